Background: an optimization exercise with open tools, aiming at small area, a short achievable clock period and few clock cycles. Do not read the settings as production practice. At most, simulation tests tie the RTL to the original design; equivalence was not proved. Order is by start time. A run may have started before the one above it ended, and the first run may already hold edits. The series may have gaps, and a smaller design here may also do less where the tests do not look. Only the layout flow was run in runs 4, 10 to 12, 17, 21, 23, 24 and 28; the RTL was not checked for function there.

[flow/run.sh]
#!/bin/bash
# synth_recipe.tcl (not shown) runs the flow's synth.tcl, then flattens the netlist and writes it again
# the make line also repeats each setting of config.mk as NAME=value (left out here)
make -C /OpenROAD-flow-scripts/flow DESIGN_CONFIG=/design/flow/config.mk WORK_HOME=/design/flow/orfs CLKGATE_MAP_FILE= SYNTH_SCRIPT=/design/flow/synth_recipe.tcl finish
[flow/config.mk]
export PLATFORM = sky130hd
export DESIGN_NAME = path_math
export DESIGN_NICKNAME = path_math
export VERILOG_FILES = /design/flow/design.v
export SDC_FILE = /design/flow/constraint.sdc
export NUM_CORES = 4
export LEC_CHECK = 0
export CAP_MARGIN = 20
export CORE_MARGIN = 2
export CORE_UTILIZATION = 40
export SLEW_MARGIN = 20
[flow/constraint.sdc]
create_clock -name core_clock -period 12.0 [get_ports {clock}]
set_input_delay 2.4000 -clock core_clock [delete_from_list [all_inputs] [get_ports {clock}]]
set_output_delay 2.4000 -clock core_clock [all_outputs]
set_load 0.01 [all_outputs]
[flow/design.v]
`timescale 1ns / 1ps
module abs_diff_7(
    input [7:0] x,
    input [7:0] y,
    output [7:0] absdiff
    );
	 assign absdiff = (x>y) ? x-y : y-x;
endmodule
`timescale 1ns / 1ps
module abs_diff_9(
    input [9:0] x,
    input [9:0] y,
    output [9:0] absdiff
    );
	 assign absdiff = (x>y) ? x-y : y-x;
endmodule
`timescale 1ns / 1ps
module abs_val_8
    (input signed [8:0] v,
     output wire [7:0] absv);
     assign absv = (v[8] == 1) ? ((~v)+1) : v;
endmodule
`timescale 1ns / 1ps
module quadrant(
    input signed [8:0] x,
    input signed [8:0] y,
    output [1:0] q
    );
	 wire [1:0] x_p;
	 wire [1:0] x_n;
	 assign x_p = (y >= 0) ? 0 : 3;
	 assign x_n = (y >= 0) ? 1 : 2;
	 assign q = (x >= 0) ? x_p : x_n;
endmodule
`timescale 1ns / 1ps
module polar_to_cartesian
    (input [11:0] r_theta,  
     output reg signed [8:0] x_value,  
     output reg signed [8:0] y_value);
	parameter POS = 9'sb0_0000_0001;
	parameter NEG = 9'sb1_1111_1111;
   parameter ZERO = 9'sb0_0000_0000;
   wire [31:0] rsin_15deg;  
   wire [31:0] rsin_30deg;  
   wire [31:0] rsin_45deg;  
   wire [31:0] rsin_60deg;  
   wire [31:0] rsin_75deg;  
   assign rsin_15deg = (r_theta[7:0]*66) >> 8;  
   assign rsin_30deg = r_theta[7:0] >> 2;  
   assign rsin_45deg = (r_theta[7:0]*181) >> 8;             
   assign rsin_60deg = (r_theta[7:0]*222) >> 8;  
   assign rsin_75deg = (r_theta[7:0]*247) >> 8;
   always @(*) begin
      case (r_theta[11:8])
         4'h1: begin  
            x_value = POS*rsin_75deg[7:0]; 
            y_value = POS*rsin_15deg[7:0];
         end
         4'h2: begin  
            x_value = POS*rsin_60deg[7:0]; 
            y_value = POS*rsin_30deg[7:0];
         end
         4'h3: begin  
            x_value = POS*rsin_45deg[7:0]; 
            y_value = POS*rsin_45deg[7:0];
         end
         4'h4: begin  
            x_value = POS*rsin_30deg[7:0]; 
            y_value = POS*rsin_60deg[7:0];
         end
         4'h5: begin  
            x_value = POS*rsin_15deg[7:0]; 
            y_value = POS*rsin_75deg[7:0];
         end
         4'h6: begin  
            x_value = POS*ZERO; 
            y_value = POS*r_theta[7:0];
         end
         4'h7: begin  
            x_value = NEG*rsin_15deg[7:0]; 
            y_value = POS*rsin_75deg[7:0];
         end
         4'h8: begin  
            x_value = NEG*rsin_30deg[7:0]; 
            y_value = POS*rsin_60deg[7:0];
         end
         4'h9: begin  
            x_value = NEG*rsin_45deg[7:0]; 
            y_value = POS*rsin_45deg[7:0];
         end
         4'hA: begin  
            x_value = NEG*rsin_60deg[7:0]; 
            y_value = POS*rsin_30deg[7:0];
         end
         4'hB: begin  
            x_value = NEG*rsin_75deg[7:0]; 
            y_value = POS*rsin_15deg[7:0];
         end
         4'hC: begin  
            x_value = NEG*r_theta[7:0]; 
            y_value = ZERO;
         end
         default: begin  
            x_value = POS*r_theta[7:0]; 
            y_value = ZERO;
         end
      endcase
   end
endmodule
`timescale 1ns / 1ps
module calc_abs7rtan_00_75_15
    (input [7:0] r,
     output wire [7:0] abs7rtan_15,
     output wire [7:0] abs7rtan_30,
     output wire [7:0] abs7rtan_45,
     output wire [9:0] abs7rtan_60,
     output wire [9:0] abs7rtan_75);
		wire signed [31:0] rtan_15deg;  
		wire signed [31:0] rtan_30deg;  
		wire signed [31:0] rtan_60deg;  
		wire signed [31:0] rtan_75deg;  
		assign rtan_15deg = (r*16'sh0225) >>> 11;
		assign rtan_30deg = (r*16'sh024f) >>> 10;
		assign rtan_60deg = (r*16'sh0DDB) >>> 11;
		assign rtan_75deg = (r*16'sh1DDB) >>> 11;
		assign abs7rtan_15 = rtan_15deg[7:0];
		assign abs7rtan_30 = rtan_30deg[7:0];
		assign abs7rtan_45 = r;
		assign abs7rtan_60 = rtan_60deg[9:0];
		assign abs7rtan_75 = rtan_75deg[9:0];
endmodule
`timescale 1ns / 1ps
module find_min_5_vals_cascading(
    input [7:0] input1,
    input [7:0] input2,
    input [7:0] input3,
    input [7:0] input4,
    input [7:0] input5,
    output [2:0] output_index
    );
	wire comp1_2;
	wire comp2_3;
	wire comp3_4;
	wire comp4_5;
	assign comp1_2 = input1 >= input2;
	assign comp2_3 = input2 >= input3;
	assign comp3_4 = input3 >= input4;
	assign comp4_5 = input4 >= input5;
	wire is1;
	wire is5;
	wire is2;
	wire is4;
	assign is1 = ((!comp1_2) & (!comp2_3) & (!comp3_4) & (!comp4_5));
	assign is5 = (comp1_2 & comp2_3 & comp3_4 & comp4_5);
	assign is2 = ((!is1) & (!is5) & (!comp2_3) & (!comp3_4));
	assign is4 = ((!is1) & (!is5) & (comp2_3) & (comp3_4));
	assign output_index = is1 ? 3'h1 : (is5 ? 3'h5 : (is2 ? 3'h2 : (is4 ? 3'h4 : 3'h3)));
endmodule
`timescale 1ns / 1ps
module calc_r_y_theta(
   input [7:0] y,
   input [7:0] x,  
   input [3:0] theta,
   output reg [7:0] r);
   wire [31:0] r_15deg;  
   wire [31:0] r_30deg;  
   wire [31:0] r_45deg;  
   wire [31:0] r_60deg;  
   wire [31:0] r_75deg;  
   assign r_15deg = (y*989) >> 10;
   assign r_30deg = y >> 9;
   assign r_45deg = (y*362) >> 10;
   assign r_60deg = (y*296) >> 10;
   assign r_75deg = (y*265) >> 10;
   always @(*) begin
      case(theta)
         1: r = r_15deg[7:0];
         2: r = r_30deg[7:0];
         3: r = r_45deg[7:0];
         4: r = r_60deg[7:0];
         5: r = r_75deg[7:0];
         6: r = y;  
         default: r = x;  
      endcase
   end
endmodule
`timescale 1ns / 1ps
module orientation_math
    (input [11:0] r_theta_original,  
     input [11:0] r_theta_final,  
     input clock,
     input enable,
     input reset,
     output reg done,
     output reg [4:0] orientation);
	parameter DEG360 = 5'h18;
	parameter DEG180 = 5'h0C;
	parameter ERROR_FACTOR = 4;
	reg [3:0] state;
	parameter IDLE 			 	= 4'h0;
	parameter SHORTCUT_TEST		= 4'h1;
	parameter SHORTCUT_TEST_2	= 4'h2;
	parameter PTC					= 4'h3;
	parameter DELTAS				= 4'h4;
	parameter ABS_DELTA_QUAD 	= 4'h5;
	parameter DX_TAN				= 4'h6;
	parameter ABS_DIFF			= 4'h7;
	parameter BASE_ANGLE_CALC	= 4'h8;
	parameter CALC_ORIENTATION	= 4'h9;
	parameter REPORT			 	= 4'hF;
	reg [4:0] original_base_angle;
	reg [4:0] shortcut_quadrant_adjust;
	reg signed [8:0] x_original;
	reg signed [8:0] y_original;
	reg signed [8:0] x_final;
	reg signed [8:0] y_final;
	wire signed [8:0] x_original_t;
	wire signed [8:0] y_original_t;
	wire signed [8:0] x_final_t;
	wire signed [8:0] y_final_t;
	polar_to_cartesian ptc_original (.r_theta(r_theta_original),.x_value(x_original_t),.y_value(y_original_t));
	polar_to_cartesian ptc_final (.r_theta(r_theta_final),.x_value(x_final_t),.y_value(y_final_t));
	reg signed [8:0] delta_y;
	reg signed [8:0] delta_x;
	wire [7:0] abs_delta_x_t;
	wire [7:0] abs_delta_y_t;
	reg [7:0] abs_delta_x;
	reg [7:0] abs_delta_y;
	reg [1:0] quadrant;
	wire [1:0] quadrant_t;
	abs_val_8 absx (.v(delta_x),.absv(abs_delta_x_t));
	abs_val_8 absy (.v(delta_y),.absv(abs_delta_y_t));
	quadrant q1 (.x(delta_x),.y(delta_y),.q(quadrant_t));
	reg [7:0] abs_dx_tan15;
	reg [7:0] abs_dx_tan30;
	reg [7:0] abs_dx_tan45;
	reg [9:0] abs_dx_tan60;
	reg [9:0] abs_dx_tan75;
	wire [7:0] abs_dx_tan15_t;
	wire [7:0] abs_dx_tan30_t;
	wire [7:0] abs_dx_tan45_t;
	wire [9:0] abs_dx_tan60_t;
	wire [9:0] abs_dx_tan75_t;
	calc_abs7rtan_00_75_15 abstan(.r(abs_delta_x),.abs7rtan_15(abs_dx_tan15_t),
											 .abs7rtan_30(abs_dx_tan30_t),.abs7rtan_45(abs_dx_tan45_t),
											 .abs7rtan_60(abs_dx_tan60_t),.abs7rtan_75(abs_dx_tan75_t));
	reg [7:0] diff_15;
	reg [7:0] diff_30;
	reg [7:0] diff_45;
	reg [7:0] diff_60;
	reg [7:0] diff_75;
	wire [7:0] diff_15_t;
	wire [7:0] diff_30_t;
	wire [7:0] diff_45_t;
	wire [9:0] diff_60_t;
	wire [9:0] diff_75_t;
	abs_diff_7 abdiff15 (.y(abs_delta_y),.x(abs_dx_tan15),.absdiff(diff_15_t));
	abs_diff_7 abdiff30 (.y(abs_delta_y),.x(abs_dx_tan30),.absdiff(diff_30_t));
	abs_diff_7 abdiff45 (.y(abs_delta_y),.x(abs_dx_tan45),.absdiff(diff_45_t));
	abs_diff_9 abdiff60 (.y({2'b00,abs_delta_y}),.x(abs_dx_tan60),.absdiff(diff_60_t));
	abs_diff_9 abdiff75 (.y({2'b00,abs_delta_y}),.x(abs_dx_tan75),.absdiff(diff_75_t));
	reg [2:0] base_angle;
	wire [2:0] base_angle_t;
	find_min_5_vals_cascading min5( 	.input1(diff_15),.input2(diff_30),
												.input3(diff_45),.input4(diff_60),
												.input5(diff_75),.output_index(base_angle_t));
   always @(posedge clock) begin
      if (reset) begin
         state <= IDLE;
         done <= 0;
			orientation <= 5'h00;
      end
      else begin
         case(state)
				SHORTCUT_TEST: begin
					if (r_theta_original[11:8] == r_theta_final[11:8]) begin
						original_base_angle <= {1'b0,r_theta_original[11:8]};
						shortcut_quadrant_adjust <= (r_theta_final[7:0] >= r_theta_original[7:0]) ? 0 : 12;
						state <= SHORTCUT_TEST_2;
					end
					else begin
						state <= PTC;
					end
				end
				SHORTCUT_TEST_2: begin
					orientation <= original_base_angle + shortcut_quadrant_adjust;
					state <= REPORT;
				end
				PTC: begin
					x_original <= x_original_t;
					y_original <= y_original_t;
					x_final <= x_final_t;
					y_final <= y_final_t;
					state <= DELTAS;
				end
				DELTAS: begin
					delta_x <= x_final - x_original;
					delta_y <= y_final - y_original;
					state <= ABS_DELTA_QUAD;
				end
				ABS_DELTA_QUAD: begin
					abs_delta_x <= abs_delta_x_t;
					abs_delta_y <= abs_delta_y_t;
					quadrant <= quadrant_t;
					state <= DX_TAN;
				end
				DX_TAN: begin
					if (abs_delta_y <= ERROR_FACTOR) begin
						orientation <= 0 + (delta_x < 0 ? 12 : 0);
						state <= REPORT;
					end
					else if (abs_delta_x <= ERROR_FACTOR) begin
						orientation <= 6 + (delta_y < 0 ? 12 : 0);
						state <= REPORT;
					end
					else begin
						abs_dx_tan15 <= abs_dx_tan15_t;
						abs_dx_tan30 <= abs_dx_tan30_t;
						abs_dx_tan45 <= abs_dx_tan45_t;
						abs_dx_tan60 <= abs_dx_tan60_t;
						abs_dx_tan75 <= abs_dx_tan75_t;
						state <= ABS_DIFF;
					end
				end
				ABS_DIFF: begin
					diff_15 <= diff_15_t;
					diff_30 <= diff_30_t;
					diff_45 <= diff_45_t;
					diff_60 <= diff_60_t > 8'hFF ? 8'hFE : diff_60_t[7:0];  
					diff_75 <= diff_75_t > 8'hFF ? 8'hFF : diff_75_t[7:0];
					state <= BASE_ANGLE_CALC;
   			end
				BASE_ANGLE_CALC: begin
					base_angle <= base_angle_t;
					state <= CALC_ORIENTATION;
				end
				CALC_ORIENTATION: begin
					case(quadrant)
						1: orientation <= (DEG180 - base_angle);  
						2: orientation <= (DEG180 + base_angle);  
						3: orientation <= (DEG360 - base_angle);  
						default: orientation <= base_angle;  
					endcase
					state <= REPORT;
				end
				REPORT: begin
					done <= 1;
					state <= IDLE;
					if (orientation >= DEG360) begin
						orientation <= orientation - DEG360;
					end
				end
				default: begin
					if (enable) begin
						state <= SHORTCUT_TEST;
						done <= 0;
					end
				end
			endcase
		end
	end
endmodule
`timescale 1ns / 1ps
module path_math
    (input [11:0] location,  
     input [11:0] target,  
     input [4:0] current_orientation,  
     input clock,
     input enable,
     input reset,
     output reg done,
	  output reg [4:0] needed_orientation,  
     output reg [11:0] move_command);  
	parameter DEG360 = 5'h18;
	parameter DEG180 = 5'h0C;
	reg [3:0] state;
	parameter IDLE 			 			= 4'h0;
	parameter NEEDED_ORIENTATION_1	= 4'h1;
	parameter ONE_CYCLE_DELAY_1		= 4'h2;
	parameter NEEDED_ORIENTATION_2	= 4'h3;
	parameter ONE_CYCLE_DELAY_2		= 4'h4;
	parameter PTC_AND_ANGLE 			= 4'h5;
	parameter DELTAS						= 4'h6;
	parameter ABS_DELTA_QUAD 			= 4'h7;
   parameter ORIENT_BASE_ANGLE		= 4'h8;
	parameter ABS_DY_DIV_SIN			= 4'h9;
	parameter REPORT			 			= 4'hF;
	reg orientation_helper_enable;
   wire [4:0] orientation_t;
	wire orientation_done;
   orientation_math om (.r_theta_original(location),.r_theta_final(target),.orientation(orientation_t),
                        .enable(orientation_helper_enable),.done(orientation_done),.reset(reset),.clock(clock));
   reg [4:0] angle;
	reg signed [8:0] x_location;
	reg signed [8:0] y_location;
	reg signed [8:0] x_target;
	reg signed [8:0] y_target;
	wire signed [8:0] x_location_t;
	wire signed [8:0] y_location_t;
	wire signed [8:0] x_target_t;
	wire signed [8:0] y_target_t;
	polar_to_cartesian ptc_original (.r_theta(location),.x_value(x_location_t),.y_value(y_location_t));
	polar_to_cartesian ptc_final (.r_theta(target),.x_value(x_target_t),.y_value(y_target_t));
	reg signed [8:0] delta_y;
	reg signed [8:0] delta_x;
	wire [7:0] abs_delta_x_t;
	wire [7:0] abs_delta_y_t;
	reg [7:0] abs_delta_x;
	reg [7:0] abs_delta_y;
	reg [1:0] quadrant;
	wire [1:0] quadrant_t;
	abs_val_8 absx (.v(delta_x),.absv(abs_delta_x_t));
	abs_val_8 absy (.v(delta_y),.absv(abs_delta_y_t));
	quadrant q1 (.x(delta_x),.y(delta_y),.q(quadrant_t));
	reg [2:0] base_angle;
	reg [6:0] distance;
   wire [7:0] distance_t;
	calc_r_y_theta calcr (.y(abs_delta_y),.x(abs_delta_x),.theta(base_angle),.r(distance_t));
	always @(posedge clock) begin
      if (reset) begin
         state <= IDLE;
         done <= 0;
			angle <= 0;
         x_location <= 0;
         y_location <= 0;
         x_target <= 0;
         y_target <= 0;
         delta_x <= 0;
         delta_y <= 0;
         abs_delta_x <= 0;
         abs_delta_y <= 0;
         quadrant <= 0;
         base_angle <= 0;
         distance <= 0;
         move_command <= 0;
			orientation_helper_enable <= 0;
			needed_orientation <= 0;
      end
      else begin
         case(state)
				NEEDED_ORIENTATION_1: begin
					orientation_helper_enable <= 1;
					state <= ONE_CYCLE_DELAY_1;
				end
				ONE_CYCLE_DELAY_1: state <= NEEDED_ORIENTATION_2;
				NEEDED_ORIENTATION_2: begin
					orientation_helper_enable <= 0;
					if (orientation_done) begin
						needed_orientation <= orientation_t;
						state <= ONE_CYCLE_DELAY_2;
					end
				end
				ONE_CYCLE_DELAY_2: state <= PTC_AND_ANGLE;
				PTC_AND_ANGLE: begin
               angle <= needed_orientation - current_orientation + ((current_orientation > needed_orientation) ? DEG360 : 0);
					x_location <= x_location_t;
					y_location <= y_location_t;
					x_target <= x_target_t;
					y_target <= y_target_t;
					state <= DELTAS;
				end
				DELTAS: begin
					delta_x <= x_target - x_location;
					delta_y <= y_target - y_location;
					state <= ABS_DELTA_QUAD;
				end
				ABS_DELTA_QUAD: begin
					abs_delta_x <= abs_delta_x_t;
					abs_delta_y <= abs_delta_y_t;
					quadrant <= quadrant_t;
					state <= ORIENT_BASE_ANGLE;
				end
				ORIENT_BASE_ANGLE: begin
               case (quadrant)
                  1: base_angle <= (DEG180 - needed_orientation);
                  2: base_angle <= (needed_orientation - DEG180);
                  3: base_angle <= (DEG360 - needed_orientation);
                  default: base_angle <= needed_orientation[3:0];
               endcase
               state <= ABS_DY_DIV_SIN;
				end
				ABS_DY_DIV_SIN: begin
					distance <= distance_t[6:0];
					state <= REPORT;
				end
				REPORT: begin
					done <= 1;
					state <= IDLE;
					move_command <= {angle,distance};
				end
				default: begin
					if (enable) begin
						state <= NEEDED_ORIENTATION_1;
						done <= 0;
						orientation_helper_enable <= 0;
						needed_orientation <= 0;
					end
				end
			endcase
		end
	end
endmodule
==> results.txt, run 1 <==
status=timing/DRC/antenna clean; Post-Syn Area per Cell=9.12 µm²; # setup viols final=0; synthesis warning total=5; RSZ-0062 raised after global routing=false; clock buffer count from CTS=31; crit path time final=10.67 ns; Reg2Reg Depth=17; Crit path arrival time=10.98 ns; detailed-route via count=30.7k; Mapped Cells=~4.5k; RD Place Congestion=0.927; clock sink count=275; Max stage delay cell, worst path=clkdlybuf4s50_1; final setup skew=roughly 0.02 ns; Detailed Route WL=107 mm; Top Metal Used=met4; layout cell share with drive strength beyond 1=3.65%; first-pass GRT wire length=171 mm; 1st-pass router iterations=7; EDFF count, synth=159; vias in the first global route=approximately 31k; Port Buf Inserts=49; pin count of the biggest net entering global routing=68; root buffer cell=clkbuf_16; Top delay family on crit path=adder cells; CP required=roughly 12 ns; FF/Latch Area=7100 µm²; Synth-to-Final Area Change=7.97%; Synth area leaders=ha_1 (24%), fa_1 (18%), edfxtp_1 (12%); Top FF cell, synth=edfxtp_1; Final Max Slew Viols=0; fin worst setup slack=approximately 1.3 ns; Slew headroom=a little under a third; critical path fanouts, max=9; Post-Place Setup Slack=0.788 ns; antenna violation net count after detailed routing=0; chip width=324 µm; CTS Buffer Depth=3; Distinct cells, synth=93; most frequent cells in the layout=inv_1 (900), ha_1 (784), fa_1 (367), nand2_1 (257), a21oi_1 (251); classification of the worst setup path=primary input to flip-flop; mux cell area share after synthesis=~1.2%; synthesized-area fraction occupied by adder cells=41.9%; metal2 WL=49.3 mm; Min-Delay Startpoint=move_command[4]$_SDFFE_PP0P_; Starting Density=40.3%; syn nets=5672; synthesized area=41000 µm²; CP Launch Type=primary input; 1st-iter DRT viols=approximately 2.3k; Yosys top cell by area=ha_1; Simple-Gate Fraction of Synth Area=about a tenth; worst skew pair latency=0.57 ns; Seq/Total Area, Yosys=17.3%; HP Class=flip-flop to flip-flop; initial antenna violation count=2; Synth Area in Compound Gates=13.9%; XOR/XNOR Fraction of Synth Area=6.60%; Fmax achieved=~94 MHz; total grt overflow=0; R2R setup slack=a little over 6 ns; hold endpoint=move_command[4]$_SDFFE_PP0P_; commonest non-fill, non-tap cell in the layout=inv_1; met3 wire len=4.96 mm; largest family of logic cells by synthesized area=adder cells; Final Util=43.5%; FF-to-FF Start=om.abs_delta_x[7]$_DFFE_PP_; total of max-cap violations=0; H-tree Lvls=1; Worst path most repeated cell=fa_1; Tcrit/Tclk final=between 80% and 90%; CTS resizes=0; mean number of vias per cell=5.19; post-DR wirelength/cell=18.1 µm; Final TNS setup=0 ns; final-report hold violation count=0; Die Span Y=roughly 320 µm; io pins=50; Final Net Count=5713; crit-path max cell delay=0.83 ns; GRT Overall Usage=between 20% and 30%; post-DP HPWL=88.8 mm; register bit total from synthesis=275; reg2reg end=om.abs_dx_tan75[9]$_DFFE_PP_; worst hold path stage count=2; M1 wire length=50.4 mm; post-CTS setup buffers=0; row count=117; Fill cells=9970; CP Buf/Inv Count=7; register clock-pin slew on the reported worst setup and hold paths=0.06 ns; top-area cell type share of the netlist area=23.9%; die area=105000 µm²; async set or reset register ratio after synthesis=0%; Hold Buf Count CTS=0; multi-input logic area=around 30000 µm²; CTS tree=done; diode count=0; Core ar.=102000 µm²; DRC=0; worst-margin pin slew=1.03 ns; Setup crit end kind=flip-flop
cell usage after synthesis, drive strengths merged, types with 8 or more instances:
master  instances
o21ai         154
mux2i          36
buf            19
a311oi          8
a32oi          10
nor3           61
nor2          236
nand2         257
edfxtp        159
o211ai         24
and2           17
dfxtp         116
a211oi         49
a31oi          40
or3            19
a22oi          32
xnor2         228
a21boi         13
o22ai          19
nor4           11
nand4          27
a21oi         253
nor2b          58
inv           900
a211o          10
nand2b         59
o31ai          23
clkbuf         72
o221ai         13
ha            784
fa            367
o21bai         20
a21o           87
nand3          53
mux2           12
and3            8
xor2           78
a221oi         22
or2            17
o21a           19
cell type report:
class                           count  area share [%]
Multi-Input combinational cell   3223            68.2
Inverter                          900            7.64
Clock inverter                     19           0.328
Clock buffer                       38            1.98
Tap cell                         1368            3.87
Timing Repair Buffer               99            1.95
Sequential cell                   275            16.0
cells by family (layout without fill, tap and decap cells):
group / count (synthesis) / after routing
adder cells (fa/ha/maj): 1151 / 1151
buffers and inverters: 991 / 1056
AO/OA/AOI/OAI: 862 / 862
AND/OR/NAND/NOR: 856 / 856
XOR/XNOR: 306 / 306
flip-flops: 275 / 275
multiplexers: 48 / 48
metrics by stage:
stage	hold WS [ns]	instance area, µm²	std cells
6_report	0.455	44200	5922
5_1_grt	0.479	44200	5922
4_1_cts	0.457	44200	5922
3_5_place_dp	0.447	43200	5865
3_3_place_gp	0.440	43200	5865
2_1_floorplan	0.432	41000	4489
worst register-to-register path, delay by kind of cell, from the launching register on:
kind	cells	cell delay, ns
adder cells (fa/ha/maj)	5	2.27
AO/OA/AOI/OAI	8	2.08
flip-flops	1	0.82
buffers and inverters	3	0.31
XOR/XNOR	1	0.09
layer usage:
metal	up-vias	GRT usage (%)
met5	-	0
met4	0	4.95
met3	151	2.19
met2	700	34.4
met1	14700	28.7
li1	15200	-
how the worst max path moves through the flow:
stage / endpoint / depth (start not counted) / startpoint / slack, ns
floorplan: om.x_original[7]$_DFFE_PP_ / 27 / location[2] / 2.15
global placement: om.x_final[7]$_DFFE_PP_ / 30 / target[5] / 0.94
detailed placement: om.x_final[7]$_DFFE_PP_ / 31 / target[3] / 0.79
CTS: om.x_final[7]$_DFFE_PP_ / 29 / target[3] / 1.36
global route: om.x_final[7]$_DFFE_PP_ / 29 / target[3] / 0.83
finish: om.x_final[7]$_DFFE_PP_ / 29 / target[3] / 1.33
registers in the layout (all words and copies together) (netlist names), 9 cells and up:
name	cells
om.x_final	9
om.delta_y	9
move_command	12
om.abs_dx_tan75	10
om.delta_x	9
om.x_original	9
x_target	9
x_location	9
delta_y	9
Testbench counts, summed over its fixed seeds: cycles 308,942.
Power of run 1 is left out: the tool's default activity adds up to more than one toggle a clock period on the data nets, which glitch-free logic cannot reach.
==> run 2: changes to the inputs <==
--- a/flow/design.v
+++ b/flow/design.v
@@ -369,134 +369,134 @@
      input enable,
      input reset,
      output reg done,
-	  output reg [4:0] needed_orientation,  
-     output reg [11:0] move_command);  
-	parameter DEG360 = 5'h18;
-	parameter DEG180 = 5'h0C;
-	reg [3:0] state;
-	parameter IDLE 			 			= 4'h0;
-	parameter NEEDED_ORIENTATION_1	= 4'h1;
-	parameter ONE_CYCLE_DELAY_1		= 4'h2;
-	parameter NEEDED_ORIENTATION_2	= 4'h3;
-	parameter ONE_CYCLE_DELAY_2		= 4'h4;
-	parameter PTC_AND_ANGLE 			= 4'h5;
-	parameter DELTAS						= 4'h6;
-	parameter ABS_DELTA_QUAD 			= 4'h7;
-   parameter ORIENT_BASE_ANGLE		= 4'h8;
-	parameter ABS_DY_DIV_SIN			= 4'h9;
-	parameter REPORT			 			= 4'hF;
-	reg orientation_helper_enable;
-   wire [4:0] orientation_t;
-	wire orientation_done;
-   orientation_math om (.r_theta_original(location),.r_theta_final(target),.orientation(orientation_t),
-                        .enable(orientation_helper_enable),.done(orientation_done),.reset(reset),.clock(clock));
-   reg [4:0] angle;
-	reg signed [8:0] x_location;
-	reg signed [8:0] y_location;
-	reg signed [8:0] x_target;
-	reg signed [8:0] y_target;
-	wire signed [8:0] x_location_t;
-	wire signed [8:0] y_location_t;
-	wire signed [8:0] x_target_t;
-	wire signed [8:0] y_target_t;
-	polar_to_cartesian ptc_original (.r_theta(location),.x_value(x_location_t),.y_value(y_location_t));
-	polar_to_cartesian ptc_final (.r_theta(target),.x_value(x_target_t),.y_value(y_target_t));
-	reg signed [8:0] delta_y;
-	reg signed [8:0] delta_x;
-	wire [7:0] abs_delta_x_t;
-	wire [7:0] abs_delta_y_t;
-	reg [7:0] abs_delta_x;
-	reg [7:0] abs_delta_y;
-	reg [1:0] quadrant;
-	wire [1:0] quadrant_t;
-	abs_val_8 absx (.v(delta_x),.absv(abs_delta_x_t));
-	abs_val_8 absy (.v(delta_y),.absv(abs_delta_y_t));
-	quadrant q1 (.x(delta_x),.y(delta_y),.q(quadrant_t));
-	reg [2:0] base_angle;
-	reg [6:0] distance;
-   wire [7:0] distance_t;
-	calc_r_y_theta calcr (.y(abs_delta_y),.x(abs_delta_x),.theta(base_angle),.r(distance_t));
-	always @(posedge clock) begin
+     output reg [4:0] needed_orientation,  
+     output [11:0] move_command);  
+   wire [8:0] x_l, y_l, x_t, y_t;
+   ptc_fast ptc_l (.r_theta(location), .x(x_l), .y(y_l));
+   ptc_fast ptc_t (.r_theta(target),   .x(x_t), .y(y_t));
+   reg [8:0] delta_x, delta_y;
+   reg       busy;
+   always @(posedge clock) begin
+      delta_x <= x_t - x_l;
+      delta_y <= y_t - y_l;
+      busy <= enable & ~reset;
+   end
+   wire       dxneg = delta_x[8];
+   wire       dyneg = delta_y[8];
+   wire [8:0] ndx = -delta_x;
+   wire [8:0] ndy = -delta_y;
+   wire [7:0] a = dxneg ? ndx[7:0] : delta_x[7:0];
+   wire [7:0] y = dyneg ? ndy[7:0] : delta_y[7:0];
+   wire [1:0] quad = {dyneg, dxneg ^ dyneg};  
+   wire [17:0] p549 = a * 10'd549;
+   wire [17:0] p591 = a * 10'd591;
+   wire [6:0]  t15  = p549[17:11];
+   wire [7:0]  t30  = p591[17:10];
+   wire [6:0]  c549 = t15 + (|p549[10:0]);
+   wire [9:0]  w    = {a, 1'b0} + a - c549;         
+   wire [9:0]  t60  = {a, 1'b0} - c549;
+   wire [8:0]  y2   = {y, 1'b0};
+   wire c12 = y2 >= t15 + t30;
+   wire c23 = y2 >= t30 + a;
+   wire c34 = y2 >= w;
+   wire c45 = ({1'b0, y} >= w) | (t60 == {2'b00, y} + 10'd255);
+   wire is1 = ~c12 & ~c23 & ~c34 & ~c45;
+   wire is5 = c12 & c23 & c34 & c45;
+   wire is2 = ~is1 & ~is5 & ~c23 & ~c34;
+   wire is4 = ~is1 & ~is5 & c23 & c34;
+   wire [2:0] b = is1 ? 3'd1 : (is5 ? 3'd5 : (is2 ? 3'd2 : (is4 ? 3'd4 : 3'd3)));
+   wire ysmall = (y <= 8'd4);
+   wire asmall = (a <= 8'd4);
+   reg [4:0] need_n;
+   always @(*) begin
+      if (ysmall) need_n = dxneg ? 5'd12 : 5'd0;
+      else if (asmall) need_n = dyneg ? 5'd18 : 5'd6;
+      else case (quad)
+         2'd1: need_n = 5'd12 - b;
+         2'd2: need_n = 5'd12 + b;
+         2'd3: need_n = 5'd24 - b;
+         default: need_n = {2'b00, b};
+      endcase
+   end
+   wire [2:0] ba_n = ysmall ? 3'd0 : (asmall ? 3'd6 : b);
+   wire       same = (location[11:8] == target[11:8]);
+   wire [4:0] sum_s = {1'b0, location[11:8]} + ((target[7:0] >= location[7:0]) ? 5'd0 : 5'd12);
+   wire [4:0] need_s = (sum_s >= 5'd24) ? sum_s - 5'd24 : sum_s;
+   reg  [2:0] ba_s;
+   always @(*) begin
+      case (quad)
+         2'd1: ba_s = 3'd4 - need_s[2:0];
+         2'd2: ba_s = need_s[2:0] + 3'd4;
+         2'd3: ba_s = 3'd0 - need_s[2:0];
+         default: ba_s = need_s[2:0];
+      endcase
+   end
+   wire [4:0] need = same ? need_s : need_n;
+   wire [2:0] ba   = same ? ba_s : ba_n;
+   wire [17:0] r15 = y * 10'd989;
+   wire [17:0] r45 = y * 10'd362;
+   wire [17:0] r60 = y * 10'd296;
+   wire [17:0] r75 = y * 10'd265;
+   reg  [6:0]  dist_v;
+   always @(*) begin
+      case (ba)
+         3'd1: dist_v = r15[16:10];
+         3'd2: dist_v = 7'd0;
+         3'd3: dist_v = r45[16:10];
+         3'd4: dist_v = r60[16:10];
+         3'd5: dist_v = r75[16:10];
+         3'd6: dist_v = y[6:0];
+         default: dist_v = a[6:0];
+      endcase
+   end
+   reg [4:0] cur;
+   reg [6:0] distance;
+   always @(posedge clock) begin
       if (reset) begin
-         state <= IDLE;
-         done <= 0;
-			angle <= 0;
-         x_location <= 0;
-         y_location <= 0;
-         x_target <= 0;
-         y_target <= 0;
-         delta_x <= 0;
-         delta_y <= 0;
-         abs_delta_x <= 0;
-         abs_delta_y <= 0;
-         quadrant <= 0;
-         base_angle <= 0;
-         distance <= 0;
-         move_command <= 0;
-			orientation_helper_enable <= 0;
-			needed_orientation <= 0;
+         done <= 1'b0;
+      end else if (busy) begin
+         done <= 1'b1;
+      end else if (enable) begin
+         done <= 1'b0;
       end
-      else begin
-         case(state)
-				NEEDED_ORIENTATION_1: begin
-					orientation_helper_enable <= 1;
-					state <= ONE_CYCLE_DELAY_1;
-				end
-				ONE_CYCLE_DELAY_1: state <= NEEDED_ORIENTATION_2;
-				NEEDED_ORIENTATION_2: begin
-					orientation_helper_enable <= 0;
-					if (orientation_done) begin
-						needed_orientation <= orientation_t;
-						state <= ONE_CYCLE_DELAY_2;
-					end
-				end
-				ONE_CYCLE_DELAY_2: state <= PTC_AND_ANGLE;
-				PTC_AND_ANGLE: begin
-               angle <= needed_orientation - current_orientation + ((current_orientation > needed_orientation) ? DEG360 : 0);
-					x_location <= x_location_t;
-					y_location <= y_location_t;
-					x_target <= x_target_t;
-					y_target <= y_target_t;
-					state <= DELTAS;
-				end
-				DELTAS: begin
-					delta_x <= x_target - x_location;
-					delta_y <= y_target - y_location;
-					state <= ABS_DELTA_QUAD;
-				end
-				ABS_DELTA_QUAD: begin
-					abs_delta_x <= abs_delta_x_t;
-					abs_delta_y <= abs_delta_y_t;
-					quadrant <= quadrant_t;
-					state <= ORIENT_BASE_ANGLE;
-				end
-				ORIENT_BASE_ANGLE: begin
-               case (quadrant)
-                  1: base_angle <= (DEG180 - needed_orientation);
-                  2: base_angle <= (needed_orientation - DEG180);
-                  3: base_angle <= (DEG360 - needed_orientation);
-                  default: base_angle <= needed_orientation[3:0];
-               endcase
-               state <= ABS_DY_DIV_SIN;
-				end
-				ABS_DY_DIV_SIN: begin
-					distance <= distance_t[6:0];
-					state <= REPORT;
-				end
-				REPORT: begin
-					done <= 1;
-					state <= IDLE;
-					move_command <= {angle,distance};
-				end
-				default: begin
-					if (enable) begin
-						state <= NEEDED_ORIENTATION_1;
-						done <= 0;
-						orientation_helper_enable <= 0;
-						needed_orientation <= 0;
-					end
-				end
-			endcase
-		end
-	end
+      if (busy) begin
+         needed_orientation <= need;
+         cur <= current_orientation;
+         distance <= dist_v;
+      end
+   end
+   wire [4:0] angle = needed_orientation - cur + ((cur > needed_orientation) ? 5'd24 : 5'd0);
+   assign move_command = {angle, distance};
+endmodule
+module ptc_fast
+    (input [11:0] r_theta,
+     output reg [8:0] x,
+     output reg [8:0] y);
+   wire [7:0] r = r_theta[7:0];
+   wire [15:0] p33  = r * 6'd33;
+   wire [15:0] p181 = r * 8'd181;
+   wire [15:0] p111 = r * 7'd111;
+   wire [15:0] p247 = r * 8'd247;
+   wire [7:0] m15 = p33[14:7];
+   wire [7:0] m30 = {2'b00, r[7:2]};
+   wire [7:0] m45 = p181[15:8];
+   wire [7:0] m60 = p111[14:7];
+   wire [7:0] m75 = p247[15:8];
+   always @(*) begin
+      case (r_theta[11:8])
+         4'h1: begin x = {1'b0, m75}; y = {1'b0, m15}; end
+         4'h2: begin x = {1'b0, m60}; y = {1'b0, m30}; end
+         4'h3: begin x = {1'b0, m45}; y = {1'b0, m45}; end
+         4'h4: begin x = {1'b0, m30}; y = {1'b0, m60}; end
+         4'h5: begin x = {1'b0, m15}; y = {1'b0, m75}; end
+         4'h6: begin x = 9'd0;        y = {1'b0, r};   end
+         4'h7: begin x = -{1'b0, m15}; y = {1'b0, m75}; end
+         4'h8: begin x = -{1'b0, m30}; y = {1'b0, m60}; end
+         4'h9: begin x = -{1'b0, m45}; y = {1'b0, m45}; end
+         4'hA: begin x = -{1'b0, m60}; y = {1'b0, m30}; end
+         4'hB: begin x = -{1'b0, m75}; y = {1'b0, m15}; end
+         4'hC: begin x = -{1'b0, r};   y = 9'd0;        end
+         default: begin x = {1'b0, r}; y = 9'd0; end
+      endcase
+   end
 endmodule
==> run 2 against run 1 <==
  * Synthesized cell count fell by 42%
  * Area after synthesis fell by 46%
  * Critical path depth rose by 12
  * Register-to-register slack got worse by 5.3 ns
  * Largest cell class unchanged
  * Core utilization barely moved
  * Via count fell by 39%
  * Die area fell by 45%
==> results.txt, run 2 <==
status=timing/DRC/antenna clean; Worst path most repeated cell=ha_1; Slew headroom=31.4% (+0.91 points); Die Span Y=240 µm (-26%); diode count=0 (unchanged); detailed-route via count=18.8k (-39%); DRC=0 (unchanged); Final TNS setup=0 ns (unchanged); synth cell count leaders=ha_1 (542), inv_1 (452), fa_1 (187); post-DR wirelength/cell=18.9 µm (+4.1%); Max stage delay cell, worst path=dfxtp_2; 1st-pass router iterations=7 (unchanged); syn nets=3366 (-41%); total grt overflow=0 (unchanged); FF-to-FF Start=delta_x[0]$_DFF_P_; Crit path arrival time=11.18 ns (+0.20 ns); Fmax achieved=90.3 MHz (-3.6%); synthesis warning total=2 (-3); Final Max Slew Viols=0 (unchanged); CTS tree=done; RSZ-0062 raised after global routing=false; 1st-iter DRT viols=1082 (-52%); io pins=50 (unchanged); CTS resizes=0 (unchanged); async set or reset register ratio after synthesis=0% (unchanged); post-route cell area=23900 µm² (-46%); post-DP HPWL=53.3 mm (-40%); Setup crit end kind=flip-flop; root buffer cell=clkbuf_16; final setup skew=0.00609 ns (-0.0140 ns); EDFF count, synth=17 (-89%); total of max-cap violations=0 (unchanged); post-CTS setup buffers=0 (unchanged); H-tree Lvls=2 (+1); GRT Overall Usage=22.5% (+1.9 points); commonest non-fill, non-tap cell in the layout=ha_1; Final Net Count=3410 (-40%); initial antenna violation count=1 (-1); mean number of vias per cell=5.54 (+6.8%); Critical Path Start=delta_x[0]$_DFF_P_; row count=86 (-26%); register clock-pin slew on the reported worst setup and hold paths=0.06 ns (about the same); Synth area leaders=ha_1 (30%), fa_1 (17%), inv_1 (7.6%); clock buffer count from CTS=5 (-84%); crit path time final=11.07 ns (+0.397 ns); pin count of the biggest net entering global routing=33 (-51%); Post-DP Area=23800 µm² (-45%); Min-Delay Startpoint=done$_SDFFE_PP0P_; RD Place Congestion=0.982 (+6.0%); final-report hold violation count=0 (unchanged); chip width=240 µm (-26%); Detailed Route WL=64.1 mm (-40%); clock sink count=37 (-87%); HP Class=flip-flop to flip-flop; Mapped Cells=2605 (-42%); classification of the worst setup path=flip-flop to flip-flop; most frequent cells in the layout=ha_1 (542), inv_1 (452), fa_1 (187), xnor2_1 (141), o21ai_0 (123); Yosys top cell by area=ha_1; Distinct cells, synth=101 (+8.6%); Synth-to-Final Area Change=7.52%; Post-Syn Area per Cell=8.55 µm² (-6.3%); crit-path max cell delay=0.55 ns (-0.28 ns); critical path fanouts, max=15 (+6); synthesized area=22300 µm² (-46%); hold slack=0.522 ns (+0.0665 ns); CTS Buffer Depth=2 (-1); top-area cell type share of the netlist area=30.5% (+6.5 points); worst skew pair latency=0.29 ns (-0.28 ns); # setup viols final=0 (unchanged); Seq/Total Area, Yosys=4.09% (-13 points); die area=57600 µm² (-45%); register bit total from synthesis=37 (-87%); first-pass GRT wire length=103 mm (-40%); Starting Density=40.4% (+0.16 points); Top FF cell, synth=dfxtp_1; CP required=12.11 ns (-0.20 ns); antenna violation net count after detailed routing=0 (unchanged); Port Buf Inserts=49 (unchanged); Core ar.=55100 µm² (-46%); Hold Buf Count CTS=0 (unchanged); Tcrit/Tclk final=92.2% (+3.3 points); vias in the first global route=19.1k (-38%); CP Launch Type=flip-flop; worst-margin pin slew=1.03 ns (-0.00804 ns); cell with the most instances after synthesis=ha_1; top flop regs=delta_x x9, delta_y x9, distance x7; layout cell share with drive strength beyond 1=3.92% (+0.28 points)
[run 2: cell count changes after synthesis, sizes merged, moves of 32 or more]
cell	previous run	this run
a21o	87	50
a21oi	253	119
clkbuf	72	37
dfxtp	116	20
edfxtp	159	17
fa	367	187
ha	784	542
inv	900	454
nand2	257	118
nand2b	59	27
nor2	236	105
xnor2	228	146
[run 2: worst max-delay path, delay by kind of cell (launching register included)]
kind | cells | cell delay, ns
flops | 1 | 0.55
simple gates | 6 | 1.77
xor+xnor | 3 | 0.69
fa+ha+maj | 9 | 3.06
buf+inv | 6 | 1.08
compound gates | 17 | 3.75
[run 2: cell families (layout without fill, tap and decap cells)]
| family | after synthesis | in the layout | share of synthesized area (%) |
|---|---|---|---|
| flip-flops | 37 | 37 | 4.09 |
| adder cells (fa/ha/maj) | 731 | 731 | 47.4 |
| XOR/XNOR | 228 | 228 | 9.34 |
| AO/OA/AOI/OAI | 592 | 592 | 18.5 |
| buffers and inverters | 502 | 547 | 8.57 |
| AND/OR/NAND/NOR | 500 | 500 | 11.5 |
| multiplexers | 15 | 15 | 0.685 |
[run 2: layout make-up]
class,instances,area [µm²]
Clock buffer,6,129
Fill cell,5553,31100
Tap cell,748,936
Multi-Input combinational cell,2066,19500
Clock inverter,2,10.0
Inverter,454,1700
Sequential cell,37,912
Timing Repair Buffer,85,761
[run 2: metrics by stage]
stage          instances  util (%)  worst slack, ns
3_3_place_gp        3390      43.2            0.856
2_1_floorplan       2605         -             2.19
6_report            3398      43.5            0.932
3_5_place_dp        3390      43.2            0.452
5_1_grt             3398      43.5            0.152
4_1_cts             3398      43.4            0.398
[run 2: per-layer routing]
layer  vias up  track usage [%]  routed length, µm
met5         -                0                 13
met4         2             6.14               1850
met3       113             1.86               2790
met2       499             39.7              31100
met1      9058             29.5              28300
li1       9160                -                  -
[run 2: final timing paths]
path | slack [ns] | depth (start not counted) | endpoint
worst max register to register | 0.93 | 41 | distance[5]$_DFFE_PP_
worst min register to register | 0.52 | 2 | done$_SDFFE_PP0P_
worst max-delay path | 0.93 | 41 | distance[5]$_DFFE_PP_
worst min-delay path | 0.52 | 2 | done$_SDFFE_PP0P_
Testbench counts for the RTL of run 2, summed over its fixed seeds: cycles 32,000.
Power of run 2 is left out for the same reason.
==> run 3: changes to the inputs <==
--- a/flow/design.v
+++ b/flow/design.v
@@ -371,35 +371,36 @@
      output reg done,
      output reg [4:0] needed_orientation,  
      output [11:0] move_command);  
-   wire [8:0] x_l, y_l, x_t, y_t;
-   ptc_fast ptc_l (.r_theta(location), .x(x_l), .y(y_l));
-   ptc_fast ptc_t (.r_theta(target),   .x(x_t), .y(y_t));
-   reg [8:0] delta_x, delta_y;
-   reg       busy;
+   wire [7:0] xm_l, ym_l, xm_t, ym_t;
+   wire       xs_l, xs_t;
+   ptc_mag ptc_l (.r_theta(location), .xm(xm_l), .ym(ym_l), .xs(xs_l));
+   ptc_mag ptc_t (.r_theta(target),   .xm(xm_t), .ym(ym_t), .xs(xs_t));
+   wire       xsame = (xs_t == xs_l);
+   reg [8:0] ex, delta_y;
+   reg       exneg, busy;
    always @(posedge clock) begin
-      delta_x <= x_t - x_l;
-      delta_y <= y_t - y_l;
+      ex <= {1'b0, xm_t} + ({1'b0, xm_l} ^ {9{xsame}}) + {8'd0, xsame};
+      exneg <= xs_t;
+      delta_y <= {1'b0, ym_t} - {1'b0, ym_l};
       busy <= enable & ~reset;
    end
-   wire       dxneg = delta_x[8];
+   wire       exnz  = |ex;
+   wire       dxneg = exneg ? ((exnz & ~ex[8]) | (ex == 9'h100)) : ex[8];
    wire       dyneg = delta_y[8];
-   wire [8:0] ndx = -delta_x;
-   wire [8:0] ndy = -delta_y;
-   wire [7:0] a = dxneg ? ndx[7:0] : delta_x[7:0];
-   wire [7:0] y = dyneg ? ndy[7:0] : delta_y[7:0];
+   wire [7:0] a = ex[8] ? 8'd0 - ex[7:0] : ex[7:0];
+   wire [7:0] y = dyneg ? 8'd0 - delta_y[7:0] : delta_y[7:0];
    wire [1:0] quad = {dyneg, dxneg ^ dyneg};  
-   wire [17:0] p549 = a * 10'd549;
-   wire [17:0] p591 = a * 10'd591;
+   wire [17:0] p549 = {a, 9'd0} + {a, 5'd0} + {a, 2'd0} + a;
+   wire [17:0] p591 = {a, 9'd0} + {a, 6'd0} + {a, 4'd0} - a;
    wire [6:0]  t15  = p549[17:11];
    wire [7:0]  t30  = p591[17:10];
-   wire [6:0]  c549 = t15 + (|p549[10:0]);
-   wire [9:0]  w    = {a, 1'b0} + a - c549;         
-   wire [9:0]  t60  = {a, 1'b0} - c549;
-   wire [8:0]  y2   = {y, 1'b0};
-   wire c12 = y2 >= t15 + t30;
-   wire c23 = y2 >= t30 + a;
-   wire c34 = y2 >= w;
-   wire c45 = ({1'b0, y} >= w) | (t60 == {2'b00, y} + 10'd255);
+   wire [10:0] y2   = {2'b00, y, 1'b0};
+   wire [10:0] a3   = {2'b00, a, 1'b0} + {3'b000, a};
+   wire c12 = y2 >= {4'd0, t15} + {3'd0, t30};
+   wire c23 = y2 >= {3'd0, t30} + {3'd0, a};
+   wire c34 = y2 + {4'd0, t15} + 11'd1 >= a3;
+   wire c45 = ({3'd0, y} + {4'd0, t15} + 11'd1 >= a3) |
+              ({2'b00, a, 1'b0} - {4'd0, t15} - {3'd0, y} == 11'd256);
    wire is1 = ~c12 & ~c23 & ~c34 & ~c45;
    wire is5 = c12 & c23 & c34 & c45;
    wire is2 = ~is1 & ~is5 & ~c23 & ~c34;
@@ -433,17 +434,17 @@
    end
    wire [4:0] need = same ? need_s : need_n;
    wire [2:0] ba   = same ? ba_s : ba_n;
-   wire [17:0] r15 = y * 10'd989;
-   wire [17:0] r45 = y * 10'd362;
-   wire [17:0] r60 = y * 10'd296;
-   wire [17:0] r75 = y * 10'd265;
+   wire [17:0] r15 = {y, 10'd0} - {y, 5'd0} - {y, 1'd0} - y;
+   wire [17:0] r45 = {y, 7'd0} + {y, 5'd0} + {y, 4'd0} + {y, 2'd0} + y;   
+   wire [17:0] r60 = {y, 5'd0} + {y, 2'd0} + y;                           
+   wire [17:0] r75 = {y, 8'd0} + {y, 3'd0} + y;                           
    reg  [6:0]  dist_v;
    always @(*) begin
       case (ba)
          3'd1: dist_v = r15[16:10];
          3'd2: dist_v = 7'd0;
-         3'd3: dist_v = r45[16:10];
-         3'd4: dist_v = r60[16:10];
+         3'd3: dist_v = r45[15:9];
+         3'd4: dist_v = r60[13:7];
          3'd5: dist_v = r75[16:10];
          3'd6: dist_v = y[6:0];
          default: dist_v = a[6:0];
@@ -468,35 +469,33 @@
    wire [4:0] angle = needed_orientation - cur + ((cur > needed_orientation) ? 5'd24 : 5'd0);
    assign move_command = {angle, distance};
 endmodule
-module ptc_fast
+module ptc_mag
     (input [11:0] r_theta,
-     output reg [8:0] x,
-     output reg [8:0] y);
+     output reg [7:0] xm,
+     output reg [7:0] ym,
+     output xs);
    wire [7:0] r = r_theta[7:0];
-   wire [15:0] p33  = r * 6'd33;
-   wire [15:0] p181 = r * 8'd181;
-   wire [15:0] p111 = r * 7'd111;
-   wire [15:0] p247 = r * 8'd247;
-   wire [7:0] m15 = p33[14:7];
-   wire [7:0] m30 = {2'b00, r[7:2]};
-   wire [7:0] m45 = p181[15:8];
-   wire [7:0] m60 = p111[14:7];
-   wire [7:0] m75 = p247[15:8];
+   wire [3:0] t = r_theta[11:8];
+   wire [11:0] r9  = {r, 3'd0} + r;                        
+   wire [7:0]  m15 = ({1'b0, r} + r[7:5]) >> 2;           
+   wire [7:0]  m30 = {2'b00, r[7:2]};
+   wire [15:0] p181 = {r9, 4'd0} + {r9, 2'd0} + r;        
+   wire [7:0]  m45 = p181[15:8];
+   wire [15:0] p111 = {r, 7'd0} - {r, 4'd0} - r;          
+   wire [7:0]  m60 = p111[14:7];
+   wire [15:0] p247 = {r, 8'd0} - r9;                     
+   wire [7:0]  m75 = p247[15:8];
+   wire [2:0] k = (t <= 4'd6) ? t[2:0] : ((t <= 4'd12) ? 3'd4 - t[2:0] : 3'd0);
+   assign xs = (t >= 4'd7) && (t <= 4'd12);
    always @(*) begin
-      case (r_theta[11:8])
-         4'h1: begin x = {1'b0, m75}; y = {1'b0, m15}; end
-         4'h2: begin x = {1'b0, m60}; y = {1'b0, m30}; end
-         4'h3: begin x = {1'b0, m45}; y = {1'b0, m45}; end
-         4'h4: begin x = {1'b0, m30}; y = {1'b0, m60}; end
-         4'h5: begin x = {1'b0, m15}; y = {1'b0, m75}; end
-         4'h6: begin x = 9'd0;        y = {1'b0, r};   end
-         4'h7: begin x = -{1'b0, m15}; y = {1'b0, m75}; end
-         4'h8: begin x = -{1'b0, m30}; y = {1'b0, m60}; end
-         4'h9: begin x = -{1'b0, m45}; y = {1'b0, m45}; end
-         4'hA: begin x = -{1'b0, m60}; y = {1'b0, m30}; end
-         4'hB: begin x = -{1'b0, m75}; y = {1'b0, m15}; end
-         4'hC: begin x = -{1'b0, r};   y = 9'd0;        end
-         default: begin x = {1'b0, r}; y = 9'd0; end
+      case (k)
+        3'd1: begin xm = m75; ym = m15; end
+        3'd2: begin xm = m60; ym = m30; end
+        3'd3: begin xm = m45; ym = m45; end
+        3'd4: begin xm = m30; ym = m60; end
+        3'd5: begin xm = m15; ym = m75; end
+        3'd6: begin xm = 8'd0; ym = r; end
+        default: begin xm = r; ym = 8'd0; end
       endcase
    end
 endmodule
==> run 3 against run 2 <==
  * Via count shrank 27%
  * Critical endpoint is now distance[4]$_DFFE_PP_
  * First-iteration DRC count grew 0.28%
  * Still clean
  * Global-route usage shrank 1.1 points
  * Final area shrank 33%
  * Largest cell class unchanged
  * Critical path depth shrank 6
  * Core utilization grew 0.43 points
==> results.txt, run 3 <==
chip width=196 µm (-18%); most frequent cells in the layout=ha_1 (327), inv_1 (179), a21oi_1 (158), xnor2_1 (129), nor2_1 (117); Detailed Route WL=41.3 mm (-36%); Synth area leaders=ha_1 (28%), xnor2_1 (8.1%), fa_1 (6.7%); first-pass GRT wire length=68.0 mm (-34%); final std cells w/o fill=2364 (-30%); post-DP HPWL=32.6 mm (-39%); Setup crit end kind=flip-flop; Max stage delay cell, worst path=dfxtp_1; worst-margin pin slew=0.989 ns (-0.0369 ns); Yosys top cell by area=ha_1; DRC=0 (unchanged); Final TNS setup=0 ns (unchanged); initial antenna violation count=1 (unchanged); CP required=12.04 ns (-0.07 ns); synthesized area=14700 µm² (-34%); Mapped Cells=1870 (-28%); Post-DP Area=15800 µm² (-33%); top-area cell type share of the netlist area=27.8% (-2.7 points); final setup skew=0.00895 ns (+0.00286 ns); io pins=50 (unchanged); detailed-route via count=13.7k (-27%); synth cell count leaders=ha_1 (327), inv_1 (179), a21oi_1 (158); diode count=0 (unchanged); Reg2Reg Depth=35 (-15%); classification of the worst setup path=flip-flop to flip-flop; Fill cells=3716 (-33%); Fmax achieved=97.7 MHz (+8.1%); Hold Buf Count CTS=0 (unchanged); post-DR wirelength/cell=17.5 µm (-7.4%); CTS tree=done; post-placement cell count=2356 (-31%); 1st-iter DRT viols=1085 (+0.28%); RD Place Congestion=0.935 (-4.8%); register clock-pin slew on the reported worst setup and hold paths=0.07 ns (about the same); status=timing/DRC/antenna clean; EDFF count, synth=17 (unchanged); FF-to-FF Start=ex[0]$_DFF_P_; Final Net Count=2303 (-32%); Port Buf Inserts=49 (unchanged); Tcrit/Tclk final=85.3% (-6.9 points); Starting Density=40.4% (about the same); RSZ-0062 raised after global routing=false; Synth-to-Final Area Change=8.64%; Slew headroom=33.4% (+2.1 points); pin count of the biggest net entering global routing=25 (-24%); hold slack=0.520 ns (-0.00213 ns); cell with the most instances after synthesis=ha_1; total of max-cap violations=0 (unchanged); CTS Buffer Depth=2 (unchanged); synthesis warning total=2 (unchanged); register bit total from synthesis=38 (+2.7%); vias in the first global route=13.2k (-31%); layout cell share with drive strength beyond 1=4.38% (+0.45 points); H-tree Lvls=2 (unchanged); R2R setup slack=1.77 ns (+0.83 ns); die area=38400 µm² (-33%); commonest non-fill, non-tap cell in the layout=ha_1; GRT Overall Usage=21.5% (-1.1 points); Worst path most repeated cell=ha_1; 1st-pass router iterations=6 (-1); crit-path max cell delay=0.88 ns (+0.33 ns); Top FF cell, synth=dfxtp_1; antenna violation net count after detailed routing=0 (unchanged); Crit path arrival time=10.28 ns (-0.90 ns); Distinct cells, synth=93 (-7.9%); Worst Setup EP=distance[4]$_DFFE_PP_; post-route cell area=16000 µm² (-33%); critical path fanouts, max=17 (+2); clock buffer count from CTS=5 (unchanged); row count=70 (-19%); Core ar.=36400 µm² (-34%); total grt overflow=0 (unchanged); reg2reg end=distance[4]$_DFFE_PP_; clock sink count=38 (+2.7%); Final Max Slew Viols=0 (unchanged); Critical Path Start=ex[0]$_DFF_P_; syn nets=2278 (-32%); HP Class=flip-flop to flip-flop; root buffer cell=clkbuf_16; mean number of vias per cell=5.78 (+4.3%); crit path time final=10.23 ns (-0.833 ns); final-report hold violation count=0 (unchanged); post-CTS setup buffers=0 (unchanged); worst skew pair latency=0.29 ns (about the same); CTS resizes=0 (unchanged); async set or reset register ratio after synthesis=0% (unchanged); Seq/Total Area, Yosys=6.32% (+2.2 points); Die Span Y=196 µm (-18%); # setup viols final=0 (unchanged); CP Launch Type=flip-flop; top flop regs=delta_y x9, ex x9, distance x7; Post-Syn Area per Cell=7.87 µm² (-7.9%)
[run 3: worst max-delay path, delay by kind of cell (launching register included)]
family	cells	cell delay [ns]
compound gates	13	3.10
simple gates	9	2.76
fa+ha+maj	5	1.37
flops	1	0.88
buf+inv	3	0.77
mux	2	0.59
xor+xnor	3	0.50
[run 3: how the worst min path moves through the flow]
| stage | from | to | slack (ns) | cells after the start |
|---|---|---|---|---|
| finish | done$_SDFFE_PP0P_ | done$_SDFFE_PP0P_ | 0.52 | 2 |
| detailed placement | done$_SDFFE_PP0P_ | done$_SDFFE_PP0P_ | 0.50 | 2 |
| global placement | done$_SDFFE_PP0P_ | done$_SDFFE_PP0P_ | 0.47 | 2 |
| global route | done$_SDFFE_PP0P_ | done$_SDFFE_PP0P_ | 0.56 | 2 |
| CTS | done$_SDFFE_PP0P_ | done$_SDFFE_PP0P_ | 0.51 | 2 |
| floorplan | done$_SDFFE_PP0P_ | done$_SDFFE_PP0P_ | 0.53 | 2 |
[run 3: metrics by stage]
stage               util (%)  worst slack, ns
global route            43.9            0.994
global placement        43.4             2.07
floorplan                  -             2.67
detailed placement      43.4             1.93
finish                  43.9             1.77
CTS                     43.9             1.87
[run 3: kinds of logic after synthesis]
group | synth area share (%)
XOR/XNOR | 11.1
adder cells (fa/ha/maj) | 35.4
multiplexers | 0.799
AO/OA/AOI/OAI | 25.1
flip-flops | 6.32
buffers and inverters | 6.30
AND/OR/NAND/NOR | 15.0
[run 3: layer usage]
layer	share of wire, %	global-route usage (%)	wire length [µm]	vias up
li1	-	-	-	6817
met1	46	28.4	19100	6388
met2	48	37.8	19700	395
met3	4.1	1.68	1680	62
met4	2.1	5.30	865	2
met5	0.031	0	13	-
[run 3: layout make-up]
cell class / count / area (µm²) / area share (%)
sequential: 38 / 931 / 5.82
multi-input combinational: 1588 / 12900 / 80.9
tap: 468 / 586 / 3.66
timing repair buffer: 72 / 663 / 4.15
clock buffer: 8 / 168 / 1.05
inverter: 190 / 713 / 4.46
Testbench counts for the RTL of run 3, summed over its fixed seeds: cycles 32,000.
Power of run 3 is left out for the same reason.
## Run 4: large edit since run 3, in outline
flow/design.v: 501 -> 3961 lines; modules unchanged: 9
  path_math: edited, 108 -> 118 lines, not shown
  ptc_mag: edited, 30 -> 25 lines
  pm_ptc_products: new, 731 lines, not shown
  pm_deltas: new, 351 lines, not shown
  pm_compare: new, 1550 lines, shown in part
  pm_distance: new, 725 lines, not shown
  pm_abs: new, 98 lines
==> module ptc_mag as of run 4 <==
module ptc_mag
    (input [11:0] r_theta,
     output reg [7:0] xm,
     output reg [7:0] ym,
     output xs);
   wire [7:0] r = r_theta[7:0];
   wire [3:0] t = r_theta[11:8];
   wire [6:0] m15;                    
   wire [7:0] m30 = {2'b00, r[7:2]};
   wire [7:0] m45, m60, m75;          
   pm_ptc_products pp (.r(r), .m15(m15), .m45(m45), .m60(m60), .m75(m75));
   wire [2:0] k = (t <= 4'd6) ? t[2:0] : ((t <= 4'd12) ? 3'd4 - t[2:0] : 3'd0);
   assign xs = (t >= 4'd7) && (t <= 4'd12);
   always @(*) begin
      case (k)
        3'd1: begin xm = m75; ym = {1'b0, m15}; end
        3'd2: begin xm = m60; ym = m30; end
        3'd3: begin xm = m45; ym = m45; end
        3'd4: begin xm = m30; ym = m60; end
        3'd5: begin xm = {1'b0, m15}; ym = m75; end
        3'd6: begin xm = 8'd0; ym = r; end
        default: begin xm = r; ym = 8'd0; end
      endcase
   end
endmodule
==> module pm_compare as of run 4, first 126 of 1550 lines <==
module pm_compare
   (input [7:0] ac,
    input sx,
    input [7:0] yc,
    input sy,
    output c12,
    output c23,
    output c34,
    output c45);
   wire c_0;
   wire c_1;
   wire c_2;
   wire c_3;
   wire c_4;
   wire c_5;
   wire c_6;
   wire c_7;
   wire c_8;
   wire c_9;
   wire c_10;
   wire c_11;
   wire c_12;
   wire c_13;
   wire c_14;
   wire c_15;
   wire c_16;
   wire c_17;
   wire c_18;
   wire c_19;
   wire c_20;
   wire c_21;
   wire c_22;
   wire c_23;
   wire c_24;
   wire c_25;
   wire c_26;
   wire c_27;
   wire c_28;
   wire c_29;
   wire c_30;
   wire c_31;
   wire c_32;
   wire c_33;
   wire c_34;
   wire c_35;
   wire c_36;
   wire c_37;
   wire c_38;
   wire c_39;
   wire c_40;
   wire c_41;
   wire c_42;
   wire c_43;
   wire c_44;
   wire c_45;
   wire c_46;
   wire c_47;
   wire c_48;
   wire c_49;
   wire c_50;
   wire c_51;
   wire c_52;
   wire c_53;
   wire c_54;
   wire c_55;
   wire c_56;
   wire c_57;
   wire c_58;
   wire c_59;
   wire c_60;
   wire c_61;
   wire c_62;
   wire c_63;
   wire c_64;
   wire c_65;
   wire c_66;
   wire c_67;
   wire c_68;
   wire c_69;
   wire c_70;
   wire c_71;
   wire c_72;
   wire c_73;
   wire c_74;
   wire c_75;
   wire c_76;
   wire c_77;
   wire c_78;
   wire c_79;
   wire c_80;
   wire c_81;
   wire c_82;
   wire c_83;
   wire c_84;
   wire c_85;
   wire c_86;
   wire c_87;
   wire c_88;
   wire c_89;
   wire c_90;
   wire c_91;
   wire c_92;
   wire c_93;
   wire c_94;
   wire c_95;
   wire c_96;
   wire c_97;
   wire c_98;
   wire c_99;
   wire c_100;
   wire c_101;
   wire c_102;
   wire c_103;
   wire c_104;
   wire c_105;
   wire c_106;
   wire c_107;
   wire c_108;
   wire c_109;
   wire c_110;
   wire c_111;
   wire c_112;
   wire c_113;
   wire c_114;
   wire c_115;
   wire c_116;
==> module pm_abs as of run 4 <==
module pm_abs
   (input [7:0] ac,
    input sx,
    input [7:0] yc,
    input sy,
    output [7:0] y,
    output [6:0] a);
   wire i_0;
   wire i_1;
   wire i_2;
   wire i_3;
   wire i_4;
   wire i_5;
   wire i_6;
   wire i_7;
   wire i_8;
   wire i_9;
   wire i_10;
   wire i_11;
   wire i_12;
   wire i_13;
   wire i_14;
   wire i_15;
   wire i_16;
   wire i_17;
   wire i_18;
   wire i_19;
   wire i_20;
   wire i_21;
   wire i_22;
   wire i_23;
   wire i_24;
   wire i_25;
   wire i_26;
   wire i_27;
   wire i_28;
   wire i_29;
   wire i_30;
   wire i_31;
   wire i_32;
   wire i_33;
   wire i_34;
   wire i_35;
   wire i_36;
   wire i_37;
   wire i_38;
   wire i_39;
   wire i_40;
   wire i_41;
   wire i_42;
   wire i_43;
   assign i_0 = yc[0] & sy;
   assign i_1 = yc[0] ^ sy;
   assign i_2 = yc[1] & i_0;
   assign i_3 = yc[1] & i_1;
   assign i_4 = yc[3] & yc[2];
   assign i_5 = yc[5] & yc[4];
   assign i_6 = yc[2] & i_2;
   assign i_7 = yc[2] & i_3;
   assign i_8 = i_4 & i_2;
   assign i_9 = i_4 & i_3;
   assign i_10 = yc[6] & i_5;
   assign i_11 = yc[4] & i_8;
   assign i_12 = yc[4] & i_9;
   assign i_13 = i_5 & i_8;
   assign i_14 = i_5 & i_9;
   assign i_15 = i_10 & i_8;
   assign i_16 = i_10 & i_9;
   assign i_17 = yc[1] ^ i_0;
   assign i_18 = yc[2] ^ i_2;
   assign i_19 = yc[3] ^ i_6;
   assign i_20 = yc[4] ^ i_8;
   assign i_21 = yc[5] ^ i_11;
   assign i_22 = yc[6] ^ i_13;
   assign i_23 = yc[7] ^ i_15;
   assign i_24 = ac[0] & sx;
   assign i_25 = ac[0] ^ sx;
   assign i_26 = ac[1] & i_24;
   assign i_27 = ac[1] & i_25;
   assign i_28 = ac[3] & ac[2];
   assign i_29 = ac[5] & ac[4];
   assign i_30 = ac[2] & i_26;
   assign i_31 = ac[2] & i_27;
   assign i_32 = i_28 & i_26;
   assign i_33 = i_28 & i_27;
   assign i_34 = ac[4] & i_32;
   assign i_35 = ac[4] & i_33;
   assign i_36 = i_29 & i_32;
   assign i_37 = i_29 & i_33;
   assign i_38 = ac[1] ^ i_24;
   assign i_39 = ac[2] ^ i_26;
   assign i_40 = ac[3] ^ i_30;
   assign i_41 = ac[4] ^ i_32;
   assign i_42 = ac[5] ^ i_34;
   assign i_43 = ac[6] ^ i_36;
   assign y = {i_23, i_22, i_21, i_20, i_19, i_18, i_17, i_1};
   assign a = {i_43, i_42, i_41, i_40, i_39, i_38, i_25};
endmodule
--- a/flow/config.mk
+++ b/flow/config.mk
@@ -5,7 +5,9 @@
 export SDC_FILE = /design/flow/constraint.sdc
 export NUM_CORES = 4
 export LEC_CHECK = 0
+export ABC_CLOCK_PERIOD_IN_PS = 6000
 export CAP_MARGIN = 20
 export CORE_MARGIN = 2
 export CORE_UTILIZATION = 40
+export SETUP_SLACK_MARGIN = 4
 export SLEW_MARGIN = 20
==> run 4 against run 3 <==
  * Non-clock buffer count is 27 higher
  * Die area is 1.9% higher
  * Hold slack worse by 0.030 ns
  * Sequential cell count is 17 higher
  * Via count is 14% lower
  * Area after synthesis is 1.9% higher
  * Sequential share of layout area is 2.8 points higher
  * Critical path type is now primary input to flip-flop
  * Critical endpoint is now ex[8]$_DFF_P_
==> results.txt, run 4 <==
H-tree Lvls=2 (unchanged); Setup crit end kind=flip-flop; HP Class=flip-flop to flip-flop; top flop regs=dy x9, ex x9, ry x8; mean number of vias per cell=5.33 (-7.8%); RD Place Congestion=0.897 (-4.0%); Synth area leaders=ha_1 (28%), fa_1 (21%), inv_1 (8.2%); Yosys top cell by area=ha_1; DRC=0 (unchanged); # setup viols final=0 (unchanged); die area=39100 µm² (+1.9%); chip width=198 µm (+0.93%); Crit path arrival time=7.91 ns (-2.37 ns); register bit total from synthesis=55 (+45%); Synth Area in Compound Gates=17.2% (-7.8 points); CTS tree=done; antenna violation net count after detailed routing=0 (unchanged); crit path time final=7.72 ns (-2.52 ns); RSZ-0062 raised after global routing=false; async set or reset register ratio after synthesis=0% (unchanged); 1st-pass router iterations=7 (+1); Core ar.=36800 µm² (+0.96%); GR Util met2=34.6% (-3.2 points); mux cell area share after synthesis=0.409% (-0.39 points); synth cell count leaders=ha_1 (338), inv_1 (326), fa_1 (154); vias in the first global route=11.9k (-9.9%); initial antenna violation count=0 (-1); synthesis warning total=2 (unchanged); CTS Buffer Depth=2 (unchanged); busiest grt layer=met2; Synth-to-Final Area Change=11.2%; Distinct cells, synth=78 (-16%); post-DR wirelength/cell=16.9 µm (-3.6%); synthesized-area fraction occupied by adder cells=48.8% (+13 points); classification of the worst setup path=primary input to flip-flop; CP required=12.19 ns (+0.15 ns); final-report hold violation count=0 (unchanged); pin count of the biggest net entering global routing=35 (+40%); synthesized area=15000 µm² (+1.9%); critical path fanouts, max=18 (+1); met3 Usage GRT=1.40% (-0.28 points); clock buffer count from CTS=5 (unchanged); post-DP HPWL=30.3 mm (-6.9%); layout cell share with drive strength beyond 1=8.06% (+3.7 points); row count=70 (unchanged); Fmax achieved=130 MHz (+33%); cell with the most instances after synthesis=ha_1; commonest non-fill, non-tap cell in the layout=ha_1; largest family of logic cells by synthesized area=adder cells; 1st-iter DRT viols=634 (-42%); Port Buf Inserts=49 (unchanged); Tcrit/Tclk final=64.3% (-21 points); Top FF cell, synth=edfxtp_1; worst skew pair latency=0.30 ns (about the same); Starting Density=40.8% (+0.38 points); Final Net Count=2272 (-1.3%); io pins=50 (unchanged); Final TNS setup=0 ns (unchanged); detailed-route via count=11.8k (-14%); most frequent cells in the layout=ha_1 (332), inv_1 (316), fa_1 (145), a21oi_1 (89), nor2_1 (83); register clock-pin slew on the reported worst setup and hold paths=0.07 ns (about the same); first-pass GRT wire length=61.7 mm (-9.4%); syn nets=2204 (-3.2%); diode count=0 (unchanged); Mapped Cells=1680 (-10%); GR Util met1=26.1% (-2.3 points); EDFF count, synth=34 (+17); Slew headroom=35.3% (+1.9 points); Final Max Slew Viols=0 (unchanged); total grt overflow=0 (unchanged); worst-margin pin slew=0.967 ns (-0.0222 ns); clock sink count=55 (+45%); final setup skew=0.00729 ns (-0.00166 ns); Simple-Gate Fraction of Synth Area=8.85% (-6.1 points); root buffer cell=clkbuf_16; total of max-cap violations=0 (unchanged); Detailed Route WL=37.4 mm (-9.6%); GRT Overall Usage=19.6% (-1.9 points); Die Span Y=198 µm (+0.93%); CP Launch Type=primary input; top-area cell type share of the netlist area=28.2% (+0.40 points); Post-Syn Area per Cell=8.93 µm² (+13%); XOR/XNOR Fraction of Synth Area=5.77% (-5.3 points); status=timing/DRC/antenna clean; Seq/Total Area, Yosys=9.61% (+3.3 points)
[run 4: cell count changes in the layout (fill, tap and decap cells not counted), moves of 16 or more]
cell / previous run / this run
a21oi_1: 158 / 89
buf_4: 23 / 44
clkdlybuf4s50_1: 49 / 33
edfxtp_1: 17 / 34
fa_1: 49 / 145
inv_1: 179 / 316
nand2_1: 115 / 70
nor2_1: 117 / 83
nor3_1: 42 / 19
xnor2_1: 129 / 60
[run 4: kinds of logic after synthesis]
kind of cell,after synthesis
adders and majority gates,493
buffers and inverters,365
AOI/OAI and AO/OA,387
DFF,55
xor gates and xnor gates,98
and+or+nand+nor,276
muxes,6
[run 4: what timing repair did]
item,4_1_cts,5_1_grt
pin swaps,5,30
endpoints found under the setup margin,16,12
hold buffers,0,0
resized for setup,47,57
gates cloned,0,1
setup buffers,15,19
[run 4: metrics by stage]
step                      util, %  setup slack [ns]  area, µm²  hold WS [ns]  std cells
after floorplan                 -              4.12      15000         0.455       1680
after global placement       43.6              3.04      16000         0.460       2174
after detailed placement     43.6              2.93      16000         0.470       2174
after CTS                    44.6              3.98      16400         0.488       2197
after global routing         45.4              3.98      16700         0.526       2217
final                        45.4              4.28      16700         0.490       2217
[run 4: metal layers]
layer  up-vias  part of all wire (%)  wire [µm]
li1       5852                     -          -
met1      5670                    46      17100
met2       241                    49      18300
met3        51                   3.2       1180
met4         0                   2.2        836
met5         -                     0          0
[run 4: cell type report]
| class | count | area (µm²) |
|---|---|---|
| clock buffer | 5 | 125 |
| fill | 3525 | 20100 |
| clock inverter | 3 | 22.5 |
| timing repair buffer | 99 | 893 |
| sequential | 55 | 1440 |
| multi-input combinational | 1260 | 12400 |
| tap | 468 | 586 |
| inverter | 327 | 1260 |
[run 4: path summary, 6_finish.rpt]
| kind | start | end | slack (ns) | cells past startpoint |
|---|---|---|---|---|
| hold / removal | busy$_DFF_P_ | done$_SDFFE_PP0P_ | 0.49 | 2 |
| hold reg to reg | busy$_DFF_P_ | done$_SDFFE_PP0P_ | 0.49 | 2 |
| setup / recovery | target[6] | ex[8]$_DFF_P_ | 4.28 | 26 |
| setup reg to reg | ex[8]$_DFF_P_ | r_c45$_DFFE_PP_ | 4.33 | 33 |
[run 4: worst max-delay path, stage by stage]
cell and delay [ns]:
clkdlybuf4s50_1 0.42, buf_6 0.18, fa_1 0.50, inv_1 0.06, fa_1 0.49, inv_1 0.04, ha_1 0.28, nor2b_1 0.13
o21ai_1 0.12, nand2b_1 0.09, fa_2 0.34, fa_2 0.36, inv_1 0.08, fa_1 0.43, nor2_2 0.11, a21oi_1 0.05
o211ai_1 0.16, ha_1 0.31, ha_1 0.30, a21o_1 0.17, a21oi_2 0.15, nor2b_1 0.06, o21a_1 0.21, nor4_1 0.22
nor3_1 0.09, xor2_1 0.16
Power of run 4 is left out for the same reason.
==> run 5: changes to the inputs <==
--- a/flow/design.v
+++ b/flow/design.v
@@ -397,8 +397,8 @@
    wire [7:0] y;
    wire [6:0] a;
    pm_abs ab (.ac(ac), .sx(sx), .yc(yc), .sy(sy), .y(y), .a(a));
-   wire ysmall = ($signed(dy) >= -9'sd4) && ($signed(dy) <= 9'sd4);
-   wire asmall = (($signed(ex) >= -9'sd4) && ($signed(ex) <= 9'sd4)) || (ex == 9'h100);
+   wire ysmall = dy[8] ? (dy[7:0] >= 8'hFC) : (dy[7:0] <= 8'd4);
+   wire asmall = ex[8] ? ((ex[7:0] >= 8'hFC) || (ex[7:0] == 8'h00)) : (ex[7:0] <= 8'd4);
    wire c12, c23, c34, c45;
    pm_compare cmp (.ac(ac), .sx(sx), .yc(yc), .sy(sy), .c12(c12), .c23(c23), .c34(c34), .c45(c45));
    wire       same = (location[11:8] == target[11:8]);
--- a/flow/config.mk
+++ b/flow/config.mk
@@ -5,9 +5,7 @@
 export SDC_FILE = /design/flow/constraint.sdc
 export NUM_CORES = 4
 export LEC_CHECK = 0
-export ABC_CLOCK_PERIOD_IN_PS = 6000
 export CAP_MARGIN = 20
 export CORE_MARGIN = 2
 export CORE_UTILIZATION = 40
-export SETUP_SLACK_MARGIN = 4
 export SLEW_MARGIN = 20
==> run 5 against run 4 <==
  * Setup slack got worse by 1.0 ns
  * Still clean on timing, DRC and antenna
  * Core utilization fell by 1.6 points
  * Critical endpoint unchanged
  * Routed wire length decreased by 2.8%
  * Final area decreased by 3.8%
  * Register-to-register slack got worse by 0.30 ns
  * Non-clock buffer count down 37
  * Final cell count decreased by 2.5%
  * Synthesized cell count shrank 0.71%
  * Die area down 0.56%
==> results.txt, run 5 <==
total grt overflow=0 (unchanged); Slew headroom=34.8% (-0.54 points); Post-Syn Area per Cell=8.94 µm² (+0.14%); # setup viols final=0 (unchanged); root buffer cell=clkbuf_16; DRC=0 (unchanged); CP Buf/Inv Count=4 (-1); vias in the first global route=12.2k (+2.5%); 1st-iter DRT viols=717 (+13%); HP Class=flip-flop to flip-flop; Starting Density=40.6% (-0.14 points); commonest non-fill, non-tap cell in the layout=ha_1; layout cell share with drive strength beyond 1=3.01% (-5.1 points); Worst path most repeated cell=fa_1; die area=38900 µm² (-0.56%); Final Net Count=2205 (-2.9%); worst skew pair latency=0.30 ns (about the same); GRT Overall Usage=19.6% (-0.031 points); Port Buf Inserts=49 (unchanged); chip width=197 µm (-0.28%); total of max-cap violations=0 (unchanged); Top delay family on crit path=adder cells; syn nets=2180 (-1.1%); register bit total from synthesis=55 (unchanged); RD Place Congestion=0.866 (-3.5%); CTS Buffer Depth=2 (unchanged); worst-margin pin slew=0.975 ns (+0.00808 ns); Core ar.=36700 µm² (-0.24%); first-pass GRT wire length=62.0 mm (+0.50%); Fmax achieved=115 MHz (-12%); async set or reset register ratio after synthesis=0% (unchanged); register clock-pin slew on the reported worst setup and hold paths=0.07 ns (about the same); final setup skew=0.00558 ns (-0.00170 ns); post-CTS setup buffers=0 (-15); Distinct cells, synth=87 (+12%); detailed-route via count=11.7k (-0.82%); Setup crit end kind=flip-flop; row count=70 (unchanged); classification of the worst setup path=primary input to flip-flop; CTS tree=done; final-report hold violation count=0 (unchanged); Die Span Y=197 µm (-0.28%); synthesized area=14900 µm² (-0.58%); CTS resizes=0 (-100%); Tcrit/Tclk final=72.8% (+8.4 points); RSZ-0062 raised after global routing=false; synthesis warning total=2 (unchanged); Detailed Route WL=36.3 mm (-2.8%); critical path fanouts, max=17 (-1); CP required=12.19 ns (about the same); post-DP HPWL=30.1 mm (-0.75%); crit path time final=8.73 ns (+1.01 ns); initial antenna violation count=0 (unchanged); Synth-to-Final Area Change=7.64%; Max stage delay cell, worst path=clkdlybuf4s50_1; Final Max Slew Viols=0 (unchanged); Crit path arrival time=8.92 ns (+1.01 ns); Final TNS setup=0 ns (unchanged); synth cell count leaders=ha_1 (327), inv_1 (317), fa_1 (153); EDFF count, synth=34 (unchanged); Top FF cell, synth=edfxtp_1; crit-path max cell delay=0.95 ns (+0.45 ns); top flop regs=dy x9, ex x9, ry x8; Synth area leaders=ha_1 (27%), fa_1 (21%), inv_1 (8.0%); Hold Buf Count CTS=0 (unchanged); pin count of the biggest net entering global routing=34 (-2.9%); antenna violation net count after detailed routing=0 (unchanged); diode count=0 (unchanged); 1st-pass router iterations=5 (-2); H-tree Lvls=2 (unchanged); top-area cell type share of the netlist area=27.4% (-0.76 points); mean number of vias per cell=5.42 (+1.7%); CP Launch Type=primary input; Seq/Total Area, Yosys=9.66% (+0.056 points); post-DR wirelength/cell=16.8 µm (-0.28%); io pins=50 (unchanged); Mapped Cells=1668 (-0.71%); status=timing/DRC/antenna clean; clock buffer count from CTS=5 (unchanged); FF/Latch Area=1440 µm² (about the same); Yosys top cell by area=ha_1; Fill cells=3632 (+3.0%); most frequent cells in the layout=ha_1 (327), inv_1 (317), fa_1 (153), a21oi_1 (97), nor2_1 (81); multi-input logic area=12100 µm² (-2.4%); cell with the most instances after synthesis=ha_1; clock sink count=55 (unchanged)
-- run 5: cell types whose count changed after synthesis, sizes merged, moves of 8 or more --
| cell | previous run | this run |
|---|---|---|
| xnor2 | 63 | 74 |
| o221ai | 11 | 2 |
| o21ai | 82 | 69 |
| nand3 | 20 | 31 |
| nand2 | 70 | 62 |
| ha | 338 | 327 |
-- run 5: cell type report --
cell class / instances / area share (%)
Inverter: 322 / 7.53
Multi-Input combinational cell: 1247 / 75.1
Tap cell: 468 / 3.65
Clock buffer: 5 / 0.779
Clock inverter: 3 / 0.273
Sequential cell: 55 / 8.98
Timing Repair Buffer: 62 / 3.66
-- run 5: final timing paths --
kind | start | end | slack, ns | cells past startpoint
hold reg to reg | done$_SDFFE_PP0P_ | done$_SDFFE_PP0P_ | 0.50 | 2
hold / removal | done$_SDFFE_PP0P_ | done$_SDFFE_PP0P_ | 0.50 | 2
setup / recovery | location[6] | ex[8]$_DFF_P_ | 3.27 | 25
setup reg to reg | ex[8]$_DFF_P_ | r_c45$_DFFE_PP_ | 4.03 | 30
-- run 5: through the flow --
| stage | instances | utilization [%] | instance area (µm²) | hold WS, ns | setup slack, ns |
|---|---|---|---|---|---|
| 2_1_floorplan | 1668 | - | 14900 | 0.512 | 4.23 |
| 3_5_place_dp | 2154 | 43.3 | 15900 | 0.488 | 2.98 |
| 5_1_grt | 2162 | 43.8 | 16100 | 0.524 | 2.91 |
| 4_1_cts | 2162 | 43.8 | 16100 | 0.504 | 3.30 |
| 3_3_place_gp | 2154 | 43.3 | 15900 | 0.477 | 3.13 |
| 6_report | 2162 | 43.8 | 16100 | 0.500 | 3.27 |
-- run 5: kinds of logic (layout without fill, tap and decap cells) --
group           count (synthesis)  count (layout)  share of synthesized area, %
compound gates                371             371                          17.0
buf+inv                       366             392                          9.46
fa+ha+maj                     483             483                          48.2
flops                          55              55                          9.66
simple gates                  285             285                          9.32
mux                             2               2                         0.134
xor+xnor                      106             106                          6.27
-- run 5: worst reg2reg max path: cells and delay by family, from the launching register on --
kind | cells | cell delay [ns]
adders and majority gates | 9 | 2.99
buffers and inverters | 5 | 0.75
xor gates and xnor gates | 3 | 1.36
DFF | 1 | 0.31
AOI/OAI and AO/OA | 8 | 1.49
and+or+nand+nor | 5 | 0.92
-- run 5: per-layer routing --
metal	vias up	GRT usage [%]	wire, µm
met5	-	0	0
met4	0	4.20	711
met3	49	1.59	1410
met2	286	35.0	17900
met1	5665	25.8	16300
li1	5717	-	-
Testbench counts for the RTL of run 5, summed over its fixed seeds: cycles 32,000.
Power of run 5 is left out for the same reason.
==> run 6: changes to the inputs <==
--- a/flow/config.mk
+++ b/flow/config.mk
@@ -5,7 +5,9 @@
 export SDC_FILE = /design/flow/constraint.sdc
 export NUM_CORES = 4
 export LEC_CHECK = 0
+export ABC_CLOCK_PERIOD_IN_PS = 4000
 export CAP_MARGIN = 20
 export CORE_MARGIN = 2
 export CORE_UTILIZATION = 40
+export SETUP_SLACK_MARGIN = 5
 export SLEW_MARGIN = 20
==> run 6 against run 5 <==
  * First-iteration DRC count is 20% higher
  * Core utilization increased by 5.2 points
  * Critical path depth rose by 1
  * Setup slack gained 1.4 ns
  * Area after synthesis unchanged
  * Still clean on timing, DRC and antenna
  * Synthesized cell count unchanged
  * Die area is the same
  * Sequential share of layout area is 0.90 points lower
  * Via count up 5.3%
  * Non-clock buffer count rose by 111
  * Final cell count is 5.1% higher
  * Maximum frequency up 19%
  * Highest routed layer unchanged
==> results.txt, run 6 <==
status=timing/DRC/antenna clean; CTS Buffer Depth=2 (unchanged); crit-path max cell delay=0.50 ns (-0.45 ns); first-pass GRT wire length=65.6 mm (+5.8%); syn nets=2180 (unchanged); die area=38900 µm² (unchanged); initial antenna violation count=0 (unchanged); critical path depth=26 (+4.0%); top flop regs=dy x9, ex x9, ry x8; Crit path arrival time=7.50 ns (-1.42 ns); synthesized area=14900 µm² (unchanged); pin count of the biggest net entering global routing=33 (-2.9%); Starting Density=40.6% (unchanged); Yosys top cell by area=ha_1; Mapped Cells=1668 (unchanged); Post-Syn Area per Cell=8.94 µm² (unchanged); classification of the worst setup path=primary input to flip-flop; worst hold path stage count=2 (unchanged); Setup crit end kind=flip-flop; row count=70 (unchanged); final-report hold violation count=0 (unchanged); worst-margin pin slew=0.976 ns (+0.000900 ns); critical path fanouts, max=3 (-14); cell with the most instances after synthesis=ha_1; vias in the first global route=12.9k (+5.4%); GRT Overall Usage=20.9% (+1.3 points); clock sink count=55 (unchanged); synthesis warning total=2 (unchanged); CP Buf/Inv Count=5 (+1); clock buffer count from CTS=5 (unchanged); layout cell share with drive strength beyond 1=18.7% (+16 points); synth cell count leaders=ha_1 (327), inv_1 (317), fa_1 (153); Distinct cells, synth=87 (unchanged); crit path time final=7.32 ns (-1.42 ns); Top delay family on crit path=adder cells; total grt overflow=0 (unchanged); most frequent cells in the layout=ha_1 (303), inv_1 (287), fa_1 (136), buf_4 (111), a21oi_1 (82); Port Buf Inserts=49 (unchanged); mean number of vias per cell=5.43 (+0.16%); RD Place Congestion=0.861 (-0.59%); register clock-pin slew on the reported worst setup and hold paths=0.07 ns (about the same); post-DP HPWL=30.1 mm (about the same); async set or reset register ratio after synthesis=0% (unchanged); Max stage delay cell, worst path=fa_1; Seq/Total Area, Yosys=9.66% (unchanged); commonest non-fill, non-tap cell in the layout=ha_1; Tcrit/Tclk final=61.0% (-12 points); worst skew pair latency=0.30 ns (about the same); final setup skew=0.00555 ns (-0.0000348 ns); Final Max Slew Viols=0 (unchanged); 1st-pass router iterations=6 (+1); CTS tree=done; detailed-route via count=12.3k (+5.3%); RSZ-0062 raised after global routing=true; CP required=12.19 ns (about the same); H-tree Lvls=2 (unchanged); Core ar.=36700 µm² (unchanged); Final TNS setup=0 ns (unchanged); diode count=0 (unchanged); CP Launch Type=primary input; HP Class=flip-flop to flip-flop; antenna violation net count after detailed routing=0 (unchanged); chip width=197 µm (unchanged); 1st-iter DRT viols=857 (+20%); # setup viols final=0 (unchanged); Detailed Route WL=39.8 mm (+9.6%); Die Span Y=197 µm (unchanged); total of max-cap violations=0 (unchanged); Slew headroom=34.7% (-0.060 points); io pins=50 (unchanged); Final Net Count=2316 (+5.0%); root buffer cell=clkbuf_16; register bit total from synthesis=55 (unchanged); Synth-to-Final Area Change=20.3%; Top FF cell, synth=edfxtp_1; post-DR wirelength/cell=17.5 µm (+4.3%); Reg2Reg Depth=30 (unchanged); EDFF count, synth=34 (unchanged); top-area cell type share of the netlist area=27.4% (unchanged); DRC=0 (unchanged); Fmax achieved=137 MHz (+19%); Synth area leaders=ha_1 (27%), fa_1 (21%), inv_1 (8.0%)
[run 6: cells by family after synthesis]
logic type,count (synthesis),share of synthesized area (%)
adder cells (fa/ha/maj),483,48.2
XOR/XNOR,106,6.27
multiplexers,2,0.134
buffers and inverters,366,9.46
AND/OR/NAND/NOR,285,9.32
flip-flops,55,9.66
AO/OA/AOI/OAI,371,17.0
[run 6: area by class of cell]
type | instances | area [µm²]
Multi-Input combinational cell | 1247 | 12900
Inverter | 322 | 1280
Fill cell | 3438 | 18800
Tap cell | 468 | 586
Timing Repair Buffer | 173 | 1530
Clock inverter | 3 | 23.8
Clock buffer | 5 | 125
Sequential cell | 55 | 1450
[run 6: final timing paths]
kind,slack (ns),endpoint,startpoint
setup / recovery,4.68,ex[8]$_DFF_P_,target[5]
hold / removal,0.52,done$_SDFFE_PP0P_,done$_SDFFE_PP0P_
setup reg to reg,5.17,r_c45$_DFFE_PP_,ex[8]$_DFF_P_
hold reg to reg,0.52,done$_SDFFE_PP0P_,done$_SDFFE_PP0P_
[run 6: through the flow]
step           setup slack [ns]  hold WS (ns)  std cells  utilization (%)  cell area (µm²)
3_5_place_dp               3.15         0.510       2152             43.6            16000
2_1_floorplan              4.63         0.512       1668                -            15100
6_report                   4.68         0.524       2273             48.9            17900
5_1_grt                    4.51         0.549       2273             48.9            17900
4_1_cts                    4.68         0.527       2240             47.1            17300
3_3_place_gp               3.25         0.484       2152             43.6            16000
[run 6: timing repair]
| action | 4_1_cts | 5_1_grt |
|---|---|---|
| hold buffers | 0 | 0 |
| setup endpoints to repair | 29 | 22 |
| buffers inserted | 79 | 33 |
| pin swaps | 90 | 81 |
| resized for setup | 230 | 84 |
| gates cloned | 1 | 0 |
[run 6: tightest hold or removal path, cell delays in order (launching register included)]
cell     delay, ns
dfxtp_1       0.34
a21oi_1       0.06
nor2_1        0.08
[run 6: layer usage]
metal  up-vias  global-route usage, %  wire length [µm]
met4         0                   5.43              1170
met3        79                   2.13              1680
met2       322                   37.4             19600
li1       5949                      -                 -
met5         -                      0                 0
met1      5988                   27.0             17400
Power of run 6 is left out for the same reason.
==> run 7: changes to the inputs <==
==> flow/config.mk (replaced) <==
export PLATFORM = sky130hd
export DESIGN_NAME = path_math
export DESIGN_NICKNAME = path_math
export VERILOG_FILES = /design/flow/design.v
export SDC_FILE = /design/flow/constraint.sdc
export NUM_CORES = 4
export LEC_CHECK = 0
export ABC_CLOCK_PERIOD_IN_PS = 6000
export CAP_MARGIN = 5
export CORE_MARGIN = 2
export CORE_UTILIZATION = 40
export SETUP_SLACK_MARGIN = 4
export SLEW_MARGIN = 5
==> run 7 against run 6 <==
  * Clock skew about the same
  * Setup slack worse by 0.47 ns
  * Register-to-register slack worse by 0.66 ns
  * Area after synthesis unchanged
  * Via count down 4.3%
  * Sequential share of layout area up 0.66 points
  * Maximum frequency down 6.0%
  * Largest cell class unchanged
  * Final cell count down 3.3%
  * Core utilization down 3.9 points
  * Sequential cell count unchanged
  * Routed wire length down 7.3%
==> results.txt, run 7 <==
status=timing/DRC/antenna clean; final-report hold violation count=0 (unchanged); cell with the most instances after synthesis=ha_1; io pins=50 (unchanged); Fmax achieved=129 MHz (-6.0%); mean number of vias per cell=5.37 (-1.1%); Tcrit/Tclk final=64.8% (+3.9 points); antenna violation net count after detailed routing=0 (unchanged); total grt overflow=0 (unchanged); Min-Delay Startpoint=done$_SDFFE_PP0P_; reg2reg end=r_c45$_DFFE_PP_; initial antenna violation count=0 (unchanged); FF-to-FF Start=ex[8]$_DFF_P_; synthesized area=14900 µm² (unchanged); Hold Buf Count CTS=0 (unchanged); post-DP HPWL=30.1 mm (about the same); Slew headroom=33.1% (-1.6 points); clock sink count=55 (unchanged); CTS tree=done; Critical Path Start=target[7]; Final Util=45.0% (-3.9 points); Final Net Count=2242 (-3.2%); Post-Syn Area per Cell=8.94 µm² (unchanged); EDFF count, synth=34 (unchanged); die area=38900 µm² (unchanged); Final TNS setup=0 ns (unchanged); # setup viols final=0 (unchanged); RD Place Congestion=0.866 (+0.59%); Reg2Reg Depth=31 (+3.3%); post-DR wirelength/cell=16.8 µm (-4.1%); 1st-iter DRT viols=715 (-17%); top flop regs=dy x9, ex x9, ry x8; Synth-to-Final Area Change=10.7%; synth cell count leaders=ha_1 (327), inv_1 (317), fa_1 (153); Starting Density=40.6% (unchanged); Crit path arrival time=7.97 ns (+0.47 ns); most frequent cells in the layout=ha_1 (324), inv_1 (309), fa_1 (149), a21oi_1 (94), nor2_1 (79); detailed-route via count=11.8k (-4.3%); Detailed Route WL=36.9 mm (-7.3%); root buffer cell=clkbuf_16; crit path time final=7.78 ns (+0.465 ns); layout cell share with drive strength beyond 1=7.68% (-11 points); Die Span Y=197 µm (unchanged); Final Max Slew Viols=0 (unchanged); Synth area leaders=ha_1 (27%), fa_1 (21%), inv_1 (8.0%); classification of the worst setup path=primary input to flip-flop; first-pass GRT wire length=62.5 mm (-4.7%); DRC=0 (unchanged); CTS Buffer Depth=2 (unchanged); row count=70 (unchanged); GRT Overall Usage=19.8% (-1.1 points); async set or reset register ratio after synthesis=0% (unchanged); CP Launch Type=primary input; total of max-cap violations=0 (unchanged); clock buffer count from CTS=5 (unchanged); H-tree Lvls=2 (unchanged); FF/Latch Area=1440 µm² (-0.52%); R2R setup slack=4.51 ns (-0.66 ns); 1st-pass router iterations=6 (unchanged); critical path fanouts, max=5 (+2); syn nets=2180 (unchanged); Port Buf Inserts=49 (unchanged); Setup crit end kind=flip-flop; Distinct cells, synth=87 (unchanged); diode count=0 (unchanged); CP required=12.19 ns (about the same); Yosys top cell by area=ha_1; Fill cells=3602 (+4.8%); vias in the first global route=12.3k (-4.4%); HP Class=flip-flop to flip-flop; top-area cell type share of the netlist area=27.4% (unchanged); synthesis warning total=2 (unchanged); final setup skew=0.00521 ns (-0.000338 ns); Seq/Total Area, Yosys=9.66% (unchanged); commonest non-fill, non-tap cell in the layout=ha_1; Mapped Cells=1668 (unchanged); RSZ-0062 raised after global routing=true; chip width=197 µm (unchanged); worst-margin pin slew=1.00 ns (+0.0240 ns); worst skew pair latency=0.30 ns (about the same); Core ar.=36700 µm² (unchanged); register bit total from synthesis=55 (unchanged); pin count of the biggest net entering global routing=34 (+3.0%); register clock-pin slew on the reported worst setup and hold paths=0.07 ns (about the same); multi-input logic area=12200 µm² (-5.6%); Top FF cell, synth=edfxtp_1; hold endpoint=done$_SDFFE_PP0P_; worst hold path stage count=2 (unchanged)
run 7: cell counts after synthesis:
Identical to the previous run, type by type.
run 7: worst max path at each step:
stage / to / slack, ns / cells after the start
6_report: ex[8]$_DFF_P_ / 4.22 / 25
5_1_grt: r_c45$_DFFE_PP_ / 3.95 / 31
4_1_cts: ex[8]$_DFF_P_ / 3.99 / 25
3_5_place_dp: ex[8]$_DFF_P_ / 2.98 / 25
3_3_place_gp: dy[7]$_DFF_P_ / 3.13 / 22
2_1_floorplan: ex[8]$_DFF_P_ / 4.23 / 25
run 7: worst max-delay path, stage by stage:
cell and delay [ns]:
clkdlybuf4s50_1 0.41, buf_6 0.14, ha_4 0.26, inv_1 0.07
fa_1 0.49, inv_1 0.06, fa_1 0.45, ha_1 0.29
o21ai_1 0.08, nand2b_1 0.09, fa_2 0.37, fa_2 0.35
a21o_1 0.16, a21o_1 0.18, inv_2 0.07, fa_1 0.43
nand2b_4 0.16, o2111ai_2 0.11, ha_1 0.29, ha_1 0.29
nor2b_1 0.13, o21a_2 0.24, nor4_4 0.23, nor3_2 0.06
xor2_1 0.15
run 7: cell type report:
| class | instances | share of cell area [%] |
|---|---|---|
| clock buffer | 5 | 0.758 |
| tap | 468 | 3.55 |
| clock inverter | 3 | 0.265 |
| multi-input combinational | 1247 | 74.0 |
| timing repair buffer | 99 | 5.23 |
| inverter | 322 | 7.48 |
| sequential | 55 | 8.73 |
run 7: through the flow:
stage / setup slack, ns / cells / instance area [µm²] / hold slack, ns
after floorplan: 4.23 / 1668 / 14900 / 0.512
after global placement: 3.13 / 2154 / 15900 / 0.477
after detailed placement: 2.98 / 2154 / 15900 / 0.488
after CTS: 3.99 / 2173 / 16200 / 0.504
after global routing: 3.95 / 2199 / 16500 / 0.524
final: 4.22 / 2199 / 16500 / 0.500
run 7: layer usage:
layer	part of all wire, %	vias to the layer above	track usage (%)
met4	2.2	0	4.90
met5	0	-	0
li1	-	5782	-
met2	49	266	35.3
met3	3.7	54	1.74
met1	45	5700	25.8
run 7: what timing repair did:
| action | CTS | global route |
|---|---|---|
| buffers inserted | 11 | 26 |
| pin swaps | 1 | 12 |
| resized for setup | 33 | 62 |
| setup endpoints to repair | 16 | 14 |
run 7: kinds of logic (layout without fill, tap and decap cells):
logic type | Yosys count | count (layout) | share of synthesized area, %
muxes | 2 | 2 | 0.134
buffers and inverters | 366 | 429 | 9.46
AOI/OAI and AO/OA | 371 | 371 | 17.0
xor gates and xnor gates | 106 | 106 | 6.27
DFF | 55 | 55 | 9.66
adders and majority gates | 483 | 483 | 48.2
and+or+nand+nor | 285 | 285 | 9.32
Power of run 7 is left out for the same reason.
==> run 8: too many edits to list; what changed since run 7 <==
flow/design.v: 3961 -> 3807 lines; modules unchanged: 13
  path_math: edited, 118 -> 124 lines, not shown
  pm_compare: edited, 1550 -> 1382 lines, shown in part
  pm_abs: edited, 98 -> 106 lines
==> module pm_compare as of run 8, first 126 of 1382 lines <==
module pm_compare
   (input [7:0] a,
    input [7:0] y,
    output c12,
    output c23,
    output c34,
    output c45);
   wire c_0;
   wire c_1;
   wire c_2;
   wire c_3;
   wire c_4;
   wire c_5;
   wire c_6;
   wire c_7;
   wire c_8;
   wire c_9;
   wire c_10;
   wire c_11;
   wire c_12;
   wire c_13;
   wire c_14;
   wire c_15;
   wire c_16;
   wire c_17;
   wire c_18;
   wire c_19;
   wire c_20;
   wire c_21;
   wire c_22;
   wire c_23;
   wire c_24;
   wire c_25;
   wire c_26;
   wire c_27;
   wire c_28;
   wire c_29;
   wire c_30;
   wire c_31;
   wire c_32;
   wire c_33;
   wire c_34;
   wire c_35;
   wire c_36;
   wire c_37;
   wire c_38;
   wire c_39;
   wire c_40;
   wire c_41;
   wire c_42;
   wire c_43;
   wire c_44;
   wire c_45;
   wire c_46;
   wire c_47;
   wire c_48;
   wire c_49;
   wire c_50;
   wire c_51;
   wire c_52;
   wire c_53;
   wire c_54;
   wire c_55;
   wire c_56;
   wire c_57;
   wire c_58;
   wire c_59;
   wire c_60;
   wire c_61;
   wire c_62;
   wire c_63;
   wire c_64;
   wire c_65;
   wire c_66;
   wire c_67;
   wire c_68;
   wire c_69;
   wire c_70;
   wire c_71;
   wire c_72;
   wire c_73;
   wire c_74;
   wire c_75;
   wire c_76;
   wire c_77;
   wire c_78;
   wire c_79;
   wire c_80;
   wire c_81;
   wire c_82;
   wire c_83;
   wire c_84;
   wire c_85;
   wire c_86;
   wire c_87;
   wire c_88;
   wire c_89;
   wire c_90;
   wire c_91;
   wire c_92;
   wire c_93;
   wire c_94;
   wire c_95;
   wire c_96;
   wire c_97;
   wire c_98;
   wire c_99;
   wire c_100;
   wire c_101;
   wire c_102;
   wire c_103;
   wire c_104;
   wire c_105;
   wire c_106;
   wire c_107;
   wire c_108;
   wire c_109;
   wire c_110;
   wire c_111;
   wire c_112;
   wire c_113;
   wire c_114;
   wire c_115;
   wire c_116;
   wire c_117;
   wire c_118;
==> module pm_abs, changes in run 8 <==
@@ -4,7 +4,7 @@
     input [7:0] yc,
     input sy,
     output [7:0] y,
-    output [6:0] a);
+    output [7:0] a);
    wire i_0;
    wire i_1;
    wire i_2;
@@ -49,6 +49,10 @@
    wire i_41;
    wire i_42;
    wire i_43;
+   wire i_44;
+   wire i_45;
+   wire i_46;
+   wire i_47;
    assign i_0 = yc[0] & sy;
    assign i_1 = yc[0] ^ sy;
    assign i_2 = yc[1] & i_0;
@@ -83,16 +87,20 @@
    assign i_31 = ac[2] & i_27;
    assign i_32 = i_28 & i_26;
    assign i_33 = i_28 & i_27;
-   assign i_34 = ac[4] & i_32;
-   assign i_35 = ac[4] & i_33;
-   assign i_36 = i_29 & i_32;
-   assign i_37 = i_29 & i_33;
-   assign i_38 = ac[1] ^ i_24;
-   assign i_39 = ac[2] ^ i_26;
-   assign i_40 = ac[3] ^ i_30;
-   assign i_41 = ac[4] ^ i_32;
-   assign i_42 = ac[5] ^ i_34;
-   assign i_43 = ac[6] ^ i_36;
+   assign i_34 = ac[6] & i_29;
+   assign i_35 = ac[4] & i_32;
+   assign i_36 = ac[4] & i_33;
+   assign i_37 = i_29 & i_32;
+   assign i_38 = i_29 & i_33;
+   assign i_39 = i_34 & i_32;
+   assign i_40 = i_34 & i_33;
+   assign i_41 = ac[1] ^ i_24;
+   assign i_42 = ac[2] ^ i_26;
+   assign i_43 = ac[3] ^ i_30;
+   assign i_44 = ac[4] ^ i_32;
+   assign i_45 = ac[5] ^ i_35;
+   assign i_46 = ac[6] ^ i_37;
+   assign i_47 = ac[7] ^ i_39;
    assign y = {i_23, i_22, i_21, i_20, i_19, i_18, i_17, i_1};
-   assign a = {i_43, i_42, i_41, i_40, i_39, i_38, i_25};
+   assign a = {i_47, i_46, i_45, i_44, i_43, i_42, i_41, i_25};
 endmodule
--- a/flow/config.mk
+++ b/flow/config.mk
@@ -6,8 +6,8 @@
 export NUM_CORES = 4
 export LEC_CHECK = 0
 export ABC_CLOCK_PERIOD_IN_PS = 6000
-export CAP_MARGIN = 5
+export CAP_MARGIN = 20
 export CORE_MARGIN = 2
 export CORE_UTILIZATION = 40
 export SETUP_SLACK_MARGIN = 4
-export SLEW_MARGIN = 5
+export SLEW_MARGIN = 20
==> run 8 against run 7 <==
  * Still clean
  * Global-route usage rose by 0.13 points
  * Hold slack got worse by 0.0016 ns
  * Die area fell by 4.7%
  * Critical path depth rose by 2
  * Via count fell by 1.2%
  * Synthesized cell count fell by 2.2%
  * Critical endpoint is now ex[7]$_DFF_P_
==> results.txt, run 8 <==
Distinct cells, synth=80 (-8.0%); antenna violation net count after detailed routing=0 (unchanged); diode count=0 (unchanged); met3 wire len=1.29 mm (-6.6%); Synth area leaders=ha_1 (28%), fa_1 (18%), inv_1 (8.3%); Top FF cell, synth=edfxtp_1; Yosys top cell by area=ha_1; Crit path arrival time=8.08 ns (+0.11 ns); initial antenna violation count=0 (unchanged); post-DP HPWL=28.7 mm (-4.5%); critical path fanouts, max=10 (+5); total grt overflow=0 (unchanged); pin count of the biggest net entering global routing=29 (-15%); Final Max Slew Viols=0 (unchanged); EDFF count, synth=27 (-21%); M1 wire length=16.0 mm (-3.7%); CTS tree=done; cell with the most instances after synthesis=ha_1; chip width=192 µm (-2.4%); root buffer cell=clkbuf_16; CP required=12.22 ns (+0.03 ns); top-area cell type share of the netlist area=28.4% (+0.94 points); die area=37000 µm² (-4.7%); Fmax achieved=127 MHz (-0.99%); final std cells w/o fill=2161 (-1.7%); R2R setup slack=4.37 ns (-0.14 ns); vias in the first global route=11.6k (-5.6%); 1st-iter DRT viols=610 (-15%); async set or reset register ratio after synthesis=0% (unchanged); crit path time final=7.86 ns (+0.0774 ns); Post-Syn Area per Cell=8.71 µm² (-2.6%); HP Class=flip-flop to flip-flop; CP Launch Type=primary input; worst-margin pin slew=1.01 ns (+0.0113 ns); Final Net Count=2179 (-2.8%); final-report hold violation count=0 (unchanged); metal2 WL=17.7 mm (-2.4%); 1st-pass router iterations=6 (unchanged); # setup viols final=0 (unchanged); row count=69 (-1.4%); Top Metal Used=met4; RD Place Congestion=0.898 (+3.6%); register clock-pin slew on the reported worst setup and hold paths=0.07 ns (about the same); commonest non-fill, non-tap cell in the layout=ha_1; CTS Buffer Depth=2 (unchanged); Die Span Y=192 µm (-2.4%); synthesis warning total=2 (unchanged); Detailed Route WL=35.6 mm (-3.5%); Port Buf Inserts=49 (unchanged); register bit total from synthesis=48 (-13%); status=timing/DRC/antenna clean; post-DR wirelength/cell=16.5 µm (-1.8%); Starting Density=40.3% (-0.33 points); detailed-route via count=11.7k (-1.2%); Final TNS setup=0 ns (unchanged); final setup skew=0.00604 ns (+0.000831 ns); classification of the worst setup path=primary input to flip-flop; worst skew pair latency=0.29 ns (about the same); clock buffer count from CTS=5 (unchanged); Core ar.=35200 µm² (-4.0%); layout cell share with drive strength beyond 1=8.88% (+1.2 points); syn nets=2111 (-3.2%); synth cell count leaders=ha_1 (322), inv_1 (315), fa_1 (126); Mapped Cells=1631 (-2.2%); DRC=0 (unchanged); Setup crit end kind=flip-flop; io pins=50 (unchanged); Slew headroom=32.6% (-0.53 points); first-pass GRT wire length=59.8 mm (-4.3%); RSZ-0062 raised after global routing=false; top flop regs=dy x9, ex x9, ry x8; GRT Overall Usage=19.9% (+0.13 points); synthesized area=14200 µm² (-4.8%); total of max-cap violations=0 (unchanged); Seq/Total Area, Yosys=8.67% (-0.99 points); Hold Buf Count CTS=0 (unchanged); clock sink count=48 (-13%); post-placement cell count=2116 (-1.8%); most frequent cells in the layout=ha_1 (316), inv_1 (307), fa_1 (120), a21oi_1 (83), o21ai_0 (77); H-tree Lvls=2 (unchanged); Tcrit/Tclk final=65.5% (+0.64 points); Synth-to-Final Area Change=11.9%; mean number of vias per cell=5.40 (+0.53%)
## run 8: timing repair
item                                    CTS  global route
buffers inserted                         12            24
pin swaps                                11            19
endpoints found under the setup margin   17            18
cloned                                    1             0
gates resized for setup                  53            69
## run 8: path summary, 6_finish.rpt
kind / from / to / depth (start not counted)
worst max-delay path: target[5] / ex[7]$_DFF_P_ / 27
worst min-delay path: done$_SDFFE_PP0P_ / done$_SDFFE_PP0P_ / 2
worst max register to register: ex[0]$_DFF_P_ / r_c45$_DFFE_PP_ / 33
worst min register to register: done$_SDFFE_PP0P_ / done$_SDFFE_PP0P_ / 2
## run 8: logic make-up (layout without fill, tap and decap cells)
| family | Yosys count | in the layout | share of synthesized area, % |
|---|---|---|---|
| xor gates and xnor gates | 106 | 106 | 7.01 |
| adders and majority gates | 453 | 453 | 46.5 |
| DFF | 48 | 48 | 8.67 |
| buffers and inverters | 355 | 424 | 9.64 |
| AOI/OAI and AO/OA | 376 | 376 | 17.3 |
| muxes | 11 | 11 | 0.890 |
| and+or+nand+nor | 282 | 282 | 9.97 |
## run 8: stage by stage
step | instance area (µm²) | util (%) | hold slack (ns) | worst slack [ns]
floorplan | 14200 | - | 0.525 | 4.08
global placement | 15200 | 43.1 | 0.469 | 3.17
detailed placement | 15200 | 43.1 | 0.498 | 3.12
CTS | 15600 | 44.3 | 0.514 | 4.00
global route | 15900 | 45.1 | 0.543 | 3.97
finish | 15900 | 45.1 | 0.498 | 4.14
## run 8: layout make-up
type	count	area [µm²]
Clock buffer	7	155
Clock inverter	1	5.00
Fill cell	3499	19300
Inverter	319	1230
Multi-Input combinational cell	1228	11800
Sequential cell	48	1240
Tap cell	461	577
Timing Repair Buffer	97	855
## run 8: metal layers
layer | vias up | track usage [%]
met3 | 51 | 1.64
li1 | 5726 | -
met4 | 0 | 4.40
met2 | 277 | 36.0
met1 | 5605 | 25.8
met5 | - | 0
## run 8: worst max-delay path, cell delays in order
cell	delay, ns
clkbuf_2	0.13
buf_12	0.16
ha_4	0.26
inv_1	0.07
fa_1	0.48
inv_1	0.05
fa_1	0.44
ha_1	0.28
o21ai_0	0.08
nand2b_1	0.10
fa_2	0.20
inv_2	0.04
fa_2	0.55
nor2_1	0.05
a221o_1	0.28
a221oi_1	0.22
o21ai_0	0.22
ha_1	0.39
fa_1	0.44
a21o_1	0.20
a21oi_2	0.16
nor2b_1	0.06
o21a_1	0.23
buf_4	0.15
o21a_1	0.20
nor2_2	0.12
xnor2_1	0.12
Testbench counts for the RTL of run 8, summed over its fixed seeds: cycles 32,000.
Power of run 8 is left out for the same reason.
==> run 9: changes to the inputs <==
--- a/flow/config.mk
+++ b/flow/config.mk
@@ -6,8 +6,8 @@
 export NUM_CORES = 4
 export LEC_CHECK = 0
 export ABC_CLOCK_PERIOD_IN_PS = 6000
-export CAP_MARGIN = 20
+export CAP_MARGIN = 5
 export CORE_MARGIN = 2
 export CORE_UTILIZATION = 40
 export SETUP_SLACK_MARGIN = 4
-export SLEW_MARGIN = 20
+export SLEW_MARGIN = 5
==> run 9 against run 8 <==
  * Still clean
  * Die area is the same
  * Clock-buffer cell count is the same
  * Core utilization is the same
  * First-iteration DRC count is the same
  * Hold slack is the same
  * Sequential share of layout area is the same
  * Global-route usage is the same
  * Maximum frequency is the same
  * Critical path type unchanged
==> results.txt, run 9 <==
Slew headroom=32.6% (unchanged); top-area cell type share of the netlist area=28.4% (unchanged); root buffer cell=clkbuf_16; post-DP HPWL=28.7 mm (unchanged); register bit total from synthesis=48 (unchanged); 1st-iter DRT viols=610 (unchanged); synth cell count leaders=ha_1 (322), inv_1 (315), fa_1 (126); HP Class=flip-flop to flip-flop; Synth area leaders=ha_1 (28%), fa_1 (18%), inv_1 (8.3%); hold slack=0.498 ns (unchanged); async set or reset register ratio after synthesis=0% (unchanged); Yosys top cell by area=ha_1; Fmax achieved=127 MHz (unchanged); io pins=50 (unchanged); antenna violation net count after detailed routing=0 (unchanged); Die Span Y=192 µm (unchanged); Seq/Total Area, Yosys=8.67% (unchanged); row count=69 (unchanged); 1st-pass router iterations=6 (unchanged); clock buffer count from CTS=5 (unchanged); top flop regs=dy x9, ex x9, ry x8; post-DR wirelength/cell=16.5 µm (unchanged); pin count of the biggest net entering global routing=29 (unchanged); Final Max Slew Viols=0 (unchanged); DRC=0 (unchanged); die area=37000 µm² (unchanged); mean number of vias per cell=5.40 (unchanged); Hold Buf Count CTS=0 (unchanged); Setup crit end kind=flip-flop; CTS Buffer Depth=2 (unchanged); diode count=0 (unchanged); CP Launch Type=primary input; total of max-cap violations=0 (unchanged); Core ar.=35200 µm² (unchanged); Starting Density=40.3% (unchanged); GRT Overall Usage=19.9% (unchanged); worst-margin pin slew=1.01 ns (unchanged); register clock-pin slew on the reported worst setup and hold paths=0.07 ns (about the same); Post-Syn Area per Cell=8.71 µm² (unchanged); layout cell share with drive strength beyond 1=8.88% (unchanged); first-pass GRT wire length=59.8 mm (unchanged); RD Place Congestion=0.898 (unchanged); final setup skew=0.00604 ns (unchanged); crit path time final=7.86 ns (unchanged); CP required=12.22 ns (about the same); CTS tree=done; Mapped Cells=1631 (unchanged); status=timing/DRC/antenna clean; Distinct cells, synth=80 (unchanged); chip width=192 µm (unchanged); Final TNS setup=0 ns (unchanged); Final Net Count=2179 (unchanged); final-report hold violation count=0 (unchanged); critical path fanouts, max=10 (unchanged); syn nets=2111 (unchanged); most frequent cells in the layout=ha_1 (316), inv_1 (307), fa_1 (120), a21oi_1 (83), o21ai_0 (77); initial antenna violation count=0 (unchanged); RSZ-0062 raised after global routing=false; classification of the worst setup path=primary input to flip-flop; Detailed Route WL=35.6 mm (unchanged); worst skew pair latency=0.29 ns (about the same); synthesized area=14200 µm² (unchanged); vias in the first global route=11.6k (unchanged); EDFF count, synth=27 (unchanged); clock sink count=48 (unchanged); H-tree Lvls=2 (unchanged); Top FF cell, synth=edfxtp_1; Tcrit/Tclk final=65.5% (unchanged); total grt overflow=0 (unchanged); detailed-route via count=11.7k (unchanged); Port Buf Inserts=49 (unchanged); cell with the most instances after synthesis=ha_1; synthesis warning total=2 (unchanged); commonest non-fill, non-tap cell in the layout=ha_1; # setup viols final=0 (unchanged); Synth-to-Final Area Change=11.9% (unchanged); Crit path arrival time=8.08 ns (about the same)
## run 9: cell counts after synthesis
Identical to the previous run, type by type.
## run 9: per-layer routing
metal  wire length (µm)  track usage [%]  vias to the layer above
li1                   -                -                     5726
met1              16000             25.8                     5605
met2              17700             36.0                      277
met3               1290             1.64                       51
met4                670             4.40                        0
met5                  0                0                        -
## run 9: layout make-up
type                       instances  area (µm²)
inverter                         319        1230
multi-input combinational       1228       11800
fill                            3499       19300
timing repair buffer              97         855
clock buffer                       7         155
clock inverter                     1        5.00
tap                              461         577
sequential                        48        1240
## run 9: cell families (layout without fill, tap and decap cells)
logic type	Yosys count	in the layout	share of synthesized area (%)
buffers and inverters	355	424	9.64
AO/OA/AOI/OAI	376	376	17.3
flip-flops	48	48	8.67
AND/OR/NAND/NOR	282	282	9.97
multiplexers	11	11	0.890
XOR/XNOR	106	106	7.01
adder cells (fa/ha/maj)	453	453	46.5
## run 9: path summary, 6_finish.rpt
kind,startpoint,end,slack (ns),cells after the start
max,target[5],ex[7]$_DFF_P_,4.14,27
min,done$_SDFFE_PP0P_,done$_SDFFE_PP0P_,0.50,2
max reg2reg,ex[0]$_DFF_P_,r_c45$_DFFE_PP_,4.37,33
min reg2reg,done$_SDFFE_PP0P_,done$_SDFFE_PP0P_,0.50,2
## run 9: per-stage QoR
stage / worst slack (ns) / area [µm²] / instances / utilization (%)
6_report: 4.14 / 15900 / 2161 / 45.1
5_1_grt: 3.97 / 15900 / 2161 / 45.1
4_1_cts: 4.00 / 15600 / 2137 / 44.3
3_5_place_dp: 3.12 / 15200 / 2116 / 43.1
3_3_place_gp: 3.17 / 15200 / 2116 / 43.1
2_1_floorplan: 4.08 / 14200 / 1631 / -
## run 9: repair_timing
| action | CTS | global route |
|---|---|---|
| gates resized for setup | 53 | 69 |
| pin swaps | 11 | 19 |
| setup buffers | 12 | 24 |
| gates cloned | 1 | 0 |
| endpoints found under the setup margin | 17 | 18 |
| endpoints found under the hold margin | 0 | 0 |
## run 9: worst max-delay path, cell delays in order
cell      delay (ns)
clkbuf_2        0.13
buf_12          0.16
ha_4            0.26
inv_1           0.07
fa_1            0.48
inv_1           0.05
fa_1            0.44
ha_1            0.28
o21ai_0         0.08
nand2b_1        0.10
fa_2            0.20
inv_2           0.04
fa_2            0.55
nor2_1          0.05
a221o_1         0.28
a221oi_1        0.22
o21ai_0         0.22
ha_1            0.39
fa_1            0.44
a21o_1          0.20
a21oi_2         0.16
nor2b_1         0.06
o21a_1          0.23
buf_4           0.15
o21a_1          0.20
nor2_2          0.12
xnor2_1         0.12
Power of run 9 is left out for the same reason.
--- run 10: outline of the changes from run 9 ---
flow/design.v: 3807 -> 1610 lines; modules unchanged: 11
  pm_ptc_products: edited, 731 -> 219 lines, not shown
  pm_deltas: edited, 351 -> 109 lines, not shown
  pm_compare: edited, 1382 -> 559 lines, shown in part
  pm_distance: edited, 725 -> 199 lines, not shown
  pm_abs: edited, 106 -> 12 lines
==> module pm_compare as of run 10, first 126 of 559 lines <==
module pm_compare
   (input [7:0] a,
    input [7:0] y,
    output c12,
    output c23,
    output c34,
    output c45);
   wire c_0;
   wire c_1;
   wire c_2;
   wire c_3;
   wire c_4;
   wire c_5;
   wire c_6;
   wire c_7;
   wire c_8;
   wire c_9;
   wire c_10;
   wire c_11;
   wire c_12;
   wire c_13;
   wire c_14;
   wire c_15;
   wire c_17;
   wire c_18;
   wire c_19;
   wire c_20;
   wire c_21;
   wire c_22;
   wire c_23;
   wire c_24;
   wire c_25;
   wire c_26;
   wire c_27;
   wire c_28;
   wire c_29;
   wire c_30;
   wire c_31;
   wire c_32;
   wire c_33;
   wire c_34;
   wire c_35;
   wire c_36;
   wire c_37;
   wire c_38;
   wire c_39;
   wire c_40;
   wire c_41;
   wire c_42;
   wire c_43;
   wire c_44;
   wire c_45;
   wire c_46;
   wire c_47;
   wire c_48;
   wire c_49;
   wire c_50;
   wire c_51;
   wire c_52;
   wire c_53;
   wire c_54;
   wire c_55;
   wire c_56;
   wire c_58;
   wire c_59;
   wire c_60;
   wire c_61;
   wire c_62;
   wire c_63;
   wire c_64;
   wire c_66;
   wire c_67;
   wire c_68;
   wire c_69;
   wire c_70;
   wire c_71;
   wire c_72;
   wire c_73;
   wire c_74;
   wire c_75;
   wire c_76;
   wire c_77;
   wire c_78;
   wire c_79;
   wire c_80;
   wire c_81;
   wire c_82;
   wire c_83;
   wire c_84;
   wire c_85;
   wire c_86;
   wire c_87;
   wire c_88;
   wire c_89;
   wire c_90;
   wire c_91;
   wire c_92;
   wire c_93;
   wire c_94;
   wire c_95;
   wire c_96;
   wire c_97;
   wire c_98;
   wire c_99;
   wire c_100;
   wire c_101;
   wire c_102;
   wire c_103;
   wire c_104;
   wire c_105;
   wire c_106;
   wire c_107;
   wire c_108;
   wire c_109;
   wire c_110;
   wire c_112;
   wire c_113;
   wire c_114;
   wire c_115;
   wire c_116;
   wire c_117;
   wire c_118;
   wire c_119;
   wire c_120;
   wire c_121;
   wire c_122;
==> module pm_abs as of run 10 <==
module pm_abs
   (input [7:0] ac,
    input sx,
    input [7:0] yc,
    input sy,
    output [7:0] y,
    output [7:0] a);
   wire [7:0] i_s0 = {yc[7], yc[6], yc[5], yc[4], yc[3], yc[2], yc[1], yc[0]} + {1'b0, 1'b0, 1'b0, 1'b0, 1'b0, 1'b0, 1'b0, sy};
   wire [7:0] i_s1 = {ac[7], ac[6], ac[5], ac[4], ac[3], ac[2], ac[1], ac[0]} + {1'b0, 1'b0, 1'b0, 1'b0, 1'b0, 1'b0, 1'b0, sx};
   assign y = {i_s0[7], i_s0[6], i_s0[5], i_s0[4], i_s0[3], i_s0[2], i_s0[1], i_s0[0]};
   assign a = {i_s1[7], i_s1[6], i_s1[5], i_s1[4], i_s1[3], i_s1[2], i_s1[1], i_s1[0]};
endmodule
==> run 10 against run 9 <==
  * Die area is 5.0% higher
  * Global-route usage is 0.91 points higher
  * Sequential share of layout area is 0.21 points lower
  * Clock-buffer cell count is 1 lower
  * Via count is 14% higher
  * Critical path depth is 4 lower
  * Sequential cell count stayed put
  * Hold slack better by 0.0091 ns
  * Non-clock buffer count is 19 lower
  * Setup slack better by 0.079 ns
==> results.txt, run 10 <==
CTS tree=done; status=timing/DRC/antenna clean; total grt overflow=0 (unchanged); most frequent cells in the layout=ha_1 (343), inv_1 (244), a21oi_1 (139), nor2_1 (122), xnor2_1 (105); Worst path most repeated cell=ha_1; cell with the most instances after synthesis=ha_1; io pins=50 (unchanged); H-tree Lvls=2 (unchanged); GRT Overall Usage=20.8% (+0.91 points); worst skew pair latency=0.30 ns (about the same); Seq/Total Area, Yosys=8.25% (-0.42 points); top flop regs=dy x9, ex x9, ry x8; top-area cell type share of the netlist area=28.8% (+0.46 points); multi-input logic area=12600 µm² (+6.8%); antenna violation net count after detailed routing=0 (unchanged); initial antenna violation count=1 (+1); Core ar.=36700 µm² (+4.2%); DRC=0 (unchanged); diode count=0 (unchanged); crit-path cells=clkdlybuf4s50_1, inv_1, ha_1, ha_1, nor4b_1, o311a_1, or2_2, nor2_1, o21bai_1, xor2_1, a221o_1, a211oi_1, xnor2_1, ha_1, ha_1, a21o_1, a21oi_1, nor2b_1, o21ai_0, nand2_1, a21oi_1, o21bai_1, xnor2_1; root buffer cell=clkbuf_16; crit path time final=7.78 ns (-0.0788 ns); synthesis warning total=2 (unchanged); post-DP HPWL=32.0 mm (+11%); detailed-route via count=13.3k (+14%); worst hold path stage count=2 (unchanged); Tcrit/Tclk final=64.8% (-0.66 points); Final Net Count=2329 (+6.9%); RD Place Congestion=0.919 (+2.4%); Post-Syn Area per Cell=8.10 µm² (-7.0%); Top FF cell, synth=edfxtp_1; clock sink count=48 (unchanged); Final TNS setup=0 ns (unchanged); 1st-pass router iterations=6 (unchanged); Detailed Route WL=39.7 mm (+11%); chip width=197 µm (+2.5%); clock buffer count from CTS=5 (unchanged); 1st-iter DRT viols=885 (+45%); layout cell share with drive strength beyond 1=5.25% (-3.6 points); Mapped Cells=1844 (+13%); first-pass GRT wire length=66.5 mm (+11%); CP Launch Type=primary input; Reg2Reg Depth=30 (-9.1%); synth cell count leaders=ha_1 (344), inv_1 (247), a21oi_1 (140); Distinct cells, synth=94 (+18%); Port Buf Inserts=49 (unchanged); worst-margin pin slew=1.15 ns (+0.134 ns); post-DR wirelength/cell=16.9 µm (+2.4%); Crit path arrival time=7.97 ns (-0.11 ns); # setup viols final=0 (unchanged); pin count of the biggest net entering global routing=29 (unchanged); register bit total from synthesis=48 (unchanged); FF/Latch Area=1230 µm² (-0.40%); Slew headroom=23.4% (-9.2 points); HP Class=flip-flop to flip-flop; die area=38900 µm² (+5.0%); syn nets=2289 (+8.4%); commonest non-fill, non-tap cell in the layout=ha_1; Fmax achieved=129 MHz (+1.0%); Fill cells=3680 (+5.2%); crit-path max cell delay=0.85 ns (+0.30 ns); Final Max Slew Viols=0 (unchanged); row count=70 (+1.4%); total of max-cap violations=0 (unchanged); mean number of vias per cell=5.65 (+4.7%); Starting Density=40.7% (+0.37 points); classification of the worst setup path=primary input to flip-flop; Setup crit end kind=flip-flop; CTS Buffer Depth=2 (unchanged); final-report hold violation count=0 (unchanged); CP required=12.19 ns (-0.03 ns); synthesized area=14900 µm² (+5.1%); R2R setup slack=4.53 ns (+0.16 ns); final setup skew=0.00817 ns (+0.00213 ns); Max stage delay cell, worst path=clkdlybuf4s50_1; Synth area leaders=ha_1 (29%), fa_1 (9.3%), inv_1 (6.2%); Hold Buf Count CTS=0 (unchanged); Yosys top cell by area=ha_1; RSZ-0062 raised after global routing=true; Synth-to-Final Area Change=8.94%; critical path fanouts, max=11 (+1); Die Span Y=197 µm (+2.5%); async set or reset register ratio after synthesis=0% (unchanged); vias in the first global route=13.1k (+13%); EDFF count, synth=27 (unchanged); register clock-pin slew on the reported worst setup and hold paths=0.07 ns (about the same)
[run 10: cell types whose count changed after synthesis, sizes merged, moves of 9 or more]
cell / delta
nand3: +9
nor3: +18
ha: +22
nor2: +58
nand2: +27
a211oi: +9
xnor2: +35
inv: -69
clkbuf: +16
o211ai: -13
fa: -57
a21oi: +49
or2: +10
[run 10: what timing repair did]
action	4_1_cts	5_1_grt
gates resized for setup	8	26
buffers inserted	1	9
pin swaps	0	1
hold endpoints to repair	0	0
endpoints found under the setup margin	5	9
[run 10: final timing paths]
path                      from                end
max                location[0]      ex[8]$_DFF_P_
min          done$_SDFFE_PP0P_  done$_SDFFE_PP0P_
max reg2reg      ex[8]$_DFF_P_    r_c34$_DFFE_PP_
min reg2reg  done$_SDFFE_PP0P_  done$_SDFFE_PP0P_
[run 10: stage by stage]
stage	utilization, %	hold WS, ns	area (µm²)	instances	setup slack, ns
final	44.3	0.507	16300	2353	4.22
after global routing	44.3	0.559	16300	2353	3.81
after CTS	44.0	0.511	16100	2344	4.00
after detailed placement	43.5	0.496	16000	2335	3.47
after global placement	43.5	0.489	16000	2335	3.56
after floorplan	-	0.490	14900	1844	4.90
[run 10: cells by family (layout without fill, tap and decap cells)]
family                   after synthesis  in the layout  synth area share (%)
AO/OA/AOI/OAI                        476            476                  21.2
XOR/XNOR                             144            144                  8.74
adder cells (fa/ha/maj)              420            420                  38.5
buffers and inverters                295            336                  7.53
flip-flops                            48             48                  8.25
multiplexers                          11             11                 0.771
AND/OR/NAND/NOR                      450            450                  14.9
[run 10: layer usage]
metal	vias up	track usage [%]	share of wire, %
li1	6627	-	-
met1	6293	27.7	46
met2	314	36.3	48
met3	54	1.86	3.8
met4	2	5.01	2.1
met5	-	0	0.028
[run 10: critical path, delay by kind of cell]
kind / cells / cell delay, ns
AO/OA/AOI/OAI: 9 / 1.98
XOR/XNOR: 3 / 0.46
adder cells (fa/ha/maj): 4 / 1.17
buffers and inverters: 2 / 1.15
AND/OR/NAND/NOR: 5 / 0.82
[run 10: cell type report]
type	count	area share (%)
Clock inverter	2	0.0923
Multi-Input combinational cell	1501	77.6
Timing Repair Buffer	78	4.29
Clock buffer	6	0.923
Sequential cell	48	7.59
Tap cell	468	3.60
Inverter	250	5.85
Power of run 10 is left out for the same reason.
==> run 11: changes to the inputs <==
--- a/flow/design.v
+++ b/flow/design.v
@@ -375,9 +375,9 @@
    wire       xs_l, xs_t;
    ptc_mag ptc_l (.r_theta(location), .xm(xm_l), .ym(ym_l), .xs(xs_l));
    ptc_mag ptc_t (.r_theta(target),   .xm(xm_t), .ym(ym_t), .xs(xs_t));
-   wire [8:0] ex_t, dy_t;
-   pm_deltas dl (.xm_t(xm_t), .xm_l(xm_l), .xsame(xs_t == xs_l), .ym_t(ym_t), .ym_l(ym_l),
-                 .ex(ex_t), .dy(dy_t));
+   wire       xsame = (xs_t == xs_l);
+   wire [8:0] ex_t = {1'b0, xm_t} + ({1'b0, xm_l} ^ {9{xsame}}) + {8'd0, xsame};
+   wire [8:0] dy_t = {1'b0, ym_t} - {1'b0, ym_l};
    reg [8:0] ex, dy;
    reg       exneg, busy;
    always @(posedge clock) begin
@@ -729,115 +729,6 @@
    assign m60 = {p_s72[14], p_s72[13], p_s72[12], p_s72[11], p_s72[10], p_s72[9], p_s72[8], p_s72[7]};
    assign m75 = {p_s105[15], p_s105[14], p_s105[13], p_s105[12], p_s105[11], p_s105[10], p_s105[9], p_s105[8]};
 endmodule
-module pm_deltas
-   (input [7:0] xm_t,
-    input [7:0] xm_l,
-    input xsame,
-    input [7:0] ym_t,
-    input [7:0] ym_l,
-    output [8:0] ex,
-    output [8:0] dy);
-   wire d_0;
-   wire d_1;
-   wire d_2;
-   wire d_3;
-   wire d_4;
-   wire d_5;
-   wire d_6;
-   wire d_7;
-   wire d_8;
-   wire d_9;
-   wire d_10;
-   wire d_11;
-   wire d_12;
-   wire d_13;
-   wire d_14;
-   wire d_15;
-   wire d_16;
-   wire d_17;
-   wire d_18;
-   wire d_19;
-   wire d_20;
-   wire d_21;
-   wire d_22;
-   wire d_23;
-   wire d_25;
-   wire d_26;
-   wire d_27;
-   wire d_28;
-   wire d_29;
-   wire d_30;
-   wire d_31;
-   wire d_32;
-   wire d_33;
-   wire d_34;
-   wire d_35;
-   wire d_36;
-   wire d_37;
-   wire d_38;
-   wire d_39;
-   wire d_40;
-   wire d_41;
-   wire d_42;
-   wire d_43;
-   wire d_44;
-   wire d_45;
-   wire d_46;
-   wire d_47;
-   wire d_48;
-   assign d_0 = xm_l[0] ^ xsame;
-   assign d_1 = xm_l[1] ^ xsame;
-   assign d_2 = xm_l[2] ^ xsame;
-   assign d_3 = xm_l[3] ^ xsame;
-   assign d_4 = xm_l[4] ^ xsame;
-   assign d_5 = xm_l[5] ^ xsame;
-   assign d_6 = xm_l[6] ^ xsame;
-   assign d_7 = xm_l[7] ^ xsame;
-   assign d_8 = xm_t[0] ^ d_0;
-   assign d_9 = xm_t[0] & d_0;
-   assign d_10 = xm_t[1] ^ d_1;
-   assign d_11 = xm_t[1] & d_1;
-   assign d_12 = xm_t[2] ^ d_2;
-   assign d_13 = xm_t[2] & d_2;
-   assign d_14 = xm_t[3] ^ d_3;
-   assign d_15 = xm_t[3] & d_3;
-   assign d_16 = xm_t[4] ^ d_4;
-   assign d_17 = xm_t[4] & d_4;
-   assign d_18 = xm_t[5] ^ d_5;
-   assign d_19 = xm_t[5] & d_5;
-   assign d_20 = xm_t[6] ^ d_6;
-   assign d_21 = xm_t[6] & d_6;
-   assign d_22 = xm_t[7] ^ d_7;
-   assign d_23 = xm_t[7] & d_7;
-   wire [8:0] d_s24 = {xsame, d_22, d_20, d_18, d_16, d_14, d_12, d_10, d_8} + {d_23, d_21, d_19, d_17, d_15, d_13, d_11, d_9, xsame};
-   assign d_25 = ~ym_l[0];
-   assign d_26 = ~ym_l[1];
-   assign d_27 = ~ym_l[2];
-   assign d_28 = ~ym_l[3];
-   assign d_29 = ~ym_l[4];
-   assign d_30 = ~ym_l[5];
-   assign d_31 = ~ym_l[6];
-   assign d_32 = ~ym_l[7];
-   assign d_33 = ym_t[0] ^ d_25;
-   assign d_34 = ym_t[0] & d_25;
-   assign d_35 = ym_t[1] ^ d_26;
-   assign d_36 = ym_t[1] & d_26;
-   assign d_37 = ym_t[2] ^ d_27;
-   assign d_38 = ym_t[2] & d_27;
-   assign d_39 = ym_t[3] ^ d_28;
-   assign d_40 = ym_t[3] & d_28;
-   assign d_41 = ym_t[4] ^ d_29;
-   assign d_42 = ym_t[4] & d_29;
-   assign d_43 = ym_t[5] ^ d_30;
-   assign d_44 = ym_t[5] & d_30;
-   assign d_45 = ym_t[6] ^ d_31;
-   assign d_46 = ym_t[6] & d_31;
-   assign d_47 = ym_t[7] ^ d_32;
-   assign d_48 = ym_t[7] & d_32;
-   wire [8:0] d_s49 = {1'b1, d_47, d_45, d_43, d_41, d_39, d_37, d_35, d_33} + {d_48, d_46, d_44, d_42, d_40, d_38, d_36, d_34, 1'b1};
-   assign ex = {d_s24[8], d_s24[7], d_s24[6], d_s24[5], d_s24[4], d_s24[3], d_s24[2], d_s24[1], d_s24[0]};
-   assign dy = {d_s49[8], d_s49[7], d_s49[6], d_s49[5], d_s49[4], d_s49[3], d_s49[2], d_s49[1], d_s49[0]};
-endmodule
 module pm_compare
    (input [7:0] a,
     input [7:0] y,
==> run 11 against run 10 <==
  * Core utilization is essentially flat
  * Largest cell class unchanged
  * Critical path depth shrank 1
  * Highest routed layer unchanged
  * Area after synthesis shrank 1.2%
  * Critical endpoint is now move_command[11]
  * Hold slack lost 0.013 ns
  * Die area shrank 1.2%
  * Critical path type is now flip-flop to output port
  * Non-clock buffer count grew 1
==> results.txt, run 11 <==
status=timing/DRC/antenna clean; 1st-pass router iterations=5 (-1); HP Class=flip-flop to flip-flop; Die Span Y=196 µm (-0.60%); worst hold path stage count=2 (unchanged); Final Net Count=2295 (-1.5%); Top FF cell, synth=edfxtp_1; crit path time final=7.65 ns (-0.127 ns); post-DR wirelength/cell=17.0 µm (+0.49%); post-route cell area=16100 µm² (-0.77%); 1st-iter DRT viols=788 (-11%); Core ar.=36400 µm² (-0.72%); Min-Delay Startpoint=done$_SDFFE_PP0P_; post-DP HPWL=31.9 mm (-0.30%); Simple-Gate Fraction of Synth Area=14.7% (-0.26 points); CTS Buffer Depth=2 (unchanged); Synth-to-Final Area Change=9.44%; Tcrit/Tclk final=63.8% (-1.1 points); vias in the first global route=13.2k (+0.23%); synthesized area=14700 µm² (-1.2%); Fill cells=3639 (-1.1%); critical path fanouts, max=4 (-7); Detailed Route WL=39.7 mm (-0.19%); busiest grt layer=met2; syn nets=2255 (-1.5%); Post-DP Area=15800 µm² (-1.2%); mean number of vias per cell=5.67 (+0.36%); Final Max Slew Viols=0 (unchanged); # setup viols final=0 (unchanged); commonest non-fill, non-tap cell in the layout=ha_1; Setup crit end kind=output port; Synth area leaders=ha_1 (28%), fa_1 (9.4%), inv_1 (6.6%); io pins=50 (unchanged); Distinct cells, synth=89 (-5.3%); RSZ-0062 raised after global routing=true; Seq/Total Area, Yosys=8.35% (+0.10 points); H-tree Lvls=2 (unchanged); Reg2Reg Depth=31 (+3.3%); Yosys top cell by area=ha_1; Fmax achieved=131 MHz (+1.7%); die area=38400 µm² (-1.2%); worst-margin pin slew=1.20 ns (+0.0533 ns); worst skew pair latency=0.30 ns (about the same); Final TNS setup=0 ns (unchanged); EDFF count, synth=27 (unchanged); top-area cell type share of the netlist area=27.7% (-1.2 points); layout cell share with drive strength beyond 1=4.71% (-0.54 points); reg2reg end=r_c34$_DFFE_PP_; final setup skew=0.0120 ns (+0.00387 ns); GR Util met2=37.2% (+0.93 points); XOR/XNOR Fraction of Synth Area=8.58% (-0.16 points); crit-path cells=or4_1, nand2_1, ha_1, xnor2_1, o21ai_0, o21ai_0, nand2_1, a221oi_2, a21oi_1, ha_1, o21ai_0, nand2b_1, a21oi_1, nor2b_1, o22ai_2, fa_1, inv_1, ha_1, a21oi_1, xnor2_1, xnor2_1, clkdlybuf4s50_1; DRC=0 (unchanged); CTS tree=done; CP Launch Type=flip-flop; diode count=0 (unchanged); cell with the most instances after synthesis=ha_1; first-pass GRT wire length=65.8 mm (-1.1%); Max stage delay cell, worst path=clkdlybuf4s50_1; RD Place Congestion=0.922 (+0.35%); Crit path arrival time=5.25 ns (-2.72 ns); GRT Overall Usage=20.7% (-0.15 points); synthesis warning total=2 (unchanged); detailed-route via count=13.2k (-0.32%); Port Buf Inserts=49 (unchanged); root buffer cell=clkbuf_16; hold endpoint=done$_SDFFE_PP0P_; total of max-cap violations=0 (unchanged); initial antenna violation count=1 (unchanged); Synth Area in Compound Gates=22.2% (+1.0 points); pin count of the biggest net entering global routing=29 (unchanged); synth cell count leaders=ha_1 (326), inv_1 (259), a21oi_1 (131); register clock-pin slew on the reported worst setup and hold paths=0.07 ns (about the same); R2R setup slack=4.46 ns (-0.07 ns); Mapped Cells=1828 (-0.87%); FF-to-FF Start=ex[8]$_DFF_P_; mux cell area share after synthesis=0.568% (-0.20 points); met3 Usage GRT=1.01% (-0.85 points); CP Buf/Inv Count=2 (unchanged); Top delay family on crit path=adder cells; top flop regs=dy x9, ex x9, ry x8; Slew headroom=20.0% (-3.4 points); total grt overflow=0 (unchanged); crit-path max cell delay=0.56 ns (-0.29 ns); clock buffer count from CTS=5 (unchanged); chip width=196 µm (-0.60%); Starting Density=40.5% (-0.21 points); clock sink count=48 (unchanged); row count=70 (unchanged); async set or reset register ratio after synthesis=0% (unchanged); Post-Syn Area per Cell=8.07 µm² (-0.36%); classification of the worst setup path=flip-flop to output port; largest family of logic cells by synthesized area=adder cells; most frequent cells in the layout=ha_1 (326), inv_1 (259), a21oi_1 (131), nor2_1 (102), nand2_1 (91); GR Util met1=26.6% (-1.1 points); CP required=9.60 ns (-2.59 ns); synthesized-area fraction occupied by adder cells=37.6% (-0.91 points); final-report hold violation count=0 (unchanged); antenna violation net count after detailed routing=0 (unchanged); register bit total from synthesis=48 (unchanged)
[run 11: cell families after synthesis]
kind of cell / count (synthesis)
XOR/XNOR: 141
multiplexers: 8
buffers and inverters: 308
AND/OR/NAND/NOR: 430
flip-flops: 48
adder cells (fa/ha/maj): 404
AO/OA/AOI/OAI: 489
[run 11: how the worst max path moves through the flow]
| stage | start | endpoint | slack [ns] | cells past startpoint |
|---|---|---|---|---|
| 2_1_floorplan | ex[8]$_DFF_P_ | r_c34$_DFFE_PP_ | 4.26 | 34 |
| 3_3_place_gp | target[3] | dy[7]$_DFF_P_ | 3.64 | 23 |
| 3_5_place_dp | target[3] | dy[7]$_DFF_P_ | 3.52 | 23 |
| 4_1_cts | target[7] | dy[7]$_DFF_P_ | 3.93 | 24 |
| 5_1_grt | location[3] | dy[7]$_DFF_P_ | 3.98 | 23 |
| 6_report | r_c23$_DFFE_PP_ | move_command[11] | 4.35 | 22 |
[run 11: timing repair]
action | in CTS | in global routing
endpoints found under the setup margin | 5 | 13
hold buffers | 0 | 0
resized for setup | 4 | 27
setup buffers | 0 | 14
pin swaps | 0 | 2
[run 11: final cells by class]
cell class / count / area [µm²] / area share (%)
clock buffers: 6 / 129 / 0.798
clock inverters: 2 / 60.1 / 0.372
inverters: 262 / 987 / 6.12
multi-input cells: 1472 / 12400 / 76.9
flip-flops and latches: 48 / 1240 / 7.66
well taps: 468 / 586 / 3.63
repair buffers: 79 / 724 / 4.49
[run 11: through the flow]
step | hold slack [ns] | util, % | cells | setup WS, ns
2_1_floorplan | 0.489 | - | 1828 | 4.26
3_3_place_gp | 0.474 | 43.3 | 2315 | 3.64
3_5_place_dp | 0.483 | 43.3 | 2315 | 3.52
4_1_cts | 0.498 | 43.8 | 2323 | 3.93
5_1_grt | 0.527 | 44.3 | 2337 | 3.98
6_report | 0.494 | 44.3 | 2337 | 4.35
[run 11: layer usage]
metal | vias up | routed length [µm]
met5 | - | 14
met2 | 286 | 19300
met1 | 6316 | 17900
li1 | 6572 | -
met3 | 71 | 1330
met4 | 2 | 1090
[run 11: tightest hold or removal path: cells and delay by family, from the launching register on]
| family | cells | cell delay (ns) |
|---|---|---|
| flip-flops | 1 | 0.32 |
| AND/OR/NAND/NOR | 1 | 0.08 |
| AO/OA/AOI/OAI | 1 | 0.06 |
Power of run 11 is left out for the same reason.
==> run 12: changes to the inputs <==
--- a/flow/config.mk
+++ b/flow/config.mk
@@ -5,7 +5,6 @@
 export SDC_FILE = /design/flow/constraint.sdc
 export NUM_CORES = 4
 export LEC_CHECK = 0
-export ABC_CLOCK_PERIOD_IN_PS = 6000
 export CAP_MARGIN = 5
 export CORE_MARGIN = 2
 export CORE_UTILIZATION = 40
==> run 12 against run 11 <==
  * Still clean on timing, DRC and antenna
  * First-iteration DRC count stayed put
  * Non-clock buffer count stayed put
  * Die area stayed put
  * Register-to-register slack hardly changed
  * Setup slack stayed put
  * Highest routed layer unchanged
==> results.txt, run 12 <==
status=timing/DRC/antenna clean; die area=38400 µm² (unchanged); Top delay family on crit path=adder cells; clock buffer count from CTS=5 (unchanged); H-tree Lvls=2 (unchanged); synthesized area=14700 µm² (unchanged); detailed-route via count=13.2k (unchanged); layout cell share with drive strength beyond 1=4.71% (unchanged); critical path fanouts, max=4 (unchanged); Synth area leaders=ha_1 (28%), fa_1 (9.4%), inv_1 (6.6%); Final Max Slew Viols=0 (unchanged); chip width=196 µm (unchanged); worst-margin pin slew=1.20 ns (unchanged); Tcrit/Tclk final=63.8% (unchanged); 1st-iter DRT viols=788 (unchanged); cell with the most instances after synthesis=ha_1; CTS Buffer Depth=2 (unchanged); Mapped Cells=1828 (unchanged); crit path time final=7.65 ns (unchanged); worst skew pair latency=0.30 ns (about the same); clock sink count=48 (unchanged); Slew headroom=20.0% (unchanged); # setup viols final=0 (unchanged); GRT Overall Usage=20.7% (unchanged); most frequent cells in the layout=ha_1 (326), inv_1 (259), a21oi_1 (131), nor2_1 (102), nand2_1 (91); crit-path cells=or4_1, nand2_1, ha_1, xnor2_1, o21ai_0, o21ai_0, nand2_1, a221oi_2, a21oi_1, ha_1, o21ai_0, nand2b_1, a21oi_1, nor2b_1, o22ai_2, fa_1, inv_1, ha_1, a21oi_1, xnor2_1, xnor2_1, clkdlybuf4s50_1; Final Net Count=2295 (unchanged); final setup skew=0.0120 ns (unchanged); R2R setup slack=4.46 ns (about the same); Reg2Reg Depth=31 (unchanged); DRC=0 (unchanged); vias in the first global route=13.2k (unchanged); initial antenna violation count=1 (unchanged); post-DR wirelength/cell=17.0 µm (unchanged); Max stage delay cell, worst path=clkdlybuf4s50_1; HP Class=flip-flop to flip-flop; root buffer cell=clkbuf_16; FF-to-FF Start=ex[8]$_DFF_P_; first-pass GRT wire length=65.8 mm (unchanged); Core ar.=36400 µm² (unchanged); synth cell count leaders=ha_1 (326), inv_1 (259), a21oi_1 (131); total of max-cap violations=0 (unchanged); Die Span Y=196 µm (unchanged); Critical Path Start=r_c23$_DFFE_PP_; register bit total from synthesis=48 (unchanged); mean number of vias per cell=5.67 (unchanged); Post-Syn Area per Cell=8.07 µm² (unchanged); crit-path max cell delay=0.56 ns (about the same); Starting Density=40.5% (unchanged); synthesis warning total=2 (unchanged); Setup crit end kind=output port; io pins=50 (unchanged); critical path depth=22 (unchanged); Top FF cell, synth=edfxtp_1; Detailed Route WL=39.7 mm (unchanged); RSZ-0062 raised after global routing=true; EDFF count, synth=27 (unchanged); Yosys top cell by area=ha_1; top-area cell type share of the netlist area=27.7% (unchanged); CP required=9.60 ns (about the same); reg2reg end=r_c34$_DFFE_PP_; Fmax achieved=131 MHz (unchanged); top flop regs=dy x9, ex x9, ry x8; CP Buf/Inv Count=2 (unchanged); diode count=0 (unchanged); total grt overflow=0 (unchanged); Worst Setup EP=move_command[11]; syn nets=2255 (unchanged); antenna violation net count after detailed routing=0 (unchanged); Port Buf Inserts=49 (unchanged); Final TNS setup=0 ns (unchanged); multi-input logic area=12400 µm² (unchanged); FF/Latch Area=1240 µm² (unchanged); 1st-pass router iterations=5 (unchanged); classification of the worst setup path=flip-flop to output port; Distinct cells, synth=89 (unchanged); Seq/Total Area, Yosys=8.35% (unchanged); register clock-pin slew on the reported worst setup and hold paths=0.07 ns (about the same); final-report hold violation count=0 (unchanged); Fill cells=3639 (unchanged); Synth-to-Final Area Change=9.44% (unchanged); pin count of the biggest net entering global routing=29 (unchanged); post-DP HPWL=31.9 mm (unchanged); Crit path arrival time=5.25 ns (about the same); CP Launch Type=flip-flop; commonest non-fill, non-tap cell in the layout=ha_1; async set or reset register ratio after synthesis=0% (unchanged); RD Place Congestion=0.922 (unchanged); row count=70 (unchanged); CTS tree=done
==> run 12: routing by layer <==
| metal | vias to the layer above | track usage (%) | wire length, µm |
|---|---|---|---|
| met4 | 2 | 6.29 | 1090 |
| li1 | 6572 | - | - |
| met5 | - | 0 | 14 |
| met3 | 71 | 1.01 | 1330 |
| met1 | 6316 | 26.6 | 17900 |
| met2 | 286 | 37.2 | 19300 |
==> run 12: logic make-up (layout without fill, tap and decap cells) <==
family	count (synthesis)	in the layout	share of synthesized area (%)
xor+xnor	141	141	8.58
fa+ha+maj	404	404	37.6
simple gates	430	430	14.7
compound gates	489	489	22.2
mux	8	8	0.568
buf+inv	308	349	7.97
flops	48	48	8.35
==> run 12: what timing repair did <==
action / 4_1_cts / 5_1_grt
setup buffers: 0 / 14
hold buffers: 0 / 0
pin swaps: 0 / 2
resized for setup: 4 / 27
endpoints found under the setup margin: 5 / 13
==> run 12: worst register-to-register path: cells and delay by family, from the launching register on <==
kind,cells,cell delay [ns]
simple gates,3,0.68
compound gates,16,2.93
fa+ha+maj,8,2.54
buf+inv,2,0.31
flops,1,0.49
xor+xnor,2,0.37
==> run 12: stage by stage <==
step           hold WS (ns)  instances  utilization, %  setup WS (ns)  instance area (µm²)
2_1_floorplan         0.489       1828               -           4.26                14700
3_3_place_gp          0.474       2315            43.3           3.64                15800
3_5_place_dp          0.483       2315            43.3           3.52                15800
4_1_cts               0.498       2323            43.8           3.93                16000
5_1_grt               0.527       2337            44.3           3.98                16100
6_report              0.494       2337            44.3           4.35                16100
==> run 12: final cells by class <==
type                       instances  share of cell area (%)
multi-input combinational       1472                    76.9
sequential                        48                    7.66
clock inverter                     2                   0.372
timing repair buffer              79                    4.49
inverter                         262                    6.12
tap                              468                    3.63
clock buffer                       6                   0.798
==> run 12: how the worst min path moves through the flow <==
| stage | cells past startpoint | slack, ns | end | from |
|---|---|---|---|---|
| after CTS | 2 | 0.50 | done$_SDFFE_PP0P_ | done$_SDFFE_PP0P_ |
| after global routing | 2 | 0.53 | done$_SDFFE_PP0P_ | done$_SDFFE_PP0P_ |
| after global placement | 2 | 0.47 | done$_SDFFE_PP0P_ | done$_SDFFE_PP0P_ |
| final | 2 | 0.49 | done$_SDFFE_PP0P_ | done$_SDFFE_PP0P_ |
| after detailed placement | 2 | 0.48 | done$_SDFFE_PP0P_ | done$_SDFFE_PP0P_ |
| after floorplan | 0 | 0.49 | r_quad[1]$_DFFE_PP_ | dy[8]$_DFF_P_ |
Power of run 12 is left out for the same reason.
==> run 13: changes to the inputs <==
--- a/flow/design.v
+++ b/flow/design.v
@@ -830,7 +830,6 @@
    wire c_94;
    wire c_95;
    wire c_96;
-   wire c_97;
    wire c_98;
    wire c_99;
    wire c_100;
@@ -839,11 +838,11 @@
    wire c_103;
    wire c_104;
    wire c_105;
-   wire c_106;
    wire c_107;
    wire c_108;
    wire c_109;
    wire c_110;
+   wire c_111;
    wire c_112;
    wire c_113;
    wire c_114;
@@ -870,7 +869,6 @@
    wire c_135;
    wire c_136;
    wire c_137;
-   wire c_138;
    wire c_139;
    wire c_140;
    wire c_141;
@@ -890,6 +888,7 @@
    wire c_155;
    wire c_156;
    wire c_157;
+   wire c_158;
    wire c_159;
    wire c_160;
    wire c_161;
@@ -902,7 +901,6 @@
    wire c_168;
    wire c_169;
    wire c_170;
-   wire c_171;
    wire c_172;
    wire c_173;
    wire c_174;
@@ -914,7 +912,6 @@
    wire c_180;
    wire c_181;
    wire c_182;
-   wire c_183;
    wire c_184;
    wire c_185;
    wire c_186;
@@ -942,70 +939,14 @@
    wire c_208;
    wire c_209;
    wire c_210;
-   wire c_211;
    wire c_212;
+   wire c_213;
    wire c_214;
    wire c_215;
    wire c_216;
    wire c_217;
    wire c_218;
    wire c_219;
-   wire c_220;
-   wire c_221;
-   wire c_222;
-   wire c_223;
-   wire c_224;
-   wire c_225;
-   wire c_226;
-   wire c_227;
-   wire c_228;
-   wire c_229;
-   wire c_230;
-   wire c_231;
-   wire c_232;
-   wire c_233;
-   wire c_234;
-   wire c_235;
-   wire c_236;
-   wire c_237;
-   wire c_238;
-   wire c_239;
-   wire c_240;
-   wire c_241;
-   wire c_242;
-   wire c_243;
-   wire c_244;
-   wire c_245;
-   wire c_246;
-   wire c_247;
-   wire c_248;
-   wire c_249;
-   wire c_250;
-   wire c_251;
-   wire c_252;
-   wire c_253;
-   wire c_254;
-   wire c_255;
-   wire c_256;
-   wire c_257;
-   wire c_258;
-   wire c_259;
-   wire c_260;
-   wire c_261;
-   wire c_262;
-   wire c_263;
-   wire c_264;
-   wire c_265;
-   wire c_266;
-   wire c_267;
-   wire c_269;
-   wire c_270;
-   wire c_271;
-   wire c_272;
-   wire c_273;
-   wire c_274;
-   wire c_275;
-   wire c_276;
    assign c_0 = a[5] ^ a[3];
    assign c_1 = a[5] & a[3];
    assign c_2 = a[6] ^ a[4] ^ a[1];
@@ -1072,221 +1013,164 @@
    assign c_63 = ~c_s16[16];
    assign c_64 = ~c_s16[17];
    wire [9:0] c_s65 = {1'b1, a[7], a[6], a[5], a[4], a[3], a[2], a[1], a[0], c_58} + {1'b0, 1'b1, 1'b1, c_64, c_63, c_62, c_61, c_60, c_59, 1'b1};
-   assign c_66 = ~c_s16[11];
-   assign c_67 = ~c_s57[10];
-   assign c_68 = ~c_s16[12];
-   assign c_69 = ~c_s57[11];
-   assign c_70 = ~c_s16[13];
-   assign c_71 = ~c_s57[12];
-   assign c_72 = ~c_s16[14];
-   assign c_73 = ~c_s57[13];
-   assign c_74 = ~c_s16[15];
-   assign c_75 = ~c_s57[14];
-   assign c_76 = ~c_s16[16];
-   assign c_77 = ~c_s57[15];
-   assign c_78 = ~c_s16[17];
-   assign c_79 = ~c_s57[16];
-   assign c_80 = ~c_s57[17];
-   assign c_81 = y[0] ^ c_68;
-   assign c_82 = y[0] & c_68;
-   assign c_83 = y[1] ^ c_70;
-   assign c_84 = y[1] & c_70;
-   assign c_85 = y[2] ^ c_72;
-   assign c_86 = y[2] & c_72;
-   assign c_87 = y[3] ^ c_74;
-   assign c_88 = y[3] & c_74;
-   assign c_89 = y[4] ^ c_76;
-   assign c_90 = y[4] & c_76;
-   assign c_91 = y[5] ^ c_78;
-   assign c_92 = y[5] & c_78;
-   assign c_93 = y[6] ^ c_80;
-   assign c_94 = y[6] & c_80;
-   assign c_95 = c_81 ^ c_69;
-   assign c_96 = c_81 & c_69;
-   assign c_97 = c_83 ^ c_71 ^ c_82;
-   assign c_98 = (c_83 & c_71) | (c_83 & c_82) | (c_71 & c_82);
-   assign c_99 = c_85 ^ c_73 ^ c_84;
-   assign c_100 = (c_85 & c_73) | (c_85 & c_84) | (c_73 & c_84);
-   assign c_101 = c_87 ^ c_75 ^ c_86;
-   assign c_102 = (c_87 & c_75) | (c_87 & c_86) | (c_75 & c_86);
-   assign c_103 = c_89 ^ c_77 ^ c_88;
-   assign c_104 = (c_89 & c_77) | (c_89 & c_88) | (c_77 & c_88);
-   assign c_105 = c_91 ^ c_79 ^ c_90;
-   assign c_106 = (c_91 & c_79) | (c_91 & c_90) | (c_79 & c_90);
-   assign c_107 = c_93 ^ 1'b1 ^ c_92;
-   assign c_108 = (c_93 & 1'b1) | (c_93 & c_92) | (1'b1 & c_92);
-   assign c_109 = y[7] ^ c_94;
-   assign c_110 = y[7] & c_94;
-   wire [10:0] c_s111 = {1'b1, 1'b1, c_109, c_107, c_105, c_103, c_101, c_99, c_97, c_95, c_66} + {1'b0, c_110, c_108, c_106, c_104, c_102, c_100, c_98, c_96, 1'b1, c_67};
-   assign c_112 = ~c_s57[10];
-   assign c_113 = ~a[0];
-   assign c_114 = ~c_s57[11];
-   assign c_115 = ~a[1];
-   assign c_116 = ~c_s57[12];
-   assign c_117 = ~a[2];
-   assign c_118 = ~c_s57[13];
-   assign c_119 = ~a[3];
-   assign c_120 = ~c_s57[14];
-   assign c_121 = ~a[4];
-   assign c_122 = ~c_s57[15];
-   assign c_123 = ~a[5];
-   assign c_124 = ~c_s57[16];
-   assign c_125 = ~a[6];
-   assign c_126 = ~c_s57[17];
-   assign c_127 = ~a[7];
-   assign c_128 = y[0] ^ c_114;
-   assign c_129 = y[0] & c_114;
-   assign c_130 = y[1] ^ c_116;
-   assign c_131 = y[1] & c_116;
-   assign c_132 = y[2] ^ c_118;
-   assign c_133 = y[2] & c_118;
-   assign c_134 = y[3] ^ c_120;
-   assign c_135 = y[3] & c_120;
-   assign c_136 = y[4] ^ c_122;
-   assign c_137 = y[4] & c_122;
-   assign c_138 = y[5] ^ c_124;
-   assign c_139 = y[5] & c_124;
-   assign c_140 = y[6] ^ c_126;
-   assign c_141 = y[6] & c_126;
-   assign c_142 = c_128 ^ c_115;
-   assign c_143 = c_128 & c_115;
-   assign c_144 = c_130 ^ c_117 ^ c_129;
-   assign c_145 = (c_130 & c_117) | (c_130 & c_129) | (c_117 & c_129);
-   assign c_146 = c_132 ^ c_119 ^ c_131;
-   assign c_147 = (c_132 & c_119) | (c_132 & c_131) | (c_119 & c_131);
-   assign c_148 = c_134 ^ c_121 ^ c_133;
-   assign c_149 = (c_134 & c_121) | (c_134 & c_133) | (c_121 & c_133);
-   assign c_150 = c_136 ^ c_123 ^ c_135;
-   assign c_151 = (c_136 & c_123) | (c_136 & c_135) | (c_123 & c_135);
-   assign c_152 = c_138 ^ c_125 ^ c_137;
-   assign c_153 = (c_138 & c_125) | (c_138 & c_137) | (c_125 & c_137);
-   assign c_154 = c_140 ^ c_127 ^ c_139;
-   assign c_155 = (c_140 & c_127) | (c_140 & c_139) | (c_127 & c_139);
-   assign c_156 = y[7] ^ c_141;
-   assign c_157 = y[7] & c_141;
-   wire [10:0] c_s158 = {1'b1, 1'b1, c_156, c_154, c_152, c_150, c_148, c_146, c_144, c_142, c_112} + {1'b0, c_157, c_155, c_153, c_151, c_149, c_147, c_145, c_143, 1'b1, c_113};
-   assign c_159 = ~c_s65[0];
-   assign c_160 = ~a[0];
-   assign c_161 = ~c_s65[1];
-   assign c_162 = ~a[1];
-   assign c_163 = ~c_s65[2];
-   assign c_164 = ~a[2];
-   assign c_165 = ~c_s65[3];
-   assign c_166 = ~a[3];
-   assign c_167 = ~c_s65[4];
-   assign c_168 = ~a[4];
-   assign c_169 = ~c_s65[5];
-   assign c_170 = ~a[5];
-   assign c_171 = ~c_s65[6];
-   assign c_172 = ~a[6];
-   assign c_173 = ~c_s65[7];
-   assign c_174 = ~a[7];
-   assign c_175 = ~c_s65[8];
-   assign c_176 = ~c_s65[9];
-   assign c_177 = y[0] ^ c_161;
-   assign c_178 = y[0] & c_161;
-   assign c_179 = y[1] ^ c_163;
-   assign c_180 = y[1] & c_163;
-   assign c_181 = y[2] ^ c_165;
-   assign c_182 = y[2] & c_165;
-   assign c_183 = y[3] ^ c_167;
-   assign c_184 = y[3] & c_167;
-   assign c_185 = y[4] ^ c_169;
-   assign c_186 = y[4] & c_169;
-   assign c_187 = y[5] ^ c_171;
-   assign c_188 = y[5] & c_171;
-   assign c_189 = y[6] ^ c_173;
-   assign c_190 = y[6] & c_173;
-   assign c_191 = y[7] ^ c_175;
-   assign c_192 = y[7] & c_175;
-   assign c_193 = c_159 ^ c_160;
-   assign c_194 = c_159 & c_160;
-   assign c_195 = c_177 ^ c_162 ^ 1'b1;
-   assign c_196 = (c_177 & c_162) | (c_177 & 1'b1) | (c_162 & 1'b1);
-   assign c_197 = c_179 ^ c_164 ^ c_178;
-   assign c_198 = (c_179 & c_164) | (c_179 & c_178) | (c_164 & c_178);
-   assign c_199 = c_181 ^ c_166 ^ c_180;
-   assign c_200 = (c_181 & c_166) | (c_181 & c_180) | (c_166 & c_180);
-   assign c_201 = c_183 ^ c_168 ^ c_182;
-   assign c_202 = (c_183 & c_168) | (c_183 & c_182) | (c_168 & c_182);
-   assign c_203 = c_185 ^ c_170 ^ c_184;
-   assign c_204 = (c_185 & c_170) | (c_185 & c_184) | (c_170 & c_184);
-   assign c_205 = c_187 ^ c_172 ^ c_186;
-   assign c_206 = (c_187 & c_172) | (c_187 & c_186) | (c_172 & c_186);
-   assign c_207 = c_189 ^ c_174 ^ c_188;
-   assign c_208 = (c_189 & c_174) | (c_189 & c_188) | (c_174 & c_188);
-   assign c_209 = c_191 ^ 1'b1 ^ c_190;
-   assign c_210 = (c_191 & 1'b1) | (c_191 & c_190) | (1'b1 & c_190);
-   assign c_211 = c_176 ^ 1'b1 ^ c_192;
-   assign c_212 = (c_176 & 1'b1) | (c_176 & c_192) | (1'b1 & c_192);
-   wire [11:0] c_s213 = {1'b1, c_212, c_211, c_209, c_207, c_205, c_203, c_201, c_199, c_197, c_195, c_193} + {1'b0, 1'b0, c_210, c_208, c_206, c_204, c_202, c_200, c_198, c_196, c_194, 1'b1};
-   assign c_214 = ~c_s65[0];
-   assign c_215 = ~a[0];
-   assign c_216 = ~c_s65[1];
-   assign c_217 = ~a[1];
-   assign c_218 = ~c_s65[2];
-   assign c_219 = ~a[2];
-   assign c_220 = ~c_s65[3];
-   assign c_221 = ~a[3];
-   assign c_222 = ~c_s65[4];
-   assign c_223 = ~a[4];
-   assign c_224 = ~c_s65[5];
-   assign c_225 = ~a[5];
-   assign c_226 = ~c_s65[6];
-   assign c_227 = ~a[6];
-   assign c_228 = ~c_s65[7];
-   assign c_229 = ~a[7];
-   assign c_230 = ~c_s65[8];
-   assign c_231 = ~c_s65[9];
-   assign c_232 = y[0] ^ c_214;
-   assign c_233 = y[0] & c_214;
-   assign c_234 = y[1] ^ c_216 ^ c_217;
-   assign c_235 = (y[1] & c_216) | (y[1] & c_217) | (c_216 & c_217);
-   assign c_236 = y[2] ^ c_218;
-   assign c_237 = y[2] & c_218;
-   assign c_238 = y[3] ^ c_220;
-   assign c_239 = y[3] & c_220;
-   assign c_240 = y[4] ^ c_222;
-   assign c_241 = y[4] & c_222;
-   assign c_242 = y[5] ^ c_224;
-   assign c_243 = y[5] & c_224;
-   assign c_244 = y[6] ^ c_226;
-   assign c_245 = y[6] & c_226;
-   assign c_246 = y[7] ^ c_228;
-   assign c_247 = y[7] & c_228;
-   assign c_248 = c_232 ^ c_215;
-   assign c_249 = c_232 & c_215;
-   assign c_250 = c_234 ^ 1'b1 ^ c_233;
-   assign c_251 = (c_234 & 1'b1) | (c_234 & c_233) | (1'b1 & c_233);
-   assign c_252 = c_236 ^ c_219 ^ c_235;
-   assign c_253 = (c_236 & c_219) | (c_236 & c_235) | (c_219 & c_235);
-   assign c_254 = c_238 ^ c_221 ^ c_237;
-   assign c_255 = (c_238 & c_221) | (c_238 & c_237) | (c_221 & c_237);
-   assign c_256 = c_240 ^ c_223 ^ c_239;
-   assign c_257 = (c_240 & c_223) | (c_240 & c_239) | (c_223 & c_239);
-   assign c_258 = c_242 ^ c_225 ^ c_241;
-   assign c_259 = (c_242 & c_225) | (c_242 & c_241) | (c_225 & c_241);
-   assign c_260 = c_244 ^ c_227 ^ c_243;
-   assign c_261 = (c_244 & c_227) | (c_244 & c_243) | (c_227 & c_243);
-   assign c_262 = c_246 ^ c_229 ^ c_245;
-   assign c_263 = (c_246 & c_229) | (c_246 & c_245) | (c_229 & c_245);
-   assign c_264 = c_230 ^ 1'b1 ^ c_247;
-   assign c_265 = (c_230 & 1'b1) | (c_230 & c_247) | (1'b1 & c_247);
-   assign c_266 = c_231 ^ 1'b1;
-   assign c_267 = c_231 & 1'b1;
-   wire [11:0] c_s268 = {1'b1, c_267, c_266, c_264, c_262, c_260, c_258, c_256, c_254, c_252, c_250, c_248} + {1'b0, 1'b0, c_265, c_263, c_261, c_259, c_257, c_255, c_253, c_251, c_249, 1'b1};
-   assign c_269 = c_s65[0] ^ y[0];
-   assign c_270 = c_s65[1] ^ y[1];
-   assign c_271 = c_s65[2] ^ y[2];
-   assign c_272 = c_s65[3] ^ y[3];
-   assign c_273 = c_s65[4] ^ y[4];
-   assign c_274 = c_s65[5] ^ y[5];
-   assign c_275 = c_s65[6] ^ y[6];
-   assign c_276 = c_s65[7] ^ y[7];
-   assign c12 = ~c_s111[10];
-   assign c23 = ~c_s158[10];
-   assign c34 = ~c_s213[11];
-   assign c45 = ~c_s268[11] | (~c_s65[9] & c_s65[8] & ~(c_269 | c_270 | c_271 | c_272 | c_273 | c_274 | c_275 | c_276));
+   assign c_66 = ~a[0];
+   assign c_67 = ~c_s16[11];
+   assign c_68 = ~a[1];
+   assign c_69 = ~c_s16[12];
+   assign c_70 = ~a[2];
+   assign c_71 = ~c_s16[13];
+   assign c_72 = ~a[3];
+   assign c_73 = ~c_s16[14];
+   assign c_74 = ~a[4];
+   assign c_75 = ~c_s16[15];
+   assign c_76 = ~a[5];
+   assign c_77 = ~c_s16[16];
+   assign c_78 = ~a[6];
+   assign c_79 = ~c_s16[17];
+   assign c_80 = ~a[7];
+   assign c_81 = c_66 ^ c_67;
+   assign c_82 = c_66 & c_67;
+   assign c_83 = c_68 ^ c_69;
+   assign c_84 = c_68 & c_69;
+   assign c_85 = c_70 ^ a[0] ^ c_71;
+   assign c_86 = (c_70 & a[0]) | (c_70 & c_71) | (a[0] & c_71);
+   assign c_87 = c_72 ^ a[1] ^ c_73;
+   assign c_88 = (c_72 & a[1]) | (c_72 & c_73) | (a[1] & c_73);
+   assign c_89 = c_74 ^ a[2] ^ c_75;
+   assign c_90 = (c_74 & a[2]) | (c_74 & c_75) | (a[2] & c_75);
+   assign c_91 = c_76 ^ a[3] ^ c_77;
+   assign c_92 = (c_76 & a[3]) | (c_76 & c_77) | (a[3] & c_77);
+   assign c_93 = c_78 ^ a[4] ^ c_79;
+   assign c_94 = (c_78 & a[4]) | (c_78 & c_79) | (a[4] & c_79);
+   assign c_95 = c_80 ^ a[5] ^ 1'b1;
+   assign c_96 = (c_80 & a[5]) | (c_80 & 1'b1) | (a[5] & 1'b1);
+   wire [10:0] c_s97 = {1'b1, a[7], a[6], c_95, c_93, c_91, c_89, c_87, c_85, c_83, c_81} + {1'b0, 1'b1, c_96, c_94, c_92, c_90, c_88, c_86, c_84, c_82, 1'b1};
+   assign c_98 = ~c_s57[10];
+   assign c_99 = ~c_s57[11];
+   assign c_100 = ~c_s57[12];
+   assign c_101 = ~c_s57[13];
+   assign c_102 = ~c_s57[14];
+   assign c_103 = ~c_s57[15];
+   assign c_104 = ~c_s57[16];
+   assign c_105 = ~c_s57[17];
+   wire [10:0] c_s106 = {1'b1, 1'b1, y[7], y[6], y[5], y[4], y[3], y[2], y[1], y[0], c_98} + {1'b0, 1'b0, 1'b1, c_105, c_104, c_103, c_102, c_101, c_100, c_99, 1'b1};
+   assign c_107 = ~c_s16[11];
+   assign c_108 = ~c_s16[12];
+   assign c_109 = ~c_s16[13];
+   assign c_110 = ~c_s16[14];
+   assign c_111 = ~c_s16[15];
+   assign c_112 = ~c_s16[16];
+   assign c_113 = ~c_s16[17];
+   assign c_114 = c_s106[0] ^ c_107;
+   assign c_115 = c_s106[0] & c_107;
+   assign c_116 = c_s106[1] ^ c_108;
+   assign c_117 = c_s106[1] & c_108;
+   assign c_118 = c_s106[2] ^ c_109;
+   assign c_119 = c_s106[2] & c_109;
+   assign c_120 = c_s106[3] ^ c_110;
+   assign c_121 = c_s106[3] & c_110;
+   assign c_122 = c_s106[4] ^ c_111;
+   assign c_123 = c_s106[4] & c_111;
+   assign c_124 = c_s106[5] ^ c_112;
+   assign c_125 = c_s106[5] & c_112;
+   assign c_126 = c_s106[6] ^ c_113;
+   assign c_127 = c_s106[6] & c_113;
+   assign c_128 = c_s106[7] ^ 1'b1;
+   assign c_129 = c_s106[7] & 1'b1;
+   assign c_130 = c_s106[8] ^ 1'b1;
+   assign c_131 = c_s106[8] & 1'b1;
+   assign c_132 = c_s106[9] ^ 1'b1;
+   assign c_133 = c_s106[9] & 1'b1;
+   assign c_134 = c_s106[10] ^ 1'b1;
+   assign c_135 = c_s106[10] & 1'b1;
+   assign c_136 = c_s106[10] ^ 1'b1;
+   assign c_137 = c_s106[10] & 1'b1;
+   wire [11:0] c_s138 = {c_136, c_134, c_132, c_130, c_128, c_126, c_124, c_122, c_120, c_118, c_116, c_114} + {c_135, c_133, c_131, c_129, c_127, c_125, c_123, c_121, c_119, c_117, c_115, 1'b1};
+   assign c_139 = ~a[0];
+   assign c_140 = ~a[1];
+   assign c_141 = ~a[2];
+   assign c_142 = ~a[3];
+   assign c_143 = ~a[4];
+   assign c_144 = ~a[5];
+   assign c_145 = ~a[6];
+   assign c_146 = ~a[7];
+   assign c_147 = c_s106[0] ^ c_139;
+   assign c_148 = c_s106[0] & c_139;
+   assign c_149 = c_s106[1] ^ c_140;
+   assign c_150 = c_s106[1] & c_140;
+   assign c_151 = c_s106[2] ^ c_141;
+   assign c_152 = c_s106[2] & c_141;
+   assign c_153 = c_s106[3] ^ c_142;
+   assign c_154 = c_s106[3] & c_142;
+   assign c_155 = c_s106[4] ^ c_143;
+   assign c_156 = c_s106[4] & c_143;
+   assign c_157 = c_s106[5] ^ c_144;
+   assign c_158 = c_s106[5] & c_144;
+   assign c_159 = c_s106[6] ^ c_145;
+   assign c_160 = c_s106[6] & c_145;
+   assign c_161 = c_s106[7] ^ c_146;
+   assign c_162 = c_s106[7] & c_146;
+   assign c_163 = c_s106[8] ^ 1'b1;
+   assign c_164 = c_s106[8] & 1'b1;
+   assign c_165 = c_s106[9] ^ 1'b1;
+   assign c_166 = c_s106[9] & 1'b1;
+   assign c_167 = c_s106[10] ^ 1'b1;
+   assign c_168 = c_s106[10] & 1'b1;
+   assign c_169 = c_s106[10] ^ 1'b1;
+   assign c_170 = c_s106[10] & 1'b1;
+   wire [11:0] c_s171 = {c_169, c_167, c_165, c_163, c_161, c_159, c_157, c_155, c_153, c_151, c_149, c_147} + {c_168, c_166, c_164, c_162, c_160, c_158, c_156, c_154, c_152, c_150, c_148, 1'b1};
+   assign c_172 = ~c_s97[0];
+   assign c_173 = ~c_s97[1];
+   assign c_174 = ~c_s97[2];
+   assign c_175 = ~c_s97[3];
+   assign c_176 = ~c_s97[4];
+   assign c_177 = ~c_s97[5];
+   assign c_178 = ~c_s97[6];
+   assign c_179 = ~c_s97[7];
+   assign c_180 = ~c_s97[8];
+   assign c_181 = ~c_s97[9];
+   assign c_182 = ~c_s97[10];
+   wire [11:0] c_s183 = {1'b1, c_182, c_181, y[7], y[6], y[5], y[4], y[3], y[2], y[1], y[0], c_172} + {1'b0, 1'b0, 1'b0, c_180, c_179, c_178, c_177, c_176, c_175, c_174, c_173, 1'b1};
+   assign c_184 = ~c_s97[0];
+   assign c_185 = ~c_s97[1];
+   assign c_186 = ~c_s97[2];
+   assign c_187 = ~c_s97[3];
+   assign c_188 = ~c_s97[4];
+   assign c_189 = ~c_s97[5];
+   assign c_190 = ~c_s97[6];
+   assign c_191 = ~c_s97[7];
+   assign c_192 = ~c_s97[8];
+   assign c_193 = ~c_s97[9];
+   assign c_194 = ~c_s97[10];
+   assign c_195 = y[0] ^ c_184;
+   assign c_196 = y[0] & c_184;
+   assign c_197 = y[1] ^ c_185;
+   assign c_198 = y[1] & c_185;
+   assign c_199 = y[2] ^ c_186;
+   assign c_200 = y[2] & c_186;
+   assign c_201 = y[3] ^ c_187;
+   assign c_202 = y[3] & c_187;
+   assign c_203 = y[4] ^ c_188;
+   assign c_204 = y[4] & c_188;
+   assign c_205 = y[5] ^ c_189;
+   assign c_206 = y[5] & c_189;
+   assign c_207 = y[6] ^ c_190;
+   assign c_208 = y[6] & c_190;
+   assign c_209 = y[7] ^ c_191;
+   assign c_210 = y[7] & c_191;
+   wire [11:0] c_s211 = {1'b1, c_194, c_193, c_192, c_209, c_207, c_205, c_203, c_201, c_199, c_197, c_195} + {1'b0, 1'b0, 1'b0, c_210, c_208, c_206, c_204, c_202, c_200, c_198, c_196, 1'b1};
+   assign c_212 = c_s65[0] ^ y[0];
+   assign c_213 = c_s65[1] ^ y[1];
+   assign c_214 = c_s65[2] ^ y[2];
+   assign c_215 = c_s65[3] ^ y[3];
+   assign c_216 = c_s65[4] ^ y[4];
+   assign c_217 = c_s65[5] ^ y[5];
+   assign c_218 = c_s65[6] ^ y[6];
+   assign c_219 = c_s65[7] ^ y[7];
+   assign c12 = ~c_s138[11];
+   assign c23 = ~c_s171[11];
+   assign c34 = ~c_s183[11];
+   assign c45 = ~c_s211[11] | (~c_s65[9] & c_s65[8] & ~(c_212 | c_213 | c_214 | c_215 | c_216 | c_217 | c_218 | c_219));
 endmodule
 module pm_distance
    (input [7:0] y,
@@ -1294,7 +1178,6 @@
     output [6:0] d3,
     output [6:0] d4,
     output [6:0] d5);
-   wire q_0;
    wire q_1;
    wire q_2;
    wire q_3;
@@ -1319,7 +1202,6 @@
    wire q_22;
    wire q_23;
    wire q_24;
-   wire q_25;
    wire q_26;
    wire q_27;
    wire q_28;
@@ -1338,154 +1220,61 @@
    wire q_41;
    wire q_42;
    wire q_43;
+   wire q_44;
    wire q_45;
-   wire q_46;
-   wire q_47;
-   wire q_48;
-   wire q_49;
-   wire q_50;
-   wire q_51;
-   wire q_52;
-   wire q_53;
-   wire q_54;
-   wire q_55;
-   wire q_56;
-   wire q_57;
-   wire q_58;
-   wire q_59;
-   wire q_60;
-   wire q_61;
-   wire q_62;
-   wire q_63;
-   wire q_64;
-   wire q_65;
-   wire q_66;
-   wire q_67;
-   wire q_68;
-   wire q_69;
-   wire q_70;
-   wire q_71;
-   wire q_72;
-   wire q_73;
-   wire q_74;
-   wire q_75;
-   wire q_76;
-   wire q_77;
-   wire q_78;
-   wire q_79;
-   wire q_80;
-   wire q_81;
-   wire q_82;
-   wire q_84;
-   wire q_85;
-   wire q_86;
-   wire q_87;
-   wire q_88;
-   wire q_89;
-   wire q_90;
-   wire q_91;
-   wire q_92;
-   wire q_93;
-   assign q_0 = ~y[0];
-   assign q_1 = ~y[1];
-   assign q_2 = ~y[2];
-   assign q_3 = ~y[3];
-   assign q_4 = ~y[0];
-   assign q_5 = ~y[4];
-   assign q_6 = ~y[1];
-   assign q_7 = ~y[5];
-   assign q_8 = ~y[2];
-   assign q_9 = ~y[6];
-   assign q_10 = ~y[3];
-   assign q_11 = ~y[7];
-   assign q_12 = ~y[4];
-   assign q_13 = ~y[5];
-   assign q_14 = ~y[6];
-   assign q_15 = ~y[7];
-   assign q_16 = y[5] ^ q_3;
-   assign q_17 = y[5] & q_3;
-   assign q_18 = y[6] ^ q_5;
-   assign q_19 = y[6] & q_5;
-   assign q_20 = y[7] ^ q_7;
-   assign q_21 = y[7] & q_7;
-   assign q_22 = y[2] ^ q_0;
-   assign q_23 = y[2] & q_0;
-   assign q_24 = y[3] ^ q_1;
-   assign q_25 = y[3] & q_1;
-   assign q_26 = y[4] ^ q_2;
-   assign q_27 = y[4] & q_2;
-   assign q_28 = q_16 ^ q_4 ^ 1'b1;
-   assign q_29 = (q_16 & q_4) | (q_16 & 1'b1) | (q_4 & 1'b1);
-   assign q_30 = q_18 ^ q_6 ^ q_17;
-   assign q_31 = (q_18 & q_6) | (q_18 & q_17) | (q_6 & q_17);
-   assign q_32 = q_20 ^ q_8 ^ q_19;
-   assign q_33 = (q_20 & q_8) | (q_20 & q_19) | (q_8 & q_19);
-   assign q_34 = q_9 ^ q_10 ^ q_21;
-   assign q_35 = (q_9 & q_10) | (q_9 & q_21) | (q_10 & q_21);
-   assign q_36 = q_11 ^ q_12;
-   assign q_37 = q_11 & q_12;
-   assign q_38 = q_13 ^ y[0] ^ 1'b1;
-   assign q_39 = (q_13 & y[0]) | (q_13 & 1'b1) | (y[0] & 1'b1);
-   assign q_40 = q_14 ^ y[1] ^ 1'b1;
-   assign q_41 = (q_14 & y[1]) | (q_14 & 1'b1) | (y[1] & 1'b1);
-   assign q_42 = q_15 ^ y[2] ^ 1'b1;
-   assign q_43 = (q_15 & y[2]) | (q_15 & 1'b1) | (y[2] & 1'b1);
-   wire [16:0] q_s44 = {y[6], y[5], y[4], y[3], q_42, q_40, q_38, q_36, q_34, q_32, q_30, q_28, q_26, q_24, q_22, y[1], y[0]} + {1'b1, 1'b1, 1'b1, q_43, q_41, q_39, q_37, q_35, q_33, q_31, q_29, q_27, q_25, q_23, 1'b1, 1'b0, 1'b0};
-   assign q_45 = y[7] ^ y[5];
-   assign q_46 = y[7] & y[5];
-   assign q_47 = y[6] ^ y[4];
-   assign q_48 = y[6] & y[4];
-   assign q_49 = y[7] ^ y[5];
-   assign q_50 = y[7] & y[5];
-   assign q_51 = y[5] ^ y[3];
-   assign q_52 = y[5] & y[3];
-   assign q_53 = y[6] ^ y[4] ^ y[2];
-   assign q_54 = (y[6] & y[4]) | (y[6] & y[2]) | (y[4] & y[2]);
-   assign q_55 = q_45 ^ y[3] ^ y[2];
-   assign q_56 = (q_45 & y[3]) | (q_45 & y[2]) | (y[3] & y[2]);
-   assign q_57 = q_47 ^ y[3] ^ y[1];
-   assign q_58 = (q_47 & y[3]) | (q_47 & y[1]) | (y[3] & y[1]);
-   assign q_59 = q_49 ^ y[4] ^ y[2];
-   assign q_60 = (q_49 & y[4]) | (q_49 & y[2]) | (y[4] & y[2]);
-   assign q_61 = y[6] ^ y[5] ^ y[3];
-   assign q_62 = (y[6] & y[5]) | (y[6] & y[3]) | (y[5] & y[3]);
-   assign q_63 = y[7] ^ y[6];
-   assign q_64 = y[7] & y[6];
-   assign q_65 = y[4] ^ y[2];
-   assign q_66 = y[4] & y[2];
-   assign q_67 = q_51 ^ y[1] ^ y[0];
-   assign q_68 = (q_51 & y[1]) | (q_51 & y[0]) | (y[1] & y[0]);
-   assign q_69 = q_53 ^ y[1] ^ q_52;
-   assign q_70 = (q_53 & y[1]) | (q_53 & q_52) | (y[1] & q_52);
-   assign q_71 = q_55 ^ y[0] ^ q_54;
-   assign q_72 = (q_55 & y[0]) | (q_55 & q_54) | (y[0] & q_54);
-   assign q_73 = q_57 ^ q_46 ^ q_56;
-   assign q_74 = (q_57 & q_46) | (q_57 & q_56) | (q_46 & q_56);
-   assign q_75 = q_59 ^ q_48 ^ q_58;
-   assign q_76 = (q_59 & q_48) | (q_59 & q_58) | (q_48 & q_58);
-   assign q_77 = q_61 ^ q_50 ^ q_60;
-   assign q_78 = (q_61 & q_50) | (q_61 & q_60) | (q_50 & q_60);
-   assign q_79 = q_63 ^ y[4] ^ q_62;
-   assign q_80 = (q_63 & y[4]) | (q_63 & q_62) | (y[4] & q_62);
-   assign q_81 = y[7] ^ y[5] ^ q_64;
-   assign q_82 = (y[7] & y[5]) | (y[7] & q_64) | (y[5] & q_64);
-   wire [15:0] q_s83 = {1'b0, y[7], y[6], q_81, q_79, q_77, q_75, q_73, q_71, q_69, q_67, q_65, y[3], y[2], y[1], y[0]} + {1'b0, 1'b0, q_82, q_80, q_78, q_76, q_74, q_72, q_70, q_68, q_66, y[0], y[1], y[0], 1'b0, 1'b0};
-   assign q_84 = y[5] ^ y[3];
-   assign q_85 = y[5] & y[3];
-   assign q_86 = y[6] ^ y[4] ^ y[1];
-   assign q_87 = (y[6] & y[4]) | (y[6] & y[1]) | (y[4] & y[1]);
-   assign q_88 = y[7] ^ y[5] ^ y[2];
-   assign q_89 = (y[7] & y[5]) | (y[7] & y[2]) | (y[5] & y[2]);
-   assign q_90 = y[6] ^ y[3];
-   assign q_91 = y[6] & y[3];
-   assign q_92 = y[7] ^ y[4];
-   assign q_93 = y[7] & y[4];
-   wire [13:0] q_s94 = {1'b0, y[7], y[6], y[5], q_92, q_90, q_88, q_86, q_84, y[4], y[3], y[2], y[1], y[0]} + {1'b0, 1'b0, 1'b0, q_93, q_91, q_89, q_87, q_85, y[0], y[2], y[1], y[0], 1'b0, 1'b0};
-   wire [16:0] q_s95 = {1'b0, y[7], y[6], y[5], y[4], y[3], y[7], y[6], y[5], y[7], y[6], y[5], y[4], y[3], y[2], y[1], y[0]} + {1'b0, 1'b0, 1'b0, 1'b0, 1'b0, 1'b0, y[2], y[1], y[0], y[4], y[3], y[2], y[1], y[0], 1'b0, 1'b0, 1'b0};
-   assign d1 = {q_s44[16], q_s44[15], q_s44[14], q_s44[13], q_s44[12], q_s44[11], q_s44[10]};
-   assign d3 = {q_s83[15], q_s83[14], q_s83[13], q_s83[12], q_s83[11], q_s83[10], q_s83[9]};
-   assign d4 = {q_s94[13], q_s94[12], q_s94[11], q_s94[10], q_s94[9], q_s94[8], q_s94[7]};
-   assign d5 = {q_s95[16], q_s95[15], q_s95[14], q_s95[13], q_s95[12], q_s95[11], q_s95[10]};
+   wire [11:0] q_s0 = {1'b0, y[7], y[6], y[5], y[4], y[3], y[2], y[1], y[0], y[2], y[1], y[0]} + {1'b0, 1'b0, 1'b0, 1'b0, y[7], y[6], y[5], y[4], y[3], 1'b0, 1'b0, 1'b0};
+   assign q_1 = ~q_s0[0];
+   assign q_2 = ~q_s0[1];
+   assign q_3 = ~q_s0[2];
+   assign q_4 = ~q_s0[3];
+   assign q_5 = ~q_s0[4];
+   assign q_6 = ~q_s0[5];
+   assign q_7 = ~q_s0[6];
+   assign q_8 = ~q_s0[7];
+   assign q_9 = ~q_s0[8];
+   assign q_10 = ~q_s0[9];
+   assign q_11 = ~q_s0[10];
+   assign q_12 = ~q_s0[11];
+   assign q_13 = q_1 ^ y[2];
+   assign q_14 = q_1 & y[2];
+   assign q_15 = q_2 ^ y[3];
+   assign q_16 = q_2 & y[3];
+   assign q_17 = q_3 ^ y[4];
+   assign q_18 = q_3 & y[4];
+   assign q_19 = q_4 ^ y[5];
+   assign q_20 = q_4 & y[5];
+   assign q_21 = q_5 ^ y[6];
+   assign q_22 = q_5 & y[6];
+   assign q_23 = q_6 ^ y[7];
+   assign q_24 = q_6 & y[7];
+   wire [16:0] q_s25 = {y[6], y[5], y[4], y[3], y[2], y[1], y[0], q_8, q_7, q_23, q_21, q_19, q_17, q_15, q_13, y[1], y[0]} + {1'b1, 1'b1, 1'b1, q_12, q_11, q_10, q_9, 1'b0, q_24, q_22, q_20, q_18, q_16, q_14, 1'b1, 1'b0, 1'b0};
+   assign q_26 = q_s0[0] ^ q_s0[2];
+   assign q_27 = q_s0[0] & q_s0[2];
+   assign q_28 = q_s0[1] ^ q_s0[3] ^ y[5];
+   assign q_29 = (q_s0[1] & q_s0[3]) | (q_s0[1] & y[5]) | (q_s0[3] & y[5]);
+   assign q_30 = q_s0[2] ^ q_s0[4] ^ y[6];
+   assign q_31 = (q_s0[2] & q_s0[4]) | (q_s0[2] & y[6]) | (q_s0[4] & y[6]);
+   assign q_32 = q_s0[3] ^ q_s0[5] ^ y[7];
+   assign q_33 = (q_s0[3] & q_s0[5]) | (q_s0[3] & y[7]) | (q_s0[5] & y[7]);
+   assign q_34 = q_s0[4] ^ q_s0[6];
+   assign q_35 = q_s0[4] & q_s0[6];
+   assign q_36 = q_s0[5] ^ q_s0[7];
+   assign q_37 = q_s0[5] & q_s0[7];
+   assign q_38 = q_s0[6] ^ q_s0[8];
+   assign q_39 = q_s0[6] & q_s0[8];
+   assign q_40 = q_s0[7] ^ q_s0[9];
+   assign q_41 = q_s0[7] & q_s0[9];
+   assign q_42 = q_s0[8] ^ q_s0[10];
+   assign q_43 = q_s0[8] & q_s0[10];
+   assign q_44 = q_s0[9] ^ q_s0[11];
+   assign q_45 = q_s0[9] & q_s0[11];
+   wire [15:0] q_s46 = {q_s0[11], q_s0[10], q_44, q_42, q_40, q_38, q_36, q_34, q_32, q_30, q_28, q_26, q_s0[1], q_s0[0], y[1], y[0]} + {1'b0, q_45, q_43, q_41, q_39, q_37, q_35, q_33, q_31, q_29, q_27, y[4], y[3], y[2], 1'b0, 1'b0};
+   wire [13:0] q_s47 = {q_s0[11], q_s0[10], q_s0[9], q_s0[8], q_s0[7], q_s0[6], q_s0[5], q_s0[4], q_s0[3], q_s0[2], q_s0[1], q_s0[0], y[1], y[0]} + {1'b0, 1'b0, 1'b0, 1'b0, 1'b0, 1'b0, y[7], y[6], y[5], y[4], y[3], y[2], 1'b0, 1'b0};
+   wire [16:0] q_s48 = {1'b0, y[7], y[6], y[5], y[4], y[3], y[2], y[1], y[0], q_s0[7], q_s0[6], q_s0[5], q_s0[4], q_s0[3], q_s0[2], q_s0[1], q_s0[0]} + {1'b0, 1'b0, 1'b0, 1'b0, 1'b0, q_s0[11], q_s0[10], q_s0[9], q_s0[8], 1'b0, 1'b0, 1'b0, 1'b0, 1'b0, 1'b0, 1'b0, 1'b0};
+   assign d1 = {q_s25[16], q_s25[15], q_s25[14], q_s25[13], q_s25[12], q_s25[11], q_s25[10]};
+   assign d3 = {q_s46[15], q_s46[14], q_s46[13], q_s46[12], q_s46[11], q_s46[10], q_s46[9]};
+   assign d4 = {q_s47[13], q_s47[12], q_s47[11], q_s47[10], q_s47[9], q_s47[8], q_s47[7]};
+   assign d5 = {q_s48[16], q_s48[15], q_s48[14], q_s48[13], q_s48[12], q_s48[11], q_s48[10]};
 endmodule
 module pm_abs
    (input [7:0] ac,
==> run 13 against run 12 <==
  * Final cell count is 1.5% lower
  * Sequential share of layout area increased by 0.33 points
  * Clock skew shrank 0.0076 ns
  * Non-clock buffer count is the same
  * Sequential cell count is the same
  * Routed wire length fell by 3.6%
  * Hold slack gained 0.0088 ns
  * Via count is 1.8% lower
  * Clock-buffer cell count increased by 1
  * Die area shrank 4.2%
==> results.txt, run 13 <==
CP Launch Type=flip-flop; Yosys top cell by area=ha_1; mean number of vias per cell=5.65 (-0.34%); Core ar.=34600 µm² (-5.0%); post-DP HPWL=30.9 mm (-3.1%); crit path time final=7.71 ns (+0.0566 ns); synth cell count leaders=ha_1 (324), inv_1 (202), a21oi_1 (154); Post-Place Setup Slack=3.63 ns (+0.111 ns); Final Max Slew Viols=0 (unchanged); io pins=50 (unchanged); total grt overflow=0 (unchanged); Slew headroom=22.5% (+2.6 points); Simple-Gate Fraction of Synth Area=16.5% (+1.8 points); FF/Latch Area=1230 µm² (-0.10%); Detailed Route WL=38.2 mm (-3.6%); CTS Buffer Depth=2 (unchanged); critical path fanouts, max=5 (+1); commonest non-fill, non-tap cell in the layout=ha_1; detailed-route via count=13.0k (-1.8%); XOR/XNOR Fraction of Synth Area=9.66% (+1.1 points); synthesized-area fraction occupied by adder cells=34.9% (-2.7 points); FF-to-FF Start=ex[8]$_DFF_P_; pin count of the biggest net entering global routing=29 (unchanged); Synth-to-Final Area Change=9.60%; # setup viols final=0 (unchanged); clock buffer count from CTS=5 (unchanged); RSZ-0062 raised after global routing=false; Synth Area in Compound Gates=22.6% (+0.38 points); Tcrit/Tclk final=64.2% (+0.47 points); final-report hold violation count=0 (unchanged); multi-input logic area=12000 µm² (-3.7%); clock sink count=48 (unchanged); post-DR wirelength/cell=16.6 µm (-2.1%); Distinct cells, synth=89 (unchanged); 1st-pass router iterations=5 (unchanged); Top FF cell, synth=edfxtp_1; Reg2Reg Depth=34 (+9.7%); Post-Syn Area per Cell=7.82 µm² (-3.1%); CP required=9.60 ns (about the same); Mapped Cells=1805 (-1.3%); die area=36800 µm² (-4.2%); Starting Density=40.8% (+0.28 points); diode count=0 (unchanged); chip width=192 µm (-2.1%); Port Buf Inserts=49 (unchanged); CTS tree=done; Die Span Y=192 µm (-2.1%); total of max-cap violations=0 (unchanged); row count=68 (-2.9%); final setup skew=0.00442 ns (-0.00763 ns); register bit total from synthesis=48 (unchanged); top-area cell type share of the netlist area=28.7% (+1.1 points); EDFF count, synth=27 (unchanged); worst skew pair latency=0.29 ns (about the same); worst hold path stage count=2 (unchanged); classification of the worst setup path=flip-flop to output port; cell with the most instances after synthesis=ha_1; 1st-iter DRT viols=773 (-1.9%); Crit path arrival time=5.31 ns (+0.06 ns); synthesized area=14100 µm² (-4.3%); layout cell share with drive strength beyond 1=4.27% (-0.43 points); register clock-pin slew on the reported worst setup and hold paths=0.07 ns (about the same); GRT Overall Usage=20.8% (+0.14 points); initial antenna violation count=0 (-1); status=timing/DRC/antenna clean; vias in the first global route=12.4k (-5.6%); Final Net Count=2245 (-2.2%); largest family of logic cells by synthesized area=adder cells; Min-Delay Startpoint=done$_SDFFE_PP0P_; first-pass GRT wire length=62.5 mm (-5.0%); Final TNS setup=0 ns (unchanged); Fmax achieved=130 MHz (-0.73%); syn nets=2203 (-2.3%); RD Place Congestion=0.949 (+2.9%); antenna violation net count after detailed routing=0 (unchanged); top flop regs=dy x9, ex x9, ry x8; Critical Path Start=r_quad[1]$_DFFE_PP_; HP Class=flip-flop to flip-flop; fin worst setup slack=4.29 ns (-0.0566 ns); DRC=0 (unchanged); Seq/Total Area, Yosys=8.72% (+0.38 points); Setup crit end kind=output port; most frequent cells in the layout=ha_1 (322), inv_1 (201), a21oi_1 (154), nor2_1 (121), o21ai_0 (116); async set or reset register ratio after synthesis=0% (unchanged); root buffer cell=clkbuf_16; worst-margin pin slew=1.16 ns (-0.0383 ns); Fill cells=3472 (-4.6%); mux cell area share after synthesis=0.683% (+0.11 points); synthesis warning total=2 (unchanged); Synth area leaders=ha_1 (29%), xnor2_1 (6.2%), fa_1 (6.0%); H-tree Lvls=2 (unchanged)
run 13: worst max-delay path, stage by stage (launching register included):
cell             delay, ns
edfxtp_1              0.43
ha_1                  0.27
inv_1                 0.08
ha_1                  0.32
xor2_1                0.15
o21ai_0               0.08
a21oi_1               0.09
a311o_1               0.33
a221oi_1              0.30
a21oi_1               0.15
ha_2                  0.42
o21a_1                0.13
o21ai_0               0.07
nand2b_1              0.08
a21oi_1               0.08
a31oi_2               0.22
fa_1                  0.46
ha_1                  0.33
a21oi_1               0.17
xnor2_1               0.15
xnor2_1               0.14
clkdlybuf4s50_1       0.57
run 13: kinds of logic (layout without fill, tap and decap cells):
| family | after synthesis | in the layout |
|---|---|---|
| buf+inv | 254 | 297 |
| simple gates | 466 | 466 |
| fa+ha+maj | 369 | 369 |
| mux | 9 | 9 |
| flops | 48 | 48 |
| compound gates | 505 | 505 |
| xor+xnor | 154 | 154 |
run 13: repair_timing:
item                       4_1_cts  5_1_grt
setup endpoints to repair        1       12
setup buffers                    0       14
hold buffers                     0        0
pin swaps                        0        1
gates resized for setup          1       20
run 13: final timing paths:
path	endpoint	slack, ns
max	move_command[11]	4.29
min	done$_SDFFE_PP0P_	0.50
max reg2reg	r_c23$_DFFE_PP_	4.54
min reg2reg	done$_SDFFE_PP0P_	0.50
run 13: cell type report:
cell class              instances  share of cell area, %
well taps                     455                   3.68
clock buffers                   7                   1.13
clock inverters                 1                 0.0566
flip-flops and latches         48                   7.98
repair buffers                 79                   4.74
multi-input cells            1503                   77.3
inverters                     210                   5.12
run 13: routing by layer:
layer | GRT usage, % | share of wire, % | vias up
met2 | 36.4 | 48 | 363
met5 | 0 | 0 | -
li1 | - | - | 6534
met3 | 1.75 | 4.0 | 55
met4 | 5.56 | 2.2 | 0
met1 | 27.3 | 46 | 6058
run 13: metrics by stage:
step | util [%] | instance area (µm²) | std cells | hold WS [ns]
2_1_floorplan | - | 14100 | 1805 | 0.525
3_3_place_gp | 43.6 | 15100 | 2281 | 0.472
3_5_place_dp | 43.6 | 15100 | 2281 | 0.484
4_1_cts | 44.2 | 15300 | 2289 | 0.500
5_1_grt | 44.7 | 15500 | 2303 | 0.541
6_report | 44.7 | 15500 | 2303 | 0.503
Testbench counts for the RTL of run 13, summed over its fixed seeds: cycles 32,000.
Power of run 13 is left out for the same reason.
==> run 14: changes to the inputs <==
--- a/flow/config.mk
+++ b/flow/config.mk
@@ -8,5 +8,5 @@
 export CAP_MARGIN = 5
 export CORE_MARGIN = 2
 export CORE_UTILIZATION = 40
-export SETUP_SLACK_MARGIN = 4
+export SETUP_SLACK_MARGIN = 5
 export SLEW_MARGIN = 5
==> run 14 against run 13 <==
  * Die area is the same
  * Hold slack is essentially flat
  * Still clean
  * Synthesized cell count is the same
==> results.txt, run 14 <==
status=timing/DRC/antenna clean; Top delay family on crit path=adder cells; post-DR wirelength/cell=16.8 µm (+1.1%); classification of the worst setup path=primary input to flip-flop; Post-Syn Area per Cell=7.82 µm² (unchanged); detailed-route via count=13.3k (+2.4%); synth cell count leaders=ha_1 (324), inv_1 (202), a21oi_1 (154); H-tree Lvls=2 (unchanged); cell with the most instances after synthesis=ha_1; Final Max Slew Viols=0 (unchanged); first-pass GRT wire length=64.1 mm (+2.6%); diode count=0 (unchanged); worst skew pair latency=0.29 ns (about the same); top-area cell type share of the netlist area=28.7% (unchanged); row count=68 (unchanged); Hold Buf Count CTS=0 (unchanged); # setup viols final=0 (unchanged); clock sink count=48 (unchanged); Setup crit end kind=flip-flop; RD Place Congestion=0.949 (unchanged); Starting Density=40.8% (unchanged); mean number of vias per cell=5.62 (-0.46%); clock buffer count from CTS=5 (unchanged); Port Buf Inserts=49 (unchanged); final-report hold violation count=0 (unchanged); Fmax achieved=145 MHz (+12%); crit-path cells=buf_4, fa_1, inv_1, fa_1, inv_1, ha_1, and3_1, a221o_1, a21oi_2, o21bai_2, buf_4, a21oi_4, o21ai_0, nand3b_1, nand4_1, ha_1, nand3_1, nand2_1, a41o_1, o31a_1, o21a_1, nor2_1, xnor2_1; io pins=50 (unchanged); root buffer cell=clkbuf_16; 1st-pass router iterations=6 (+1); register bit total from synthesis=48 (unchanged); CP required=12.22 ns (+2.62 ns); Final Net Count=2310 (+2.9%); critical path fanouts, max=15 (+10); post-DP HPWL=30.9 mm (unchanged); synthesis warning total=2 (unchanged); Synth area leaders=ha_1 (29%), xnor2_1 (6.2%), fa_1 (6.0%); Die Span Y=192 µm (unchanged); DRC=0 (unchanged); Fill cells=3363 (-3.1%); worst-margin pin slew=1.19 ns (+0.0301 ns); HP Class=flip-flop to flip-flop; synthesized area=14100 µm² (unchanged); pin count of the biggest net entering global routing=29 (unchanged); crit path time final=6.89 ns (-0.815 ns); 1st-iter DRT viols=933 (+21%); GRT Overall Usage=21.3% (+0.54 points); initial antenna violation count=0 (unchanged); Detailed Route WL=39.8 mm (+3.9%); CTS tree=done; EDFF count, synth=27 (unchanged); vias in the first global route=12.8k (+3.2%); chip width=192 µm (unchanged); Crit path arrival time=7.11 ns (+1.80 ns); async set or reset register ratio after synthesis=0% (unchanged); total of max-cap violations=0 (unchanged); syn nets=2203 (unchanged); total grt overflow=0 (unchanged); die area=36800 µm² (unchanged); RSZ-0062 raised after global routing=true; antenna violation net count after detailed routing=0 (unchanged); CP Buf/Inv Count=4 (+2); Distinct cells, synth=89 (unchanged); final setup skew=0.00370 ns (-0.000723 ns); crit-path max cell delay=0.52 ns (-0.05 ns); register clock-pin slew on the reported worst setup and hold paths=0.07 ns (about the same); layout cell share with drive strength beyond 1=14.5% (+10 points); Top FF cell, synth=edfxtp_1; Mapped Cells=1805 (unchanged); Seq/Total Area, Yosys=8.72% (unchanged); Synth-to-Final Area Change=18.1%; Max stage delay cell, worst path=fa_1; Slew headroom=20.6% (-1.9 points); CP Launch Type=primary input; Yosys top cell by area=ha_1; Core ar.=34600 µm² (unchanged); Tcrit/Tclk final=57.4% (-6.8 points); CTS Buffer Depth=2 (unchanged); Final TNS setup=0 ns (unchanged); top flop regs=dy x9, ex x9, ry x8; commonest non-fill, non-tap cell in the layout=ha_1; most frequent cells in the layout=ha_1 (307), inv_1 (188), a21oi_1 (122), nor2_1 (114), nand2_1 (106)
[run 14: cell type report]
cell class / count / area, µm² / area share (%)
well taps: 455 / 569 / 3.42
multi-input cells: 1503 / 12600 / 75.6
flip-flops and latches: 48 / 1240 / 7.43
inverters: 210 / 827 / 4.96
clock inverters: 1 / 8.76 / 0.0525
repair buffers: 144 / 1250 / 7.48
clock buffers: 7 / 175 / 1.05
[run 14: final timing paths]
path                          start                 to  slack [ns]  cells past startpoint
setup reg to reg      ex[8]$_DFF_P_    r_c45$_DFFE_PP_        5.33                     33
setup / recovery          target[4]      ex[7]$_DFF_P_        5.11                     23
hold / removal    done$_SDFFE_PP0P_  done$_SDFFE_PP0P_        0.50                      2
hold reg to reg   done$_SDFFE_PP0P_  done$_SDFFE_PP0P_        0.50                      2
[run 14: kinds of logic after synthesis]
group	count (synthesis)	share of synthesized area [%]
buf+inv	254	6.91
fa+ha+maj	369	34.9
simple gates	466	16.5
flops	48	8.72
mux	9	0.683
xor+xnor	154	9.66
compound gates	505	22.6
[run 14: tightest hold or removal path, delay by kind of cell, from the launching register on]
kind | cells | cell delay [ns]
flops | 1 | 0.33
compound gates | 1 | 0.06
simple gates | 1 | 0.08
[run 14: stage by stage]
| step | std cells | area (µm²) | worst slack (ns) | util, % | hold WS (ns) |
|---|---|---|---|---|---|
| after floorplan | 1805 | 14100 | 5.22 | - | 0.525 |
| after global placement | 2281 | 15100 | 3.83 | 43.6 | 0.472 |
| after detailed placement | 2281 | 15100 | 3.63 | 43.6 | 0.484 |
| after CTS | 2321 | 15800 | 4.94 | 45.7 | 0.500 |
| after global routing | 2368 | 16700 | 4.97 | 48.1 | 0.541 |
| final | 2368 | 16700 | 5.11 | 48.1 | 0.503 |
[run 14: routing by layer]
layer  GRT usage, %  routed length (µm)  up-vias
met5              0                   0        -
met4           5.44                 865        0
met3           1.63                1610       60
met2           38.0               19400      349
met1           27.7               17800     6252
li1               -                   -     6655
[run 14: timing repair]
item                                    CTS  global route
endpoints found under the setup margin   34            29
gates resized for setup                 112           151
pin swaps                                31            69
endpoints found under the hold margin     0             0
buffers inserted                         31            47
gates cloned                              1             0
Power of run 14 is left out for the same reason.
==> run 15: changes to the inputs <==
--- a/flow/config.mk
+++ b/flow/config.mk
@@ -7,6 +7,6 @@
 export LEC_CHECK = 0
 export CAP_MARGIN = 5
 export CORE_MARGIN = 2
-export CORE_UTILIZATION = 40
+export CORE_UTILIZATION = 60
 export SETUP_SLACK_MARGIN = 5
 export SLEW_MARGIN = 5
==> run 15 against run 14 <==
  * Final cell count fell by 6.0%
  * Hold slack lost 0.016 ns
  * Die area is 33% lower
  * Register-to-register slack is essentially flat
  * Non-clock buffer count down 7
  * Still clean on timing, DRC and antenna
  * Clock skew up 0.0071 ns
  * Sequential share of layout area up 0.17 points
  * Via count down 0.20%
  * Routed wire length decreased by 3.7%
  * Final area down 2.3%
  * Highest routed layer unchanged
  * First-iteration DRC count rose by 4.6%
==> results.txt, run 15 <==
R2R setup slack=5.34 ns (about the same); final setup skew=0.0108 ns (+0.00713 ns); total grt overflow=0 (unchanged); Core ar.=23300 µm² (-33%); 1st-pass router iterations=6 (unchanged); initial antenna violation count=0 (unchanged); async set or reset register ratio after synthesis=0% (unchanged); layout cell share with drive strength beyond 1=13.3% (-1.2 points); reg2reg end=r_c45$_DFFE_PP_; commonest non-fill, non-tap cell in the layout=ha_1; synth cell count leaders=ha_1 (324), inv_1 (202), a21oi_1 (154); chip width=157 µm (-18%); detailed-route via count=13.3k (-0.20%); DRC=0 (unchanged); Top delay family on crit path=adder cells; crit path time final=6.88 ns (-0.0118 ns); pin count of the biggest net entering global routing=28 (-3.4%); worst hold path stage count=2 (unchanged); CP Launch Type=flip-flop; Synth-to-Final Area Change=15.4%; antenna violation net count after detailed routing=0 (unchanged); Die Span Y=157 µm (-18%); Yosys top cell by area=ha_1; Seq/Total Area, Yosys=8.72% (unchanged); Port Buf Inserts=49 (unchanged); Synth area leaders=ha_1 (29%), xnor2_1 (6.2%), fa_1 (6.0%); Min-Delay Startpoint=busy$_DFF_P_; row count=56 (-18%); register clock-pin slew on the reported worst setup and hold paths=0.07 ns (about the same); mux cell area share after synthesis=0.683% (unchanged); post-DR wirelength/cell=17.2 µm (+2.5%); vias in the first global route=12.6k (-2.1%); Final Util=70.0% (+22 points); clock buffer count from CTS=5 (unchanged); 1st-iter DRT viols=976 (+4.6%); Final Net Count=2303 (-0.30%); classification of the worst setup path=flip-flop to output port; crit-path cells=ha_4, inv_4, ha_4, xor2_1, o21ai_1, a21oi_1, a311o_1, a221oi_2, a21oi_2, ha_1, o21a_1, o21ai_1, nand2b_1, a21oi_2, a31oi_2, fa_1, ha_4, a21oi_4, xnor2_2, xnor2_1, buf_2; RSZ-0062 raised after global routing=true; status=timing/DRC/antenna clean; most frequent cells in the layout=ha_1 (312), inv_1 (192), a21oi_1 (130), nor2_1 (115), nand2_1 (102); FF-to-FF Start=ex[0]$_DFF_P_; total of max-cap violations=0 (unchanged); H-tree Lvls=2 (unchanged); Top FF cell, synth=edfxtp_1; Fill cells=1977 (-41%); top flop regs=dy x9, ex x9, ry x8; Crit path arrival time=4.48 ns (-2.63 ns); multi-input logic area=12500 µm² (-0.56%); clock sink count=48 (unchanged); synthesis warning total=2 (unchanged); Reg2Reg Depth=32 (-3.0%); Mapped Cells=1805 (unchanged); cell with the most instances after synthesis=ha_1; register bit total from synthesis=48 (unchanged); mean number of vias per cell=5.97 (+6.2%); critical path fanouts, max=4 (-11); # setup viols final=0 (unchanged); EDFF count, synth=27 (unchanged); Simple-Gate Fraction of Synth Area=16.5% (unchanged); top-area cell type share of the netlist area=28.7% (unchanged); worst skew pair latency=0.29 ns (about the same); Slew headroom=39.0% (+18 points); Detailed Route WL=38.3 mm (-3.7%); first-pass GRT wire length=60.8 mm (-5.2%); Distinct cells, synth=89 (unchanged); die area=24800 µm² (-33%); crit-path max cell delay=0.61 ns (+0.09 ns); Post-Syn Area per Cell=7.82 µm² (unchanged); Max stage delay cell, worst path=fa_1; worst-margin pin slew=0.915 ns (-0.275 ns); CP required=9.60 ns (-2.62 ns); final-report hold violation count=0 (unchanged); post-DP HPWL=29.4 mm (-4.7%); largest family of logic cells by synthesized area=adder cells; RD Place Congestion=0.943 (-0.60%); io pins=50 (unchanged); Final TNS setup=0 ns (unchanged); Fmax achieved=145 MHz (+0.17%); FF/Latch Area=1240 µm² (-0.10%); Final Max Slew Viols=0 (unchanged); XOR/XNOR Fraction of Synth Area=9.66% (unchanged); Synth Area in Compound Gates=22.6% (unchanged); syn nets=2203 (unchanged); CP Buf/Inv Count=2 (-2); HP Class=flip-flop to flip-flop; CTS tree=done; GRT Overall Usage=30.0% (+8.7 points); diode count=0 (unchanged); synthesized-area fraction occupied by adder cells=34.9% (unchanged); Tcrit/Tclk final=57.3% (-0.098 points); Worst path most repeated cell=ha_4; CTS Buffer Depth=2 (unchanged); root buffer cell=clkbuf_16; Starting Density=60.7% (+20 points); Setup crit end kind=output port; synthesized area=14100 µm² (unchanged); hold endpoint=done$_SDFFE_PP0P_; Hold Buf Count CTS=0 (unchanged)
run 15: changes by cell type in the layout (fill, tap and decap cells not counted), moves of 4 or more:
cell / previous run / this run
nand2_1: 106 / 102
a21oi_1: 122 / 130
a21oi_2: 31 / 23
nand2_2: 1 / 5
inv_1: 188 / 192
ha_1: 307 / 312
run 15: worst max path at each step:
stage / start / end / depth (start not counted)
6_report: r_quad[0]$_DFFE_PP_ / move_command[11] / 21
5_1_grt: r_quad[0]$_DFFE_PP_ / move_command[11] / 20
4_1_cts: target[7] / ex[8]$_DFF_P_ / 22
3_5_place_dp: location[5] / dy[8]$_DFF_P_ / 22
3_3_place_gp: location[5] / dy[8]$_DFF_P_ / 22
2_1_floorplan: location[4] / ex[7]$_DFF_P_ / 21
run 15: logic make-up after synthesis:
kind of cell,after synthesis
AOI/OAI and AO/OA,505
buffers and inverters,254
muxes,9
xor gates and xnor gates,154
DFF,48
adders and majority gates,369
and+or+nand+nor,466
run 15: per-stage QoR:
step | worst slack [ns] | hold slack [ns] | cells | cell area, µm²
4_1_cts | 5.00 | 0.490 | 2183 | 15600
3_3_place_gp | 3.66 | 0.471 | 2142 | 14900
2_1_floorplan | 5.22 | 0.525 | 1805 | 14100
3_5_place_dp | 3.55 | 0.473 | 2142 | 14900
5_1_grt | 4.93 | 0.551 | 2225 | 16300
6_report | 5.12 | 0.487 | 2225 | 16300
run 15: layer usage:
| layer | up-vias | routed length (µm) | global-route usage, % |
|---|---|---|---|
| met5 | - | 0 | 0 |
| met4 | 0 | 892 | 7.97 |
| met3 | 70 | 1590 | 1.84 |
| met2 | 351 | 19000 | 54.6 |
| met1 | 6234 | 16800 | 38.4 |
| li1 | 6635 | - | - |
run 15: area by class of cell:
cell class,instances,area share [%]
clock buffer,5,0.769
clock inverter,3,0.292
inverter,210,5.03
multi-input combinational,1503,77.0
sequential,48,7.60
tap,319,2.45
timing repair buffer,137,6.88
run 15: worst register-to-register path, delay by kind of cell (launching register included):
kind	cells	cell delay, ns
fa+ha+maj	7	2.11
compound gates	10	1.54
simple gates	7	1.19
xor+xnor	4	0.77
buf+inv	4	0.44
flops	1	0.34
run 15: what timing repair did:
item                                    CTS  global route
resized for setup                       114           126
hold endpoints to repair                  0             0
pin swaps                                14            38
endpoints found under the setup margin   34            27
buffers inserted                         33            42
Power of run 15 is left out for the same reason.
==> run 16: changes to the inputs <==
==> flow/flow/run.sh (new file) <==
#!/bin/bash
set -euo pipefail
sed -E 's/SETUP_SLACK_MARGIN=[0-9.]+/SETUP_SLACK_MARGIN=6.5/' standard.sh > standard_margin.sh
bash standard_margin.sh > orfs_make.log 2>&1
==> flow/standard.sh (new file) <==
#!/bin/bash
# synth_recipe.tcl (not shown) runs the flow's synth.tcl, then flattens the netlist and writes it again
# the make line also repeats each setting of config.mk as NAME=value (left out here)
make -C /OpenROAD-flow-scripts/flow DESIGN_CONFIG=/design/flow/config.mk WORK_HOME=/design/flow/orfs CLKGATE_MAP_FILE= SYNTH_SCRIPT=/design/flow/synth_recipe.tcl "${@:-finish}"
--- a/flow/config.mk
+++ b/flow/config.mk
@@ -7,6 +7,6 @@
 export LEC_CHECK = 0
 export CAP_MARGIN = 5
 export CORE_MARGIN = 2
-export CORE_UTILIZATION = 60
+export CORE_UTILIZATION = 40
 export SETUP_SLACK_MARGIN = 5
 export SLEW_MARGIN = 5
removed: flow/run.sh
==> run 16 against run 15 <==
  * Via count up 4.2%
  * Core utilization down 16 points
  * Non-clock buffer count up 98
==> results.txt, run 16 <==
RD Place Congestion=0.905 (-4.1%); detailed-route via count=13.8k (+4.2%); worst-margin pin slew=1.15 ns (+0.235 ns); EDFF count, synth=27 (unchanged); Tcrit/Tclk final=55.9% (-1.4 points); root buffer cell=clkbuf_16; 1st-pass router iterations=6 (unchanged); die area=36800 µm² (+49%); synthesized area=14100 µm² (unchanged); commonest non-fill, non-tap cell in the layout=ha_1; Max stage delay cell, worst path=fa_1; crit path time final=6.71 ns (-0.168 ns); RSZ-0062 raised after global routing=true; post-DR wirelength/cell=17.5 µm (+1.7%); Fmax achieved=149 MHz (+2.5%); CTS tree=done; Synth area leaders=ha_1 (29%), xnor2_1 (6.2%), fa_1 (6.0%); Setup crit end kind=flip-flop; Crit path arrival time=6.93 ns (+2.45 ns); layout cell share with drive strength beyond 1=27.1% (+14 points); Yosys top cell by area=ha_1; first-pass GRT wire length=67.5 mm (+11%); Seq/Total Area, Yosys=8.72% (unchanged); H-tree Lvls=2 (unchanged); Port Buf Inserts=49 (unchanged); post-DP HPWL=31.2 mm (+6.0%); HP Class=flip-flop to flip-flop; final setup skew=0.00604 ns (-0.00479 ns); CTS Buffer Depth=2 (unchanged); CP Buf/Inv Count=5 (+3); Hold Buf Count CTS=0 (unchanged); mean number of vias per cell=5.63 (-5.8%); status=timing/DRC/antenna clean; clock buffer count from CTS=5 (unchanged); vias in the first global route=13.2k (+5.3%); Slew headroom=23.2% (-16 points); Final Max Slew Viols=0 (unchanged); Core ar.=34600 µm² (+49%); initial antenna violation count=0 (unchanged); antenna violation net count after detailed routing=0 (unchanged); synthesis warning total=2 (unchanged); Distinct cells, synth=89 (unchanged); Final TNS setup=0 ns (unchanged); Final Net Count=2401 (+4.3%); worst skew pair latency=0.28 ns (about the same); fin worst setup slack=5.29 ns (+0.168 ns); crit-path cells=buf_6, buf_8, ha_4, inv_4, fa_1, inv_2, fa_1, ha_4, a21o_1, o21ai_2, nand2b_1, a21oi_2, xor2_1, nor2_2, buf_6, a2111oi_4, ha_1, nor2b_4, o21ai_2, nand2b_1, a21o_1, a21o_1, a21o_1, a21oi_2; io pins=50 (unchanged); Die Span Y=192 µm (+22%); total grt overflow=0 (unchanged); hold slack=0.503 ns (+0.0163 ns); Top delay family on crit path=adder cells; GRT Overall Usage=22.6% (-7.4 points); row count=68 (+21%); Post-Place Setup Slack=4.00 ns (+0.441 ns); Synth-to-Final Area Change=32.2%; CP Launch Type=primary input; critical path fanouts, max=3 (-1); CP required=12.22 ns (+2.62 ns); cell with the most instances after synthesis=ha_1; Detailed Route WL=43.0 mm (+12%); crit-path max cell delay=0.56 ns (-0.05 ns); most frequent cells in the layout=ha_1 (271), inv_1 (169), buf_4 (155), nor2_1 (110), nand2_1 (97); Mapped Cells=1805 (unchanged); # setup viols final=0 (unchanged); Top FF cell, synth=edfxtp_1; register bit total from synthesis=48 (unchanged); Post-Syn Area per Cell=7.82 µm² (unchanged); chip width=192 µm (+22%); top-area cell type share of the netlist area=28.7% (unchanged); register clock-pin slew on the reported worst setup and hold paths=0.06 ns (about the same); classification of the worst setup path=primary input to flip-flop; syn nets=2203 (unchanged); diode count=0 (unchanged); async set or reset register ratio after synthesis=0% (unchanged); pin count of the biggest net entering global routing=29 (+3.6%); Starting Density=40.8% (-20 points); Worst path most repeated cell=a21o_1; final-report hold violation count=0 (unchanged); top flop regs=dy x9, ex x9, ry x8; total of max-cap violations=0 (unchanged); Final Util=53.9% (-16 points); clock sink count=48 (unchanged); 1st-iter DRT viols=878 (-10%); DRC=0 (unchanged); synth cell count leaders=ha_1 (324), inv_1 (202), a21oi_1 (154)
[run 16: changes by cell type in the layout (fill, tap and decap cells not counted), moves of 23 or more]
cell / change
buf_6: +28
a21oi_1: -37
a21oi_2: +31
ha_4: +37
inv_1: -23
buf_4: +65
o21ai_0: -29
ha_1: -41
[run 16: cell families after synthesis]
kind of cell	count (synthesis)	synth area share (%)
AOI/OAI and AO/OA	505	22.6
xor gates and xnor gates	154	9.66
adders and majority gates	369	34.9
buffers and inverters	254	6.91
DFF	48	8.72
muxes	9	0.683
and+or+nand+nor	466	16.5
[run 16: area by class of cell]
class	instances	area, µm²
clock buffer	7	133
clock inverter	1	5.00
fill	3187	16000
inverter	210	847
multi-input combinational	1503	13800
sequential	48	1250
tap	455	569
timing repair buffer	235	2030
[run 16: per-layer routing]
metal	GRT usage, %	vias up	share of wire, %	routed length, µm
met2	41.0	345	51	21800
met3	1.35	65	3.9	1690
met1	29.5	6604	44	18700
met4	4.76	0	1.9	809
met5	0	-	0	0
li1	-	6829	-	-
[run 16: per-stage QoR]
stage / std cells / cell area [µm²]
final: 2459 / 18700
after global routing: 2459 / 18700
after CTS: 2412 / 17600
after detailed placement: 2281 / 15600
after global placement: 2281 / 15600
after floorplan: 1805 / 14600
[run 16: worst register-to-register path, delay by kind of cell, from the launching register on]
| kind | cells | cell delay [ns] |
|---|---|---|
| compound gates | 12 | 1.52 |
| flops | 1 | 0.33 |
| fa+ha+maj | 7 | 2.06 |
| xor+xnor | 3 | 0.66 |
| buf+inv | 6 | 0.61 |
| simple gates | 6 | 0.89 |
[run 16: path summary, 6_finish.rpt]
path	from	end	slack [ns]	depth (start not counted)
hold reg to reg	done$_SDFFE_PP0P_	done$_SDFFE_PP0P_	0.50	2
hold / removal	done$_SDFFE_PP0P_	done$_SDFFE_PP0P_	0.50	2
setup / recovery	location[7]	dy[8]$_DFF_P_	5.29	24
setup reg to reg	ex[0]$_DFF_P_	r_c45$_DFFE_PP_	5.68	34
[run 16: repair_timing]
action,4_1_cts,5_1_grt
pin swaps,135,144
cloned,0,1
setup endpoints to repair,42,42
resized for setup,299,143
buffers inserted,123,46
Power of run 16 is left out for the same reason.
==> run 17: changes to the inputs <==
--- a/flow/design.v
+++ b/flow/design.v
@@ -376,16 +376,30 @@
    ptc_mag ptc_l (.r_theta(location), .xm(xm_l), .ym(ym_l), .xs(xs_l));
    ptc_mag ptc_t (.r_theta(target),   .xm(xm_t), .ym(ym_t), .xs(xs_t));
    wire       xsame = (xs_t == xs_l);
-   wire [8:0] ex_t = {1'b0, xm_t} + ({1'b0, xm_l} ^ {9{xsame}}) + {8'd0, xsame};
-   wire [8:0] dy_t = {1'b0, ym_t} - {1'b0, ym_l};
-   reg [8:0] ex, dy;
+   wire [8:0] ex_a = {1'b0, xm_t};
+   wire [8:0] ex_b = {1'b0, xm_l} ^ {9{xsame}};
+   wire [8:0] dy_a = {1'b0, ym_t};
+   wire [8:0] dy_b = ~{1'b0, ym_l};
+   wire [4:0] ex_lo_t = {1'b0, ex_a[3:0]} + {1'b0, ex_b[3:0]} + {4'd0, xsame};
+   wire [4:0] dy_lo_t = {1'b0, dy_a[3:0]} + {1'b0, dy_b[3:0]} + 5'd1;
+   reg [4:0] ex_lo, dy_lo;
+   reg [3:0] exa_hi, dya_hi;
+   reg [4:0] exb_hi, dyb_hi;
    reg       exneg, busy;
    always @(posedge clock) begin
-      ex <= ex_t;
-      dy <= dy_t;
+      ex_lo <= ex_lo_t;
+      dy_lo <= dy_lo_t;
+      exa_hi <= ex_a[7:4];
+      exb_hi <= ex_b[8:4];
+      dya_hi <= dy_a[7:4];
+      dyb_hi <= dy_b[8:4];
       exneg <= xs_t;
       busy <= enable & ~reset;
    end
+   wire [4:0] ex_hi = {1'b0, exa_hi} + exb_hi + {4'd0, ex_lo[4]};
+   wire [4:0] dy_hi = {1'b0, dya_hi} + dyb_hi + {4'd0, dy_lo[4]};
+   wire [8:0] ex = {ex_hi, ex_lo[3:0]};
+   wire [8:0] dy = {dy_hi, dy_lo[3:0]};
    wire       ex_nz = |ex;
    wire       dxneg = exneg ? ((ex_nz & ~ex[8]) | (ex == 9'h100)) : ex[8];
    wire       dyneg = dy[8];
@@ -402,20 +416,22 @@
    pm_compare cmp (.a(a), .y(y), .c12(c12), .c23(c23), .c34(c34), .c45(c45));
    wire       same = (location[11:8] == target[11:8]);
    wire [4:0] sum_s = {1'b0, location[11:8]} + ((target[7:0] >= location[7:0]) ? 5'd0 : 5'd12);
-   wire [4:0] need_s_t = (sum_s >= 5'd24) ? sum_s - 5'd24 : sum_s;
-   reg  [2:0] ba_s_t;
+   wire [4:0] need_s = (sum_s >= 5'd24) ? sum_s - 5'd24 : sum_s;
+   wire       pre = same | ysmall | asmall;
+   wire [4:0] need_p = same ? need_s : (ysmall ? (dxneg ? 5'd12 : 5'd0) : (dyneg ? 5'd18 : 5'd6));
+   reg  [2:0] ba_p;
    always @(*) begin
       case (quad)
-         2'd1: ba_s_t = 3'd4 - need_s_t[2:0];
-         2'd2: ba_s_t = need_s_t[2:0] + 3'd4;
-         2'd3: ba_s_t = 3'd0 - need_s_t[2:0];
-         default: ba_s_t = need_s_t[2:0];
+         2'd1: ba_p = 3'd4 - need_p[2:0];
+         2'd2: ba_p = need_p[2:0] + 3'd4;
+         2'd3: ba_p = 3'd0 - need_p[2:0];
+         default: ba_p = need_p[2:0];
       endcase
    end
-   wire use_a = same ? (ba_s_t == 3'd0 || ba_s_t == 3'd7) : ysmall;
-   reg       r_c12, r_c23, r_c34, r_c45, r_ysmall, r_asmall, r_same;
+   wire use_a = pre & ((ba_p == 3'd0) | (ba_p == 3'd7));
+   reg       r_c12, r_c23, r_c34, r_c45, r_pre;
    reg [1:0] r_quad;
-   reg [4:0] need_s, cur;
+   reg [4:0] r_need_p, cur;
    reg [7:0] ry;
    always @(posedge clock) begin
       if (reset) begin
@@ -430,11 +446,9 @@
          r_c23 <= c23;
          r_c34 <= c34;
          r_c45 <= c45;
-         r_ysmall <= ysmall;
-         r_asmall <= asmall;
-         r_same <= same;
+         r_pre <= pre;
          r_quad <= quad;
-         need_s <= need_s_t;
+         r_need_p <= need_p;
          cur <= current_orientation;
          ry <= use_a ? a : y;
       end
@@ -444,30 +458,26 @@
    wire is2 = ~is1 & ~is5 & ~r_c23 & ~r_c34;
    wire is4 = ~is1 & ~is5 & r_c23 & r_c34;
    wire [2:0] b = is1 ? 3'd1 : (is5 ? 3'd5 : (is2 ? 3'd2 : (is4 ? 3'd4 : 3'd3)));
-   wire o_dyneg = r_quad[1];
-   wire o_dxneg = r_quad[1] ^ r_quad[0];
    reg [4:0] need_n;
    always @(*) begin
-      if (r_ysmall) need_n = o_dxneg ? 5'd12 : 5'd0;
-      else if (r_asmall) need_n = o_dyneg ? 5'd18 : 5'd6;
-      else case (r_quad)
+      case (r_quad)
          2'd1: need_n = 5'd12 - b;
          2'd2: need_n = 5'd12 + b;
          2'd3: need_n = 5'd24 - b;
          default: need_n = {2'b00, b};
       endcase
    end
-   reg [2:0] ba_s;
+   wire [4:0] need = r_pre ? r_need_p : need_n;
+   reg  [2:0] ba_o;
    always @(*) begin
       case (r_quad)
-         2'd1: ba_s = 3'd4 - need_s[2:0];
-         2'd2: ba_s = need_s[2:0] + 3'd4;
-         2'd3: ba_s = 3'd0 - need_s[2:0];
-         default: ba_s = need_s[2:0];
+         2'd1: ba_o = 3'd4 - r_need_p[2:0];
+         2'd2: ba_o = r_need_p[2:0] + 3'd4;
+         2'd3: ba_o = 3'd0 - r_need_p[2:0];
+         default: ba_o = r_need_p[2:0];
       endcase
    end
-   wire [4:0] need = r_same ? need_s : need_n;
-   wire [2:0] ba = r_same ? ba_s : (r_ysmall ? 3'd0 : (r_asmall ? 3'd6 : b));
+   wire [2:0] ba = r_pre ? ba_o : b;
    wire [6:0] d1, d3, d4, d5;
    pm_distance dd (.y(ry), .d1(d1), .d3(d3), .d4(d4), .d5(d5));
    reg  [6:0]  dist_v;
==> flow/run.sh (new file) <==
#!/bin/bash
# synth_recipe.tcl (not shown) runs the flow's synth.tcl, then flattens the netlist and writes it again
# the make line also repeats each setting of config.mk as NAME=value (left out here)
make -C /OpenROAD-flow-scripts/flow DESIGN_CONFIG=/design/flow/config.mk WORK_HOME=/design/flow/orfs CLKGATE_MAP_FILE= SYNTH_SCRIPT=/design/flow/synth_recipe.tcl finish
--- a/flow/config.mk
+++ b/flow/config.mk
@@ -7,6 +7,6 @@
 export LEC_CHECK = 0
 export CAP_MARGIN = 5
 export CORE_MARGIN = 2
-export CORE_UTILIZATION = 40
+export CORE_UTILIZATION = 60
 export SETUP_SLACK_MARGIN = 5
 export SLEW_MARGIN = 5
removed: flow/flow/run.sh
removed: flow/standard.sh
==> run 17 against run 16 <==
  * Routed wire length is 8.8% lower
  * Final cell count down 10%
  * Sequential cell count increased by 7
  * Via count down 3.7%
  * Setup slack lost 0.65 ns
  * Largest cell class unchanged
  * Synthesized cell count is 2.4% lower
  * Still clean
  * Die area fell by 32%
  * Area after synthesis increased by 0.82%
  * Core utilization grew 18 points
  * Final area decreased by 9.8%
==> results.txt, run 17 <==
Seq/Total Area, Yosys=9.50% (+0.77 points); RD Place Congestion=0.930 (+2.8%); mean number of vias per cell=6.04 (+7.3%); clock sink count=55 (+15%); pin count of the biggest net entering global routing=27 (-6.9%); FF/Latch Area=1360 µm² (+8.3%); top-area cell type share of the netlist area=28.3% (-0.41 points); antenna violation net count after detailed routing=0 (unchanged); fin worst setup slack=4.64 ns (-0.651 ns); GRT Overall Usage=30.4% (+7.7 points); Post-Syn Area per Cell=8.07 µm² (+3.3%); CP Buf/Inv Count=4 (-1); Synth-to-Final Area Change=18.2%; Mapped Cells=1762 (-2.4%); worst-margin pin slew=1.15 ns (-0.00290 ns); post-DP HPWL=29.3 mm (-6.3%); synth cell count leaders=ha_1 (322), inv_1 (195), a21oi_1 (133); Final Max Slew Viols=0 (unchanged); register bit total from synthesis=55 (+15%); Largest Register=ry; 1st-pass router iterations=7 (+1); syn nets=2162 (-1.9%); die area=25000 µm² (-32%); io pins=50 (unchanged); cell with the most instances after synthesis=ha_1; register clock-pin slew on the reported worst setup and hold paths=0.08 ns (+0.02 ns); worst skew pair latency=0.30 ns (+0.02 ns); Yosys top cell by area=ha_1; Top FF cell, synth=dfxtp_1; Crit path arrival time=7.42 ns (+0.49 ns); Final TNS setup=0 ns (unchanged); HP Class=flip-flop to flip-flop; synthesized area=14200 µm² (+0.82%); Setup crit end kind=flip-flop; 1st-iter DRT viols=954 (+8.7%); clock buffer count from CTS=5 (unchanged); commonest non-fill, non-tap cell in the layout=ha_1; async set or reset register ratio after synthesis=0% (unchanged); Final Net Count=2288 (-4.7%); Detailed Route WL=39.2 mm (-8.8%); most frequent cells in the layout=ha_1 (302), inv_1 (180), nand2_1 (117), nor2_1 (116), a21oi_1 (110); Slew headroom=23.4% (+0.19 points); Die Span Y=158 µm (-18%); final setup skew=0.00666 ns (+0.000623 ns); critical path fanouts, max=7 (+4); root buffer cell=clkbuf_16; H-tree Lvls=2 (unchanged); multi-input logic area=12800 µm² (-7.4%); Starting Density=60.8% (+20 points); # setup viols final=0 (unchanged); CP required=12.05 ns (-0.17 ns); classification of the worst setup path=flip-flop to flip-flop; detailed-route via count=13.3k (-3.7%); synthesis warning total=2 (unchanged); diode count=0 (unchanged); Fill cells=1851 (-42%); Distinct cells, synth=93 (+4.5%); CTS tree=done; initial antenna violation count=1 (+1); crit path time final=7.36 ns (+0.651 ns); Tcrit/Tclk final=61.4% (+5.4 points); row count=56 (-18%); Post-Place Setup Slack=3.69 ns (-0.306 ns); CTS Buffer Depth=2 (unchanged); Max stage delay cell, worst path=fa_1; DRC=0 (unchanged); status=timing/DRC/antenna clean; total of max-cap violations=0 (unchanged); first-pass GRT wire length=61.5 mm (-8.9%); Port Buf Inserts=49 (unchanged); layout cell share with drive strength beyond 1=15.9% (-11 points); Top delay family on crit path=compound AO/OA/AOI/OAI gates; chip width=158 µm (-18%); crit-path max cell delay=0.50 ns (-0.06 ns); EDFF count, synth=25 (-7.4%); CP Launch Type=flip-flop; max FFs per register=8; Fmax achieved=136 MHz (-8.8%); RSZ-0062 raised after global routing=true; final-report hold violation count=0 (unchanged); post-DR wirelength/cell=17.8 µm (+1.6%); vias in the first global route=12.6k (-4.5%); total grt overflow=0 (unchanged); Synth area leaders=ha_1 (28%), xnor2_1 (6.9%), fa_1 (6.5%); Core ar.=23400 µm² (-32%)
==> run 17: repair_timing <==
item	CTS	global route
hold buffers	0	0
pin swaps	53	37
endpoints found under the setup margin	27	21
buffers inserted	55	39
gates resized for setup	103	95
==> run 17: per-stage QoR <==
step / area (µm²) / utilization (%) / hold WS, ns / cells
floorplan: 14400 / - / 0.525 / 1762
CTS: 16200 / 69.3 / 0.516 / 2169
detailed placement: 15200 / 65.0 / 0.497 / 2106
finish: 16800 / 71.9 / 0.504 / 2208
global placement: 15200 / 65.0 / 0.475 / 2106
global route: 16800 / 71.9 / 0.591 / 2208
==> run 17: kinds of logic (layout without fill, tap and decap cells) <==
| kind of cell | Yosys count | in the layout | synth area share, % |
|---|---|---|---|
| flip-flops | 55 | 55 | 9.50 |
| adder cells (fa/ha/maj) | 372 | 372 | 35.1 |
| AND/OR/NAND/NOR | 446 | 446 | 15.2 |
| multiplexers | 14 | 14 | 1.26 |
| AO/OA/AOI/OAI | 477 | 477 | 22.4 |
| XOR/XNOR | 157 | 157 | 10.1 |
| buffers and inverters | 241 | 368 | 6.55 |
==> run 17: path summary, 6_finish.rpt <==
kind | from | to | slack [ns] | depth (start not counted)
setup / recovery | ex_lo[4]$_DFF_P_ | r_c45$_DFFE_PP_ | 4.64 | 36
hold / removal | done$_SDFFE_PP0P_ | done$_SDFFE_PP0P_ | 0.50 | 2
setup reg to reg | ex_lo[4]$_DFF_P_ | r_c45$_DFFE_PP_ | 4.64 | 36
hold reg to reg | done$_SDFFE_PP0P_ | done$_SDFFE_PP0P_ | 0.50 | 2
==> run 17: layout make-up <==
cell class,instances,area share [%]
Timing Repair Buffer,158,7.82
Clock inverter,3,0.201
Clock buffer,5,0.744
Sequential cell,55,8.06
Inverter,202,4.73
Tap cell,319,2.37
Multi-Input combinational cell,1466,76.1
==> run 17: routing by layer <==
| metal | share of wire [%] | vias to the layer above | wire length [µm] | GRT usage [%] |
|---|---|---|---|---|
| li1 | - | 6559 | - | - |
| met1 | 42 | 6304 | 16600 | 37.8 |
| met2 | 50 | 371 | 19700 | 54.7 |
| met3 | 4.2 | 96 | 1660 | 3.04 |
| met4 | 3.3 | 2 | 1300 | 10.4 |
| met5 | 0.028 | - | 11 | 0 |
==> run 17: tightest hold or removal path, delay by kind of cell (launching register included) <==
family | cells | cell delay [ns]
flip-flops | 1 | 0.33
AND/OR/NAND/NOR | 1 | 0.08
AO/OA/AOI/OAI | 1 | 0.06
Power of run 17 is left out for the same reason.
==> run 18: changes to the inputs <==
==> flow/design.v: back to that of run 13 <==
--- a/flow/config.mk
+++ b/flow/config.mk
@@ -7,6 +7,7 @@
 export LEC_CHECK = 0
 export CAP_MARGIN = 5
 export CORE_MARGIN = 2
-export CORE_UTILIZATION = 60
+export CORE_UTILIZATION = 40
+export PLACE_DENSITY = 0.8
 export SETUP_SLACK_MARGIN = 5
 export SLEW_MARGIN = 5
==> run 18 against run 17 <==
  * Area after synthesis is 0.81% lower
  * Setup slack improved by 0.44 ns
  * Critical path type is now flip-flop to output port
  * Synthesized cell count rose by 2.4%
  * Final cell count rose by 7.0%
  * Final area decreased by 2.3%
  * Die area grew 47%
  * Sequential cell count is 7 lower
  * Highest routed layer unchanged
==> results.txt, run 18 <==
total of max-cap violations=0 (unchanged); R2R setup slack=5.24 ns (+0.60 ns); Synth-to-Final Area Change=16.4%; worst skew pair latency=0.31 ns (about the same); syn nets=2203 (+1.9%); Distinct cells, synth=89 (-4.3%); met3 wire len=2.71 mm (+63%); Detailed Route WL=41.6 mm (+6.1%); cell with the most instances after synthesis=ha_1; most frequent cells in the layout=ha_1 (310), inv_1 (192), a21oi_1 (134), nor2_1 (114), nand2_1 (105); synthesized area=14100 µm² (-0.81%); Starting Density=40.8% (-20 points); Final Max Slew Viols=0 (unchanged); Mapped Cells=1805 (+2.4%); synthesis warning total=2 (unchanged); 1st-pass router iterations=7 (unchanged); top-area cell type share of the netlist area=28.7% (+0.41 points); top flop regs=dy x9, ex x9, ry x8; # setup viols final=0 (unchanged); FF-to-FF Start=ex[4]$_DFF_P_; worst hold path stage count=2 (unchanged); Top Metal Used=met5; register bit total from synthesis=48 (-13%); Final TNS setup=0 ns (unchanged); io pins=50 (unchanged); vias in the first global route=13.6k (+7.7%); Setup crit end kind=output port; Port Buf Inserts=49 (unchanged); row count=68 (+21%); worst-margin pin slew=0.851 ns (-0.296 ns); Seq/Total Area, Yosys=8.72% (-0.77 points); synth cell count leaders=ha_1 (324), inv_1 (202), a21oi_1 (154); metal2 WL=20.4 mm (+3.6%); layout cell share with drive strength beyond 1=12.9% (-3.0 points); 1st-iter DRT viols=1292 (+35%); CP Launch Type=flip-flop; Slew headroom=42.8% (+19 points); post-DP HPWL=31.5 mm (+7.5%); Top FF cell, synth=edfxtp_1; RSZ-0062 raised after global routing=true; Hold Buf Count CTS=0 (unchanged); detailed-route via count=14.0k (+4.7%); DRC=0 (unchanged); async set or reset register ratio after synthesis=0% (unchanged); CP required=9.60 ns (-2.45 ns); Tcrit/Tclk final=57.7% (-3.6 points); register clock-pin slew on the reported worst setup and hold paths=0.08 ns (about the same); Synth area leaders=ha_1 (29%), xnor2_1 (6.2%), fa_1 (6.0%); final setup skew=0.0130 ns (+0.00633 ns); Crit path arrival time=4.53 ns (-2.89 ns); CTS Buffer Depth=2 (unchanged); root buffer cell=clkbuf_16; mean number of vias per cell=5.90 (-2.2%); Die Span Y=192 µm (+21%); die area=36800 µm² (+47%); Post-Syn Area per Cell=7.82 µm² (-3.2%); M1 wire length=17.1 mm (+3.1%); status=timing/DRC/antenna clean; Final Net Count=2304 (+0.70%); HP Class=flip-flop to flip-flop; chip width=192 µm (+21%); clock buffer count from CTS=5 (unchanged); Fmax achieved=144 MHz (+6.3%); Yosys top cell by area=ha_1; reg2reg end=r_c45$_DFFE_PP_; Reg2Reg Depth=31 (-14%); Core ar.=34600 µm² (+48%); pin count of the biggest net entering global routing=28 (+3.7%); total grt overflow=0 (unchanged); CTS tree=done; classification of the worst setup path=flip-flop to output port; commonest non-fill, non-tap cell in the layout=ha_1; crit path time final=6.93 ns (-0.438 ns); critical path fanouts, max=3 (-4); RD Place Congestion=0.976 (+4.9%); H-tree Lvls=2 (unchanged); EDFF count, synth=27 (+8.0%); hold endpoint=done$_SDFFE_PP0P_; GRT Overall Usage=21.7% (-8.6 points); final-report hold violation count=0 (unchanged); clock sink count=48 (-13%); post-DR wirelength/cell=17.6 µm (-0.83%); initial antenna violation count=1 (unchanged); Fill cells=3216 (+74%); antenna violation net count after detailed routing=0 (unchanged); first-pass GRT wire length=65.9 mm (+7.1%); Min-Delay Startpoint=busy$_DFF_P_
-- run 18: changes by cell type after synthesis, sizes merged, moves of 9 or more --
cell / before / now
xor2: 41 / 54
xnor2: 115 / 100
nand2: 118 / 107
dfxtp: 30 / 21
nand2b: 23 / 35
o21ai: 112 / 134
a22oi: 3 / 13
buf: 3 / 15
a21oi: 136 / 154
-- run 18: routing by layer --
layer	vias to the layer above	global-route usage [%]
li1	6634	-
met1	6615	26.2
met2	577	39.3
met3	125	3.27
met4	2	7.28
met5	-	0
-- run 18: through the flow --
step	hold WS, ns	cells	util, %	setup WS, ns	area, µm²
after CTS	0.463	2319	45.3	4.92	15700
after detailed placement	0.467	2280	43.6	3.53	15100
after global placement	0.456	2280	43.6	3.71	15100
final	0.461	2363	47.5	5.07	16400
after global routing	0.508	2362	47.4	4.83	16400
after floorplan	0.525	1805	-	5.22	14100
-- run 18: worst max-delay path, cell delays in order (launching register included) --
cell and delay, ns:
edfxtp_1 0.44, nor2_1 0.21, nand2_1 0.15, nand2_4 0.12
ha_4 0.14, xor2_1 0.05, o21ai_1 0.08, a21oi_1 0.08
a311o_1 0.29, a221oi_2 0.28, a21oi_2 0.08, ha_1 0.32
o21a_1 0.12, o21ai_1 0.13, nand2b_1 0.08, a21oi_2 0.18
a31oi_4 0.06, fa_1 0.60, ha_4 0.22, a21oi_2 0.14
xnor2_1 0.14, xnor2_1 0.15, buf_2 0.17
-- run 18: layout make-up --
cell class | instances | area [µm²] | share of cell area, %
inverter | 210 | 816 | 4.96
clock inverter | 1 | 8.76 | 0.0533
antenna | 1 | 2.50 | 0.0152
timing repair buffer | 138 | 1120 | 6.83
multi-input combinational | 1503 | 12500 | 76.1
clock buffer | 7 | 175 | 1.07
sequential | 48 | 1240 | 7.53
tap | 455 | 569 | 3.46
-- run 18: timing repair --
item                                    in CTS  in global routing
pin swaps                                   11                 46
endpoints found under the setup margin      27                 20
resized for setup                          113                123
buffers inserted                            31                 43
-- run 18: cell families after synthesis --
group | count (synthesis) | share of synthesized area [%]
AO/OA/AOI/OAI | 505 | 22.6
AND/OR/NAND/NOR | 466 | 16.5
adder cells (fa/ha/maj) | 369 | 34.9
buffers and inverters | 254 | 6.91
XOR/XNOR | 154 | 9.66
flip-flops | 48 | 8.72
multiplexers | 9 | 0.683
-- run 18: worst max path at each step --
stage                         start                to  slack (ns)
floorplan               location[4]     ex[7]$_DFF_P_        5.22
global placement        location[4]     dy[8]$_DFF_P_        3.71
detailed placement      location[5]     dy[7]$_DFF_P_        3.53
CTS                       target[5]     dy[7]$_DFF_P_        4.92
global route          ex[0]$_DFF_P_   r_c45$_DFFE_PP_        4.83
finish              r_c34$_DFFE_PP_  move_command[11]        5.07
Testbench counts for the RTL of run 18, summed over its fixed seeds: cycles 32,000.
Power of run 18 is left out for the same reason.
==> run 19: changes to the inputs <==
--- a/flow/config.mk
+++ b/flow/config.mk
@@ -7,7 +7,7 @@
 export LEC_CHECK = 0
 export CAP_MARGIN = 5
 export CORE_MARGIN = 2
-export CORE_UTILIZATION = 40
+export CORE_UTILIZATION = 70
 export PLACE_DENSITY = 0.8
 export SETUP_SLACK_MARGIN = 5
 export SLEW_MARGIN = 5
==> run 19 against run 18 <==
  * Still clean on timing, DRC and antenna
  * Core utilization up 36 points
  * Clock skew down 0.0074 ns
  * Area after synthesis unchanged
  * Sequential share of layout area about the same
  * Critical path type unchanged
  * Highest routed layer is now met4
==> results.txt, run 19 <==
row count=51 (-25%); Port Buf Inserts=49 (unchanged); Simple-Gate Fraction of Synth Area=16.5% (unchanged); antenna violation net count after detailed routing=0 (unchanged); RSZ-0062 raised after global routing=true; CTS tree=done; 1st-iter DRT viols=1219 (-5.7%); largest family of logic cells by synthesized area=adder cells; register clock-pin slew on the reported worst setup and hold paths=0.07 ns (about the same); CP Buf/Inv Count=4 (+3); initial antenna violation count=0 (-1); chip width=146 µm (-24%); cell with the most instances after synthesis=ha_1; Yosys top cell by area=ha_1; async set or reset register ratio after synthesis=0% (unchanged); most frequent cells in the layout=ha_1 (306), inv_1 (190), a21oi_1 (125), nor2_1 (114), nand2_1 (102); syn nets=2203 (unchanged); crit-path max cell delay=0.60 ns (about the same); critical path depth=16 (-27%); first-pass GRT wire length=63.9 mm (-3.0%); top flop regs=dy x9, ex x9, ry x8; worst skew pair latency=0.29 ns (-0.02 ns); Synth-to-Final Area Change=16.0%; # setup viols final=0 (unchanged); critical path fanouts, max=6 (+3); Die Span Y=146 µm (-24%); XOR/XNOR Fraction of Synth Area=9.66% (unchanged); crit path time final=6.91 ns (-0.0138 ns); clock sink count=48 (unchanged); Starting Density=71.8% (+31 points); synthesized-area fraction occupied by adder cells=34.9% (unchanged); detailed-route via count=14.1k (+1.3%); CP Launch Type=flip-flop; DRC=0 (unchanged); Slew headroom=32.4% (-10 points); Fmax achieved=145 MHz (+0.20%); post-DR wirelength/cell=18.9 µm (+7.2%); post-DP HPWL=30.0 mm (-4.5%); RD Place Congestion=0.948 (-2.8%); final setup skew=0.00564 ns (-0.00736 ns); mux cell area share after synthesis=0.683% (unchanged); Post-Syn Area per Cell=7.82 µm² (unchanged); H-tree Lvls=2 (unchanged); Top FF cell, synth=edfxtp_1; status=timing/DRC/antenna clean; top-area cell type share of the netlist area=28.7% (unchanged); classification of the worst setup path=flip-flop to output port; die area=21300 µm² (-42%); layout cell share with drive strength beyond 1=14.6% (+1.7 points); Seq/Total Area, Yosys=8.72% (unchanged); Reg2Reg Depth=34 (+9.7%); clock buffer count from CTS=5 (unchanged); GRT Overall Usage=35.7% (+14 points); 1st-pass router iterations=7 (unchanged); pin count of the biggest net entering global routing=28 (unchanged); Setup crit end kind=output port; final-report hold violation count=0 (unchanged); CP required=9.60 ns (about the same); Tcrit/Tclk final=57.6% (-0.11 points); total of max-cap violations=0 (unchanged); Final Net Count=2312 (+0.35%); io pins=50 (unchanged); Final Max Slew Viols=0 (unchanged); Max stage delay cell, worst path=clkdlybuf4s50_1; worst hold path stage count=2 (unchanged); Final TNS setup=0 ns (unchanged); synthesis warning total=2 (unchanged); synth cell count leaders=ha_1 (324), inv_1 (202), a21oi_1 (154); Detailed Route WL=41.2 mm (-1.1%); worst-margin pin slew=1.01 ns (+0.163 ns); Synth area leaders=ha_1 (29%), xnor2_1 (6.2%), fa_1 (6.0%); Synth Area in Compound Gates=22.6% (unchanged); CTS Buffer Depth=2 (unchanged); Mapped Cells=1805 (unchanged); total grt overflow=0 (unchanged); Worst path most repeated cell=o21ai_0; synthesized area=14100 µm² (unchanged); EDFF count, synth=27 (unchanged); vias in the first global route=13.4k (-1.4%); crit-path cells=buf_4, ha_1, a21o_1, a21oi_2, buf_4, xnor2_2, inv_1, ha_1, nor4_1, o21ai_0, a41oi_2, nor2_1, o21ai_0, o21ai_0, a221oi_1, clkdlybuf4s50_1; Crit path arrival time=4.51 ns (-0.02 ns); register bit total from synthesis=48 (unchanged); Core ar.=19700 µm² (-43%); root buffer cell=clkbuf_16; Top delay family on crit path=compound AO/OA/AOI/OAI gates; HP Class=flip-flop to flip-flop; diode count=0 (-1); Distinct cells, synth=89 (unchanged); mean number of vias per cell=6.48 (+9.8%); commonest non-fill, non-tap cell in the layout=ha_1
[run 19: cell count changes in the layout (fill, tap and decap cells not counted), moves of 3 or more]
cell,previous run,this run
ha_1,310,306
ha_4,10,14
a21oi_1,134,125
clkbuf_4,1,4
nand2_2,1,4
a21oi_2,17,26
nand2_1,105,102
buf_4,93,98
[run 19: cell type report]
| type | count | area (µm²) |
|---|---|---|
| Multi-Input combinational cell | 1503 | 12600 |
| Fill cell | 1255 | 3280 |
| Sequential cell | 48 | 1240 |
| Timing Repair Buffer | 146 | 1180 |
| Inverter | 210 | 823 |
| Tap cell | 265 | 332 |
| Clock buffer | 6 | 150 |
| Clock inverter | 2 | 17.5 |
[run 19: cells by family (layout without fill, tap and decap cells)]
family / count (synthesis) / after routing
compound gates: 505 / 505
xor+xnor: 154 / 154
fa+ha+maj: 369 / 369
buf+inv: 254 / 364
flops: 48 / 48
mux: 9 / 9
simple gates: 466 / 466
[run 19: worst paths after layout]
kind,end,slack [ns],from
setup / recovery,move_command[1],5.09,ry[1]$_DFFE_PP_
hold reg to reg,done$_SDFFE_PP0P_,0.48,busy$_DFF_P_
setup reg to reg,r_c45$_DFFE_PP_,5.22,ex[0]$_DFF_P_
hold / removal,done$_SDFFE_PP0P_,0.48,busy$_DFF_P_
[run 19: metal layers]
| layer | share of wire (%) | routed length (µm) | vias to the layer above | GRT usage [%] |
|---|---|---|---|---|
| met2 | 49 | 20200 | 716 | 63.6 |
| li1 | - | - | 6652 | - |
| met5 | 0 | 0 | - | 0 |
| met1 | 39 | 16100 | 6580 | 43.1 |
| met3 | 7.5 | 3090 | 185 | 4.80 |
| met4 | 4.5 | 1860 | 0 | 15.1 |
[run 19: per-stage QoR]
| stage | util [%] | hold slack (ns) | cell area (µm²) | std cells | setup WS [ns] |
|---|---|---|---|---|---|
| 4_1_cts | 79.2 | 0.479 | 15600 | 2136 | 5.00 |
| 5_1_grt | 83.3 | 0.559 | 16400 | 2180 | 4.91 |
| 6_report | 83.3 | 0.478 | 16400 | 2180 | 5.09 |
| 3_3_place_gp | 75.8 | 0.457 | 14900 | 2095 | 3.83 |
| 2_1_floorplan | - | 0.525 | 14100 | 1805 | 5.22 |
| 3_5_place_dp | 75.8 | 0.464 | 14900 | 2095 | 3.63 |
[run 19: repair_timing]
item / in CTS / in global routing
hold buffers: 0 / 0
endpoints found under the setup margin: 33 / 28
buffers inserted: 33 / 44
resized for setup: 110 / 152
pin swaps: 14 / 48
[run 19: worst reg2reg max path: cells and delay by family, from the launching register on]
family	cells	cell delay (ns)
adder cells (fa/ha/maj)	7	2.30
AO/OA/AOI/OAI	12	1.71
AND/OR/NAND/NOR	7	1.02
buffers and inverters	6	0.73
XOR/XNOR	2	0.43
flip-flops	1	0.32
Power of run 19 is left out for the same reason.
==> run 20: changes to the inputs <==
--- a/flow/design.v
+++ b/flow/design.v
@@ -402,20 +402,22 @@
    pm_compare cmp (.a(a), .y(y), .c12(c12), .c23(c23), .c34(c34), .c45(c45));
    wire       same = (location[11:8] == target[11:8]);
    wire [4:0] sum_s = {1'b0, location[11:8]} + ((target[7:0] >= location[7:0]) ? 5'd0 : 5'd12);
-   wire [4:0] need_s_t = (sum_s >= 5'd24) ? sum_s - 5'd24 : sum_s;
-   reg  [2:0] ba_s_t;
+   wire [4:0] need_s = (sum_s >= 5'd24) ? sum_s - 5'd24 : sum_s;
+   wire       pre = same | ysmall | asmall;
+   wire [4:0] need_p = same ? need_s : (ysmall ? (dxneg ? 5'd12 : 5'd0) : (dyneg ? 5'd18 : 5'd6));
+   reg  [2:0] ba_p;
    always @(*) begin
       case (quad)
-         2'd1: ba_s_t = 3'd4 - need_s_t[2:0];
-         2'd2: ba_s_t = need_s_t[2:0] + 3'd4;
-         2'd3: ba_s_t = 3'd0 - need_s_t[2:0];
-         default: ba_s_t = need_s_t[2:0];
+         2'd1: ba_p = 3'd4 - need_p[2:0];
+         2'd2: ba_p = need_p[2:0] + 3'd4;
+         2'd3: ba_p = 3'd0 - need_p[2:0];
+         default: ba_p = need_p[2:0];
       endcase
    end
-   wire use_a = same ? (ba_s_t == 3'd0 || ba_s_t == 3'd7) : ysmall;
-   reg       r_c12, r_c23, r_c34, r_c45, r_ysmall, r_asmall, r_same;
+   wire use_a = pre & ((ba_p == 3'd0) | (ba_p == 3'd7));
+   reg       r_c12, r_c23, r_c34, r_c45, r_pre;
    reg [1:0] r_quad;
-   reg [4:0] need_s, cur;
+   reg [4:0] r_need_p, cur;
    reg [7:0] ry;
    always @(posedge clock) begin
       if (reset) begin
@@ -430,11 +432,9 @@
          r_c23 <= c23;
          r_c34 <= c34;
          r_c45 <= c45;
-         r_ysmall <= ysmall;
-         r_asmall <= asmall;
-         r_same <= same;
+         r_pre <= pre;
          r_quad <= quad;
-         need_s <= need_s_t;
+         r_need_p <= need_p;
          cur <= current_orientation;
          ry <= use_a ? a : y;
       end
@@ -444,30 +444,26 @@
    wire is2 = ~is1 & ~is5 & ~r_c23 & ~r_c34;
    wire is4 = ~is1 & ~is5 & r_c23 & r_c34;
    wire [2:0] b = is1 ? 3'd1 : (is5 ? 3'd5 : (is2 ? 3'd2 : (is4 ? 3'd4 : 3'd3)));
-   wire o_dyneg = r_quad[1];
-   wire o_dxneg = r_quad[1] ^ r_quad[0];
    reg [4:0] need_n;
    always @(*) begin
-      if (r_ysmall) need_n = o_dxneg ? 5'd12 : 5'd0;
-      else if (r_asmall) need_n = o_dyneg ? 5'd18 : 5'd6;
-      else case (r_quad)
+      case (r_quad)
          2'd1: need_n = 5'd12 - b;
          2'd2: need_n = 5'd12 + b;
          2'd3: need_n = 5'd24 - b;
          default: need_n = {2'b00, b};
       endcase
    end
-   reg [2:0] ba_s;
+   wire [4:0] need = r_pre ? r_need_p : need_n;
+   reg  [2:0] ba_o;
    always @(*) begin
       case (r_quad)
-         2'd1: ba_s = 3'd4 - need_s[2:0];
-         2'd2: ba_s = need_s[2:0] + 3'd4;
-         2'd3: ba_s = 3'd0 - need_s[2:0];
-         default: ba_s = need_s[2:0];
+         2'd1: ba_o = 3'd4 - r_need_p[2:0];
+         2'd2: ba_o = r_need_p[2:0] + 3'd4;
+         2'd3: ba_o = 3'd0 - r_need_p[2:0];
+         default: ba_o = r_need_p[2:0];
       endcase
    end
-   wire [4:0] need = r_same ? need_s : need_n;
-   wire [2:0] ba = r_same ? ba_s : (r_ysmall ? 3'd0 : (r_asmall ? 3'd6 : b));
+   wire [2:0] ba = r_pre ? ba_o : b;
    wire [6:0] d1, d3, d4, d5;
    pm_distance dd (.y(ry), .d1(d1), .d3(d3), .d4(d4), .d5(d5));
    reg  [6:0]  dist_v;
--- a/flow/config.mk
+++ b/flow/config.mk
@@ -7,7 +7,6 @@
 export LEC_CHECK = 0
 export CAP_MARGIN = 5
 export CORE_MARGIN = 2
-export CORE_UTILIZATION = 70
-export PLACE_DENSITY = 0.8
+export CORE_UTILIZATION = 60
 export SETUP_SLACK_MARGIN = 5
 export SLEW_MARGIN = 5
==> run 20 against run 19 <==
  * Setup slack lost 0.092 ns
  * Via count decreased by 6.7%
  * Maximum frequency is 1.3% lower
  * Sequential cell count is 2 lower
  * Critical endpoint is now ex[8]$_DFF_P_
==> results.txt, run 20 <==
total of max-cap violations=0 (unchanged); die area=24700 µm² (+16%); Mapped Cells=1762 (-2.4%); Core ar.=23300 µm² (+18%); 1st-iter DRT viols=907 (-26%); Synth area leaders=ha_1 (29%), xnor2_1 (6.3%), fa_1 (6.0%); register clock-pin slew on the reported worst setup and hold paths=0.07 ns (about the same); HP Class=flip-flop to flip-flop; layout cell share with drive strength beyond 1=14.3% (-0.29 points); Distinct cells, synth=95 (+6.7%); Fill cells=1941 (+55%); clock sink count=46 (-4.2%); register bit total from synthesis=46 (-4.2%); vias in the first global route=12.6k (-6.0%); Top FF cell, synth=edfxtp_1; RD Place Congestion=0.923 (-2.7%); first-pass GRT wire length=61.7 mm (-3.4%); Slew headroom=26.6% (-5.8 points); synthesized area=14100 µm² (-0.41%); post-DR wirelength/cell=17.7 µm (-6.1%); Hold Buf Count CTS=0 (unchanged); GRT Overall Usage=30.4% (-5.2 points); clock buffer count from CTS=5 (unchanged); worst skew pair latency=0.29 ns (about the same); Fmax achieved=143 MHz (-1.3%); # setup viols final=0 (unchanged); synth cell count leaders=ha_1 (322), inv_1 (203), a21oi_1 (144); mean number of vias per cell=6.06 (-6.5%); CTS Buffer Depth=2 (unchanged); worst-margin pin slew=1.10 ns (+0.0854 ns); CP required=12.17 ns (+2.57 ns); final setup skew=0.00607 ns (+0.000434 ns); Seq/Total Area, Yosys=8.33% (-0.39 points); synthesis warning total=2 (unchanged); top flop regs=dy x9, ex x9, ry x8; Port Buf Inserts=49 (unchanged); post-DP HPWL=29.7 mm (-1.1%); Starting Density=60.4% (-11 points); detailed-route via count=13.2k (-6.7%); Crit path arrival time=7.17 ns (+2.66 ns); io pins=50 (unchanged); diode count=0 (unchanged); commonest non-fill, non-tap cell in the layout=ha_1; chip width=157 µm (+7.6%); initial antenna violation count=0 (unchanged); EDFF count, synth=25 (-7.4%); 1st-pass router iterations=5 (-2); cell with the most instances after synthesis=ha_1; critical path fanouts, max=5 (-1); final-report hold violation count=0 (unchanged); Final Net Count=2251 (-2.6%); Post-Syn Area per Cell=7.98 µm² (+2.0%); Tcrit/Tclk final=58.4% (+0.77 points); RSZ-0062 raised after global routing=true; Final TNS setup=0 ns (unchanged); most frequent cells in the layout=ha_1 (309), inv_1 (189), a21oi_1 (117), nor2_1 (97), xnor2_1 (96); Setup crit end kind=flip-flop; Die Span Y=157 µm (+7.6%); H-tree Lvls=2 (unchanged); CP Launch Type=primary input; Synth-to-Final Area Change=16.4%; Final Max Slew Viols=0 (unchanged); total grt overflow=0 (unchanged); DRC=0 (unchanged); crit path time final=7.00 ns (+0.0919 ns); antenna violation net count after detailed routing=0 (unchanged); async set or reset register ratio after synthesis=0% (unchanged); row count=56 (+9.8%); root buffer cell=clkbuf_16; status=timing/DRC/antenna clean; CTS tree=done; Yosys top cell by area=ha_1; syn nets=2158 (-2.0%); top-area cell type share of the netlist area=28.7% (-0.060 points); Detailed Route WL=38.6 mm (-6.3%); pin count of the biggest net entering global routing=27 (-3.6%); classification of the worst setup path=primary input to flip-flop
[run 20: cell count changes in the layout (fill, tap and decap cells not counted), sizes merged, moves of 6 or more]
| cell | before | now |
|---|---|---|
| a21o | 39 | 48 |
| a21oi | 154 | 144 |
| buf | 104 | 90 |
| mux2i | 7 | 14 |
| nand2 | 107 | 89 |
| nand2b | 35 | 26 |
| nor2 | 122 | 100 |
| nor3 | 48 | 41 |
| o21a | 17 | 25 |
| o21ai | 134 | 93 |
| or4 | 1 | 7 |
[run 20: worst max-delay path, cell delays in order]
cell,delay [ns]
buf_8,0.10
buf_12,0.12
ha_4,0.28
inv_4,0.04
fa_1,0.55
inv_2,0.04
fa_1,0.48
ha_4,0.30
nand3_2,0.07
a21oi_2,0.15
o21ai_2,0.11
a211oi_4,0.30
o21ai_2,0.10
nor3b_4,0.16
or4_4,0.55
o21ai_2,0.14
a21oi_2,0.08
xnor2_1,0.14
ha_1,0.38
inv_1,0.06
o21bai_1,0.15
a21oi_2,0.09
o21bai_1,0.18
a21oi_2,0.08
xnor2_1,0.11
[run 20: stage by stage]
step	area [µm²]	worst slack (ns)	hold slack, ns	instances	util (%)
6_report	16400	5.00	0.503	2175	70.3
5_1_grt	16400	4.81	0.571	2175	70.3
4_1_cts	15700	4.96	0.507	2140	67.3
3_5_place_dp	14800	3.63	0.492	2094	63.8
3_3_place_gp	14800	3.77	0.481	2094	63.8
2_1_floorplan	14100	5.02	0.489	1762	-
[run 20: what timing repair did]
item / in CTS / in global routing
cloned: 2 / 0
resized for setup: 124 / 112
setup endpoints to repair: 27 / 28
pin swaps: 29 / 54
buffers inserted: 36 / 35
[run 20: per-layer routing]
layer / up-vias / part of all wire [%] / track usage [%]
met5: - / 0 / 0
met4: 0 / 2.7 / 8.79
met3: 77 / 4.7 / 3.39
met2: 357 / 49 / 54.3
met1: 6215 / 44 / 38.7
li1: 6540 / - / -
[run 20: worst paths after layout]
kind	startpoint	cells after the start	endpoint	slack (ns)
setup reg to reg	ex[8]$_DFF_P_	29	r_c45$_DFFE_PP_	5.25
setup / recovery	location[5]	25	ex[8]$_DFF_P_	5.00
hold / removal	done$_SDFFE_PP0P_	2	done$_SDFFE_PP0P_	0.50
hold reg to reg	done$_SDFFE_PP0P_	2	done$_SDFFE_PP0P_	0.50
[run 20: cell type report]
cell class | count | area, µm² | area share (%)
inverter | 205 | 798 | 4.88
tap | 319 | 399 | 2.44
sequential | 46 | 1180 | 7.20
clock buffer | 6 | 150 | 0.918
multi-input combinational | 1461 | 12600 | 76.9
clock inverter | 2 | 13.8 | 0.0841
timing repair buffer | 136 | 1240 | 7.57
[run 20: cell families (layout without fill, tap and decap cells)]
group           count (synthesis)  after routing  synth area share, %
simple gates                  427            427                 15.7
xor+xnor                      156            156                 9.77
buf+inv                       255            349                 6.92
mux                            18             18                 1.37
compound gates                493            493                 23.1
flops                          46             46                 8.33
fa+ha+maj                     367            367                 34.9
Testbench counts for the RTL of run 20, summed over its fixed seeds: cycles 32,000.
Power of run 20 is left out for the same reason.
==> run 21: changes to the inputs <==
--- a/flow/design.v
+++ b/flow/design.v
@@ -376,16 +376,30 @@
    ptc_mag ptc_l (.r_theta(location), .xm(xm_l), .ym(ym_l), .xs(xs_l));
    ptc_mag ptc_t (.r_theta(target),   .xm(xm_t), .ym(ym_t), .xs(xs_t));
    wire       xsame = (xs_t == xs_l);
-   wire [8:0] ex_t = {1'b0, xm_t} + ({1'b0, xm_l} ^ {9{xsame}}) + {8'd0, xsame};
-   wire [8:0] dy_t = {1'b0, ym_t} - {1'b0, ym_l};
-   reg [8:0] ex, dy;
+   wire [8:0] ex_a = {1'b0, xm_t};
+   wire [8:0] ex_b = {1'b0, xm_l} ^ {9{xsame}};
+   wire [8:0] dy_a = {1'b0, ym_t};
+   wire [8:0] dy_b = ~{1'b0, ym_l};
+   wire [4:0] ex_lo_t = {1'b0, ex_a[3:0]} + {1'b0, ex_b[3:0]} + {4'd0, xsame};
+   wire [4:0] dy_lo_t = {1'b0, dy_a[3:0]} + {1'b0, dy_b[3:0]} + 5'd1;
+   reg [4:0] ex_lo, dy_lo;
+   reg [3:0] exa_hi, dya_hi;
+   reg [4:0] exb_hi, dyb_hi;
    reg       exneg, busy;
    always @(posedge clock) begin
-      ex <= ex_t;
-      dy <= dy_t;
+      ex_lo <= ex_lo_t;
+      dy_lo <= dy_lo_t;
+      exa_hi <= ex_a[7:4];
+      exb_hi <= ex_b[8:4];
+      dya_hi <= dy_a[7:4];
+      dyb_hi <= dy_b[8:4];
       exneg <= xs_t;
       busy <= enable & ~reset;
    end
+   wire [4:0] ex_hi = {1'b0, exa_hi} + exb_hi + {4'd0, ex_lo[4]};
+   wire [4:0] dy_hi = {1'b0, dya_hi} + dyb_hi + {4'd0, dy_lo[4]};
+   wire [8:0] ex = {ex_hi, ex_lo[3:0]};
+   wire [8:0] dy = {dy_hi, dy_lo[3:0]};
    wire       ex_nz = |ex;
    wire       dxneg = exneg ? ((ex_nz & ~ex[8]) | (ex == 9'h100)) : ex[8];
    wire       dyneg = dy[8];
@@ -399,7 +413,7 @@
    wire ysmall = dy[8] ? (dy[7:0] >= 8'hFC) : (dy[7:0] <= 8'd4);
    wire asmall = ex[8] ? ((ex[7:0] >= 8'hFC) || (ex[7:0] == 8'h00)) : (ex[7:0] <= 8'd4);
    wire c12, c23, c34, c45;
-   pm_compare cmp (.a(a), .y(y), .c12(c12), .c23(c23), .c34(c34), .c45(c45));
+   pm_compare cmp (.ac(ac), .sx(sx), .a(a), .y(y), .c12(c12), .c23(c23), .c34(c34), .c45(c45));
    wire       same = (location[11:8] == target[11:8]);
    wire [4:0] sum_s = {1'b0, location[11:8]} + ((target[7:0] >= location[7:0]) ? 5'd0 : 5'd12);
    wire [4:0] need_s = (sum_s >= 5'd24) ? sum_s - 5'd24 : sum_s;
@@ -726,7 +740,9 @@
    assign m75 = {p_s105[15], p_s105[14], p_s105[13], p_s105[12], p_s105[11], p_s105[10], p_s105[9], p_s105[8]};
 endmodule
 module pm_compare
-   (input [7:0] a,
+   (input [7:0] ac,
+    input sx,
+    input [7:0] a,
     input [7:0] y,
     output c12,
     output c23,
@@ -748,6 +764,7 @@
    wire c_13;
    wire c_14;
    wire c_15;
+   wire c_16;
    wire c_17;
    wire c_18;
    wire c_19;
@@ -761,7 +778,6 @@
    wire c_27;
    wire c_28;
    wire c_29;
-   wire c_30;
    wire c_31;
    wire c_32;
    wire c_33;
@@ -788,6 +804,7 @@
    wire c_54;
    wire c_55;
    wire c_56;
+   wire c_57;
    wire c_58;
    wire c_59;
    wire c_60;
@@ -795,6 +812,7 @@
    wire c_62;
    wire c_63;
    wire c_64;
+   wire c_65;
    wire c_66;
    wire c_67;
    wire c_68;
@@ -817,7 +835,6 @@
    wire c_85;
    wire c_86;
    wire c_87;
-   wire c_88;
    wire c_89;
    wire c_90;
    wire c_91;
@@ -825,7 +842,7 @@
    wire c_93;
    wire c_94;
    wire c_95;
-   wire c_96;
+   wire c_97;
    wire c_98;
    wire c_99;
    wire c_100;
@@ -834,6 +851,7 @@
    wire c_103;
    wire c_104;
    wire c_105;
+   wire c_106;
    wire c_107;
    wire c_108;
    wire c_109;
@@ -855,7 +873,6 @@
    wire c_125;
    wire c_126;
    wire c_127;
-   wire c_128;
    wire c_129;
    wire c_130;
    wire c_131;
@@ -864,7 +881,7 @@
    wire c_134;
    wire c_135;
    wire c_136;
-   wire c_137;
+   wire c_138;
    wire c_139;
    wire c_140;
    wire c_141;
@@ -895,8 +912,8 @@
    wire c_166;
    wire c_167;
    wire c_168;
-   wire c_169;
    wire c_170;
+   wire c_171;
    wire c_172;
    wire c_173;
    wire c_174;
@@ -908,6 +925,7 @@
    wire c_180;
    wire c_181;
    wire c_182;
+   wire c_183;
    wire c_184;
    wire c_185;
    wire c_186;
@@ -926,7 +944,6 @@
    wire c_199;
    wire c_200;
    wire c_201;
-   wire c_202;
    wire c_203;
    wire c_204;
    wire c_205;
@@ -935,238 +952,299 @@
    wire c_208;
    wire c_209;
    wire c_210;
+   wire c_211;
    wire c_212;
    wire c_213;
-   wire c_214;
    wire c_215;
    wire c_216;
    wire c_217;
    wire c_218;
    wire c_219;
-   assign c_0 = a[5] ^ a[3];
-   assign c_1 = a[5] & a[3];
-   assign c_2 = a[6] ^ a[4] ^ a[1];
-   assign c_3 = (a[6] & a[4]) | (a[6] & a[1]) | (a[4] & a[1]);
-   assign c_4 = a[7] ^ a[5] ^ a[2];
-   assign c_5 = (a[7] & a[5]) | (a[7] & a[2]) | (a[5] & a[2]);
-   assign c_6 = a[6] ^ a[3];
-   assign c_7 = a[6] & a[3];
-   assign c_8 = a[7] ^ a[4] ^ a[0];
-   assign c_9 = (a[7] & a[4]) | (a[7] & a[0]) | (a[4] & a[0]);
-   assign c_10 = a[5] ^ a[1];
-   assign c_11 = a[5] & a[1];
-   assign c_12 = a[6] ^ a[2];
-   assign c_13 = a[6] & a[2];
-   assign c_14 = a[7] ^ a[3];
-   assign c_15 = a[7] & a[3];
-   wire [17:0] c_s16 = {1'b0, a[7], a[6], a[5], a[4], c_14, c_12, c_10, c_8, c_6, c_4, c_2, c_0, a[4], a[3], a[2], a[1], a[0]} + {1'b0, 1'b0, 1'b0, 1'b0, c_15, c_13, c_11, c_9, c_7, c_5, c_3, c_1, a[0], a[2], a[1], a[0], 1'b0, 1'b0};
-   assign c_17 = ~a[0];
-   assign c_18 = ~a[1];
-   assign c_19 = ~a[2];
-   assign c_20 = ~a[3];
-   assign c_21 = ~a[4];
-   assign c_22 = ~a[5];
-   assign c_23 = ~a[6];
-   assign c_24 = ~a[7];
-   assign c_25 = a[5] ^ a[3];
-   assign c_26 = a[5] & a[3];
-   assign c_27 = a[6] ^ a[4] ^ a[1];
-   assign c_28 = (a[6] & a[4]) | (a[6] & a[1]) | (a[4] & a[1]);
-   assign c_29 = a[7] ^ a[5] ^ a[2];
-   assign c_30 = (a[7] & a[5]) | (a[7] & a[2]) | (a[5] & a[2]);
-   assign c_31 = a[6] ^ a[3];
-   assign c_32 = a[6] & a[3];
-   assign c_33 = a[7] ^ a[4];
-   assign c_34 = a[7] & a[4];
-   assign c_35 = c_23 ^ a[2];
-   assign c_36 = c_23 & a[2];
-   assign c_37 = c_24 ^ a[3] ^ a[1];
-   assign c_38 = (c_24 & a[3]) | (c_24 & a[1]) | (a[3] & a[1]);
-   assign c_39 = a[4] ^ a[2] ^ 1'b1;
-   assign c_40 = (a[4] & a[2]) | (a[4] & 1'b1) | (a[2] & 1'b1);
-   assign c_41 = c_25 ^ a[0] ^ 1'b1;
-   assign c_42 = (c_25 & a[0]) | (c_25 & 1'b1) | (a[0] & 1'b1);
-   assign c_43 = c_27 ^ 1'b1 ^ c_26;
-   assign c_44 = (c_27 & 1'b1) | (c_27 & c_26) | (1'b1 & c_26);
-   assign c_45 = c_29 ^ 1'b1 ^ c_28;
-   assign c_46 = (c_29 & 1'b1) | (c_29 & c_28) | (1'b1 & c_28);
-   assign c_47 = c_31 ^ 1'b1 ^ c_30;
-   assign c_48 = (c_31 & 1'b1) | (c_31 & c_30) | (1'b1 & c_30);
-   assign c_49 = c_33 ^ 1'b1 ^ c_32;
-   assign c_50 = (c_33 & 1'b1) | (c_33 & c_32) | (1'b1 & c_32);
-   assign c_51 = a[5] ^ 1'b1 ^ c_34;
-   assign c_52 = (a[5] & 1'b1) | (a[5] & c_34) | (1'b1 & c_34);
-   assign c_53 = a[6] ^ 1'b1;
-   assign c_54 = a[6] & 1'b1;
-   assign c_55 = a[7] ^ 1'b1;
-   assign c_56 = a[7] & 1'b1;
-   wire [17:0] c_s57 = {1'b1, c_55, c_53, c_51, c_49, c_47, c_45, c_43, c_41, c_39, c_37, c_35, c_22, c_21, c_20, c_19, c_18, c_17} + {c_56, c_54, c_52, c_50, c_48, c_46, c_44, c_42, c_40, c_38, c_36, a[0], a[1], a[0], 1'b0, 1'b0, 1'b0, 1'b1};
-   assign c_58 = ~c_s16[11];
-   assign c_59 = ~c_s16[12];
-   assign c_60 = ~c_s16[13];
-   assign c_61 = ~c_s16[14];
-   assign c_62 = ~c_s16[15];
-   assign c_63 = ~c_s16[16];
-   assign c_64 = ~c_s16[17];
-   wire [9:0] c_s65 = {1'b1, a[7], a[6], a[5], a[4], a[3], a[2], a[1], a[0], c_58} + {1'b0, 1'b1, 1'b1, c_64, c_63, c_62, c_61, c_60, c_59, 1'b1};
-   assign c_66 = ~a[0];
-   assign c_67 = ~c_s16[11];
-   assign c_68 = ~a[1];
-   assign c_69 = ~c_s16[12];
-   assign c_70 = ~a[2];
-   assign c_71 = ~c_s16[13];
-   assign c_72 = ~a[3];
-   assign c_73 = ~c_s16[14];
-   assign c_74 = ~a[4];
-   assign c_75 = ~c_s16[15];
-   assign c_76 = ~a[5];
-   assign c_77 = ~c_s16[16];
-   assign c_78 = ~a[6];
-   assign c_79 = ~c_s16[17];
-   assign c_80 = ~a[7];
-   assign c_81 = c_66 ^ c_67;
-   assign c_82 = c_66 & c_67;
-   assign c_83 = c_68 ^ c_69;
-   assign c_84 = c_68 & c_69;
-   assign c_85 = c_70 ^ a[0] ^ c_71;
-   assign c_86 = (c_70 & a[0]) | (c_70 & c_71) | (a[0] & c_71);
-   assign c_87 = c_72 ^ a[1] ^ c_73;
-   assign c_88 = (c_72 & a[1]) | (c_72 & c_73) | (a[1] & c_73);
-   assign c_89 = c_74 ^ a[2] ^ c_75;
-   assign c_90 = (c_74 & a[2]) | (c_74 & c_75) | (a[2] & c_75);
-   assign c_91 = c_76 ^ a[3] ^ c_77;
-   assign c_92 = (c_76 & a[3]) | (c_76 & c_77) | (a[3] & c_77);
-   assign c_93 = c_78 ^ a[4] ^ c_79;
-   assign c_94 = (c_78 & a[4]) | (c_78 & c_79) | (a[4] & c_79);
-   assign c_95 = c_80 ^ a[5] ^ 1'b1;
-   assign c_96 = (c_80 & a[5]) | (c_80 & 1'b1) | (a[5] & 1'b1);
-   wire [10:0] c_s97 = {1'b1, a[7], a[6], c_95, c_93, c_91, c_89, c_87, c_85, c_83, c_81} + {1'b0, 1'b1, c_96, c_94, c_92, c_90, c_88, c_86, c_84, c_82, 1'b1};
-   assign c_98 = ~c_s57[10];
-   assign c_99 = ~c_s57[11];
-   assign c_100 = ~c_s57[12];
-   assign c_101 = ~c_s57[13];
-   assign c_102 = ~c_s57[14];
-   assign c_103 = ~c_s57[15];
-   assign c_104 = ~c_s57[16];
-   assign c_105 = ~c_s57[17];
-   wire [10:0] c_s106 = {1'b1, 1'b1, y[7], y[6], y[5], y[4], y[3], y[2], y[1], y[0], c_98} + {1'b0, 1'b0, 1'b1, c_105, c_104, c_103, c_102, c_101, c_100, c_99, 1'b1};
-   assign c_107 = ~c_s16[11];
-   assign c_108 = ~c_s16[12];
-   assign c_109 = ~c_s16[13];
-   assign c_110 = ~c_s16[14];
-   assign c_111 = ~c_s16[15];
-   assign c_112 = ~c_s16[16];
-   assign c_113 = ~c_s16[17];
-   assign c_114 = c_s106[0] ^ c_107;
-   assign c_115 = c_s106[0] & c_107;
-   assign c_116 = c_s106[1] ^ c_108;
-   assign c_117 = c_s106[1] & c_108;
-   assign c_118 = c_s106[2] ^ c_109;
-   assign c_119 = c_s106[2] & c_109;
-   assign c_120 = c_s106[3] ^ c_110;
-   assign c_121 = c_s106[3] & c_110;
-   assign c_122 = c_s106[4] ^ c_111;
-   assign c_123 = c_s106[4] & c_111;
-   assign c_124 = c_s106[5] ^ c_112;
-   assign c_125 = c_s106[5] & c_112;
-   assign c_126 = c_s106[6] ^ c_113;
-   assign c_127 = c_s106[6] & c_113;
-   assign c_128 = c_s106[7] ^ 1'b1;
-   assign c_129 = c_s106[7] & 1'b1;
-   assign c_130 = c_s106[8] ^ 1'b1;
-   assign c_131 = c_s106[8] & 1'b1;
-   assign c_132 = c_s106[9] ^ 1'b1;
-   assign c_133 = c_s106[9] & 1'b1;
-   assign c_134 = c_s106[10] ^ 1'b1;
-   assign c_135 = c_s106[10] & 1'b1;
-   assign c_136 = c_s106[10] ^ 1'b1;
-   assign c_137 = c_s106[10] & 1'b1;
-   wire [11:0] c_s138 = {c_136, c_134, c_132, c_130, c_128, c_126, c_124, c_122, c_120, c_118, c_116, c_114} + {c_135, c_133, c_131, c_129, c_127, c_125, c_123, c_121, c_119, c_117, c_115, 1'b1};
-   assign c_139 = ~a[0];
-   assign c_140 = ~a[1];
-   assign c_141 = ~a[2];
-   assign c_142 = ~a[3];
-   assign c_143 = ~a[4];
-   assign c_144 = ~a[5];
-   assign c_145 = ~a[6];
-   assign c_146 = ~a[7];
-   assign c_147 = c_s106[0] ^ c_139;
-   assign c_148 = c_s106[0] & c_139;
-   assign c_149 = c_s106[1] ^ c_140;
-   assign c_150 = c_s106[1] & c_140;
-   assign c_151 = c_s106[2] ^ c_141;
-   assign c_152 = c_s106[2] & c_141;
-   assign c_153 = c_s106[3] ^ c_142;
-   assign c_154 = c_s106[3] & c_142;
-   assign c_155 = c_s106[4] ^ c_143;
-   assign c_156 = c_s106[4] & c_143;
-   assign c_157 = c_s106[5] ^ c_144;
-   assign c_158 = c_s106[5] & c_144;
-   assign c_159 = c_s106[6] ^ c_145;
-   assign c_160 = c_s106[6] & c_145;
-   assign c_161 = c_s106[7] ^ c_146;
-   assign c_162 = c_s106[7] & c_146;
-   assign c_163 = c_s106[8] ^ 1'b1;
-   assign c_164 = c_s106[8] & 1'b1;
-   assign c_165 = c_s106[9] ^ 1'b1;
-   assign c_166 = c_s106[9] & 1'b1;
-   assign c_167 = c_s106[10] ^ 1'b1;
-   assign c_168 = c_s106[10] & 1'b1;
-   assign c_169 = c_s106[10] ^ 1'b1;
-   assign c_170 = c_s106[10] & 1'b1;
-   wire [11:0] c_s171 = {c_169, c_167, c_165, c_163, c_161, c_159, c_157, c_155, c_153, c_151, c_149, c_147} + {c_168, c_166, c_164, c_162, c_160, c_158, c_156, c_154, c_152, c_150, c_148, 1'b1};
-   assign c_172 = ~c_s97[0];
-   assign c_173 = ~c_s97[1];
-   assign c_174 = ~c_s97[2];
-   assign c_175 = ~c_s97[3];
-   assign c_176 = ~c_s97[4];
-   assign c_177 = ~c_s97[5];
-   assign c_178 = ~c_s97[6];
-   assign c_179 = ~c_s97[7];
-   assign c_180 = ~c_s97[8];
-   assign c_181 = ~c_s97[9];
-   assign c_182 = ~c_s97[10];
-   wire [11:0] c_s183 = {1'b1, c_182, c_181, y[7], y[6], y[5], y[4], y[3], y[2], y[1], y[0], c_172} + {1'b0, 1'b0, 1'b0, c_180, c_179, c_178, c_177, c_176, c_175, c_174, c_173, 1'b1};
-   assign c_184 = ~c_s97[0];
-   assign c_185 = ~c_s97[1];
-   assign c_186 = ~c_s97[2];
-   assign c_187 = ~c_s97[3];
-   assign c_188 = ~c_s97[4];
-   assign c_189 = ~c_s97[5];
-   assign c_190 = ~c_s97[6];
-   assign c_191 = ~c_s97[7];
-   assign c_192 = ~c_s97[8];
-   assign c_193 = ~c_s97[9];
-   assign c_194 = ~c_s97[10];
-   assign c_195 = y[0] ^ c_184;
-   assign c_196 = y[0] & c_184;
-   assign c_197 = y[1] ^ c_185;
-   assign c_198 = y[1] & c_185;
-   assign c_199 = y[2] ^ c_186;
-   assign c_200 = y[2] & c_186;
-   assign c_201 = y[3] ^ c_187;
-   assign c_202 = y[3] & c_187;
-   assign c_203 = y[4] ^ c_188;
-   assign c_204 = y[4] & c_188;
-   assign c_205 = y[5] ^ c_189;
-   assign c_206 = y[5] & c_189;
-   assign c_207 = y[6] ^ c_190;
-   assign c_208 = y[6] & c_190;
-   assign c_209 = y[7] ^ c_191;
-   assign c_210 = y[7] & c_191;
-   wire [11:0] c_s211 = {1'b1, c_194, c_193, c_192, c_209, c_207, c_205, c_203, c_201, c_199, c_197, c_195} + {1'b0, 1'b0, 1'b0, c_210, c_208, c_206, c_204, c_202, c_200, c_198, c_196, 1'b1};
-   assign c_212 = c_s65[0] ^ y[0];
-   assign c_213 = c_s65[1] ^ y[1];
-   assign c_214 = c_s65[2] ^ y[2];
-   assign c_215 = c_s65[3] ^ y[3];
-   assign c_216 = c_s65[4] ^ y[4];
-   assign c_217 = c_s65[5] ^ y[5];
-   assign c_218 = c_s65[6] ^ y[6];
-   assign c_219 = c_s65[7] ^ y[7];
-   assign c12 = ~c_s138[11];
-   assign c23 = ~c_s171[11];
-   assign c34 = ~c_s183[11];
-   assign c45 = ~c_s211[11] | (~c_s65[9] & c_s65[8] & ~(c_212 | c_213 | c_214 | c_215 | c_216 | c_217 | c_218 | c_219));
+   wire c_220;
+   wire c_221;
+   wire c_222;
+   wire c_223;
+   wire c_224;
+   wire c_225;
+   wire c_226;
+   wire c_227;
+   wire c_228;
+   wire c_229;
+   wire c_230;
+   wire c_231;
+   wire c_232;
+   wire c_233;
+   wire c_234;
+   wire c_235;
+   wire c_236;
+   wire c_237;
+   wire c_238;
+   wire c_239;
+   wire c_240;
+   wire c_241;
+   wire c_243;
+   wire c_244;
+   wire c_245;
+   wire c_246;
+   wire c_247;
+   wire c_248;
+   wire c_249;
+   wire c_250;
+   assign c_0 = ac[5] ^ ac[3];
+   assign c_1 = ac[5] & ac[3];
+   assign c_2 = ac[6] ^ ac[4];
+   assign c_3 = ac[6] & ac[4];
+   assign c_4 = ac[7] ^ ac[5];
+   assign c_5 = ac[7] & ac[5];
+   assign c_6 = ac[7] ^ ac[4];
+   assign c_7 = ac[7] & ac[4];
+   assign c_8 = ac[2] ^ ac[0];
+   assign c_9 = ac[2] & ac[0];
+   assign c_10 = ac[3] ^ ac[1];
+   assign c_11 = ac[3] & ac[1];
+   assign c_12 = ac[4] ^ ac[2];
+   assign c_13 = ac[4] & ac[2];
+   assign c_14 = c_0 ^ ac[0] ^ sx;
+   assign c_15 = (c_0 & ac[0]) | (c_0 & sx) | (ac[0] & sx);
+   assign c_16 = c_2 ^ ac[1] ^ c_1;
+   assign c_17 = (c_2 & ac[1]) | (c_2 & c_1) | (ac[1] & c_1);
+   assign c_18 = c_4 ^ ac[2] ^ c_3;
+   assign c_19 = (c_4 & ac[2]) | (c_4 & c_3) | (ac[2] & c_3);
+   assign c_20 = ac[6] ^ ac[3] ^ c_5;
+   assign c_21 = (ac[6] & ac[3]) | (ac[6] & c_5) | (ac[3] & c_5);
+   assign c_22 = c_6 ^ ac[0] ^ sx;
+   assign c_23 = (c_6 & ac[0]) | (c_6 & sx) | (ac[0] & sx);
+   assign c_24 = ac[5] ^ ac[1] ^ c_7;
+   assign c_25 = (ac[5] & ac[1]) | (ac[5] & c_7) | (ac[1] & c_7);
+   assign c_26 = ac[6] ^ ac[2];
+   assign c_27 = ac[6] & ac[2];
+   assign c_28 = ac[7] ^ ac[3];
+   assign c_29 = ac[7] & ac[3];
+   wire [17:0] c_s30 = {1'b0, ac[7], ac[6], ac[5], ac[4], c_28, c_26, c_24, c_22, c_20, c_18, c_16, c_14, c_12, c_10, c_8, ac[1], ac[0]} + {1'b0, 1'b0, 1'b0, 1'b0, c_29, c_27, c_25, c_23, c_21, c_19, c_17, c_15, c_13, c_11, c_9, sx, 1'b0, sx};
+   assign c_31 = ~ac[0];
+   assign c_32 = ~sx;
+   assign c_33 = ~ac[1];
+   assign c_34 = ~ac[2];
+   assign c_35 = ~ac[3];
+   assign c_36 = ~ac[4];
+   assign c_37 = ~ac[5];
+   assign c_38 = ~ac[6];
+   assign c_39 = ~ac[7];
+   assign c_40 = ac[5] ^ ac[3];
+   assign c_41 = ac[5] & ac[3];
+   assign c_42 = ac[6] ^ ac[4];
+   assign c_43 = ac[6] & ac[4];
+   assign c_44 = ac[7] ^ ac[5];
+   assign c_45 = ac[7] & ac[5];
+   assign c_46 = c_38 ^ ac[2];
+   assign c_47 = c_38 & ac[2];
+   assign c_48 = c_39 ^ ac[3];
+   assign c_49 = c_39 & ac[3];
+   assign c_50 = ac[4] ^ ac[2];
+   assign c_51 = ac[4] & ac[2];
+   assign c_52 = c_40 ^ ac[0] ^ sx;
+   assign c_53 = (c_40 & ac[0]) | (c_40 & sx) | (ac[0] & sx);
+   assign c_54 = c_42 ^ ac[1] ^ 1'b1;
+   assign c_55 = (c_42 & ac[1]) | (c_42 & 1'b1) | (ac[1] & 1'b1);
+   assign c_56 = c_44 ^ ac[2] ^ 1'b1;
+   assign c_57 = (c_44 & ac[2]) | (c_44 & 1'b1) | (ac[2] & 1'b1);
+   assign c_58 = ac[6] ^ ac[3] ^ 1'b1;
+   assign c_59 = (ac[6] & ac[3]) | (ac[6] & 1'b1) | (ac[3] & 1'b1);
+   assign c_60 = ac[7] ^ ac[4];
+   assign c_61 = ac[7] & ac[4];
+   assign c_62 = c_36 ^ ac[0];
+   assign c_63 = c_36 & ac[0];
+   assign c_64 = c_37 ^ ac[1];
+   assign c_65 = c_37 & ac[1];
+   assign c_66 = c_46 ^ ac[0] ^ sx;
+   assign c_67 = (c_46 & ac[0]) | (c_46 & sx) | (ac[0] & sx);
+   assign c_68 = c_48 ^ ac[1] ^ c_47;
+   assign c_69 = (c_48 & ac[1]) | (c_48 & c_47) | (ac[1] & c_47);
+   assign c_70 = c_50 ^ 1'b1 ^ c_49;
+   assign c_71 = (c_50 & 1'b1) | (c_50 & c_49) | (1'b1 & c_49);
+   assign c_72 = c_52 ^ 1'b1 ^ c_51;
+   assign c_73 = (c_52 & 1'b1) | (c_52 & c_51) | (1'b1 & c_51);
+   assign c_74 = c_54 ^ c_41 ^ c_53;
+   assign c_75 = (c_54 & c_41) | (c_54 & c_53) | (c_41 & c_53);
+   assign c_76 = c_56 ^ c_43 ^ c_55;
+   assign c_77 = (c_56 & c_43) | (c_56 & c_55) | (c_43 & c_55);
+   assign c_78 = c_58 ^ c_45 ^ c_57;
+   assign c_79 = (c_58 & c_45) | (c_58 & c_57) | (c_45 & c_57);
+   assign c_80 = c_60 ^ 1'b1 ^ c_59;
+   assign c_81 = (c_60 & 1'b1) | (c_60 & c_59) | (1'b1 & c_59);
+   assign c_82 = ac[5] ^ 1'b1 ^ c_61;
+   assign c_83 = (ac[5] & 1'b1) | (ac[5] & c_61) | (1'b1 & c_61);
+   assign c_84 = ac[6] ^ 1'b1;
+   assign c_85 = ac[6] & 1'b1;
+   assign c_86 = ac[7] ^ 1'b1;
+   assign c_87 = ac[7] & 1'b1;
+   wire [17:0] c_s88 = {1'b1, c_86, c_84, c_82, c_80, c_78, c_76, c_74, c_72, c_70, c_68, c_66, c_64, c_62, c_35, c_34, c_33, c_31} + {c_87, c_85, c_83, c_81, c_79, c_77, c_75, c_73, c_71, c_69, c_67, c_65, c_63, sx, 1'b0, 1'b0, 1'b0, c_32};
+   assign c_89 = ~c_s30[11];
+   assign c_90 = ~c_s30[12];
+   assign c_91 = ~c_s30[13];
+   assign c_92 = ~c_s30[14];
+   assign c_93 = ~c_s30[15];
+   assign c_94 = ~c_s30[16];
+   assign c_95 = ~c_s30[17];
+   wire [9:0] c_s96 = {1'b1, a[7], a[6], a[5], a[4], a[3], a[2], a[1], a[0], c_89} + {1'b0, 1'b1, 1'b1, c_95, c_94, c_93, c_92, c_91, c_90, 1'b1};
+   assign c_97 = ~a[0];
+   assign c_98 = ~c_s30[11];
+   assign c_99 = ~a[1];
+   assign c_100 = ~c_s30[12];
+   assign c_101 = ~a[2];
+   assign c_102 = ~c_s30[13];
+   assign c_103 = ~a[3];
+   assign c_104 = ~c_s30[14];
+   assign c_105 = ~a[4];
+   assign c_106 = ~c_s30[15];
+   assign c_107 = ~a[5];
+   assign c_108 = ~c_s30[16];
+   assign c_109 = ~a[6];
+   assign c_110 = ~c_s30[17];
+   assign c_111 = ~a[7];
+   assign c_112 = c_97 ^ c_98;
+   assign c_113 = c_97 & c_98;
+   assign c_114 = c_99 ^ c_100;
+   assign c_115 = c_99 & c_100;
+   assign c_116 = c_101 ^ a[0] ^ c_102;
+   assign c_117 = (c_101 & a[0]) | (c_101 & c_102) | (a[0] & c_102);
+   assign c_118 = c_103 ^ a[1] ^ c_104;
+   assign c_119 = (c_103 & a[1]) | (c_103 & c_104) | (a[1] & c_104);
+   assign c_120 = c_105 ^ a[2] ^ c_106;
+   assign c_121 = (c_105 & a[2]) | (c_105 & c_106) | (a[2] & c_106);
+   assign c_122 = c_107 ^ a[3] ^ c_108;
+   assign c_123 = (c_107 & a[3]) | (c_107 & c_108) | (a[3] & c_108);
+   assign c_124 = c_109 ^ a[4] ^ c_110;
+   assign c_125 = (c_109 & a[4]) | (c_109 & c_110) | (a[4] & c_110);
+   assign c_126 = c_111 ^ a[5] ^ 1'b1;
+   assign c_127 = (c_111 & a[5]) | (c_111 & 1'b1) | (a[5] & 1'b1);
+   wire [10:0] c_s128 = {1'b1, a[7], a[6], c_126, c_124, c_122, c_120, c_118, c_116, c_114, c_112} + {1'b0, 1'b1, c_127, c_125, c_123, c_121, c_119, c_117, c_115, c_113, 1'b1};
+   assign c_129 = ~c_s88[10];
+   assign c_130 = ~c_s88[11];
+   assign c_131 = ~c_s88[12];
+   assign c_132 = ~c_s88[13];
+   assign c_133 = ~c_s88[14];
+   assign c_134 = ~c_s88[15];
+   assign c_135 = ~c_s88[16];
+   assign c_136 = ~c_s88[17];
+   wire [10:0] c_s137 = {1'b1, 1'b1, y[7], y[6], y[5], y[4], y[3], y[2], y[1], y[0], c_129} + {1'b0, 1'b0, 1'b1, c_136, c_135, c_134, c_133, c_132, c_131, c_130, 1'b1};
+   assign c_138 = ~c_s30[11];
+   assign c_139 = ~c_s30[12];
+   assign c_140 = ~c_s30[13];
+   assign c_141 = ~c_s30[14];
+   assign c_142 = ~c_s30[15];
+   assign c_143 = ~c_s30[16];
+   assign c_144 = ~c_s30[17];
+   assign c_145 = c_s137[0] ^ c_138;
+   assign c_146 = c_s137[0] & c_138;
+   assign c_147 = c_s137[1] ^ c_139;
+   assign c_148 = c_s137[1] & c_139;
+   assign c_149 = c_s137[2] ^ c_140;
+   assign c_150 = c_s137[2] & c_140;
+   assign c_151 = c_s137[3] ^ c_141;
+   assign c_152 = c_s137[3] & c_141;
+   assign c_153 = c_s137[4] ^ c_142;
+   assign c_154 = c_s137[4] & c_142;
+   assign c_155 = c_s137[5] ^ c_143;
+   assign c_156 = c_s137[5] & c_143;
+   assign c_157 = c_s137[6] ^ c_144;
+   assign c_158 = c_s137[6] & c_144;
+   assign c_159 = c_s137[7] ^ 1'b1;
+   assign c_160 = c_s137[7] & 1'b1;
+   assign c_161 = c_s137[8] ^ 1'b1;
+   assign c_162 = c_s137[8] & 1'b1;
+   assign c_163 = c_s137[9] ^ 1'b1;
+   assign c_164 = c_s137[9] & 1'b1;
+   assign c_165 = c_s137[10] ^ 1'b1;
+   assign c_166 = c_s137[10] & 1'b1;
+   assign c_167 = c_s137[10] ^ 1'b1;
+   assign c_168 = c_s137[10] & 1'b1;
+   wire [11:0] c_s169 = {c_167, c_165, c_163, c_161, c_159, c_157, c_155, c_153, c_151, c_149, c_147, c_145} + {c_166, c_164, c_162, c_160, c_158, c_156, c_154, c_152, c_150, c_148, c_146, 1'b1};
+   assign c_170 = ~a[0];
+   assign c_171 = ~a[1];
+   assign c_172 = ~a[2];
+   assign c_173 = ~a[3];
+   assign c_174 = ~a[4];
+   assign c_175 = ~a[5];
+   assign c_176 = ~a[6];
+   assign c_177 = ~a[7];
+   assign c_178 = c_s137[0] ^ c_170;
+   assign c_179 = c_s137[0] & c_170;
+   assign c_180 = c_s137[1] ^ c_171;
+   assign c_181 = c_s137[1] & c_171;
+   assign c_182 = c_s137[2] ^ c_172;
+   assign c_183 = c_s137[2] & c_172;
+   assign c_184 = c_s137[3] ^ c_173;
+   assign c_185 = c_s137[3] & c_173;
+   assign c_186 = c_s137[4] ^ c_174;
+   assign c_187 = c_s137[4] & c_174;
+   assign c_188 = c_s137[5] ^ c_175;
+   assign c_189 = c_s137[5] & c_175;
+   assign c_190 = c_s137[6] ^ c_176;
+   assign c_191 = c_s137[6] & c_176;
+   assign c_192 = c_s137[7] ^ c_177;
+   assign c_193 = c_s137[7] & c_177;
+   assign c_194 = c_s137[8] ^ 1'b1;
+   assign c_195 = c_s137[8] & 1'b1;
+   assign c_196 = c_s137[9] ^ 1'b1;
+   assign c_197 = c_s137[9] & 1'b1;
+   assign c_198 = c_s137[10] ^ 1'b1;
+   assign c_199 = c_s137[10] & 1'b1;
+   assign c_200 = c_s137[10] ^ 1'b1;
+   assign c_201 = c_s137[10] & 1'b1;
+   wire [11:0] c_s202 = {c_200, c_198, c_196, c_194, c_192, c_190, c_188, c_186, c_184, c_182, c_180, c_178} + {c_199, c_197, c_195, c_193, c_191, c_189, c_187, c_185, c_183, c_181, c_179, 1'b1};
+   assign c_203 = ~c_s128[0];
+   assign c_204 = ~c_s128[1];
+   assign c_205 = ~c_s128[2];
+   assign c_206 = ~c_s128[3];
+   assign c_207 = ~c_s128[4];
+   assign c_208 = ~c_s128[5];
+   assign c_209 = ~c_s128[6];
+   assign c_210 = ~c_s128[7];
+   assign c_211 = ~c_s128[8];
+   assign c_212 = ~c_s128[9];
+   assign c_213 = ~c_s128[10];
+   wire [11:0] c_s214 = {1'b1, c_213, c_212, y[7], y[6], y[5], y[4], y[3], y[2], y[1], y[0], c_203} + {1'b0, 1'b0, 1'b0, c_211, c_210, c_209, c_208, c_207, c_206, c_205, c_204, 1'b1};
+   assign c_215 = ~c_s128[0];
+   assign c_216 = ~c_s128[1];
+   assign c_217 = ~c_s128[2];
+   assign c_218 = ~c_s128[3];
+   assign c_219 = ~c_s128[4];
+   assign c_220 = ~c_s128[5];
+   assign c_221 = ~c_s128[6];
+   assign c_222 = ~c_s128[7];
+   assign c_223 = ~c_s128[8];
+   assign c_224 = ~c_s128[9];
+   assign c_225 = ~c_s128[10];
+   assign c_226 = y[0] ^ c_215;
+   assign c_227 = y[0] & c_215;
+   assign c_228 = y[1] ^ c_216;
+   assign c_229 = y[1] & c_216;
+   assign c_230 = y[2] ^ c_217;
+   assign c_231 = y[2] & c_217;
+   assign c_232 = y[3] ^ c_218;
+   assign c_233 = y[3] & c_218;
+   assign c_234 = y[4] ^ c_219;
+   assign c_235 = y[4] & c_219;
+   assign c_236 = y[5] ^ c_220;
+   assign c_237 = y[5] & c_220;
+   assign c_238 = y[6] ^ c_221;
+   assign c_239 = y[6] & c_221;
+   assign c_240 = y[7] ^ c_222;
+   assign c_241 = y[7] & c_222;
+   wire [11:0] c_s242 = {1'b1, c_225, c_224, c_223, c_240, c_238, c_236, c_234, c_232, c_230, c_228, c_226} + {1'b0, 1'b0, 1'b0, c_241, c_239, c_237, c_235, c_233, c_231, c_229, c_227, 1'b1};
+   assign c_243 = c_s96[0] ^ y[0];
+   assign c_244 = c_s96[1] ^ y[1];
+   assign c_245 = c_s96[2] ^ y[2];
+   assign c_246 = c_s96[3] ^ y[3];
+   assign c_247 = c_s96[4] ^ y[4];
+   assign c_248 = c_s96[5] ^ y[5];
+   assign c_249 = c_s96[6] ^ y[6];
+   assign c_250 = c_s96[7] ^ y[7];
+   assign c12 = ~c_s169[11];
+   assign c23 = ~c_s202[11];
+   assign c34 = ~c_s214[11];
+   assign c45 = ~c_s242[11] | (~c_s96[9] & c_s96[8] & ~(c_243 | c_244 | c_245 | c_246 | c_247 | c_248 | c_249 | c_250));
 endmodule
 module pm_distance
    (input [7:0] y,
==> run 21 against run 20 <==
  * Still clean on timing, DRC and antenna
  * Critical endpoint is now r_c45$_DFFE_PP_
  * Core utilization fell by 2.6 points
  * Global-route usage fell by 1.5 points
  * Sequential share of layout area rose by 1.1 points
==> results.txt, run 21 <==
root buffer cell=clkbuf_16; synthesis warning total=2 (unchanged); HP Class=flip-flop to flip-flop; total grt overflow=0 (unchanged); GR Util met1=37.3% (-1.4 points); classification of the worst setup path=flip-flop to flip-flop; Synth area leaders=ha_1 (28%), xnor2_1 (7.1%), fa_1 (6.9%); # setup viols final=0 (unchanged); largest family of logic cells by synthesized area=adder cells; 1st-iter DRT viols=842 (-7.2%); Largest Register=ry; CP Buf/Inv Count=6 (+1); RSZ-0062 raised after global routing=true; EDFF count, synth=25 (unchanged); crit-path max cell delay=0.45 ns (-0.10 ns); register bit total from synthesis=55 (+20%); multi-input logic area=12700 µm² (+0.78%); GR Util met2=51.8% (-2.5 points); post-DP HPWL=29.4 mm (-0.92%); worst-margin pin slew=1.18 ns (+0.0822 ns); Hold Buf Count CTS=0 (unchanged); FF/Latch Area=1350 µm² (+15%); Detailed Route WL=37.5 mm (-2.9%); Final Max Slew Viols=0 (unchanged); Fill cells=2097 (+8.0%); Synth Area in Compound Gates=21.2% (-1.9 points); register clock-pin slew on the reported worst setup and hold paths=0.08 ns (about the same); Core ar.=24100 µm² (+3.6%); async set or reset register ratio after synthesis=0% (unchanged); total of max-cap violations=0 (unchanged); final-report hold violation count=0 (unchanged); DRC=0 (unchanged); worst hold path stage count=2 (unchanged); most frequent cells in the layout=ha_1 (311), inv_1 (202), a21oi_1 (125), nand2_1 (116), xnor2_1 (104); post-DR wirelength/cell=17.0 µm (-4.0%); Final Net Count=2278 (+1.2%); detailed-route via count=13.1k (-0.86%); pin count of the biggest net entering global routing=27 (unchanged); RD Place Congestion=0.942 (+2.1%); status=timing/DRC/antenna clean; Mapped Cells=1815 (+3.0%); first-pass GRT wire length=61.6 mm (-0.19%); Synth-to-Final Area Change=11.9%; Yosys top cell by area=ha_1; final setup skew=0.0139 ns (+0.00785 ns); commonest non-fill, non-tap cell in the layout=ha_1; io pins=50 (unchanged); Top FF cell, synth=dfxtp_1; mux cell area share after synthesis=1.51% (+0.14 points); top-area cell type share of the netlist area=27.5% (-1.1 points); initial antenna violation count=1 (+1); Setup crit end kind=flip-flop; syn nets=2218 (+2.8%); diode count=0 (unchanged); synthesized-area fraction occupied by adder cells=34.5% (-0.40 points); row count=57 (+1.8%); Reg2Reg Depth=38 (+31%); Final TNS setup=0 ns (unchanged); Distinct cells, synth=99 (+4.2%); max FFs per register=8; layout cell share with drive strength beyond 1=9.54% (-4.7 points); CTS Buffer Depth=2 (unchanged); CP Launch Type=flip-flop; synth cell count leaders=ha_1 (321), inv_1 (210), a21oi_1 (139); Tcrit/Tclk final=60.2% (+1.8 points); antenna violation net count after detailed routing=0 (unchanged); crit path time final=7.23 ns (+0.221 ns); Fmax achieved=138 MHz (-3.1%); Port Buf Inserts=49 (unchanged); Slew headroom=21.1% (-5.5 points); GRT Overall Usage=28.9% (-1.5 points); chip width=160 µm (+1.8%); critical path depth=38 (+52%); H-tree Lvls=2 (unchanged); clock buffer count from CTS=5 (unchanged); Max stage delay cell, worst path=fa_1; cell with the most instances after synthesis=ha_1; met3 Usage GRT=2.05% (-1.3 points); CTS tree=done; critical path fanouts, max=6 (+1); vias in the first global route=12.6k (+0.29%); clock sink count=55 (+20%); Post-Syn Area per Cell=8.04 µm² (+0.78%); 1st-pass router iterations=5 (unchanged); Crit path arrival time=7.29 ns (+0.12 ns); CP required=12.07 ns (-0.10 ns); XOR/XNOR Fraction of Synth Area=11.5% (+1.7 points); Seq/Total Area, Yosys=9.26% (+0.93 points); Starting Density=60.5% (+0.11 points); Die Span Y=160 µm (+1.8%); busiest grt layer=met2; die area=25600 µm² (+3.7%); worst skew pair latency=0.31 ns (+0.02 ns); synthesized area=14600 µm² (+3.8%); Simple-Gate Fraction of Synth Area=15.2% (-0.52 points); mean number of vias per cell=5.94 (-2.0%); Top delay family on crit path=adder cells
## run 21: cell types whose count changed in the layout (fill, tap and decap cells not counted), moves of 9 or more
cell,before,now
dfxtp_1,18,28
nand2_1,87,116
inv_1,189,202
nand3_1,29,43
o21ai_0,75,91
a21o_1,48,58
xnor2_4,0,9
buf_4,80,47
## run 21: area by class of cell
class / instances / share of cell area [%]
repair buffers: 100 / 5.59
clock inverters: 3 / 0.161
multi-input cells: 1498 / 77.7
flip-flops and latches: 55 / 8.29
clock buffers: 5 / 0.767
inverters: 215 / 5.04
well taps: 324 / 2.48
## run 21: what timing repair did
action                                  CTS  global route
endpoints found under the setup margin   15            20
gates resized for setup                  50            53
setup buffers                            32            11
pin swaps                                22            27
## run 21: worst reg2reg max path: cells and delay by family, from the launching register on
family	cells	cell delay (ns)
AND/OR/NAND/NOR	8	1.09
AO/OA/AOI/OAI	13	1.84
buffers and inverters	6	0.74
flip-flops	1	0.35
adder cells (fa/ha/maj)	7	2.21
XOR/XNOR	4	0.73
## run 21: kinds of logic (layout without fill, tap and decap cells)
logic type | count (synthesis) | after routing
AND/OR/NAND/NOR | 452 | 452
flip-flops | 55 | 55
buffers and inverters | 262 | 323
AO/OA/AOI/OAI | 481 | 481
multiplexers | 18 | 18
adder cells (fa/ha/maj) | 372 | 372
XOR/XNOR | 175 | 175
## run 21: through the flow
stage                     instance area [µm²]  utilization, %  instances  hold slack [ns]  setup WS [ns]
after floorplan                         14700               -       1815            0.525           4.95
after global placement                  15500            64.2       2149            0.474           4.17
after detailed placement                15500            64.2       2149            0.481           3.94
after CTS                               16100            66.6       2189            0.498           4.82
after global routing                    16300            67.7       2200            0.540           4.57
final                                   16300            67.7       2200            0.494           4.77
## run 21: worst paths after layout
| kind | endpoint | startpoint | slack [ns] |
|---|---|---|---|
| max | r_c45$_DFFE_PP_ | ex_lo[4]$_DFF_P_ | 4.77 |
| min | done$_SDFFE_PP0P_ | done$_SDFFE_PP0P_ | 0.49 |
| max reg2reg | r_c45$_DFFE_PP_ | ex_lo[4]$_DFF_P_ | 4.77 |
| min reg2reg | done$_SDFFE_PP0P_ | done$_SDFFE_PP0P_ | 0.49 |
## run 21: per-layer routing
layer / part of all wire (%) / routed length, µm
met3: 3.7 / 1400
met2: 49 / 18400
met4: 2.5 / 935
met5: 0.045 / 17
met1: 44 / 16700
Power of run 21 is left out for the same reason.
==> run 22: changes to the inputs <==
--- a/flow/design.v
+++ b/flow/design.v
@@ -376,30 +376,18 @@
    ptc_mag ptc_l (.r_theta(location), .xm(xm_l), .ym(ym_l), .xs(xs_l));
    ptc_mag ptc_t (.r_theta(target),   .xm(xm_t), .ym(ym_t), .xs(xs_t));
    wire       xsame = (xs_t == xs_l);
-   wire [8:0] ex_a = {1'b0, xm_t};
-   wire [8:0] ex_b = {1'b0, xm_l} ^ {9{xsame}};
-   wire [8:0] dy_a = {1'b0, ym_t};
-   wire [8:0] dy_b = ~{1'b0, ym_l};
-   wire [4:0] ex_lo_t = {1'b0, ex_a[3:0]} + {1'b0, ex_b[3:0]} + {4'd0, xsame};
-   wire [4:0] dy_lo_t = {1'b0, dy_a[3:0]} + {1'b0, dy_b[3:0]} + 5'd1;
-   reg [4:0] ex_lo, dy_lo;
-   reg [3:0] exa_hi, dya_hi;
-   reg [4:0] exb_hi, dyb_hi;
+   wire [9:0] ex_s = {1'b0, xm_t, xsame} + {xsame, xm_l ^ {8{xsame}}, xsame};
+   wire [9:0] dy_s = {1'b0, ym_t, 1'b1} + {1'b1, ~ym_l, 1'b1};
+   wire [8:0] ex_t = ex_s[9:1];
+   wire [8:0] dy_t = dy_s[9:1];
+   reg [8:0] ex, dy;
    reg       exneg, busy;
    always @(posedge clock) begin
-      ex_lo <= ex_lo_t;
-      dy_lo <= dy_lo_t;
-      exa_hi <= ex_a[7:4];
-      exb_hi <= ex_b[8:4];
-      dya_hi <= dy_a[7:4];
-      dyb_hi <= dy_b[8:4];
+      ex <= ex_t;
+      dy <= dy_t;
       exneg <= xs_t;
       busy <= enable & ~reset;
    end
-   wire [4:0] ex_hi = {1'b0, exa_hi} + exb_hi + {4'd0, ex_lo[4]};
-   wire [4:0] dy_hi = {1'b0, dya_hi} + dyb_hi + {4'd0, dy_lo[4]};
-   wire [8:0] ex = {ex_hi, ex_lo[3:0]};
-   wire [8:0] dy = {dy_hi, dy_lo[3:0]};
    wire       ex_nz = |ex;
    wire       dxneg = exneg ? ((ex_nz & ~ex[8]) | (ex == 9'h100)) : ex[8];
    wire       dyneg = dy[8];
@@ -413,25 +401,23 @@
    wire ysmall = dy[8] ? (dy[7:0] >= 8'hFC) : (dy[7:0] <= 8'd4);
    wire asmall = ex[8] ? ((ex[7:0] >= 8'hFC) || (ex[7:0] == 8'h00)) : (ex[7:0] <= 8'd4);
    wire c12, c23, c34, c45;
-   pm_compare cmp (.ac(ac), .sx(sx), .a(a), .y(y), .c12(c12), .c23(c23), .c34(c34), .c45(c45));
+   pm_compare cmp (.a(a), .y(y), .c12(c12), .c23(c23), .c34(c34), .c45(c45));
    wire       same = (location[11:8] == target[11:8]);
    wire [4:0] sum_s = {1'b0, location[11:8]} + ((target[7:0] >= location[7:0]) ? 5'd0 : 5'd12);
-   wire [4:0] need_s = (sum_s >= 5'd24) ? sum_s - 5'd24 : sum_s;
-   wire       pre = same | ysmall | asmall;
-   wire [4:0] need_p = same ? need_s : (ysmall ? (dxneg ? 5'd12 : 5'd0) : (dyneg ? 5'd18 : 5'd6));
-   reg  [2:0] ba_p;
+   wire [4:0] need_s_t = (sum_s >= 5'd24) ? sum_s - 5'd24 : sum_s;
+   reg  [2:0] ba_s_t;
    always @(*) begin
       case (quad)
-         2'd1: ba_p = 3'd4 - need_p[2:0];
-         2'd2: ba_p = need_p[2:0] + 3'd4;
-         2'd3: ba_p = 3'd0 - need_p[2:0];
-         default: ba_p = need_p[2:0];
+         2'd1: ba_s_t = 3'd4 - need_s_t[2:0];
+         2'd2: ba_s_t = need_s_t[2:0] + 3'd4;
+         2'd3: ba_s_t = 3'd0 - need_s_t[2:0];
+         default: ba_s_t = need_s_t[2:0];
       endcase
    end
-   wire use_a = pre & ((ba_p == 3'd0) | (ba_p == 3'd7));
-   reg       r_c12, r_c23, r_c34, r_c45, r_pre;
+   wire use_a = same ? (ba_s_t == 3'd0 || ba_s_t == 3'd7) : ysmall;
+   reg       r_c12, r_c23, r_c34, r_c45, r_ysmall, r_asmall, r_same;
    reg [1:0] r_quad;
-   reg [4:0] r_need_p, cur;
+   reg [4:0] need_s, cur;
    reg [7:0] ry;
    always @(posedge clock) begin
       if (reset) begin
@@ -446,9 +432,11 @@
          r_c23 <= c23;
          r_c34 <= c34;
          r_c45 <= c45;
-         r_pre <= pre;
+         r_ysmall <= ysmall;
+         r_asmall <= asmall;
+         r_same <= same;
          r_quad <= quad;
-         r_need_p <= need_p;
+         need_s <= need_s_t;
          cur <= current_orientation;
          ry <= use_a ? a : y;
       end
@@ -458,26 +446,30 @@
    wire is2 = ~is1 & ~is5 & ~r_c23 & ~r_c34;
    wire is4 = ~is1 & ~is5 & r_c23 & r_c34;
    wire [2:0] b = is1 ? 3'd1 : (is5 ? 3'd5 : (is2 ? 3'd2 : (is4 ? 3'd4 : 3'd3)));
+   wire o_dyneg = r_quad[1];
+   wire o_dxneg = r_quad[1] ^ r_quad[0];
    reg [4:0] need_n;
    always @(*) begin
-      case (r_quad)
+      if (r_ysmall) need_n = o_dxneg ? 5'd12 : 5'd0;
+      else if (r_asmall) need_n = o_dyneg ? 5'd18 : 5'd6;
+      else case (r_quad)
          2'd1: need_n = 5'd12 - b;
          2'd2: need_n = 5'd12 + b;
          2'd3: need_n = 5'd24 - b;
          default: need_n = {2'b00, b};
       endcase
    end
-   wire [4:0] need = r_pre ? r_need_p : need_n;
-   reg  [2:0] ba_o;
+   reg [2:0] ba_s;
    always @(*) begin
       case (r_quad)
-         2'd1: ba_o = 3'd4 - r_need_p[2:0];
-         2'd2: ba_o = r_need_p[2:0] + 3'd4;
-         2'd3: ba_o = 3'd0 - r_need_p[2:0];
-         default: ba_o = r_need_p[2:0];
+         2'd1: ba_s = 3'd4 - need_s[2:0];
+         2'd2: ba_s = need_s[2:0] + 3'd4;
+         2'd3: ba_s = 3'd0 - need_s[2:0];
+         default: ba_s = need_s[2:0];
       endcase
    end
-   wire [2:0] ba = r_pre ? ba_o : b;
+   wire [4:0] need = r_same ? need_s : need_n;
+   wire [2:0] ba = r_same ? ba_s : (r_ysmall ? 3'd0 : (r_asmall ? 3'd6 : b));
    wire [6:0] d1, d3, d4, d5;
    pm_distance dd (.y(ry), .d1(d1), .d3(d3), .d4(d4), .d5(d5));
    reg  [6:0]  dist_v;
@@ -508,16 +500,16 @@
    pm_ptc_products pp (.r(r), .m15(m15), .m45(m45), .m60(m60), .m75(m75));
    wire [2:0] k = (t <= 4'd6) ? t[2:0] : ((t <= 4'd12) ? 3'd4 - t[2:0] : 3'd0);
    assign xs = (t >= 4'd7) && (t <= 4'd12);
+   wire j1 = (k == 3'd1) | (k == 3'd5);
+   wire j2 = (k == 3'd2) | (k == 3'd4);
+   wire j3 = (k == 3'd3);
+   wire j0 = ~(j1 | j2 | j3);
+   wire [7:0] sm = ({8{j1}} & {1'b0, m15}) | ({8{j2}} & m30) | ({8{j3}} & m45);
+   wire [7:0] lg = ({8{j1}} & m75) | ({8{j2}} & m60) | ({8{j3}} & m45) | ({8{j0}} & r);
+   wire swap = (k >= 3'd4);
    always @(*) begin
-      case (k)
-        3'd1: begin xm = m75; ym = {1'b0, m15}; end
-        3'd2: begin xm = m60; ym = m30; end
-        3'd3: begin xm = m45; ym = m45; end
-        3'd4: begin xm = m30; ym = m60; end
-        3'd5: begin xm = {1'b0, m15}; ym = m75; end
-        3'd6: begin xm = 8'd0; ym = r; end
-        default: begin xm = r; ym = 8'd0; end
-      endcase
+      xm = swap ? sm : lg;
+      ym = swap ? lg : sm;
    end
 endmodule
 module pm_ptc_products
@@ -740,9 +732,7 @@
    assign m75 = {p_s105[15], p_s105[14], p_s105[13], p_s105[12], p_s105[11], p_s105[10], p_s105[9], p_s105[8]};
 endmodule
 module pm_compare
-   (input [7:0] ac,
-    input sx,
-    input [7:0] a,
+   (input [7:0] a,
     input [7:0] y,
     output c12,
     output c23,
@@ -764,7 +754,6 @@
    wire c_13;
    wire c_14;
    wire c_15;
-   wire c_16;
    wire c_17;
    wire c_18;
    wire c_19;
@@ -778,6 +767,7 @@
    wire c_27;
    wire c_28;
    wire c_29;
+   wire c_30;
    wire c_31;
    wire c_32;
    wire c_33;
@@ -804,7 +794,6 @@
    wire c_54;
    wire c_55;
    wire c_56;
-   wire c_57;
    wire c_58;
    wire c_59;
    wire c_60;
@@ -812,7 +801,6 @@
    wire c_62;
    wire c_63;
    wire c_64;
-   wire c_65;
    wire c_66;
    wire c_67;
    wire c_68;
@@ -835,6 +823,7 @@
    wire c_85;
    wire c_86;
    wire c_87;
+   wire c_88;
    wire c_89;
    wire c_90;
    wire c_91;
@@ -842,7 +831,7 @@
    wire c_93;
    wire c_94;
    wire c_95;
-   wire c_97;
+   wire c_96;
    wire c_98;
    wire c_99;
    wire c_100;
@@ -851,7 +840,6 @@
    wire c_103;
    wire c_104;
    wire c_105;
-   wire c_106;
    wire c_107;
    wire c_108;
    wire c_109;
@@ -873,6 +861,7 @@
    wire c_125;
    wire c_126;
    wire c_127;
+   wire c_128;
    wire c_129;
    wire c_130;
    wire c_131;
@@ -881,7 +870,7 @@
    wire c_134;
    wire c_135;
    wire c_136;
-   wire c_138;
+   wire c_137;
    wire c_139;
    wire c_140;
    wire c_141;
@@ -912,8 +901,8 @@
    wire c_166;
    wire c_167;
    wire c_168;
+   wire c_169;
    wire c_170;
-   wire c_171;
    wire c_172;
    wire c_173;
    wire c_174;
@@ -925,7 +914,6 @@
    wire c_180;
    wire c_181;
    wire c_182;
-   wire c_183;
    wire c_184;
    wire c_185;
    wire c_186;
@@ -944,6 +932,7 @@
    wire c_199;
    wire c_200;
    wire c_201;
+   wire c_202;
    wire c_203;
    wire c_204;
    wire c_205;
@@ -952,299 +941,238 @@
    wire c_208;
    wire c_209;
    wire c_210;
-   wire c_211;
    wire c_212;
    wire c_213;
+   wire c_214;
    wire c_215;
    wire c_216;
    wire c_217;
    wire c_218;
    wire c_219;
-   wire c_220;
-   wire c_221;
-   wire c_222;
-   wire c_223;
-   wire c_224;
-   wire c_225;
-   wire c_226;
-   wire c_227;
-   wire c_228;
-   wire c_229;
-   wire c_230;
-   wire c_231;
-   wire c_232;
-   wire c_233;
-   wire c_234;
-   wire c_235;
-   wire c_236;
-   wire c_237;
-   wire c_238;
-   wire c_239;
-   wire c_240;
-   wire c_241;
-   wire c_243;
-   wire c_244;
-   wire c_245;
-   wire c_246;
-   wire c_247;
-   wire c_248;
-   wire c_249;
-   wire c_250;
-   assign c_0 = ac[5] ^ ac[3];
-   assign c_1 = ac[5] & ac[3];
-   assign c_2 = ac[6] ^ ac[4];
-   assign c_3 = ac[6] & ac[4];
-   assign c_4 = ac[7] ^ ac[5];
-   assign c_5 = ac[7] & ac[5];
-   assign c_6 = ac[7] ^ ac[4];
-   assign c_7 = ac[7] & ac[4];
-   assign c_8 = ac[2] ^ ac[0];
-   assign c_9 = ac[2] & ac[0];
-   assign c_10 = ac[3] ^ ac[1];
-   assign c_11 = ac[3] & ac[1];
-   assign c_12 = ac[4] ^ ac[2];
-   assign c_13 = ac[4] & ac[2];
-   assign c_14 = c_0 ^ ac[0] ^ sx;
-   assign c_15 = (c_0 & ac[0]) | (c_0 & sx) | (ac[0] & sx);
-   assign c_16 = c_2 ^ ac[1] ^ c_1;
-   assign c_17 = (c_2 & ac[1]) | (c_2 & c_1) | (ac[1] & c_1);
-   assign c_18 = c_4 ^ ac[2] ^ c_3;
-   assign c_19 = (c_4 & ac[2]) | (c_4 & c_3) | (ac[2] & c_3);
-   assign c_20 = ac[6] ^ ac[3] ^ c_5;
-   assign c_21 = (ac[6] & ac[3]) | (ac[6] & c_5) | (ac[3] & c_5);
-   assign c_22 = c_6 ^ ac[0] ^ sx;
-   assign c_23 = (c_6 & ac[0]) | (c_6 & sx) | (ac[0] & sx);
-   assign c_24 = ac[5] ^ ac[1] ^ c_7;
-   assign c_25 = (ac[5] & ac[1]) | (ac[5] & c_7) | (ac[1] & c_7);
-   assign c_26 = ac[6] ^ ac[2];
-   assign c_27 = ac[6] & ac[2];
-   assign c_28 = ac[7] ^ ac[3];
-   assign c_29 = ac[7] & ac[3];
-   wire [17:0] c_s30 = {1'b0, ac[7], ac[6], ac[5], ac[4], c_28, c_26, c_24, c_22, c_20, c_18, c_16, c_14, c_12, c_10, c_8, ac[1], ac[0]} + {1'b0, 1'b0, 1'b0, 1'b0, c_29, c_27, c_25, c_23, c_21, c_19, c_17, c_15, c_13, c_11, c_9, sx, 1'b0, sx};
-   assign c_31 = ~ac[0];
-   assign c_32 = ~sx;
-   assign c_33 = ~ac[1];
-   assign c_34 = ~ac[2];
-   assign c_35 = ~ac[3];
-   assign c_36 = ~ac[4];
-   assign c_37 = ~ac[5];
-   assign c_38 = ~ac[6];
-   assign c_39 = ~ac[7];
-   assign c_40 = ac[5] ^ ac[3];
-   assign c_41 = ac[5] & ac[3];
-   assign c_42 = ac[6] ^ ac[4];
-   assign c_43 = ac[6] & ac[4];
-   assign c_44 = ac[7] ^ ac[5];
-   assign c_45 = ac[7] & ac[5];
-   assign c_46 = c_38 ^ ac[2];
-   assign c_47 = c_38 & ac[2];
-   assign c_48 = c_39 ^ ac[3];
-   assign c_49 = c_39 & ac[3];
-   assign c_50 = ac[4] ^ ac[2];
-   assign c_51 = ac[4] & ac[2];
-   assign c_52 = c_40 ^ ac[0] ^ sx;
-   assign c_53 = (c_40 & ac[0]) | (c_40 & sx) | (ac[0] & sx);
-   assign c_54 = c_42 ^ ac[1] ^ 1'b1;
-   assign c_55 = (c_42 & ac[1]) | (c_42 & 1'b1) | (ac[1] & 1'b1);
-   assign c_56 = c_44 ^ ac[2] ^ 1'b1;
-   assign c_57 = (c_44 & ac[2]) | (c_44 & 1'b1) | (ac[2] & 1'b1);
-   assign c_58 = ac[6] ^ ac[3] ^ 1'b1;
-   assign c_59 = (ac[6] & ac[3]) | (ac[6] & 1'b1) | (ac[3] & 1'b1);
-   assign c_60 = ac[7] ^ ac[4];
-   assign c_61 = ac[7] & ac[4];
-   assign c_62 = c_36 ^ ac[0];
-   assign c_63 = c_36 & ac[0];
-   assign c_64 = c_37 ^ ac[1];
-   assign c_65 = c_37 & ac[1];
-   assign c_66 = c_46 ^ ac[0] ^ sx;
-   assign c_67 = (c_46 & ac[0]) | (c_46 & sx) | (ac[0] & sx);
-   assign c_68 = c_48 ^ ac[1] ^ c_47;
-   assign c_69 = (c_48 & ac[1]) | (c_48 & c_47) | (ac[1] & c_47);
-   assign c_70 = c_50 ^ 1'b1 ^ c_49;
-   assign c_71 = (c_50 & 1'b1) | (c_50 & c_49) | (1'b1 & c_49);
-   assign c_72 = c_52 ^ 1'b1 ^ c_51;
-   assign c_73 = (c_52 & 1'b1) | (c_52 & c_51) | (1'b1 & c_51);
-   assign c_74 = c_54 ^ c_41 ^ c_53;
-   assign c_75 = (c_54 & c_41) | (c_54 & c_53) | (c_41 & c_53);
-   assign c_76 = c_56 ^ c_43 ^ c_55;
-   assign c_77 = (c_56 & c_43) | (c_56 & c_55) | (c_43 & c_55);
-   assign c_78 = c_58 ^ c_45 ^ c_57;
-   assign c_79 = (c_58 & c_45) | (c_58 & c_57) | (c_45 & c_57);
-   assign c_80 = c_60 ^ 1'b1 ^ c_59;
-   assign c_81 = (c_60 & 1'b1) | (c_60 & c_59) | (1'b1 & c_59);
-   assign c_82 = ac[5] ^ 1'b1 ^ c_61;
-   assign c_83 = (ac[5] & 1'b1) | (ac[5] & c_61) | (1'b1 & c_61);
-   assign c_84 = ac[6] ^ 1'b1;
-   assign c_85 = ac[6] & 1'b1;
-   assign c_86 = ac[7] ^ 1'b1;
-   assign c_87 = ac[7] & 1'b1;
-   wire [17:0] c_s88 = {1'b1, c_86, c_84, c_82, c_80, c_78, c_76, c_74, c_72, c_70, c_68, c_66, c_64, c_62, c_35, c_34, c_33, c_31} + {c_87, c_85, c_83, c_81, c_79, c_77, c_75, c_73, c_71, c_69, c_67, c_65, c_63, sx, 1'b0, 1'b0, 1'b0, c_32};
-   assign c_89 = ~c_s30[11];
-   assign c_90 = ~c_s30[12];
-   assign c_91 = ~c_s30[13];
-   assign c_92 = ~c_s30[14];
-   assign c_93 = ~c_s30[15];
-   assign c_94 = ~c_s30[16];
-   assign c_95 = ~c_s30[17];
-   wire [9:0] c_s96 = {1'b1, a[7], a[6], a[5], a[4], a[3], a[2], a[1], a[0], c_89} + {1'b0, 1'b1, 1'b1, c_95, c_94, c_93, c_92, c_91, c_90, 1'b1};
-   assign c_97 = ~a[0];
-   assign c_98 = ~c_s30[11];
-   assign c_99 = ~a[1];
-   assign c_100 = ~c_s30[12];
-   assign c_101 = ~a[2];
-   assign c_102 = ~c_s30[13];
-   assign c_103 = ~a[3];
-   assign c_104 = ~c_s30[14];
-   assign c_105 = ~a[4];
-   assign c_106 = ~c_s30[15];
-   assign c_107 = ~a[5];
-   assign c_108 = ~c_s30[16];
-   assign c_109 = ~a[6];
-   assign c_110 = ~c_s30[17];
-   assign c_111 = ~a[7];
-   assign c_112 = c_97 ^ c_98;
-   assign c_113 = c_97 & c_98;
-   assign c_114 = c_99 ^ c_100;
-   assign c_115 = c_99 & c_100;
-   assign c_116 = c_101 ^ a[0] ^ c_102;
-   assign c_117 = (c_101 & a[0]) | (c_101 & c_102) | (a[0] & c_102);
-   assign c_118 = c_103 ^ a[1] ^ c_104;
-   assign c_119 = (c_103 & a[1]) | (c_103 & c_104) | (a[1] & c_104);
-   assign c_120 = c_105 ^ a[2] ^ c_106;
-   assign c_121 = (c_105 & a[2]) | (c_105 & c_106) | (a[2] & c_106);
-   assign c_122 = c_107 ^ a[3] ^ c_108;
-   assign c_123 = (c_107 & a[3]) | (c_107 & c_108) | (a[3] & c_108);
-   assign c_124 = c_109 ^ a[4] ^ c_110;
-   assign c_125 = (c_109 & a[4]) | (c_109 & c_110) | (a[4] & c_110);
-   assign c_126 = c_111 ^ a[5] ^ 1'b1;
-   assign c_127 = (c_111 & a[5]) | (c_111 & 1'b1) | (a[5] & 1'b1);
-   wire [10:0] c_s128 = {1'b1, a[7], a[6], c_126, c_124, c_122, c_120, c_118, c_116, c_114, c_112} + {1'b0, 1'b1, c_127, c_125, c_123, c_121, c_119, c_117, c_115, c_113, 1'b1};
-   assign c_129 = ~c_s88[10];
-   assign c_130 = ~c_s88[11];
-   assign c_131 = ~c_s88[12];
-   assign c_132 = ~c_s88[13];
-   assign c_133 = ~c_s88[14];
-   assign c_134 = ~c_s88[15];
-   assign c_135 = ~c_s88[16];
-   assign c_136 = ~c_s88[17];
-   wire [10:0] c_s137 = {1'b1, 1'b1, y[7], y[6], y[5], y[4], y[3], y[2], y[1], y[0], c_129} + {1'b0, 1'b0, 1'b1, c_136, c_135, c_134, c_133, c_132, c_131, c_130, 1'b1};
-   assign c_138 = ~c_s30[11];
-   assign c_139 = ~c_s30[12];
-   assign c_140 = ~c_s30[13];
-   assign c_141 = ~c_s30[14];
-   assign c_142 = ~c_s30[15];
-   assign c_143 = ~c_s30[16];
-   assign c_144 = ~c_s30[17];
-   assign c_145 = c_s137[0] ^ c_138;
-   assign c_146 = c_s137[0] & c_138;
-   assign c_147 = c_s137[1] ^ c_139;
-   assign c_148 = c_s137[1] & c_139;
-   assign c_149 = c_s137[2] ^ c_140;
-   assign c_150 = c_s137[2] & c_140;
-   assign c_151 = c_s137[3] ^ c_141;
-   assign c_152 = c_s137[3] & c_141;
-   assign c_153 = c_s137[4] ^ c_142;
-   assign c_154 = c_s137[4] & c_142;
-   assign c_155 = c_s137[5] ^ c_143;
-   assign c_156 = c_s137[5] & c_143;
-   assign c_157 = c_s137[6] ^ c_144;
-   assign c_158 = c_s137[6] & c_144;
-   assign c_159 = c_s137[7] ^ 1'b1;
-   assign c_160 = c_s137[7] & 1'b1;
-   assign c_161 = c_s137[8] ^ 1'b1;
-   assign c_162 = c_s137[8] & 1'b1;
-   assign c_163 = c_s137[9] ^ 1'b1;
-   assign c_164 = c_s137[9] & 1'b1;
-   assign c_165 = c_s137[10] ^ 1'b1;
-   assign c_166 = c_s137[10] & 1'b1;
-   assign c_167 = c_s137[10] ^ 1'b1;
-   assign c_168 = c_s137[10] & 1'b1;
-   wire [11:0] c_s169 = {c_167, c_165, c_163, c_161, c_159, c_157, c_155, c_153, c_151, c_149, c_147, c_145} + {c_166, c_164, c_162, c_160, c_158, c_156, c_154, c_152, c_150, c_148, c_146, 1'b1};
-   assign c_170 = ~a[0];
-   assign c_171 = ~a[1];
-   assign c_172 = ~a[2];
-   assign c_173 = ~a[3];
-   assign c_174 = ~a[4];
-   assign c_175 = ~a[5];
-   assign c_176 = ~a[6];
-   assign c_177 = ~a[7];
-   assign c_178 = c_s137[0] ^ c_170;
-   assign c_179 = c_s137[0] & c_170;
-   assign c_180 = c_s137[1] ^ c_171;
-   assign c_181 = c_s137[1] & c_171;
-   assign c_182 = c_s137[2] ^ c_172;
-   assign c_183 = c_s137[2] & c_172;
-   assign c_184 = c_s137[3] ^ c_173;
-   assign c_185 = c_s137[3] & c_173;
-   assign c_186 = c_s137[4] ^ c_174;
-   assign c_187 = c_s137[4] & c_174;
-   assign c_188 = c_s137[5] ^ c_175;
-   assign c_189 = c_s137[5] & c_175;
-   assign c_190 = c_s137[6] ^ c_176;
-   assign c_191 = c_s137[6] & c_176;
-   assign c_192 = c_s137[7] ^ c_177;
-   assign c_193 = c_s137[7] & c_177;
-   assign c_194 = c_s137[8] ^ 1'b1;
-   assign c_195 = c_s137[8] & 1'b1;
-   assign c_196 = c_s137[9] ^ 1'b1;
-   assign c_197 = c_s137[9] & 1'b1;
-   assign c_198 = c_s137[10] ^ 1'b1;
-   assign c_199 = c_s137[10] & 1'b1;
-   assign c_200 = c_s137[10] ^ 1'b1;
-   assign c_201 = c_s137[10] & 1'b1;
-   wire [11:0] c_s202 = {c_200, c_198, c_196, c_194, c_192, c_190, c_188, c_186, c_184, c_182, c_180, c_178} + {c_199, c_197, c_195, c_193, c_191, c_189, c_187, c_185, c_183, c_181, c_179, 1'b1};
-   assign c_203 = ~c_s128[0];
-   assign c_204 = ~c_s128[1];
-   assign c_205 = ~c_s128[2];
-   assign c_206 = ~c_s128[3];
-   assign c_207 = ~c_s128[4];
-   assign c_208 = ~c_s128[5];
-   assign c_209 = ~c_s128[6];
-   assign c_210 = ~c_s128[7];
-   assign c_211 = ~c_s128[8];
-   assign c_212 = ~c_s128[9];
-   assign c_213 = ~c_s128[10];
-   wire [11:0] c_s214 = {1'b1, c_213, c_212, y[7], y[6], y[5], y[4], y[3], y[2], y[1], y[0], c_203} + {1'b0, 1'b0, 1'b0, c_211, c_210, c_209, c_208, c_207, c_206, c_205, c_204, 1'b1};
-   assign c_215 = ~c_s128[0];
-   assign c_216 = ~c_s128[1];
-   assign c_217 = ~c_s128[2];
-   assign c_218 = ~c_s128[3];
-   assign c_219 = ~c_s128[4];
-   assign c_220 = ~c_s128[5];
-   assign c_221 = ~c_s128[6];
-   assign c_222 = ~c_s128[7];
-   assign c_223 = ~c_s128[8];
-   assign c_224 = ~c_s128[9];
-   assign c_225 = ~c_s128[10];
-   assign c_226 = y[0] ^ c_215;
-   assign c_227 = y[0] & c_215;
-   assign c_228 = y[1] ^ c_216;
-   assign c_229 = y[1] & c_216;
-   assign c_230 = y[2] ^ c_217;
-   assign c_231 = y[2] & c_217;
-   assign c_232 = y[3] ^ c_218;
-   assign c_233 = y[3] & c_218;
-   assign c_234 = y[4] ^ c_219;
-   assign c_235 = y[4] & c_219;
-   assign c_236 = y[5] ^ c_220;
-   assign c_237 = y[5] & c_220;
-   assign c_238 = y[6] ^ c_221;
-   assign c_239 = y[6] & c_221;
-   assign c_240 = y[7] ^ c_222;
-   assign c_241 = y[7] & c_222;
-   wire [11:0] c_s242 = {1'b1, c_225, c_224, c_223, c_240, c_238, c_236, c_234, c_232, c_230, c_228, c_226} + {1'b0, 1'b0, 1'b0, c_241, c_239, c_237, c_235, c_233, c_231, c_229, c_227, 1'b1};
-   assign c_243 = c_s96[0] ^ y[0];
-   assign c_244 = c_s96[1] ^ y[1];
-   assign c_245 = c_s96[2] ^ y[2];
-   assign c_246 = c_s96[3] ^ y[3];
-   assign c_247 = c_s96[4] ^ y[4];
-   assign c_248 = c_s96[5] ^ y[5];
-   assign c_249 = c_s96[6] ^ y[6];
-   assign c_250 = c_s96[7] ^ y[7];
-   assign c12 = ~c_s169[11];
-   assign c23 = ~c_s202[11];
-   assign c34 = ~c_s214[11];
-   assign c45 = ~c_s242[11] | (~c_s96[9] & c_s96[8] & ~(c_243 | c_244 | c_245 | c_246 | c_247 | c_248 | c_249 | c_250));
+   assign c_0 = a[5] ^ a[3];
+   assign c_1 = a[5] & a[3];
+   assign c_2 = a[6] ^ a[4] ^ a[1];
+   assign c_3 = (a[6] & a[4]) | (a[6] & a[1]) | (a[4] & a[1]);
+   assign c_4 = a[7] ^ a[5] ^ a[2];
+   assign c_5 = (a[7] & a[5]) | (a[7] & a[2]) | (a[5] & a[2]);
+   assign c_6 = a[6] ^ a[3];
+   assign c_7 = a[6] & a[3];
+   assign c_8 = a[7] ^ a[4] ^ a[0];
+   assign c_9 = (a[7] & a[4]) | (a[7] & a[0]) | (a[4] & a[0]);
+   assign c_10 = a[5] ^ a[1];
+   assign c_11 = a[5] & a[1];
+   assign c_12 = a[6] ^ a[2];
+   assign c_13 = a[6] & a[2];
+   assign c_14 = a[7] ^ a[3];
+   assign c_15 = a[7] & a[3];
+   wire [17:0] c_s16 = {1'b0, a[7], a[6], a[5], a[4], c_14, c_12, c_10, c_8, c_6, c_4, c_2, c_0, a[4], a[3], a[2], a[1], a[0]} + {1'b0, 1'b0, 1'b0, 1'b0, c_15, c_13, c_11, c_9, c_7, c_5, c_3, c_1, a[0], a[2], a[1], a[0], 1'b0, 1'b0};
+   assign c_17 = ~a[0];
+   assign c_18 = ~a[1];
+   assign c_19 = ~a[2];
+   assign c_20 = ~a[3];
+   assign c_21 = ~a[4];
+   assign c_22 = ~a[5];
+   assign c_23 = ~a[6];
+   assign c_24 = ~a[7];
+   assign c_25 = a[5] ^ a[3];
+   assign c_26 = a[5] & a[3];
+   assign c_27 = a[6] ^ a[4] ^ a[1];
+   assign c_28 = (a[6] & a[4]) | (a[6] & a[1]) | (a[4] & a[1]);
+   assign c_29 = a[7] ^ a[5] ^ a[2];
+   assign c_30 = (a[7] & a[5]) | (a[7] & a[2]) | (a[5] & a[2]);
+   assign c_31 = a[6] ^ a[3];
+   assign c_32 = a[6] & a[3];
+   assign c_33 = a[7] ^ a[4];
+   assign c_34 = a[7] & a[4];
+   assign c_35 = c_23 ^ a[2];
+   assign c_36 = c_23 & a[2];
+   assign c_37 = c_24 ^ a[3] ^ a[1];
+   assign c_38 = (c_24 & a[3]) | (c_24 & a[1]) | (a[3] & a[1]);
+   assign c_39 = a[4] ^ a[2] ^ 1'b1;
+   assign c_40 = (a[4] & a[2]) | (a[4] & 1'b1) | (a[2] & 1'b1);
+   assign c_41 = c_25 ^ a[0] ^ 1'b1;
+   assign c_42 = (c_25 & a[0]) | (c_25 & 1'b1) | (a[0] & 1'b1);
+   assign c_43 = c_27 ^ 1'b1 ^ c_26;
+   assign c_44 = (c_27 & 1'b1) | (c_27 & c_26) | (1'b1 & c_26);
+   assign c_45 = c_29 ^ 1'b1 ^ c_28;
+   assign c_46 = (c_29 & 1'b1) | (c_29 & c_28) | (1'b1 & c_28);
+   assign c_47 = c_31 ^ 1'b1 ^ c_30;
+   assign c_48 = (c_31 & 1'b1) | (c_31 & c_30) | (1'b1 & c_30);
+   assign c_49 = c_33 ^ 1'b1 ^ c_32;
+   assign c_50 = (c_33 & 1'b1) | (c_33 & c_32) | (1'b1 & c_32);
+   assign c_51 = a[5] ^ 1'b1 ^ c_34;
+   assign c_52 = (a[5] & 1'b1) | (a[5] & c_34) | (1'b1 & c_34);
+   assign c_53 = a[6] ^ 1'b1;
+   assign c_54 = a[6] & 1'b1;
+   assign c_55 = a[7] ^ 1'b1;
+   assign c_56 = a[7] & 1'b1;
+   wire [17:0] c_s57 = {1'b1, c_55, c_53, c_51, c_49, c_47, c_45, c_43, c_41, c_39, c_37, c_35, c_22, c_21, c_20, c_19, c_18, c_17} + {c_56, c_54, c_52, c_50, c_48, c_46, c_44, c_42, c_40, c_38, c_36, a[0], a[1], a[0], 1'b0, 1'b0, 1'b0, 1'b1};
+   assign c_58 = ~c_s16[11];
+   assign c_59 = ~c_s16[12];
+   assign c_60 = ~c_s16[13];
+   assign c_61 = ~c_s16[14];
+   assign c_62 = ~c_s16[15];
+   assign c_63 = ~c_s16[16];
+   assign c_64 = ~c_s16[17];
+   wire [9:0] c_s65 = {1'b1, a[7], a[6], a[5], a[4], a[3], a[2], a[1], a[0], c_58} + {1'b0, 1'b1, 1'b1, c_64, c_63, c_62, c_61, c_60, c_59, 1'b1};
+   assign c_66 = ~a[0];
+   assign c_67 = ~c_s16[11];
+   assign c_68 = ~a[1];
+   assign c_69 = ~c_s16[12];
+   assign c_70 = ~a[2];
+   assign c_71 = ~c_s16[13];
+   assign c_72 = ~a[3];
+   assign c_73 = ~c_s16[14];
+   assign c_74 = ~a[4];
+   assign c_75 = ~c_s16[15];
+   assign c_76 = ~a[5];
+   assign c_77 = ~c_s16[16];
+   assign c_78 = ~a[6];
+   assign c_79 = ~c_s16[17];
+   assign c_80 = ~a[7];
+   assign c_81 = c_66 ^ c_67;
+   assign c_82 = c_66 & c_67;
+   assign c_83 = c_68 ^ c_69;
+   assign c_84 = c_68 & c_69;
+   assign c_85 = c_70 ^ a[0] ^ c_71;
+   assign c_86 = (c_70 & a[0]) | (c_70 & c_71) | (a[0] & c_71);
+   assign c_87 = c_72 ^ a[1] ^ c_73;
+   assign c_88 = (c_72 & a[1]) | (c_72 & c_73) | (a[1] & c_73);
+   assign c_89 = c_74 ^ a[2] ^ c_75;
+   assign c_90 = (c_74 & a[2]) | (c_74 & c_75) | (a[2] & c_75);
+   assign c_91 = c_76 ^ a[3] ^ c_77;
+   assign c_92 = (c_76 & a[3]) | (c_76 & c_77) | (a[3] & c_77);
+   assign c_93 = c_78 ^ a[4] ^ c_79;
+   assign c_94 = (c_78 & a[4]) | (c_78 & c_79) | (a[4] & c_79);
+   assign c_95 = c_80 ^ a[5] ^ 1'b1;
+   assign c_96 = (c_80 & a[5]) | (c_80 & 1'b1) | (a[5] & 1'b1);
+   wire [10:0] c_s97 = {1'b1, a[7], a[6], c_95, c_93, c_91, c_89, c_87, c_85, c_83, c_81} + {1'b0, 1'b1, c_96, c_94, c_92, c_90, c_88, c_86, c_84, c_82, 1'b1};
+   assign c_98 = ~c_s57[10];
+   assign c_99 = ~c_s57[11];
+   assign c_100 = ~c_s57[12];
+   assign c_101 = ~c_s57[13];
+   assign c_102 = ~c_s57[14];
+   assign c_103 = ~c_s57[15];
+   assign c_104 = ~c_s57[16];
+   assign c_105 = ~c_s57[17];
+   wire [10:0] c_s106 = {1'b1, 1'b1, y[7], y[6], y[5], y[4], y[3], y[2], y[1], y[0], c_98} + {1'b0, 1'b0, 1'b1, c_105, c_104, c_103, c_102, c_101, c_100, c_99, 1'b1};
+   assign c_107 = ~c_s16[11];
+   assign c_108 = ~c_s16[12];
+   assign c_109 = ~c_s16[13];
+   assign c_110 = ~c_s16[14];
+   assign c_111 = ~c_s16[15];
+   assign c_112 = ~c_s16[16];
+   assign c_113 = ~c_s16[17];
+   assign c_114 = c_s106[0] ^ c_107;
+   assign c_115 = c_s106[0] & c_107;
+   assign c_116 = c_s106[1] ^ c_108;
+   assign c_117 = c_s106[1] & c_108;
+   assign c_118 = c_s106[2] ^ c_109;
+   assign c_119 = c_s106[2] & c_109;
+   assign c_120 = c_s106[3] ^ c_110;
+   assign c_121 = c_s106[3] & c_110;
+   assign c_122 = c_s106[4] ^ c_111;
+   assign c_123 = c_s106[4] & c_111;
+   assign c_124 = c_s106[5] ^ c_112;
+   assign c_125 = c_s106[5] & c_112;
+   assign c_126 = c_s106[6] ^ c_113;
+   assign c_127 = c_s106[6] & c_113;
+   assign c_128 = c_s106[7] ^ 1'b1;
+   assign c_129 = c_s106[7] & 1'b1;
+   assign c_130 = c_s106[8] ^ 1'b1;
+   assign c_131 = c_s106[8] & 1'b1;
+   assign c_132 = c_s106[9] ^ 1'b1;
+   assign c_133 = c_s106[9] & 1'b1;
+   assign c_134 = c_s106[10] ^ 1'b1;
+   assign c_135 = c_s106[10] & 1'b1;
+   assign c_136 = c_s106[10] ^ 1'b1;
+   assign c_137 = c_s106[10] & 1'b1;
+   wire [11:0] c_s138 = {c_136, c_134, c_132, c_130, c_128, c_126, c_124, c_122, c_120, c_118, c_116, c_114} + {c_135, c_133, c_131, c_129, c_127, c_125, c_123, c_121, c_119, c_117, c_115, 1'b1};
+   assign c_139 = ~a[0];
+   assign c_140 = ~a[1];
+   assign c_141 = ~a[2];
+   assign c_142 = ~a[3];
+   assign c_143 = ~a[4];
+   assign c_144 = ~a[5];
+   assign c_145 = ~a[6];
+   assign c_146 = ~a[7];
+   assign c_147 = c_s106[0] ^ c_139;
+   assign c_148 = c_s106[0] & c_139;
+   assign c_149 = c_s106[1] ^ c_140;
+   assign c_150 = c_s106[1] & c_140;
+   assign c_151 = c_s106[2] ^ c_141;
+   assign c_152 = c_s106[2] & c_141;
+   assign c_153 = c_s106[3] ^ c_142;
+   assign c_154 = c_s106[3] & c_142;
+   assign c_155 = c_s106[4] ^ c_143;
+   assign c_156 = c_s106[4] & c_143;
+   assign c_157 = c_s106[5] ^ c_144;
+   assign c_158 = c_s106[5] & c_144;
+   assign c_159 = c_s106[6] ^ c_145;
+   assign c_160 = c_s106[6] & c_145;
+   assign c_161 = c_s106[7] ^ c_146;
+   assign c_162 = c_s106[7] & c_146;
+   assign c_163 = c_s106[8] ^ 1'b1;
+   assign c_164 = c_s106[8] & 1'b1;
+   assign c_165 = c_s106[9] ^ 1'b1;
+   assign c_166 = c_s106[9] & 1'b1;
+   assign c_167 = c_s106[10] ^ 1'b1;
+   assign c_168 = c_s106[10] & 1'b1;
+   assign c_169 = c_s106[10] ^ 1'b1;
+   assign c_170 = c_s106[10] & 1'b1;
+   wire [11:0] c_s171 = {c_169, c_167, c_165, c_163, c_161, c_159, c_157, c_155, c_153, c_151, c_149, c_147} + {c_168, c_166, c_164, c_162, c_160, c_158, c_156, c_154, c_152, c_150, c_148, 1'b1};
+   assign c_172 = ~c_s97[0];
+   assign c_173 = ~c_s97[1];
+   assign c_174 = ~c_s97[2];
+   assign c_175 = ~c_s97[3];
+   assign c_176 = ~c_s97[4];
+   assign c_177 = ~c_s97[5];
+   assign c_178 = ~c_s97[6];
+   assign c_179 = ~c_s97[7];
+   assign c_180 = ~c_s97[8];
+   assign c_181 = ~c_s97[9];
+   assign c_182 = ~c_s97[10];
+   wire [11:0] c_s183 = {1'b1, c_182, c_181, y[7], y[6], y[5], y[4], y[3], y[2], y[1], y[0], c_172} + {1'b0, 1'b0, 1'b0, c_180, c_179, c_178, c_177, c_176, c_175, c_174, c_173, 1'b1};
+   assign c_184 = ~c_s97[0];
+   assign c_185 = ~c_s97[1];
+   assign c_186 = ~c_s97[2];
+   assign c_187 = ~c_s97[3];
+   assign c_188 = ~c_s97[4];
+   assign c_189 = ~c_s97[5];
+   assign c_190 = ~c_s97[6];
+   assign c_191 = ~c_s97[7];
+   assign c_192 = ~c_s97[8];
+   assign c_193 = ~c_s97[9];
+   assign c_194 = ~c_s97[10];
+   assign c_195 = y[0] ^ c_184;
+   assign c_196 = y[0] & c_184;
+   assign c_197 = y[1] ^ c_185;
+   assign c_198 = y[1] & c_185;
+   assign c_199 = y[2] ^ c_186;
+   assign c_200 = y[2] & c_186;
+   assign c_201 = y[3] ^ c_187;
+   assign c_202 = y[3] & c_187;
+   assign c_203 = y[4] ^ c_188;
+   assign c_204 = y[4] & c_188;
+   assign c_205 = y[5] ^ c_189;
+   assign c_206 = y[5] & c_189;
+   assign c_207 = y[6] ^ c_190;
+   assign c_208 = y[6] & c_190;
+   assign c_209 = y[7] ^ c_191;
+   assign c_210 = y[7] & c_191;
+   wire [11:0] c_s211 = {1'b1, c_194, c_193, c_192, c_209, c_207, c_205, c_203, c_201, c_199, c_197, c_195} + {1'b0, 1'b0, 1'b0, c_210, c_208, c_206, c_204, c_202, c_200, c_198, c_196, 1'b1};
+   assign c_212 = c_s65[0] ^ y[0];
+   assign c_213 = c_s65[1] ^ y[1];
+   assign c_214 = c_s65[2] ^ y[2];
+   assign c_215 = c_s65[3] ^ y[3];
+   assign c_216 = c_s65[4] ^ y[4];
+   assign c_217 = c_s65[5] ^ y[5];
+   assign c_218 = c_s65[6] ^ y[6];
+   assign c_219 = c_s65[7] ^ y[7];
+   assign c12 = ~c_s138[11];
+   assign c23 = ~c_s171[11];
+   assign c34 = ~c_s183[11];
+   assign c45 = ~c_s211[11] | (~c_s65[9] & c_s65[8] & ~(c_212 | c_213 | c_214 | c_215 | c_216 | c_217 | c_218 | c_219));
 endmodule
 module pm_distance
    (input [7:0] y,
--- a/flow/config.mk
+++ b/flow/config.mk
@@ -7,6 +7,6 @@
 export LEC_CHECK = 0
 export CAP_MARGIN = 5
 export CORE_MARGIN = 2
-export CORE_UTILIZATION = 60
+export CORE_UTILIZATION = 40
 export SETUP_SLACK_MARGIN = 5
 export SLEW_MARGIN = 5
==> run 22 against run 21 <==
  * Synthesized cell count decreased by 5.8%
  * Hold slack worse by 0.018 ns
  * Global-route usage is 9.3 points lower
  * Register-to-register slack improved by 0.54 ns
  * Clock-buffer cell count is 1 higher
  * Via count shrank 5.4%
  * Setup slack improved by 0.37 ns
  * Non-clock buffer count is 32 higher
  * Sequential share of layout area shrank 0.65 points
  * Final area decreased by 0.58%
  * Critical endpoint is now dy[8]$_DFF_P_
  * Sequential cell count decreased by 7
==> results.txt, run 22 <==
Final Max Slew Viols=0 (unchanged); total of max-cap violations=0 (unchanged); clock sink count=48 (-13%); synthesized area=13700 µm² (-5.8%); Tcrit/Tclk final=57.1% (-3.1 points); cell with the most instances after synthesis=ha_1; Seq/Total Area, Yosys=8.96% (-0.30 points); status=timing/DRC/antenna clean; RD Place Congestion=0.866 (-8.1%); CTS Buffer Depth=2 (unchanged); CTS tree=done; layout cell share with drive strength beyond 1=15.7% (+6.2 points); 1st-iter DRT viols=731 (-13%); antenna violation net count after detailed routing=0 (unchanged); HP Class=flip-flop to flip-flop; Crit path arrival time=7.08 ns (-0.21 ns); top flop regs=dy x9, ex x9, ry x8; register clock-pin slew on the reported worst setup and hold paths=0.06 ns (-0.02 ns); post-DR wirelength/cell=16.2 µm (-5.1%); worst-margin pin slew=1.07 ns (-0.113 ns); Synth-to-Final Area Change=18.1%; Post-Syn Area per Cell=8.04 µm² (about the same); H-tree Lvls=2 (unchanged); RSZ-0062 raised after global routing=true; vias in the first global route=11.9k (-5.7%); top-area cell type share of the netlist area=29.6% (+2.1 points); Distinct cells, synth=86 (-13%); row count=67 (+18%); Fmax achieved=146 MHz (+5.4%); Slew headroom=28.3% (+7.2 points); # setup viols final=0 (unchanged); pin count of the biggest net entering global routing=28 (+3.7%); R2R setup slack=5.31 ns (+0.54 ns); Final Net Count=2200 (-3.4%); Hold Buf Count CTS=0 (unchanged); Top FF cell, synth=edfxtp_1; EDFF count, synth=27 (+8.0%); synth cell count leaders=ha_1 (325), inv_1 (197), a21oi_1 (132); synthesis warning total=2 (unchanged); root buffer cell=clkbuf_16; classification of the worst setup path=primary input to flip-flop; Starting Density=40.8% (-20 points); Yosys top cell by area=ha_1; die area=35800 µm² (+40%); final setup skew=0.0105 ns (-0.00346 ns); Final TNS setup=0 ns (unchanged); detailed-route via count=12.4k (-5.4%); initial antenna violation count=0 (-1); diode count=0 (unchanged); mean number of vias per cell=5.49 (-7.6%); crit path time final=6.86 ns (-0.368 ns); Synth area leaders=ha_1 (30%), xnor2_1 (6.4%), fa_1 (6.0%); CP Launch Type=primary input; clock buffer count from CTS=5 (unchanged); DRC=0 (unchanged); most frequent cells in the layout=ha_1 (307), inv_1 (186), a21oi_1 (103), nor2_1 (98), xnor2_1 (91); commonest non-fill, non-tap cell in the layout=ha_1; first-pass GRT wire length=58.6 mm (-4.8%); Setup crit end kind=flip-flop; syn nets=2107 (-5.0%); chip width=189 µm (+18%); critical path fanouts, max=3 (-3); total grt overflow=0 (unchanged); GRT Overall Usage=19.7% (-9.3 points); CP required=12.22 ns (+0.15 ns); 1st-pass router iterations=7 (+2); Die Span Y=189 µm (+18%); register bit total from synthesis=48 (-13%); post-DP HPWL=28.4 mm (-3.5%); async set or reset register ratio after synthesis=0% (unchanged); Core ar.=33700 µm² (+40%); worst skew pair latency=0.30 ns (about the same); Mapped Cells=1709 (-5.8%); io pins=50 (unchanged); Port Buf Inserts=49 (unchanged); Detailed Route WL=36.4 mm (-2.9%); final-report hold violation count=0 (unchanged)
-- run 22: metrics by stage --
step | area (µm²) | worst slack, ns | hold slack (ns) | instances | utilization [%]
3_5_place_dp | 14700 | 3.51 | 0.466 | 2170 | 43.5
2_1_floorplan | 13700 | 5.08 | 0.525 | 1709 | -
4_1_cts | 15400 | 4.98 | 0.483 | 2217 | 45.8
5_1_grt | 16200 | 4.93 | 0.509 | 2251 | 48.2
3_3_place_gp | 14700 | 3.64 | 0.459 | 2170 | 43.5
6_report | 16200 | 5.14 | 0.477 | 2251 | 48.2
-- run 22: final cells by class --
| cell class | instances | area [µm²] |
|---|---|---|
| Clock inverter | 2 | 15.0 |
| Timing Repair Buffer | 132 | 1090 |
| Multi-Input combinational cell | 1414 | 12400 |
| Sequential cell | 48 | 1240 |
| Fill cell | 3332 | 17500 |
| Tap cell | 448 | 561 |
| Clock buffer | 6 | 150 |
| Inverter | 201 | 796 |
-- run 22: worst paths after layout --
path	to	from	cells past startpoint
setup / recovery	dy[8]$_DFF_P_	target[5]	24
hold / removal	done$_SDFFE_PP0P_	busy$_DFF_P_	2
setup reg to reg	r_c23$_DFFE_PP_	ex[4]$_DFF_P_	31
hold reg to reg	done$_SDFFE_PP0P_	busy$_DFF_P_	2
-- run 22: what timing repair did --
action                                  4_1_cts  5_1_grt
endpoints found under the setup margin       27       29
hold endpoints to repair                      0        0
pin swaps                                    25       68
gates resized for setup                     125      147
buffers inserted                             39       34
-- run 22: worst max-delay path, cell delays in order --
cell and delay [ns]:
dlygate4sd2_1 0.26, buf_12 0.13, ha_4 0.26, inv_2 0.05, fa_1 0.49, inv_1 0.05
fa_1 0.47, ha_4 0.29, nand3_1 0.08, o21ai_2 0.16, a21oi_2 0.10, o21ba_4 0.23
o21bai_4 0.16, xnor2_2 0.15, nor2_2 0.08, a2111oi_4 0.33, mux2i_1 0.15, ha_1 0.35
o21ai_0 0.09, nand2b_1 0.11, a21o_1 0.19, a21o_1 0.20, a21o_1 0.18, a21oi_1 0.13
-- run 22: cell families after synthesis --
group	share of synthesized area (%)
AND/OR/NAND/NOR	15.0
multiplexers	1.79
buffers and inverters	6.98
flip-flops	8.96
adder cells (fa/ha/maj)	35.6
XOR/XNOR	10.3
AO/OA/AOI/OAI	21.4
-- run 22: metal layers --
metal  GRT usage (%)  part of all wire, %  vias to the layer above
li1                -                    -                     6258
met1            25.6                   46                     5848
met2            36.1                   50                      218
met3            1.00                  2.7                       40
met4            3.61                  1.5                        0
met5               0                    0                        -
Testbench counts for the RTL of run 22, summed over its fixed seeds: cycles 32,000.
Power of run 22 is left out for the same reason.
==> run 23: changes to the inputs <==
--- a/flow/design.v
+++ b/flow/design.v
@@ -518,7 +518,6 @@
     output [7:0] m45,
     output [7:0] m60,
     output [7:0] m75);
-   wire p_1;
    wire p_2;
    wire p_3;
    wire p_4;
@@ -539,7 +538,6 @@
    wire p_19;
    wire p_20;
    wire p_21;
-   wire p_22;
    wire p_23;
    wire p_24;
    wire p_25;
@@ -556,6 +554,7 @@
    wire p_36;
    wire p_37;
    wire p_38;
+   wire p_39;
    wire p_40;
    wire p_41;
    wire p_42;
@@ -571,7 +570,6 @@
    wire p_52;
    wire p_53;
    wire p_54;
-   wire p_55;
    wire p_56;
    wire p_57;
    wire p_58;
@@ -584,152 +582,79 @@
    wire p_65;
    wire p_66;
    wire p_67;
-   wire p_68;
-   wire p_69;
-   wire p_70;
-   wire p_71;
-   wire p_73;
-   wire p_74;
-   wire p_75;
-   wire p_76;
-   wire p_77;
-   wire p_78;
-   wire p_79;
-   wire p_80;
-   wire p_81;
-   wire p_82;
-   wire p_83;
-   wire p_84;
-   wire p_85;
-   wire p_86;
-   wire p_87;
-   wire p_88;
-   wire p_89;
-   wire p_90;
-   wire p_91;
-   wire p_92;
-   wire p_93;
-   wire p_94;
-   wire p_95;
-   wire p_96;
-   wire p_97;
-   wire p_98;
-   wire p_99;
-   wire p_100;
-   wire p_101;
-   wire p_102;
-   wire p_103;
-   wire p_104;
-   wire [13:0] p_s0 = {1'b0, r[7], r[6], r[5], r[4], r[3], r[2], r[1], r[0], r[4], r[3], r[2], r[1], r[0]} + {1'b0, 1'b0, 1'b0, 1'b0, 1'b0, 1'b0, r[7], r[6], r[5], 1'b0, 1'b0, 1'b0, 1'b0, 1'b0};
-   assign p_1 = r[7] ^ r[5];
-   assign p_2 = r[7] & r[5];
-   assign p_3 = r[6] ^ r[4];
-   assign p_4 = r[6] & r[4];
-   assign p_5 = r[7] ^ r[5];
-   assign p_6 = r[7] & r[5];
-   assign p_7 = r[5] ^ r[3];
-   assign p_8 = r[5] & r[3];
-   assign p_9 = r[6] ^ r[4] ^ r[2];
-   assign p_10 = (r[6] & r[4]) | (r[6] & r[2]) | (r[4] & r[2]);
-   assign p_11 = p_1 ^ r[3] ^ r[2];
-   assign p_12 = (p_1 & r[3]) | (p_1 & r[2]) | (r[3] & r[2]);
-   assign p_13 = p_3 ^ r[3] ^ r[1];
-   assign p_14 = (p_3 & r[3]) | (p_3 & r[1]) | (r[3] & r[1]);
-   assign p_15 = p_5 ^ r[4] ^ r[2];
-   assign p_16 = (p_5 & r[4]) | (p_5 & r[2]) | (r[4] & r[2]);
-   assign p_17 = r[6] ^ r[5] ^ r[3];
-   assign p_18 = (r[6] & r[5]) | (r[6] & r[3]) | (r[5] & r[3]);
-   assign p_19 = r[7] ^ r[6];
-   assign p_20 = r[7] & r[6];
-   assign p_21 = r[4] ^ r[2];
-   assign p_22 = r[4] & r[2];
-   assign p_23 = p_7 ^ r[1] ^ r[0];
-   assign p_24 = (p_7 & r[1]) | (p_7 & r[0]) | (r[1] & r[0]);
-   assign p_25 = p_9 ^ r[1] ^ p_8;
-   assign p_26 = (p_9 & r[1]) | (p_9 & p_8) | (r[1] & p_8);
-   assign p_27 = p_11 ^ r[0] ^ p_10;
-   assign p_28 = (p_11 & r[0]) | (p_11 & p_10) | (r[0] & p_10);
-   assign p_29 = p_13 ^ p_2 ^ p_12;
-   assign p_30 = (p_13 & p_2) | (p_13 & p_12) | (p_2 & p_12);
-   assign p_31 = p_15 ^ p_4 ^ p_14;
-   assign p_32 = (p_15 & p_4) | (p_15 & p_14) | (p_4 & p_14);
-   assign p_33 = p_17 ^ p_6 ^ p_16;
-   assign p_34 = (p_17 & p_6) | (p_17 & p_16) | (p_6 & p_16);
-   assign p_35 = p_19 ^ r[4] ^ p_18;
-   assign p_36 = (p_19 & r[4]) | (p_19 & p_18) | (r[4] & p_18);
-   assign p_37 = r[7] ^ r[5] ^ p_20;
-   assign p_38 = (r[7] & r[5]) | (r[7] & p_20) | (r[5] & p_20);
-   wire [15:0] p_s39 = {1'b0, r[7], r[6], p_37, p_35, p_33, p_31, p_29, p_27, p_25, p_23, p_21, r[3], r[2], r[1], r[0]} + {1'b0, 1'b0, p_38, p_36, p_34, p_32, p_30, p_28, p_26, p_24, p_22, r[0], r[1], r[0], 1'b0, 1'b0};
-   assign p_40 = ~r[0];
-   assign p_41 = ~r[1];
-   assign p_42 = ~r[2];
-   assign p_43 = ~r[3];
-   assign p_44 = ~r[4];
-   assign p_45 = ~r[0];
-   assign p_46 = ~r[5];
-   assign p_47 = ~r[1];
-   assign p_48 = ~r[6];
-   assign p_49 = ~r[2];
-   assign p_50 = ~r[7];
-   assign p_51 = ~r[3];
-   assign p_52 = ~r[4];
-   assign p_53 = ~r[5];
-   assign p_54 = ~r[6];
-   assign p_55 = ~r[7];
-   assign p_56 = p_44 ^ p_45;
-   assign p_57 = p_44 & p_45;
-   assign p_58 = p_46 ^ p_47;
-   assign p_59 = p_46 & p_47;
-   assign p_60 = p_48 ^ p_49;
-   assign p_61 = p_48 & p_49;
-   assign p_62 = p_50 ^ p_51 ^ r[0];
-   assign p_63 = (p_50 & p_51) | (p_50 & r[0]) | (p_51 & r[0]);
-   assign p_64 = p_52 ^ r[1] ^ 1'b1;
-   assign p_65 = (p_52 & r[1]) | (p_52 & 1'b1) | (r[1] & 1'b1);
-   assign p_66 = p_53 ^ r[2] ^ 1'b1;
-   assign p_67 = (p_53 & r[2]) | (p_53 & 1'b1) | (r[2] & 1'b1);
-   assign p_68 = p_54 ^ r[3] ^ 1'b1;
-   assign p_69 = (p_54 & r[3]) | (p_54 & 1'b1) | (r[3] & 1'b1);
-   assign p_70 = p_55 ^ r[4] ^ 1'b1;
-   assign p_71 = (p_55 & r[4]) | (p_55 & 1'b1) | (r[4] & 1'b1);
-   wire [14:0] p_s72 = {r[7], r[6], r[5], p_70, p_68, p_66, p_64, p_62, p_60, p_58, p_56, p_43, p_42, p_41, p_40} + {1'b1, 1'b1, p_71, p_69, p_67, p_65, p_63, p_61, p_59, p_57, 1'b1, 1'b0, 1'b0, 1'b0, 1'b1};
-   assign p_73 = ~r[0];
-   assign p_74 = ~r[1];
-   assign p_75 = ~r[2];
-   assign p_76 = ~r[3];
-   assign p_77 = ~r[0];
-   assign p_78 = ~r[4];
-   assign p_79 = ~r[1];
-   assign p_80 = ~r[5];
-   assign p_81 = ~r[2];
-   assign p_82 = ~r[6];
-   assign p_83 = ~r[3];
-   assign p_84 = ~r[7];
-   assign p_85 = ~r[4];
-   assign p_86 = ~r[5];
-   assign p_87 = ~r[6];
-   assign p_88 = ~r[7];
-   assign p_89 = p_76 ^ p_77;
-   assign p_90 = p_76 & p_77;
-   assign p_91 = p_78 ^ p_79;
-   assign p_92 = p_78 & p_79;
-   assign p_93 = p_80 ^ p_81;
-   assign p_94 = p_80 & p_81;
-   assign p_95 = p_82 ^ p_83;
-   assign p_96 = p_82 & p_83;
-   assign p_97 = p_84 ^ p_85;
-   assign p_98 = p_84 & p_85;
-   assign p_99 = p_86 ^ r[0] ^ 1'b1;
-   assign p_100 = (p_86 & r[0]) | (p_86 & 1'b1) | (r[0] & 1'b1);
-   assign p_101 = p_87 ^ r[1] ^ 1'b1;
-   assign p_102 = (p_87 & r[1]) | (p_87 & 1'b1) | (r[1] & 1'b1);
-   assign p_103 = p_88 ^ r[2] ^ 1'b1;
-   assign p_104 = (p_88 & r[2]) | (p_88 & 1'b1) | (r[2] & 1'b1);
-   wire [15:0] p_s105 = {r[7], r[6], r[5], r[4], r[3], p_103, p_101, p_99, p_97, p_95, p_93, p_91, p_89, p_75, p_74, p_73} + {1'b1, 1'b1, 1'b1, 1'b1, p_104, p_102, p_100, p_98, p_96, p_94, p_92, p_90, 1'b1, 1'b0, 1'b0, 1'b1};
-   assign m15 = {p_s0[13], p_s0[12], p_s0[11], p_s0[10], p_s0[9], p_s0[8], p_s0[7]};
-   assign m45 = {p_s39[15], p_s39[14], p_s39[13], p_s39[12], p_s39[11], p_s39[10], p_s39[9], p_s39[8]};
-   assign m60 = {p_s72[14], p_s72[13], p_s72[12], p_s72[11], p_s72[10], p_s72[9], p_s72[8], p_s72[7]};
-   assign m75 = {p_s105[15], p_s105[14], p_s105[13], p_s105[12], p_s105[11], p_s105[10], p_s105[9], p_s105[8]};
+   wire [11:0] p_s0 = {1'b0, r[7], r[6], r[5], r[4], r[3], r[2], r[1], r[0], r[2], r[1], r[0]} + {1'b0, 1'b0, 1'b0, 1'b0, r[7], r[6], r[5], r[4], r[3], 1'b0, 1'b0, 1'b0};
+   wire [13:0] p_s1 = {1'b0, r[7], r[6], r[5], r[4], r[3], r[2], r[1], r[0], r[4], r[3], r[2], r[1], r[0]} + {1'b0, 1'b0, 1'b0, 1'b0, 1'b0, 1'b0, r[7], r[6], r[5], 1'b0, 1'b0, 1'b0, 1'b0, 1'b0};
+   assign p_2 = p_s0[0] ^ p_s0[2];
+   assign p_3 = p_s0[0] & p_s0[2];
+   assign p_4 = p_s0[1] ^ p_s0[3] ^ r[5];
+   assign p_5 = (p_s0[1] & p_s0[3]) | (p_s0[1] & r[5]) | (p_s0[3] & r[5]);
+   assign p_6 = p_s0[2] ^ p_s0[4] ^ r[6];
+   assign p_7 = (p_s0[2] & p_s0[4]) | (p_s0[2] & r[6]) | (p_s0[4] & r[6]);
+   assign p_8 = p_s0[3] ^ p_s0[5] ^ r[7];
+   assign p_9 = (p_s0[3] & p_s0[5]) | (p_s0[3] & r[7]) | (p_s0[5] & r[7]);
+   assign p_10 = p_s0[4] ^ p_s0[6];
+   assign p_11 = p_s0[4] & p_s0[6];
+   assign p_12 = p_s0[5] ^ p_s0[7];
+   assign p_13 = p_s0[5] & p_s0[7];
+   assign p_14 = p_s0[6] ^ p_s0[8];
+   assign p_15 = p_s0[6] & p_s0[8];
+   assign p_16 = p_s0[7] ^ p_s0[9];
+   assign p_17 = p_s0[7] & p_s0[9];
+   assign p_18 = p_s0[8] ^ p_s0[10];
+   assign p_19 = p_s0[8] & p_s0[10];
+   assign p_20 = p_s0[9] ^ p_s0[11];
+   assign p_21 = p_s0[9] & p_s0[11];
+   wire [15:0] p_s22 = {p_s0[11], p_s0[10], p_20, p_18, p_16, p_14, p_12, p_10, p_8, p_6, p_4, p_2, p_s0[1], p_s0[0], r[1], r[0]} + {1'b0, p_21, p_19, p_17, p_15, p_13, p_11, p_9, p_7, p_5, p_3, r[4], r[3], r[2], 1'b0, 1'b0};
+   assign p_23 = ~r[0];
+   assign p_24 = ~r[1];
+   assign p_25 = ~r[2];
+   assign p_26 = ~r[3];
+   assign p_27 = ~r[4];
+   assign p_28 = ~r[0];
+   assign p_29 = ~r[5];
+   assign p_30 = ~r[1];
+   assign p_31 = ~r[6];
+   assign p_32 = ~r[2];
+   assign p_33 = ~r[7];
+   assign p_34 = ~r[3];
+   assign p_35 = ~r[4];
+   assign p_36 = ~r[5];
+   assign p_37 = ~r[6];
+   assign p_38 = ~r[7];
+   assign p_39 = p_27 ^ p_28;
+   assign p_40 = p_27 & p_28;
+   assign p_41 = p_29 ^ p_30;
+   assign p_42 = p_29 & p_30;
+   assign p_43 = p_31 ^ p_32;
+   assign p_44 = p_31 & p_32;
+   assign p_45 = p_33 ^ p_34 ^ r[0];
+   assign p_46 = (p_33 & p_34) | (p_33 & r[0]) | (p_34 & r[0]);
+   assign p_47 = p_35 ^ r[1] ^ 1'b1;
+   assign p_48 = (p_35 & r[1]) | (p_35 & 1'b1) | (r[1] & 1'b1);
+   assign p_49 = p_36 ^ r[2] ^ 1'b1;
+   assign p_50 = (p_36 & r[2]) | (p_36 & 1'b1) | (r[2] & 1'b1);
+   assign p_51 = p_37 ^ r[3] ^ 1'b1;
+   assign p_52 = (p_37 & r[3]) | (p_37 & 1'b1) | (r[3] & 1'b1);
+   assign p_53 = p_38 ^ r[4] ^ 1'b1;
+   assign p_54 = (p_38 & r[4]) | (p_38 & 1'b1) | (r[4] & 1'b1);
+   wire [14:0] p_s55 = {r[7], r[6], r[5], p_53, p_51, p_49, p_47, p_45, p_43, p_41, p_39, p_26, p_25, p_24, p_23} + {1'b1, 1'b1, p_54, p_52, p_50, p_48, p_46, p_44, p_42, p_40, 1'b1, 1'b0, 1'b0, 1'b0, 1'b1};
+   assign p_56 = ~p_s0[0];
+   assign p_57 = ~p_s0[1];
+   assign p_58 = ~p_s0[2];
+   assign p_59 = ~p_s0[3];
+   assign p_60 = ~p_s0[4];
+   assign p_61 = ~p_s0[5];
+   assign p_62 = ~p_s0[6];
+   assign p_63 = ~p_s0[7];
+   assign p_64 = ~p_s0[8];
+   assign p_65 = ~p_s0[9];
+   assign p_66 = ~p_s0[10];
+   assign p_67 = ~p_s0[11];
+   wire [15:0] p_s68 = {r[7], r[6], r[5], r[4], r[3], r[2], r[1], r[0], p_63, p_62, p_61, p_60, p_59, p_58, p_57, p_56} + {1'b1, 1'b1, 1'b1, 1'b1, p_67, p_66, p_65, p_64, 1'b0, 1'b0, 1'b0, 1'b0, 1'b0, 1'b0, 1'b0, 1'b1};
+   assign m15 = {p_s1[13], p_s1[12], p_s1[11], p_s1[10], p_s1[9], p_s1[8], p_s1[7]};
+   assign m45 = {p_s22[15], p_s22[14], p_s22[13], p_s22[12], p_s22[11], p_s22[10], p_s22[9], p_s22[8]};
+   assign m60 = {p_s55[14], p_s55[13], p_s55[12], p_s55[11], p_s55[10], p_s55[9], p_s55[8], p_s55[7]};
+   assign m75 = {p_s68[15], p_s68[14], p_s68[13], p_s68[12], p_s68[11], p_s68[10], p_s68[9], p_s68[8]};
 endmodule
 module pm_compare
    (input [7:0] a,
--- a/flow/config.mk
+++ b/flow/config.mk
@@ -7,6 +7,6 @@
 export LEC_CHECK = 0
 export CAP_MARGIN = 5
 export CORE_MARGIN = 2
-export CORE_UTILIZATION = 40
+export CORE_UTILIZATION = 60
 export SETUP_SLACK_MARGIN = 5
 export SLEW_MARGIN = 5
==> run 23 against run 22 <==
  * Core utilization increased by 22 points
  * Hold slack improved by 0.021 ns
  * Still clean
  * Critical path depth unchanged
  * Largest cell class unchanged
  * Synthesized cell count increased by 2.8%
  * Via count increased by 3.8%
==> results.txt, run 23 <==
status=timing/DRC/antenna clean; H-tree Lvls=2 (unchanged); Synth-to-Final Area Change=16.2%; EDFF count, synth=27 (unchanged); worst skew pair latency=0.30 ns (about the same); mean number of vias per cell=6.05 (+10%); RSZ-0062 raised after global routing=true; clock sink count=48 (unchanged); worst-margin pin slew=1.18 ns (+0.107 ns); root buffer cell=clkbuf_16; Slew headroom=21.5% (-6.7 points); final setup skew=0.0141 ns (+0.00359 ns); 1st-iter DRT viols=726 (-0.68%); total grt overflow=0 (unchanged); vias in the first global route=12.4k (+3.8%); initial antenna violation count=0 (unchanged); register clock-pin slew on the reported worst setup and hold paths=0.07 ns (about the same); Hold Buf Count CTS=0 (unchanged); CP Launch Type=primary input; layout cell share with drive strength beyond 1=13.8% (-1.9 points); DRC=0 (unchanged); Top delay family on crit path=adder cells; Yosys top cell by area=ha_1; row count=55 (-18%); Die Span Y=155 µm (-18%); commonest non-fill, non-tap cell in the layout=ha_1; 1st-pass router iterations=6 (-1); synthesized area=13600 µm² (-0.87%); crit-path cells=buf_6, ha_4, fa_2, inv_1, fa_1, inv_1, ha_4, a21o_1, nor3_2, o21ai_2, a31oi_2, xor2_1, nor3_2, a221o_1, a21oi_2, mux2i_2, xnor2_1, ha_1, nor2b_2, o21a_1, o21ai_1, nand2b_1, a211o_1, xnor2_1; CTS Buffer Depth=2 (unchanged); Starting Density=60.7% (+20 points); Final TNS setup=0 ns (unchanged); Crit path arrival time=7.16 ns (+0.08 ns); io pins=50 (unchanged); GRT Overall Usage=29.7% (+10 points); most frequent cells in the layout=ha_1 (288), inv_1 (185), a21oi_1 (138), xnor2_1 (116), nand2_1 (115); first-pass GRT wire length=59.0 mm (+0.66%); cell with the most instances after synthesis=ha_1; register bit total from synthesis=48 (unchanged); Mapped Cells=1757 (+2.8%); CP required=12.18 ns (-0.04 ns); CP Buf/Inv Count=3 (-1); Seq/Total Area, Yosys=9.04% (+0.079 points); Max stage delay cell, worst path=fa_2; die area=23900 µm² (-33%); Synth area leaders=ha_1 (29%), xnor2_1 (8.1%), edfxtp_1 (6.0%); chip width=155 µm (-18%); Port Buf Inserts=49 (unchanged); synth cell count leaders=ha_1 (313), inv_1 (196), a21oi_1 (160); final-report hold violation count=0 (unchanged); Setup crit end kind=flip-flop; Fill cells=1860 (-44%); Fmax achieved=143 MHz (-1.7%); post-DR wirelength/cell=17.1 µm (+6.1%); crit path time final=6.98 ns (+0.122 ns); CTS tree=done; Final Net Count=2207 (+0.32%); Core ar.=22400 µm² (-33%); synthesis warning total=2 (unchanged); clock buffer count from CTS=5 (unchanged); async set or reset register ratio after synthesis=0% (unchanged); RD Place Congestion=0.909 (+5.0%); top-area cell type share of the netlist area=28.8% (-0.84 points); Final Max Slew Viols=0 (unchanged); Tcrit/Tclk final=58.2% (+1.0 points); Detailed Route WL=36.4 mm (about the same); antenna violation net count after detailed routing=0 (unchanged); total of max-cap violations=0 (unchanged); Post-Syn Area per Cell=7.75 µm² (-3.6%); top flop regs=dy x9, ex x9, ry x8; crit-path max cell delay=0.58 ns (+0.09 ns); pin count of the biggest net entering global routing=29 (+3.6%); HP Class=flip-flop to flip-flop; critical path fanouts, max=13 (+10); # setup viols final=0 (unchanged); classification of the worst setup path=primary input to flip-flop; syn nets=2127 (+0.95%); detailed-route via count=12.8k (+3.8%); Top FF cell, synth=edfxtp_1; diode count=0 (unchanged); post-DP HPWL=28.4 mm (+0.19%); Distinct cells, synth=80 (-7.0%)
run 23: changes by cell type in the layout (fill, tap and decap cells not counted), sizes merged, moves of 9 or more:
cell / change
buf: -11
nand2: +37
xnor2: +26
a21oi: +29
xor2: -9
ha: -12
fa: -16
o21ai: +10
run 23: through the flow:
stage | area (µm²) | setup WS [ns] | util [%] | instances | hold WS (ns)
after global routing | 15800 | 4.65 | 70.5 | 2123 | 0.570
after floorplan | 13600 | 5.09 | - | 1757 | 0.522
after global placement | 14400 | 3.76 | 64.0 | 2052 | 0.472
final | 15800 | 5.02 | 70.5 | 2123 | 0.498
after CTS | 15000 | 4.86 | 66.8 | 2093 | 0.501
after detailed placement | 14400 | 3.65 | 64.0 | 2052 | 0.485
run 23: final cells by class:
| class | count | area, µm² | share of cell area (%) |
|---|---|---|---|
| timing repair buffer | 119 | 983 | 6.22 |
| sequential | 48 | 1240 | 7.86 |
| tap | 285 | 357 | 2.25 |
| multi-input combinational | 1464 | 12300 | 77.7 |
| inverter | 199 | 763 | 4.82 |
| clock buffer | 7 | 175 | 1.11 |
| clock inverter | 1 | 8.76 | 0.0554 |
run 23: path summary, 6_finish.rpt:
path                                        start                 to  slack [ns]  depth (start not counted)
worst max-delay path                  location[0]      ex[8]$_DFF_P_        5.02                         24
worst min-delay path            done$_SDFFE_PP0P_  done$_SDFFE_PP0P_        0.50                          2
worst max register to register      ex[2]$_DFF_P_    r_c45$_DFFE_PP_        5.05                         31
worst min register to register  done$_SDFFE_PP0P_  done$_SDFFE_PP0P_        0.50                          2
run 23: cells by family (layout without fill, tap and decap cells):
logic type / Yosys count / after routing / synth area share [%]
DFF: 48 / 48 / 9.04
buffers and inverters: 245 / 326 / 6.82
AOI/OAI and AO/OA: 485 / 485 / 22.6
xor gates and xnor gates: 175 / 175 / 11.6
muxes: 21 / 21 / 1.54
and+or+nand+nor: 443 / 443 / 15.9
adders and majority gates: 340 / 340 / 32.6
run 23: metal layers:
layer	share of wire, %	vias up	GRT usage [%]
met5	0	-	0
met4	3.6	0	11.2
met3	4.3	97	2.80
met2	49	342	52.6
met1	43	5982	37.4
li1	-	6413	-
run 23: worst register-to-register path, delay by kind of cell (launching register included):
kind / cells / cell delay (ns)
and+or+nand+nor: 7 / 1.08
AOI/OAI and AO/OA: 13 / 2.29
xor gates and xnor gates: 3 / 0.63
buffers and inverters: 2 / 0.34
DFF: 1 / 0.44
adders and majority gates: 6 / 1.91
run 23: what timing repair did:
item | in CTS | in global routing
resized for setup | 101 | 161
endpoints found under the setup margin | 23 | 20
pin swaps | 21 | 66
buffers inserted | 33 | 30
Power of run 23 is left out for the same reason.
==> run 24: changes to the inputs <==
--- a/flow/design.v
+++ b/flow/design.v
@@ -404,20 +404,22 @@
    pm_compare cmp (.a(a), .y(y), .c12(c12), .c23(c23), .c34(c34), .c45(c45));
    wire       same = (location[11:8] == target[11:8]);
    wire [4:0] sum_s = {1'b0, location[11:8]} + ((target[7:0] >= location[7:0]) ? 5'd0 : 5'd12);
-   wire [4:0] need_s_t = (sum_s >= 5'd24) ? sum_s - 5'd24 : sum_s;
-   reg  [2:0] ba_s_t;
+   wire [4:0] need_s = (sum_s >= 5'd24) ? sum_s - 5'd24 : sum_s;
+   wire       pre = same | ysmall | asmall;
+   wire [4:0] need_p = same ? need_s : (ysmall ? (dxneg ? 5'd12 : 5'd0) : (dyneg ? 5'd18 : 5'd6));
+   reg  [2:0] ba_p;
    always @(*) begin
       case (quad)
-         2'd1: ba_s_t = 3'd4 - need_s_t[2:0];
-         2'd2: ba_s_t = need_s_t[2:0] + 3'd4;
-         2'd3: ba_s_t = 3'd0 - need_s_t[2:0];
-         default: ba_s_t = need_s_t[2:0];
+         2'd1: ba_p = 3'd4 - need_p[2:0];
+         2'd2: ba_p = need_p[2:0] + 3'd4;
+         2'd3: ba_p = 3'd0 - need_p[2:0];
+         default: ba_p = need_p[2:0];
       endcase
    end
-   wire use_a = same ? (ba_s_t == 3'd0 || ba_s_t == 3'd7) : ysmall;
-   reg       r_c12, r_c23, r_c34, r_c45, r_ysmall, r_asmall, r_same;
+   wire use_a = pre & ((ba_p == 3'd0) | (ba_p == 3'd7));
+   reg       r_c12, r_c23, r_c34, r_c45, r_pre;
    reg [1:0] r_quad;
-   reg [4:0] need_s, cur;
+   reg [4:0] r_need_p, cur;
    reg [7:0] ry;
    always @(posedge clock) begin
       if (reset) begin
@@ -432,11 +434,9 @@
          r_c23 <= c23;
          r_c34 <= c34;
          r_c45 <= c45;
-         r_ysmall <= ysmall;
-         r_asmall <= asmall;
-         r_same <= same;
+         r_pre <= pre;
          r_quad <= quad;
-         need_s <= need_s_t;
+         r_need_p <= need_p;
          cur <= current_orientation;
          ry <= use_a ? a : y;
       end
@@ -446,30 +446,26 @@
    wire is2 = ~is1 & ~is5 & ~r_c23 & ~r_c34;
    wire is4 = ~is1 & ~is5 & r_c23 & r_c34;
    wire [2:0] b = is1 ? 3'd1 : (is5 ? 3'd5 : (is2 ? 3'd2 : (is4 ? 3'd4 : 3'd3)));
-   wire o_dyneg = r_quad[1];
-   wire o_dxneg = r_quad[1] ^ r_quad[0];
    reg [4:0] need_n;
    always @(*) begin
-      if (r_ysmall) need_n = o_dxneg ? 5'd12 : 5'd0;
-      else if (r_asmall) need_n = o_dyneg ? 5'd18 : 5'd6;
-      else case (r_quad)
+      case (r_quad)
          2'd1: need_n = 5'd12 - b;
          2'd2: need_n = 5'd12 + b;
          2'd3: need_n = 5'd24 - b;
          default: need_n = {2'b00, b};
       endcase
    end
-   reg [2:0] ba_s;
+   wire [4:0] need = r_pre ? r_need_p : need_n;
+   reg  [2:0] ba_o;
    always @(*) begin
       case (r_quad)
-         2'd1: ba_s = 3'd4 - need_s[2:0];
-         2'd2: ba_s = need_s[2:0] + 3'd4;
-         2'd3: ba_s = 3'd0 - need_s[2:0];
-         default: ba_s = need_s[2:0];
+         2'd1: ba_o = 3'd4 - r_need_p[2:0];
+         2'd2: ba_o = r_need_p[2:0] + 3'd4;
+         2'd3: ba_o = 3'd0 - r_need_p[2:0];
+         default: ba_o = r_need_p[2:0];
       endcase
    end
-   wire [4:0] need = r_same ? need_s : need_n;
-   wire [2:0] ba = r_same ? ba_s : (r_ysmall ? 3'd0 : (r_asmall ? 3'd6 : b));
+   wire [2:0] ba = r_pre ? ba_o : b;
    wire [6:0] d1, d3, d4, d5;
    pm_distance dd (.y(ry), .d1(d1), .d3(d3), .d4(d4), .d5(d5));
    reg  [6:0]  dist_v;
@@ -518,6 +514,7 @@
     output [7:0] m45,
     output [7:0] m60,
     output [7:0] m75);
+   wire p_1;
    wire p_2;
    wire p_3;
    wire p_4;
@@ -538,6 +535,7 @@
    wire p_19;
    wire p_20;
    wire p_21;
+   wire p_22;
    wire p_23;
    wire p_24;
    wire p_25;
@@ -554,7 +552,6 @@
    wire p_36;
    wire p_37;
    wire p_38;
-   wire p_39;
    wire p_40;
    wire p_41;
    wire p_42;
@@ -570,6 +567,7 @@
    wire p_52;
    wire p_53;
    wire p_54;
+   wire p_55;
    wire p_56;
    wire p_57;
    wire p_58;
@@ -582,79 +580,152 @@
    wire p_65;
    wire p_66;
    wire p_67;
-   wire [11:0] p_s0 = {1'b0, r[7], r[6], r[5], r[4], r[3], r[2], r[1], r[0], r[2], r[1], r[0]} + {1'b0, 1'b0, 1'b0, 1'b0, r[7], r[6], r[5], r[4], r[3], 1'b0, 1'b0, 1'b0};
-   wire [13:0] p_s1 = {1'b0, r[7], r[6], r[5], r[4], r[3], r[2], r[1], r[0], r[4], r[3], r[2], r[1], r[0]} + {1'b0, 1'b0, 1'b0, 1'b0, 1'b0, 1'b0, r[7], r[6], r[5], 1'b0, 1'b0, 1'b0, 1'b0, 1'b0};
-   assign p_2 = p_s0[0] ^ p_s0[2];
-   assign p_3 = p_s0[0] & p_s0[2];
-   assign p_4 = p_s0[1] ^ p_s0[3] ^ r[5];
-   assign p_5 = (p_s0[1] & p_s0[3]) | (p_s0[1] & r[5]) | (p_s0[3] & r[5]);
-   assign p_6 = p_s0[2] ^ p_s0[4] ^ r[6];
-   assign p_7 = (p_s0[2] & p_s0[4]) | (p_s0[2] & r[6]) | (p_s0[4] & r[6]);
-   assign p_8 = p_s0[3] ^ p_s0[5] ^ r[7];
-   assign p_9 = (p_s0[3] & p_s0[5]) | (p_s0[3] & r[7]) | (p_s0[5] & r[7]);
-   assign p_10 = p_s0[4] ^ p_s0[6];
-   assign p_11 = p_s0[4] & p_s0[6];
-   assign p_12 = p_s0[5] ^ p_s0[7];
-   assign p_13 = p_s0[5] & p_s0[7];
-   assign p_14 = p_s0[6] ^ p_s0[8];
-   assign p_15 = p_s0[6] & p_s0[8];
-   assign p_16 = p_s0[7] ^ p_s0[9];
-   assign p_17 = p_s0[7] & p_s0[9];
-   assign p_18 = p_s0[8] ^ p_s0[10];
-   assign p_19 = p_s0[8] & p_s0[10];
-   assign p_20 = p_s0[9] ^ p_s0[11];
-   assign p_21 = p_s0[9] & p_s0[11];
-   wire [15:0] p_s22 = {p_s0[11], p_s0[10], p_20, p_18, p_16, p_14, p_12, p_10, p_8, p_6, p_4, p_2, p_s0[1], p_s0[0], r[1], r[0]} + {1'b0, p_21, p_19, p_17, p_15, p_13, p_11, p_9, p_7, p_5, p_3, r[4], r[3], r[2], 1'b0, 1'b0};
-   assign p_23 = ~r[0];
-   assign p_24 = ~r[1];
-   assign p_25 = ~r[2];
-   assign p_26 = ~r[3];
-   assign p_27 = ~r[4];
-   assign p_28 = ~r[0];
-   assign p_29 = ~r[5];
-   assign p_30 = ~r[1];
-   assign p_31 = ~r[6];
-   assign p_32 = ~r[2];
-   assign p_33 = ~r[7];
-   assign p_34 = ~r[3];
-   assign p_35 = ~r[4];
-   assign p_36 = ~r[5];
-   assign p_37 = ~r[6];
-   assign p_38 = ~r[7];
-   assign p_39 = p_27 ^ p_28;
-   assign p_40 = p_27 & p_28;
-   assign p_41 = p_29 ^ p_30;
-   assign p_42 = p_29 & p_30;
-   assign p_43 = p_31 ^ p_32;
-   assign p_44 = p_31 & p_32;
-   assign p_45 = p_33 ^ p_34 ^ r[0];
-   assign p_46 = (p_33 & p_34) | (p_33 & r[0]) | (p_34 & r[0]);
-   assign p_47 = p_35 ^ r[1] ^ 1'b1;
-   assign p_48 = (p_35 & r[1]) | (p_35 & 1'b1) | (r[1] & 1'b1);
-   assign p_49 = p_36 ^ r[2] ^ 1'b1;
-   assign p_50 = (p_36 & r[2]) | (p_36 & 1'b1) | (r[2] & 1'b1);
-   assign p_51 = p_37 ^ r[3] ^ 1'b1;
-   assign p_52 = (p_37 & r[3]) | (p_37 & 1'b1) | (r[3] & 1'b1);
-   assign p_53 = p_38 ^ r[4] ^ 1'b1;
-   assign p_54 = (p_38 & r[4]) | (p_38 & 1'b1) | (r[4] & 1'b1);
-   wire [14:0] p_s55 = {r[7], r[6], r[5], p_53, p_51, p_49, p_47, p_45, p_43, p_41, p_39, p_26, p_25, p_24, p_23} + {1'b1, 1'b1, p_54, p_52, p_50, p_48, p_46, p_44, p_42, p_40, 1'b1, 1'b0, 1'b0, 1'b0, 1'b1};
-   assign p_56 = ~p_s0[0];
-   assign p_57 = ~p_s0[1];
-   assign p_58 = ~p_s0[2];
-   assign p_59 = ~p_s0[3];
-   assign p_60 = ~p_s0[4];
-   assign p_61 = ~p_s0[5];
-   assign p_62 = ~p_s0[6];
-   assign p_63 = ~p_s0[7];
-   assign p_64 = ~p_s0[8];
-   assign p_65 = ~p_s0[9];
-   assign p_66 = ~p_s0[10];
-   assign p_67 = ~p_s0[11];
-   wire [15:0] p_s68 = {r[7], r[6], r[5], r[4], r[3], r[2], r[1], r[0], p_63, p_62, p_61, p_60, p_59, p_58, p_57, p_56} + {1'b1, 1'b1, 1'b1, 1'b1, p_67, p_66, p_65, p_64, 1'b0, 1'b0, 1'b0, 1'b0, 1'b0, 1'b0, 1'b0, 1'b1};
-   assign m15 = {p_s1[13], p_s1[12], p_s1[11], p_s1[10], p_s1[9], p_s1[8], p_s1[7]};
-   assign m45 = {p_s22[15], p_s22[14], p_s22[13], p_s22[12], p_s22[11], p_s22[10], p_s22[9], p_s22[8]};
-   assign m60 = {p_s55[14], p_s55[13], p_s55[12], p_s55[11], p_s55[10], p_s55[9], p_s55[8], p_s55[7]};
-   assign m75 = {p_s68[15], p_s68[14], p_s68[13], p_s68[12], p_s68[11], p_s68[10], p_s68[9], p_s68[8]};
+   wire p_68;
+   wire p_69;
+   wire p_70;
+   wire p_71;
+   wire p_73;
+   wire p_74;
+   wire p_75;
+   wire p_76;
+   wire p_77;
+   wire p_78;
+   wire p_79;
+   wire p_80;
+   wire p_81;
+   wire p_82;
+   wire p_83;
+   wire p_84;
+   wire p_85;
+   wire p_86;
+   wire p_87;
+   wire p_88;
+   wire p_89;
+   wire p_90;
+   wire p_91;
+   wire p_92;
+   wire p_93;
+   wire p_94;
+   wire p_95;
+   wire p_96;
+   wire p_97;
+   wire p_98;
+   wire p_99;
+   wire p_100;
+   wire p_101;
+   wire p_102;
+   wire p_103;
+   wire p_104;
+   wire [13:0] p_s0 = {1'b0, r[7], r[6], r[5], r[4], r[3], r[2], r[1], r[0], r[4], r[3], r[2], r[1], r[0]} + {1'b0, 1'b0, 1'b0, 1'b0, 1'b0, 1'b0, r[7], r[6], r[5], 1'b0, 1'b0, 1'b0, 1'b0, 1'b0};
+   assign p_1 = r[7] ^ r[5];
+   assign p_2 = r[7] & r[5];
+   assign p_3 = r[6] ^ r[4];
+   assign p_4 = r[6] & r[4];
+   assign p_5 = r[7] ^ r[5];
+   assign p_6 = r[7] & r[5];
+   assign p_7 = r[5] ^ r[3];
+   assign p_8 = r[5] & r[3];
+   assign p_9 = r[6] ^ r[4] ^ r[2];
+   assign p_10 = (r[6] & r[4]) | (r[6] & r[2]) | (r[4] & r[2]);
+   assign p_11 = p_1 ^ r[3] ^ r[2];
+   assign p_12 = (p_1 & r[3]) | (p_1 & r[2]) | (r[3] & r[2]);
+   assign p_13 = p_3 ^ r[3] ^ r[1];
+   assign p_14 = (p_3 & r[3]) | (p_3 & r[1]) | (r[3] & r[1]);
+   assign p_15 = p_5 ^ r[4] ^ r[2];
+   assign p_16 = (p_5 & r[4]) | (p_5 & r[2]) | (r[4] & r[2]);
+   assign p_17 = r[6] ^ r[5] ^ r[3];
+   assign p_18 = (r[6] & r[5]) | (r[6] & r[3]) | (r[5] & r[3]);
+   assign p_19 = r[7] ^ r[6];
+   assign p_20 = r[7] & r[6];
+   assign p_21 = r[4] ^ r[2];
+   assign p_22 = r[4] & r[2];
+   assign p_23 = p_7 ^ r[1] ^ r[0];
+   assign p_24 = (p_7 & r[1]) | (p_7 & r[0]) | (r[1] & r[0]);
+   assign p_25 = p_9 ^ r[1] ^ p_8;
+   assign p_26 = (p_9 & r[1]) | (p_9 & p_8) | (r[1] & p_8);
+   assign p_27 = p_11 ^ r[0] ^ p_10;
+   assign p_28 = (p_11 & r[0]) | (p_11 & p_10) | (r[0] & p_10);
+   assign p_29 = p_13 ^ p_2 ^ p_12;
+   assign p_30 = (p_13 & p_2) | (p_13 & p_12) | (p_2 & p_12);
+   assign p_31 = p_15 ^ p_4 ^ p_14;
+   assign p_32 = (p_15 & p_4) | (p_15 & p_14) | (p_4 & p_14);
+   assign p_33 = p_17 ^ p_6 ^ p_16;
+   assign p_34 = (p_17 & p_6) | (p_17 & p_16) | (p_6 & p_16);
+   assign p_35 = p_19 ^ r[4] ^ p_18;
+   assign p_36 = (p_19 & r[4]) | (p_19 & p_18) | (r[4] & p_18);
+   assign p_37 = r[7] ^ r[5] ^ p_20;
+   assign p_38 = (r[7] & r[5]) | (r[7] & p_20) | (r[5] & p_20);
+   wire [15:0] p_s39 = {1'b0, r[7], r[6], p_37, p_35, p_33, p_31, p_29, p_27, p_25, p_23, p_21, r[3], r[2], r[1], r[0]} + {1'b0, 1'b0, p_38, p_36, p_34, p_32, p_30, p_28, p_26, p_24, p_22, r[0], r[1], r[0], 1'b0, 1'b0};
+   assign p_40 = ~r[0];
+   assign p_41 = ~r[1];
+   assign p_42 = ~r[2];
+   assign p_43 = ~r[3];
+   assign p_44 = ~r[4];
+   assign p_45 = ~r[0];
+   assign p_46 = ~r[5];
+   assign p_47 = ~r[1];
+   assign p_48 = ~r[6];
+   assign p_49 = ~r[2];
+   assign p_50 = ~r[7];
+   assign p_51 = ~r[3];
+   assign p_52 = ~r[4];
+   assign p_53 = ~r[5];
+   assign p_54 = ~r[6];
+   assign p_55 = ~r[7];
+   assign p_56 = p_44 ^ p_45;
+   assign p_57 = p_44 & p_45;
+   assign p_58 = p_46 ^ p_47;
+   assign p_59 = p_46 & p_47;
+   assign p_60 = p_48 ^ p_49;
+   assign p_61 = p_48 & p_49;
+   assign p_62 = p_50 ^ p_51 ^ r[0];
+   assign p_63 = (p_50 & p_51) | (p_50 & r[0]) | (p_51 & r[0]);
+   assign p_64 = p_52 ^ r[1] ^ 1'b1;
+   assign p_65 = (p_52 & r[1]) | (p_52 & 1'b1) | (r[1] & 1'b1);
+   assign p_66 = p_53 ^ r[2] ^ 1'b1;
+   assign p_67 = (p_53 & r[2]) | (p_53 & 1'b1) | (r[2] & 1'b1);
+   assign p_68 = p_54 ^ r[3] ^ 1'b1;
+   assign p_69 = (p_54 & r[3]) | (p_54 & 1'b1) | (r[3] & 1'b1);
+   assign p_70 = p_55 ^ r[4] ^ 1'b1;
+   assign p_71 = (p_55 & r[4]) | (p_55 & 1'b1) | (r[4] & 1'b1);
+   wire [14:0] p_s72 = {r[7], r[6], r[5], p_70, p_68, p_66, p_64, p_62, p_60, p_58, p_56, p_43, p_42, p_41, p_40} + {1'b1, 1'b1, p_71, p_69, p_67, p_65, p_63, p_61, p_59, p_57, 1'b1, 1'b0, 1'b0, 1'b0, 1'b1};
+   assign p_73 = ~r[0];
+   assign p_74 = ~r[1];
+   assign p_75 = ~r[2];
+   assign p_76 = ~r[3];
+   assign p_77 = ~r[0];
+   assign p_78 = ~r[4];
+   assign p_79 = ~r[1];
+   assign p_80 = ~r[5];
+   assign p_81 = ~r[2];
+   assign p_82 = ~r[6];
+   assign p_83 = ~r[3];
+   assign p_84 = ~r[7];
+   assign p_85 = ~r[4];
+   assign p_86 = ~r[5];
+   assign p_87 = ~r[6];
+   assign p_88 = ~r[7];
+   assign p_89 = p_76 ^ p_77;
+   assign p_90 = p_76 & p_77;
+   assign p_91 = p_78 ^ p_79;
+   assign p_92 = p_78 & p_79;
+   assign p_93 = p_80 ^ p_81;
+   assign p_94 = p_80 & p_81;
+   assign p_95 = p_82 ^ p_83;
+   assign p_96 = p_82 & p_83;
+   assign p_97 = p_84 ^ p_85;
+   assign p_98 = p_84 & p_85;
+   assign p_99 = p_86 ^ r[0] ^ 1'b1;
+   assign p_100 = (p_86 & r[0]) | (p_86 & 1'b1) | (r[0] & 1'b1);
+   assign p_101 = p_87 ^ r[1] ^ 1'b1;
+   assign p_102 = (p_87 & r[1]) | (p_87 & 1'b1) | (r[1] & 1'b1);
+   assign p_103 = p_88 ^ r[2] ^ 1'b1;
+   assign p_104 = (p_88 & r[2]) | (p_88 & 1'b1) | (r[2] & 1'b1);
+   wire [15:0] p_s105 = {r[7], r[6], r[5], r[4], r[3], p_103, p_101, p_99, p_97, p_95, p_93, p_91, p_89, p_75, p_74, p_73} + {1'b1, 1'b1, 1'b1, 1'b1, p_104, p_102, p_100, p_98, p_96, p_94, p_92, p_90, 1'b1, 1'b0, 1'b0, 1'b1};
+   assign m15 = {p_s0[13], p_s0[12], p_s0[11], p_s0[10], p_s0[9], p_s0[8], p_s0[7]};
+   assign m45 = {p_s39[15], p_s39[14], p_s39[13], p_s39[12], p_s39[11], p_s39[10], p_s39[9], p_s39[8]};
+   assign m60 = {p_s72[14], p_s72[13], p_s72[12], p_s72[11], p_s72[10], p_s72[9], p_s72[8], p_s72[7]};
+   assign m75 = {p_s105[15], p_s105[14], p_s105[13], p_s105[12], p_s105[11], p_s105[10], p_s105[9], p_s105[8]};
 endmodule
 module pm_compare
    (input [7:0] a,
==> run 24 against run 23 <==
  * Still clean on timing, DRC and antenna
  * Clock skew down 0.0079 ns
  * First-iteration DRC count down 6.6%
  * Non-clock buffer count up 3
  * Sequential cell count down 2
  * Largest cell class unchanged
==> results.txt, run 24 <==
CP Launch Type=primary input; 1st-pass router iterations=8 (+2); first-pass GRT wire length=58.1 mm (-1.5%); worst-margin pin slew=1.11 ns (-0.0672 ns); Final Max Slew Viols=0 (unchanged); busiest grt layer=met2; root buffer cell=clkbuf_16; worst skew pair latency=0.29 ns (about the same); hold slack=0.492 ns (-0.00573 ns); Final Net Count=2205 (-0.091%); CP required=12.21 ns (+0.03 ns); CTS Buffer Depth=2 (unchanged); Slew headroom=26.0% (+4.5 points); Setup crit end kind=flip-flop; Synth area leaders=ha_1 (29%), xnor2_1 (6.3%), fa_1 (5.9%); post-DR wirelength/cell=17.1 µm (about the same); top flop regs=dy x9, ex x9, ry x8; 1st-iter DRT viols=678 (-6.6%); Final TNS setup=0 ns (unchanged); Distinct cells, synth=86 (+7.5%); cell with the most instances after synthesis=ha_1; Die Span Y=156 µm (+0.74%); antenna violation net count after detailed routing=0 (unchanged); classification of the worst setup path=primary input to flip-flop; diode count=0 (unchanged); FF-to-FF Start=ex[0]$_DFF_P_; final setup skew=0.00620 ns (-0.00786 ns); total grt overflow=0 (unchanged); Tcrit/Tclk final=57.7% (-0.51 points); syn nets=2117 (-0.47%); total of max-cap violations=0 (unchanged); Synth-to-Final Area Change=15.0%; register clock-pin slew on the reported worst setup and hold paths=0.06 ns (about the same); CTS tree=done; die area=24300 µm² (+1.5%); Top FF cell, synth=edfxtp_1; final-report hold violation count=0 (unchanged); synthesis warning total=2 (unchanged); clock buffer count from CTS=5 (unchanged); Detailed Route WL=35.9 mm (-1.3%); Core ar.=22600 µm² (+0.92%); Starting Density=61.1% (+0.36 points); Seq/Total Area, Yosys=8.47% (-0.57 points); clock sink count=46 (-4.2%); H-tree Lvls=2 (unchanged); crit path time final=6.92 ns (-0.0614 ns); post-DP HPWL=28.3 mm (-0.59%); # setup viols final=0 (unchanged); initial antenna violation count=0 (unchanged); GR Util met1=36.8% (-0.59 points); GRT Overall Usage=28.9% (-0.75 points); EDFF count, synth=25 (-7.4%); synth cell count leaders=ha_1 (323), inv_1 (203), a21oi_1 (110); RD Place Congestion=0.964 (+6.1%); RSZ-0062 raised after global routing=true; layout cell share with drive strength beyond 1=13.9% (+0.10 points); io pins=50 (unchanged); synthesized area=13800 µm² (+1.5%); critical path fanouts, max=12 (-1); most frequent cells in the layout=ha_1 (307), inv_1 (190), nand2_1 (101), o21ai_0 (92), xnor2_1 (91); chip width=156 µm (+0.74%); Yosys top cell by area=ha_1; DRC=0 (unchanged); Post-Syn Area per Cell=8.03 µm² (+3.6%); status=timing/DRC/antenna clean; Fmax achieved=145 MHz (+0.89%); pin count of the biggest net entering global routing=27 (-6.9%); Min-Delay Startpoint=done$_SDFFE_PP0P_; commonest non-fill, non-tap cell in the layout=ha_1; top-area cell type share of the netlist area=29.2% (+0.47 points); HP Class=flip-flop to flip-flop; Crit path arrival time=7.13 ns (-0.03 ns); vias in the first global route=12.0k (-3.0%); register bit total from synthesis=46 (-4.2%); detailed-route via count=12.6k (-1.6%); mean number of vias per cell=6.03 (-0.23%); async set or reset register ratio after synthesis=0% (unchanged); Mapped Cells=1721 (-2.0%); GR Util met2=53.1% (+0.46 points); row count=55 (unchanged); Port Buf Inserts=49 (unchanged); Critical Path Start=location[4]; met3 Usage GRT=1.53% (-1.3 points)
## run 24: changes by cell type after synthesis, moves of 12 or more
cell     delta
fa_1       +16
nor2_1     -16
a21oi_1    -50
xnor2_1    -27
o21a_1     +13
nand2_1    -15
or3_1      +12
## run 24: path summary, 6_finish.rpt
check | cells past startpoint | to | slack [ns]
worst max-delay path | 17 | ex[8]$_DFF_P_ | 5.08
worst min-delay path | 2 | done$_SDFFE_PP0P_ | 0.49
worst max register to register | 32 | r_c45$_DFFE_PP_ | 5.25
worst min register to register | 2 | done$_SDFFE_PP0P_ | 0.49
## run 24: area by class of cell
class                      instances  area [µm²]
multi-input combinational       1428       12400
fill                            1890        6740
sequential                        46        1180
timing repair buffer             122        1020
inverter                         206         815
tap                              285         357
clock buffer                       6         150
clock inverter                     2        17.5
## run 24: cells by family after synthesis
group | Yosys count | share of synthesized area, %
AOI/OAI and AO/OA | 455 | 21.6
xor gates and xnor gates | 148 | 9.63
adders and majority gates | 364 | 35.2
buffers and inverters | 247 | 6.92
DFF | 46 | 8.47
muxes | 32 | 2.43
and+or+nand+nor | 429 | 15.8
## run 24: routing by layer
| layer | vias to the layer above | part of all wire (%) |
|---|---|---|
| met5 | - | 0 |
| met4 | 0 | 2.8 |
| met3 | 61 | 3.2 |
| met2 | 289 | 50 |
| met1 | 5957 | 44 |
| li1 | 6328 | - |
## run 24: repair_timing
item                                    4_1_cts  5_1_grt
hold buffers                                  0        0
resized for setup                           127      117
pin swaps                                    14       41
setup buffers                                32       31
endpoints found under the hold margin         0        0
endpoints found under the setup margin       23       21
## run 24: critical path, stage by stage
cell,delay (ns)
buf_2,0.30
clkinvlp_4,0.27
ha_1,0.35
ha_1,0.20
or4_1,0.52
a221oi_2,0.32
o21bai_1,0.22
a41oi_1,0.35
and4_1,0.31
nor2_1,0.05
o311ai_0,0.48
a221oi_1,0.18
xor2_1,0.19
ha_1,0.34
and3_1,0.21
a211oi_2,0.26
xor2_1,0.16
## run 24: through the flow
step	setup WS, ns	util, %	instances	cell area (µm²)
floorplan	5.05	-	1721	13800
global placement	3.79	64.4	2024	14600
detailed placement	3.64	64.4	2024	14600
CTS	4.93	67.4	2064	15300
global route	4.88	70.2	2095	15900
finish	5.08	70.2	2095	15900
Power of run 24 is left out for the same reason.
==> run 25: changes to the inputs <==
==> flow/design.v: back to that of run 22 <==
==> run 25 against run 24 <==
  * Highest routed layer is now met5
  * Core utilization up 0.17 points
  * Routed wire length is 0.71% lower
  * Still clean on timing, DRC and antenna
  * First-iteration DRC count increased by 13%
  * Die area is 0.62% lower
  * Sequential cell count rose by 2
==> results.txt, run 25 <==
register clock-pin slew on the reported worst setup and hold paths=0.07 ns (about the same); commonest non-fill, non-tap cell in the layout=ha_1; Detailed Route WL=35.7 mm (-0.71%); most frequent cells in the layout=ha_1 (309), inv_1 (188), a21oi_1 (104), nor2_1 (98), xnor2_1 (95); classification of the worst setup path=primary input to flip-flop; Max stage delay cell, worst path=fa_1; Tcrit/Tclk final=57.1% (-0.57 points); Top delay family on crit path=adder cells; clock buffer count from CTS=5 (unchanged); Worst path most repeated cell=o21a_1; CP required=12.22 ns (about the same); vias in the first global route=12.3k (+2.1%); post-DP HPWL=27.9 mm (-1.3%); Crit path arrival time=7.07 ns (-0.06 ns); cell with the most instances after synthesis=ha_1; Slew headroom=31.1% (+5.1 points); DRC=0 (unchanged); first-pass GRT wire length=58.3 mm (+0.25%); initial antenna violation count=1 (+1); CP Launch Type=primary input; Yosys top cell by area=ha_1; Top FF cell, synth=edfxtp_1; register bit total from synthesis=48 (+4.3%); post-DR wirelength/cell=17.1 µm (-0.38%); Setup crit end kind=flip-flop; Distinct cells, synth=86 (unchanged); Fmax achieved=146 MHz (+0.99%); root buffer cell=clkbuf_16; crit-path cells=clkbuf_4, ha_4, inv_1, fa_1, inv_1, fa_1, ha_4, nand3_2, o21ai_4, xor2_1, nand3_1, a31o_2, xor2_1, ha_1, nor2b_1, o21a_1, o21a_1, o21a_1, o31a_1, a21oi_1, xnor2_1; critical path fanouts, max=12 (unchanged); # setup viols final=0 (unchanged); layout cell share with drive strength beyond 1=14.8% (+0.89 points); Synth-to-Final Area Change=15.6%; row count=55 (unchanged); Post-Syn Area per Cell=8.04 µm² (about the same); HP Class=flip-flop to flip-flop; chip width=155 µm (-0.31%); detailed-route via count=12.5k (-1.1%); CTS tree=done; Starting Density=60.9% (-0.20 points); RD Place Congestion=0.932 (-3.4%); top-area cell type share of the netlist area=29.6% (+0.37 points); antenna violation net count after detailed routing=0 (unchanged); io pins=50 (unchanged); Final Max Slew Viols=0 (unchanged); async set or reset register ratio after synthesis=0% (unchanged); GRT Overall Usage=29.1% (+0.16 points); final setup skew=0.00915 ns (+0.00295 ns); H-tree Lvls=2 (unchanged); CTS Buffer Depth=2 (unchanged); crit path time final=6.85 ns (-0.0680 ns); Synth area leaders=ha_1 (30%), xnor2_1 (6.4%), fa_1 (6.0%); pin count of the biggest net entering global routing=28 (+3.7%); Die Span Y=155 µm (-0.31%); worst-margin pin slew=1.03 ns (-0.0819 ns); die area=24100 µm² (-0.62%); total grt overflow=0 (unchanged); Port Buf Inserts=49 (unchanged); syn nets=2107 (-0.47%); top flop regs=dy x9, ex x9, ry x8; EDFF count, synth=27 (+8.0%); synth cell count leaders=ha_1 (325), inv_1 (197), a21oi_1 (132); CP Buf/Inv Count=3 (+1); RSZ-0062 raised after global routing=true; 1st-pass router iterations=5 (-3); crit-path max cell delay=0.48 ns (-0.04 ns); mean number of vias per cell=5.98 (-0.78%); Hold Buf Count CTS=0 (unchanged); Seq/Total Area, Yosys=8.96% (+0.49 points); Final TNS setup=0 ns (unchanged); Mapped Cells=1709 (-0.70%); Final Util=70.4% (+0.17 points); worst skew pair latency=0.29 ns (about the same); clock sink count=48 (+4.3%); synthesized area=13700 µm² (-0.63%); Fill cells=1903 (+0.69%); status=timing/DRC/antenna clean; total of max-cap violations=0 (unchanged); Core ar.=22600 µm² (-0.30%); final-report hold violation count=0 (unchanged); diode count=0 (unchanged); Final Net Count=2200 (-0.23%); synthesis warning total=2 (unchanged); 1st-iter DRT viols=763 (+13%)
==> run 25: logic make-up (layout without fill, tap and decap cells) <==
logic type                 count (synthesis)  count (layout)  synth area share, %
AOI/OAI and AO/OA                        453             453                 21.4
xor gates and xnor gates                 158             158                 10.3
buffers and inverters                    247             341                 6.98
and+or+nand+nor                          414             414                 15.0
DFF                                       48              48                 8.96
muxes                                     23              23                 1.79
adders and majority gates                366             366                 35.6
==> run 25: worst paths after layout <==
check	start	to	slack, ns	cells after the start
max reg2reg	ex[4]$_DFF_P_	r_c45$_DFFE_PP_	5.23	29
min reg2reg	busy$_DFF_P_	done$_SDFFE_PP0P_	0.48	2
max	location[7]	ex[6]$_DFF_P_	5.15	21
min	busy$_DFF_P_	done$_SDFFE_PP0P_	0.48	2
==> run 25: repair_timing <==
item,CTS,global route
gates resized for setup,104,165
hold endpoints to repair,0,0
endpoints found under the setup margin,32,28
pin swaps,14,57
setup buffers,34,39
==> run 25: per-stage QoR <==
stage	hold WS [ns]	instance area, µm²	worst slack, ns	instances
6_report	0.480	15900	5.15	2088
5_1_grt	0.522	15900	4.91	2088
4_1_cts	0.481	15100	4.90	2049
3_5_place_dp	0.465	14500	3.59	2007
3_3_place_gp	0.461	14500	3.68	2007
2_1_floorplan	0.525	13700	5.08	1709
==> run 25: per-layer routing <==
| layer | GRT usage [%] | part of all wire, % | vias up |
|---|---|---|---|
| li1 | - | - | 6249 |
| met1 | 36.9 | 44 | 5878 |
| met2 | 52.6 | 50 | 300 |
| met3 | 1.92 | 3.8 | 66 |
| met4 | 9.48 | 2.6 | 2 |
| met5 | 0 | 0.036 | - |
==> run 25: worst register-to-register path: cells and delay by family (launching register included) <==
family	cells	cell delay (ns)
adders and majority gates	6	1.80
AOI/OAI and AO/OA	9	1.43
and+or+nand+nor	6	1.41
xor gates and xnor gates	3	0.81
muxes	2	0.43
DFF	1	0.35
buffers and inverters	3	0.31
==> run 25: area by class of cell <==
type	count	area, µm²	area share, %
multi-input combinational	1414	12300	77.3
sequential	48	1240	7.80
timing repair buffer	132	1070	6.74
inverter	201	792	4.99
tap	285	357	2.24
clock buffer	6	129	0.811
clock inverter	2	12.5	0.0788
Testbench counts for the RTL of run 25, summed over its fixed seeds: cycles 32,000.
Power of run 25 is left out for the same reason.
==> run 26: changes to the inputs <==
--- a/flow/config.mk
+++ b/flow/config.mk
@@ -5,8 +5,8 @@
 export SDC_FILE = /design/flow/constraint.sdc
 export NUM_CORES = 4
 export LEC_CHECK = 0
-export CAP_MARGIN = 5
+export CAP_MARGIN = 0
 export CORE_MARGIN = 2
 export CORE_UTILIZATION = 60
 export SETUP_SLACK_MARGIN = 5
-export SLEW_MARGIN = 5
+export SLEW_MARGIN = 0
==> run 26 against run 25 <==
  * Still clean on timing, DRC and antenna
  * Via count unchanged
  * Clock skew unchanged
  * Hold slack unchanged
  * Setup slack unchanged
  * Final area unchanged
  * Non-clock buffer count unchanged
  * Synthesized cell count unchanged
  * Sequential cell count unchanged
  * Critical endpoint unchanged
==> results.txt, run 26 <==
register clock-pin slew on the reported worst setup and hold paths=0.07 ns (about the same); synthesized area=13700 µm² (unchanged); post-placement cell count=2007 (unchanged); post-DP HPWL=27.9 mm (unchanged); Final Net Count=2200 (unchanged); classification of the worst setup path=primary input to flip-flop; synthesis warning total=2 (unchanged); HP Class=flip-flop to flip-flop; total of max-cap violations=0 (unchanged); chip width=155 µm (unchanged); synth cell count leaders=ha_1 (325), inv_1 (197), a21oi_1 (132); antenna violation net count after detailed routing=0 (unchanged); Tcrit/Tclk final=57.1% (unchanged); clock sink count=48 (unchanged); hold endpoint=done$_SDFFE_PP0P_; Final TNS setup=0 ns (unchanged); final-report hold violation count=0 (unchanged); RSZ-0062 raised after global routing=true; status=timing/DRC/antenna clean; Mapped Cells=1709 (unchanged); crit path time final=6.85 ns (unchanged); Distinct cells, synth=86 (unchanged); first-pass GRT wire length=58.3 mm (unchanged); pin count of the biggest net entering global routing=28 (unchanged); 1st-pass router iterations=5 (unchanged); post-DR wirelength/cell=17.1 µm (unchanged); top flop regs=dy x9, ex x9, ry x8; critical path fanouts, max=12 (unchanged); async set or reset register ratio after synthesis=0% (unchanged); Synth area leaders=ha_1 (30%), xnor2_1 (6.4%), fa_1 (6.0%); Core ar.=22600 µm² (unchanged); Slew headroom=31.1% (unchanged); total grt overflow=0 (unchanged); Synth-to-Final Area Change=15.6% (unchanged); Starting Density=60.9% (unchanged); final std cells w/o fill=2088 (unchanged); crit-path cells=clkbuf_4, ha_4, inv_1, fa_1, inv_1, fa_1, ha_4, nand3_2, o21ai_4, xor2_1, nand3_1, a31o_2, xor2_1, ha_1, nor2b_1, o21a_1, o21a_1, o21a_1, o31a_1, a21oi_1, xnor2_1; Min-Delay Startpoint=busy$_DFF_P_; detailed-route via count=12.5k (unchanged); GRT Overall Usage=29.1% (unchanged); cell with the most instances after synthesis=ha_1; Reg2Reg Depth=29 (unchanged); R2R setup slack=5.23 ns (about the same); Top FF cell, synth=edfxtp_1; 1st-iter DRT viols=763 (unchanged); CTS tree=done; register bit total from synthesis=48 (unchanged); reg2reg end=r_c45$_DFFE_PP_; most frequent cells in the layout=ha_1 (309), inv_1 (188), a21oi_1 (104), nor2_1 (98), xnor2_1 (95); root buffer cell=clkbuf_16; Fmax achieved=146 MHz (unchanged); Port Buf Inserts=49 (unchanged); Final Max Slew Viols=0 (unchanged); io pins=50 (unchanged); crit-path max cell delay=0.48 ns (about the same); syn nets=2107 (unchanged); DRC=0 (unchanged); diode count=0 (unchanged); Die Span Y=155 µm (unchanged); Setup crit end kind=flip-flop; RD Place Congestion=0.932 (unchanged); CP required=12.22 ns (about the same); Post-Syn Area per Cell=8.04 µm² (unchanged); Detailed Route WL=35.7 mm (unchanged); Worst path most repeated cell=o21a_1; initial antenna violation count=1 (unchanged); worst hold path stage count=2 (unchanged); row count=55 (unchanged); vias in the first global route=12.3k (unchanged); Seq/Total Area, Yosys=8.96% (unchanged); layout cell share with drive strength beyond 1=14.8% (unchanged); top-area cell type share of the netlist area=29.6% (unchanged); CP Launch Type=primary input; Max stage delay cell, worst path=fa_1; worst skew pair latency=0.29 ns (about the same); CTS Buffer Depth=2 (unchanged); H-tree Lvls=2 (unchanged); die area=24100 µm² (unchanged); Crit path arrival time=7.07 ns (about the same); mean number of vias per cell=5.98 (unchanged); # setup viols final=0 (unchanged); worst-margin pin slew=1.03 ns (unchanged); final setup skew=0.00915 ns (unchanged); commonest non-fill, non-tap cell in the layout=ha_1; Fill cells=1903 (unchanged); clock buffer count from CTS=5 (unchanged); EDFF count, synth=27 (unchanged); Yosys top cell by area=ha_1; FF-to-FF Start=ex[4]$_DFF_P_
==> run 26: cell counts after synthesis <==
Identical to the previous run, type by type.
==> run 26: area by class of cell <==
cell class,instances,area (µm²),area share (%)
clock inverter,2,12.5,0.0788
multi-input combinational,1414,12300,77.3
tap,285,357,2.24
clock buffer,6,129,0.811
inverter,201,792,4.99
sequential,48,1240,7.80
timing repair buffer,132,1070,6.74
==> run 26: repair_timing <==
action	CTS	global route
resized for setup	104	165
setup endpoints to repair	32	28
pin swaps	14	57
endpoints found under the hold margin	0	0
hold buffers	0	0
buffers inserted	34	39
==> run 26: routing by layer <==
metal  share of wire (%)  wire length (µm)  global-route usage (%)
met1                  44             15600                    36.9
met2                  50             17700                    52.6
met3                 3.8              1350                    1.92
met4                 2.6               927                    9.48
met5               0.036                13                       0
==> run 26: worst max path at each step <==
| stage | from | endpoint | slack (ns) | depth (start not counted) |
|---|---|---|---|---|
| after floorplan | location[5] | ex[8]$_DFF_P_ | 5.08 | 21 |
| after detailed placement | location[5] | dy[7]$_DFF_P_ | 3.59 | 24 |
| final | location[7] | ex[6]$_DFF_P_ | 5.15 | 21 |
| after global routing | ex[4]$_DFF_P_ | r_c45$_DFFE_PP_ | 4.91 | 30 |
| after global placement | target[5] | ex[7]$_DFF_P_ | 3.68 | 21 |
| after CTS | target[3] | ex[7]$_DFF_P_ | 4.90 | 20 |
==> run 26: through the flow <==
| stage | setup slack (ns) | hold WS [ns] | utilization [%] | instance area [µm²] |
|---|---|---|---|---|
| 6_report | 5.15 | 0.480 | 70.4 | 15900 |
| 5_1_grt | 4.91 | 0.522 | 70.4 | 15900 |
| 4_1_cts | 4.90 | 0.481 | 66.7 | 15100 |
| 3_5_place_dp | 3.59 | 0.465 | 64.1 | 14500 |
| 3_3_place_gp | 3.68 | 0.461 | 64.1 | 14500 |
| 2_1_floorplan | 5.08 | 0.525 | - | 13700 |
==> run 26: cell families after synthesis <==
group	Yosys count	synth area share, %
compound gates	453	21.4
simple gates	414	15.0
fa+ha+maj	366	35.6
buf+inv	247	6.98
xor+xnor	158	10.3
flops	48	8.96
mux	23	1.79
==> run 26: worst max-delay path, delay by kind of cell <==
kind                       cells  cell delay, ns
adders and majority gates      5            1.85
and+or+nand+nor                3            0.37
AOI/OAI and AO/OA              7            1.55
buffers and inverters          3            0.29
xor gates and xnor gates       3            0.59
Power of run 26 is left out for the same reason.
==> run 27: changes to the inputs <==
==> flow/flow/run.sh (new file) <==
#!/bin/bash
set -euo pipefail
sed -E 's/SETUP_SLACK_MARGIN=[0-9.]+/SETUP_SLACK_MARGIN=5.6/' standard.sh > standard_margin.sh
bash standard_margin.sh > orfs_make.log 2>&1
==> flow/standard.sh (new file) <==
#!/bin/bash
# synth_recipe.tcl (not shown) runs the flow's synth.tcl, then flattens the netlist and writes it again
# the make line also repeats each setting of config.mk as NAME=value (left out here)
make -C /OpenROAD-flow-scripts/flow DESIGN_CONFIG=/design/flow/config.mk WORK_HOME=/design/flow/orfs CLKGATE_MAP_FILE= SYNTH_SCRIPT=/design/flow/synth_recipe.tcl "${@:-finish}"
--- a/flow/config.mk
+++ b/flow/config.mk
@@ -5,8 +5,8 @@
 export SDC_FILE = /design/flow/constraint.sdc
 export NUM_CORES = 4
 export LEC_CHECK = 0
-export CAP_MARGIN = 0
+export CAP_MARGIN = 5
 export CORE_MARGIN = 2
 export CORE_UTILIZATION = 60
 export SETUP_SLACK_MARGIN = 5
-export SLEW_MARGIN = 0
+export SLEW_MARGIN = 5
removed: flow/run.sh
==> run 27 against run 26 <==
  * Clock skew down 0.0014 ns
  * Critical path depth up 12
  * Area after synthesis unchanged
  * Register-to-register slack worse by 0.03 ns
  * Clock-buffer cell count up 2
  * Maximum frequency up 0.69%
  * Final area up 9.9%
  * Critical path type is now flip-flop to flip-flop
==> results.txt, run 27 <==
FF-to-FF Start=ex[4]$_DFF_P_; Slew headroom=21.8% (-9.3 points); HP Class=flip-flop to flip-flop; 1st-iter DRT viols=735 (-3.7%); io pins=50 (unchanged); critical path fanouts, max=4 (-8); top-area cell type share of the netlist area=29.6% (unchanged); Fill cells=1581 (-17%); total grt overflow=0 (unchanged); layout cell share with drive strength beyond 1=24.4% (+9.5 points); crit-path max cell delay=0.60 ns (+0.12 ns); pin count of the biggest net entering global routing=25 (-11%); synthesis warning total=2 (unchanged); Distinct cells, synth=86 (unchanged); 1st-pass router iterations=6 (+1); vias in the first global route=12.5k (+1.6%); Max stage delay cell, worst path=fa_1; commonest non-fill, non-tap cell in the layout=ha_1; register bit total from synthesis=48 (unchanged); Post-Syn Area per Cell=8.04 µm² (unchanged); Tcrit/Tclk final=56.7% (-0.39 points); Die Span Y=155 µm (unchanged); async set or reset register ratio after synthesis=0% (unchanged); antenna violation net count after detailed routing=0 (unchanged); synthesized area=13700 µm² (unchanged); final setup skew=0.00775 ns (-0.00140 ns); RSZ-0062 raised after global routing=true; DRC=0 (unchanged); Core ar.=22600 µm² (unchanged); CP required=12.04 ns (-0.18 ns); CTS Buffer Depth=2 (unchanged); # setup viols final=0 (unchanged); root buffer cell=clkbuf_16; post-DP HPWL=27.9 mm (-0.18%); hold slack=0.508 ns (+0.0284 ns); clock buffer count from CTS=5 (unchanged); Port Buf Inserts=49 (unchanged); status=timing/DRC/antenna clean; CP Buf/Inv Count=3 (unchanged); EDFF count, synth=27 (unchanged); crit path time final=6.80 ns (-0.0471 ns); Min-Delay Startpoint=done$_SDFFE_PP0P_; post-DR wirelength/cell=18.2 µm (+6.4%); clock sink count=48 (unchanged); Crit path arrival time=6.84 ns (-0.23 ns); mean number of vias per cell=6.08 (+1.5%); RD Place Congestion=0.916 (-1.7%); Yosys top cell by area=ha_1; Top FF cell, synth=edfxtp_1; Top delay family on crit path=adder cells; initial antenna violation count=0 (-1); detailed-route via count=13.1k (+4.7%); die area=24100 µm² (unchanged); first-pass GRT wire length=60.3 mm (+3.5%); Starting Density=60.9% (unchanged); classification of the worst setup path=flip-flop to flip-flop; worst skew pair latency=0.29 ns (about the same); CP Launch Type=flip-flop; Synth area leaders=ha_1 (30%), xnor2_1 (6.4%), fa_1 (6.0%); Synth-to-Final Area Change=27.0%; syn nets=2107 (unchanged); Final Max Slew Viols=0 (unchanged); cell with the most instances after synthesis=ha_1; chip width=155 µm (unchanged); row count=55 (unchanged); Setup crit end kind=flip-flop; total of max-cap violations=0 (unchanged); Seq/Total Area, Yosys=8.96% (unchanged); Hold Buf Count CTS=0 (unchanged); synth cell count leaders=ha_1 (325), inv_1 (197), a21oi_1 (132); GRT Overall Usage=30.3% (+1.2 points); Mapped Cells=1709 (unchanged); Final Net Count=2265 (+3.0%); most frequent cells in the layout=ha_1 (287), inv_1 (175), buf_4 (126), nor2_1 (92), xnor2_1 (85); CTS tree=done; final-report hold violation count=0 (unchanged); Detailed Route WL=39.1 mm (+9.7%); Final TNS setup=0 ns (unchanged); Critical Path Start=ex[4]$_DFF_P_; top flop regs=dy x9, ex x9, ry x8; H-tree Lvls=2 (unchanged); worst-margin pin slew=1.17 ns (+0.139 ns); register clock-pin slew on the reported worst setup and hold paths=0.07 ns (about the same); diode count=0 (unchanged); Fmax achieved=147 MHz (+0.69%)
## run 27: cell counts after synthesis
No cell type changed its count.
## run 27: repair_timing
| item | CTS | global route |
|---|---|---|
| pin swaps | 123 | 141 |
| setup endpoints to repair | 38 | 33 |
| resized for setup | 301 | 148 |
| setup buffers | 99 | 43 |
## run 27: kinds of logic (layout without fill, tap and decap cells)
group                      count (synthesis)  in the layout  synth area share (%)
AOI/OAI and AO/OA                        453            453                  21.4
xor gates and xnor gates                 158            158                  10.3
adders and majority gates                366            366                  35.6
buffers and inverters                    247            406                  6.98
DFF                                       48             48                  8.96
muxes                                     23             23                  1.79
and+or+nand+nor                          414            414                  15.0
## run 27: tightest hold or removal path: stages, from the launching register on
cell and delay, ns:
dfxtp_1 0.33, a21oi_1 0.07, nor2_1 0.07
## run 27: layout make-up
class	count	area [µm²]	share of cell area, %
multi-input combinational	1414	13100	75.3
timing repair buffer	197	1720	9.85
sequential	48	1240	7.13
inverter	201	807	4.62
tap	285	357	2.04
clock buffer	8	179	1.03
## run 27: through the flow
stage          util, %  cells  setup WS (ns)  area (µm²)
4_1_cts           72.8   2110           5.22       16400
3_5_place_dp      64.8   2003           3.83       14600
2_1_floorplan        -   1709           5.49       13900
5_1_grt           77.3   2153           5.01       17500
3_3_place_gp      64.8   2003           3.94       14600
6_report          77.3   2153           5.20       17500
## run 27: worst paths after layout
| path | end | slack (ns) | cells past startpoint |
|---|---|---|---|
| setup / recovery | r_c45$_DFFE_PP_ | 5.20 | 33 |
| setup reg to reg | r_c45$_DFFE_PP_ | 5.20 | 33 |
| hold reg to reg | done$_SDFFE_PP0P_ | 0.51 | 2 |
| hold / removal | done$_SDFFE_PP0P_ | 0.51 | 2 |
## run 27: per-layer routing
layer | vias up | part of all wire (%) | wire length, µm | track usage [%]
met5 | - | 0 | 0 | 0
met4 | 0 | 2.5 | 988 | 8.48
met3 | 78 | 3.3 | 1310 | 1.81
met2 | 325 | 51 | 20100 | 56.2
met1 | 6272 | 43 | 16700 | 37.8
li1 | 6406 | - | - | -
Power of run 27 is left out for the same reason.
==> run 28: changes to the inputs <==
--- a/flow/design.v
+++ b/flow/design.v
@@ -401,7 +401,7 @@
    wire ysmall = dy[8] ? (dy[7:0] >= 8'hFC) : (dy[7:0] <= 8'd4);
    wire asmall = ex[8] ? ((ex[7:0] >= 8'hFC) || (ex[7:0] == 8'h00)) : (ex[7:0] <= 8'd4);
    wire c12, c23, c34, c45;
-   pm_compare cmp (.a(a), .y(y), .c12(c12), .c23(c23), .c34(c34), .c45(c45));
+   pm_compare cmp (.ac(ac), .sx(sx), .a(a), .y(y), .c12(c12), .c23(c23), .c34(c34), .c45(c45));
    wire       same = (location[11:8] == target[11:8]);
    wire [4:0] sum_s = {1'b0, location[11:8]} + ((target[7:0] >= location[7:0]) ? 5'd0 : 5'd12);
    wire [4:0] need_s_t = (sum_s >= 5'd24) ? sum_s - 5'd24 : sum_s;
@@ -732,7 +732,9 @@
    assign m75 = {p_s105[15], p_s105[14], p_s105[13], p_s105[12], p_s105[11], p_s105[10], p_s105[9], p_s105[8]};
 endmodule
 module pm_compare
-   (input [7:0] a,
+   (input [7:0] ac,
+    input sx,
+    input [7:0] a,
     input [7:0] y,
     output c12,
     output c23,
@@ -754,6 +756,7 @@
    wire c_13;
    wire c_14;
    wire c_15;
+   wire c_16;
    wire c_17;
    wire c_18;
    wire c_19;
@@ -767,7 +770,6 @@
    wire c_27;
    wire c_28;
    wire c_29;
-   wire c_30;
    wire c_31;
    wire c_32;
    wire c_33;
@@ -794,6 +796,7 @@
    wire c_54;
    wire c_55;
    wire c_56;
+   wire c_57;
    wire c_58;
    wire c_59;
    wire c_60;
@@ -801,6 +804,7 @@
    wire c_62;
    wire c_63;
    wire c_64;
+   wire c_65;
    wire c_66;
    wire c_67;
    wire c_68;
@@ -823,7 +827,6 @@
    wire c_85;
    wire c_86;
    wire c_87;
-   wire c_88;
    wire c_89;
    wire c_90;
    wire c_91;
@@ -831,7 +834,7 @@
    wire c_93;
    wire c_94;
    wire c_95;
-   wire c_96;
+   wire c_97;
    wire c_98;
    wire c_99;
    wire c_100;
@@ -840,6 +843,7 @@
    wire c_103;
    wire c_104;
    wire c_105;
+   wire c_106;
    wire c_107;
    wire c_108;
    wire c_109;
@@ -861,7 +865,6 @@
    wire c_125;
    wire c_126;
    wire c_127;
-   wire c_128;
    wire c_129;
    wire c_130;
    wire c_131;
@@ -870,7 +873,7 @@
    wire c_134;
    wire c_135;
    wire c_136;
-   wire c_137;
+   wire c_138;
    wire c_139;
    wire c_140;
    wire c_141;
@@ -901,8 +904,8 @@
    wire c_166;
    wire c_167;
    wire c_168;
-   wire c_169;
    wire c_170;
+   wire c_171;
    wire c_172;
    wire c_173;
    wire c_174;
@@ -914,6 +917,7 @@
    wire c_180;
    wire c_181;
    wire c_182;
+   wire c_183;
    wire c_184;
    wire c_185;
    wire c_186;
@@ -932,7 +936,6 @@
    wire c_199;
    wire c_200;
    wire c_201;
-   wire c_202;
    wire c_203;
    wire c_204;
    wire c_205;
@@ -941,238 +944,299 @@
    wire c_208;
    wire c_209;
    wire c_210;
+   wire c_211;
    wire c_212;
    wire c_213;
-   wire c_214;
    wire c_215;
    wire c_216;
    wire c_217;
    wire c_218;
    wire c_219;
-   assign c_0 = a[5] ^ a[3];
-   assign c_1 = a[5] & a[3];
-   assign c_2 = a[6] ^ a[4] ^ a[1];
-   assign c_3 = (a[6] & a[4]) | (a[6] & a[1]) | (a[4] & a[1]);
-   assign c_4 = a[7] ^ a[5] ^ a[2];
-   assign c_5 = (a[7] & a[5]) | (a[7] & a[2]) | (a[5] & a[2]);
-   assign c_6 = a[6] ^ a[3];
-   assign c_7 = a[6] & a[3];
-   assign c_8 = a[7] ^ a[4] ^ a[0];
-   assign c_9 = (a[7] & a[4]) | (a[7] & a[0]) | (a[4] & a[0]);
-   assign c_10 = a[5] ^ a[1];
-   assign c_11 = a[5] & a[1];
-   assign c_12 = a[6] ^ a[2];
-   assign c_13 = a[6] & a[2];
-   assign c_14 = a[7] ^ a[3];
-   assign c_15 = a[7] & a[3];
-   wire [17:0] c_s16 = {1'b0, a[7], a[6], a[5], a[4], c_14, c_12, c_10, c_8, c_6, c_4, c_2, c_0, a[4], a[3], a[2], a[1], a[0]} + {1'b0, 1'b0, 1'b0, 1'b0, c_15, c_13, c_11, c_9, c_7, c_5, c_3, c_1, a[0], a[2], a[1], a[0], 1'b0, 1'b0};
-   assign c_17 = ~a[0];
-   assign c_18 = ~a[1];
-   assign c_19 = ~a[2];
-   assign c_20 = ~a[3];
-   assign c_21 = ~a[4];
-   assign c_22 = ~a[5];
-   assign c_23 = ~a[6];
-   assign c_24 = ~a[7];
-   assign c_25 = a[5] ^ a[3];
-   assign c_26 = a[5] & a[3];
-   assign c_27 = a[6] ^ a[4] ^ a[1];
-   assign c_28 = (a[6] & a[4]) | (a[6] & a[1]) | (a[4] & a[1]);
-   assign c_29 = a[7] ^ a[5] ^ a[2];
-   assign c_30 = (a[7] & a[5]) | (a[7] & a[2]) | (a[5] & a[2]);
-   assign c_31 = a[6] ^ a[3];
-   assign c_32 = a[6] & a[3];
-   assign c_33 = a[7] ^ a[4];
-   assign c_34 = a[7] & a[4];
-   assign c_35 = c_23 ^ a[2];
-   assign c_36 = c_23 & a[2];
-   assign c_37 = c_24 ^ a[3] ^ a[1];
-   assign c_38 = (c_24 & a[3]) | (c_24 & a[1]) | (a[3] & a[1]);
-   assign c_39 = a[4] ^ a[2] ^ 1'b1;
-   assign c_40 = (a[4] & a[2]) | (a[4] & 1'b1) | (a[2] & 1'b1);
-   assign c_41 = c_25 ^ a[0] ^ 1'b1;
-   assign c_42 = (c_25 & a[0]) | (c_25 & 1'b1) | (a[0] & 1'b1);
-   assign c_43 = c_27 ^ 1'b1 ^ c_26;
-   assign c_44 = (c_27 & 1'b1) | (c_27 & c_26) | (1'b1 & c_26);
-   assign c_45 = c_29 ^ 1'b1 ^ c_28;
-   assign c_46 = (c_29 & 1'b1) | (c_29 & c_28) | (1'b1 & c_28);
-   assign c_47 = c_31 ^ 1'b1 ^ c_30;
-   assign c_48 = (c_31 & 1'b1) | (c_31 & c_30) | (1'b1 & c_30);
-   assign c_49 = c_33 ^ 1'b1 ^ c_32;
-   assign c_50 = (c_33 & 1'b1) | (c_33 & c_32) | (1'b1 & c_32);
-   assign c_51 = a[5] ^ 1'b1 ^ c_34;
-   assign c_52 = (a[5] & 1'b1) | (a[5] & c_34) | (1'b1 & c_34);
-   assign c_53 = a[6] ^ 1'b1;
-   assign c_54 = a[6] & 1'b1;
-   assign c_55 = a[7] ^ 1'b1;
-   assign c_56 = a[7] & 1'b1;
-   wire [17:0] c_s57 = {1'b1, c_55, c_53, c_51, c_49, c_47, c_45, c_43, c_41, c_39, c_37, c_35, c_22, c_21, c_20, c_19, c_18, c_17} + {c_56, c_54, c_52, c_50, c_48, c_46, c_44, c_42, c_40, c_38, c_36, a[0], a[1], a[0], 1'b0, 1'b0, 1'b0, 1'b1};
-   assign c_58 = ~c_s16[11];
-   assign c_59 = ~c_s16[12];
-   assign c_60 = ~c_s16[13];
-   assign c_61 = ~c_s16[14];
-   assign c_62 = ~c_s16[15];
-   assign c_63 = ~c_s16[16];
-   assign c_64 = ~c_s16[17];
-   wire [9:0] c_s65 = {1'b1, a[7], a[6], a[5], a[4], a[3], a[2], a[1], a[0], c_58} + {1'b0, 1'b1, 1'b1, c_64, c_63, c_62, c_61, c_60, c_59, 1'b1};
-   assign c_66 = ~a[0];
-   assign c_67 = ~c_s16[11];
-   assign c_68 = ~a[1];
-   assign c_69 = ~c_s16[12];
-   assign c_70 = ~a[2];
-   assign c_71 = ~c_s16[13];
-   assign c_72 = ~a[3];
-   assign c_73 = ~c_s16[14];
-   assign c_74 = ~a[4];
-   assign c_75 = ~c_s16[15];
-   assign c_76 = ~a[5];
-   assign c_77 = ~c_s16[16];
-   assign c_78 = ~a[6];
-   assign c_79 = ~c_s16[17];
-   assign c_80 = ~a[7];
-   assign c_81 = c_66 ^ c_67;
-   assign c_82 = c_66 & c_67;
-   assign c_83 = c_68 ^ c_69;
-   assign c_84 = c_68 & c_69;
-   assign c_85 = c_70 ^ a[0] ^ c_71;
-   assign c_86 = (c_70 & a[0]) | (c_70 & c_71) | (a[0] & c_71);
-   assign c_87 = c_72 ^ a[1] ^ c_73;
-   assign c_88 = (c_72 & a[1]) | (c_72 & c_73) | (a[1] & c_73);
-   assign c_89 = c_74 ^ a[2] ^ c_75;
-   assign c_90 = (c_74 & a[2]) | (c_74 & c_75) | (a[2] & c_75);
-   assign c_91 = c_76 ^ a[3] ^ c_77;
-   assign c_92 = (c_76 & a[3]) | (c_76 & c_77) | (a[3] & c_77);
-   assign c_93 = c_78 ^ a[4] ^ c_79;
-   assign c_94 = (c_78 & a[4]) | (c_78 & c_79) | (a[4] & c_79);
-   assign c_95 = c_80 ^ a[5] ^ 1'b1;
-   assign c_96 = (c_80 & a[5]) | (c_80 & 1'b1) | (a[5] & 1'b1);
-   wire [10:0] c_s97 = {1'b1, a[7], a[6], c_95, c_93, c_91, c_89, c_87, c_85, c_83, c_81} + {1'b0, 1'b1, c_96, c_94, c_92, c_90, c_88, c_86, c_84, c_82, 1'b1};
-   assign c_98 = ~c_s57[10];
-   assign c_99 = ~c_s57[11];
-   assign c_100 = ~c_s57[12];
-   assign c_101 = ~c_s57[13];
-   assign c_102 = ~c_s57[14];
-   assign c_103 = ~c_s57[15];
-   assign c_104 = ~c_s57[16];
-   assign c_105 = ~c_s57[17];
-   wire [10:0] c_s106 = {1'b1, 1'b1, y[7], y[6], y[5], y[4], y[3], y[2], y[1], y[0], c_98} + {1'b0, 1'b0, 1'b1, c_105, c_104, c_103, c_102, c_101, c_100, c_99, 1'b1};
-   assign c_107 = ~c_s16[11];
-   assign c_108 = ~c_s16[12];
-   assign c_109 = ~c_s16[13];
-   assign c_110 = ~c_s16[14];
-   assign c_111 = ~c_s16[15];
-   assign c_112 = ~c_s16[16];
-   assign c_113 = ~c_s16[17];
-   assign c_114 = c_s106[0] ^ c_107;
-   assign c_115 = c_s106[0] & c_107;
-   assign c_116 = c_s106[1] ^ c_108;
-   assign c_117 = c_s106[1] & c_108;
-   assign c_118 = c_s106[2] ^ c_109;
-   assign c_119 = c_s106[2] & c_109;
-   assign c_120 = c_s106[3] ^ c_110;
-   assign c_121 = c_s106[3] & c_110;
-   assign c_122 = c_s106[4] ^ c_111;
-   assign c_123 = c_s106[4] & c_111;
-   assign c_124 = c_s106[5] ^ c_112;
-   assign c_125 = c_s106[5] & c_112;
-   assign c_126 = c_s106[6] ^ c_113;
-   assign c_127 = c_s106[6] & c_113;
-   assign c_128 = c_s106[7] ^ 1'b1;
-   assign c_129 = c_s106[7] & 1'b1;
-   assign c_130 = c_s106[8] ^ 1'b1;
-   assign c_131 = c_s106[8] & 1'b1;
-   assign c_132 = c_s106[9] ^ 1'b1;
-   assign c_133 = c_s106[9] & 1'b1;
-   assign c_134 = c_s106[10] ^ 1'b1;
-   assign c_135 = c_s106[10] & 1'b1;
-   assign c_136 = c_s106[10] ^ 1'b1;
-   assign c_137 = c_s106[10] & 1'b1;
-   wire [11:0] c_s138 = {c_136, c_134, c_132, c_130, c_128, c_126, c_124, c_122, c_120, c_118, c_116, c_114} + {c_135, c_133, c_131, c_129, c_127, c_125, c_123, c_121, c_119, c_117, c_115, 1'b1};
-   assign c_139 = ~a[0];
-   assign c_140 = ~a[1];
-   assign c_141 = ~a[2];
-   assign c_142 = ~a[3];
-   assign c_143 = ~a[4];
-   assign c_144 = ~a[5];
-   assign c_145 = ~a[6];
-   assign c_146 = ~a[7];
-   assign c_147 = c_s106[0] ^ c_139;
-   assign c_148 = c_s106[0] & c_139;
-   assign c_149 = c_s106[1] ^ c_140;
-   assign c_150 = c_s106[1] & c_140;
-   assign c_151 = c_s106[2] ^ c_141;
-   assign c_152 = c_s106[2] & c_141;
-   assign c_153 = c_s106[3] ^ c_142;
-   assign c_154 = c_s106[3] & c_142;
-   assign c_155 = c_s106[4] ^ c_143;
-   assign c_156 = c_s106[4] & c_143;
-   assign c_157 = c_s106[5] ^ c_144;
-   assign c_158 = c_s106[5] & c_144;
-   assign c_159 = c_s106[6] ^ c_145;
-   assign c_160 = c_s106[6] & c_145;
-   assign c_161 = c_s106[7] ^ c_146;
-   assign c_162 = c_s106[7] & c_146;
-   assign c_163 = c_s106[8] ^ 1'b1;
-   assign c_164 = c_s106[8] & 1'b1;
-   assign c_165 = c_s106[9] ^ 1'b1;
-   assign c_166 = c_s106[9] & 1'b1;
-   assign c_167 = c_s106[10] ^ 1'b1;
-   assign c_168 = c_s106[10] & 1'b1;
-   assign c_169 = c_s106[10] ^ 1'b1;
-   assign c_170 = c_s106[10] & 1'b1;
-   wire [11:0] c_s171 = {c_169, c_167, c_165, c_163, c_161, c_159, c_157, c_155, c_153, c_151, c_149, c_147} + {c_168, c_166, c_164, c_162, c_160, c_158, c_156, c_154, c_152, c_150, c_148, 1'b1};
-   assign c_172 = ~c_s97[0];
-   assign c_173 = ~c_s97[1];
-   assign c_174 = ~c_s97[2];
-   assign c_175 = ~c_s97[3];
-   assign c_176 = ~c_s97[4];
-   assign c_177 = ~c_s97[5];
-   assign c_178 = ~c_s97[6];
-   assign c_179 = ~c_s97[7];
-   assign c_180 = ~c_s97[8];
-   assign c_181 = ~c_s97[9];
-   assign c_182 = ~c_s97[10];
-   wire [11:0] c_s183 = {1'b1, c_182, c_181, y[7], y[6], y[5], y[4], y[3], y[2], y[1], y[0], c_172} + {1'b0, 1'b0, 1'b0, c_180, c_179, c_178, c_177, c_176, c_175, c_174, c_173, 1'b1};
-   assign c_184 = ~c_s97[0];
-   assign c_185 = ~c_s97[1];
-   assign c_186 = ~c_s97[2];
-   assign c_187 = ~c_s97[3];
-   assign c_188 = ~c_s97[4];
-   assign c_189 = ~c_s97[5];
-   assign c_190 = ~c_s97[6];
-   assign c_191 = ~c_s97[7];
-   assign c_192 = ~c_s97[8];
-   assign c_193 = ~c_s97[9];
-   assign c_194 = ~c_s97[10];
-   assign c_195 = y[0] ^ c_184;
-   assign c_196 = y[0] & c_184;
-   assign c_197 = y[1] ^ c_185;
-   assign c_198 = y[1] & c_185;
-   assign c_199 = y[2] ^ c_186;
-   assign c_200 = y[2] & c_186;
-   assign c_201 = y[3] ^ c_187;
-   assign c_202 = y[3] & c_187;
-   assign c_203 = y[4] ^ c_188;
-   assign c_204 = y[4] & c_188;
-   assign c_205 = y[5] ^ c_189;
-   assign c_206 = y[5] & c_189;
-   assign c_207 = y[6] ^ c_190;
-   assign c_208 = y[6] & c_190;
-   assign c_209 = y[7] ^ c_191;
-   assign c_210 = y[7] & c_191;
-   wire [11:0] c_s211 = {1'b1, c_194, c_193, c_192, c_209, c_207, c_205, c_203, c_201, c_199, c_197, c_195} + {1'b0, 1'b0, 1'b0, c_210, c_208, c_206, c_204, c_202, c_200, c_198, c_196, 1'b1};
-   assign c_212 = c_s65[0] ^ y[0];
-   assign c_213 = c_s65[1] ^ y[1];
-   assign c_214 = c_s65[2] ^ y[2];
-   assign c_215 = c_s65[3] ^ y[3];
-   assign c_216 = c_s65[4] ^ y[4];
-   assign c_217 = c_s65[5] ^ y[5];
-   assign c_218 = c_s65[6] ^ y[6];
-   assign c_219 = c_s65[7] ^ y[7];
-   assign c12 = ~c_s138[11];
-   assign c23 = ~c_s171[11];
-   assign c34 = ~c_s183[11];
-   assign c45 = ~c_s211[11] | (~c_s65[9] & c_s65[8] & ~(c_212 | c_213 | c_214 | c_215 | c_216 | c_217 | c_218 | c_219));
+   wire c_220;
+   wire c_221;
+   wire c_222;
+   wire c_223;
+   wire c_224;
+   wire c_225;
+   wire c_226;
+   wire c_227;
+   wire c_228;
+   wire c_229;
+   wire c_230;
+   wire c_231;
+   wire c_232;
+   wire c_233;
+   wire c_234;
+   wire c_235;
+   wire c_236;
+   wire c_237;
+   wire c_238;
+   wire c_239;
+   wire c_240;
+   wire c_241;
+   wire c_243;
+   wire c_244;
+   wire c_245;
+   wire c_246;
+   wire c_247;
+   wire c_248;
+   wire c_249;
+   wire c_250;
+   assign c_0 = ac[5] ^ ac[3];
+   assign c_1 = ac[5] & ac[3];
+   assign c_2 = ac[6] ^ ac[4];
+   assign c_3 = ac[6] & ac[4];
+   assign c_4 = ac[7] ^ ac[5];
+   assign c_5 = ac[7] & ac[5];
+   assign c_6 = ac[7] ^ ac[4];
+   assign c_7 = ac[7] & ac[4];
+   assign c_8 = ac[2] ^ ac[0];
+   assign c_9 = ac[2] & ac[0];
+   assign c_10 = ac[3] ^ ac[1];
+   assign c_11 = ac[3] & ac[1];
+   assign c_12 = ac[4] ^ ac[2];
+   assign c_13 = ac[4] & ac[2];
+   assign c_14 = c_0 ^ ac[0] ^ sx;
+   assign c_15 = (c_0 & ac[0]) | (c_0 & sx) | (ac[0] & sx);
+   assign c_16 = c_2 ^ ac[1] ^ c_1;
+   assign c_17 = (c_2 & ac[1]) | (c_2 & c_1) | (ac[1] & c_1);
+   assign c_18 = c_4 ^ ac[2] ^ c_3;
+   assign c_19 = (c_4 & ac[2]) | (c_4 & c_3) | (ac[2] & c_3);
+   assign c_20 = ac[6] ^ ac[3] ^ c_5;
+   assign c_21 = (ac[6] & ac[3]) | (ac[6] & c_5) | (ac[3] & c_5);
+   assign c_22 = c_6 ^ ac[0] ^ sx;
+   assign c_23 = (c_6 & ac[0]) | (c_6 & sx) | (ac[0] & sx);
+   assign c_24 = ac[5] ^ ac[1] ^ c_7;
+   assign c_25 = (ac[5] & ac[1]) | (ac[5] & c_7) | (ac[1] & c_7);
+   assign c_26 = ac[6] ^ ac[2];
+   assign c_27 = ac[6] & ac[2];
+   assign c_28 = ac[7] ^ ac[3];
+   assign c_29 = ac[7] & ac[3];
+   wire [17:0] c_s30 = {1'b0, ac[7], ac[6], ac[5], ac[4], c_28, c_26, c_24, c_22, c_20, c_18, c_16, c_14, c_12, c_10, c_8, ac[1], ac[0]} + {1'b0, 1'b0, 1'b0, 1'b0, c_29, c_27, c_25, c_23, c_21, c_19, c_17, c_15, c_13, c_11, c_9, sx, 1'b0, sx};
+   assign c_31 = ~ac[0];
+   assign c_32 = ~sx;
+   assign c_33 = ~ac[1];
+   assign c_34 = ~ac[2];
+   assign c_35 = ~ac[3];
+   assign c_36 = ~ac[4];
+   assign c_37 = ~ac[5];
+   assign c_38 = ~ac[6];
+   assign c_39 = ~ac[7];
+   assign c_40 = ac[5] ^ ac[3];
+   assign c_41 = ac[5] & ac[3];
+   assign c_42 = ac[6] ^ ac[4];
+   assign c_43 = ac[6] & ac[4];
+   assign c_44 = ac[7] ^ ac[5];
+   assign c_45 = ac[7] & ac[5];
+   assign c_46 = c_38 ^ ac[2];
+   assign c_47 = c_38 & ac[2];
+   assign c_48 = c_39 ^ ac[3];
+   assign c_49 = c_39 & ac[3];
+   assign c_50 = ac[4] ^ ac[2];
+   assign c_51 = ac[4] & ac[2];
+   assign c_52 = c_40 ^ ac[0] ^ sx;
+   assign c_53 = (c_40 & ac[0]) | (c_40 & sx) | (ac[0] & sx);
+   assign c_54 = c_42 ^ ac[1] ^ 1'b1;
+   assign c_55 = (c_42 & ac[1]) | (c_42 & 1'b1) | (ac[1] & 1'b1);
+   assign c_56 = c_44 ^ ac[2] ^ 1'b1;
+   assign c_57 = (c_44 & ac[2]) | (c_44 & 1'b1) | (ac[2] & 1'b1);
+   assign c_58 = ac[6] ^ ac[3] ^ 1'b1;
+   assign c_59 = (ac[6] & ac[3]) | (ac[6] & 1'b1) | (ac[3] & 1'b1);
+   assign c_60 = ac[7] ^ ac[4];
+   assign c_61 = ac[7] & ac[4];
+   assign c_62 = c_36 ^ ac[0];
+   assign c_63 = c_36 & ac[0];
+   assign c_64 = c_37 ^ ac[1];
+   assign c_65 = c_37 & ac[1];
+   assign c_66 = c_46 ^ ac[0] ^ sx;
+   assign c_67 = (c_46 & ac[0]) | (c_46 & sx) | (ac[0] & sx);
+   assign c_68 = c_48 ^ ac[1] ^ c_47;
+   assign c_69 = (c_48 & ac[1]) | (c_48 & c_47) | (ac[1] & c_47);
+   assign c_70 = c_50 ^ 1'b1 ^ c_49;
+   assign c_71 = (c_50 & 1'b1) | (c_50 & c_49) | (1'b1 & c_49);
+   assign c_72 = c_52 ^ 1'b1 ^ c_51;
+   assign c_73 = (c_52 & 1'b1) | (c_52 & c_51) | (1'b1 & c_51);
+   assign c_74 = c_54 ^ c_41 ^ c_53;
+   assign c_75 = (c_54 & c_41) | (c_54 & c_53) | (c_41 & c_53);
+   assign c_76 = c_56 ^ c_43 ^ c_55;
+   assign c_77 = (c_56 & c_43) | (c_56 & c_55) | (c_43 & c_55);
+   assign c_78 = c_58 ^ c_45 ^ c_57;
+   assign c_79 = (c_58 & c_45) | (c_58 & c_57) | (c_45 & c_57);
+   assign c_80 = c_60 ^ 1'b1 ^ c_59;
+   assign c_81 = (c_60 & 1'b1) | (c_60 & c_59) | (1'b1 & c_59);
+   assign c_82 = ac[5] ^ 1'b1 ^ c_61;
+   assign c_83 = (ac[5] & 1'b1) | (ac[5] & c_61) | (1'b1 & c_61);
+   assign c_84 = ac[6] ^ 1'b1;
+   assign c_85 = ac[6] & 1'b1;
+   assign c_86 = ac[7] ^ 1'b1;
+   assign c_87 = ac[7] & 1'b1;
+   wire [17:0] c_s88 = {1'b1, c_86, c_84, c_82, c_80, c_78, c_76, c_74, c_72, c_70, c_68, c_66, c_64, c_62, c_35, c_34, c_33, c_31} + {c_87, c_85, c_83, c_81, c_79, c_77, c_75, c_73, c_71, c_69, c_67, c_65, c_63, sx, 1'b0, 1'b0, 1'b0, c_32};
+   assign c_89 = ~c_s30[11];
+   assign c_90 = ~c_s30[12];
+   assign c_91 = ~c_s30[13];
+   assign c_92 = ~c_s30[14];
+   assign c_93 = ~c_s30[15];
+   assign c_94 = ~c_s30[16];
+   assign c_95 = ~c_s30[17];
+   wire [9:0] c_s96 = {1'b1, a[7], a[6], a[5], a[4], a[3], a[2], a[1], a[0], c_89} + {1'b0, 1'b1, 1'b1, c_95, c_94, c_93, c_92, c_91, c_90, 1'b1};
+   assign c_97 = ~a[0];
+   assign c_98 = ~c_s30[11];
+   assign c_99 = ~a[1];
+   assign c_100 = ~c_s30[12];
+   assign c_101 = ~a[2];
+   assign c_102 = ~c_s30[13];
+   assign c_103 = ~a[3];
+   assign c_104 = ~c_s30[14];
+   assign c_105 = ~a[4];
+   assign c_106 = ~c_s30[15];
+   assign c_107 = ~a[5];
+   assign c_108 = ~c_s30[16];
+   assign c_109 = ~a[6];
+   assign c_110 = ~c_s30[17];
+   assign c_111 = ~a[7];
+   assign c_112 = c_97 ^ c_98;
+   assign c_113 = c_97 & c_98;
+   assign c_114 = c_99 ^ c_100;
+   assign c_115 = c_99 & c_100;
+   assign c_116 = c_101 ^ a[0] ^ c_102;
+   assign c_117 = (c_101 & a[0]) | (c_101 & c_102) | (a[0] & c_102);
+   assign c_118 = c_103 ^ a[1] ^ c_104;
+   assign c_119 = (c_103 & a[1]) | (c_103 & c_104) | (a[1] & c_104);
+   assign c_120 = c_105 ^ a[2] ^ c_106;
+   assign c_121 = (c_105 & a[2]) | (c_105 & c_106) | (a[2] & c_106);
+   assign c_122 = c_107 ^ a[3] ^ c_108;
+   assign c_123 = (c_107 & a[3]) | (c_107 & c_108) | (a[3] & c_108);
+   assign c_124 = c_109 ^ a[4] ^ c_110;
+   assign c_125 = (c_109 & a[4]) | (c_109 & c_110) | (a[4] & c_110);
+   assign c_126 = c_111 ^ a[5] ^ 1'b1;
+   assign c_127 = (c_111 & a[5]) | (c_111 & 1'b1) | (a[5] & 1'b1);
+   wire [10:0] c_s128 = {1'b1, a[7], a[6], c_126, c_124, c_122, c_120, c_118, c_116, c_114, c_112} + {1'b0, 1'b1, c_127, c_125, c_123, c_121, c_119, c_117, c_115, c_113, 1'b1};
+   assign c_129 = ~c_s88[10];
+   assign c_130 = ~c_s88[11];
+   assign c_131 = ~c_s88[12];
+   assign c_132 = ~c_s88[13];
+   assign c_133 = ~c_s88[14];
+   assign c_134 = ~c_s88[15];
+   assign c_135 = ~c_s88[16];
+   assign c_136 = ~c_s88[17];
+   wire [10:0] c_s137 = {1'b1, 1'b1, y[7], y[6], y[5], y[4], y[3], y[2], y[1], y[0], c_129} + {1'b0, 1'b0, 1'b1, c_136, c_135, c_134, c_133, c_132, c_131, c_130, 1'b1};
+   assign c_138 = ~c_s30[11];
+   assign c_139 = ~c_s30[12];
+   assign c_140 = ~c_s30[13];
+   assign c_141 = ~c_s30[14];
+   assign c_142 = ~c_s30[15];
+   assign c_143 = ~c_s30[16];
+   assign c_144 = ~c_s30[17];
+   assign c_145 = c_s137[0] ^ c_138;
+   assign c_146 = c_s137[0] & c_138;
+   assign c_147 = c_s137[1] ^ c_139;
+   assign c_148 = c_s137[1] & c_139;
+   assign c_149 = c_s137[2] ^ c_140;
+   assign c_150 = c_s137[2] & c_140;
+   assign c_151 = c_s137[3] ^ c_141;
+   assign c_152 = c_s137[3] & c_141;
+   assign c_153 = c_s137[4] ^ c_142;
+   assign c_154 = c_s137[4] & c_142;
+   assign c_155 = c_s137[5] ^ c_143;
+   assign c_156 = c_s137[5] & c_143;
+   assign c_157 = c_s137[6] ^ c_144;
+   assign c_158 = c_s137[6] & c_144;
+   assign c_159 = c_s137[7] ^ 1'b1;
+   assign c_160 = c_s137[7] & 1'b1;
+   assign c_161 = c_s137[8] ^ 1'b1;
+   assign c_162 = c_s137[8] & 1'b1;
+   assign c_163 = c_s137[9] ^ 1'b1;
+   assign c_164 = c_s137[9] & 1'b1;
+   assign c_165 = c_s137[10] ^ 1'b1;
+   assign c_166 = c_s137[10] & 1'b1;
+   assign c_167 = c_s137[10] ^ 1'b1;
+   assign c_168 = c_s137[10] & 1'b1;
+   wire [11:0] c_s169 = {c_167, c_165, c_163, c_161, c_159, c_157, c_155, c_153, c_151, c_149, c_147, c_145} + {c_166, c_164, c_162, c_160, c_158, c_156, c_154, c_152, c_150, c_148, c_146, 1'b1};
+   assign c_170 = ~a[0];
+   assign c_171 = ~a[1];
+   assign c_172 = ~a[2];
+   assign c_173 = ~a[3];
+   assign c_174 = ~a[4];
+   assign c_175 = ~a[5];
+   assign c_176 = ~a[6];
+   assign c_177 = ~a[7];
+   assign c_178 = c_s137[0] ^ c_170;
+   assign c_179 = c_s137[0] & c_170;
+   assign c_180 = c_s137[1] ^ c_171;
+   assign c_181 = c_s137[1] & c_171;
+   assign c_182 = c_s137[2] ^ c_172;
+   assign c_183 = c_s137[2] & c_172;
+   assign c_184 = c_s137[3] ^ c_173;
+   assign c_185 = c_s137[3] & c_173;
+   assign c_186 = c_s137[4] ^ c_174;
+   assign c_187 = c_s137[4] & c_174;
+   assign c_188 = c_s137[5] ^ c_175;
+   assign c_189 = c_s137[5] & c_175;
+   assign c_190 = c_s137[6] ^ c_176;
+   assign c_191 = c_s137[6] & c_176;
+   assign c_192 = c_s137[7] ^ c_177;
+   assign c_193 = c_s137[7] & c_177;
+   assign c_194 = c_s137[8] ^ 1'b1;
+   assign c_195 = c_s137[8] & 1'b1;
+   assign c_196 = c_s137[9] ^ 1'b1;
+   assign c_197 = c_s137[9] & 1'b1;
+   assign c_198 = c_s137[10] ^ 1'b1;
+   assign c_199 = c_s137[10] & 1'b1;
+   assign c_200 = c_s137[10] ^ 1'b1;
+   assign c_201 = c_s137[10] & 1'b1;
+   wire [11:0] c_s202 = {c_200, c_198, c_196, c_194, c_192, c_190, c_188, c_186, c_184, c_182, c_180, c_178} + {c_199, c_197, c_195, c_193, c_191, c_189, c_187, c_185, c_183, c_181, c_179, 1'b1};
+   assign c_203 = ~c_s128[0];
+   assign c_204 = ~c_s128[1];
+   assign c_205 = ~c_s128[2];
+   assign c_206 = ~c_s128[3];
+   assign c_207 = ~c_s128[4];
+   assign c_208 = ~c_s128[5];
+   assign c_209 = ~c_s128[6];
+   assign c_210 = ~c_s128[7];
+   assign c_211 = ~c_s128[8];
+   assign c_212 = ~c_s128[9];
+   assign c_213 = ~c_s128[10];
+   wire [11:0] c_s214 = {1'b1, c_213, c_212, y[7], y[6], y[5], y[4], y[3], y[2], y[1], y[0], c_203} + {1'b0, 1'b0, 1'b0, c_211, c_210, c_209, c_208, c_207, c_206, c_205, c_204, 1'b1};
+   assign c_215 = ~c_s128[0];
+   assign c_216 = ~c_s128[1];
+   assign c_217 = ~c_s128[2];
+   assign c_218 = ~c_s128[3];
+   assign c_219 = ~c_s128[4];
+   assign c_220 = ~c_s128[5];
+   assign c_221 = ~c_s128[6];
+   assign c_222 = ~c_s128[7];
+   assign c_223 = ~c_s128[8];
+   assign c_224 = ~c_s128[9];
+   assign c_225 = ~c_s128[10];
+   assign c_226 = y[0] ^ c_215;
+   assign c_227 = y[0] & c_215;
+   assign c_228 = y[1] ^ c_216;
+   assign c_229 = y[1] & c_216;
+   assign c_230 = y[2] ^ c_217;
+   assign c_231 = y[2] & c_217;
+   assign c_232 = y[3] ^ c_218;
+   assign c_233 = y[3] & c_218;
+   assign c_234 = y[4] ^ c_219;
+   assign c_235 = y[4] & c_219;
+   assign c_236 = y[5] ^ c_220;
+   assign c_237 = y[5] & c_220;
+   assign c_238 = y[6] ^ c_221;
+   assign c_239 = y[6] & c_221;
+   assign c_240 = y[7] ^ c_222;
+   assign c_241 = y[7] & c_222;
+   wire [11:0] c_s242 = {1'b1, c_225, c_224, c_223, c_240, c_238, c_236, c_234, c_232, c_230, c_228, c_226} + {1'b0, 1'b0, 1'b0, c_241, c_239, c_237, c_235, c_233, c_231, c_229, c_227, 1'b1};
+   assign c_243 = c_s96[0] ^ y[0];
+   assign c_244 = c_s96[1] ^ y[1];
+   assign c_245 = c_s96[2] ^ y[2];
+   assign c_246 = c_s96[3] ^ y[3];
+   assign c_247 = c_s96[4] ^ y[4];
+   assign c_248 = c_s96[5] ^ y[5];
+   assign c_249 = c_s96[6] ^ y[6];
+   assign c_250 = c_s96[7] ^ y[7];
+   assign c12 = ~c_s169[11];
+   assign c23 = ~c_s202[11];
+   assign c34 = ~c_s214[11];
+   assign c45 = ~c_s242[11] | (~c_s96[9] & c_s96[8] & ~(c_243 | c_244 | c_245 | c_246 | c_247 | c_248 | c_249 | c_250));
 endmodule
 module pm_distance
    (input [7:0] y,
==> flow/run.sh (new file) <==
#!/bin/bash
# synth_recipe.tcl (not shown) runs the flow's synth.tcl, then flattens the netlist and writes it again
# the make line also repeats each setting of config.mk as NAME=value (left out here)
make -C /OpenROAD-flow-scripts/flow DESIGN_CONFIG=/design/flow/config.mk WORK_HOME=/design/flow/orfs CLKGATE_MAP_FILE= SYNTH_SCRIPT=/design/flow/synth_recipe.tcl finish
removed: flow/flow/run.sh
removed: flow/standard.sh
==> run 28 against run 27 <==
  * Hold slack improved by 0.025 ns
  * Global-route usage fell by 1.4 points
  * Clock skew fell by 0.0052 ns
  * Synthesized cell count rose by 5.3%
  * Critical path depth fell by 10
==> results.txt, run 28 <==
Fmax achieved=143 MHz (-2.6%); Synth-to-Final Area Change=13.1%; Final TNS setup=0 ns (unchanged); top flop regs=dy x9, ex x9, ry x8; CP required=9.60 ns (-2.44 ns); Distinct cells, synth=94 (+9.3%); CP Launch Type=flip-flop; Top FF cell, synth=edfxtp_1; GRT Overall Usage=28.9% (-1.4 points); Top Metal Used=met4; Mapped Cells=1800 (+5.3%); Post-Syn Area per Cell=8.00 µm² (-0.48%); metal2 WL=18.6 mm (-7.8%); Crit path arrival time=4.59 ns (-2.25 ns); clock sink count=48 (unchanged); Hold Buf Count CTS=0 (unchanged); commonest non-fill, non-tap cell in the layout=ha_1; post-DR wirelength/cell=17.1 µm (-5.9%); Final Net Count=2284 (+0.84%); # setup viols final=0 (unchanged); crit path time final=6.99 ns (+0.183 ns); syn nets=2212 (+5.0%); RD Place Congestion=0.948 (+3.4%); Critical Path Start=r_c45$_DFFE_PP_; register clock-pin slew on the reported worst setup and hold paths=0.06 ns (about the same); chip width=159 µm (+2.3%); async set or reset register ratio after synthesis=0% (unchanged); layout cell share with drive strength beyond 1=11.4% (-13 points); Die Span Y=159 µm (+2.3%); H-tree Lvls=2 (unchanged); Setup crit end kind=output port; FF-to-FF Start=ex[8]$_DFF_P_; total of max-cap violations=0 (unchanged); worst skew pair latency=0.29 ns (about the same); Port Buf Inserts=49 (unchanged); detailed-route via count=13.1k (+0.15%); first-pass GRT wire length=61.6 mm (+2.1%); Worst path most repeated cell=a21oi_2; met3 wire len=1.23 mm (-6.2%); worst-margin pin slew=0.958 ns (-0.207 ns); RSZ-0062 raised after global routing=true; HP Class=flip-flop to flip-flop; total grt overflow=0 (unchanged); status=timing/DRC/antenna clean; register bit total from synthesis=48 (unchanged); crit-path cells=or4_4, nand2_4, ha_4, xnor2_2, nor2_1, a21oi_1, nor2_1, a211o_1, a221oi_2, a21oi_2, ha_1, inv_2, nor2_2, o21ai_1, nand2b_1, a21oi_2, a31oi_2, fa_1, ha_4, a21oi_2, xnor2_1, xnor2_1, buf_2; initial antenna violation count=0 (unchanged); synthesized area=14400 µm² (+4.8%); critical path fanouts, max=3 (-1); row count=56 (+1.8%); synth cell count leaders=ha_1 (336), inv_1 (221), a21oi_1 (142); Max stage delay cell, worst path=or4_4; 1st-iter DRT viols=689 (-6.3%); M1 wire length=16.6 mm (-0.32%); crit-path max cell delay=0.59 ns (about the same); 1st-pass router iterations=5 (-1); pin count of the biggest net entering global routing=29 (+16%); Seq/Total Area, Yosys=8.55% (-0.41 points); DRC=0 (unchanged); Detailed Route WL=37.5 mm (-4.2%); Starting Density=61.2% (+0.30 points); vias in the first global route=12.7k (+1.7%); classification of the worst setup path=flip-flop to output port; root buffer cell=clkbuf_16; Synth area leaders=ha_1 (29%), xnor2_1 (6.5%), fa_1 (6.1%); die area=25300 µm² (+4.7%); top-area cell type share of the netlist area=29.2% (-0.40 points); CTS tree=done; synthesis warning total=2 (unchanged); Yosys top cell by area=ha_1; clock buffer count from CTS=5 (unchanged); final-report hold violation count=0 (unchanged); diode count=0 (unchanged); Min-Delay Startpoint=done$_SDFFE_PP0P_; io pins=50 (unchanged); post-DP HPWL=29.7 mm (+6.7%); EDFF count, synth=27 (unchanged); cell with the most instances after synthesis=ha_1; most frequent cells in the layout=ha_1 (327), inv_1 (213), a21oi_1 (122), xnor2_1 (100), nor2_1 (97); Slew headroom=36.1% (+14 points); Fill cells=2040 (+29%); antenna violation net count after detailed routing=0 (unchanged); final setup skew=0.00253 ns (-0.00522 ns); CTS Buffer Depth=2 (unchanged); Core ar.=23500 µm² (+4.3%); mean number of vias per cell=5.98 (-1.6%); Tcrit/Tclk final=58.2% (+1.5 points); Final Max Slew Viols=0 (unchanged)
run 28: metal layers:
| metal | track usage (%) | vias up |
|---|---|---|
| met4 | 8.43 | 0 |
| met1 | 36.2 | 6163 |
| li1 | - | 6550 |
| met5 | 0 | - |
| met3 | 1.67 | 69 |
| met2 | 53.5 | 319 |
run 28: repair_timing:
item / 4_1_cts / 5_1_grt
setup buffers: 31 / 21
pin swaps: 25 / 34
hold endpoints to repair: 0 / 0
resized for setup: 112 / 95
cloned: 1 / 0
endpoints found under the setup margin: 25 / 18
run 28: per-stage QoR:
stage	util [%]	hold WS (ns)	instances	instance area, µm²	setup WS [ns]
after global placement	64.5	0.474	2131	15200	3.87
after global routing	69.2	0.561	2192	16300	4.79
after CTS	67.4	0.544	2171	15900	4.89
after detailed placement	64.5	0.530	2131	15200	3.72
final	69.2	0.533	2192	16300	5.01
after floorplan	-	0.489	1800	14400	5.11
run 28: cells by family after synthesis:
group                      after synthesis  synth area share (%)
muxes                                   18                  1.28
DFF                                     48                  8.55
buffers and inverters                  277                  7.29
AOI/OAI and AO/OA                      484                  21.9
xor gates and xnor gates               164                  10.4
adders and majority gates              383                  35.5
and+or+nand+nor                        426                  15.1
run 28: worst paths after layout:
check	endpoint	slack [ns]	cells past startpoint
worst min-delay path	done$_SDFFE_PP0P_	0.53	2
worst min register to register	done$_SDFFE_PP0P_	0.53	2
worst max register to register	r_c45$_DFFE_PP_	5.34	30
worst max-delay path	move_command[11]	5.01	23
run 28: worst max-delay path, delay by kind of cell, from the launching register on:
kind                       cells  cell delay [ns]
adders and majority gates      4             1.20
AOI/OAI and AO/OA              8             1.11
and+or+nand+nor                6             0.96
DFF                            1             0.44
xor gates and xnor gates       3             0.38
buffers and inverters          2             0.20
run 28: area by class of cell:
cell class / instances / area [µm²] / share of cell area (%)
Clock inverter: 1 / 8.76 / 0.0538
Sequential cell: 48 / 1230 / 7.56
Tap cell: 319 / 399 / 2.45
Timing Repair Buffer: 114 / 961 / 5.90
Inverter: 228 / 885 / 5.43
Multi-Input combinational cell: 1475 / 12600 / 77.6
Clock buffer: 7 / 164 / 1.01
Power of run 28 is left out for the same reason.
==> run 29: changes to the inputs <==
==> flow/design.v: back to that of run 22 <==
--- a/flow/config.mk
+++ b/flow/config.mk
@@ -7,6 +7,6 @@
 export LEC_CHECK = 0
 export CAP_MARGIN = 5
 export CORE_MARGIN = 2
-export CORE_UTILIZATION = 60
+export CORE_UTILIZATION = 50
 export SETUP_SLACK_MARGIN = 5
 export SLEW_MARGIN = 5
==> run 29 against run 28 <==
  * Clock-buffer cell count stayed put
  * Clock skew grew 0.0017 ns
  * Highest routed layer is now met5
  * Final area is 1.5% lower
  * Synthesized cell count shrank 5.1%
  * Maximum frequency increased by 2.6%
  * Routed wire length fell by 3.2%
  * Critical path depth is 7 lower
  * Global-route usage shrank 4.0 points
  * Die area is 14% higher
  * Final cell count fell by 2.3%
==> results.txt, run 29 <==
status=timing/DRC/antenna clean; classification of the worst setup path=flip-flop to output port; synth cell count leaders=ha_1 (325), inv_1 (197), a21oi_1 (132); H-tree Lvls=2 (unchanged); final-report hold violation count=0 (unchanged); 1st-iter DRT viols=663 (-3.8%); Distinct cells, synth=86 (-8.5%); mean number of vias per cell=5.80 (-3.0%); die area=28800 µm² (+14%); Detailed Route WL=36.3 mm (-3.2%); Post-Syn Area per Cell=8.04 µm² (+0.48%); CP Buf/Inv Count=3 (+1); CP Launch Type=flip-flop; CTS Buffer Depth=2 (unchanged); root buffer cell=clkbuf_16; Core ar.=27000 µm² (+14%); synthesis warning total=2 (unchanged); GRT Overall Usage=24.9% (-4.0 points); worst hold path stage count=2 (unchanged); critical path fanouts, max=4 (+1); Hold Buf Count CTS=0 (unchanged); Starting Density=51.0% (-10 points); crit-path max cell delay=0.48 ns (-0.11 ns); HP Class=flip-flop to flip-flop; total of max-cap violations=0 (unchanged); Top delay family on crit path=compound AO/OA/AOI/OAI gates; Port Buf Inserts=49 (unchanged); first-pass GRT wire length=58.7 mm (-4.7%); Final TNS setup=0 ns (unchanged); initial antenna violation count=1 (+1); crit path time final=6.81 ns (-0.175 ns); crit-path cells=ha_1, fa_1, xor2_2, buf_4, inv_1, ha_1, ha_1, o21a_1, a21oi_1, o31ai_1, a21oi_1, o21bai_1, a211oi_1, xnor2_1, a221o_1, clkdlybuf4s50_1; register bit total from synthesis=48 (unchanged); commonest non-fill, non-tap cell in the layout=ha_1; Seq/Total Area, Yosys=8.96% (+0.41 points); CP required=9.60 ns (about the same); Worst path most repeated cell=ha_1; Final Max Slew Viols=0 (unchanged); worst-margin pin slew=0.993 ns (+0.0344 ns); Final Net Count=2198 (-3.8%); top-area cell type share of the netlist area=29.6% (+0.40 points); R2R setup slack=5.22 ns (-0.12 ns); EDFF count, synth=27 (unchanged); reg2reg end=r_c45$_DFFE_PP_; Mapped Cells=1709 (-5.1%); layout cell share with drive strength beyond 1=14.9% (+3.5 points); Slew headroom=33.5% (-2.6 points); diode count=0 (unchanged); post-DR wirelength/cell=17.0 µm (-0.92%); final setup skew=0.00422 ns (+0.00170 ns); total grt overflow=0 (unchanged); register clock-pin slew on the reported worst setup and hold paths=0.07 ns (about the same); syn nets=2107 (-4.7%); detailed-route via count=12.4k (-5.2%); antenna violation net count after detailed routing=0 (unchanged); io pins=50 (unchanged); row count=60 (+7.1%); Synth area leaders=ha_1 (30%), xnor2_1 (6.4%), fa_1 (6.0%); async set or reset register ratio after synthesis=0% (unchanged); RSZ-0062 raised after global routing=true; Tcrit/Tclk final=56.8% (-1.5 points); chip width=170 µm (+6.8%); clock buffer count from CTS=5 (unchanged); synthesized area=13700 µm² (-4.6%); FF-to-FF Start=ex[4]$_DFF_P_; RD Place Congestion=0.949 (+0.18%); Crit path arrival time=4.41 ns (-0.18 ns); clock sink count=48 (unchanged); Min-Delay Startpoint=busy$_DFF_P_; Synth-to-Final Area Change=16.8%; Max stage delay cell, worst path=clkdlybuf4s50_1; top flop regs=dy x9, ex x9, ry x8; DRC=0 (unchanged); worst skew pair latency=0.29 ns (about the same); hold endpoint=done$_SDFFE_PP0P_; Reg2Reg Depth=30 (unchanged); cell with the most instances after synthesis=ha_1; CTS tree=done; Die Span Y=170 µm (+6.8%); Fmax achieved=147 MHz (+2.6%); # setup viols final=0 (unchanged); Top FF cell, synth=edfxtp_1; 1st-pass router iterations=5 (unchanged); most frequent cells in the layout=ha_1 (308), inv_1 (187), a21oi_1 (105), nor2_1 (100), xnor2_1 (94); Yosys top cell by area=ha_1; post-DP HPWL=28.3 mm (-4.9%); vias in the first global route=11.8k (-6.8%); pin count of the biggest net entering global routing=28 (-3.4%); Setup crit end kind=output port
==> run 29: cell types whose count changed in the layout (fill, tap and decap cells not counted), sizes merged, moves of 7 or more <==
cell	change
o21ai	-8
o22ai	+7
nor2	+8
nand4	-10
buf	+18
a21oi	-11
ha	-11
a221oi	-13
inv	-29
xnor2	-7
a21o	-8
==> run 29: metal layers <==
metal  vias to the layer above  track usage, %  wire, µm
met5                         -               0        13
met4                         2            6.17       828
met3                        60            1.35      1050
met2                       229            45.5     18000
met1                      5870            32.1     16500
li1                       6257               -         -
==> run 29: logic make-up (layout without fill, tap and decap cells) <==
kind of cell	count (synthesis)	after routing	synth area share, %
buffers and inverters	247	339	6.98
muxes	23	23	1.79
adders and majority gates	366	366	35.6
and+or+nand+nor	414	414	15.0
DFF	48	48	8.96
xor gates and xnor gates	158	158	10.3
AOI/OAI and AO/OA	453	453	21.4
==> run 29: per-stage QoR <==
step	hold WS [ns]	instances	worst slack, ns	util, %	instance area, µm²
after floorplan	0.525	1709	5.08	-	13700
after global placement	0.458	2062	3.69	53.9	14500
after detailed placement	0.472	2062	3.44	53.9	14500
after CTS	0.488	2102	4.92	56.2	15200
after global routing	0.510	2142	4.82	59.5	16000
final	0.480	2142	5.19	59.5	16000
==> run 29: final cells by class <==
type / count / area, µm²
Clock buffer: 7 / 175
Clock inverter: 1 / 8.76
Fill cell: 2497 / 10900
Inverter: 201 / 797
Multi-Input combinational cell: 1414 / 12300
Sequential cell: 48 / 1240
Tap cell: 341 / 427
Timing Repair Buffer: 130 / 1060
==> run 29: how the worst max path moves through the flow <==
stage / startpoint / to / slack [ns] / cells after the start
finish: ry[3]$_DFFE_PP_ / move_command[5] / 5.19 / 16
floorplan: location[5] / ex[8]$_DFF_P_ / 5.08 / 21
detailed placement: location[5] / dy[7]$_DFF_P_ / 3.44 / 24
CTS: ex[3]$_DFF_P_ / r_c45$_DFFE_PP_ / 4.92 / 28
global placement: target[5] / ex[7]$_DFF_P_ / 3.69 / 21
global route: ex[4]$_DFF_P_ / r_c45$_DFFE_PP_ / 4.82 / 32
==> run 29: repair_timing <==
| action | in CTS | in global routing |
|---|---|---|
| cloned | 0 | 0 |
| endpoints found under the setup margin | 35 | 27 |
| resized for setup | 120 | 159 |
| pin swaps | 11 | 47 |
| buffers inserted | 32 | 40 |
| hold endpoints to repair | 0 | 0 |
==> run 29: worst register-to-register path, delay by kind of cell, from the launching register on <==
kind	cells	cell delay (ns)
adders and majority gates	6	1.79
AOI/OAI and AO/OA	9	1.42
buffers and inverters	2	0.21
and+or+nand+nor	8	1.73
muxes	2	0.43
xor gates and xnor gates	3	0.58
DFF	1	0.35
Testbench counts for the RTL of run 29, summed over its fixed seeds: cycles 32,000.
Power of run 29 is left out for the same reason.
==> run 30: changes to the inputs <==
--- a/flow/config.mk
+++ b/flow/config.mk
@@ -7,6 +7,7 @@
 export LEC_CHECK = 0
 export CAP_MARGIN = 5
 export CORE_MARGIN = 2
-export CORE_UTILIZATION = 50
+export CORE_UTILIZATION = 60
+export PLACE_DENSITY = 0.7
 export SETUP_SLACK_MARGIN = 5
 export SLEW_MARGIN = 5
==> run 30 against run 29 <==
  * Still clean on timing, DRC and antenna
  * Global-route usage up 3.4 points
  * Largest cell class unchanged
  * Sequential share of layout area about the same
  * Synthesized cell count did not move
  * Core utilization increased by 11 points
==> results.txt, run 30 <==
layout cell share with drive strength beyond 1=14.9% (-0.019 points); top-area cell type share of the netlist area=29.6% (unchanged); synthesis warning total=2 (unchanged); critical path fanouts, max=8 (+4); mean number of vias per cell=6.01 (+3.6%); synth cell count leaders=ha_1 (325), inv_1 (197), a21oi_1 (132); Final Util=70.9% (+11 points); Slew headroom=21.5% (-12 points); 1st-iter DRT viols=615 (-7.2%); total grt overflow=0 (unchanged); EDFF count, synth=27 (unchanged); final setup skew=0.00958 ns (+0.00536 ns); Synth-to-Final Area Change=16.5%; Hold Buf Count CTS=0 (unchanged); io pins=50 (unchanged); # setup viols final=0 (unchanged); CP Launch Type=primary input; async set or reset register ratio after synthesis=0% (unchanged); Final Max Slew Viols=0 (unchanged); DRC=0 (unchanged); Yosys top cell by area=ha_1; worst-margin pin slew=1.18 ns (+0.184 ns); post-DR wirelength/cell=17.1 µm (+0.58%); total of max-cap violations=0 (unchanged); Setup crit end kind=flip-flop; initial antenna violation count=0 (-1); Distinct cells, synth=86 (unchanged); Post-Syn Area per Cell=8.04 µm² (unchanged); Top FF cell, synth=edfxtp_1; worst skew pair latency=0.29 ns (about the same); H-tree Lvls=2 (unchanged); Final TNS setup=0 ns (unchanged); Port Buf Inserts=49 (unchanged); Core ar.=22600 µm² (-16%); Seq/Total Area, Yosys=8.96% (unchanged); Tcrit/Tclk final=57.1% (+0.32 points); clock sink count=48 (unchanged); Crit path arrival time=7.03 ns (+2.62 ns); Fmax achieved=146 MHz (-0.56%); row count=55 (-8.3%); CTS tree=done; RD Place Congestion=0.926 (-2.4%); first-pass GRT wire length=56.8 mm (-3.3%); GRT Overall Usage=28.3% (+3.4 points); CP required=12.18 ns (+2.58 ns); final-report hold violation count=0 (unchanged); HP Class=flip-flop to flip-flop; Starting Density=60.9% (+9.9 points); RSZ-0062 raised after global routing=true; status=timing/DRC/antenna clean; Mapped Cells=1709 (unchanged); clock buffer count from CTS=5 (unchanged); diode count=0 (unchanged); classification of the worst setup path=primary input to flip-flop; pin count of the biggest net entering global routing=29 (+3.6%); most frequent cells in the layout=ha_1 (312), inv_1 (185), a21oi_1 (108), nor2_1 (99), xnor2_1 (93); root buffer cell=clkbuf_16; cell with the most instances after synthesis=ha_1; top flop regs=dy x9, ex x9, ry x8; 1st-pass router iterations=5 (unchanged); Detailed Route WL=35.7 mm (-1.6%); synthesized area=13700 µm² (unchanged); Die Span Y=155 µm (-8.5%); vias in the first global route=11.7k (-0.82%); register clock-pin slew on the reported worst setup and hold paths=0.06 ns (about the same); Final Net Count=2207 (+0.41%); hold slack=0.511 ns (+0.0310 ns); CTS Buffer Depth=2 (unchanged); detailed-route via count=12.6k (+1.3%); post-DP HPWL=27.1 mm (-4.3%); antenna violation net count after detailed routing=0 (unchanged); die area=24100 µm² (-16%); commonest non-fill, non-tap cell in the layout=ha_1; chip width=155 µm (-8.5%); syn nets=2107 (unchanged); Synth area leaders=ha_1 (30%), xnor2_1 (6.4%), fa_1 (6.0%); register bit total from synthesis=48 (unchanged); crit path time final=6.85 ns (+0.0387 ns)
==> run 30: cell count changes in the layout (fill, tap and decap cells not counted), sizes merged <==
cell,change
buf,+9
bufinv,+2
clkbuf,-3
clkdlybuf4s50,+1
clkinv,+1
clkinvlp,-1
dlymetal6s2s,+1
inv,-1
==> run 30: metal layers <==
metal | up-vias | track usage [%] | routed length (µm)
li1 | 6284 | - | -
met1 | 5949 | 35.9 | 15700
met2 | 293 | 51.1 | 17800
met3 | 59 | 2.45 | 1250
met4 | 0 | 8.65 | 941
met5 | - | 0 | 0
==> run 30: worst paths after layout <==
kind                           from                 to  slack [ns]  cells past startpoint
setup / recovery        location[7]      ex[8]$_DFF_P_        5.15                     23
hold / removal    done$_SDFFE_PP0P_  done$_SDFFE_PP0P_        0.51                      2
setup reg to reg      ex[4]$_DFF_P_    r_c45$_DFFE_PP_        5.23                     29
hold reg to reg   done$_SDFFE_PP0P_  done$_SDFFE_PP0P_        0.51                      2
==> run 30: kinds of logic (layout without fill, tap and decap cells) <==
group | count (synthesis) | count (layout) | synth area share [%]
AOI/OAI and AO/OA | 453 | 453 | 21.4
and+or+nand+nor | 414 | 414 | 15.0
adders and majority gates | 366 | 366 | 35.6
buffers and inverters | 247 | 348 | 6.98
xor gates and xnor gates | 158 | 158 | 10.3
DFF | 48 | 48 | 8.96
muxes | 23 | 23 | 1.79
==> run 30: area by class of cell <==
type / instances / area, µm²
fill: 1806 / 6560
timing repair buffer: 139 / 1150
inverter: 201 / 795
sequential: 48 / 1240
tap: 285 / 357
clock buffer: 6 / 129
multi-input combinational: 1414 / 12300
clock inverter: 2 / 60.1
==> run 30: stage by stage <==
| step | std cells | setup WS [ns] | instance area (µm²) |
|---|---|---|---|
| 2_1_floorplan | 1709 | 5.08 | 13700 |
| 3_3_place_gp | 2006 | 3.71 | 14500 |
| 3_5_place_dp | 2006 | 3.56 | 14500 |
| 4_1_cts | 2045 | 5.00 | 15100 |
| 5_1_grt | 2095 | 4.85 | 16000 |
| 6_report | 2095 | 5.15 | 16000 |
==> run 30: critical path, stage by stage <==
cell and delay (ns):
buf_12 0.12, ha_4 0.28, inv_4 0.04, fa_1 0.51, inv_2 0.04, fa_1 0.49
ha_4 0.32, nand3_4 0.07, o21ai_4 0.25, a21oi_2 0.09, xor2_1 0.20, nor2_2 0.11
a2111oi_4 0.33, mux2i_1 0.15, xnor2_1 0.15, ha_1 0.34, o21a_1 0.13, o21a_1 0.20
o21a_1 0.20, o31a_1 0.32, nand4_1 0.10, nand2_1 0.07, xnor2_1 0.12
==> run 30: what timing repair did <==
action / 4_1_cts / 5_1_grt
setup buffers: 31 / 50
endpoints found under the setup margin: 28 / 28
pin swaps: 17 / 72
gates resized for setup: 119 / 151
Power of run 30 is left out for the same reason.

[static timing again, ports no longer ideal]
The results above use ideal ports. As a check the final layouts listed here were re-extracted and re-timed, cells and wires unchanged.
Step 1: set_driving_cell puts a clkbuf_16 on clock and a buf_2 on each other input, an assumption about the parent block.
Step 2 also shifts input and output timing later by t, the mid clock arrival at the registers, as if the neighbouring blocks saw the same clock.
a / b / c = no drivers / after step 1 / after step 2; a / b = the first two.
| run | shift t [ns] | slack for setup (ns) | hold WS [ns] | clock arrival spread, ns |
|---|---|---|---|---|
| run 1 | 0.625 | 1.329 / 1.372 / 0.747 | 0.455 / 0.455 / 0.455 | 0.023 / 0.022 |
| run 2 | 0.326 | 0.932 / 0.932 / 0.932 | 0.522 / 0.522 / 0.522 | 0.006 / 0.007 |
| run 3 | 0.323 | 1.765 / 1.765 / 1.765 | 0.520 / 0.520 / 0.520 | 0.009 / 0.009 |
| run 4 | 0.340 | 4.281 / 4.297 / 3.957 | 0.490 / 0.490 / 0.490 | 0.007 / 0.007 |
| run 5 | 0.342 | 3.268 / 3.291 / 2.949 | 0.500 / 0.500 / 0.500 | 0.006 / 0.006 |
| run 6 | 0.339 | 4.684 / 4.695 / 4.356 | 0.524 / 0.524 / 0.524 | 0.007 / 0.006 |
| run 7 | 0.339 | 4.219 / 4.237 / 3.898 | 0.500 / 0.500 / 0.500 | 0.006 / 0.005 |
| run 8 | 0.331 | 4.142 / 4.160 / 3.830 | 0.498 / 0.498 / 0.498 | 0.007 / 0.007 |
| run 9 | 0.331 | 4.142 / 4.160 / 3.830 | 0.498 / 0.498 / 0.498 | 0.007 / 0.007 |
| run 10 | 0.336 | 4.220 / 4.235 / 3.899 | 0.507 / 0.507 / 0.507 | 0.008 / 0.008 |
| run 11 | 0.328 | 4.348 / 4.310 / 4.072 | 0.494 / 0.494 / 0.494 | 0.013 / 0.013 |
| run 12 | 0.328 | 4.348 / 4.310 / 4.072 | 0.494 / 0.494 / 0.494 | 0.013 / 0.013 |
| run 13 | 0.327 | 4.291 / 4.250 / 4.034 | 0.503 / 0.503 / 0.503 | 0.006 / 0.006 |
| run 14 | 0.324 | 5.106 / 5.124 / 4.800 | 0.503 / 0.503 / 0.503 | 0.003 / 0.004 |
| run 15 | 0.327 | 5.118 / 5.079 / 4.863 | 0.487 / 0.487 / 0.487 | 0.010 / 0.011 |
| run 16 | 0.319 | 5.286 / 5.293 / 4.974 | 0.503 / 0.503 / 0.503 | 0.006 / 0.006 |
| run 17 | 0.333 | 4.635 / 4.635 / 4.635 | 0.504 / 0.504 / 0.504 | 0.007 / 0.007 |
| run 18 | 0.341 | 5.073 / 5.031 / 4.809 | 0.461 / 0.461 / 0.461 | 0.016 / 0.015 |
| run 19 | 0.323 | 5.087 / 5.051 / 4.817 | 0.478 / 0.478 / 0.478 | 0.005 / 0.005 |
| run 20 | 0.318 | 4.995 / 4.989 / 4.671 | 0.503 / 0.503 / 0.503 | 0.006 / 0.006 |
| run 21 | 0.351 | 4.775 / 4.775 / 4.775 | 0.494 / 0.494 / 0.494 | 0.014 / 0.014 |
| run 22 | 0.337 | 5.143 / 5.132 / 4.832 | 0.477 / 0.477 / 0.477 | 0.011 / 0.011 |
| run 23 | 0.339 | 5.021 / 5.022 / 4.697 | 0.498 / 0.498 / 0.498 | 0.014 / 0.014 |
| run 24 | 0.320 | 5.082 / 5.095 / 4.775 | 0.492 / 0.492 / 0.492 | 0.007 / 0.007 |
| run 25 | 0.335 | 5.150 / 5.110 / 4.842 | 0.480 / 0.480 / 0.480 | 0.010 / 0.010 |
| run 26 | 0.335 | 5.150 / 5.110 / 4.842 | 0.480 / 0.480 / 0.480 | 0.010 / 0.010 |
| run 27 | 0.330 | 5.197 / 5.197 / 4.902 | 0.508 / 0.508 / 0.508 | 0.008 / 0.008 |
| run 28 | 0.327 | 5.014 / 4.972 / 4.806 | 0.533 / 0.533 / 0.533 | 0.002 / 0.003 |
| run 29 | 0.328 | 5.189 / 5.149 / 4.927 | 0.480 / 0.480 / 0.480 | 0.005 / 0.005 |
| run 30 | 0.330 | 5.150 / 5.146 / 4.816 | 0.511 / 0.511 / 0.511 | 0.010 / 0.010 |
After both steps setup and hold are still met in every run listed. The setup slack of run 1, which loses most, moves by +0.043 ns with the drivers and by -0.582 ns with both steps.
